This design comes from an exercise in tuning for small area, a short achievable clock period and few clock cycles on the open sky130 flow, not from production work.
RTL that was checked went through simulation tests only; none was proved equivalent to the original.
Runs are listed by start time; runs that overlapped did not see each other's results, and the first one shown may already differ from the original design.
Some runs may be left out. An edit can pass the tests and still lose a function that they never use.
Function not checked in runs 2 to 4, 7 to 9, 11 and 13 to 16: the RTL went through the layout flow alone.
The clock port is modelled as an ideal driver; clocking choices that lean on that would not hold on a real chip.

==> flow/design.v <==
module conv_yt(
input             rst,
input             clk, 
output            M0_R_req,
output     [31:0] M0_addr,
input      [31:0] M0_R_data,
output     [3:0]  M0_W_req,
output     [31:0] M0_W_data,
output            M1_R_req,
output     [31:0] M1_addr,
input      [31:0] M1_R_data,
output reg [3:0]  M1_W_req,
output     [31:0] M1_W_data,
input             start,
output reg        finish
);
parameter [2:0] STATE_IDLE   = 3'b000,
                STATE_SETW   = 3'b001,
                STATE_CAL    = 3'b010,
                STATE_FINISH = 3'b011;
reg               weights_write_latched;
reg               buff_write_latched;
reg        [31:0] licnt;
reg        [31:0] limit;
reg               stop_M1_W;
reg        [31:0] delay_weight2;
reg        [31:0] weight_delay;
reg        [31:0] delay_buff;
reg        [31:0] delay_buff2;
reg        [ 2:0] state;
reg        [ 2:0] nxt_state;
reg               setw_b;
reg        [31:0] cnt;
reg               cnt_rst;
reg signed [31:0] weights         [0: 9];
reg signed [31:0] buff            [0:58];
wire        [31:0]partial_product_round[0:8]; 
wire        [63:0]partial_product [0: 8];
reg               weights_input;
reg               buff_write;
reg               weights_write;
wire              state_setw_done;
wire              state_cal_done;
wire       [31:0] out;
integer           i;
reg               licnt_write;
assign partial_product[0] = buff[0] * weights[0];
assign partial_product[1] = buff[1] * weights[1];
assign partial_product[2] = buff[2] * weights[2];
assign partial_product[3] = buff[28] * weights[3];
assign partial_product[4] = buff[29] * weights[4];
assign partial_product[5] = buff[30] * weights[5];
assign partial_product[6] = buff[56] * weights[6];
assign partial_product[7] = buff[57] * weights[7];
assign partial_product[8] = buff[58] * weights[8];
assign partial_product_round[0] = partial_product[0][47:16] + {31'b0 , partial_product[0][15]};
assign partial_product_round[1] = partial_product[1][47:16] + {31'b0 , partial_product[1][15]};
assign partial_product_round[2] = partial_product[2][47:16] + {31'b0 , partial_product[2][15]};
assign partial_product_round[3] = partial_product[3][47:16] + {31'b0 , partial_product[3][15]};
assign partial_product_round[4] = partial_product[4][47:16] + {31'b0 , partial_product[4][15]};
assign partial_product_round[5] = partial_product[5][47:16] + {31'b0 , partial_product[5][15]};
assign partial_product_round[6] = partial_product[6][47:16] + {31'b0 , partial_product[6][15]};
assign partial_product_round[7] = partial_product[7][47:16] + {31'b0 , partial_product[7][15]};
assign partial_product_round[8] = partial_product[8][47:16] + {31'b0 , partial_product[8][15]};
assign out = partial_product_round[0] + partial_product_round[1] + partial_product_round[2] +
             partial_product_round[3] + partial_product_round[4] + partial_product_round[5] +
             partial_product_round[6] + partial_product_round[7] + partial_product_round[8] +
             weights[9];
assign M0_R_req   = 1'b1;
assign M0_W_req   = 4'b0000;
assign M0_W_data  = 32'b0;
assign M1_R_req   = 1'b1;
assign M0_addr    = weights_input ? {20'b0, licnt, 2'b0} : {20'b0, cnt + 10'd784, 2'b0};
assign M1_addr    = {20'b0, cnt-32'd56 ,2'b0};
assign M1_W_data  = out;
assign state_setw_done   = cnt == 32'd9;
assign state_cal_done    = cnt == 32'd783;
reg    [31:0]  M1_addr_delay2;
reg    [31:0]  M1_addr_delay;
always @(posedge clk) begin
    if (~rst) state <= STATE_IDLE;
    else      state <= nxt_state;
end
always @(*) begin
    nxt_state = state;
    case(state)
        STATE_IDLE  :   nxt_state = start                ? STATE_SETW     : STATE_IDLE;
        STATE_SETW  :   nxt_state = state_setw_done      ? STATE_CAL      : STATE_SETW;
        STATE_CAL   :   nxt_state = state_cal_done       ? STATE_FINISH   : STATE_CAL;
        STATE_FINISH:   nxt_state = STATE_IDLE;
    endcase
end
always @(*) begin
    cnt_rst       = 1'b0;
    weights_write = 1'b0;
    buff_write    = 1'b0;
    finish        = 1'b0;
    M1_W_req      = 4'b0000;
    licnt_write   = 1'b0;
    weights_input = 1'b0;
    case(state)
        STATE_IDLE:   begin 
            cnt_rst       = start;
        end
        STATE_SETW:   begin 
            cnt_rst       = state_setw_done;
            weights_write = 1'b1;
            weights_input = 1'b0;
        end
        STATE_CAL:    begin 
            cnt_rst       = state_cal_done;
            buff_write    = 1'b1;
            licnt_write   = 1'b1;
            weights_input = 1'b1;
            if((licnt>=58)&&stop_M1_W==1'b1)begin
                M1_W_req  = 4'b1111;
            end
        end
        STATE_FINISH: begin 
            finish            = 1'b1;
        end
    endcase
end
always @(posedge clk) begin
    if (~rst) begin
        buff_write_latched <= 1'b0;
    end
    else begin
        buff_write_latched <= buff_write;
    end
end
always @(posedge clk) begin
    if (~rst) begin
        weights_write_latched <= 1'b0;
    end
    else begin
        weights_write_latched <= weights_write;
    end
end
always @(posedge clk) begin
    if (~licnt_write) begin
        limit     <= 32'd30;
        licnt     <= 32'b0;
    end
    else begin
        if(licnt==783||licnt==784)begin
            stop_M1_W <= 1'b1;
        end
        else begin
            if(licnt<=limit)begin
                if(licnt < limit-1)begin
                    licnt <= licnt + 32'b1;
                stop_M1_W <= 1'b1;
            end
                else begin
                    licnt <= licnt + 32'b1;
                    stop_M1_W <= 1'b0;
                end
            end
            else begin
                licnt <= licnt + 32'b1;
                stop_M1_W <= 1'b1;
                limit <= limit + 28;
            end
        end
    end
end
always @(posedge clk) begin
    if (~rst) begin
        cnt <= 32'b0;
    end
    else begin
        if(cnt_rst==1)begin
            cnt <= 32'b0;
        end
        else begin
            if(licnt!=limit)begin
                if(licnt!=limit+1)begin
                   cnt <= cnt + 32'b1;
                end
            end
        end
    end
end
always @(posedge clk) begin
    if (~rst) begin
        for (i = 0; i < 10; i = i + 1) begin
            weights[i] <= 32'b0;
        end
    end
    else begin
        if (weights_write_latched) begin
            weights[9] <= M0_R_data;
            for (i = 0; i < 9; i = i + 1) begin
                weights[i] <= weights[i + 1];
            end
        end
    end
end
always @(posedge clk) begin
    if (~rst) begin
        for (i = 0; i < 59; i = i + 1) begin
            buff[i] <= 32'b0;
        end
    end
    else begin
        if (buff_write_latched) begin 
            buff[58]   <= M0_R_data;
            for (i = 0; i < 58; i = i + 1) begin
                buff[i] <= buff[i + 1];
            end
        end
    end
end
endmodule
==> flow/run.sh <==
#!/bin/bash
# synth_recipe.tcl (not shown) runs the flow's synth.tcl, then flattens the netlist and writes it again
# the make line also repeats each setting of config.mk as NAME=value (left out here)
make -C /OpenROAD-flow-scripts/flow DESIGN_CONFIG=/design/flow/config.mk WORK_HOME=/design/flow/orfs CLKGATE_MAP_FILE= SYNTH_SCRIPT=/design/flow/synth_recipe.tcl finish
==> flow/config.mk <==
export PLATFORM = sky130hd
export DESIGN_NAME = conv_yt
export DESIGN_NICKNAME = conv_yt
export VERILOG_FILES = /design/flow/design.v
export SDC_FILE = /design/flow/constraint.sdc
export NUM_CORES = 4
export LEC_CHECK = 0
export CAP_MARGIN = 20
export CORE_MARGIN = 2
export CORE_UTILIZATION = 40
export SLEW_MARGIN = 20
==> flow/constraint.sdc <==
create_clock -name core_clock -period 26.0 [get_ports {clk}]
set_input_delay 5.2000 -clock core_clock [delete_from_list [all_inputs] [get_ports {clk}]]
set_output_delay 5.2000 -clock core_clock [all_outputs]
set_load 0.01 [all_outputs]
==> flow_summary.ini, run 1 <==
[outcome]
status = finished clean

[place]
placed_cell_area_sq_um = 364700
portBuffers = 131
routabilityCongestion = 0.9779
dp_slack_ns = 3.790
hpwl_mm = 786.7

[detailed_routing]
wl_met3_mm = 97.41
via_count = 240500
wl_mm = 1054
wl_per_cell_um = 22.27
drt_first_pass_iters = 6
vias_per_cell = 5.078
highest_layer = met5
met1_length_mm = 422.6
drc = 0
antenna_left = 0
drt_iter0_drc = 16900
wl_met2_mm = 470.7

[worst_setup_path]
slowest_stage = a221oi_1
crit_top_cell = fa_1
max_stage_delay_ns = 0.96
critPathMaxFanout = 24
critPathKind = reg2out
worstSetupStartpointType = flip-flop
cp.required_ns = 20.80
cp.arrival_ns = 18.37
cp-end-kind = output port

[global_routing]
grt_max_degree = 284
grt.total_usage_pct = 24.00
gr-total-overflow = 0
grt_pass1_vias = 263900
antenna_found_initial = 61
grt_pass1_wl_mm = 1631

[layout]
nFillCells = 84490
final_util_pct = 42.67
syn_to_final_growth_pct = 6.375
fin_nets = 44920
final_cell_area_sq_um = 374300
drive_above_1_share_pct = 3.466
layout_commonest_cell = fa_1
regArea_sq_um = 46270
most-common-layout-cells = 7,791 x fa_1, 7,748 x inv_1, 4,324 x nand2_1
multi_input_area_sq_um = 268600

[flow_run]
max-cap-violations = 0

[sta]
skew_ns = 0.1364
setup-violations-final = 0
clock.fmax_ghz = 0.04243
finalHoldViolCount = 0
period_minus_slack_ns = 23.57
finalMaxSlewViolations = 0
period_share_pct = 90.64
tightest_slew_ns = 1.332
final.setup.tns_ns = 0
grt_setup_unrepaired = no
max-slew-margin-rel_pct = 10.93
worst_slack_ns = 2.433

[logic_synthesis]
synth.avg_cell_area_sq_um = 9.609
synthCells = 36620
ys_seq_elements = 2307
netlist.area_leader.share_pct = 44.33
yosysTopAreaCell = fa_1
ys_warn_count = 3
synth_edf_count = 1
ys.flop_type = dfxtp_1
async_flop_share_pct = 0
ys_seq_area_share_pct = 13.13
yosysUniqueCellTypes = 83
synth_top_cells_by_area = fa_1 44%, dfxtp_1 13%, inv_1 8.3%
syn_area_sq_um = 351900

[clocking]
cts_buffers = 279
post_cts_buffers = 0
cts.htree.levels = 5
root_buffer = clkbuf_16
cts_tree = yes
ctsResizeCount = 0
cts_max_path_buffers = 4
cts_hold_buf = 0
clk_pin_slew_ns = 0.06
clock_sinks = 2307
clkLatencyLatePin_ns = 1.01

[floorplanning]
dieHeight_um = 941.9
row_count = 344
io_pins = 206
start_util_pct = 40.12
coreArea_sq_um = 877200
dieArea_sq_um = 887200
die_w_um = 941.9

[min_path]
hold_path_class = reg2reg
==> logic make-up (layout without fill, tap and decap cells) <==
| group | count (synthesis) | in the layout | share of synthesized area, % |
|---|---|---|---|
| other cells | 2 | 85 | 0.002134 |
| compound gates | 709 | 709 | 1.312 |
| simple gates | 11320 | 11320 | 16.83 |
| xor+xnor | 774 | 774 | 1.936 |
| flops | 2307 | 2307 | 13.13 |
| fa+ha+maj | 9334 | 9334 | 49.81 |
| mux | 2214 | 2214 | 6.299 |
| buf+inv | 9965 | 9023 | 10.68 |
==> metrics by stage <==
step	std cells	hold slack (ns)
2_1_floorplan	36660	0.4643
3_3_place_gp	46820	0.4738
3_5_place_dp	46820	0.4925
4_1_cts	47310	0.4220
5_1_grt	47320	0.4793
6_report	47350	0.3963
==> state kept, by name, indices dropped and copies added, names as in the netlist, named ones only <==
register	cells
stop_M1_W	1
weights_write_latched	1
buff	1888
licnt	32
weights	320
cnt	32
state	1
limit	30
buff_write_latched	1
==> Yosys cell counts (all sizes together) (59+ instances only) <==
master  count
a21o      118
a21oi     197
and2     3852
buf       188
clkbuf   2029
dfxtp    2306
fa       7792
ha       1542
inv      7748
mux2i    2210
nand2    4324
nand2b    119
nand3      85
nand4      59
nor2      255
nor2b    2368
nor3       90
o21a       74
o21ai     145
xnor2     567
xor2      205
==> critical path, delay by kind of cell (launching register included) <==
family          cells  cell delay [ns]
flops               1             0.81
xor+xnor           14             4.20
simple gates        4             0.50
buf+inv             7             1.54
fa+ha+maj          14             7.42
compound gates     10             2.78
==> final timing paths <==
check,start,slack [ns],endpoint,cells past startpoint
setup / recovery,buff[58][6],2.43,M1_W_data[31],49
setup reg to reg,buff_write_latched,19.01,buff[6][29],9
hold reg to reg,buff[22][28],0.40,buff[21][28],2
hold / removal,buff[22][28],0.40,buff[21][28],2
==> layout make-up <==
type,count,share of cell area [%]
antenna,43,0.02875
clock buffer,382,2.126
clock inverter,105,0.3737
timing repair buffer,788,1.704
multi-input combinational,24390,71.76
inverter,7748,7.770
tap,11590,3.874
sequential,2307,12.36
==> routing by layer <==
layer  up-vias  global-route usage (%)
li1     103600                       -
met1    125100                   31.14
met2      9498                   37.93
met3      2233                   5.875
met4        34                   11.32
met5         -                 0.06928
Testbench counts, summed over its fixed seeds: cycles 20,400.
Power of run 1 is not shown: the default activity estimate is doubtful for this run.
==> inputs of run 2 (changes only) <==
==> flow/design.v (replaced) <==
module conv_yt(
input             rst,
input             clk,
output            M0_R_req,
output     [31:0] M0_addr,
input      [31:0] M0_R_data,
output     [3:0]  M0_W_req,
output     [31:0] M0_W_data,
output            M1_R_req,
output     [31:0] M1_addr,
input      [31:0] M1_R_data,
output reg [3:0]  M1_W_req,
output     [31:0] M1_W_data,
input             start,
output reg        finish
);
localparam [1:0] S_IDLE = 2'd0, S_LOAD = 2'd1, S_PIX = 2'd2;
function [9:0] waddr;
    input [3:0] k;
    case (k)
        4'd0: waddr = 10'd787;
        4'd1: waddr = 10'd790;
        4'd2: waddr = 10'd784;
        4'd3: waddr = 10'd788;
        4'd4: waddr = 10'd791;
        4'd5: waddr = 10'd785;
        4'd6: waddr = 10'd789;
        4'd7: waddr = 10'd792;
        4'd8: waddr = 10'd786;
        4'd9: waddr = 10'd793;
        default: waddr = 10'd0;
    endcase
endfunction
reg  [1:0]  st;
reg  [3:0]  k;           
reg  [9:0]  raddr;       
reg  [2:0]  ph;          
reg  [4:0]  x;           
reg         nar;         
reg         dld_v;       
reg  [3:0]  dld_k;
reg         dlw;         
reg         d_v, d_pass, d_col, d_wr, d_last;
reg         m_v, m_pass, m_col, m_wr, m_last;
reg  [31:0] px;                  
reg  [31:0] s0 [0:2];            
reg  [31:0] s1 [0:2];
reg  [31:0] s2 [0:2];
reg  [31:0] bias;
reg  [31:0] acc0, acc1, acc2;
reg  [31:0] outd;
reg         wr_r;
reg         fin_r;
reg  [9:0]  widx;
wire last_ph = (ph == (nar ? 3'd2 : 3'd5));
wire r_last  = (raddr == 10'd783) && last_ph;
wire narrow_new = (s2[2][31:17] == {15{s2[2][31]}});
always @(posedge clk) begin
    if (~rst) begin
        st    <= S_IDLE;
        k     <= 4'd0;
        raddr <= waddr(4'd0);
        ph    <= 3'd0;
        x     <= 5'd0;
        dld_v <= 1'b0;
        d_v   <= 1'b0;
    end else begin
        dld_v <= 1'b0;
        d_v   <= 1'b0;
        case (st)
        S_IDLE: begin
            if (start) begin
                st    <= S_LOAD;
                k     <= 4'd1;
                raddr <= waddr(4'd1);
                dld_v <= 1'b1;
                dld_k <= 4'd0;
            end
        end
        S_LOAD: begin
            dld_v <= 1'b1;
            dld_k <= k;
            k     <= k + 4'd1;
            raddr <= waddr(k + 4'd1);
            if (k == 4'd9) begin
                st <= S_PIX;
                ph <= 3'd0;
                x  <= 5'd0;
            end
        end
        default: begin
            d_v    <= 1'b1;
            d_pass <= ph[2] | (ph == 3'd3);
            d_col  <= last_ph;
            d_wr   <= (x >= 5'd2);
            d_last <= r_last;
            if (last_ph) begin
                ph <= 3'd0;
                x  <= (x == 5'd27) ? 5'd0 : x + 5'd1;
                raddr <= raddr - 10'd55;
            end else begin
                ph <= ph + 3'd1;
                raddr <= (ph == 3'd2) ? raddr - 10'd56 : raddr + 10'd28;
            end
            if (r_last) begin
                st    <= S_IDLE;
                raddr <= waddr(4'd0);
            end
        end
        endcase
    end
end
always @(posedge clk) begin
    s0[0] <= s1[0]; s0[1] <= s1[1]; s0[2] <= s1[2];
    s1[0] <= s2[0]; s1[1] <= s2[1]; s1[2] <= s2[2];
    if (dld_v && dld_k != 4'd9) begin
        s2[0] <= s0[1]; s2[1] <= s0[2]; s2[2] <= M0_R_data;
    end else begin
        s2[0] <= s0[0]; s2[1] <= s0[1]; s2[2] <= s0[2];
    end
    if (dld_v && dld_k == 4'd9) bias <= M0_R_data;
    dlw <= dld_v && dld_k != 4'd9;
    if (st == S_IDLE) nar <= 1'b1;
    else if (dlw) nar <= nar & narrow_new;
    px <= M0_R_data;
end
wire [18:0] e0 = m_pass ? {{4{s0[0][31]}}, s0[0][31:17]} : {s0[0][17:0], 1'b0};
wire [18:0] e1 = m_pass ? {{4{s0[1][31]}}, s0[1][31:17]} : {s0[1][17:0], 1'b0};
wire [18:0] e2 = m_pass ? {{4{s0[2][31]}}, s0[2][31:17]} : {s0[2][17:0], 1'b0};
wire [47:0] a0 = m_pass ? {18'b0, acc0[31:2]} : {acc0, 16'b0};
wire [47:0] a1 = m_pass ? {18'b0, acc1[31:2]} : {acc1, 16'b0};
wire [47:0] a2 = m_pass ? {18'b0, acc2[31:2]} : {acc2, 16'b0};
wire [47:0] t0, t1, t2;
mac9 u0(.x(px), .e(e0), .a(a0), .rnd(~m_pass), .s(t0));
mac9 u1(.x(px), .e(e1), .a(a1), .rnd(~m_pass), .s(t1));
mac9 u2(.x(px), .e(e2), .a(a2), .rnd(~m_pass), .s(t2));
wire [31:0] r0 = m_pass ? {t0[29:0], acc0[1:0]} : t0[47:16];
wire [31:0] r1 = m_pass ? {t1[29:0], acc1[1:0]} : t1[47:16];
wire [31:0] r2 = m_pass ? {t2[29:0], acc2[1:0]} : t2[47:16];
always @(posedge clk) begin
    if (~rst) begin
        m_v  <= 1'b0;
        wr_r <= 1'b0;
        fin_r <= 1'b0;
    end else begin
        m_v   <= d_v;
        wr_r  <= m_v & m_col & m_wr;
        fin_r <= m_v & m_last;
    end
    m_pass <= d_pass;
    m_col  <= d_col;
    m_wr   <= d_wr;
    m_last <= d_last;
    if (m_col | ~m_v) begin
        acc0 <= bias;
        acc1 <= r0;
        acc2 <= r1;
    end else begin
        acc0 <= r0;
        acc1 <= r1;
        acc2 <= r2;
    end
    outd <= r2;
    if (st == S_IDLE && start) widx <= 10'd0;
    else if (wr_r) widx <= widx + 10'd1;
end
assign M0_R_req  = 1'b1;
assign M0_addr   = {20'b0, raddr, 2'b0};
assign M0_W_req  = 4'b0000;
assign M0_W_data = 32'b0;
assign M1_R_req  = 1'b1;
assign M1_addr   = {20'b0, widx, 2'b0};
assign M1_W_data = outd;
always @(*) begin
    M1_W_req = {4{wr_r}};
    finish   = fin_r;
end
endmodule
module mac9(input [31:0] x, input [18:0] e, input [47:0] a, input rnd, output [47:0] s);
  wire [8:0] neg, two, one;
  genvar g;
  generate for (g = 0; g < 9; g = g + 1) begin : enc
    assign neg[g] = e[2*g+2];
    assign one[g] = e[2*g+1] ^ e[2*g];
    assign two[g] = (e[2*g+2] & ~e[2*g+1] & ~e[2*g]) | (~e[2*g+2] & e[2*g+1] & e[2*g]);
  end endgenerate
  wire pp0_0;
  assign pp0_0 = ((one[0] & x[0])) ^ neg[0];
  wire pp0_1;
  assign pp0_1 = ((one[0] & x[1]) | (two[0] & x[0])) ^ neg[0];
  wire pp0_2;
  assign pp0_2 = ((one[0] & x[2]) | (two[0] & x[1])) ^ neg[0];
  wire pp0_3;
  assign pp0_3 = ((one[0] & x[3]) | (two[0] & x[2])) ^ neg[0];
  wire pp0_4;
  assign pp0_4 = ((one[0] & x[4]) | (two[0] & x[3])) ^ neg[0];
  wire pp0_5;
  assign pp0_5 = ((one[0] & x[5]) | (two[0] & x[4])) ^ neg[0];
  wire pp0_6;
  assign pp0_6 = ((one[0] & x[6]) | (two[0] & x[5])) ^ neg[0];
  wire pp0_7;
  assign pp0_7 = ((one[0] & x[7]) | (two[0] & x[6])) ^ neg[0];
  wire pp0_8;
  assign pp0_8 = ((one[0] & x[8]) | (two[0] & x[7])) ^ neg[0];
  wire pp0_9;
  assign pp0_9 = ((one[0] & x[9]) | (two[0] & x[8])) ^ neg[0];
  wire pp0_10;
  assign pp0_10 = ((one[0] & x[10]) | (two[0] & x[9])) ^ neg[0];
  wire pp0_11;
  assign pp0_11 = ((one[0] & x[11]) | (two[0] & x[10])) ^ neg[0];
  wire pp0_12;
  assign pp0_12 = ((one[0] & x[12]) | (two[0] & x[11])) ^ neg[0];
  wire pp0_13;
  assign pp0_13 = ((one[0] & x[13]) | (two[0] & x[12])) ^ neg[0];
  wire pp0_14;
  assign pp0_14 = ((one[0] & x[14]) | (two[0] & x[13])) ^ neg[0];
  wire pp0_15;
  assign pp0_15 = ((one[0] & x[15]) | (two[0] & x[14])) ^ neg[0];
  wire pp0_16;
  assign pp0_16 = ((one[0] & x[16]) | (two[0] & x[15])) ^ neg[0];
  wire pp0_17;
  assign pp0_17 = ((one[0] & x[17]) | (two[0] & x[16])) ^ neg[0];
  wire pp0_18;
  assign pp0_18 = ((one[0] & x[18]) | (two[0] & x[17])) ^ neg[0];
  wire pp0_19;
  assign pp0_19 = ((one[0] & x[19]) | (two[0] & x[18])) ^ neg[0];
  wire pp0_20;
  assign pp0_20 = ((one[0] & x[20]) | (two[0] & x[19])) ^ neg[0];
  wire pp0_21;
  assign pp0_21 = ((one[0] & x[21]) | (two[0] & x[20])) ^ neg[0];
  wire pp0_22;
  assign pp0_22 = ((one[0] & x[22]) | (two[0] & x[21])) ^ neg[0];
  wire pp0_23;
  assign pp0_23 = ((one[0] & x[23]) | (two[0] & x[22])) ^ neg[0];
  wire pp0_24;
  assign pp0_24 = ((one[0] & x[24]) | (two[0] & x[23])) ^ neg[0];
  wire pp0_25;
  assign pp0_25 = ((one[0] & x[25]) | (two[0] & x[24])) ^ neg[0];
  wire pp0_26;
  assign pp0_26 = ((one[0] & x[26]) | (two[0] & x[25])) ^ neg[0];
  wire pp0_27;
  assign pp0_27 = ((one[0] & x[27]) | (two[0] & x[26])) ^ neg[0];
  wire pp0_28;
  assign pp0_28 = ((one[0] & x[28]) | (two[0] & x[27])) ^ neg[0];
  wire pp0_29;
  assign pp0_29 = ((one[0] & x[29]) | (two[0] & x[28])) ^ neg[0];
  wire pp0_30;
  assign pp0_30 = ((one[0] & x[30]) | (two[0] & x[29])) ^ neg[0];
  wire pp0_31;
  assign pp0_31 = ((one[0] & x[31]) | (two[0] & x[30])) ^ neg[0];
  wire pp0_32;
  assign pp0_32 = ((one[0] & x[31]) | (two[0] & x[31])) ^ neg[0];
  wire pp0_33;
  assign pp0_33 = ~(((one[0] & x[31]) | (two[0] & x[31])) ^ neg[0]);
  wire pp1_0;
  assign pp1_0 = ((one[1] & x[0])) ^ neg[1];
  wire pp1_1;
  assign pp1_1 = ((one[1] & x[1]) | (two[1] & x[0])) ^ neg[1];
  wire pp1_2;
  assign pp1_2 = ((one[1] & x[2]) | (two[1] & x[1])) ^ neg[1];
  wire pp1_3;
  assign pp1_3 = ((one[1] & x[3]) | (two[1] & x[2])) ^ neg[1];
  wire pp1_4;
  assign pp1_4 = ((one[1] & x[4]) | (two[1] & x[3])) ^ neg[1];
  wire pp1_5;
  assign pp1_5 = ((one[1] & x[5]) | (two[1] & x[4])) ^ neg[1];
  wire pp1_6;
  assign pp1_6 = ((one[1] & x[6]) | (two[1] & x[5])) ^ neg[1];
  wire pp1_7;
  assign pp1_7 = ((one[1] & x[7]) | (two[1] & x[6])) ^ neg[1];
  wire pp1_8;
  assign pp1_8 = ((one[1] & x[8]) | (two[1] & x[7])) ^ neg[1];
  wire pp1_9;
  assign pp1_9 = ((one[1] & x[9]) | (two[1] & x[8])) ^ neg[1];
  wire pp1_10;
  assign pp1_10 = ((one[1] & x[10]) | (two[1] & x[9])) ^ neg[1];
  wire pp1_11;
  assign pp1_11 = ((one[1] & x[11]) | (two[1] & x[10])) ^ neg[1];
  wire pp1_12;
  assign pp1_12 = ((one[1] & x[12]) | (two[1] & x[11])) ^ neg[1];
  wire pp1_13;
  assign pp1_13 = ((one[1] & x[13]) | (two[1] & x[12])) ^ neg[1];
  wire pp1_14;
  assign pp1_14 = ((one[1] & x[14]) | (two[1] & x[13])) ^ neg[1];
  wire pp1_15;
  assign pp1_15 = ((one[1] & x[15]) | (two[1] & x[14])) ^ neg[1];
  wire pp1_16;
  assign pp1_16 = ((one[1] & x[16]) | (two[1] & x[15])) ^ neg[1];
  wire pp1_17;
  assign pp1_17 = ((one[1] & x[17]) | (two[1] & x[16])) ^ neg[1];
  wire pp1_18;
  assign pp1_18 = ((one[1] & x[18]) | (two[1] & x[17])) ^ neg[1];
  wire pp1_19;
  assign pp1_19 = ((one[1] & x[19]) | (two[1] & x[18])) ^ neg[1];
  wire pp1_20;
  assign pp1_20 = ((one[1] & x[20]) | (two[1] & x[19])) ^ neg[1];
  wire pp1_21;
  assign pp1_21 = ((one[1] & x[21]) | (two[1] & x[20])) ^ neg[1];
  wire pp1_22;
  assign pp1_22 = ((one[1] & x[22]) | (two[1] & x[21])) ^ neg[1];
  wire pp1_23;
  assign pp1_23 = ((one[1] & x[23]) | (two[1] & x[22])) ^ neg[1];
  wire pp1_24;
  assign pp1_24 = ((one[1] & x[24]) | (two[1] & x[23])) ^ neg[1];
  wire pp1_25;
  assign pp1_25 = ((one[1] & x[25]) | (two[1] & x[24])) ^ neg[1];
  wire pp1_26;
  assign pp1_26 = ((one[1] & x[26]) | (two[1] & x[25])) ^ neg[1];
  wire pp1_27;
  assign pp1_27 = ((one[1] & x[27]) | (two[1] & x[26])) ^ neg[1];
  wire pp1_28;
  assign pp1_28 = ((one[1] & x[28]) | (two[1] & x[27])) ^ neg[1];
  wire pp1_29;
  assign pp1_29 = ((one[1] & x[29]) | (two[1] & x[28])) ^ neg[1];
  wire pp1_30;
  assign pp1_30 = ((one[1] & x[30]) | (two[1] & x[29])) ^ neg[1];
  wire pp1_31;
  assign pp1_31 = ((one[1] & x[31]) | (two[1] & x[30])) ^ neg[1];
  wire pp1_32;
  assign pp1_32 = ((one[1] & x[31]) | (two[1] & x[31])) ^ neg[1];
  wire pp1_33;
  assign pp1_33 = ~(((one[1] & x[31]) | (two[1] & x[31])) ^ neg[1]);
  wire pp2_0;
  assign pp2_0 = ((one[2] & x[0])) ^ neg[2];
  wire pp2_1;
  assign pp2_1 = ((one[2] & x[1]) | (two[2] & x[0])) ^ neg[2];
  wire pp2_2;
  assign pp2_2 = ((one[2] & x[2]) | (two[2] & x[1])) ^ neg[2];
  wire pp2_3;
  assign pp2_3 = ((one[2] & x[3]) | (two[2] & x[2])) ^ neg[2];
  wire pp2_4;
  assign pp2_4 = ((one[2] & x[4]) | (two[2] & x[3])) ^ neg[2];
  wire pp2_5;
  assign pp2_5 = ((one[2] & x[5]) | (two[2] & x[4])) ^ neg[2];
  wire pp2_6;
  assign pp2_6 = ((one[2] & x[6]) | (two[2] & x[5])) ^ neg[2];
  wire pp2_7;
  assign pp2_7 = ((one[2] & x[7]) | (two[2] & x[6])) ^ neg[2];
  wire pp2_8;
  assign pp2_8 = ((one[2] & x[8]) | (two[2] & x[7])) ^ neg[2];
  wire pp2_9;
  assign pp2_9 = ((one[2] & x[9]) | (two[2] & x[8])) ^ neg[2];
  wire pp2_10;
  assign pp2_10 = ((one[2] & x[10]) | (two[2] & x[9])) ^ neg[2];
  wire pp2_11;
  assign pp2_11 = ((one[2] & x[11]) | (two[2] & x[10])) ^ neg[2];
  wire pp2_12;
  assign pp2_12 = ((one[2] & x[12]) | (two[2] & x[11])) ^ neg[2];
  wire pp2_13;
  assign pp2_13 = ((one[2] & x[13]) | (two[2] & x[12])) ^ neg[2];
  wire pp2_14;
  assign pp2_14 = ((one[2] & x[14]) | (two[2] & x[13])) ^ neg[2];
  wire pp2_15;
  assign pp2_15 = ((one[2] & x[15]) | (two[2] & x[14])) ^ neg[2];
  wire pp2_16;
  assign pp2_16 = ((one[2] & x[16]) | (two[2] & x[15])) ^ neg[2];
  wire pp2_17;
  assign pp2_17 = ((one[2] & x[17]) | (two[2] & x[16])) ^ neg[2];
  wire pp2_18;
  assign pp2_18 = ((one[2] & x[18]) | (two[2] & x[17])) ^ neg[2];
  wire pp2_19;
  assign pp2_19 = ((one[2] & x[19]) | (two[2] & x[18])) ^ neg[2];
  wire pp2_20;
  assign pp2_20 = ((one[2] & x[20]) | (two[2] & x[19])) ^ neg[2];
  wire pp2_21;
  assign pp2_21 = ((one[2] & x[21]) | (two[2] & x[20])) ^ neg[2];
  wire pp2_22;
  assign pp2_22 = ((one[2] & x[22]) | (two[2] & x[21])) ^ neg[2];
  wire pp2_23;
  assign pp2_23 = ((one[2] & x[23]) | (two[2] & x[22])) ^ neg[2];
  wire pp2_24;
  assign pp2_24 = ((one[2] & x[24]) | (two[2] & x[23])) ^ neg[2];
  wire pp2_25;
  assign pp2_25 = ((one[2] & x[25]) | (two[2] & x[24])) ^ neg[2];
  wire pp2_26;
  assign pp2_26 = ((one[2] & x[26]) | (two[2] & x[25])) ^ neg[2];
  wire pp2_27;
  assign pp2_27 = ((one[2] & x[27]) | (two[2] & x[26])) ^ neg[2];
  wire pp2_28;
  assign pp2_28 = ((one[2] & x[28]) | (two[2] & x[27])) ^ neg[2];
  wire pp2_29;
  assign pp2_29 = ((one[2] & x[29]) | (two[2] & x[28])) ^ neg[2];
  wire pp2_30;
  assign pp2_30 = ((one[2] & x[30]) | (two[2] & x[29])) ^ neg[2];
  wire pp2_31;
  assign pp2_31 = ((one[2] & x[31]) | (two[2] & x[30])) ^ neg[2];
  wire pp2_32;
  assign pp2_32 = ((one[2] & x[31]) | (two[2] & x[31])) ^ neg[2];
  wire pp2_33;
  assign pp2_33 = ~(((one[2] & x[31]) | (two[2] & x[31])) ^ neg[2]);
  wire pp3_0;
  assign pp3_0 = ((one[3] & x[0])) ^ neg[3];
  wire pp3_1;
  assign pp3_1 = ((one[3] & x[1]) | (two[3] & x[0])) ^ neg[3];
  wire pp3_2;
  assign pp3_2 = ((one[3] & x[2]) | (two[3] & x[1])) ^ neg[3];
  wire pp3_3;
  assign pp3_3 = ((one[3] & x[3]) | (two[3] & x[2])) ^ neg[3];
  wire pp3_4;
  assign pp3_4 = ((one[3] & x[4]) | (two[3] & x[3])) ^ neg[3];
  wire pp3_5;
  assign pp3_5 = ((one[3] & x[5]) | (two[3] & x[4])) ^ neg[3];
  wire pp3_6;
  assign pp3_6 = ((one[3] & x[6]) | (two[3] & x[5])) ^ neg[3];
  wire pp3_7;
  assign pp3_7 = ((one[3] & x[7]) | (two[3] & x[6])) ^ neg[3];
  wire pp3_8;
  assign pp3_8 = ((one[3] & x[8]) | (two[3] & x[7])) ^ neg[3];
  wire pp3_9;
  assign pp3_9 = ((one[3] & x[9]) | (two[3] & x[8])) ^ neg[3];
  wire pp3_10;
  assign pp3_10 = ((one[3] & x[10]) | (two[3] & x[9])) ^ neg[3];
  wire pp3_11;
  assign pp3_11 = ((one[3] & x[11]) | (two[3] & x[10])) ^ neg[3];
  wire pp3_12;
  assign pp3_12 = ((one[3] & x[12]) | (two[3] & x[11])) ^ neg[3];
  wire pp3_13;
  assign pp3_13 = ((one[3] & x[13]) | (two[3] & x[12])) ^ neg[3];
  wire pp3_14;
  assign pp3_14 = ((one[3] & x[14]) | (two[3] & x[13])) ^ neg[3];
  wire pp3_15;
  assign pp3_15 = ((one[3] & x[15]) | (two[3] & x[14])) ^ neg[3];
  wire pp3_16;
  assign pp3_16 = ((one[3] & x[16]) | (two[3] & x[15])) ^ neg[3];
  wire pp3_17;
  assign pp3_17 = ((one[3] & x[17]) | (two[3] & x[16])) ^ neg[3];
  wire pp3_18;
  assign pp3_18 = ((one[3] & x[18]) | (two[3] & x[17])) ^ neg[3];
  wire pp3_19;
  assign pp3_19 = ((one[3] & x[19]) | (two[3] & x[18])) ^ neg[3];
  wire pp3_20;
  assign pp3_20 = ((one[3] & x[20]) | (two[3] & x[19])) ^ neg[3];
  wire pp3_21;
  assign pp3_21 = ((one[3] & x[21]) | (two[3] & x[20])) ^ neg[3];
  wire pp3_22;
  assign pp3_22 = ((one[3] & x[22]) | (two[3] & x[21])) ^ neg[3];
  wire pp3_23;
  assign pp3_23 = ((one[3] & x[23]) | (two[3] & x[22])) ^ neg[3];
  wire pp3_24;
  assign pp3_24 = ((one[3] & x[24]) | (two[3] & x[23])) ^ neg[3];
  wire pp3_25;
  assign pp3_25 = ((one[3] & x[25]) | (two[3] & x[24])) ^ neg[3];
  wire pp3_26;
  assign pp3_26 = ((one[3] & x[26]) | (two[3] & x[25])) ^ neg[3];
  wire pp3_27;
  assign pp3_27 = ((one[3] & x[27]) | (two[3] & x[26])) ^ neg[3];
  wire pp3_28;
  assign pp3_28 = ((one[3] & x[28]) | (two[3] & x[27])) ^ neg[3];
  wire pp3_29;
  assign pp3_29 = ((one[3] & x[29]) | (two[3] & x[28])) ^ neg[3];
  wire pp3_30;
  assign pp3_30 = ((one[3] & x[30]) | (two[3] & x[29])) ^ neg[3];
  wire pp3_31;
  assign pp3_31 = ((one[3] & x[31]) | (two[3] & x[30])) ^ neg[3];
  wire pp3_32;
  assign pp3_32 = ((one[3] & x[31]) | (two[3] & x[31])) ^ neg[3];
  wire pp3_33;
  assign pp3_33 = ~(((one[3] & x[31]) | (two[3] & x[31])) ^ neg[3]);
  wire pp4_0;
  assign pp4_0 = ((one[4] & x[0])) ^ neg[4];
  wire pp4_1;
  assign pp4_1 = ((one[4] & x[1]) | (two[4] & x[0])) ^ neg[4];
  wire pp4_2;
  assign pp4_2 = ((one[4] & x[2]) | (two[4] & x[1])) ^ neg[4];
  wire pp4_3;
  assign pp4_3 = ((one[4] & x[3]) | (two[4] & x[2])) ^ neg[4];
  wire pp4_4;
  assign pp4_4 = ((one[4] & x[4]) | (two[4] & x[3])) ^ neg[4];
  wire pp4_5;
  assign pp4_5 = ((one[4] & x[5]) | (two[4] & x[4])) ^ neg[4];
  wire pp4_6;
  assign pp4_6 = ((one[4] & x[6]) | (two[4] & x[5])) ^ neg[4];
  wire pp4_7;
  assign pp4_7 = ((one[4] & x[7]) | (two[4] & x[6])) ^ neg[4];
  wire pp4_8;
  assign pp4_8 = ((one[4] & x[8]) | (two[4] & x[7])) ^ neg[4];
  wire pp4_9;
  assign pp4_9 = ((one[4] & x[9]) | (two[4] & x[8])) ^ neg[4];
  wire pp4_10;
  assign pp4_10 = ((one[4] & x[10]) | (two[4] & x[9])) ^ neg[4];
  wire pp4_11;
  assign pp4_11 = ((one[4] & x[11]) | (two[4] & x[10])) ^ neg[4];
  wire pp4_12;
  assign pp4_12 = ((one[4] & x[12]) | (two[4] & x[11])) ^ neg[4];
  wire pp4_13;
  assign pp4_13 = ((one[4] & x[13]) | (two[4] & x[12])) ^ neg[4];
  wire pp4_14;
  assign pp4_14 = ((one[4] & x[14]) | (two[4] & x[13])) ^ neg[4];
  wire pp4_15;
  assign pp4_15 = ((one[4] & x[15]) | (two[4] & x[14])) ^ neg[4];
  wire pp4_16;
  assign pp4_16 = ((one[4] & x[16]) | (two[4] & x[15])) ^ neg[4];
  wire pp4_17;
  assign pp4_17 = ((one[4] & x[17]) | (two[4] & x[16])) ^ neg[4];
  wire pp4_18;
  assign pp4_18 = ((one[4] & x[18]) | (two[4] & x[17])) ^ neg[4];
  wire pp4_19;
  assign pp4_19 = ((one[4] & x[19]) | (two[4] & x[18])) ^ neg[4];
  wire pp4_20;
  assign pp4_20 = ((one[4] & x[20]) | (two[4] & x[19])) ^ neg[4];
  wire pp4_21;
  assign pp4_21 = ((one[4] & x[21]) | (two[4] & x[20])) ^ neg[4];
  wire pp4_22;
  assign pp4_22 = ((one[4] & x[22]) | (two[4] & x[21])) ^ neg[4];
  wire pp4_23;
  assign pp4_23 = ((one[4] & x[23]) | (two[4] & x[22])) ^ neg[4];
  wire pp4_24;
  assign pp4_24 = ((one[4] & x[24]) | (two[4] & x[23])) ^ neg[4];
  wire pp4_25;
  assign pp4_25 = ((one[4] & x[25]) | (two[4] & x[24])) ^ neg[4];
  wire pp4_26;
  assign pp4_26 = ((one[4] & x[26]) | (two[4] & x[25])) ^ neg[4];
  wire pp4_27;
  assign pp4_27 = ((one[4] & x[27]) | (two[4] & x[26])) ^ neg[4];
  wire pp4_28;
  assign pp4_28 = ((one[4] & x[28]) | (two[4] & x[27])) ^ neg[4];
  wire pp4_29;
  assign pp4_29 = ((one[4] & x[29]) | (two[4] & x[28])) ^ neg[4];
  wire pp4_30;
  assign pp4_30 = ((one[4] & x[30]) | (two[4] & x[29])) ^ neg[4];
  wire pp4_31;
  assign pp4_31 = ((one[4] & x[31]) | (two[4] & x[30])) ^ neg[4];
  wire pp4_32;
  assign pp4_32 = ((one[4] & x[31]) | (two[4] & x[31])) ^ neg[4];
  wire pp4_33;
  assign pp4_33 = ~(((one[4] & x[31]) | (two[4] & x[31])) ^ neg[4]);
  wire pp5_0;
  assign pp5_0 = ((one[5] & x[0])) ^ neg[5];
  wire pp5_1;
  assign pp5_1 = ((one[5] & x[1]) | (two[5] & x[0])) ^ neg[5];
  wire pp5_2;
  assign pp5_2 = ((one[5] & x[2]) | (two[5] & x[1])) ^ neg[5];
  wire pp5_3;
  assign pp5_3 = ((one[5] & x[3]) | (two[5] & x[2])) ^ neg[5];
  wire pp5_4;
  assign pp5_4 = ((one[5] & x[4]) | (two[5] & x[3])) ^ neg[5];
  wire pp5_5;
  assign pp5_5 = ((one[5] & x[5]) | (two[5] & x[4])) ^ neg[5];
  wire pp5_6;
  assign pp5_6 = ((one[5] & x[6]) | (two[5] & x[5])) ^ neg[5];
  wire pp5_7;
  assign pp5_7 = ((one[5] & x[7]) | (two[5] & x[6])) ^ neg[5];
  wire pp5_8;
  assign pp5_8 = ((one[5] & x[8]) | (two[5] & x[7])) ^ neg[5];
  wire pp5_9;
  assign pp5_9 = ((one[5] & x[9]) | (two[5] & x[8])) ^ neg[5];
  wire pp5_10;
  assign pp5_10 = ((one[5] & x[10]) | (two[5] & x[9])) ^ neg[5];
  wire pp5_11;
  assign pp5_11 = ((one[5] & x[11]) | (two[5] & x[10])) ^ neg[5];
  wire pp5_12;
  assign pp5_12 = ((one[5] & x[12]) | (two[5] & x[11])) ^ neg[5];
  wire pp5_13;
  assign pp5_13 = ((one[5] & x[13]) | (two[5] & x[12])) ^ neg[5];
  wire pp5_14;
  assign pp5_14 = ((one[5] & x[14]) | (two[5] & x[13])) ^ neg[5];
  wire pp5_15;
  assign pp5_15 = ((one[5] & x[15]) | (two[5] & x[14])) ^ neg[5];
  wire pp5_16;
  assign pp5_16 = ((one[5] & x[16]) | (two[5] & x[15])) ^ neg[5];
  wire pp5_17;
  assign pp5_17 = ((one[5] & x[17]) | (two[5] & x[16])) ^ neg[5];
  wire pp5_18;
  assign pp5_18 = ((one[5] & x[18]) | (two[5] & x[17])) ^ neg[5];
  wire pp5_19;
  assign pp5_19 = ((one[5] & x[19]) | (two[5] & x[18])) ^ neg[5];
  wire pp5_20;
  assign pp5_20 = ((one[5] & x[20]) | (two[5] & x[19])) ^ neg[5];
  wire pp5_21;
  assign pp5_21 = ((one[5] & x[21]) | (two[5] & x[20])) ^ neg[5];
  wire pp5_22;
  assign pp5_22 = ((one[5] & x[22]) | (two[5] & x[21])) ^ neg[5];
  wire pp5_23;
  assign pp5_23 = ((one[5] & x[23]) | (two[5] & x[22])) ^ neg[5];
  wire pp5_24;
  assign pp5_24 = ((one[5] & x[24]) | (two[5] & x[23])) ^ neg[5];
  wire pp5_25;
  assign pp5_25 = ((one[5] & x[25]) | (two[5] & x[24])) ^ neg[5];
  wire pp5_26;
  assign pp5_26 = ((one[5] & x[26]) | (two[5] & x[25])) ^ neg[5];
  wire pp5_27;
  assign pp5_27 = ((one[5] & x[27]) | (two[5] & x[26])) ^ neg[5];
  wire pp5_28;
  assign pp5_28 = ((one[5] & x[28]) | (two[5] & x[27])) ^ neg[5];
  wire pp5_29;
  assign pp5_29 = ((one[5] & x[29]) | (two[5] & x[28])) ^ neg[5];
  wire pp5_30;
  assign pp5_30 = ((one[5] & x[30]) | (two[5] & x[29])) ^ neg[5];
  wire pp5_31;
  assign pp5_31 = ((one[5] & x[31]) | (two[5] & x[30])) ^ neg[5];
  wire pp5_32;
  assign pp5_32 = ((one[5] & x[31]) | (two[5] & x[31])) ^ neg[5];
  wire pp5_33;
  assign pp5_33 = ~(((one[5] & x[31]) | (two[5] & x[31])) ^ neg[5]);
  wire pp6_0;
  assign pp6_0 = ((one[6] & x[0])) ^ neg[6];
  wire pp6_1;
  assign pp6_1 = ((one[6] & x[1]) | (two[6] & x[0])) ^ neg[6];
  wire pp6_2;
  assign pp6_2 = ((one[6] & x[2]) | (two[6] & x[1])) ^ neg[6];
  wire pp6_3;
  assign pp6_3 = ((one[6] & x[3]) | (two[6] & x[2])) ^ neg[6];
  wire pp6_4;
  assign pp6_4 = ((one[6] & x[4]) | (two[6] & x[3])) ^ neg[6];
  wire pp6_5;
  assign pp6_5 = ((one[6] & x[5]) | (two[6] & x[4])) ^ neg[6];
  wire pp6_6;
  assign pp6_6 = ((one[6] & x[6]) | (two[6] & x[5])) ^ neg[6];
  wire pp6_7;
  assign pp6_7 = ((one[6] & x[7]) | (two[6] & x[6])) ^ neg[6];
  wire pp6_8;
  assign pp6_8 = ((one[6] & x[8]) | (two[6] & x[7])) ^ neg[6];
  wire pp6_9;
  assign pp6_9 = ((one[6] & x[9]) | (two[6] & x[8])) ^ neg[6];
  wire pp6_10;
  assign pp6_10 = ((one[6] & x[10]) | (two[6] & x[9])) ^ neg[6];
  wire pp6_11;
  assign pp6_11 = ((one[6] & x[11]) | (two[6] & x[10])) ^ neg[6];
  wire pp6_12;
  assign pp6_12 = ((one[6] & x[12]) | (two[6] & x[11])) ^ neg[6];
  wire pp6_13;
  assign pp6_13 = ((one[6] & x[13]) | (two[6] & x[12])) ^ neg[6];
  wire pp6_14;
  assign pp6_14 = ((one[6] & x[14]) | (two[6] & x[13])) ^ neg[6];
  wire pp6_15;
  assign pp6_15 = ((one[6] & x[15]) | (two[6] & x[14])) ^ neg[6];
  wire pp6_16;
  assign pp6_16 = ((one[6] & x[16]) | (two[6] & x[15])) ^ neg[6];
  wire pp6_17;
  assign pp6_17 = ((one[6] & x[17]) | (two[6] & x[16])) ^ neg[6];
  wire pp6_18;
  assign pp6_18 = ((one[6] & x[18]) | (two[6] & x[17])) ^ neg[6];
  wire pp6_19;
  assign pp6_19 = ((one[6] & x[19]) | (two[6] & x[18])) ^ neg[6];
  wire pp6_20;
  assign pp6_20 = ((one[6] & x[20]) | (two[6] & x[19])) ^ neg[6];
  wire pp6_21;
  assign pp6_21 = ((one[6] & x[21]) | (two[6] & x[20])) ^ neg[6];
  wire pp6_22;
  assign pp6_22 = ((one[6] & x[22]) | (two[6] & x[21])) ^ neg[6];
  wire pp6_23;
  assign pp6_23 = ((one[6] & x[23]) | (two[6] & x[22])) ^ neg[6];
  wire pp6_24;
  assign pp6_24 = ((one[6] & x[24]) | (two[6] & x[23])) ^ neg[6];
  wire pp6_25;
  assign pp6_25 = ((one[6] & x[25]) | (two[6] & x[24])) ^ neg[6];
  wire pp6_26;
  assign pp6_26 = ((one[6] & x[26]) | (two[6] & x[25])) ^ neg[6];
  wire pp6_27;
  assign pp6_27 = ((one[6] & x[27]) | (two[6] & x[26])) ^ neg[6];
  wire pp6_28;
  assign pp6_28 = ((one[6] & x[28]) | (two[6] & x[27])) ^ neg[6];
  wire pp6_29;
  assign pp6_29 = ((one[6] & x[29]) | (two[6] & x[28])) ^ neg[6];
  wire pp6_30;
  assign pp6_30 = ((one[6] & x[30]) | (two[6] & x[29])) ^ neg[6];
  wire pp6_31;
  assign pp6_31 = ((one[6] & x[31]) | (two[6] & x[30])) ^ neg[6];
  wire pp6_32;
  assign pp6_32 = ((one[6] & x[31]) | (two[6] & x[31])) ^ neg[6];
  wire pp6_33;
  assign pp6_33 = ~(((one[6] & x[31]) | (two[6] & x[31])) ^ neg[6]);
  wire pp7_0;
  assign pp7_0 = ((one[7] & x[0])) ^ neg[7];
  wire pp7_1;
  assign pp7_1 = ((one[7] & x[1]) | (two[7] & x[0])) ^ neg[7];
  wire pp7_2;
  assign pp7_2 = ((one[7] & x[2]) | (two[7] & x[1])) ^ neg[7];
  wire pp7_3;
  assign pp7_3 = ((one[7] & x[3]) | (two[7] & x[2])) ^ neg[7];
  wire pp7_4;
  assign pp7_4 = ((one[7] & x[4]) | (two[7] & x[3])) ^ neg[7];
  wire pp7_5;
  assign pp7_5 = ((one[7] & x[5]) | (two[7] & x[4])) ^ neg[7];
  wire pp7_6;
  assign pp7_6 = ((one[7] & x[6]) | (two[7] & x[5])) ^ neg[7];
  wire pp7_7;
  assign pp7_7 = ((one[7] & x[7]) | (two[7] & x[6])) ^ neg[7];
  wire pp7_8;
  assign pp7_8 = ((one[7] & x[8]) | (two[7] & x[7])) ^ neg[7];
  wire pp7_9;
  assign pp7_9 = ((one[7] & x[9]) | (two[7] & x[8])) ^ neg[7];
  wire pp7_10;
  assign pp7_10 = ((one[7] & x[10]) | (two[7] & x[9])) ^ neg[7];
  wire pp7_11;
  assign pp7_11 = ((one[7] & x[11]) | (two[7] & x[10])) ^ neg[7];
  wire pp7_12;
  assign pp7_12 = ((one[7] & x[12]) | (two[7] & x[11])) ^ neg[7];
  wire pp7_13;
  assign pp7_13 = ((one[7] & x[13]) | (two[7] & x[12])) ^ neg[7];
  wire pp7_14;
  assign pp7_14 = ((one[7] & x[14]) | (two[7] & x[13])) ^ neg[7];
  wire pp7_15;
  assign pp7_15 = ((one[7] & x[15]) | (two[7] & x[14])) ^ neg[7];
  wire pp7_16;
  assign pp7_16 = ((one[7] & x[16]) | (two[7] & x[15])) ^ neg[7];
  wire pp7_17;
  assign pp7_17 = ((one[7] & x[17]) | (two[7] & x[16])) ^ neg[7];
  wire pp7_18;
  assign pp7_18 = ((one[7] & x[18]) | (two[7] & x[17])) ^ neg[7];
  wire pp7_19;
  assign pp7_19 = ((one[7] & x[19]) | (two[7] & x[18])) ^ neg[7];
  wire pp7_20;
  assign pp7_20 = ((one[7] & x[20]) | (two[7] & x[19])) ^ neg[7];
  wire pp7_21;
  assign pp7_21 = ((one[7] & x[21]) | (two[7] & x[20])) ^ neg[7];
  wire pp7_22;
  assign pp7_22 = ((one[7] & x[22]) | (two[7] & x[21])) ^ neg[7];
  wire pp7_23;
  assign pp7_23 = ((one[7] & x[23]) | (two[7] & x[22])) ^ neg[7];
  wire pp7_24;
  assign pp7_24 = ((one[7] & x[24]) | (two[7] & x[23])) ^ neg[7];
  wire pp7_25;
  assign pp7_25 = ((one[7] & x[25]) | (two[7] & x[24])) ^ neg[7];
  wire pp7_26;
  assign pp7_26 = ((one[7] & x[26]) | (two[7] & x[25])) ^ neg[7];
  wire pp7_27;
  assign pp7_27 = ((one[7] & x[27]) | (two[7] & x[26])) ^ neg[7];
  wire pp7_28;
  assign pp7_28 = ((one[7] & x[28]) | (two[7] & x[27])) ^ neg[7];
  wire pp7_29;
  assign pp7_29 = ((one[7] & x[29]) | (two[7] & x[28])) ^ neg[7];
  wire pp7_30;
  assign pp7_30 = ((one[7] & x[30]) | (two[7] & x[29])) ^ neg[7];
  wire pp7_31;
  assign pp7_31 = ((one[7] & x[31]) | (two[7] & x[30])) ^ neg[7];
  wire pp7_32;
  assign pp7_32 = ((one[7] & x[31]) | (two[7] & x[31])) ^ neg[7];
  wire pp7_33;
  assign pp7_33 = ~(((one[7] & x[31]) | (two[7] & x[31])) ^ neg[7]);
  wire pp8_0;
  assign pp8_0 = ((one[8] & x[0])) ^ neg[8];
  wire pp8_1;
  assign pp8_1 = ((one[8] & x[1]) | (two[8] & x[0])) ^ neg[8];
  wire pp8_2;
  assign pp8_2 = ((one[8] & x[2]) | (two[8] & x[1])) ^ neg[8];
  wire pp8_3;
  assign pp8_3 = ((one[8] & x[3]) | (two[8] & x[2])) ^ neg[8];
  wire pp8_4;
  assign pp8_4 = ((one[8] & x[4]) | (two[8] & x[3])) ^ neg[8];
  wire pp8_5;
  assign pp8_5 = ((one[8] & x[5]) | (two[8] & x[4])) ^ neg[8];
  wire pp8_6;
  assign pp8_6 = ((one[8] & x[6]) | (two[8] & x[5])) ^ neg[8];
  wire pp8_7;
  assign pp8_7 = ((one[8] & x[7]) | (two[8] & x[6])) ^ neg[8];
  wire pp8_8;
  assign pp8_8 = ((one[8] & x[8]) | (two[8] & x[7])) ^ neg[8];
  wire pp8_9;
  assign pp8_9 = ((one[8] & x[9]) | (two[8] & x[8])) ^ neg[8];
  wire pp8_10;
  assign pp8_10 = ((one[8] & x[10]) | (two[8] & x[9])) ^ neg[8];
  wire pp8_11;
  assign pp8_11 = ((one[8] & x[11]) | (two[8] & x[10])) ^ neg[8];
  wire pp8_12;
  assign pp8_12 = ((one[8] & x[12]) | (two[8] & x[11])) ^ neg[8];
  wire pp8_13;
  assign pp8_13 = ((one[8] & x[13]) | (two[8] & x[12])) ^ neg[8];
  wire pp8_14;
  assign pp8_14 = ((one[8] & x[14]) | (two[8] & x[13])) ^ neg[8];
  wire pp8_15;
  assign pp8_15 = ((one[8] & x[15]) | (two[8] & x[14])) ^ neg[8];
  wire pp8_16;
  assign pp8_16 = ((one[8] & x[16]) | (two[8] & x[15])) ^ neg[8];
  wire pp8_17;
  assign pp8_17 = ((one[8] & x[17]) | (two[8] & x[16])) ^ neg[8];
  wire pp8_18;
  assign pp8_18 = ((one[8] & x[18]) | (two[8] & x[17])) ^ neg[8];
  wire pp8_19;
  assign pp8_19 = ((one[8] & x[19]) | (two[8] & x[18])) ^ neg[8];
  wire pp8_20;
  assign pp8_20 = ((one[8] & x[20]) | (two[8] & x[19])) ^ neg[8];
  wire pp8_21;
  assign pp8_21 = ((one[8] & x[21]) | (two[8] & x[20])) ^ neg[8];
  wire pp8_22;
  assign pp8_22 = ((one[8] & x[22]) | (two[8] & x[21])) ^ neg[8];
  wire pp8_23;
  assign pp8_23 = ((one[8] & x[23]) | (two[8] & x[22])) ^ neg[8];
  wire pp8_24;
  assign pp8_24 = ((one[8] & x[24]) | (two[8] & x[23])) ^ neg[8];
  wire pp8_25;
  assign pp8_25 = ((one[8] & x[25]) | (two[8] & x[24])) ^ neg[8];
  wire pp8_26;
  assign pp8_26 = ((one[8] & x[26]) | (two[8] & x[25])) ^ neg[8];
  wire pp8_27;
  assign pp8_27 = ((one[8] & x[27]) | (two[8] & x[26])) ^ neg[8];
  wire pp8_28;
  assign pp8_28 = ((one[8] & x[28]) | (two[8] & x[27])) ^ neg[8];
  wire pp8_29;
  assign pp8_29 = ((one[8] & x[29]) | (two[8] & x[28])) ^ neg[8];
  wire pp8_30;
  assign pp8_30 = ((one[8] & x[30]) | (two[8] & x[29])) ^ neg[8];
  wire pp8_31;
  assign pp8_31 = ((one[8] & x[31]) | (two[8] & x[30])) ^ neg[8];
  wire hs1;
  wire hc1;
  assign hs1 = pp0_14 ^ pp1_12;
  assign hc1 = pp0_14 & pp1_12;
  wire fs2;
  wire fc2;
  assign fs2 = pp0_15 ^ pp1_13 ^ pp2_11;
  assign fc2 = (pp0_15 & pp1_13) | (pp0_15 & pp2_11) | (pp1_13 & pp2_11);
  wire fs3;
  wire fc3;
  assign fs3 = pp0_16 ^ pp1_14 ^ pp2_12;
  assign fc3 = (pp0_16 & pp1_14) | (pp0_16 & pp2_12) | (pp1_14 & pp2_12);
  wire fs4;
  wire fc4;
  assign fs4 = pp0_17 ^ pp1_15 ^ pp2_13;
  assign fc4 = (pp0_17 & pp1_15) | (pp0_17 & pp2_13) | (pp1_15 & pp2_13);
  wire fs5;
  wire fc5;
  assign fs5 = pp0_18 ^ pp1_16 ^ pp2_14;
  assign fc5 = (pp0_18 & pp1_16) | (pp0_18 & pp2_14) | (pp1_16 & pp2_14);
  wire fs6;
  wire fc6;
  assign fs6 = pp0_19 ^ pp1_17 ^ pp2_15;
  assign fc6 = (pp0_19 & pp1_17) | (pp0_19 & pp2_15) | (pp1_17 & pp2_15);
  wire fs7;
  wire fc7;
  assign fs7 = pp0_20 ^ pp1_18 ^ pp2_16;
  assign fc7 = (pp0_20 & pp1_18) | (pp0_20 & pp2_16) | (pp1_18 & pp2_16);
  wire fs8;
  wire fc8;
  assign fs8 = pp0_21 ^ pp1_19 ^ pp2_17;
  assign fc8 = (pp0_21 & pp1_19) | (pp0_21 & pp2_17) | (pp1_19 & pp2_17);
  wire fs9;
  wire fc9;
  assign fs9 = pp0_22 ^ pp1_20 ^ pp2_18;
  assign fc9 = (pp0_22 & pp1_20) | (pp0_22 & pp2_18) | (pp1_20 & pp2_18);
  wire fs10;
  wire fc10;
  assign fs10 = pp0_23 ^ pp1_21 ^ pp2_19;
  assign fc10 = (pp0_23 & pp1_21) | (pp0_23 & pp2_19) | (pp1_21 & pp2_19);
  wire fs11;
  wire fc11;
  assign fs11 = pp0_24 ^ pp1_22 ^ pp2_20;
  assign fc11 = (pp0_24 & pp1_22) | (pp0_24 & pp2_20) | (pp1_22 & pp2_20);
  wire fs12;
  wire fc12;
  assign fs12 = pp0_25 ^ pp1_23 ^ pp2_21;
  assign fc12 = (pp0_25 & pp1_23) | (pp0_25 & pp2_21) | (pp1_23 & pp2_21);
  wire fs13;
  wire fc13;
  assign fs13 = pp0_26 ^ pp1_24 ^ pp2_22;
  assign fc13 = (pp0_26 & pp1_24) | (pp0_26 & pp2_22) | (pp1_24 & pp2_22);
  wire fs14;
  wire fc14;
  assign fs14 = pp0_27 ^ pp1_25 ^ pp2_23;
  assign fc14 = (pp0_27 & pp1_25) | (pp0_27 & pp2_23) | (pp1_25 & pp2_23);
  wire fs15;
  wire fc15;
  assign fs15 = pp0_28 ^ pp1_26 ^ pp2_24;
  assign fc15 = (pp0_28 & pp1_26) | (pp0_28 & pp2_24) | (pp1_26 & pp2_24);
  wire fs16;
  wire fc16;
  assign fs16 = pp0_29 ^ pp1_27 ^ pp2_25;
  assign fc16 = (pp0_29 & pp1_27) | (pp0_29 & pp2_25) | (pp1_27 & pp2_25);
  wire fs17;
  wire fc17;
  assign fs17 = pp0_30 ^ pp1_28 ^ pp2_26;
  assign fc17 = (pp0_30 & pp1_28) | (pp0_30 & pp2_26) | (pp1_28 & pp2_26);
  wire fs18;
  wire fc18;
  assign fs18 = pp0_31 ^ pp1_29 ^ pp2_27;
  assign fc18 = (pp0_31 & pp1_29) | (pp0_31 & pp2_27) | (pp1_29 & pp2_27);
  wire fs19;
  wire fc19;
  assign fs19 = pp0_32 ^ pp1_30 ^ pp2_28;
  assign fc19 = (pp0_32 & pp1_30) | (pp0_32 & pp2_28) | (pp1_30 & pp2_28);
  wire fs20;
  wire fc20;
  assign fs20 = pp0_33 ^ pp1_31 ^ pp2_29;
  assign fc20 = (pp0_33 & pp1_31) | (pp0_33 & pp2_29) | (pp1_31 & pp2_29);
  wire fs21;
  wire fc21;
  assign fs21 = pp1_32 ^ pp2_30 ^ pp3_28;
  assign fc21 = (pp1_32 & pp2_30) | (pp1_32 & pp3_28) | (pp2_30 & pp3_28);
  wire hs22;
  wire hc22;
  assign hs22 = pp1_33 ^ pp2_31;
  assign hc22 = pp1_33 & pp2_31;
  wire hs23;
  wire hc23;
  assign hs23 = pp2_32 ^ pp3_30;
  assign hc23 = pp2_32 & pp3_30;
  wire hs24;
  wire hc24;
  assign hs24 = pp0_8 ^ pp1_6;
  assign hc24 = pp0_8 & pp1_6;
  wire hs25;
  wire hc25;
  assign hs25 = pp0_9 ^ pp1_7;
  assign hc25 = pp0_9 & pp1_7;
  wire fs26;
  wire fc26;
  assign fs26 = pp0_10 ^ pp1_8 ^ pp2_6;
  assign fc26 = (pp0_10 & pp1_8) | (pp0_10 & pp2_6) | (pp1_8 & pp2_6);
  wire fs27;
  wire fc27;
  assign fs27 = pp0_11 ^ pp1_9 ^ pp2_7;
  assign fc27 = (pp0_11 & pp1_9) | (pp0_11 & pp2_7) | (pp1_9 & pp2_7);
  wire fs28;
  wire fc28;
  assign fs28 = pp0_12 ^ pp1_10 ^ pp2_8;
  assign fc28 = (pp0_12 & pp1_10) | (pp0_12 & pp2_8) | (pp1_10 & pp2_8);
  wire hs29;
  wire hc29;
  assign hs29 = pp3_6 ^ pp4_4;
  assign hc29 = pp3_6 & pp4_4;
  wire fs30;
  wire fc30;
  assign fs30 = pp0_13 ^ pp1_11 ^ pp2_9;
  assign fc30 = (pp0_13 & pp1_11) | (pp0_13 & pp2_9) | (pp1_11 & pp2_9);
  wire hs31;
  wire hc31;
  assign hs31 = pp3_7 ^ pp4_5;
  assign hc31 = pp3_7 & pp4_5;
  wire fs32;
  wire fc32;
  assign fs32 = hs1 ^ pp2_10 ^ pp3_8;
  assign fc32 = (hs1 & pp2_10) | (hs1 & pp3_8) | (pp2_10 & pp3_8);
  wire fs33;
  wire fc33;
  assign fs33 = pp4_6 ^ pp5_4 ^ pp6_2;
  assign fc33 = (pp4_6 & pp5_4) | (pp4_6 & pp6_2) | (pp5_4 & pp6_2);
  wire fs34;
  wire fc34;
  assign fs34 = fs2 ^ pp3_9 ^ pp4_7;
  assign fc34 = (fs2 & pp3_9) | (fs2 & pp4_7) | (pp3_9 & pp4_7);
  wire fs35;
  wire fc35;
  assign fs35 = pp5_5 ^ pp6_3 ^ pp7_1;
  assign fc35 = (pp5_5 & pp6_3) | (pp5_5 & pp7_1) | (pp6_3 & pp7_1);
  wire fs36;
  wire fc36;
  assign fs36 = fs3 ^ pp3_10 ^ pp4_8;
  assign fc36 = (fs3 & pp3_10) | (fs3 & pp4_8) | (pp3_10 & pp4_8);
  wire fs37;
  wire fc37;
  assign fs37 = pp5_6 ^ pp6_4 ^ pp7_2;
  assign fc37 = (pp5_6 & pp6_4) | (pp5_6 & pp7_2) | (pp6_4 & pp7_2);
  wire fs38;
  wire fc38;
  assign fs38 = fs4 ^ pp3_11 ^ pp4_9;
  assign fc38 = (fs4 & pp3_11) | (fs4 & pp4_9) | (pp3_11 & pp4_9);
  wire fs39;
  wire fc39;
  assign fs39 = pp5_7 ^ pp6_5 ^ pp7_3;
  assign fc39 = (pp5_7 & pp6_5) | (pp5_7 & pp7_3) | (pp6_5 & pp7_3);
  wire fs40;
  wire fc40;
  assign fs40 = fs5 ^ pp3_12 ^ pp4_10;
  assign fc40 = (fs5 & pp3_12) | (fs5 & pp4_10) | (pp3_12 & pp4_10);
  wire fs41;
  wire fc41;
  assign fs41 = pp5_8 ^ pp6_6 ^ pp7_4;
  assign fc41 = (pp5_8 & pp6_6) | (pp5_8 & pp7_4) | (pp6_6 & pp7_4);
  wire fs42;
  wire fc42;
  assign fs42 = fs6 ^ pp3_13 ^ pp4_11;
  assign fc42 = (fs6 & pp3_13) | (fs6 & pp4_11) | (pp3_13 & pp4_11);
  wire fs43;
  wire fc43;
  assign fs43 = pp5_9 ^ pp6_7 ^ pp7_5;
  assign fc43 = (pp5_9 & pp6_7) | (pp5_9 & pp7_5) | (pp6_7 & pp7_5);
  wire fs44;
  wire fc44;
  assign fs44 = fs7 ^ pp3_14 ^ pp4_12;
  assign fc44 = (fs7 & pp3_14) | (fs7 & pp4_12) | (pp3_14 & pp4_12);
  wire fs45;
  wire fc45;
  assign fs45 = pp5_10 ^ pp6_8 ^ pp7_6;
  assign fc45 = (pp5_10 & pp6_8) | (pp5_10 & pp7_6) | (pp6_8 & pp7_6);
  wire fs46;
  wire fc46;
  assign fs46 = fs8 ^ pp3_15 ^ pp4_13;
  assign fc46 = (fs8 & pp3_15) | (fs8 & pp4_13) | (pp3_15 & pp4_13);
  wire fs47;
  wire fc47;
  assign fs47 = pp5_11 ^ pp6_9 ^ pp7_7;
  assign fc47 = (pp5_11 & pp6_9) | (pp5_11 & pp7_7) | (pp6_9 & pp7_7);
  wire fs48;
  wire fc48;
  assign fs48 = fs9 ^ pp3_16 ^ pp4_14;
  assign fc48 = (fs9 & pp3_16) | (fs9 & pp4_14) | (pp3_16 & pp4_14);
  wire fs49;
  wire fc49;
  assign fs49 = pp5_12 ^ pp6_10 ^ pp7_8;
  assign fc49 = (pp5_12 & pp6_10) | (pp5_12 & pp7_8) | (pp6_10 & pp7_8);
  wire fs50;
  wire fc50;
  assign fs50 = fs10 ^ pp3_17 ^ pp4_15;
  assign fc50 = (fs10 & pp3_17) | (fs10 & pp4_15) | (pp3_17 & pp4_15);
  wire fs51;
  wire fc51;
  assign fs51 = pp5_13 ^ pp6_11 ^ pp7_9;
  assign fc51 = (pp5_13 & pp6_11) | (pp5_13 & pp7_9) | (pp6_11 & pp7_9);
  wire fs52;
  wire fc52;
  assign fs52 = fs11 ^ pp3_18 ^ pp4_16;
  assign fc52 = (fs11 & pp3_18) | (fs11 & pp4_16) | (pp3_18 & pp4_16);
  wire fs53;
  wire fc53;
  assign fs53 = pp5_14 ^ pp6_12 ^ pp7_10;
  assign fc53 = (pp5_14 & pp6_12) | (pp5_14 & pp7_10) | (pp6_12 & pp7_10);
  wire fs54;
  wire fc54;
  assign fs54 = fs12 ^ pp3_19 ^ pp4_17;
  assign fc54 = (fs12 & pp3_19) | (fs12 & pp4_17) | (pp3_19 & pp4_17);
  wire fs55;
  wire fc55;
  assign fs55 = pp5_15 ^ pp6_13 ^ pp7_11;
  assign fc55 = (pp5_15 & pp6_13) | (pp5_15 & pp7_11) | (pp6_13 & pp7_11);
  wire fs56;
  wire fc56;
  assign fs56 = fs13 ^ pp3_20 ^ pp4_18;
  assign fc56 = (fs13 & pp3_20) | (fs13 & pp4_18) | (pp3_20 & pp4_18);
  wire fs57;
  wire fc57;
  assign fs57 = pp5_16 ^ pp6_14 ^ pp7_12;
  assign fc57 = (pp5_16 & pp6_14) | (pp5_16 & pp7_12) | (pp6_14 & pp7_12);
  wire fs58;
  wire fc58;
  assign fs58 = fs14 ^ pp3_21 ^ pp4_19;
  assign fc58 = (fs14 & pp3_21) | (fs14 & pp4_19) | (pp3_21 & pp4_19);
  wire fs59;
  wire fc59;
  assign fs59 = pp5_17 ^ pp6_15 ^ pp7_13;
  assign fc59 = (pp5_17 & pp6_15) | (pp5_17 & pp7_13) | (pp6_15 & pp7_13);
  wire fs60;
  wire fc60;
  assign fs60 = fs15 ^ pp3_22 ^ pp4_20;
  assign fc60 = (fs15 & pp3_22) | (fs15 & pp4_20) | (pp3_22 & pp4_20);
  wire fs61;
  wire fc61;
  assign fs61 = pp5_18 ^ pp6_16 ^ pp7_14;
  assign fc61 = (pp5_18 & pp6_16) | (pp5_18 & pp7_14) | (pp6_16 & pp7_14);
  wire fs62;
  wire fc62;
  assign fs62 = fs16 ^ pp3_23 ^ pp4_21;
  assign fc62 = (fs16 & pp3_23) | (fs16 & pp4_21) | (pp3_23 & pp4_21);
  wire fs63;
  wire fc63;
  assign fs63 = pp5_19 ^ pp6_17 ^ pp7_15;
  assign fc63 = (pp5_19 & pp6_17) | (pp5_19 & pp7_15) | (pp6_17 & pp7_15);
  wire fs64;
  wire fc64;
  assign fs64 = fs17 ^ pp3_24 ^ pp4_22;
  assign fc64 = (fs17 & pp3_24) | (fs17 & pp4_22) | (pp3_24 & pp4_22);
  wire fs65;
  wire fc65;
  assign fs65 = pp5_20 ^ pp6_18 ^ pp7_16;
  assign fc65 = (pp5_20 & pp6_18) | (pp5_20 & pp7_16) | (pp6_18 & pp7_16);
  wire fs66;
  wire fc66;
  assign fs66 = fs18 ^ pp3_25 ^ pp4_23;
  assign fc66 = (fs18 & pp3_25) | (fs18 & pp4_23) | (pp3_25 & pp4_23);
  wire fs67;
  wire fc67;
  assign fs67 = pp5_21 ^ pp6_19 ^ pp7_17;
  assign fc67 = (pp5_21 & pp6_19) | (pp5_21 & pp7_17) | (pp6_19 & pp7_17);
  wire fs68;
  wire fc68;
  assign fs68 = fs19 ^ pp3_26 ^ pp4_24;
  assign fc68 = (fs19 & pp3_26) | (fs19 & pp4_24) | (pp3_26 & pp4_24);
  wire fs69;
  wire fc69;
  assign fs69 = pp5_22 ^ pp6_20 ^ pp7_18;
  assign fc69 = (pp5_22 & pp6_20) | (pp5_22 & pp7_18) | (pp6_20 & pp7_18);
  wire fs70;
  wire fc70;
  assign fs70 = fs20 ^ pp3_27 ^ pp4_25;
  assign fc70 = (fs20 & pp3_27) | (fs20 & pp4_25) | (pp3_27 & pp4_25);
  wire fs71;
  wire fc71;
  assign fs71 = pp5_23 ^ pp6_21 ^ pp7_19;
  assign fc71 = (pp5_23 & pp6_21) | (pp5_23 & pp7_19) | (pp6_21 & pp7_19);
  wire fs72;
  wire fc72;
  assign fs72 = fs21 ^ pp4_26 ^ pp5_24;
  assign fc72 = (fs21 & pp4_26) | (fs21 & pp5_24) | (pp4_26 & pp5_24);
  wire fs73;
  wire fc73;
  assign fs73 = pp6_22 ^ pp7_20 ^ pp8_18;
  assign fc73 = (pp6_22 & pp7_20) | (pp6_22 & pp8_18) | (pp7_20 & pp8_18);
  wire fs74;
  wire fc74;
  assign fs74 = hs22 ^ pp3_29 ^ pp4_27;
  assign fc74 = (hs22 & pp3_29) | (hs22 & pp4_27) | (pp3_29 & pp4_27);
  wire fs75;
  wire fc75;
  assign fs75 = pp5_25 ^ pp6_23 ^ pp7_21;
  assign fc75 = (pp5_25 & pp6_23) | (pp5_25 & pp7_21) | (pp6_23 & pp7_21);
  wire fs76;
  wire fc76;
  assign fs76 = hs23 ^ pp4_28 ^ pp5_26;
  assign fc76 = (hs23 & pp4_28) | (hs23 & pp5_26) | (pp4_28 & pp5_26);
  wire fs77;
  wire fc77;
  assign fs77 = pp6_24 ^ pp7_22 ^ pp8_20;
  assign fc77 = (pp6_24 & pp7_22) | (pp6_24 & pp8_20) | (pp7_22 & pp8_20);
  wire fs78;
  wire fc78;
  assign fs78 = pp2_33 ^ pp3_31 ^ pp4_29;
  assign fc78 = (pp2_33 & pp3_31) | (pp2_33 & pp4_29) | (pp3_31 & pp4_29);
  wire fs79;
  wire fc79;
  assign fs79 = pp5_27 ^ pp6_25 ^ pp7_23;
  assign fc79 = (pp5_27 & pp6_25) | (pp5_27 & pp7_23) | (pp6_25 & pp7_23);
  wire fs80;
  wire fc80;
  assign fs80 = pp3_32 ^ pp4_30 ^ pp5_28;
  assign fc80 = (pp3_32 & pp4_30) | (pp3_32 & pp5_28) | (pp4_30 & pp5_28);
  wire hs81;
  wire hc81;
  assign hs81 = pp6_26 ^ pp7_24;
  assign hc81 = pp6_26 & pp7_24;
  wire fs82;
  wire fc82;
  assign fs82 = pp3_33 ^ pp4_31 ^ pp5_29;
  assign fc82 = (pp3_33 & pp4_31) | (pp3_33 & pp5_29) | (pp4_31 & pp5_29);
  wire fs83;
  wire fc83;
  assign fs83 = pp4_32 ^ pp5_30 ^ pp6_28;
  assign fc83 = (pp4_32 & pp5_30) | (pp4_32 & pp6_28) | (pp5_30 & pp6_28);
  wire hs84;
  wire hc84;
  assign hs84 = pp4_33 ^ pp5_31;
  assign hc84 = pp4_33 & pp5_31;
  wire hs85;
  wire hc85;
  assign hs85 = pp5_32 ^ pp6_30;
  assign hc85 = pp5_32 & pp6_30;
  wire hs86;
  wire hc86;
  assign hs86 = pp0_4 ^ pp1_2;
  assign hc86 = pp0_4 & pp1_2;
  wire hs87;
  wire hc87;
  assign hs87 = pp0_5 ^ pp1_3;
  assign hc87 = pp0_5 & pp1_3;
  wire fs88;
  wire fc88;
  assign fs88 = pp0_6 ^ pp1_4 ^ pp2_2;
  assign fc88 = (pp0_6 & pp1_4) | (pp0_6 & pp2_2) | (pp1_4 & pp2_2);
  wire fs89;
  wire fc89;
  assign fs89 = pp0_7 ^ pp1_5 ^ pp2_3;
  assign fc89 = (pp0_7 & pp1_5) | (pp0_7 & pp2_3) | (pp1_5 & pp2_3);
  wire fs90;
  wire fc90;
  assign fs90 = hs24 ^ pp2_4 ^ pp3_2;
  assign fc90 = (hs24 & pp2_4) | (hs24 & pp3_2) | (pp2_4 & pp3_2);
  wire fs91;
  wire fc91;
  assign fs91 = hs25 ^ pp2_5 ^ pp3_3;
  assign fc91 = (hs25 & pp2_5) | (hs25 & pp3_3) | (pp2_5 & pp3_3);
  wire fs92;
  wire fc92;
  assign fs92 = fs26 ^ pp3_4 ^ pp4_2;
  assign fc92 = (fs26 & pp3_4) | (fs26 & pp4_2) | (pp3_4 & pp4_2);
  wire hs93;
  wire hc93;
  assign hs93 = pp5_0 ^ neg[5];
  assign hc93 = pp5_0 & neg[5];
  wire fs94;
  wire fc94;
  assign fs94 = fs27 ^ pp3_5 ^ pp4_3;
  assign fc94 = (fs27 & pp3_5) | (fs27 & pp4_3) | (pp3_5 & pp4_3);
  wire hs95;
  wire hc95;
  assign hs95 = pp5_1 ^ a[11];
  assign hc95 = pp5_1 & a[11];
  wire fs96;
  wire fc96;
  assign fs96 = fs28 ^ hs29 ^ pp5_2;
  assign fc96 = (fs28 & hs29) | (fs28 & pp5_2) | (hs29 & pp5_2);
  wire fs97;
  wire fc97;
  assign fs97 = pp6_0 ^ neg[6] ^ a[12];
  assign fc97 = (pp6_0 & neg[6]) | (pp6_0 & a[12]) | (neg[6] & a[12]);
  wire fs98;
  wire fc98;
  assign fs98 = fs30 ^ hs31 ^ pp5_3;
  assign fc98 = (fs30 & hs31) | (fs30 & pp5_3) | (hs31 & pp5_3);
  wire fs99;
  wire fc99;
  assign fs99 = pp6_1 ^ a[13] ^ fc28;
  assign fc99 = (pp6_1 & a[13]) | (pp6_1 & fc28) | (a[13] & fc28);
  wire fs100;
  wire fc100;
  assign fs100 = fs32 ^ fs33 ^ pp7_0;
  assign fc100 = (fs32 & fs33) | (fs32 & pp7_0) | (fs33 & pp7_0);
  wire fs101;
  wire fc101;
  assign fs101 = neg[7] ^ a[14] ^ fc30;
  assign fc101 = (neg[7] & a[14]) | (neg[7] & fc30) | (a[14] & fc30);
  wire fs102;
  wire fc102;
  assign fs102 = fs34 ^ fs35 ^ rnd;
  assign fc102 = (fs34 & fs35) | (fs34 & rnd) | (fs35 & rnd);
  wire fs103;
  wire fc103;
  assign fs103 = a[15] ^ hc1 ^ fc32;
  assign fc103 = (a[15] & hc1) | (a[15] & fc32) | (hc1 & fc32);
  wire fs104;
  wire fc104;
  assign fs104 = fs36 ^ fs37 ^ pp8_0;
  assign fc104 = (fs36 & fs37) | (fs36 & pp8_0) | (fs37 & pp8_0);
  wire fs105;
  wire fc105;
  assign fs105 = neg[8] ^ a[16] ^ fc2;
  assign fc105 = (neg[8] & a[16]) | (neg[8] & fc2) | (a[16] & fc2);
  wire fs106;
  wire fc106;
  assign fs106 = fs38 ^ fs39 ^ pp8_1;
  assign fc106 = (fs38 & fs39) | (fs38 & pp8_1) | (fs39 & pp8_1);
  wire fs107;
  wire fc107;
  assign fs107 = a[17] ^ fc3 ^ fc36;
  assign fc107 = (a[17] & fc3) | (a[17] & fc36) | (fc3 & fc36);
  wire fs108;
  wire fc108;
  assign fs108 = fs40 ^ fs41 ^ pp8_2;
  assign fc108 = (fs40 & fs41) | (fs40 & pp8_2) | (fs41 & pp8_2);
  wire fs109;
  wire fc109;
  assign fs109 = a[18] ^ fc4 ^ fc38;
  assign fc109 = (a[18] & fc4) | (a[18] & fc38) | (fc4 & fc38);
  wire fs110;
  wire fc110;
  assign fs110 = fs42 ^ fs43 ^ pp8_3;
  assign fc110 = (fs42 & fs43) | (fs42 & pp8_3) | (fs43 & pp8_3);
  wire fs111;
  wire fc111;
  assign fs111 = a[19] ^ fc5 ^ fc40;
  assign fc111 = (a[19] & fc5) | (a[19] & fc40) | (fc5 & fc40);
  wire fs112;
  wire fc112;
  assign fs112 = fs44 ^ fs45 ^ pp8_4;
  assign fc112 = (fs44 & fs45) | (fs44 & pp8_4) | (fs45 & pp8_4);
  wire fs113;
  wire fc113;
  assign fs113 = a[20] ^ fc6 ^ fc42;
  assign fc113 = (a[20] & fc6) | (a[20] & fc42) | (fc6 & fc42);
  wire fs114;
  wire fc114;
  assign fs114 = fs46 ^ fs47 ^ pp8_5;
  assign fc114 = (fs46 & fs47) | (fs46 & pp8_5) | (fs47 & pp8_5);
  wire fs115;
  wire fc115;
  assign fs115 = a[21] ^ fc7 ^ fc44;
  assign fc115 = (a[21] & fc7) | (a[21] & fc44) | (fc7 & fc44);
  wire fs116;
  wire fc116;
  assign fs116 = fs48 ^ fs49 ^ pp8_6;
  assign fc116 = (fs48 & fs49) | (fs48 & pp8_6) | (fs49 & pp8_6);
  wire fs117;
  wire fc117;
  assign fs117 = a[22] ^ fc8 ^ fc46;
  assign fc117 = (a[22] & fc8) | (a[22] & fc46) | (fc8 & fc46);
  wire fs118;
  wire fc118;
  assign fs118 = fs50 ^ fs51 ^ pp8_7;
  assign fc118 = (fs50 & fs51) | (fs50 & pp8_7) | (fs51 & pp8_7);
  wire fs119;
  wire fc119;
  assign fs119 = a[23] ^ fc9 ^ fc48;
  assign fc119 = (a[23] & fc9) | (a[23] & fc48) | (fc9 & fc48);
  wire fs120;
  wire fc120;
  assign fs120 = fs52 ^ fs53 ^ pp8_8;
  assign fc120 = (fs52 & fs53) | (fs52 & pp8_8) | (fs53 & pp8_8);
  wire fs121;
  wire fc121;
  assign fs121 = a[24] ^ fc10 ^ fc50;
  assign fc121 = (a[24] & fc10) | (a[24] & fc50) | (fc10 & fc50);
  wire fs122;
  wire fc122;
  assign fs122 = fs54 ^ fs55 ^ pp8_9;
  assign fc122 = (fs54 & fs55) | (fs54 & pp8_9) | (fs55 & pp8_9);
  wire fs123;
  wire fc123;
  assign fs123 = a[25] ^ fc11 ^ fc52;
  assign fc123 = (a[25] & fc11) | (a[25] & fc52) | (fc11 & fc52);
  wire fs124;
  wire fc124;
  assign fs124 = fs56 ^ fs57 ^ pp8_10;
  assign fc124 = (fs56 & fs57) | (fs56 & pp8_10) | (fs57 & pp8_10);
  wire fs125;
  wire fc125;
  assign fs125 = a[26] ^ fc12 ^ fc54;
  assign fc125 = (a[26] & fc12) | (a[26] & fc54) | (fc12 & fc54);
  wire fs126;
  wire fc126;
  assign fs126 = fs58 ^ fs59 ^ pp8_11;
  assign fc126 = (fs58 & fs59) | (fs58 & pp8_11) | (fs59 & pp8_11);
  wire fs127;
  wire fc127;
  assign fs127 = a[27] ^ fc13 ^ fc56;
  assign fc127 = (a[27] & fc13) | (a[27] & fc56) | (fc13 & fc56);
  wire fs128;
  wire fc128;
  assign fs128 = fs60 ^ fs61 ^ pp8_12;
  assign fc128 = (fs60 & fs61) | (fs60 & pp8_12) | (fs61 & pp8_12);
  wire fs129;
  wire fc129;
  assign fs129 = a[28] ^ fc14 ^ fc58;
  assign fc129 = (a[28] & fc14) | (a[28] & fc58) | (fc14 & fc58);
  wire fs130;
  wire fc130;
  assign fs130 = fs62 ^ fs63 ^ pp8_13;
  assign fc130 = (fs62 & fs63) | (fs62 & pp8_13) | (fs63 & pp8_13);
  wire fs131;
  wire fc131;
  assign fs131 = a[29] ^ fc15 ^ fc60;
  assign fc131 = (a[29] & fc15) | (a[29] & fc60) | (fc15 & fc60);
  wire fs132;
  wire fc132;
  assign fs132 = fs64 ^ fs65 ^ pp8_14;
  assign fc132 = (fs64 & fs65) | (fs64 & pp8_14) | (fs65 & pp8_14);
  wire fs133;
  wire fc133;
  assign fs133 = a[30] ^ fc16 ^ fc62;
  assign fc133 = (a[30] & fc16) | (a[30] & fc62) | (fc16 & fc62);
  wire fs134;
  wire fc134;
  assign fs134 = fs66 ^ fs67 ^ pp8_15;
  assign fc134 = (fs66 & fs67) | (fs66 & pp8_15) | (fs67 & pp8_15);
  wire fs135;
  wire fc135;
  assign fs135 = a[31] ^ fc17 ^ fc64;
  assign fc135 = (a[31] & fc17) | (a[31] & fc64) | (fc17 & fc64);
  wire fs136;
  wire fc136;
  assign fs136 = fs68 ^ fs69 ^ pp8_16;
  assign fc136 = (fs68 & fs69) | (fs68 & pp8_16) | (fs69 & pp8_16);
  wire fs137;
  wire fc137;
  assign fs137 = a[32] ^ fc18 ^ fc66;
  assign fc137 = (a[32] & fc18) | (a[32] & fc66) | (fc18 & fc66);
  wire fs138;
  wire fc138;
  assign fs138 = fs70 ^ fs71 ^ pp8_17;
  assign fc138 = (fs70 & fs71) | (fs70 & pp8_17) | (fs71 & pp8_17);
  wire fs139;
  wire fc139;
  assign fs139 = 1'b1 ^ a[33] ^ fc19;
  assign fc139 = (1'b1 & a[33]) | (1'b1 & fc19) | (a[33] & fc19);
  wire fs140;
  wire fc140;
  assign fs140 = fs72 ^ fs73 ^ 1'b1;
  assign fc140 = (fs72 & fs73) | (fs72 & 1'b1) | (fs73 & 1'b1);
  wire fs141;
  wire fc141;
  assign fs141 = a[34] ^ fc20 ^ fc70;
  assign fc141 = (a[34] & fc20) | (a[34] & fc70) | (fc20 & fc70);
  wire fs142;
  wire fc142;
  assign fs142 = fs74 ^ fs75 ^ pp8_19;
  assign fc142 = (fs74 & fs75) | (fs74 & pp8_19) | (fs75 & pp8_19);
  wire fs143;
  wire fc143;
  assign fs143 = a[35] ^ fc21 ^ fc72;
  assign fc143 = (a[35] & fc21) | (a[35] & fc72) | (fc21 & fc72);
  wire fs144;
  wire fc144;
  assign fs144 = fs76 ^ fs77 ^ 1'b1;
  assign fc144 = (fs76 & fs77) | (fs76 & 1'b1) | (fs77 & 1'b1);
  wire fs145;
  wire fc145;
  assign fs145 = a[36] ^ hc22 ^ fc74;
  assign fc145 = (a[36] & hc22) | (a[36] & fc74) | (hc22 & fc74);
  wire fs146;
  wire fc146;
  assign fs146 = fs78 ^ fs79 ^ pp8_21;
  assign fc146 = (fs78 & fs79) | (fs78 & pp8_21) | (fs79 & pp8_21);
  wire fs147;
  wire fc147;
  assign fs147 = a[37] ^ hc23 ^ fc76;
  assign fc147 = (a[37] & hc23) | (a[37] & fc76) | (hc23 & fc76);
  wire fs148;
  wire fc148;
  assign fs148 = fs80 ^ hs81 ^ pp8_22;
  assign fc148 = (fs80 & hs81) | (fs80 & pp8_22) | (hs81 & pp8_22);
  wire fs149;
  wire fc149;
  assign fs149 = 1'b1 ^ a[38] ^ fc78;
  assign fc149 = (1'b1 & a[38]) | (1'b1 & fc78) | (a[38] & fc78);
  wire fs150;
  wire fc150;
  assign fs150 = fs82 ^ pp6_27 ^ pp7_25;
  assign fc150 = (fs82 & pp6_27) | (fs82 & pp7_25) | (pp6_27 & pp7_25);
  wire fs151;
  wire fc151;
  assign fs151 = pp8_23 ^ a[39] ^ fc80;
  assign fc151 = (pp8_23 & a[39]) | (pp8_23 & fc80) | (a[39] & fc80);
  wire fs152;
  wire fc152;
  assign fs152 = fs83 ^ pp7_26 ^ pp8_24;
  assign fc152 = (fs83 & pp7_26) | (fs83 & pp8_24) | (pp7_26 & pp8_24);
  wire hs153;
  wire hc153;
  assign hs153 = 1'b1 ^ a[40];
  assign hc153 = 1'b1 & a[40];
  wire fs154;
  wire fc154;
  assign fs154 = hs84 ^ pp6_29 ^ pp7_27;
  assign fc154 = (hs84 & pp6_29) | (hs84 & pp7_27) | (pp6_29 & pp7_27);
  wire hs155;
  wire hc155;
  assign hs155 = pp8_25 ^ a[41];
  assign hc155 = pp8_25 & a[41];
  wire fs156;
  wire fc156;
  assign fs156 = hs85 ^ pp7_28 ^ pp8_26;
  assign fc156 = (hs85 & pp7_28) | (hs85 & pp8_26) | (pp7_28 & pp8_26);
  wire hs157;
  wire hc157;
  assign hs157 = 1'b1 ^ a[42];
  assign hc157 = 1'b1 & a[42];
  wire fs158;
  wire fc158;
  assign fs158 = pp5_33 ^ pp6_31 ^ pp7_29;
  assign fc158 = (pp5_33 & pp6_31) | (pp5_33 & pp7_29) | (pp6_31 & pp7_29);
  wire hs159;
  wire hc159;
  assign hs159 = pp8_27 ^ a[43];
  assign hc159 = pp8_27 & a[43];
  wire fs160;
  wire fc160;
  assign fs160 = pp6_32 ^ pp7_30 ^ pp8_28;
  assign fc160 = (pp6_32 & pp7_30) | (pp6_32 & pp8_28) | (pp7_30 & pp8_28);
  wire hs161;
  wire hc161;
  assign hs161 = pp6_33 ^ pp7_31;
  assign hc161 = pp6_33 & pp7_31;
  wire hs162;
  wire hc162;
  assign hs162 = pp7_32 ^ pp8_30;
  assign hc162 = pp7_32 & pp8_30;
  wire hs163;
  wire hc163;
  assign hs163 = pp0_2 ^ pp1_0;
  assign hc163 = pp0_2 & pp1_0;
  wire hs164;
  wire hc164;
  assign hs164 = pp0_3 ^ pp1_1;
  assign hc164 = pp0_3 & pp1_1;
  wire fs165;
  wire fc165;
  assign fs165 = hs86 ^ pp2_0 ^ neg[2];
  assign fc165 = (hs86 & pp2_0) | (hs86 & neg[2]) | (pp2_0 & neg[2]);
  wire fs166;
  wire fc166;
  assign fs166 = hs87 ^ pp2_1 ^ a[5];
  assign fc166 = (hs87 & pp2_1) | (hs87 & a[5]) | (pp2_1 & a[5]);
  wire fs167;
  wire fc167;
  assign fs167 = fs88 ^ pp3_0 ^ neg[3];
  assign fc167 = (fs88 & pp3_0) | (fs88 & neg[3]) | (pp3_0 & neg[3]);
  wire fs168;
  wire fc168;
  assign fs168 = fs89 ^ pp3_1 ^ a[7];
  assign fc168 = (fs89 & pp3_1) | (fs89 & a[7]) | (pp3_1 & a[7]);
  wire fs169;
  wire fc169;
  assign fs169 = fs90 ^ pp4_0 ^ neg[4];
  assign fc169 = (fs90 & pp4_0) | (fs90 & neg[4]) | (pp4_0 & neg[4]);
  wire fs170;
  wire fc170;
  assign fs170 = fs91 ^ pp4_1 ^ a[9];
  assign fc170 = (fs91 & pp4_1) | (fs91 & a[9]) | (pp4_1 & a[9]);
  wire fs171;
  wire fc171;
  assign fs171 = fs92 ^ hs93 ^ a[10];
  assign fc171 = (fs92 & hs93) | (fs92 & a[10]) | (hs93 & a[10]);
  wire fs172;
  wire fc172;
  assign fs172 = fs94 ^ hs95 ^ fc26;
  assign fc172 = (fs94 & hs95) | (fs94 & fc26) | (hs95 & fc26);
  wire fs173;
  wire fc173;
  assign fs173 = fs96 ^ fs97 ^ fc27;
  assign fc173 = (fs96 & fs97) | (fs96 & fc27) | (fs97 & fc27);
  wire fs174;
  wire fc174;
  assign fs174 = fs98 ^ fs99 ^ hc29;
  assign fc174 = (fs98 & fs99) | (fs98 & hc29) | (fs99 & hc29);
  wire fs175;
  wire fc175;
  assign fs175 = fs100 ^ fs101 ^ hc31;
  assign fc175 = (fs100 & fs101) | (fs100 & hc31) | (fs101 & hc31);
  wire fs176;
  wire fc176;
  assign fs176 = fs102 ^ fs103 ^ fc33;
  assign fc176 = (fs102 & fs103) | (fs102 & fc33) | (fs103 & fc33);
  wire fs177;
  wire fc177;
  assign fs177 = fs104 ^ fs105 ^ fc34;
  assign fc177 = (fs104 & fs105) | (fs104 & fc34) | (fs105 & fc34);
  wire hs178;
  wire hc178;
  assign hs178 = fc35 ^ fc102;
  assign hc178 = fc35 & fc102;
  wire fs179;
  wire fc179;
  assign fs179 = fs106 ^ fs107 ^ fc37;
  assign fc179 = (fs106 & fs107) | (fs106 & fc37) | (fs107 & fc37);
  wire hs180;
  wire hc180;
  assign hs180 = fc104 ^ fc105;
  assign hc180 = fc104 & fc105;
  wire fs181;
  wire fc181;
  assign fs181 = fs108 ^ fs109 ^ fc39;
  assign fc181 = (fs108 & fs109) | (fs108 & fc39) | (fs109 & fc39);
  wire hs182;
  wire hc182;
  assign hs182 = fc106 ^ fc107;
  assign hc182 = fc106 & fc107;
  wire fs183;
  wire fc183;
  assign fs183 = fs110 ^ fs111 ^ fc41;
  assign fc183 = (fs110 & fs111) | (fs110 & fc41) | (fs111 & fc41);
  wire hs184;
  wire hc184;
  assign hs184 = fc108 ^ fc109;
  assign hc184 = fc108 & fc109;
  wire fs185;
  wire fc185;
  assign fs185 = fs112 ^ fs113 ^ fc43;
  assign fc185 = (fs112 & fs113) | (fs112 & fc43) | (fs113 & fc43);
  wire hs186;
  wire hc186;
  assign hs186 = fc110 ^ fc111;
  assign hc186 = fc110 & fc111;
  wire fs187;
  wire fc187;
  assign fs187 = fs114 ^ fs115 ^ fc45;
  assign fc187 = (fs114 & fs115) | (fs114 & fc45) | (fs115 & fc45);
  wire hs188;
  wire hc188;
  assign hs188 = fc112 ^ fc113;
  assign hc188 = fc112 & fc113;
  wire fs189;
  wire fc189;
  assign fs189 = fs116 ^ fs117 ^ fc47;
  assign fc189 = (fs116 & fs117) | (fs116 & fc47) | (fs117 & fc47);
  wire hs190;
  wire hc190;
  assign hs190 = fc114 ^ fc115;
  assign hc190 = fc114 & fc115;
  wire fs191;
  wire fc191;
  assign fs191 = fs118 ^ fs119 ^ fc49;
  assign fc191 = (fs118 & fs119) | (fs118 & fc49) | (fs119 & fc49);
  wire hs192;
  wire hc192;
  assign hs192 = fc116 ^ fc117;
  assign hc192 = fc116 & fc117;
  wire fs193;
  wire fc193;
  assign fs193 = fs120 ^ fs121 ^ fc51;
  assign fc193 = (fs120 & fs121) | (fs120 & fc51) | (fs121 & fc51);
  wire hs194;
  wire hc194;
  assign hs194 = fc118 ^ fc119;
  assign hc194 = fc118 & fc119;
  wire fs195;
  wire fc195;
  assign fs195 = fs122 ^ fs123 ^ fc53;
  assign fc195 = (fs122 & fs123) | (fs122 & fc53) | (fs123 & fc53);
  wire hs196;
  wire hc196;
  assign hs196 = fc120 ^ fc121;
  assign hc196 = fc120 & fc121;
  wire fs197;
  wire fc197;
  assign fs197 = fs124 ^ fs125 ^ fc55;
  assign fc197 = (fs124 & fs125) | (fs124 & fc55) | (fs125 & fc55);
  wire hs198;
  wire hc198;
  assign hs198 = fc122 ^ fc123;
  assign hc198 = fc122 & fc123;
  wire fs199;
  wire fc199;
  assign fs199 = fs126 ^ fs127 ^ fc57;
  assign fc199 = (fs126 & fs127) | (fs126 & fc57) | (fs127 & fc57);
  wire hs200;
  wire hc200;
  assign hs200 = fc124 ^ fc125;
  assign hc200 = fc124 & fc125;
  wire fs201;
  wire fc201;
  assign fs201 = fs128 ^ fs129 ^ fc59;
  assign fc201 = (fs128 & fs129) | (fs128 & fc59) | (fs129 & fc59);
  wire hs202;
  wire hc202;
  assign hs202 = fc126 ^ fc127;
  assign hc202 = fc126 & fc127;
  wire fs203;
  wire fc203;
  assign fs203 = fs130 ^ fs131 ^ fc61;
  assign fc203 = (fs130 & fs131) | (fs130 & fc61) | (fs131 & fc61);
  wire hs204;
  wire hc204;
  assign hs204 = fc128 ^ fc129;
  assign hc204 = fc128 & fc129;
  wire fs205;
  wire fc205;
  assign fs205 = fs132 ^ fs133 ^ fc63;
  assign fc205 = (fs132 & fs133) | (fs132 & fc63) | (fs133 & fc63);
  wire hs206;
  wire hc206;
  assign hs206 = fc130 ^ fc131;
  assign hc206 = fc130 & fc131;
  wire fs207;
  wire fc207;
  assign fs207 = fs134 ^ fs135 ^ fc65;
  assign fc207 = (fs134 & fs135) | (fs134 & fc65) | (fs135 & fc65);
  wire hs208;
  wire hc208;
  assign hs208 = fc132 ^ fc133;
  assign hc208 = fc132 & fc133;
  wire fs209;
  wire fc209;
  assign fs209 = fs136 ^ fs137 ^ fc67;
  assign fc209 = (fs136 & fs137) | (fs136 & fc67) | (fs137 & fc67);
  wire hs210;
  wire hc210;
  assign hs210 = fc134 ^ fc135;
  assign hc210 = fc134 & fc135;
  wire fs211;
  wire fc211;
  assign fs211 = fs138 ^ fs139 ^ fc68;
  assign fc211 = (fs138 & fs139) | (fs138 & fc68) | (fs139 & fc68);
  wire fs212;
  wire fc212;
  assign fs212 = fc69 ^ fc136 ^ fc137;
  assign fc212 = (fc69 & fc136) | (fc69 & fc137) | (fc136 & fc137);
  wire fs213;
  wire fc213;
  assign fs213 = fs140 ^ fs141 ^ fc71;
  assign fc213 = (fs140 & fs141) | (fs140 & fc71) | (fs141 & fc71);
  wire hs214;
  wire hc214;
  assign hs214 = fc138 ^ fc139;
  assign hc214 = fc138 & fc139;
  wire fs215;
  wire fc215;
  assign fs215 = fs142 ^ fs143 ^ fc73;
  assign fc215 = (fs142 & fs143) | (fs142 & fc73) | (fs143 & fc73);
  wire hs216;
  wire hc216;
  assign hs216 = fc140 ^ fc141;
  assign hc216 = fc140 & fc141;
  wire fs217;
  wire fc217;
  assign fs217 = fs144 ^ fs145 ^ fc75;
  assign fc217 = (fs144 & fs145) | (fs144 & fc75) | (fs145 & fc75);
  wire hs218;
  wire hc218;
  assign hs218 = fc142 ^ fc143;
  assign hc218 = fc142 & fc143;
  wire fs219;
  wire fc219;
  assign fs219 = fs146 ^ fs147 ^ fc77;
  assign fc219 = (fs146 & fs147) | (fs146 & fc77) | (fs147 & fc77);
  wire hs220;
  wire hc220;
  assign hs220 = fc144 ^ fc145;
  assign hc220 = fc144 & fc145;
  wire fs221;
  wire fc221;
  assign fs221 = fs148 ^ fs149 ^ fc79;
  assign fc221 = (fs148 & fs149) | (fs148 & fc79) | (fs149 & fc79);
  wire hs222;
  wire hc222;
  assign hs222 = fc146 ^ fc147;
  assign hc222 = fc146 & fc147;
  wire fs223;
  wire fc223;
  assign fs223 = fs150 ^ fs151 ^ hc81;
  assign fc223 = (fs150 & fs151) | (fs150 & hc81) | (fs151 & hc81);
  wire hs224;
  wire hc224;
  assign hs224 = fc148 ^ fc149;
  assign hc224 = fc148 & fc149;
  wire fs225;
  wire fc225;
  assign fs225 = fs152 ^ hs153 ^ fc82;
  assign fc225 = (fs152 & hs153) | (fs152 & fc82) | (hs153 & fc82);
  wire hs226;
  wire hc226;
  assign hs226 = fc150 ^ fc151;
  assign hc226 = fc150 & fc151;
  wire fs227;
  wire fc227;
  assign fs227 = fs154 ^ hs155 ^ fc83;
  assign fc227 = (fs154 & hs155) | (fs154 & fc83) | (hs155 & fc83);
  wire hs228;
  wire hc228;
  assign hs228 = fc152 ^ hc153;
  assign hc228 = fc152 & hc153;
  wire fs229;
  wire fc229;
  assign fs229 = fs156 ^ hs157 ^ hc84;
  assign fc229 = (fs156 & hs157) | (fs156 & hc84) | (hs157 & hc84);
  wire hs230;
  wire hc230;
  assign hs230 = fc154 ^ hc155;
  assign hc230 = fc154 & hc155;
  wire fs231;
  wire fc231;
  assign fs231 = fs158 ^ hs159 ^ hc85;
  assign fc231 = (fs158 & hs159) | (fs158 & hc85) | (hs159 & hc85);
  wire hs232;
  wire hc232;
  assign hs232 = fc156 ^ hc157;
  assign hc232 = fc156 & hc157;
  wire fs233;
  wire fc233;
  assign fs233 = fs160 ^ 1'b1 ^ a[44];
  assign fc233 = (fs160 & 1'b1) | (fs160 & a[44]) | (1'b1 & a[44]);
  wire hs234;
  wire hc234;
  assign hs234 = fc158 ^ hc159;
  assign hc234 = fc158 & hc159;
  wire fs235;
  wire fc235;
  assign fs235 = hs161 ^ pp8_29 ^ a[45];
  assign fc235 = (hs161 & pp8_29) | (hs161 & a[45]) | (pp8_29 & a[45]);
  wire fs236;
  wire fc236;
  assign fs236 = hs162 ^ 1'b1 ^ a[46];
  assign fc236 = (hs162 & 1'b1) | (hs162 & a[46]) | (1'b1 & a[46]);
  wire fs237;
  wire fc237;
  assign fs237 = pp7_33 ^ pp8_31 ^ a[47];
  assign fc237 = (pp7_33 & pp8_31) | (pp7_33 & a[47]) | (pp8_31 & a[47]);
  wire hs238;
  wire hc238;
  assign hs238 = pp0_0 ^ neg[0];
  assign hc238 = pp0_0 & neg[0];
  wire hs239;
  wire hc239;
  assign hs239 = pp0_1 ^ a[1];
  assign hc239 = pp0_1 & a[1];
  wire fs240;
  wire fc240;
  assign fs240 = hs163 ^ neg[1] ^ a[2];
  assign fc240 = (hs163 & neg[1]) | (hs163 & a[2]) | (neg[1] & a[2]);
  wire fs241;
  wire fc241;
  assign fs241 = hs164 ^ a[3] ^ hc163;
  assign fc241 = (hs164 & a[3]) | (hs164 & hc163) | (a[3] & hc163);
  wire fs242;
  wire fc242;
  assign fs242 = fs165 ^ a[4] ^ hc164;
  assign fc242 = (fs165 & a[4]) | (fs165 & hc164) | (a[4] & hc164);
  wire fs243;
  wire fc243;
  assign fs243 = fs166 ^ hc86 ^ fc165;
  assign fc243 = (fs166 & hc86) | (fs166 & fc165) | (hc86 & fc165);
  wire fs244;
  wire fc244;
  assign fs244 = fs167 ^ a[6] ^ hc87;
  assign fc244 = (fs167 & a[6]) | (fs167 & hc87) | (a[6] & hc87);
  wire fs245;
  wire fc245;
  assign fs245 = fs168 ^ fc88 ^ fc167;
  assign fc245 = (fs168 & fc88) | (fs168 & fc167) | (fc88 & fc167);
  wire fs246;
  wire fc246;
  assign fs246 = fs169 ^ a[8] ^ fc89;
  assign fc246 = (fs169 & a[8]) | (fs169 & fc89) | (a[8] & fc89);
  wire fs247;
  wire fc247;
  assign fs247 = fs170 ^ hc24 ^ fc90;
  assign fc247 = (fs170 & hc24) | (fs170 & fc90) | (hc24 & fc90);
  wire fs248;
  wire fc248;
  assign fs248 = fs171 ^ hc25 ^ fc91;
  assign fc248 = (fs171 & hc25) | (fs171 & fc91) | (hc25 & fc91);
  wire fs249;
  wire fc249;
  assign fs249 = fs172 ^ fc92 ^ hc93;
  assign fc249 = (fs172 & fc92) | (fs172 & hc93) | (fc92 & hc93);
  wire fs250;
  wire fc250;
  assign fs250 = fs173 ^ fc94 ^ hc95;
  assign fc250 = (fs173 & fc94) | (fs173 & hc95) | (fc94 & hc95);
  wire fs251;
  wire fc251;
  assign fs251 = fs174 ^ fc96 ^ fc97;
  assign fc251 = (fs174 & fc96) | (fs174 & fc97) | (fc96 & fc97);
  wire fs252;
  wire fc252;
  assign fs252 = fs175 ^ fc98 ^ fc99;
  assign fc252 = (fs175 & fc98) | (fs175 & fc99) | (fc98 & fc99);
  wire fs253;
  wire fc253;
  assign fs253 = fs176 ^ fc100 ^ fc101;
  assign fc253 = (fs176 & fc100) | (fs176 & fc101) | (fc100 & fc101);
  wire fs254;
  wire fc254;
  assign fs254 = fs177 ^ hs178 ^ fc103;
  assign fc254 = (fs177 & hs178) | (fs177 & fc103) | (hs178 & fc103);
  wire fs255;
  wire fc255;
  assign fs255 = fs179 ^ hs180 ^ fc177;
  assign fc255 = (fs179 & hs180) | (fs179 & fc177) | (hs180 & fc177);
  wire fs256;
  wire fc256;
  assign fs256 = fs181 ^ hs182 ^ fc179;
  assign fc256 = (fs181 & hs182) | (fs181 & fc179) | (hs182 & fc179);
  wire fs257;
  wire fc257;
  assign fs257 = fs183 ^ hs184 ^ fc181;
  assign fc257 = (fs183 & hs184) | (fs183 & fc181) | (hs184 & fc181);
  wire fs258;
  wire fc258;
  assign fs258 = fs185 ^ hs186 ^ fc183;
  assign fc258 = (fs185 & hs186) | (fs185 & fc183) | (hs186 & fc183);
  wire fs259;
  wire fc259;
  assign fs259 = fs187 ^ hs188 ^ fc185;
  assign fc259 = (fs187 & hs188) | (fs187 & fc185) | (hs188 & fc185);
  wire fs260;
  wire fc260;
  assign fs260 = fs189 ^ hs190 ^ fc187;
  assign fc260 = (fs189 & hs190) | (fs189 & fc187) | (hs190 & fc187);
  wire fs261;
  wire fc261;
  assign fs261 = fs191 ^ hs192 ^ fc189;
  assign fc261 = (fs191 & hs192) | (fs191 & fc189) | (hs192 & fc189);
  wire fs262;
  wire fc262;
  assign fs262 = fs193 ^ hs194 ^ fc191;
  assign fc262 = (fs193 & hs194) | (fs193 & fc191) | (hs194 & fc191);
  wire fs263;
  wire fc263;
  assign fs263 = fs195 ^ hs196 ^ fc193;
  assign fc263 = (fs195 & hs196) | (fs195 & fc193) | (hs196 & fc193);
  wire fs264;
  wire fc264;
  assign fs264 = fs197 ^ hs198 ^ fc195;
  assign fc264 = (fs197 & hs198) | (fs197 & fc195) | (hs198 & fc195);
  wire fs265;
  wire fc265;
  assign fs265 = fs199 ^ hs200 ^ fc197;
  assign fc265 = (fs199 & hs200) | (fs199 & fc197) | (hs200 & fc197);
  wire fs266;
  wire fc266;
  assign fs266 = fs201 ^ hs202 ^ fc199;
  assign fc266 = (fs201 & hs202) | (fs201 & fc199) | (hs202 & fc199);
  wire fs267;
  wire fc267;
  assign fs267 = fs203 ^ hs204 ^ fc201;
  assign fc267 = (fs203 & hs204) | (fs203 & fc201) | (hs204 & fc201);
  wire fs268;
  wire fc268;
  assign fs268 = fs205 ^ hs206 ^ fc203;
  assign fc268 = (fs205 & hs206) | (fs205 & fc203) | (hs206 & fc203);
  wire fs269;
  wire fc269;
  assign fs269 = fs207 ^ hs208 ^ fc205;
  assign fc269 = (fs207 & hs208) | (fs207 & fc205) | (hs208 & fc205);
  wire fs270;
  wire fc270;
  assign fs270 = fs209 ^ hs210 ^ fc207;
  assign fc270 = (fs209 & hs210) | (fs209 & fc207) | (hs210 & fc207);
  wire fs271;
  wire fc271;
  assign fs271 = fs211 ^ fs212 ^ fc209;
  assign fc271 = (fs211 & fs212) | (fs211 & fc209) | (fs212 & fc209);
  wire fs272;
  wire fc272;
  assign fs272 = fs213 ^ hs214 ^ fc211;
  assign fc272 = (fs213 & hs214) | (fs213 & fc211) | (hs214 & fc211);
  wire fs273;
  wire fc273;
  assign fs273 = fs215 ^ hs216 ^ fc213;
  assign fc273 = (fs215 & hs216) | (fs215 & fc213) | (hs216 & fc213);
  wire fs274;
  wire fc274;
  assign fs274 = fs217 ^ hs218 ^ fc215;
  assign fc274 = (fs217 & hs218) | (fs217 & fc215) | (hs218 & fc215);
  wire fs275;
  wire fc275;
  assign fs275 = fs219 ^ hs220 ^ fc217;
  assign fc275 = (fs219 & hs220) | (fs219 & fc217) | (hs220 & fc217);
  wire fs276;
  wire fc276;
  assign fs276 = fs221 ^ hs222 ^ fc219;
  assign fc276 = (fs221 & hs222) | (fs221 & fc219) | (hs222 & fc219);
  wire fs277;
  wire fc277;
  assign fs277 = fs223 ^ hs224 ^ fc221;
  assign fc277 = (fs223 & hs224) | (fs223 & fc221) | (hs224 & fc221);
  wire fs278;
  wire fc278;
  assign fs278 = fs225 ^ hs226 ^ fc223;
  assign fc278 = (fs225 & hs226) | (fs225 & fc223) | (hs226 & fc223);
  wire fs279;
  wire fc279;
  assign fs279 = fs227 ^ hs228 ^ fc225;
  assign fc279 = (fs227 & hs228) | (fs227 & fc225) | (hs228 & fc225);
  wire fs280;
  wire fc280;
  assign fs280 = fs229 ^ hs230 ^ fc227;
  assign fc280 = (fs229 & hs230) | (fs229 & fc227) | (hs230 & fc227);
  wire fs281;
  wire fc281;
  assign fs281 = fs231 ^ hs232 ^ fc229;
  assign fc281 = (fs231 & hs232) | (fs231 & fc229) | (hs232 & fc229);
  wire fs282;
  wire fc282;
  assign fs282 = fs233 ^ hs234 ^ fc231;
  assign fc282 = (fs233 & hs234) | (fs233 & fc231) | (hs234 & fc231);
  wire fs283;
  wire fc283;
  assign fs283 = fs235 ^ fc160 ^ fc233;
  assign fc283 = (fs235 & fc160) | (fs235 & fc233) | (fc160 & fc233);
  wire fs284;
  wire fc284;
  assign fs284 = fs236 ^ hc161 ^ fc235;
  assign fc284 = (fs236 & hc161) | (fs236 & fc235) | (hc161 & fc235);
  wire fs285;
  wire fc285;
  assign fs285 = fs237 ^ hc162 ^ fc236;
  assign fc285 = (fs237 & hc162) | (fs237 & fc236) | (hc162 & fc236);
  wire hs286;
  wire hc286;
  assign hs286 = fs244 ^ fc166;
  assign hc286 = fs244 & fc166;
  wire hs287;
  wire hc287;
  assign hs287 = fs245 ^ fc244;
  assign hc287 = fs245 & fc244;
  wire fs288;
  wire fc288;
  assign fs288 = fs246 ^ fc168 ^ fc245;
  assign fc288 = (fs246 & fc168) | (fs246 & fc245) | (fc168 & fc245);
  wire fs289;
  wire fc289;
  assign fs289 = fs247 ^ fc169 ^ fc246;
  assign fc289 = (fs247 & fc169) | (fs247 & fc246) | (fc169 & fc246);
  wire fs290;
  wire fc290;
  assign fs290 = fs248 ^ fc170 ^ fc247;
  assign fc290 = (fs248 & fc170) | (fs248 & fc247) | (fc170 & fc247);
  wire fs291;
  wire fc291;
  assign fs291 = fs249 ^ fc171 ^ fc248;
  assign fc291 = (fs249 & fc171) | (fs249 & fc248) | (fc171 & fc248);
  wire fs292;
  wire fc292;
  assign fs292 = fs250 ^ fc172 ^ fc249;
  assign fc292 = (fs250 & fc172) | (fs250 & fc249) | (fc172 & fc249);
  wire fs293;
  wire fc293;
  assign fs293 = fs251 ^ fc173 ^ fc250;
  assign fc293 = (fs251 & fc173) | (fs251 & fc250) | (fc173 & fc250);
  wire fs294;
  wire fc294;
  assign fs294 = fs252 ^ fc174 ^ fc251;
  assign fc294 = (fs252 & fc174) | (fs252 & fc251) | (fc174 & fc251);
  wire fs295;
  wire fc295;
  assign fs295 = fs253 ^ fc175 ^ fc252;
  assign fc295 = (fs253 & fc175) | (fs253 & fc252) | (fc175 & fc252);
  wire fs296;
  wire fc296;
  assign fs296 = fs254 ^ fc176 ^ fc253;
  assign fc296 = (fs254 & fc176) | (fs254 & fc253) | (fc176 & fc253);
  wire fs297;
  wire fc297;
  assign fs297 = fs255 ^ hc178 ^ fc254;
  assign fc297 = (fs255 & hc178) | (fs255 & fc254) | (hc178 & fc254);
  wire fs298;
  wire fc298;
  assign fs298 = fs256 ^ hc180 ^ fc255;
  assign fc298 = (fs256 & hc180) | (fs256 & fc255) | (hc180 & fc255);
  wire fs299;
  wire fc299;
  assign fs299 = fs257 ^ hc182 ^ fc256;
  assign fc299 = (fs257 & hc182) | (fs257 & fc256) | (hc182 & fc256);
  wire fs300;
  wire fc300;
  assign fs300 = fs258 ^ hc184 ^ fc257;
  assign fc300 = (fs258 & hc184) | (fs258 & fc257) | (hc184 & fc257);
  wire fs301;
  wire fc301;
  assign fs301 = fs259 ^ hc186 ^ fc258;
  assign fc301 = (fs259 & hc186) | (fs259 & fc258) | (hc186 & fc258);
  wire fs302;
  wire fc302;
  assign fs302 = fs260 ^ hc188 ^ fc259;
  assign fc302 = (fs260 & hc188) | (fs260 & fc259) | (hc188 & fc259);
  wire fs303;
  wire fc303;
  assign fs303 = fs261 ^ hc190 ^ fc260;
  assign fc303 = (fs261 & hc190) | (fs261 & fc260) | (hc190 & fc260);
  wire fs304;
  wire fc304;
  assign fs304 = fs262 ^ hc192 ^ fc261;
  assign fc304 = (fs262 & hc192) | (fs262 & fc261) | (hc192 & fc261);
  wire fs305;
  wire fc305;
  assign fs305 = fs263 ^ hc194 ^ fc262;
  assign fc305 = (fs263 & hc194) | (fs263 & fc262) | (hc194 & fc262);
  wire fs306;
  wire fc306;
  assign fs306 = fs264 ^ hc196 ^ fc263;
  assign fc306 = (fs264 & hc196) | (fs264 & fc263) | (hc196 & fc263);
  wire fs307;
  wire fc307;
  assign fs307 = fs265 ^ hc198 ^ fc264;
  assign fc307 = (fs265 & hc198) | (fs265 & fc264) | (hc198 & fc264);
  wire fs308;
  wire fc308;
  assign fs308 = fs266 ^ hc200 ^ fc265;
  assign fc308 = (fs266 & hc200) | (fs266 & fc265) | (hc200 & fc265);
  wire fs309;
  wire fc309;
  assign fs309 = fs267 ^ hc202 ^ fc266;
  assign fc309 = (fs267 & hc202) | (fs267 & fc266) | (hc202 & fc266);
  wire fs310;
  wire fc310;
  assign fs310 = fs268 ^ hc204 ^ fc267;
  assign fc310 = (fs268 & hc204) | (fs268 & fc267) | (hc204 & fc267);
  wire fs311;
  wire fc311;
  assign fs311 = fs269 ^ hc206 ^ fc268;
  assign fc311 = (fs269 & hc206) | (fs269 & fc268) | (hc206 & fc268);
  wire fs312;
  wire fc312;
  assign fs312 = fs270 ^ hc208 ^ fc269;
  assign fc312 = (fs270 & hc208) | (fs270 & fc269) | (hc208 & fc269);
  wire fs313;
  wire fc313;
  assign fs313 = fs271 ^ hc210 ^ fc270;
  assign fc313 = (fs271 & hc210) | (fs271 & fc270) | (hc210 & fc270);
  wire fs314;
  wire fc314;
  assign fs314 = fs272 ^ fc212 ^ fc271;
  assign fc314 = (fs272 & fc212) | (fs272 & fc271) | (fc212 & fc271);
  wire fs315;
  wire fc315;
  assign fs315 = fs273 ^ hc214 ^ fc272;
  assign fc315 = (fs273 & hc214) | (fs273 & fc272) | (hc214 & fc272);
  wire fs316;
  wire fc316;
  assign fs316 = fs274 ^ hc216 ^ fc273;
  assign fc316 = (fs274 & hc216) | (fs274 & fc273) | (hc216 & fc273);
  wire fs317;
  wire fc317;
  assign fs317 = fs275 ^ hc218 ^ fc274;
  assign fc317 = (fs275 & hc218) | (fs275 & fc274) | (hc218 & fc274);
  wire fs318;
  wire fc318;
  assign fs318 = fs276 ^ hc220 ^ fc275;
  assign fc318 = (fs276 & hc220) | (fs276 & fc275) | (hc220 & fc275);
  wire fs319;
  wire fc319;
  assign fs319 = fs277 ^ hc222 ^ fc276;
  assign fc319 = (fs277 & hc222) | (fs277 & fc276) | (hc222 & fc276);
  wire fs320;
  wire fc320;
  assign fs320 = fs278 ^ hc224 ^ fc277;
  assign fc320 = (fs278 & hc224) | (fs278 & fc277) | (hc224 & fc277);
  wire fs321;
  wire fc321;
  assign fs321 = fs279 ^ hc226 ^ fc278;
  assign fc321 = (fs279 & hc226) | (fs279 & fc278) | (hc226 & fc278);
  wire fs322;
  wire fc322;
  assign fs322 = fs280 ^ hc228 ^ fc279;
  assign fc322 = (fs280 & hc228) | (fs280 & fc279) | (hc228 & fc279);
  wire fs323;
  wire fc323;
  assign fs323 = fs281 ^ hc230 ^ fc280;
  assign fc323 = (fs281 & hc230) | (fs281 & fc280) | (hc230 & fc280);
  wire fs324;
  wire fc324;
  assign fs324 = fs282 ^ hc232 ^ fc281;
  assign fc324 = (fs282 & hc232) | (fs282 & fc281) | (hc232 & fc281);
  wire fs325;
  wire fc325;
  assign fs325 = fs283 ^ hc234 ^ fc282;
  assign fc325 = (fs283 & hc234) | (fs283 & fc282) | (hc234 & fc282);
  wire hs326;
  wire hc326;
  assign hs326 = fs284 ^ fc283;
  assign hc326 = fs284 & fc283;
  wire hs327;
  wire hc327;
  assign hs327 = fs285 ^ fc284;
  assign hc327 = fs285 & fc284;
  wire [47:0] ra = {hs327, hs326, fs325, fs324, fs323, fs322, fs321, fs320, fs319, fs318, fs317, fs316, fs315, fs314, fs313, fs312, fs311, fs310, fs309, fs308, fs307, fs306, fs305, fs304, fs303, fs302, fs301, fs300, fs299, fs298, fs297, fs296, fs295, fs294, fs293, fs292, fs291, fs290, fs289, fs288, hs287, hs286, fs243, fs242, fs241, fs240, hs239, hs238};
  wire [47:0] rb = {hc326, fc325, fc324, fc323, fc322, fc321, fc320, fc319, fc318, fc317, fc316, fc315, fc314, fc313, fc312, fc311, fc310, fc309, fc308, fc307, fc306, fc305, fc304, fc303, fc302, fc301, fc300, fc299, fc298, fc297, fc296, fc295, fc294, fc293, fc292, fc291, fc290, fc289, fc288, hc287, hc286, fc243, fc242, fc241, fc240, hc239, hc238, a[0]};
  assign s = ra + rb;
endmodule
--- a/flow/config.mk
+++ b/flow/config.mk
@@ -7,2 +7,3 @@
 export LEC_CHECK = 0
+export ABC_AREA = 1
 export CAP_MARGIN = 20
==> flow_summary.ini, run 2 <==
[outcome]
status = finished clean

[sta]
skew_ns = 0.07160
final.setup.tns_ns = 0
setup-violations-final = 0
finalMaxSlewViolations = 0
max-slew-margin-rel_pct = 22.06
tightest_slew_ns = 1.157
finalHoldViolCount = 0
grt_setup_unrepaired = no
period_share_pct = 40.48
period_minus_slack_ns = 10.52
clock.fmax_ghz = 0.09502

[worst_setup_path]
max_stage_delay_ns = 0.65
critPathKind = reg2reg
slowest_stage = inv_6
cp.required_ns = 26.48
cp-end-kind = flip-flop
critPathMaxFanout = 76
cp.arrival_ns = 11.00
worstSetupStartpointType = flip-flop
crit_top_cell = nand2_1

[logic_synthesis]
ys_warn_count = 4
netlist.area_leader.share_pct = 22.69
yosysUniqueCellTypes = 53
synth.avg_cell_area_sq_um = 7.659
synth_top_cells_by_area = fa_1 23%, dfxtp_1 14%, xor2_1 11%
ys_seq_area_share_pct = 16.21
ys.flop_type = dfxtp_1
ys_seq_elements = 533
yosysMostFrequentCell = nand2_1
synth_edf_count = 40
yosys-top-cells-count = 1,643 x nand2_1, 1,570 x inv_1, 846 x xor2_1
yosysTopAreaCell = fa_1
async_flop_share_pct = 0
syn_area_sq_um = 68280
synthCells = 8915

[floorplanning]
dieHeight_um = 417.2
dieArea_sq_um = 174000
coreArea_sq_um = 169500
die_w_um = 417.2
row_count = 151
io_pins = 206
start_util_pct = 40.29

[detailed_routing]
drt_first_pass_iters = 8
met1_length_mm = 108.9
vias_per_cell = 5.731
antenna_left = 0
drt_iter0_drc = 6914
wl_met2_mm = 120.2
drc = 0
wl_per_cell_um = 25.64
wl_met3_mm = 30.21
highest_layer = met5
wl_mm = 280.2
via_count = 62620

[layout]
largestRegisters = s0 (96), s1 (96), s2 (96)
layout_commonest_cell = nand2_1
fin_nets = 9843
drive_above_1_share_pct = 5.249
most-common-layout-cells = 1,617 x nand2_1, 1,567 x inv_1, 846 x xor2_1
num_antenna_cells = 0
syn_to_final_growth_pct = 5.697
nFillCells = 17180
final_util_pct = 42.59

[place]
routabilityCongestion = 1.046
portBuffers = 91
hpwl_mm = 202.4

[global_routing]
grt_pass1_wl_mm = 409.5
grt.total_usage_pct = 31.59
grt_max_degree = 77
grt_pass1_vias = 63000
gr-total-overflow = 0
antenna_found_initial = 5

[clocking]
root_buffer = clkbuf_16
ctsResizeCount = 0
cts.htree.levels = 2
clkLatencyLatePin_ns = 0.68
clk_pin_slew_ns = 0.07
cts_max_path_buffers = 3
post_cts_buffers = 0
cts_buffers = 50
clock_sinks = 533
cts_tree = yes
cts_hold_buf = 0

[min_path]
hold_path_class = reg2reg

[flow_run]
max-cap-violations = 0
run 2: changes by cell type in the layout (fill, tap and decap cells not counted), sizes merged, moves of 1813 or more:
cell / delta
inv: -6143
and2: -3836
nand2: -2670
mux2i: -2203
nor2b: -2368
dfxtp: -1813
fa: -7018
run 2: cells by family after synthesis:
group           count (synthesis)  share of synthesized area, %
xor+xnor                      937                         12.02
mux                             9                        0.1411
fa+ha+maj                    1108                         28.81
buf+inv                      2216                         13.13
flops                         533                         16.21
other cells                     2                       0.01100
compound gates               1442                         13.52
simple gates                 2668                         16.15
run 2: layer usage:
metal | vias to the layer above | track usage [%]
met5 | - | 0
met4 | 8 | 20.23
met3 | 876 | 7.961
met2 | 3706 | 48.04
met1 | 30540 | 39.86
li1 | 27490 | -
run 2: cell type report:
type	instances	area [sq um]	area share, %
Clock inverter	30	367.9	0.5097
Tap cell	2218	2775	3.845
Clock buffer	61	1324	1.834
Multi-Input combinational cell	6246	48700	67.48
Sequential cell	533	11070	15.34
Timing Repair Buffer	214	1834	2.541
Inverter	1623	6098	8.450
run 2: through the flow:
step / hold WS (ns) / instances / setup WS [ns] / cell area (sq um)
after floorplan: 0.3096 / 8995 / 19.54 / 68580
after global placement: 0.3097 / 10830 / 15.96 / 70470
after detailed placement: 0.3121 / 10830 / 15.90 / 70480
after CTS: 0.3017 / 10930 / 15.86 / 72170
after global routing: 0.3022 / 10930 / 15.22 / 72170
final: 0.2917 / 10930 / 15.48 / 72170
run 2: critical path: cells and delay by family (launching register included):
kind | cells | cell delay (ns)
AOI/OAI and AO/OA | 4 | 1.28
xor gates and xnor gates | 1 | 0.23
adders and majority gates | 6 | 2.86
buffers and inverters | 10 | 3.44
DFF | 1 | 0.57
and+or+nand+nor | 11 | 1.77
run 2: worst paths after layout:
path / from / end / slack (ns) / cells past startpoint
max: m_pass / acc1[23] / 15.48 / 32
min: s2[0][21] / s1[0][21] / 0.29 / 0
max reg2reg: m_pass / acc1[23] / 15.48 / 32
min reg2reg: s2[0][21] / s1[0][21] / 0.29 / 0
Power of run 2 is not shown: default switching activity piles up to over one toggle a cycle in this logic, so the estimate is an artifact.
==> inputs of run 3 (changes only) <==
--- a/flow/config.mk
+++ b/flow/config.mk
@@ -11,2 +11,3 @@
 export CORE_UTILIZATION = 40
+export GPL_TIMING_DRIVEN = 0
 export SLEW_MARGIN = 20
==> flow_summary.ini, run 3 <==
[clocking]
clkLatencyLatePin_ns = 0.82
post_cts_buffers = 0
cts_buffers = 61
clk_pin_slew_ns = 0.07
root_buffer = clkbuf_16
cts_hold_buf = 0
cts_max_path_buffers = 3
cts_tree = yes
cts.htree.levels = 2
ctsResizeCount = 0
clock_sinks = 533

[layout]
layout_commonest_cell = nand2_1
drive_above_1_share_pct = 8.188
nFillCells = 17760
final_cell_area_sq_um = 74890
regArea_sq_um = 11070
syn_to_final_growth_pct = 9.679
most-common-layout-cells = 1,643 x nand2_1, 1,570 x inv_1, 846 x xor2_1
largestRegisters = s0 (96), s1 (96), s2 (96)
final_util_pct = 44.19
multi_input_area_sq_um = 48570
fin_nets = 10340
layoutNonFillerInstCount = 11470

[worst_setup_path]
critPathMaxFanout = 10
cp.arrival_ns = 10.35
cp_num_buf_inv = 8
cp-end-kind = flip-flop
critPathKind = reg2reg
cp.required_ns = 26.68
worstSetupStartpointType = flip-flop
crit_top_cell = fa_1
max_stage_delay_ns = 0.79
slowest_stage = xor2_1
crit_family = adder cells
reg2reg_slack_ns = 16.33

[floorplanning]
row_count = 151
dieArea_sq_um = 174000
io_pins = 206
start_util_pct = 40.29
coreArea_sq_um = 169500
die_w_um = 417.2
dieHeight_um = 417.2

[sta]
skew_ns = 0.08863
finalHoldViolCount = 0
max-slew-margin-rel_pct = 6.349
period_minus_slack_ns = 9.671
period_share_pct = 37.20
clock.fmax_ghz = 0.1034
tightest_slew_ns = 1.405
final.setup.tns_ns = 0
finalMaxSlewViolations = 0
grt_setup_unrepaired = no
setup-violations-final = 0

[global_routing]
grt_pass1_vias = 67320
grt.total_usage_pct = 49.25
antenna_found_initial = 47
grt_max_degree = 21
gr-total-overflow = 0
grt_pass1_wl_mm = 579.0

[logic_synthesis]
synth.avg_cell_area_sq_um = 7.659
yosysTopAreaCell = fa_1
ys.flop_type = dfxtp_1
yosysUniqueCellTypes = 53
yosys-top-cells-count = 1,643 x nand2_1, 1,570 x inv_1, 846 x xor2_1
synth_top_cells_by_area = fa_1 23%, dfxtp_1 14%, xor2_1 11%
ys_seq_elements = 533
ys_seq_area_share_pct = 16.21
syn_area_sq_um = 68280
netlist.area_leader.share_pct = 22.69
synthCells = 8915
yosysMostFrequentCell = nand2_1
async_flop_share_pct = 0
ys_warn_count = 4
synth_edf_count = 40

[place]
hpwl_mm = 348.3
placed_cell_area_sq_um = 72690
portBuffers = 91
routabilityCongestion = 1.177
dp.cells = 11320

[min_path]
hold_path_class = reg2reg

[detailed_routing]
antenna_left = 0
vias_per_cell = 6.127
drt_iter0_drc = 10550
drt_first_pass_iters = 8
via_count = 70280
drc = 0
wl_mm = 437.1
wl_per_cell_um = 38.11

[flow_run]
max-cap-violations = 0

[outcome]
status = finished clean
[run 3: path summary, 6_finish.rpt]
check        startpoint        to  cells after the start
max              m_pass  acc1[12]                     28
min            s1[1][2]  s0[1][2]                      0
max reg2reg      m_pass  acc1[12]                     28
min reg2reg    s1[1][2]  s0[1][2]                      0
[run 3: logic make-up after synthesis]
family                     after synthesis  synth area share (%)
adders and majority gates             1108                 28.81
DFF                                    533                 16.21
muxes                                    9                0.1411
and+or+nand+nor                       2668                 16.15
other                                    2               0.01100
AOI/OAI and AO/OA                     1442                 13.52
buffers and inverters                 2216                 13.13
xor gates and xnor gates               937                 12.02
[run 3: layout make-up]
cell class              instances  share of cell area [%]
inverters                    1623                   8.135
plain buffers                 593                   4.127
clock inverters                29                  0.4678
clock buffers                  86                   2.311
repair buffers                111                   1.515
flip-flops and latches        533                   14.78
well taps                    2218                   3.706
multi-input cells            6246                   64.85
diodes                         31                  0.1036
[run 3: per-layer routing]
layer / GRT usage (%) / part of all wire (%)
met2: 66.94 / 38
met3: 24.25 / 15
met4: 36.70 / 9.6
met5: 1.834 / 0.17
met1: 59.11 / 37
[run 3: metrics by stage]
| stage | setup WS (ns) | hold slack [ns] |
|---|---|---|
| after floorplan | 19.54 | 0.3096 |
| after global placement | 16.39 | 0.3095 |
| after detailed placement | 16.79 | 0.3121 |
| after CTS | 16.72 | 0.3206 |
| after global routing | 16.40 | 0.3291 |
| final | 16.33 | 0.3043 |
Power of run 3 is left out for the same reason.
==> run 4: too many edits to list; what changed since run 3 <==
flow/design.v: 2106 -> 2294 lines; modules unchanged: 0
  conv_yt: edited, 178 -> 201 lines
  mac10: new, 2093 lines, shown in part
  removed: mac9
==> module conv_yt, changes in run 4 <==
@@ -44,3 +44,2 @@
 reg         m_v, m_pass, m_col, m_wr, m_last;
-reg  [31:0] px;                  
 reg  [31:0] s0 [0:2];            
@@ -56,3 +55,3 @@
 wire r_last  = (raddr == 10'd783) && last_ph;
-wire narrow_new = (s2[2][31:17] == {15{s2[2][31]}});
+wire narrow_new = (s2[2][31:19] == {13{s2[2][31]}});
 always @(posedge clk) begin
@@ -124,17 +123,41 @@
     else if (dlw) nar <= nar & narrow_new;
-    px <= M0_R_data;
-end
-wire [18:0] e0 = m_pass ? {{4{s0[0][31]}}, s0[0][31:17]} : {s0[0][17:0], 1'b0};
-wire [18:0] e1 = m_pass ? {{4{s0[1][31]}}, s0[1][31:17]} : {s0[1][17:0], 1'b0};
-wire [18:0] e2 = m_pass ? {{4{s0[2][31]}}, s0[2][31:17]} : {s0[2][17:0], 1'b0};
-wire [47:0] a0 = m_pass ? {18'b0, acc0[31:2]} : {acc0, 16'b0};
-wire [47:0] a1 = m_pass ? {18'b0, acc1[31:2]} : {acc1, 16'b0};
-wire [47:0] a2 = m_pass ? {18'b0, acc2[31:2]} : {acc2, 16'b0};
+end
+function [29:0] benc;    
+    input [20:0] e;
+    integer g;
+    begin
+        for (g = 0; g < 10; g = g + 1) begin
+            benc[g]      = e[2*g+2];
+            benc[10 + g] = e[2*g+1] ^ e[2*g];
+            benc[20 + g] = (e[2*g+2] & ~e[2*g+1] & ~e[2*g]) | (~e[2*g+2] & e[2*g+1] & e[2*g]);
+        end
+    end
+endfunction
+function [20:0] wsel;
+    input        hi;
+    input [31:0] w;
+    wsel = hi ? {{8{w[31]}}, w[31:19]} : {w[19:0], 1'b0};
+endfunction
+reg  [29:0] dg0, dg1, dg2;
+reg  [31:0] px0, px1n, px2;      
+reg         m_passn;             
+always @(posedge clk) begin
+    dg0 <= benc(wsel(d_pass, s1[0]));
+    dg1 <= benc(wsel(d_pass, s1[1]));
+    dg2 <= benc(wsel(d_pass, s1[2]));
+    px0  <= M0_R_data;
+    px1n <= ~M0_R_data;
+    if (d_v) px2 <= M0_R_data;
+    m_passn <= ~d_pass;
+end
+wire [47:0] a0 = m_pass ? {20'b0, acc0[31:4]} : {acc0, 16'b0};
+wire [47:0] a1 = m_pass ? {20'b0, acc1[31:4]} : {acc1, 16'b0};
+wire [47:0] a2 = m_pass ? {20'b0, acc2[31:4]} : {acc2, 16'b0};
 wire [47:0] t0, t1, t2;
-mac9 u0(.x(px), .e(e0), .a(a0), .rnd(~m_pass), .s(t0));
-mac9 u1(.x(px), .e(e1), .a(a1), .rnd(~m_pass), .s(t1));
-mac9 u2(.x(px), .e(e2), .a(a2), .rnd(~m_pass), .s(t2));
-wire [31:0] r0 = m_pass ? {t0[29:0], acc0[1:0]} : t0[47:16];
-wire [31:0] r1 = m_pass ? {t1[29:0], acc1[1:0]} : t1[47:16];
-wire [31:0] r2 = m_pass ? {t2[29:0], acc2[1:0]} : t2[47:16];
+mac10 u0(.x(px0),  .neg(dg0[9:0]), .one(dg0[19:10]), .two(dg0[29:20]), .a(a0), .rnd(m_passn), .s(t0));
+mac10 u1(.x(~px1n), .neg(dg1[9:0]), .one(dg1[19:10]), .two(dg1[29:20]), .a(a1), .rnd(m_passn), .s(t1));
+mac10 u2(.x(px2),  .neg(dg2[9:0]), .one(dg2[19:10]), .two(dg2[29:20]), .a(a2), .rnd(m_passn), .s(t2));
+wire [31:0] r0 = m_passn ? t0[47:16] : {t0[27:0], acc0[3:0]};
+wire [31:0] r1 = m_passn ? t1[47:16] : {t1[27:0], acc1[3:0]};
+wire [31:0] r2 = m_passn ? t2[47:16] : {t2[27:0], acc2[3:0]};
 always @(posedge clk) begin
==> module mac10 as of run 4, first 44 of 2093 lines <==
module mac10(input [31:0] x, input [9:0] neg, input [9:0] one, input [9:0] two, input [47:0] a, input rnd, output [47:0] s);
  wire pp0_0;
  assign pp0_0 = ((one[0] & x[0])) ^ neg[0];
  wire pp0_1;
  assign pp0_1 = ((one[0] & x[1]) | (two[0] & x[0])) ^ neg[0];
  wire pp0_2;
  assign pp0_2 = ((one[0] & x[2]) | (two[0] & x[1])) ^ neg[0];
  wire pp0_3;
  assign pp0_3 = ((one[0] & x[3]) | (two[0] & x[2])) ^ neg[0];
  wire pp0_4;
  assign pp0_4 = ((one[0] & x[4]) | (two[0] & x[3])) ^ neg[0];
  wire pp0_5;
  assign pp0_5 = ((one[0] & x[5]) | (two[0] & x[4])) ^ neg[0];
  wire pp0_6;
  assign pp0_6 = ((one[0] & x[6]) | (two[0] & x[5])) ^ neg[0];
  wire pp0_7;
  assign pp0_7 = ((one[0] & x[7]) | (two[0] & x[6])) ^ neg[0];
  wire pp0_8;
  assign pp0_8 = ((one[0] & x[8]) | (two[0] & x[7])) ^ neg[0];
  wire pp0_9;
  assign pp0_9 = ((one[0] & x[9]) | (two[0] & x[8])) ^ neg[0];
  wire pp0_10;
  assign pp0_10 = ((one[0] & x[10]) | (two[0] & x[9])) ^ neg[0];
  wire pp0_11;
  assign pp0_11 = ((one[0] & x[11]) | (two[0] & x[10])) ^ neg[0];
  wire pp0_12;
  assign pp0_12 = ((one[0] & x[12]) | (two[0] & x[11])) ^ neg[0];
  wire pp0_13;
  assign pp0_13 = ((one[0] & x[13]) | (two[0] & x[12])) ^ neg[0];
  wire pp0_14;
  assign pp0_14 = ((one[0] & x[14]) | (two[0] & x[13])) ^ neg[0];
  wire pp0_15;
  assign pp0_15 = ((one[0] & x[15]) | (two[0] & x[14])) ^ neg[0];
  wire pp0_16;
  assign pp0_16 = ((one[0] & x[16]) | (two[0] & x[15])) ^ neg[0];
  wire pp0_17;
  assign pp0_17 = ((one[0] & x[17]) | (two[0] & x[16])) ^ neg[0];
  wire pp0_18;
  assign pp0_18 = ((one[0] & x[18]) | (two[0] & x[17])) ^ neg[0];
  wire pp0_19;
  assign pp0_19 = ((one[0] & x[19]) | (two[0] & x[18])) ^ neg[0];
  wire pp0_20;
  assign pp0_20 = ((one[0] & x[20]) | (two[0] & x[19])) ^ neg[0];
  wire pp0_21;
--- a/flow/config.mk
+++ b/flow/config.mk
@@ -11,3 +11,2 @@
 export CORE_UTILIZATION = 40
-export GPL_TIMING_DRIVEN = 0
 export SLEW_MARGIN = 20
==> flow_summary.ini, run 4 <==
[logic_synthesis]
yosysMostFrequentCell = inv_1
ys_seq_area_share_pct = 19.21
synth_top_cells_by_area = fa_1 23%, dfxtp_1 16%, xor2_1 12%
yosys-top-cells-count = 1,838 x inv_1, 1,744 x nand2_1, 1,003 x xor2_1
yosysUniqueCellTypes = 57
netlist.area_leader.share_pct = 23.01
ys.flop_type = dfxtp_1
ys_seq_elements = 688
async_flop_share_pct = 0
syn_area_sq_um = 75440
synth_edf_count = 72
synthCells = 9685
synth.avg_cell_area_sq_um = 7.789
ys_warn_count = 4
yosysTopAreaCell = fa_1

[layout]
fin_nets = 10690
most-common-layout-cells = 1,828 x inv_1, 1,743 x nand2_1, 1,003 x xor2_1
final_util_pct = 42.99
largestRegisters = s0 (96), s1 (96), s2 (96)
layoutNonFillerInstCount = 11990
layout_commonest_cell = inv_1
drive_above_1_share_pct = 4.280
syn_to_final_growth_pct = 6.901

[detailed_routing]
wl_met2_mm = 130.6
wl_per_cell_um = 25.29
drt_iter0_drc = 7723
met1_length_mm = 122.0
vias_per_cell = 5.637
via_count = 67560
highest_layer = met5
drt_first_pass_iters = 8
wl_met3_mm = 32.04
drc = 0
wl_mm = 303.0
antenna_left = 0

[flow_run]
max-cap-violations = 0

[sta]
worst_slack_ns = 17.95
finalHoldViolCount = 0
period_minus_slack_ns = 8.047
max-slew-margin-rel_pct = 15.79
skew_ns = 0.06564
final.setup.tns_ns = 0
period_share_pct = 30.95
clock.fmax_ghz = 0.1243
tightest_slew_ns = 1.261
setup-violations-final = 0
grt_setup_unrepaired = no
finalMaxSlewViolations = 0

[global_routing]
antenna_found_initial = 16
grt_max_degree = 77
gr-total-overflow = 0
grt_pass1_vias = 67460
grt_pass1_wl_mm = 444.5
grt.total_usage_pct = 31.05

[worst_setup_path]
worstSetupStartpointType = flip-flop
crit_chain = clkinv_1 > buf_4 > o22ai_1 > xor2_1 > fa_1 > inv_1 > fa_1 > fa_1 > inv_1 > fa_1 > fa_1 > inv_1 > fa_1 > ha_1 > nand2_1 > nor2_1 > inv_1 > nor3_1 > nand4_1 > nand3_1 > nand2_1 > nand3_1 > nand3_1 > nand2_1
cp-end-kind = flip-flop
crit_family = adder cells
crit_top_cell = fa_1
critPathMaxFanout = 19
slowest_stage = clkinv_1
reg2reg_slack_ns = 17.95
cp.arrival_ns = 8.65
cp.required_ns = 26.60
critPathKind = reg2reg
max_stage_delay_ns = 0.66
cp_num_buf_inv = 6

[place]
portBuffers = 91
routabilityCongestion = 1.029
hpwl_mm = 225.7
dp.cells = 11840
dp_slack_ns = 18.29

[floorplanning]
coreArea_sq_um = 187600
dieHeight_um = 438.3
io_pins = 206
die_w_um = 438.3
start_util_pct = 40.21
row_count = 159
dieArea_sq_um = 192100

[min_path]
hold_path_class = reg2reg

[clocking]
clk_pin_slew_ns = 0.06
post_cts_buffers = 0
cts.htree.levels = 3
cts_buffers = 74
clock_sinks = 688
ctsResizeCount = 0
cts_tree = yes
cts_hold_buf = 0
cts_max_path_buffers = 3
root_buffer = clkbuf_16
clkLatencyLatePin_ns = 0.71

[outcome]
status = finished clean
run 4: logic make-up after synthesis:
group,after synthesis,synth area share [%]
other,2,0.009955
xor gates and xnor gates,1024,11.89
DFF,688,19.21
AOI/OAI and AO/OA,1486,11.76
buffers and inverters,2522,13.16
muxes,23,0.3068
adders and majority gates,1198,28.50
and+or+nand+nor,2742,15.16
run 4: through the flow:
| step | area [sq um] | hold slack [ns] |
|---|---|---|
| 5_1_grt | 80640 | 0.3247 |
| 2_1_floorplan | 75740 | 0.3096 |
| 3_5_place_dp | 77930 | 0.3121 |
| 3_3_place_gp | 77920 | 0.3102 |
| 4_1_cts | 80560 | 0.3133 |
| 6_report | 80640 | 0.3044 |
run 4: path summary, 6_finish.rpt:
check,from,endpoint,depth (start not counted)
hold reg to reg,s2[0][31],s1[0][31],0
setup reg to reg,dg1[13],acc2[24],24
hold / removal,s2[0][31],s1[0][31],0
setup / recovery,dg1[13],acc2[24],24
run 4: layout make-up:
type | count | area, sq um
fillers | 18950 | 107000
flip-flops and latches | 688 | 14510
clock buffers | 94 | 2069
inverters | 1883 | 7073
well taps | 2495 | 3122
repair buffers | 224 | 1964
clock inverters | 42 | 556.8
multi-input cells | 6555 | 51340
diodes | 4 | 10.01
run 4: worst reg2reg max path, stage by stage, from the launching register on:
cell and delay [ns]:
dfxtp_1 0.62, clkinv_1 0.67, buf_4 0.49, o22ai_1 0.23
xor2_1 0.14, fa_1 0.56, inv_1 0.05, fa_1 0.46
fa_1 0.50, inv_1 0.05, fa_1 0.45, fa_1 0.49
inv_1 0.05, fa_1 0.54, ha_1 0.58, nand2_1 0.17
nor2_1 0.26, inv_1 0.10, nor3_1 0.39, nand4_1 0.24
nand3_1 0.14, nand2_1 0.06, nand3_1 0.25, nand3_1 0.31
nand2_1 0.17
run 4: layer usage:
metal  GRT usage, %  vias to the layer above
li1               -                    29700
met1          41.40                    32850
met4          16.02                        8
met3          6.975                      913
met5         0.3970                        -
met2          46.99                     4088
Power of run 4 is left out for the same reason.
==> inputs of run 5 (changes only) <==
==> flow/design.v (replaced) <==
module conv_yt(
input             rst,
input             clk,
output            M0_R_req,
output     [31:0] M0_addr,
input      [31:0] M0_R_data,
output     [3:0]  M0_W_req,
output     [31:0] M0_W_data,
output            M1_R_req,
output     [31:0] M1_addr,
input      [31:0] M1_R_data,
output reg [3:0]  M1_W_req,
output     [31:0] M1_W_data,
input             start,
output reg        finish
);
localparam [1:0] S_IDLE = 2'd0, S_LOAD = 2'd1, S_PIX = 2'd2, S_WAIT = 2'd3;
function [9:0] waddr;
    input [3:0] k;
    case (k)
        4'd0: waddr = 10'd787;
        4'd1: waddr = 10'd790;
        4'd2: waddr = 10'd784;
        4'd3: waddr = 10'd788;
        4'd4: waddr = 10'd791;
        4'd5: waddr = 10'd785;
        4'd6: waddr = 10'd789;
        4'd7: waddr = 10'd792;
        4'd8: waddr = 10'd786;
        4'd9: waddr = 10'd793;
        default: waddr = 10'd0;
    endcase
endfunction
reg  [1:0]  st;
reg  [3:0]  k;           
reg  [9:0]  raddr;       
reg  [1:0]  ri;          
reg  [1:0]  pc;          
reg  [4:0]  x;           
reg         nar;         
reg         wx;          
reg         dld_v;       
reg  [3:0]  dld_k;
reg         dlw;         
reg         hit;         
reg         d_v, d_xh, d_yh, d_col, d_wr, d_last;
reg  [1:0]  d_al;
reg         m_v, m_col, m_wr, m_last;
reg  [1:0]  m_al, m_aln;         
reg  [31:0] s0 [0:2];            
reg  [31:0] s1 [0:2];
reg  [31:0] s2 [0:2];
reg  [31:0] bias;
reg  [31:0] acc0, acc1, acc2;
reg  [31:0] outd;
reg         wr_r;
reg         fin_r;
reg  [9:0]  widx;
wire        wy       = ~nar;
wire [1:0]  last_pc  = (wx & wy) ? 2'd3 : ((wx | wy) ? 2'd1 : 2'd0);
wire        last_col = (ri == 2'd2) && (pc == last_pc);
wire        r_last   = (raddr == 10'd783) && last_col;
wire        r_xh     = wx & pc[0];
wire        r_yh     = wy & (wx ? pc[1] : pc[0]);
wire        narrow_new = (s2[2][31:19] == {13{s2[2][31]}});
wire        px_wide  = (M0_R_data[31:20] != {12{M0_R_data[31]}});
always @(posedge clk) begin
    if (~rst) begin
        st    <= S_IDLE;
        k     <= 4'd0;
        raddr <= waddr(4'd0);
        ri    <= 2'd0;
        pc    <= 2'd0;
        x     <= 5'd0;
        dld_v <= 1'b0;
        d_v   <= 1'b0;
        hit   <= 1'b0;
        wx    <= 1'b0;
    end else begin
        dld_v <= 1'b0;
        d_v   <= 1'b0;
        hit   <= d_v & ~wx & px_wide;
        ri    <= (ri == 2'd2) ? 2'd0 : ri + 2'd1;
        if (hit) begin
            wx <= 1'b1;
            st <= S_WAIT;
        end else begin
            case (st)
            S_IDLE: begin
                if (start) begin
                    st    <= S_LOAD;
                    k     <= 4'd1;
                    raddr <= waddr(4'd1);
                    dld_v <= 1'b1;
                    dld_k <= 4'd0;
                    wx    <= 1'b0;
                end
            end
            S_LOAD: begin
                dld_v <= 1'b1;
                dld_k <= k;
                k     <= k + 4'd1;
                raddr <= waddr(k + 4'd1);
                if (k == 4'd9) begin
                    st <= S_PIX;
                    ri <= 2'd0;
                    pc <= 2'd0;
                    x  <= 5'd0;
                end
            end
            S_WAIT: begin
                if (ri == 2'd2) begin
                    st    <= S_PIX;
                    raddr <= 10'd0;
                    pc    <= 2'd0;
                    x     <= 5'd0;
                end
            end
            default: begin
                d_v    <= 1'b1;
                d_xh   <= r_xh;
                d_yh   <= r_yh;
                d_al   <= {r_xh & r_yh, r_xh ^ r_yh};
                d_col  <= last_col;
                d_wr   <= (x >= 5'd2);
                d_last <= r_last;
                if (ri != 2'd2) begin
                    raddr <= raddr + 10'd28;
                end else if (pc == last_pc) begin
                    pc    <= 2'd0;
                    x     <= (x == 5'd27) ? 5'd0 : x + 5'd1;
                    raddr <= raddr - 10'd55;
                end else begin
                    pc    <= pc + 2'd1;
                    raddr <= raddr - 10'd56;
                end
                if (r_last) begin
                    st    <= S_IDLE;
                    raddr <= waddr(4'd0);
                end
            end
            endcase
        end
    end
end
always @(posedge clk) begin
    s0[0] <= s1[0]; s0[1] <= s1[1]; s0[2] <= s1[2];
    s1[0] <= s2[0]; s1[1] <= s2[1]; s1[2] <= s2[2];
    if (dld_v && dld_k != 4'd9) begin
        s2[0] <= s0[1]; s2[1] <= s0[2]; s2[2] <= M0_R_data;
    end else begin
        s2[0] <= s0[0]; s2[1] <= s0[1]; s2[2] <= s0[2];
    end
    if (dld_v && dld_k == 4'd9) bias <= M0_R_data;
    dlw <= dld_v && dld_k != 4'd9;
    if (st == S_IDLE && start) nar <= 1'b1;
    else if (dlw) nar <= nar & narrow_new;
end
function [29:0] benc;    
    input [20:0] e;
    integer g;
    begin
        for (g = 0; g < 10; g = g + 1) begin
            benc[g]      = e[2*g+2];
            benc[10 + g] = e[2*g+1] ^ e[2*g];
            benc[20 + g] = (e[2*g+2] & ~e[2*g+1] & ~e[2*g]) | (~e[2*g+2] & e[2*g+1] & e[2*g]);
        end
    end
endfunction
function [20:0] wsel;
    input        hi;
    input [31:0] w;
    wsel = hi ? {{8{w[31]}}, w[31:19]} : {w[19:0], 1'b0};
endfunction
function [20:0] xsel;
    input        split;
    input        hi;
    input [31:0] p;
    xsel = hi ? {{9{p[31]}}, p[31:20]} : {p[20] & ~split, p[19:0]};
endfunction
reg  [29:0] dg0, dg1, dg2;
reg  [20:0] px0, px1n, px2;      
always @(posedge clk) begin
    dg0 <= benc(wsel(d_yh, s1[0]));
    dg1 <= benc(wsel(d_yh, s1[1]));
    dg2 <= benc(wsel(d_yh, s1[2]));
    px0  <= xsel(wx, d_xh, M0_R_data);
    px1n <= ~xsel(wx, d_xh, M0_R_data);
    if (d_v) px2 <= xsel(wx, d_xh, M0_R_data);
    m_al  <= d_al;
    m_aln <= ~d_al;
end
function [47:0] arow;
    input [1:0]  al;
    input [31:0] a;
    case (al)
        2'd0:    arow = {a, 16'b0};
        2'd1:    arow = {20'b0, a[31:4]};
        default: arow = {40'b0, a[31:24]};
    endcase
endfunction
function [31:0] res;
    input [1:0]  aln;
    input [47:0] t;
    input [31:0] a;
    case (aln)
        2'd3:    res = t[47:16];
        2'd2:    res = {t[27:0], a[3:0]};
        default: res = {t[7:0], a[23:0]};
    endcase
endfunction
wire [47:0] t0, t1, t2;
mac21 u0(.x(px0),   .neg(dg0[9:0]), .one(dg0[19:10]), .two(dg0[29:20]), .a(arow(m_al, acc0)), .rnd(m_aln == 2'd3), .s(t0));
mac21 u1(.x(~px1n), .neg(dg1[9:0]), .one(dg1[19:10]), .two(dg1[29:20]), .a(arow(m_al, acc1)), .rnd(m_aln == 2'd3), .s(t1));
mac21 u2(.x(px2),   .neg(dg2[9:0]), .one(dg2[19:10]), .two(dg2[29:20]), .a(arow(m_al, acc2)), .rnd(m_aln == 2'd3), .s(t2));
wire [31:0] r0 = res(m_aln, t0, acc0);
wire [31:0] r1 = res(m_aln, t1, acc1);
wire [31:0] r2 = res(m_aln, t2, acc2);
always @(posedge clk) begin
    if (~rst) begin
        m_v   <= 1'b0;
        wr_r  <= 1'b0;
        fin_r <= 1'b0;
    end else begin
        m_v   <= d_v & ~hit;
        wr_r  <= m_v & m_col & m_wr & ~hit;
        fin_r <= m_v & m_last & ~hit;
    end
    m_col  <= d_col;
    m_wr   <= d_wr;
    m_last <= d_last;
    if (m_col | ~m_v) begin
        acc0 <= bias;
        acc1 <= r0;
        acc2 <= r1;
    end else begin
        acc0 <= r0;
        acc1 <= r1;
        acc2 <= r2;
    end
    outd <= r2;
    if ((st == S_IDLE && start) || hit) widx <= 10'd0;
    else if (wr_r) widx <= widx + 10'd1;
end
assign M0_R_req  = 1'b1;
assign M0_addr   = {20'b0, raddr, 2'b0};
assign M0_W_req  = 4'b0000;
assign M0_W_data = 32'b0;
assign M1_R_req  = 1'b1;
assign M1_addr   = {20'b0, widx, 2'b0};
assign M1_W_data = outd;
always @(*) begin
    M1_W_req = {4{wr_r}};
    finish   = fin_r;
end
endmodule
module mac21(input [20:0] x, input [9:0] neg, input [9:0] one, input [9:0] two, input [47:0] a, input rnd, output [47:0] s);
  wire pp0_0;
  assign pp0_0 = ((one[0] & x[0])) ^ neg[0];
  wire pp0_1;
  assign pp0_1 = ((one[0] & x[1]) | (two[0] & x[0])) ^ neg[0];
  wire pp0_2;
  assign pp0_2 = ((one[0] & x[2]) | (two[0] & x[1])) ^ neg[0];
  wire pp0_3;
  assign pp0_3 = ((one[0] & x[3]) | (two[0] & x[2])) ^ neg[0];
  wire pp0_4;
  assign pp0_4 = ((one[0] & x[4]) | (two[0] & x[3])) ^ neg[0];
  wire pp0_5;
  assign pp0_5 = ((one[0] & x[5]) | (two[0] & x[4])) ^ neg[0];
  wire pp0_6;
  assign pp0_6 = ((one[0] & x[6]) | (two[0] & x[5])) ^ neg[0];
  wire pp0_7;
  assign pp0_7 = ((one[0] & x[7]) | (two[0] & x[6])) ^ neg[0];
  wire pp0_8;
  assign pp0_8 = ((one[0] & x[8]) | (two[0] & x[7])) ^ neg[0];
  wire pp0_9;
  assign pp0_9 = ((one[0] & x[9]) | (two[0] & x[8])) ^ neg[0];
  wire pp0_10;
  assign pp0_10 = ((one[0] & x[10]) | (two[0] & x[9])) ^ neg[0];
  wire pp0_11;
  assign pp0_11 = ((one[0] & x[11]) | (two[0] & x[10])) ^ neg[0];
  wire pp0_12;
  assign pp0_12 = ((one[0] & x[12]) | (two[0] & x[11])) ^ neg[0];
  wire pp0_13;
  assign pp0_13 = ((one[0] & x[13]) | (two[0] & x[12])) ^ neg[0];
  wire pp0_14;
  assign pp0_14 = ((one[0] & x[14]) | (two[0] & x[13])) ^ neg[0];
  wire pp0_15;
  assign pp0_15 = ((one[0] & x[15]) | (two[0] & x[14])) ^ neg[0];
  wire pp0_16;
  assign pp0_16 = ((one[0] & x[16]) | (two[0] & x[15])) ^ neg[0];
  wire pp0_17;
  assign pp0_17 = ((one[0] & x[17]) | (two[0] & x[16])) ^ neg[0];
  wire pp0_18;
  assign pp0_18 = ((one[0] & x[18]) | (two[0] & x[17])) ^ neg[0];
  wire pp0_19;
  assign pp0_19 = ((one[0] & x[19]) | (two[0] & x[18])) ^ neg[0];
  wire pp0_20;
  assign pp0_20 = ((one[0] & x[20]) | (two[0] & x[19])) ^ neg[0];
  wire pp0_21;
  assign pp0_21 = ~(((one[0] & x[20]) | (two[0] & x[20])) ^ neg[0]);
  wire pp1_0;
  assign pp1_0 = ((one[1] & x[0])) ^ neg[1];
  wire pp1_1;
  assign pp1_1 = ((one[1] & x[1]) | (two[1] & x[0])) ^ neg[1];
  wire pp1_2;
  assign pp1_2 = ((one[1] & x[2]) | (two[1] & x[1])) ^ neg[1];
  wire pp1_3;
  assign pp1_3 = ((one[1] & x[3]) | (two[1] & x[2])) ^ neg[1];
  wire pp1_4;
  assign pp1_4 = ((one[1] & x[4]) | (two[1] & x[3])) ^ neg[1];
  wire pp1_5;
  assign pp1_5 = ((one[1] & x[5]) | (two[1] & x[4])) ^ neg[1];
  wire pp1_6;
  assign pp1_6 = ((one[1] & x[6]) | (two[1] & x[5])) ^ neg[1];
  wire pp1_7;
  assign pp1_7 = ((one[1] & x[7]) | (two[1] & x[6])) ^ neg[1];
  wire pp1_8;
  assign pp1_8 = ((one[1] & x[8]) | (two[1] & x[7])) ^ neg[1];
  wire pp1_9;
  assign pp1_9 = ((one[1] & x[9]) | (two[1] & x[8])) ^ neg[1];
  wire pp1_10;
  assign pp1_10 = ((one[1] & x[10]) | (two[1] & x[9])) ^ neg[1];
  wire pp1_11;
  assign pp1_11 = ((one[1] & x[11]) | (two[1] & x[10])) ^ neg[1];
  wire pp1_12;
  assign pp1_12 = ((one[1] & x[12]) | (two[1] & x[11])) ^ neg[1];
  wire pp1_13;
  assign pp1_13 = ((one[1] & x[13]) | (two[1] & x[12])) ^ neg[1];
  wire pp1_14;
  assign pp1_14 = ((one[1] & x[14]) | (two[1] & x[13])) ^ neg[1];
  wire pp1_15;
  assign pp1_15 = ((one[1] & x[15]) | (two[1] & x[14])) ^ neg[1];
  wire pp1_16;
  assign pp1_16 = ((one[1] & x[16]) | (two[1] & x[15])) ^ neg[1];
  wire pp1_17;
  assign pp1_17 = ((one[1] & x[17]) | (two[1] & x[16])) ^ neg[1];
  wire pp1_18;
  assign pp1_18 = ((one[1] & x[18]) | (two[1] & x[17])) ^ neg[1];
  wire pp1_19;
  assign pp1_19 = ((one[1] & x[19]) | (two[1] & x[18])) ^ neg[1];
  wire pp1_20;
  assign pp1_20 = ((one[1] & x[20]) | (two[1] & x[19])) ^ neg[1];
  wire pp1_21;
  assign pp1_21 = ~(((one[1] & x[20]) | (two[1] & x[20])) ^ neg[1]);
  wire pp2_0;
  assign pp2_0 = ((one[2] & x[0])) ^ neg[2];
  wire pp2_1;
  assign pp2_1 = ((one[2] & x[1]) | (two[2] & x[0])) ^ neg[2];
  wire pp2_2;
  assign pp2_2 = ((one[2] & x[2]) | (two[2] & x[1])) ^ neg[2];
  wire pp2_3;
  assign pp2_3 = ((one[2] & x[3]) | (two[2] & x[2])) ^ neg[2];
  wire pp2_4;
  assign pp2_4 = ((one[2] & x[4]) | (two[2] & x[3])) ^ neg[2];
  wire pp2_5;
  assign pp2_5 = ((one[2] & x[5]) | (two[2] & x[4])) ^ neg[2];
  wire pp2_6;
  assign pp2_6 = ((one[2] & x[6]) | (two[2] & x[5])) ^ neg[2];
  wire pp2_7;
  assign pp2_7 = ((one[2] & x[7]) | (two[2] & x[6])) ^ neg[2];
  wire pp2_8;
  assign pp2_8 = ((one[2] & x[8]) | (two[2] & x[7])) ^ neg[2];
  wire pp2_9;
  assign pp2_9 = ((one[2] & x[9]) | (two[2] & x[8])) ^ neg[2];
  wire pp2_10;
  assign pp2_10 = ((one[2] & x[10]) | (two[2] & x[9])) ^ neg[2];
  wire pp2_11;
  assign pp2_11 = ((one[2] & x[11]) | (two[2] & x[10])) ^ neg[2];
  wire pp2_12;
  assign pp2_12 = ((one[2] & x[12]) | (two[2] & x[11])) ^ neg[2];
  wire pp2_13;
  assign pp2_13 = ((one[2] & x[13]) | (two[2] & x[12])) ^ neg[2];
  wire pp2_14;
  assign pp2_14 = ((one[2] & x[14]) | (two[2] & x[13])) ^ neg[2];
  wire pp2_15;
  assign pp2_15 = ((one[2] & x[15]) | (two[2] & x[14])) ^ neg[2];
  wire pp2_16;
  assign pp2_16 = ((one[2] & x[16]) | (two[2] & x[15])) ^ neg[2];
  wire pp2_17;
  assign pp2_17 = ((one[2] & x[17]) | (two[2] & x[16])) ^ neg[2];
  wire pp2_18;
  assign pp2_18 = ((one[2] & x[18]) | (two[2] & x[17])) ^ neg[2];
  wire pp2_19;
  assign pp2_19 = ((one[2] & x[19]) | (two[2] & x[18])) ^ neg[2];
  wire pp2_20;
  assign pp2_20 = ((one[2] & x[20]) | (two[2] & x[19])) ^ neg[2];
  wire pp2_21;
  assign pp2_21 = ~(((one[2] & x[20]) | (two[2] & x[20])) ^ neg[2]);
  wire pp3_0;
  assign pp3_0 = ((one[3] & x[0])) ^ neg[3];
  wire pp3_1;
  assign pp3_1 = ((one[3] & x[1]) | (two[3] & x[0])) ^ neg[3];
  wire pp3_2;
  assign pp3_2 = ((one[3] & x[2]) | (two[3] & x[1])) ^ neg[3];
  wire pp3_3;
  assign pp3_3 = ((one[3] & x[3]) | (two[3] & x[2])) ^ neg[3];
  wire pp3_4;
  assign pp3_4 = ((one[3] & x[4]) | (two[3] & x[3])) ^ neg[3];
  wire pp3_5;
  assign pp3_5 = ((one[3] & x[5]) | (two[3] & x[4])) ^ neg[3];
  wire pp3_6;
  assign pp3_6 = ((one[3] & x[6]) | (two[3] & x[5])) ^ neg[3];
  wire pp3_7;
  assign pp3_7 = ((one[3] & x[7]) | (two[3] & x[6])) ^ neg[3];
  wire pp3_8;
  assign pp3_8 = ((one[3] & x[8]) | (two[3] & x[7])) ^ neg[3];
  wire pp3_9;
  assign pp3_9 = ((one[3] & x[9]) | (two[3] & x[8])) ^ neg[3];
  wire pp3_10;
  assign pp3_10 = ((one[3] & x[10]) | (two[3] & x[9])) ^ neg[3];
  wire pp3_11;
  assign pp3_11 = ((one[3] & x[11]) | (two[3] & x[10])) ^ neg[3];
  wire pp3_12;
  assign pp3_12 = ((one[3] & x[12]) | (two[3] & x[11])) ^ neg[3];
  wire pp3_13;
  assign pp3_13 = ((one[3] & x[13]) | (two[3] & x[12])) ^ neg[3];
  wire pp3_14;
  assign pp3_14 = ((one[3] & x[14]) | (two[3] & x[13])) ^ neg[3];
  wire pp3_15;
  assign pp3_15 = ((one[3] & x[15]) | (two[3] & x[14])) ^ neg[3];
  wire pp3_16;
  assign pp3_16 = ((one[3] & x[16]) | (two[3] & x[15])) ^ neg[3];
  wire pp3_17;
  assign pp3_17 = ((one[3] & x[17]) | (two[3] & x[16])) ^ neg[3];
  wire pp3_18;
  assign pp3_18 = ((one[3] & x[18]) | (two[3] & x[17])) ^ neg[3];
  wire pp3_19;
  assign pp3_19 = ((one[3] & x[19]) | (two[3] & x[18])) ^ neg[3];
  wire pp3_20;
  assign pp3_20 = ((one[3] & x[20]) | (two[3] & x[19])) ^ neg[3];
  wire pp3_21;
  assign pp3_21 = ~(((one[3] & x[20]) | (two[3] & x[20])) ^ neg[3]);
  wire pp4_0;
  assign pp4_0 = ((one[4] & x[0])) ^ neg[4];
  wire pp4_1;
  assign pp4_1 = ((one[4] & x[1]) | (two[4] & x[0])) ^ neg[4];
  wire pp4_2;
  assign pp4_2 = ((one[4] & x[2]) | (two[4] & x[1])) ^ neg[4];
  wire pp4_3;
  assign pp4_3 = ((one[4] & x[3]) | (two[4] & x[2])) ^ neg[4];
  wire pp4_4;
  assign pp4_4 = ((one[4] & x[4]) | (two[4] & x[3])) ^ neg[4];
  wire pp4_5;
  assign pp4_5 = ((one[4] & x[5]) | (two[4] & x[4])) ^ neg[4];
  wire pp4_6;
  assign pp4_6 = ((one[4] & x[6]) | (two[4] & x[5])) ^ neg[4];
  wire pp4_7;
  assign pp4_7 = ((one[4] & x[7]) | (two[4] & x[6])) ^ neg[4];
  wire pp4_8;
  assign pp4_8 = ((one[4] & x[8]) | (two[4] & x[7])) ^ neg[4];
  wire pp4_9;
  assign pp4_9 = ((one[4] & x[9]) | (two[4] & x[8])) ^ neg[4];
  wire pp4_10;
  assign pp4_10 = ((one[4] & x[10]) | (two[4] & x[9])) ^ neg[4];
  wire pp4_11;
  assign pp4_11 = ((one[4] & x[11]) | (two[4] & x[10])) ^ neg[4];
  wire pp4_12;
  assign pp4_12 = ((one[4] & x[12]) | (two[4] & x[11])) ^ neg[4];
  wire pp4_13;
  assign pp4_13 = ((one[4] & x[13]) | (two[4] & x[12])) ^ neg[4];
  wire pp4_14;
  assign pp4_14 = ((one[4] & x[14]) | (two[4] & x[13])) ^ neg[4];
  wire pp4_15;
  assign pp4_15 = ((one[4] & x[15]) | (two[4] & x[14])) ^ neg[4];
  wire pp4_16;
  assign pp4_16 = ((one[4] & x[16]) | (two[4] & x[15])) ^ neg[4];
  wire pp4_17;
  assign pp4_17 = ((one[4] & x[17]) | (two[4] & x[16])) ^ neg[4];
  wire pp4_18;
  assign pp4_18 = ((one[4] & x[18]) | (two[4] & x[17])) ^ neg[4];
  wire pp4_19;
  assign pp4_19 = ((one[4] & x[19]) | (two[4] & x[18])) ^ neg[4];
  wire pp4_20;
  assign pp4_20 = ((one[4] & x[20]) | (two[4] & x[19])) ^ neg[4];
  wire pp4_21;
  assign pp4_21 = ~(((one[4] & x[20]) | (two[4] & x[20])) ^ neg[4]);
  wire pp5_0;
  assign pp5_0 = ((one[5] & x[0])) ^ neg[5];
  wire pp5_1;
  assign pp5_1 = ((one[5] & x[1]) | (two[5] & x[0])) ^ neg[5];
  wire pp5_2;
  assign pp5_2 = ((one[5] & x[2]) | (two[5] & x[1])) ^ neg[5];
  wire pp5_3;
  assign pp5_3 = ((one[5] & x[3]) | (two[5] & x[2])) ^ neg[5];
  wire pp5_4;
  assign pp5_4 = ((one[5] & x[4]) | (two[5] & x[3])) ^ neg[5];
  wire pp5_5;
  assign pp5_5 = ((one[5] & x[5]) | (two[5] & x[4])) ^ neg[5];
  wire pp5_6;
  assign pp5_6 = ((one[5] & x[6]) | (two[5] & x[5])) ^ neg[5];
  wire pp5_7;
  assign pp5_7 = ((one[5] & x[7]) | (two[5] & x[6])) ^ neg[5];
  wire pp5_8;
  assign pp5_8 = ((one[5] & x[8]) | (two[5] & x[7])) ^ neg[5];
  wire pp5_9;
  assign pp5_9 = ((one[5] & x[9]) | (two[5] & x[8])) ^ neg[5];
  wire pp5_10;
  assign pp5_10 = ((one[5] & x[10]) | (two[5] & x[9])) ^ neg[5];
  wire pp5_11;
  assign pp5_11 = ((one[5] & x[11]) | (two[5] & x[10])) ^ neg[5];
  wire pp5_12;
  assign pp5_12 = ((one[5] & x[12]) | (two[5] & x[11])) ^ neg[5];
  wire pp5_13;
  assign pp5_13 = ((one[5] & x[13]) | (two[5] & x[12])) ^ neg[5];
  wire pp5_14;
  assign pp5_14 = ((one[5] & x[14]) | (two[5] & x[13])) ^ neg[5];
  wire pp5_15;
  assign pp5_15 = ((one[5] & x[15]) | (two[5] & x[14])) ^ neg[5];
  wire pp5_16;
  assign pp5_16 = ((one[5] & x[16]) | (two[5] & x[15])) ^ neg[5];
  wire pp5_17;
  assign pp5_17 = ((one[5] & x[17]) | (two[5] & x[16])) ^ neg[5];
  wire pp5_18;
  assign pp5_18 = ((one[5] & x[18]) | (two[5] & x[17])) ^ neg[5];
  wire pp5_19;
  assign pp5_19 = ((one[5] & x[19]) | (two[5] & x[18])) ^ neg[5];
  wire pp5_20;
  assign pp5_20 = ((one[5] & x[20]) | (two[5] & x[19])) ^ neg[5];
  wire pp5_21;
  assign pp5_21 = ~(((one[5] & x[20]) | (two[5] & x[20])) ^ neg[5]);
  wire pp6_0;
  assign pp6_0 = ((one[6] & x[0])) ^ neg[6];
  wire pp6_1;
  assign pp6_1 = ((one[6] & x[1]) | (two[6] & x[0])) ^ neg[6];
  wire pp6_2;
  assign pp6_2 = ((one[6] & x[2]) | (two[6] & x[1])) ^ neg[6];
  wire pp6_3;
  assign pp6_3 = ((one[6] & x[3]) | (two[6] & x[2])) ^ neg[6];
  wire pp6_4;
  assign pp6_4 = ((one[6] & x[4]) | (two[6] & x[3])) ^ neg[6];
  wire pp6_5;
  assign pp6_5 = ((one[6] & x[5]) | (two[6] & x[4])) ^ neg[6];
  wire pp6_6;
  assign pp6_6 = ((one[6] & x[6]) | (two[6] & x[5])) ^ neg[6];
  wire pp6_7;
  assign pp6_7 = ((one[6] & x[7]) | (two[6] & x[6])) ^ neg[6];
  wire pp6_8;
  assign pp6_8 = ((one[6] & x[8]) | (two[6] & x[7])) ^ neg[6];
  wire pp6_9;
  assign pp6_9 = ((one[6] & x[9]) | (two[6] & x[8])) ^ neg[6];
  wire pp6_10;
  assign pp6_10 = ((one[6] & x[10]) | (two[6] & x[9])) ^ neg[6];
  wire pp6_11;
  assign pp6_11 = ((one[6] & x[11]) | (two[6] & x[10])) ^ neg[6];
  wire pp6_12;
  assign pp6_12 = ((one[6] & x[12]) | (two[6] & x[11])) ^ neg[6];
  wire pp6_13;
  assign pp6_13 = ((one[6] & x[13]) | (two[6] & x[12])) ^ neg[6];
  wire pp6_14;
  assign pp6_14 = ((one[6] & x[14]) | (two[6] & x[13])) ^ neg[6];
  wire pp6_15;
  assign pp6_15 = ((one[6] & x[15]) | (two[6] & x[14])) ^ neg[6];
  wire pp6_16;
  assign pp6_16 = ((one[6] & x[16]) | (two[6] & x[15])) ^ neg[6];
  wire pp6_17;
  assign pp6_17 = ((one[6] & x[17]) | (two[6] & x[16])) ^ neg[6];
  wire pp6_18;
  assign pp6_18 = ((one[6] & x[18]) | (two[6] & x[17])) ^ neg[6];
  wire pp6_19;
  assign pp6_19 = ((one[6] & x[19]) | (two[6] & x[18])) ^ neg[6];
  wire pp6_20;
  assign pp6_20 = ((one[6] & x[20]) | (two[6] & x[19])) ^ neg[6];
  wire pp6_21;
  assign pp6_21 = ~(((one[6] & x[20]) | (two[6] & x[20])) ^ neg[6]);
  wire pp7_0;
  assign pp7_0 = ((one[7] & x[0])) ^ neg[7];
  wire pp7_1;
  assign pp7_1 = ((one[7] & x[1]) | (two[7] & x[0])) ^ neg[7];
  wire pp7_2;
  assign pp7_2 = ((one[7] & x[2]) | (two[7] & x[1])) ^ neg[7];
  wire pp7_3;
  assign pp7_3 = ((one[7] & x[3]) | (two[7] & x[2])) ^ neg[7];
  wire pp7_4;
  assign pp7_4 = ((one[7] & x[4]) | (two[7] & x[3])) ^ neg[7];
  wire pp7_5;
  assign pp7_5 = ((one[7] & x[5]) | (two[7] & x[4])) ^ neg[7];
  wire pp7_6;
  assign pp7_6 = ((one[7] & x[6]) | (two[7] & x[5])) ^ neg[7];
  wire pp7_7;
  assign pp7_7 = ((one[7] & x[7]) | (two[7] & x[6])) ^ neg[7];
  wire pp7_8;
  assign pp7_8 = ((one[7] & x[8]) | (two[7] & x[7])) ^ neg[7];
  wire pp7_9;
  assign pp7_9 = ((one[7] & x[9]) | (two[7] & x[8])) ^ neg[7];
  wire pp7_10;
  assign pp7_10 = ((one[7] & x[10]) | (two[7] & x[9])) ^ neg[7];
  wire pp7_11;
  assign pp7_11 = ((one[7] & x[11]) | (two[7] & x[10])) ^ neg[7];
  wire pp7_12;
  assign pp7_12 = ((one[7] & x[12]) | (two[7] & x[11])) ^ neg[7];
  wire pp7_13;
  assign pp7_13 = ((one[7] & x[13]) | (two[7] & x[12])) ^ neg[7];
  wire pp7_14;
  assign pp7_14 = ((one[7] & x[14]) | (two[7] & x[13])) ^ neg[7];
  wire pp7_15;
  assign pp7_15 = ((one[7] & x[15]) | (two[7] & x[14])) ^ neg[7];
  wire pp7_16;
  assign pp7_16 = ((one[7] & x[16]) | (two[7] & x[15])) ^ neg[7];
  wire pp7_17;
  assign pp7_17 = ((one[7] & x[17]) | (two[7] & x[16])) ^ neg[7];
  wire pp7_18;
  assign pp7_18 = ((one[7] & x[18]) | (two[7] & x[17])) ^ neg[7];
  wire pp7_19;
  assign pp7_19 = ((one[7] & x[19]) | (two[7] & x[18])) ^ neg[7];
  wire pp7_20;
  assign pp7_20 = ((one[7] & x[20]) | (two[7] & x[19])) ^ neg[7];
  wire pp7_21;
  assign pp7_21 = ~(((one[7] & x[20]) | (two[7] & x[20])) ^ neg[7]);
  wire pp8_0;
  assign pp8_0 = ((one[8] & x[0])) ^ neg[8];
  wire pp8_1;
  assign pp8_1 = ((one[8] & x[1]) | (two[8] & x[0])) ^ neg[8];
  wire pp8_2;
  assign pp8_2 = ((one[8] & x[2]) | (two[8] & x[1])) ^ neg[8];
  wire pp8_3;
  assign pp8_3 = ((one[8] & x[3]) | (two[8] & x[2])) ^ neg[8];
  wire pp8_4;
  assign pp8_4 = ((one[8] & x[4]) | (two[8] & x[3])) ^ neg[8];
  wire pp8_5;
  assign pp8_5 = ((one[8] & x[5]) | (two[8] & x[4])) ^ neg[8];
  wire pp8_6;
  assign pp8_6 = ((one[8] & x[6]) | (two[8] & x[5])) ^ neg[8];
  wire pp8_7;
  assign pp8_7 = ((one[8] & x[7]) | (two[8] & x[6])) ^ neg[8];
  wire pp8_8;
  assign pp8_8 = ((one[8] & x[8]) | (two[8] & x[7])) ^ neg[8];
  wire pp8_9;
  assign pp8_9 = ((one[8] & x[9]) | (two[8] & x[8])) ^ neg[8];
  wire pp8_10;
  assign pp8_10 = ((one[8] & x[10]) | (two[8] & x[9])) ^ neg[8];
  wire pp8_11;
  assign pp8_11 = ((one[8] & x[11]) | (two[8] & x[10])) ^ neg[8];
  wire pp8_12;
  assign pp8_12 = ((one[8] & x[12]) | (two[8] & x[11])) ^ neg[8];
  wire pp8_13;
  assign pp8_13 = ((one[8] & x[13]) | (two[8] & x[12])) ^ neg[8];
  wire pp8_14;
  assign pp8_14 = ((one[8] & x[14]) | (two[8] & x[13])) ^ neg[8];
  wire pp8_15;
  assign pp8_15 = ((one[8] & x[15]) | (two[8] & x[14])) ^ neg[8];
  wire pp8_16;
  assign pp8_16 = ((one[8] & x[16]) | (two[8] & x[15])) ^ neg[8];
  wire pp8_17;
  assign pp8_17 = ((one[8] & x[17]) | (two[8] & x[16])) ^ neg[8];
  wire pp8_18;
  assign pp8_18 = ((one[8] & x[18]) | (two[8] & x[17])) ^ neg[8];
  wire pp8_19;
  assign pp8_19 = ((one[8] & x[19]) | (two[8] & x[18])) ^ neg[8];
  wire pp8_20;
  assign pp8_20 = ((one[8] & x[20]) | (two[8] & x[19])) ^ neg[8];
  wire pp8_21;
  assign pp8_21 = ~(((one[8] & x[20]) | (two[8] & x[20])) ^ neg[8]);
  wire pp9_0;
  assign pp9_0 = ((one[9] & x[0])) ^ neg[9];
  wire pp9_1;
  assign pp9_1 = ((one[9] & x[1]) | (two[9] & x[0])) ^ neg[9];
  wire pp9_2;
  assign pp9_2 = ((one[9] & x[2]) | (two[9] & x[1])) ^ neg[9];
  wire pp9_3;
  assign pp9_3 = ((one[9] & x[3]) | (two[9] & x[2])) ^ neg[9];
  wire pp9_4;
  assign pp9_4 = ((one[9] & x[4]) | (two[9] & x[3])) ^ neg[9];
  wire pp9_5;
  assign pp9_5 = ((one[9] & x[5]) | (two[9] & x[4])) ^ neg[9];
  wire pp9_6;
  assign pp9_6 = ((one[9] & x[6]) | (two[9] & x[5])) ^ neg[9];
  wire pp9_7;
  assign pp9_7 = ((one[9] & x[7]) | (two[9] & x[6])) ^ neg[9];
  wire pp9_8;
  assign pp9_8 = ((one[9] & x[8]) | (two[9] & x[7])) ^ neg[9];
  wire pp9_9;
  assign pp9_9 = ((one[9] & x[9]) | (two[9] & x[8])) ^ neg[9];
  wire pp9_10;
  assign pp9_10 = ((one[9] & x[10]) | (two[9] & x[9])) ^ neg[9];
  wire pp9_11;
  assign pp9_11 = ((one[9] & x[11]) | (two[9] & x[10])) ^ neg[9];
  wire pp9_12;
  assign pp9_12 = ((one[9] & x[12]) | (two[9] & x[11])) ^ neg[9];
  wire pp9_13;
  assign pp9_13 = ((one[9] & x[13]) | (two[9] & x[12])) ^ neg[9];
  wire pp9_14;
  assign pp9_14 = ((one[9] & x[14]) | (two[9] & x[13])) ^ neg[9];
  wire pp9_15;
  assign pp9_15 = ((one[9] & x[15]) | (two[9] & x[14])) ^ neg[9];
  wire pp9_16;
  assign pp9_16 = ((one[9] & x[16]) | (two[9] & x[15])) ^ neg[9];
  wire pp9_17;
  assign pp9_17 = ((one[9] & x[17]) | (two[9] & x[16])) ^ neg[9];
  wire pp9_18;
  assign pp9_18 = ((one[9] & x[18]) | (two[9] & x[17])) ^ neg[9];
  wire pp9_19;
  assign pp9_19 = ((one[9] & x[19]) | (two[9] & x[18])) ^ neg[9];
  wire pp9_20;
  assign pp9_20 = ((one[9] & x[20]) | (two[9] & x[19])) ^ neg[9];
  wire pp9_21;
  assign pp9_21 = ~(((one[9] & x[20]) | (two[9] & x[20])) ^ neg[9]);
  wire hs1;
  wire hc1;
  assign hs1 = pp0_14 ^ pp1_12;
  assign hc1 = pp0_14 & pp1_12;
  wire fs2;
  wire fc2;
  assign fs2 = pp0_15 ^ pp1_13 ^ pp2_11;
  assign fc2 = (pp0_15 & pp1_13) | (pp0_15 & pp2_11) | (pp1_13 & pp2_11);
  wire fs3;
  wire fc3;
  assign fs3 = pp0_16 ^ pp1_14 ^ pp2_12;
  assign fc3 = (pp0_16 & pp1_14) | (pp0_16 & pp2_12) | (pp1_14 & pp2_12);
  wire fs4;
  wire fc4;
  assign fs4 = pp0_17 ^ pp1_15 ^ pp2_13;
  assign fc4 = (pp0_17 & pp1_15) | (pp0_17 & pp2_13) | (pp1_15 & pp2_13);
  wire fs5;
  wire fc5;
  assign fs5 = pp0_18 ^ pp1_16 ^ pp2_14;
  assign fc5 = (pp0_18 & pp1_16) | (pp0_18 & pp2_14) | (pp1_16 & pp2_14);
  wire hs6;
  wire hc6;
  assign hs6 = pp3_12 ^ pp4_10;
  assign hc6 = pp3_12 & pp4_10;
  wire fs7;
  wire fc7;
  assign fs7 = pp0_19 ^ pp1_17 ^ pp2_15;
  assign fc7 = (pp0_19 & pp1_17) | (pp0_19 & pp2_15) | (pp1_17 & pp2_15);
  wire hs8;
  wire hc8;
  assign hs8 = pp3_13 ^ pp4_11;
  assign hc8 = pp3_13 & pp4_11;
  wire fs9;
  wire fc9;
  assign fs9 = pp0_20 ^ pp1_18 ^ pp2_16;
  assign fc9 = (pp0_20 & pp1_18) | (pp0_20 & pp2_16) | (pp1_18 & pp2_16);
  wire hs10;
  wire hc10;
  assign hs10 = pp3_14 ^ pp4_12;
  assign hc10 = pp3_14 & pp4_12;
  wire fs11;
  wire fc11;
  assign fs11 = pp0_21 ^ pp1_19 ^ pp2_17;
  assign fc11 = (pp0_21 & pp1_19) | (pp0_21 & pp2_17) | (pp1_19 & pp2_17);
  wire fs12;
  wire fc12;
  assign fs12 = pp3_15 ^ pp4_13 ^ pp5_11;
  assign fc12 = (pp3_15 & pp4_13) | (pp3_15 & pp5_11) | (pp4_13 & pp5_11);
  wire fs13;
  wire fc13;
  assign fs13 = pp1_20 ^ pp2_18 ^ pp3_16;
  assign fc13 = (pp1_20 & pp2_18) | (pp1_20 & pp3_16) | (pp2_18 & pp3_16);
  wire hs14;
  wire hc14;
  assign hs14 = pp4_14 ^ pp5_12;
  assign hc14 = pp4_14 & pp5_12;
  wire fs15;
  wire fc15;
  assign fs15 = pp1_21 ^ pp2_19 ^ pp3_17;
  assign fc15 = (pp1_21 & pp2_19) | (pp1_21 & pp3_17) | (pp2_19 & pp3_17);
  wire fs16;
  wire fc16;
  assign fs16 = pp2_20 ^ pp3_18 ^ pp4_16;
  assign fc16 = (pp2_20 & pp3_18) | (pp2_20 & pp4_16) | (pp3_18 & pp4_16);
  wire hs17;
  wire hc17;
  assign hs17 = pp2_21 ^ pp3_19;
  assign hc17 = pp2_21 & pp3_19;
  wire hs18;
  wire hc18;
  assign hs18 = pp3_20 ^ pp4_18;
  assign hc18 = pp3_20 & pp4_18;
  wire hs19;
  wire hc19;
  assign hs19 = pp0_8 ^ pp1_6;
  assign hc19 = pp0_8 & pp1_6;
  wire hs20;
  wire hc20;
  assign hs20 = pp0_9 ^ pp1_7;
  assign hc20 = pp0_9 & pp1_7;
  wire fs21;
  wire fc21;
  assign fs21 = pp0_10 ^ pp1_8 ^ pp2_6;
  assign fc21 = (pp0_10 & pp1_8) | (pp0_10 & pp2_6) | (pp1_8 & pp2_6);
  wire fs22;
  wire fc22;
  assign fs22 = pp0_11 ^ pp1_9 ^ pp2_7;
  assign fc22 = (pp0_11 & pp1_9) | (pp0_11 & pp2_7) | (pp1_9 & pp2_7);
  wire fs23;
  wire fc23;
  assign fs23 = pp0_12 ^ pp1_10 ^ pp2_8;
  assign fc23 = (pp0_12 & pp1_10) | (pp0_12 & pp2_8) | (pp1_10 & pp2_8);
  wire hs24;
  wire hc24;
  assign hs24 = pp3_6 ^ pp4_4;
  assign hc24 = pp3_6 & pp4_4;
  wire fs25;
  wire fc25;
  assign fs25 = pp0_13 ^ pp1_11 ^ pp2_9;
  assign fc25 = (pp0_13 & pp1_11) | (pp0_13 & pp2_9) | (pp1_11 & pp2_9);
  wire hs26;
  wire hc26;
  assign hs26 = pp3_7 ^ pp4_5;
  assign hc26 = pp3_7 & pp4_5;
  wire fs27;
  wire fc27;
  assign fs27 = hs1 ^ pp2_10 ^ pp3_8;
  assign fc27 = (hs1 & pp2_10) | (hs1 & pp3_8) | (pp2_10 & pp3_8);
  wire fs28;
  wire fc28;
  assign fs28 = pp4_6 ^ pp5_4 ^ pp6_2;
  assign fc28 = (pp4_6 & pp5_4) | (pp4_6 & pp6_2) | (pp5_4 & pp6_2);
  wire fs29;
  wire fc29;
  assign fs29 = fs2 ^ pp3_9 ^ pp4_7;
  assign fc29 = (fs2 & pp3_9) | (fs2 & pp4_7) | (pp3_9 & pp4_7);
  wire fs30;
  wire fc30;
  assign fs30 = pp5_5 ^ pp6_3 ^ pp7_1;
  assign fc30 = (pp5_5 & pp6_3) | (pp5_5 & pp7_1) | (pp6_3 & pp7_1);
  wire fs31;
  wire fc31;
  assign fs31 = fs3 ^ pp3_10 ^ pp4_8;
  assign fc31 = (fs3 & pp3_10) | (fs3 & pp4_8) | (pp3_10 & pp4_8);
  wire fs32;
  wire fc32;
  assign fs32 = pp5_6 ^ pp6_4 ^ pp7_2;
  assign fc32 = (pp5_6 & pp6_4) | (pp5_6 & pp7_2) | (pp6_4 & pp7_2);
  wire fs33;
  wire fc33;
  assign fs33 = fs4 ^ pp3_11 ^ pp4_9;
  assign fc33 = (fs4 & pp3_11) | (fs4 & pp4_9) | (pp3_11 & pp4_9);
  wire fs34;
  wire fc34;
  assign fs34 = pp5_7 ^ pp6_5 ^ pp7_3;
  assign fc34 = (pp5_7 & pp6_5) | (pp5_7 & pp7_3) | (pp6_5 & pp7_3);
  wire fs35;
  wire fc35;
  assign fs35 = fs5 ^ hs6 ^ pp5_8;
  assign fc35 = (fs5 & hs6) | (fs5 & pp5_8) | (hs6 & pp5_8);
  wire fs36;
  wire fc36;
  assign fs36 = pp6_6 ^ pp7_4 ^ pp8_2;
  assign fc36 = (pp6_6 & pp7_4) | (pp6_6 & pp8_2) | (pp7_4 & pp8_2);
  wire fs37;
  wire fc37;
  assign fs37 = fs7 ^ hs8 ^ pp5_9;
  assign fc37 = (fs7 & hs8) | (fs7 & pp5_9) | (hs8 & pp5_9);
  wire fs38;
  wire fc38;
  assign fs38 = pp6_7 ^ pp7_5 ^ pp8_3;
  assign fc38 = (pp6_7 & pp7_5) | (pp6_7 & pp8_3) | (pp7_5 & pp8_3);
  wire fs39;
  wire fc39;
  assign fs39 = fs9 ^ hs10 ^ pp5_10;
  assign fc39 = (fs9 & hs10) | (fs9 & pp5_10) | (hs10 & pp5_10);
  wire fs40;
  wire fc40;
  assign fs40 = pp6_8 ^ pp7_6 ^ pp8_4;
  assign fc40 = (pp6_8 & pp7_6) | (pp6_8 & pp8_4) | (pp7_6 & pp8_4);
  wire fs41;
  wire fc41;
  assign fs41 = fs11 ^ fs12 ^ pp6_9;
  assign fc41 = (fs11 & fs12) | (fs11 & pp6_9) | (fs12 & pp6_9);
  wire fs42;
  wire fc42;
  assign fs42 = pp7_7 ^ pp8_5 ^ pp9_3;
  assign fc42 = (pp7_7 & pp8_5) | (pp7_7 & pp9_3) | (pp8_5 & pp9_3);
  wire fs43;
  wire fc43;
  assign fs43 = fs13 ^ hs14 ^ pp6_10;
  assign fc43 = (fs13 & hs14) | (fs13 & pp6_10) | (hs14 & pp6_10);
  wire fs44;
  wire fc44;
  assign fs44 = pp7_8 ^ pp8_6 ^ pp9_4;
  assign fc44 = (pp7_8 & pp8_6) | (pp7_8 & pp9_4) | (pp8_6 & pp9_4);
  wire fs45;
  wire fc45;
  assign fs45 = fs15 ^ pp4_15 ^ pp5_13;
  assign fc45 = (fs15 & pp4_15) | (fs15 & pp5_13) | (pp4_15 & pp5_13);
  wire fs46;
  wire fc46;
  assign fs46 = pp6_11 ^ pp7_9 ^ pp8_7;
  assign fc46 = (pp6_11 & pp7_9) | (pp6_11 & pp8_7) | (pp7_9 & pp8_7);
  wire fs47;
  wire fc47;
  assign fs47 = fs16 ^ pp5_14 ^ pp6_12;
  assign fc47 = (fs16 & pp5_14) | (fs16 & pp6_12) | (pp5_14 & pp6_12);
  wire fs48;
  wire fc48;
  assign fs48 = pp7_10 ^ pp8_8 ^ pp9_6;
  assign fc48 = (pp7_10 & pp8_8) | (pp7_10 & pp9_6) | (pp8_8 & pp9_6);
  wire fs49;
  wire fc49;
  assign fs49 = hs17 ^ pp4_17 ^ pp5_15;
  assign fc49 = (hs17 & pp4_17) | (hs17 & pp5_15) | (pp4_17 & pp5_15);
  wire fs50;
  wire fc50;
  assign fs50 = pp6_13 ^ pp7_11 ^ pp8_9;
  assign fc50 = (pp6_13 & pp7_11) | (pp6_13 & pp8_9) | (pp7_11 & pp8_9);
  wire fs51;
  wire fc51;
  assign fs51 = hs18 ^ pp5_16 ^ pp6_14;
  assign fc51 = (hs18 & pp5_16) | (hs18 & pp6_14) | (pp5_16 & pp6_14);
  wire fs52;
  wire fc52;
  assign fs52 = pp7_12 ^ pp8_10 ^ pp9_8;
  assign fc52 = (pp7_12 & pp8_10) | (pp7_12 & pp9_8) | (pp8_10 & pp9_8);
  wire fs53;
  wire fc53;
  assign fs53 = pp3_21 ^ pp4_19 ^ pp5_17;
  assign fc53 = (pp3_21 & pp4_19) | (pp3_21 & pp5_17) | (pp4_19 & pp5_17);
  wire fs54;
  wire fc54;
  assign fs54 = pp6_15 ^ pp7_13 ^ pp8_11;
  assign fc54 = (pp6_15 & pp7_13) | (pp6_15 & pp8_11) | (pp7_13 & pp8_11);
  wire fs55;
  wire fc55;
  assign fs55 = pp4_20 ^ pp5_18 ^ pp6_16;
  assign fc55 = (pp4_20 & pp5_18) | (pp4_20 & pp6_16) | (pp5_18 & pp6_16);
  wire hs56;
  wire hc56;
  assign hs56 = pp7_14 ^ pp8_12;
  assign hc56 = pp7_14 & pp8_12;
  wire fs57;
  wire fc57;
  assign fs57 = pp4_21 ^ pp5_19 ^ pp6_17;
  assign fc57 = (pp4_21 & pp5_19) | (pp4_21 & pp6_17) | (pp5_19 & pp6_17);
  wire fs58;
  wire fc58;
  assign fs58 = pp5_20 ^ pp6_18 ^ pp7_16;
  assign fc58 = (pp5_20 & pp6_18) | (pp5_20 & pp7_16) | (pp6_18 & pp7_16);
  wire hs59;
  wire hc59;
  assign hs59 = pp5_21 ^ pp6_19;
  assign hc59 = pp5_21 & pp6_19;
  wire hs60;
  wire hc60;
  assign hs60 = pp6_20 ^ pp7_18;
  assign hc60 = pp6_20 & pp7_18;
  wire hs61;
  wire hc61;
  assign hs61 = pp0_4 ^ pp1_2;
  assign hc61 = pp0_4 & pp1_2;
  wire hs62;
  wire hc62;
  assign hs62 = pp0_5 ^ pp1_3;
  assign hc62 = pp0_5 & pp1_3;
  wire fs63;
  wire fc63;
  assign fs63 = pp0_6 ^ pp1_4 ^ pp2_2;
  assign fc63 = (pp0_6 & pp1_4) | (pp0_6 & pp2_2) | (pp1_4 & pp2_2);
  wire fs64;
  wire fc64;
  assign fs64 = pp0_7 ^ pp1_5 ^ pp2_3;
  assign fc64 = (pp0_7 & pp1_5) | (pp0_7 & pp2_3) | (pp1_5 & pp2_3);
  wire fs65;
  wire fc65;
  assign fs65 = hs19 ^ pp2_4 ^ pp3_2;
  assign fc65 = (hs19 & pp2_4) | (hs19 & pp3_2) | (pp2_4 & pp3_2);
  wire fs66;
  wire fc66;
  assign fs66 = hs20 ^ pp2_5 ^ pp3_3;
  assign fc66 = (hs20 & pp2_5) | (hs20 & pp3_3) | (pp2_5 & pp3_3);
  wire fs67;
  wire fc67;
  assign fs67 = fs21 ^ pp3_4 ^ pp4_2;
  assign fc67 = (fs21 & pp3_4) | (fs21 & pp4_2) | (pp3_4 & pp4_2);
  wire hs68;
  wire hc68;
  assign hs68 = pp5_0 ^ neg[5];
  assign hc68 = pp5_0 & neg[5];
  wire fs69;
  wire fc69;
  assign fs69 = fs22 ^ pp3_5 ^ pp4_3;
  assign fc69 = (fs22 & pp3_5) | (fs22 & pp4_3) | (pp3_5 & pp4_3);
  wire hs70;
  wire hc70;
  assign hs70 = pp5_1 ^ a[11];
  assign hc70 = pp5_1 & a[11];
  wire fs71;
  wire fc71;
  assign fs71 = fs23 ^ hs24 ^ pp5_2;
  assign fc71 = (fs23 & hs24) | (fs23 & pp5_2) | (hs24 & pp5_2);
  wire fs72;
  wire fc72;
  assign fs72 = pp6_0 ^ neg[6] ^ a[12];
  assign fc72 = (pp6_0 & neg[6]) | (pp6_0 & a[12]) | (neg[6] & a[12]);
  wire fs73;
  wire fc73;
  assign fs73 = fs25 ^ hs26 ^ pp5_3;
  assign fc73 = (fs25 & hs26) | (fs25 & pp5_3) | (hs26 & pp5_3);
  wire fs74;
  wire fc74;
  assign fs74 = pp6_1 ^ a[13] ^ fc23;
  assign fc74 = (pp6_1 & a[13]) | (pp6_1 & fc23) | (a[13] & fc23);
  wire fs75;
  wire fc75;
  assign fs75 = fs27 ^ fs28 ^ pp7_0;
  assign fc75 = (fs27 & fs28) | (fs27 & pp7_0) | (fs28 & pp7_0);
  wire fs76;
  wire fc76;
  assign fs76 = neg[7] ^ a[14] ^ fc25;
  assign fc76 = (neg[7] & a[14]) | (neg[7] & fc25) | (a[14] & fc25);
  wire fs77;
  wire fc77;
  assign fs77 = fs29 ^ fs30 ^ rnd;
  assign fc77 = (fs29 & fs30) | (fs29 & rnd) | (fs30 & rnd);
  wire fs78;
  wire fc78;
  assign fs78 = a[15] ^ hc1 ^ fc27;
  assign fc78 = (a[15] & hc1) | (a[15] & fc27) | (hc1 & fc27);
  wire fs79;
  wire fc79;
  assign fs79 = fs31 ^ fs32 ^ pp8_0;
  assign fc79 = (fs31 & fs32) | (fs31 & pp8_0) | (fs32 & pp8_0);
  wire fs80;
  wire fc80;
  assign fs80 = neg[8] ^ a[16] ^ fc2;
  assign fc80 = (neg[8] & a[16]) | (neg[8] & fc2) | (a[16] & fc2);
  wire fs81;
  wire fc81;
  assign fs81 = fs33 ^ fs34 ^ pp8_1;
  assign fc81 = (fs33 & fs34) | (fs33 & pp8_1) | (fs34 & pp8_1);
  wire fs82;
  wire fc82;
  assign fs82 = a[17] ^ fc3 ^ fc31;
  assign fc82 = (a[17] & fc3) | (a[17] & fc31) | (fc3 & fc31);
  wire fs83;
  wire fc83;
  assign fs83 = fs35 ^ fs36 ^ pp9_0;
  assign fc83 = (fs35 & fs36) | (fs35 & pp9_0) | (fs36 & pp9_0);
  wire fs84;
  wire fc84;
  assign fs84 = neg[9] ^ a[18] ^ fc4;
  assign fc84 = (neg[9] & a[18]) | (neg[9] & fc4) | (a[18] & fc4);
  wire fs85;
  wire fc85;
  assign fs85 = fs37 ^ fs38 ^ pp9_1;
  assign fc85 = (fs37 & fs38) | (fs37 & pp9_1) | (fs38 & pp9_1);
  wire fs86;
  wire fc86;
  assign fs86 = a[19] ^ fc5 ^ hc6;
  assign fc86 = (a[19] & fc5) | (a[19] & hc6) | (fc5 & hc6);
  wire fs87;
  wire fc87;
  assign fs87 = fs39 ^ fs40 ^ pp9_2;
  assign fc87 = (fs39 & fs40) | (fs39 & pp9_2) | (fs40 & pp9_2);
  wire fs88;
  wire fc88;
  assign fs88 = a[20] ^ fc7 ^ hc8;
  assign fc88 = (a[20] & fc7) | (a[20] & hc8) | (fc7 & hc8);
  wire fs89;
  wire fc89;
  assign fs89 = fs41 ^ fs42 ^ 1'b1;
  assign fc89 = (fs41 & fs42) | (fs41 & 1'b1) | (fs42 & 1'b1);
  wire fs90;
  wire fc90;
  assign fs90 = a[21] ^ fc9 ^ hc10;
  assign fc90 = (a[21] & fc9) | (a[21] & hc10) | (fc9 & hc10);
  wire fs91;
  wire fc91;
  assign fs91 = fs43 ^ fs44 ^ 1'b1;
  assign fc91 = (fs43 & fs44) | (fs43 & 1'b1) | (fs44 & 1'b1);
  wire fs92;
  wire fc92;
  assign fs92 = a[22] ^ fc11 ^ fc12;
  assign fc92 = (a[22] & fc11) | (a[22] & fc12) | (fc11 & fc12);
  wire fs93;
  wire fc93;
  assign fs93 = fs45 ^ fs46 ^ pp9_5;
  assign fc93 = (fs45 & fs46) | (fs45 & pp9_5) | (fs46 & pp9_5);
  wire fs94;
  wire fc94;
  assign fs94 = a[23] ^ fc13 ^ hc14;
  assign fc94 = (a[23] & fc13) | (a[23] & hc14) | (fc13 & hc14);
  wire fs95;
  wire fc95;
  assign fs95 = fs47 ^ fs48 ^ 1'b1;
  assign fc95 = (fs47 & fs48) | (fs47 & 1'b1) | (fs48 & 1'b1);
  wire fs96;
  wire fc96;
  assign fs96 = a[24] ^ fc15 ^ fc45;
  assign fc96 = (a[24] & fc15) | (a[24] & fc45) | (fc15 & fc45);
  wire fs97;
  wire fc97;
  assign fs97 = fs49 ^ fs50 ^ pp9_7;
  assign fc97 = (fs49 & fs50) | (fs49 & pp9_7) | (fs50 & pp9_7);
  wire fs98;
  wire fc98;
  assign fs98 = a[25] ^ fc16 ^ fc47;
  assign fc98 = (a[25] & fc16) | (a[25] & fc47) | (fc16 & fc47);
  wire fs99;
  wire fc99;
  assign fs99 = fs51 ^ fs52 ^ 1'b1;
  assign fc99 = (fs51 & fs52) | (fs51 & 1'b1) | (fs52 & 1'b1);
  wire fs100;
  wire fc100;
  assign fs100 = a[26] ^ hc17 ^ fc49;
  assign fc100 = (a[26] & hc17) | (a[26] & fc49) | (hc17 & fc49);
  wire fs101;
  wire fc101;
  assign fs101 = fs53 ^ fs54 ^ pp9_9;
  assign fc101 = (fs53 & fs54) | (fs53 & pp9_9) | (fs54 & pp9_9);
  wire fs102;
  wire fc102;
  assign fs102 = a[27] ^ hc18 ^ fc51;
  assign fc102 = (a[27] & hc18) | (a[27] & fc51) | (hc18 & fc51);
  wire fs103;
  wire fc103;
  assign fs103 = fs55 ^ hs56 ^ pp9_10;
  assign fc103 = (fs55 & hs56) | (fs55 & pp9_10) | (hs56 & pp9_10);
  wire fs104;
  wire fc104;
  assign fs104 = 1'b1 ^ a[28] ^ fc53;
  assign fc104 = (1'b1 & a[28]) | (1'b1 & fc53) | (a[28] & fc53);
  wire fs105;
  wire fc105;
  assign fs105 = fs57 ^ pp7_15 ^ pp8_13;
  assign fc105 = (fs57 & pp7_15) | (fs57 & pp8_13) | (pp7_15 & pp8_13);
  wire fs106;
  wire fc106;
  assign fs106 = pp9_11 ^ a[29] ^ fc55;
  assign fc106 = (pp9_11 & a[29]) | (pp9_11 & fc55) | (a[29] & fc55);
  wire fs107;
  wire fc107;
  assign fs107 = fs58 ^ pp8_14 ^ pp9_12;
  assign fc107 = (fs58 & pp8_14) | (fs58 & pp9_12) | (pp8_14 & pp9_12);
  wire hs108;
  wire hc108;
  assign hs108 = 1'b1 ^ a[30];
  assign hc108 = 1'b1 & a[30];
  wire fs109;
  wire fc109;
  assign fs109 = hs59 ^ pp7_17 ^ pp8_15;
  assign fc109 = (hs59 & pp7_17) | (hs59 & pp8_15) | (pp7_17 & pp8_15);
  wire hs110;
  wire hc110;
  assign hs110 = pp9_13 ^ a[31];
  assign hc110 = pp9_13 & a[31];
  wire fs111;
  wire fc111;
  assign fs111 = hs60 ^ pp8_16 ^ pp9_14;
  assign fc111 = (hs60 & pp8_16) | (hs60 & pp9_14) | (pp8_16 & pp9_14);
  wire hs112;
  wire hc112;
  assign hs112 = 1'b1 ^ a[32];
  assign hc112 = 1'b1 & a[32];
  wire fs113;
  wire fc113;
  assign fs113 = pp6_21 ^ pp7_19 ^ pp8_17;
  assign fc113 = (pp6_21 & pp7_19) | (pp6_21 & pp8_17) | (pp7_19 & pp8_17);
  wire hs114;
  wire hc114;
  assign hs114 = pp9_15 ^ a[33];
  assign hc114 = pp9_15 & a[33];
  wire fs115;
  wire fc115;
  assign fs115 = pp7_20 ^ pp8_18 ^ pp9_16;
  assign fc115 = (pp7_20 & pp8_18) | (pp7_20 & pp9_16) | (pp8_18 & pp9_16);
  wire hs116;
  wire hc116;
  assign hs116 = pp7_21 ^ pp8_19;
  assign hc116 = pp7_21 & pp8_19;
  wire hs117;
  wire hc117;
  assign hs117 = pp8_20 ^ pp9_18;
  assign hc117 = pp8_20 & pp9_18;
  wire hs118;
  wire hc118;
  assign hs118 = pp0_2 ^ pp1_0;
  assign hc118 = pp0_2 & pp1_0;
  wire hs119;
  wire hc119;
  assign hs119 = pp0_3 ^ pp1_1;
  assign hc119 = pp0_3 & pp1_1;
  wire fs120;
  wire fc120;
  assign fs120 = hs61 ^ pp2_0 ^ neg[2];
  assign fc120 = (hs61 & pp2_0) | (hs61 & neg[2]) | (pp2_0 & neg[2]);
  wire fs121;
  wire fc121;
  assign fs121 = hs62 ^ pp2_1 ^ a[5];
  assign fc121 = (hs62 & pp2_1) | (hs62 & a[5]) | (pp2_1 & a[5]);
  wire fs122;
  wire fc122;
  assign fs122 = fs63 ^ pp3_0 ^ neg[3];
  assign fc122 = (fs63 & pp3_0) | (fs63 & neg[3]) | (pp3_0 & neg[3]);
  wire fs123;
  wire fc123;
  assign fs123 = fs64 ^ pp3_1 ^ a[7];
  assign fc123 = (fs64 & pp3_1) | (fs64 & a[7]) | (pp3_1 & a[7]);
  wire fs124;
  wire fc124;
  assign fs124 = fs65 ^ pp4_0 ^ neg[4];
  assign fc124 = (fs65 & pp4_0) | (fs65 & neg[4]) | (pp4_0 & neg[4]);
  wire fs125;
  wire fc125;
  assign fs125 = fs66 ^ pp4_1 ^ a[9];
  assign fc125 = (fs66 & pp4_1) | (fs66 & a[9]) | (pp4_1 & a[9]);
  wire fs126;
  wire fc126;
  assign fs126 = fs67 ^ hs68 ^ a[10];
  assign fc126 = (fs67 & hs68) | (fs67 & a[10]) | (hs68 & a[10]);
  wire fs127;
  wire fc127;
  assign fs127 = fs69 ^ hs70 ^ fc21;
  assign fc127 = (fs69 & hs70) | (fs69 & fc21) | (hs70 & fc21);
  wire fs128;
  wire fc128;
  assign fs128 = fs71 ^ fs72 ^ fc22;
  assign fc128 = (fs71 & fs72) | (fs71 & fc22) | (fs72 & fc22);
  wire fs129;
  wire fc129;
  assign fs129 = fs73 ^ fs74 ^ hc24;
  assign fc129 = (fs73 & fs74) | (fs73 & hc24) | (fs74 & hc24);
  wire fs130;
  wire fc130;
  assign fs130 = fs75 ^ fs76 ^ hc26;
  assign fc130 = (fs75 & fs76) | (fs75 & hc26) | (fs76 & hc26);
  wire fs131;
  wire fc131;
  assign fs131 = fs77 ^ fs78 ^ fc28;
  assign fc131 = (fs77 & fs78) | (fs77 & fc28) | (fs78 & fc28);
  wire fs132;
  wire fc132;
  assign fs132 = fs79 ^ fs80 ^ fc29;
  assign fc132 = (fs79 & fs80) | (fs79 & fc29) | (fs80 & fc29);
  wire hs133;
  wire hc133;
  assign hs133 = fc30 ^ fc77;
  assign hc133 = fc30 & fc77;
  wire fs134;
  wire fc134;
  assign fs134 = fs81 ^ fs82 ^ fc32;
  assign fc134 = (fs81 & fs82) | (fs81 & fc32) | (fs82 & fc32);
  wire hs135;
  wire hc135;
  assign hs135 = fc79 ^ fc80;
  assign hc135 = fc79 & fc80;
  wire fs136;
  wire fc136;
  assign fs136 = fs83 ^ fs84 ^ fc33;
  assign fc136 = (fs83 & fs84) | (fs83 & fc33) | (fs84 & fc33);
  wire fs137;
  wire fc137;
  assign fs137 = fc34 ^ fc81 ^ fc82;
  assign fc137 = (fc34 & fc81) | (fc34 & fc82) | (fc81 & fc82);
  wire fs138;
  wire fc138;
  assign fs138 = fs85 ^ fs86 ^ fc35;
  assign fc138 = (fs85 & fs86) | (fs85 & fc35) | (fs86 & fc35);
  wire fs139;
  wire fc139;
  assign fs139 = fc36 ^ fc83 ^ fc84;
  assign fc139 = (fc36 & fc83) | (fc36 & fc84) | (fc83 & fc84);
  wire fs140;
  wire fc140;
  assign fs140 = fs87 ^ fs88 ^ fc37;
  assign fc140 = (fs87 & fs88) | (fs87 & fc37) | (fs88 & fc37);
  wire fs141;
  wire fc141;
  assign fs141 = fc38 ^ fc85 ^ fc86;
  assign fc141 = (fc38 & fc85) | (fc38 & fc86) | (fc85 & fc86);
  wire fs142;
  wire fc142;
  assign fs142 = fs89 ^ fs90 ^ fc39;
  assign fc142 = (fs89 & fs90) | (fs89 & fc39) | (fs90 & fc39);
  wire fs143;
  wire fc143;
  assign fs143 = fc40 ^ fc87 ^ fc88;
  assign fc143 = (fc40 & fc87) | (fc40 & fc88) | (fc87 & fc88);
  wire fs144;
  wire fc144;
  assign fs144 = fs91 ^ fs92 ^ fc41;
  assign fc144 = (fs91 & fs92) | (fs91 & fc41) | (fs92 & fc41);
  wire fs145;
  wire fc145;
  assign fs145 = fc42 ^ fc89 ^ fc90;
  assign fc145 = (fc42 & fc89) | (fc42 & fc90) | (fc89 & fc90);
  wire fs146;
  wire fc146;
  assign fs146 = fs93 ^ fs94 ^ fc43;
  assign fc146 = (fs93 & fs94) | (fs93 & fc43) | (fs94 & fc43);
  wire fs147;
  wire fc147;
  assign fs147 = fc44 ^ fc91 ^ fc92;
  assign fc147 = (fc44 & fc91) | (fc44 & fc92) | (fc91 & fc92);
  wire fs148;
  wire fc148;
  assign fs148 = fs95 ^ fs96 ^ fc46;
  assign fc148 = (fs95 & fs96) | (fs95 & fc46) | (fs96 & fc46);
  wire hs149;
  wire hc149;
  assign hs149 = fc93 ^ fc94;
  assign hc149 = fc93 & fc94;
  wire fs150;
  wire fc150;
  assign fs150 = fs97 ^ fs98 ^ fc48;
  assign fc150 = (fs97 & fs98) | (fs97 & fc48) | (fs98 & fc48);
  wire hs151;
  wire hc151;
  assign hs151 = fc95 ^ fc96;
  assign hc151 = fc95 & fc96;
  wire fs152;
  wire fc152;
  assign fs152 = fs99 ^ fs100 ^ fc50;
  assign fc152 = (fs99 & fs100) | (fs99 & fc50) | (fs100 & fc50);
  wire hs153;
  wire hc153;
  assign hs153 = fc97 ^ fc98;
  assign hc153 = fc97 & fc98;
  wire fs154;
  wire fc154;
  assign fs154 = fs101 ^ fs102 ^ fc52;
  assign fc154 = (fs101 & fs102) | (fs101 & fc52) | (fs102 & fc52);
  wire hs155;
  wire hc155;
  assign hs155 = fc99 ^ fc100;
  assign hc155 = fc99 & fc100;
  wire fs156;
  wire fc156;
  assign fs156 = fs103 ^ fs104 ^ fc54;
  assign fc156 = (fs103 & fs104) | (fs103 & fc54) | (fs104 & fc54);
  wire hs157;
  wire hc157;
  assign hs157 = fc101 ^ fc102;
  assign hc157 = fc101 & fc102;
  wire fs158;
  wire fc158;
  assign fs158 = fs105 ^ fs106 ^ hc56;
  assign fc158 = (fs105 & fs106) | (fs105 & hc56) | (fs106 & hc56);
  wire hs159;
  wire hc159;
  assign hs159 = fc103 ^ fc104;
  assign hc159 = fc103 & fc104;
  wire fs160;
  wire fc160;
  assign fs160 = fs107 ^ hs108 ^ fc57;
  assign fc160 = (fs107 & hs108) | (fs107 & fc57) | (hs108 & fc57);
  wire hs161;
  wire hc161;
  assign hs161 = fc105 ^ fc106;
  assign hc161 = fc105 & fc106;
  wire fs162;
  wire fc162;
  assign fs162 = fs109 ^ hs110 ^ fc58;
  assign fc162 = (fs109 & hs110) | (fs109 & fc58) | (hs110 & fc58);
  wire hs163;
  wire hc163;
  assign hs163 = fc107 ^ hc108;
  assign hc163 = fc107 & hc108;
  wire fs164;
  wire fc164;
  assign fs164 = fs111 ^ hs112 ^ hc59;
  assign fc164 = (fs111 & hs112) | (fs111 & hc59) | (hs112 & hc59);
  wire hs165;
  wire hc165;
  assign hs165 = fc109 ^ hc110;
  assign hc165 = fc109 & hc110;
  wire fs166;
  wire fc166;
  assign fs166 = fs113 ^ hs114 ^ hc60;
  assign fc166 = (fs113 & hs114) | (fs113 & hc60) | (hs114 & hc60);
  wire hs167;
  wire hc167;
  assign hs167 = fc111 ^ hc112;
  assign hc167 = fc111 & hc112;
  wire fs168;
  wire fc168;
  assign fs168 = fs115 ^ 1'b1 ^ a[34];
  assign fc168 = (fs115 & 1'b1) | (fs115 & a[34]) | (1'b1 & a[34]);
  wire hs169;
  wire hc169;
  assign hs169 = fc113 ^ hc114;
  assign hc169 = fc113 & hc114;
  wire fs170;
  wire fc170;
  assign fs170 = hs116 ^ pp9_17 ^ a[35];
  assign fc170 = (hs116 & pp9_17) | (hs116 & a[35]) | (pp9_17 & a[35]);
  wire fs171;
  wire fc171;
  assign fs171 = hs117 ^ 1'b1 ^ a[36];
  assign fc171 = (hs117 & 1'b1) | (hs117 & a[36]) | (1'b1 & a[36]);
  wire fs172;
  wire fc172;
  assign fs172 = pp8_21 ^ pp9_19 ^ a[37];
  assign fc172 = (pp8_21 & pp9_19) | (pp8_21 & a[37]) | (pp9_19 & a[37]);
  wire hs173;
  wire hc173;
  assign hs173 = pp9_20 ^ 1'b1;
  assign hc173 = pp9_20 & 1'b1;
  wire hs174;
  wire hc174;
  assign hs174 = pp0_0 ^ neg[0];
  assign hc174 = pp0_0 & neg[0];
  wire hs175;
  wire hc175;
  assign hs175 = pp0_1 ^ a[1];
  assign hc175 = pp0_1 & a[1];
  wire fs176;
  wire fc176;
  assign fs176 = hs118 ^ neg[1] ^ a[2];
  assign fc176 = (hs118 & neg[1]) | (hs118 & a[2]) | (neg[1] & a[2]);
  wire fs177;
  wire fc177;
  assign fs177 = hs119 ^ a[3] ^ hc118;
  assign fc177 = (hs119 & a[3]) | (hs119 & hc118) | (a[3] & hc118);
  wire fs178;
  wire fc178;
  assign fs178 = fs120 ^ a[4] ^ hc119;
  assign fc178 = (fs120 & a[4]) | (fs120 & hc119) | (a[4] & hc119);
  wire fs179;
  wire fc179;
  assign fs179 = fs121 ^ hc61 ^ fc120;
  assign fc179 = (fs121 & hc61) | (fs121 & fc120) | (hc61 & fc120);
  wire fs180;
  wire fc180;
  assign fs180 = fs122 ^ a[6] ^ hc62;
  assign fc180 = (fs122 & a[6]) | (fs122 & hc62) | (a[6] & hc62);
  wire fs181;
  wire fc181;
  assign fs181 = fs123 ^ fc63 ^ fc122;
  assign fc181 = (fs123 & fc63) | (fs123 & fc122) | (fc63 & fc122);
  wire fs182;
  wire fc182;
  assign fs182 = fs124 ^ a[8] ^ fc64;
  assign fc182 = (fs124 & a[8]) | (fs124 & fc64) | (a[8] & fc64);
  wire fs183;
  wire fc183;
  assign fs183 = fs125 ^ hc19 ^ fc65;
  assign fc183 = (fs125 & hc19) | (fs125 & fc65) | (hc19 & fc65);
  wire fs184;
  wire fc184;
  assign fs184 = fs126 ^ hc20 ^ fc66;
  assign fc184 = (fs126 & hc20) | (fs126 & fc66) | (hc20 & fc66);
  wire fs185;
  wire fc185;
  assign fs185 = fs127 ^ fc67 ^ hc68;
  assign fc185 = (fs127 & fc67) | (fs127 & hc68) | (fc67 & hc68);
  wire fs186;
  wire fc186;
  assign fs186 = fs128 ^ fc69 ^ hc70;
  assign fc186 = (fs128 & fc69) | (fs128 & hc70) | (fc69 & hc70);
  wire fs187;
  wire fc187;
  assign fs187 = fs129 ^ fc71 ^ fc72;
  assign fc187 = (fs129 & fc71) | (fs129 & fc72) | (fc71 & fc72);
  wire fs188;
  wire fc188;
  assign fs188 = fs130 ^ fc73 ^ fc74;
  assign fc188 = (fs130 & fc73) | (fs130 & fc74) | (fc73 & fc74);
  wire fs189;
  wire fc189;
  assign fs189 = fs131 ^ fc75 ^ fc76;
  assign fc189 = (fs131 & fc75) | (fs131 & fc76) | (fc75 & fc76);
  wire fs190;
  wire fc190;
  assign fs190 = fs132 ^ hs133 ^ fc78;
  assign fc190 = (fs132 & hs133) | (fs132 & fc78) | (hs133 & fc78);
  wire fs191;
  wire fc191;
  assign fs191 = fs134 ^ hs135 ^ fc132;
  assign fc191 = (fs134 & hs135) | (fs134 & fc132) | (hs135 & fc132);
  wire fs192;
  wire fc192;
  assign fs192 = fs136 ^ fs137 ^ fc134;
  assign fc192 = (fs136 & fs137) | (fs136 & fc134) | (fs137 & fc134);
  wire fs193;
  wire fc193;
  assign fs193 = fs138 ^ fs139 ^ fc136;
  assign fc193 = (fs138 & fs139) | (fs138 & fc136) | (fs139 & fc136);
  wire fs194;
  wire fc194;
  assign fs194 = fs140 ^ fs141 ^ fc138;
  assign fc194 = (fs140 & fs141) | (fs140 & fc138) | (fs141 & fc138);
  wire fs195;
  wire fc195;
  assign fs195 = fs142 ^ fs143 ^ fc140;
  assign fc195 = (fs142 & fs143) | (fs142 & fc140) | (fs143 & fc140);
  wire fs196;
  wire fc196;
  assign fs196 = fs144 ^ fs145 ^ fc142;
  assign fc196 = (fs144 & fs145) | (fs144 & fc142) | (fs145 & fc142);
  wire fs197;
  wire fc197;
  assign fs197 = fs146 ^ fs147 ^ fc144;
  assign fc197 = (fs146 & fs147) | (fs146 & fc144) | (fs147 & fc144);
  wire fs198;
  wire fc198;
  assign fs198 = fs148 ^ hs149 ^ fc146;
  assign fc198 = (fs148 & hs149) | (fs148 & fc146) | (hs149 & fc146);
  wire fs199;
  wire fc199;
  assign fs199 = fs150 ^ hs151 ^ fc148;
  assign fc199 = (fs150 & hs151) | (fs150 & fc148) | (hs151 & fc148);
  wire fs200;
  wire fc200;
  assign fs200 = fs152 ^ hs153 ^ fc150;
  assign fc200 = (fs152 & hs153) | (fs152 & fc150) | (hs153 & fc150);
  wire fs201;
  wire fc201;
  assign fs201 = fs154 ^ hs155 ^ fc152;
  assign fc201 = (fs154 & hs155) | (fs154 & fc152) | (hs155 & fc152);
  wire fs202;
  wire fc202;
  assign fs202 = fs156 ^ hs157 ^ fc154;
  assign fc202 = (fs156 & hs157) | (fs156 & fc154) | (hs157 & fc154);
  wire fs203;
  wire fc203;
  assign fs203 = fs158 ^ hs159 ^ fc156;
  assign fc203 = (fs158 & hs159) | (fs158 & fc156) | (hs159 & fc156);
  wire fs204;
  wire fc204;
  assign fs204 = fs160 ^ hs161 ^ fc158;
  assign fc204 = (fs160 & hs161) | (fs160 & fc158) | (hs161 & fc158);
  wire fs205;
  wire fc205;
  assign fs205 = fs162 ^ hs163 ^ fc160;
  assign fc205 = (fs162 & hs163) | (fs162 & fc160) | (hs163 & fc160);
  wire fs206;
  wire fc206;
  assign fs206 = fs164 ^ hs165 ^ fc162;
  assign fc206 = (fs164 & hs165) | (fs164 & fc162) | (hs165 & fc162);
  wire fs207;
  wire fc207;
  assign fs207 = fs166 ^ hs167 ^ fc164;
  assign fc207 = (fs166 & hs167) | (fs166 & fc164) | (hs167 & fc164);
  wire fs208;
  wire fc208;
  assign fs208 = fs168 ^ hs169 ^ fc166;
  assign fc208 = (fs168 & hs169) | (fs168 & fc166) | (hs169 & fc166);
  wire fs209;
  wire fc209;
  assign fs209 = fs170 ^ fc115 ^ fc168;
  assign fc209 = (fs170 & fc115) | (fs170 & fc168) | (fc115 & fc168);
  wire fs210;
  wire fc210;
  assign fs210 = fs171 ^ hc116 ^ fc170;
  assign fc210 = (fs171 & hc116) | (fs171 & fc170) | (hc116 & fc170);
  wire fs211;
  wire fc211;
  assign fs211 = fs172 ^ hc117 ^ fc171;
  assign fc211 = (fs172 & hc117) | (fs172 & fc171) | (hc117 & fc171);
  wire fs212;
  wire fc212;
  assign fs212 = hs173 ^ a[38] ^ fc172;
  assign fc212 = (hs173 & a[38]) | (hs173 & fc172) | (a[38] & fc172);
  wire fs213;
  wire fc213;
  assign fs213 = pp9_21 ^ a[39] ^ hc173;
  assign fc213 = (pp9_21 & a[39]) | (pp9_21 & hc173) | (a[39] & hc173);
  wire hs214;
  wire hc214;
  assign hs214 = 1'b1 ^ a[40];
  assign hc214 = 1'b1 & a[40];
  wire hs215;
  wire hc215;
  assign hs215 = 1'b1 ^ a[41];
  assign hc215 = 1'b1 & a[41];
  wire hs216;
  wire hc216;
  assign hs216 = 1'b1 ^ a[42];
  assign hc216 = 1'b1 & a[42];
  wire hs217;
  wire hc217;
  assign hs217 = 1'b1 ^ a[43];
  assign hc217 = 1'b1 & a[43];
  wire hs218;
  wire hc218;
  assign hs218 = 1'b1 ^ a[44];
  assign hc218 = 1'b1 & a[44];
  wire hs219;
  wire hc219;
  assign hs219 = 1'b1 ^ a[45];
  assign hc219 = 1'b1 & a[45];
  wire hs220;
  wire hc220;
  assign hs220 = 1'b1 ^ a[46];
  assign hc220 = 1'b1 & a[46];
  wire hs221;
  wire hc221;
  assign hs221 = 1'b1 ^ a[47];
  assign hc221 = 1'b1 & a[47];
  wire hs222;
  wire hc222;
  assign hs222 = fs180 ^ fc121;
  assign hc222 = fs180 & fc121;
  wire hs223;
  wire hc223;
  assign hs223 = fs181 ^ fc180;
  assign hc223 = fs181 & fc180;
  wire fs224;
  wire fc224;
  assign fs224 = fs182 ^ fc123 ^ fc181;
  assign fc224 = (fs182 & fc123) | (fs182 & fc181) | (fc123 & fc181);
  wire fs225;
  wire fc225;
  assign fs225 = fs183 ^ fc124 ^ fc182;
  assign fc225 = (fs183 & fc124) | (fs183 & fc182) | (fc124 & fc182);
  wire fs226;
  wire fc226;
  assign fs226 = fs184 ^ fc125 ^ fc183;
  assign fc226 = (fs184 & fc125) | (fs184 & fc183) | (fc125 & fc183);
  wire fs227;
  wire fc227;
  assign fs227 = fs185 ^ fc126 ^ fc184;
  assign fc227 = (fs185 & fc126) | (fs185 & fc184) | (fc126 & fc184);
  wire fs228;
  wire fc228;
  assign fs228 = fs186 ^ fc127 ^ fc185;
  assign fc228 = (fs186 & fc127) | (fs186 & fc185) | (fc127 & fc185);
  wire fs229;
  wire fc229;
  assign fs229 = fs187 ^ fc128 ^ fc186;
  assign fc229 = (fs187 & fc128) | (fs187 & fc186) | (fc128 & fc186);
  wire fs230;
  wire fc230;
  assign fs230 = fs188 ^ fc129 ^ fc187;
  assign fc230 = (fs188 & fc129) | (fs188 & fc187) | (fc129 & fc187);
  wire fs231;
  wire fc231;
  assign fs231 = fs189 ^ fc130 ^ fc188;
  assign fc231 = (fs189 & fc130) | (fs189 & fc188) | (fc130 & fc188);
  wire fs232;
  wire fc232;
  assign fs232 = fs190 ^ fc131 ^ fc189;
  assign fc232 = (fs190 & fc131) | (fs190 & fc189) | (fc131 & fc189);
  wire fs233;
  wire fc233;
  assign fs233 = fs191 ^ hc133 ^ fc190;
  assign fc233 = (fs191 & hc133) | (fs191 & fc190) | (hc133 & fc190);
  wire fs234;
  wire fc234;
  assign fs234 = fs192 ^ hc135 ^ fc191;
  assign fc234 = (fs192 & hc135) | (fs192 & fc191) | (hc135 & fc191);
  wire fs235;
  wire fc235;
  assign fs235 = fs193 ^ fc137 ^ fc192;
  assign fc235 = (fs193 & fc137) | (fs193 & fc192) | (fc137 & fc192);
  wire fs236;
  wire fc236;
  assign fs236 = fs194 ^ fc139 ^ fc193;
  assign fc236 = (fs194 & fc139) | (fs194 & fc193) | (fc139 & fc193);
  wire fs237;
  wire fc237;
  assign fs237 = fs195 ^ fc141 ^ fc194;
  assign fc237 = (fs195 & fc141) | (fs195 & fc194) | (fc141 & fc194);
  wire fs238;
  wire fc238;
  assign fs238 = fs196 ^ fc143 ^ fc195;
  assign fc238 = (fs196 & fc143) | (fs196 & fc195) | (fc143 & fc195);
  wire fs239;
  wire fc239;
  assign fs239 = fs197 ^ fc145 ^ fc196;
  assign fc239 = (fs197 & fc145) | (fs197 & fc196) | (fc145 & fc196);
  wire fs240;
  wire fc240;
  assign fs240 = fs198 ^ fc147 ^ fc197;
  assign fc240 = (fs198 & fc147) | (fs198 & fc197) | (fc147 & fc197);
  wire fs241;
  wire fc241;
  assign fs241 = fs199 ^ hc149 ^ fc198;
  assign fc241 = (fs199 & hc149) | (fs199 & fc198) | (hc149 & fc198);
  wire fs242;
  wire fc242;
  assign fs242 = fs200 ^ hc151 ^ fc199;
  assign fc242 = (fs200 & hc151) | (fs200 & fc199) | (hc151 & fc199);
  wire fs243;
  wire fc243;
  assign fs243 = fs201 ^ hc153 ^ fc200;
  assign fc243 = (fs201 & hc153) | (fs201 & fc200) | (hc153 & fc200);
  wire fs244;
  wire fc244;
  assign fs244 = fs202 ^ hc155 ^ fc201;
  assign fc244 = (fs202 & hc155) | (fs202 & fc201) | (hc155 & fc201);
  wire fs245;
  wire fc245;
  assign fs245 = fs203 ^ hc157 ^ fc202;
  assign fc245 = (fs203 & hc157) | (fs203 & fc202) | (hc157 & fc202);
  wire fs246;
  wire fc246;
  assign fs246 = fs204 ^ hc159 ^ fc203;
  assign fc246 = (fs204 & hc159) | (fs204 & fc203) | (hc159 & fc203);
  wire fs247;
  wire fc247;
  assign fs247 = fs205 ^ hc161 ^ fc204;
  assign fc247 = (fs205 & hc161) | (fs205 & fc204) | (hc161 & fc204);
  wire fs248;
  wire fc248;
  assign fs248 = fs206 ^ hc163 ^ fc205;
  assign fc248 = (fs206 & hc163) | (fs206 & fc205) | (hc163 & fc205);
  wire fs249;
  wire fc249;
  assign fs249 = fs207 ^ hc165 ^ fc206;
  assign fc249 = (fs207 & hc165) | (fs207 & fc206) | (hc165 & fc206);
  wire fs250;
  wire fc250;
  assign fs250 = fs208 ^ hc167 ^ fc207;
  assign fc250 = (fs208 & hc167) | (fs208 & fc207) | (hc167 & fc207);
  wire fs251;
  wire fc251;
  assign fs251 = fs209 ^ hc169 ^ fc208;
  assign fc251 = (fs209 & hc169) | (fs209 & fc208) | (hc169 & fc208);
  wire hs252;
  wire hc252;
  assign hs252 = fs210 ^ fc209;
  assign hc252 = fs210 & fc209;
  wire hs253;
  wire hc253;
  assign hs253 = fs211 ^ fc210;
  assign hc253 = fs211 & fc210;
  wire hs254;
  wire hc254;
  assign hs254 = fs212 ^ fc211;
  assign hc254 = fs212 & fc211;
  wire hs255;
  wire hc255;
  assign hs255 = fs213 ^ fc212;
  assign hc255 = fs213 & fc212;
  wire hs256;
  wire hc256;
  assign hs256 = hs214 ^ fc213;
  assign hc256 = hs214 & fc213;
  wire hs257;
  wire hc257;
  assign hs257 = hs215 ^ hc214;
  assign hc257 = hs215 & hc214;
  wire hs258;
  wire hc258;
  assign hs258 = hs216 ^ hc215;
  assign hc258 = hs216 & hc215;
  wire hs259;
  wire hc259;
  assign hs259 = hs217 ^ hc216;
  assign hc259 = hs217 & hc216;
  wire hs260;
  wire hc260;
  assign hs260 = hs218 ^ hc217;
  assign hc260 = hs218 & hc217;
  wire hs261;
  wire hc261;
  assign hs261 = hs219 ^ hc218;
  assign hc261 = hs219 & hc218;
  wire hs262;
  wire hc262;
  assign hs262 = hs220 ^ hc219;
  assign hc262 = hs220 & hc219;
  wire hs263;
  wire hc263;
  assign hs263 = hs221 ^ hc220;
  assign hc263 = hs221 & hc220;
  wire [47:0] ra = {hs263, hs262, hs261, hs260, hs259, hs258, hs257, hs256, hs255, hs254, hs253, hs252, fs251, fs250, fs249, fs248, fs247, fs246, fs245, fs244, fs243, fs242, fs241, fs240, fs239, fs238, fs237, fs236, fs235, fs234, fs233, fs232, fs231, fs230, fs229, fs228, fs227, fs226, fs225, fs224, hs223, hs222, fs179, fs178, fs177, fs176, hs175, hs174};
  wire [47:0] rb = {hc262, hc261, hc260, hc259, hc258, hc257, hc256, hc255, hc254, hc253, hc252, fc251, fc250, fc249, fc248, fc247, fc246, fc245, fc244, fc243, fc242, fc241, fc240, fc239, fc238, fc237, fc236, fc235, fc234, fc233, fc232, fc231, fc230, fc229, fc228, fc227, fc226, fc225, fc224, hc223, hc222, fc179, fc178, fc177, fc176, hc175, hc174, a[0]};
  assign s = ra + rb;
endmodule
--- a/flow/config.mk
+++ b/flow/config.mk
@@ -11,2 +11,3 @@
 export CORE_UTILIZATION = 40
+export GPL_TIMING_DRIVEN = 0
 export SLEW_MARGIN = 20
==> flow_summary.ini, run 5 <==
[floorplanning]
coreArea_sq_um = 158200
start_util_pct = 40.20
die_w_um = 402.7
dieHeight_um = 402.7
row_count = 146
io_pins = 206
dieArea_sq_um = 162200

[outcome]
status = finished clean

[detailed_routing]
wl_mm = 290.9
drt_first_pass_iters = 6
wl_per_cell_um = 26.49
vias_per_cell = 5.426
drc = 0
via_count = 59580
drt_iter0_drc = 6724
antenna_left = 0

[logic_synthesis]
yosysTopAreaCell = dfxtp_1
ys_warn_count = 4
yosysMostFrequentCell = nand2_1
ys_seq_area_share_pct = 21.88
syn_area_sq_um = 63590
synth_top_cells_by_area = dfxtp_1 19%, fa_1 18%, nand2_1 12%
synth_edf_count = 64
ys.flop_type = dfxtp_1
yosys-top-cells-count = 2,079 x nand2_1, 1,656 x inv_1, 703 x xor2_1
synth.avg_cell_area_sq_um = 7.386
async_flop_share_pct = 0
synthCells = 8610
yosysUniqueCellTypes = 61
netlist.area_leader.share_pct = 18.86
ys_seq_elements = 663

[global_routing]
grt_pass1_vias = 58330
grt_max_degree = 29
grt_pass1_wl_mm = 412.0
gr-total-overflow = 0
antenna_found_initial = 11
grt.total_usage_pct = 35.29

[worst_setup_path]
cp.arrival_ns = 8.55
reg2reg_slack_ns = 18.04
critPathMaxFanout = 10
worstSetupStartpointType = flip-flop
slowest_stage = clkbuf_1
max_stage_delay_ns = 0.69
crit_chain = clkbuf_1 > inv_1 > o21ai_0 > xor2_1 > fa_1 > fa_1 > fa_1 > inv_1 > fa_1 > fa_1 > fa_1 > inv_1 > ha_1 > a21oi_1 > o21bai_1 > a21oi_1 > nor2_1 > nor2_1 > nand2_1 > nand2_1 > nand3_1 > nand2_1 > nand2_1 > nand2_1
r2r-end = acc2[24]
rr_worst_depth = 24
cp.required_ns = 26.59
crit_start = px1n[20]
cp-end-kind = flip-flop
rr_startpoint = px1n[20]
crit_top_cell = fa_1
critPathKind = reg2reg

[place]
routabilityCongestion = 1.077
portBuffers = 91
hpwl_mm = 242.8

[sta]
clock.fmax_ghz = 0.1256
setup-violations-final = 0
period_share_pct = 30.63
grt_setup_unrepaired = no
finalMaxSlewViolations = 0
skew_ns = 0.05058
final.setup.tns_ns = 0
tightest_slew_ns = 1.196
finalHoldViolCount = 0
max-slew-margin-rel_pct = 20.00
period_minus_slack_ns = 7.964

[clocking]
clkLatencyLatePin_ns = 0.68
clk_pin_slew_ns = 0.07
cts_hold_buf = 0
cts.htree.levels = 3
post_cts_buffers = 0
root_buffer = clkbuf_16
ctsResizeCount = 0
cts_buffers = 66
clock_sinks = 663
cts_tree = yes
cts_max_path_buffers = 3

[layout]
most-common-layout-cells = 2,079 x nand2_1, 1,656 x inv_1, 703 x xor2_1
layout_commonest_cell = nand2_1
syn_to_final_growth_pct = 9.729
final_util_pct = 44.11
nFillCells = 16530
largestRegisters = s0 (96), s1 (96), s2 (96)
drive_above_1_share_pct = 4.357
fin_nets = 9821

[min_path]
min_to = s1[2][0]
hold_path_class = reg2reg
min_from = s2[2][0]
hold_depth = 0

[flow_run]
max-cap-violations = 0
==> run 5: worst max-delay path: cells and delay by family, from the launching register on <==
family / cells / cell delay [ns]
flops: 1 / 0.54
compound gates: 4 / 1.41
simple gates: 8 / 1.04
xor+xnor: 1 / 0.26
fa+ha+maj: 7 / 3.37
buf+inv: 4 / 1.24
==> run 5: layer usage <==
layer,GRT usage [%],vias to the layer above,part of all wire [%]
met5,0,-,0.031
met4,17.46,14,6.0
met3,8.811,673,10
met2,53.98,3132,43
met1,46.35,28690,41
li1,-,27070,-
==> run 5: kinds of logic (layout without fill, tap and decap cells) <==
family	count (synthesis)	count (layout)	synth area share [%]
AND/OR/NAND/NOR	2998	2998	19.25
buffers and inverters	2196	2412	13.59
AO/OA/AOI/OAI	1102	1102	10.49
adder cells (fa/ha/maj)	899	899	24.38
XOR/XNOR	728	728	10.05
flip-flops	663	663	21.88
multiplexers	22	22	0.3483
other	2	85	0.01181
==> run 5: layout make-up <==
| type | count | area (sq um) | share of cell area, % |
|---|---|---|---|
| clock inverter | 25 | 397.9 | 0.5702 |
| inverter | 1700 | 6381 | 9.145 |
| clock buffer | 94 | 1888 | 2.706 |
| sequential | 663 | 13910 | 19.94 |
| antenna | 3 | 7.507 | 0.01076 |
| tap | 2072 | 2592 | 3.715 |
| timing repair buffer | 97 | 983.4 | 1.409 |
| multi-input combinational | 5831 | 41350 | 59.25 |
| buffer | 496 | 2268 | 3.251 |
==> run 5: worst max path at each step <==
| stage | to | slack [ns] | cells after the start |
|---|---|---|---|
| 5_1_grt | acc2[20] | 17.94 | 24 |
| 3_5_place_dp | acc2[24] | 18.32 | 24 |
| 3_3_place_gp | acc2[16] | 18.23 | 26 |
| 4_1_cts | acc2[16] | 18.24 | 26 |
| 6_report | acc2[24] | 18.04 | 24 |
| 2_1_floorplan | dld_k[0] | 19.84 | 6 |
==> run 5: stage by stage <==
stage / worst slack [ns] / cell area, sq um / std cells / hold WS (ns)
2_1_floorplan: 19.84 / 63890 / 8690 / 0.3096
3_3_place_gp: 18.23 / 67400 / 10850 / 0.3102
3_5_place_dp: 18.32 / 67470 / 10860 / 0.3121
4_1_cts: 18.24 / 69750 / 10980 / 0.3059
5_1_grt: 17.94 / 69770 / 10980 / 0.3118
6_report: 18.04 / 69780 / 10980 / 0.3096
Testbench counts for the RTL of run 5, summed over its fixed seeds: cycles 52,728.
Power of run 5 is left out for the same reason.
==> inputs of run 6 (changes only) <==
==> flow/flow/run.sh (new file) <==
#!/bin/bash
# The standard layout (standard.sh), with one change: the buffers that
# buffer_ports puts on the ports become buf_4 instead of the default delay
# buffer (flow/ports.tcl, run before the placement's resizing step).
set -euo pipefail
here=$(pwd)
export PRE_RESIZE_TCL="$here/flow/ports.tcl"
bash standard.sh > "$here/standard_make.log" 2>&1
==> flow/flow/ports.tcl (new file) <==
# Port buffers: the buffers buffer_ports put on every input and output, as a
# stronger, faster buffer than the default delay cell.
set n 0
foreach inst [[ord::get_db_block] getInsts] {
  set name [$inst getName]
  if {[regexp {^(input|output)[0-9]+$} $name] && [[$inst getMaster] getName] eq "sky130_fd_sc_hd__clkdlybuf4s50_1"} {
    replace_cell $name sky130_fd_sc_hd__buf_4
    incr n
  }
}
puts "ports.tcl: replaced $n port buffers"
==> flow/standard.sh (new file) <==
#!/bin/bash
# synth_recipe.tcl (not shown) runs the flow's synth.tcl, then flattens the netlist and writes it again
# the make line also repeats each setting of config.mk as NAME=value (left out here)
make -C /OpenROAD-flow-scripts/flow DESIGN_CONFIG=/design/flow/config.mk WORK_HOME=/design/flow/orfs CLKGATE_MAP_FILE= SYNTH_SCRIPT=/design/flow/synth_recipe.tcl "${@:-finish}"
removed: flow/run.sh
==> flow_summary.ini, run 6 <==
[sta]
skew_ns = 0.04692
final.setup.tns_ns = 0
max-slew-margin-rel_pct = 13.94
hold_slack_ns = 0.3014
clock.fmax_ghz = 0.1267
period_minus_slack_ns = 7.894
finalHoldViolCount = 0
finalMaxSlewViolations = 0
period_share_pct = 30.36
tightest_slew_ns = 1.291
grt_setup_unrepaired = no
setup-violations-final = 0

[floorplanning]
io_pins = 206
dieArea_sq_um = 162200
die_w_um = 402.7
coreArea_sq_um = 158200
start_util_pct = 40.20
row_count = 146
dieHeight_um = 402.7

[global_routing]
busiest_layer = met2
antenna_found_initial = 16
use_met2_pct = 53.75
grt_pass1_wl_mm = 411.9
grt_use_met1_pct = 46.23
groute.layer.met3.usage_pct = 8.878
gr-total-overflow = 0
grt.total_usage_pct = 35.25
grt_max_degree = 29
grt_pass1_vias = 58440

[logic_synthesis]
synth_edf_count = 64
yosysTopAreaCell = dfxtp_1
yosysMostFrequentCell = nand2_1
synth.avg_cell_area_sq_um = 7.386
yosysUniqueCellTypes = 61
ys.flop_type = dfxtp_1
ys_seq_area_share_pct = 21.88
synthCells = 8610
async_flop_share_pct = 0
syn_area_sq_um = 63590
ys_warn_count = 4
ys_seq_elements = 663
yosys-top-cells-count = 2,079 x nand2_1, 1,656 x inv_1, 703 x xor2_1
synth_top_cells_by_area = dfxtp_1 19%, fa_1 18%, nand2_1 12%
netlist.area_leader.share_pct = 18.86

[clocking]
clk_pin_slew_ns = 0.07
clkLatencyLatePin_ns = 0.69
cts_tree = yes
cts_max_path_buffers = 3
clock_sinks = 663
cts_hold_buf = 0
cts.htree.levels = 3
ctsResizeCount = 0
root_buffer = clkbuf_16
post_cts_buffers = 0
cts_buffers = 69

[layout]
nFillCells = 16540
syn_to_final_growth_pct = 9.615
layoutNonFillerInstCount = 10990
final_util_pct = 44.06
largestRegisters = s0 (96), s1 (96), s2 (96)
layout_commonest_cell = nand2_1
multi_input_area_sq_um = 41350
drive_above_1_share_pct = 5.509
fin_nets = 9823
regArea_sq_um = 13910
most-common-layout-cells = 2,079 x nand2_1, 1,656 x inv_1, 703 x xor2_1

[detailed_routing]
wl_mm = 290.5
drc = 0
drt_iter0_drc = 6835
antenna_left = 0
via_count = 59440
wl_per_cell_um = 26.44
vias_per_cell = 5.410
drt_first_pass_iters = 6

[worst_setup_path]
slowest_stage = clkbuf_1
crit_start = px1n[20]
cp.arrival_ns = 8.50
cp-end-kind = flip-flop
worstSetupStartpointType = flip-flop
critPathKind = reg2reg
crit_family = adder cells
cp_num_buf_inv = 4
cp.required_ns = 26.60
max_stage_delay_ns = 0.68
rr_startpoint = px1n[20]
critPathMaxFanout = 10
crit_top_cell = nand2_1
reg2reg_slack_ns = 18.11

[flow_run]
max-cap-violations = 0

[place]
dp.cells = 10860
hpwl_mm = 242.8
portBuffers = 91
routabilityCongestion = 1.077

[outcome]
status = finished clean

[min_path]
min_from = s2[2][17]
hold_path_class = reg2reg
-- run 6: cell counts after synthesis --
Identical to the previous run, type by type.
-- run 6: path summary, 6_finish.rpt --
kind | depth (start not counted) | endpoint
worst max-delay path | 25 | acc2[24]
worst min-delay path | 0 | s1[2][17]
worst max register to register | 25 | acc2[24]
worst min register to register | 0 | s1[2][17]
-- run 6: logic make-up (layout without fill, tap and decap cells) --
family	after synthesis	count (layout)	share of synthesized area (%)
simple gates	2998	2998	19.25
buf+inv	2196	2419	13.59
compound gates	1102	1102	10.49
fa+ha+maj	899	899	24.38
xor+xnor	728	728	10.05
flops	663	663	21.88
mux	22	22	0.3483
other cells	2	84	0.01181
-- run 6: layout make-up --
cell class	instances	area share [%]
clock buffers	95	2.884
repair buffers	96	1.063
flip-flops and latches	663	19.96
plain buffers	496	3.254
well taps	2072	3.719
clock inverters	32	0.6444
multi-input cells	5831	59.31
diodes	2	0.007180
inverters	1700	9.154
-- run 6: stage by stage --
step                setup WS (ns)  cell area, sq um
finish                      18.11             69710
detailed placement          18.33             67240
floorplan                   19.84             63890
global placement            18.23             67400
global route                17.81             69700
CTS                         18.25             69700
-- run 6: layer usage --
layer	part of all wire, %	vias up
li1	-	27070
met1	41	28580
met2	43	3102
met3	10	664
met4	6.0	20
met5	0.047	-
Power of run 6 is left out for the same reason.
==> inputs of run 7 (changes only) <==
--- a/flow/design.v
+++ b/flow/design.v
@@ -45,2 +45,3 @@
 reg         hit;         
+reg         start_r;     
 reg         d_v, d_xh, d_yh, d_col, d_wr, d_last;
@@ -78,3 +79,5 @@
         wx    <= 1'b0;
+        start_r <= 1'b0;
     end else begin
+        start_r <= start;
         dld_v <= 1'b0;
@@ -89,3 +92,3 @@
             S_IDLE: begin
-                if (start) begin
+                if (start_r) begin
                     st    <= S_LOAD;
@@ -155,3 +158,3 @@
     dlw <= dld_v && dld_k != 4'd9;
-    if (st == S_IDLE && start) nar <= 1'b1;
+    if (st == S_IDLE && start_r) nar <= 1'b1;
     else if (dlw) nar <= nar & narrow_new;
@@ -241,3 +244,3 @@
     outd <= r2;
-    if ((st == S_IDLE && start) || hit) widx <= 10'd0;
+    if ((st == S_IDLE && start_r) || hit) widx <= 10'd0;
     else if (wr_r) widx <= widx + 10'd1;
@@ -1751,3 +1754,184 @@
   wire [47:0] rb = {hc262, hc261, hc260, hc259, hc258, hc257, hc256, hc255, hc254, hc253, hc252, fc251, fc250, fc249, fc248, fc247, fc246, fc245, fc244, fc243, fc242, fc241, fc240, fc239, fc238, fc237, fc236, fc235, fc234, fc233, fc232, fc231, fc230, fc229, fc228, fc227, fc226, fc225, fc224, hc223, hc222, fc179, fc178, fc177, fc176, hc175, hc174, a[0]};
-  assign s = ra + rb;
+  mac21_cpa cpa(.a(ra), .b(rb), .s(s));
+endmodule
+module mac21_cpa(input [47:0] a, input [47:0] b, output [47:0] s);
+  wire [47:0] p = a ^ b;
+  wire [47:0] g = a & b;
+  wire G1 = g[1] | (p[1] & g[0]);
+  wire G2 = g[3] | (p[3] & g[2]);
+  wire P2 = p[3] & p[2];
+  wire G3 = g[5] | (p[5] & g[4]);
+  wire P3 = p[5] & p[4];
+  wire G4 = g[7] | (p[7] & g[6]);
+  wire P4 = p[7] & p[6];
+  wire G5 = g[9] | (p[9] & g[8]);
+  wire P5 = p[9] & p[8];
+  wire G6 = g[11] | (p[11] & g[10]);
+  wire P6 = p[11] & p[10];
+  wire G7 = g[13] | (p[13] & g[12]);
+  wire P7 = p[13] & p[12];
+  wire G8 = g[15] | (p[15] & g[14]);
+  wire P8 = p[15] & p[14];
+  wire G9 = g[17] | (p[17] & g[16]);
+  wire P9 = p[17] & p[16];
+  wire G10 = g[19] | (p[19] & g[18]);
+  wire P10 = p[19] & p[18];
+  wire G11 = g[21] | (p[21] & g[20]);
+  wire P11 = p[21] & p[20];
+  wire G12 = g[23] | (p[23] & g[22]);
+  wire P12 = p[23] & p[22];
+  wire G13 = g[25] | (p[25] & g[24]);
+  wire P13 = p[25] & p[24];
+  wire G14 = g[27] | (p[27] & g[26]);
+  wire P14 = p[27] & p[26];
+  wire G15 = g[29] | (p[29] & g[28]);
+  wire P15 = p[29] & p[28];
+  wire G16 = g[31] | (p[31] & g[30]);
+  wire P16 = p[31] & p[30];
+  wire G17 = g[33] | (p[33] & g[32]);
+  wire P17 = p[33] & p[32];
+  wire G18 = g[35] | (p[35] & g[34]);
+  wire P18 = p[35] & p[34];
+  wire G19 = g[37] | (p[37] & g[36]);
+  wire P19 = p[37] & p[36];
+  wire G20 = g[39] | (p[39] & g[38]);
+  wire P20 = p[39] & p[38];
+  wire G21 = g[41] | (p[41] & g[40]);
+  wire P21 = p[41] & p[40];
+  wire G22 = g[43] | (p[43] & g[42]);
+  wire P22 = p[43] & p[42];
+  wire G23 = g[45] | (p[45] & g[44]);
+  wire P23 = p[45] & p[44];
+  wire G24 = g[47] | (p[47] & g[46]);
+  wire P24 = p[47] & p[46];
+  wire G25 = G2 | (P2 & G1);
+  wire G26 = G4 | (P4 & G3);
+  wire P26 = P4 & P3;
+  wire G27 = G6 | (P6 & G5);
+  wire P27 = P6 & P5;
+  wire G28 = G8 | (P8 & G7);
+  wire P28 = P8 & P7;
+  wire G29 = G10 | (P10 & G9);
+  wire P29 = P10 & P9;
+  wire G30 = G12 | (P12 & G11);
+  wire P30 = P12 & P11;
+  wire G31 = G14 | (P14 & G13);
+  wire P31 = P14 & P13;
+  wire G32 = G16 | (P16 & G15);
+  wire P32 = P16 & P15;
+  wire G33 = G18 | (P18 & G17);
+  wire P33 = P18 & P17;
+  wire G34 = G20 | (P20 & G19);
+  wire P34 = P20 & P19;
+  wire G35 = G22 | (P22 & G21);
+  wire P35 = P22 & P21;
+  wire G36 = G24 | (P24 & G23);
+  wire P36 = P24 & P23;
+  wire G37 = G26 | (P26 & G25);
+  wire G38 = G28 | (P28 & G27);
+  wire P38 = P28 & P27;
+  wire G39 = G30 | (P30 & G29);
+  wire P39 = P30 & P29;
+  wire G40 = G32 | (P32 & G31);
+  wire P40 = P32 & P31;
+  wire G41 = G34 | (P34 & G33);
+  wire P41 = P34 & P33;
+  wire G42 = G36 | (P36 & G35);
+  wire P42 = P36 & P35;
+  wire G43 = G38 | (P38 & G37);
+  wire G44 = G40 | (P40 & G39);
+  wire P44 = P40 & P39;
+  wire G45 = G42 | (P42 & G41);
+  wire P45 = P42 & P41;
+  wire G46 = G44 | (P44 & G43);
+  wire G47 = G45 | (P45 & G46);
+  wire G48 = G39 | (P39 & G43);
+  wire G49 = G41 | (P41 & G46);
+  wire G50 = G27 | (P27 & G37);
+  wire G51 = G29 | (P29 & G43);
+  wire G52 = G31 | (P31 & G48);
+  wire G53 = G33 | (P33 & G46);
+  wire G54 = G35 | (P35 & G49);
+  wire G55 = G3 | (P3 & G25);
+  wire G56 = G5 | (P5 & G37);
+  wire G57 = G7 | (P7 & G50);
+  wire G58 = G9 | (P9 & G43);
+  wire G59 = G11 | (P11 & G51);
+  wire G60 = G13 | (P13 & G48);
+  wire G61 = G15 | (P15 & G52);
+  wire G62 = G17 | (P17 & G46);
+  wire G63 = G19 | (P19 & G53);
+  wire G64 = G21 | (P21 & G49);
+  wire G65 = G23 | (P23 & G54);
+  wire G66 = g[2] | (p[2] & G1);
+  wire G67 = g[4] | (p[4] & G25);
+  wire G68 = g[6] | (p[6] & G55);
+  wire G69 = g[8] | (p[8] & G37);
+  wire G70 = g[10] | (p[10] & G56);
+  wire G71 = g[12] | (p[12] & G50);
+  wire G72 = g[14] | (p[14] & G57);
+  wire G73 = g[16] | (p[16] & G43);
+  wire G74 = g[18] | (p[18] & G58);
+  wire G75 = g[20] | (p[20] & G51);
+  wire G76 = g[22] | (p[22] & G59);
+  wire G77 = g[24] | (p[24] & G48);
+  wire G78 = g[26] | (p[26] & G60);
+  wire G79 = g[28] | (p[28] & G52);
+  wire G80 = g[30] | (p[30] & G61);
+  wire G81 = g[32] | (p[32] & G46);
+  wire G82 = g[34] | (p[34] & G62);
+  wire G83 = g[36] | (p[36] & G53);
+  wire G84 = g[38] | (p[38] & G63);
+  wire G85 = g[40] | (p[40] & G49);
+  wire G86 = g[42] | (p[42] & G64);
+  wire G87 = g[44] | (p[44] & G54);
+  wire G88 = g[46] | (p[46] & G65);
+  assign s[0] = p[0];
+  assign s[1] = p[1] ^ g[0];
+  assign s[2] = p[2] ^ G1;
+  assign s[3] = p[3] ^ G66;
+  assign s[4] = p[4] ^ G25;
+  assign s[5] = p[5] ^ G67;
+  assign s[6] = p[6] ^ G55;
+  assign s[7] = p[7] ^ G68;
+  assign s[8] = p[8] ^ G37;
+  assign s[9] = p[9] ^ G69;
+  assign s[10] = p[10] ^ G56;
+  assign s[11] = p[11] ^ G70;
+  assign s[12] = p[12] ^ G50;
+  assign s[13] = p[13] ^ G71;
+  assign s[14] = p[14] ^ G57;
+  assign s[15] = p[15] ^ G72;
+  assign s[16] = p[16] ^ G43;
+  assign s[17] = p[17] ^ G73;
+  assign s[18] = p[18] ^ G58;
+  assign s[19] = p[19] ^ G74;
+  assign s[20] = p[20] ^ G51;
+  assign s[21] = p[21] ^ G75;
+  assign s[22] = p[22] ^ G59;
+  assign s[23] = p[23] ^ G76;
+  assign s[24] = p[24] ^ G48;
+  assign s[25] = p[25] ^ G77;
+  assign s[26] = p[26] ^ G60;
+  assign s[27] = p[27] ^ G78;
+  assign s[28] = p[28] ^ G52;
+  assign s[29] = p[29] ^ G79;
+  assign s[30] = p[30] ^ G61;
+  assign s[31] = p[31] ^ G80;
+  assign s[32] = p[32] ^ G46;
+  assign s[33] = p[33] ^ G81;
+  assign s[34] = p[34] ^ G62;
+  assign s[35] = p[35] ^ G82;
+  assign s[36] = p[36] ^ G53;
+  assign s[37] = p[37] ^ G83;
+  assign s[38] = p[38] ^ G63;
+  assign s[39] = p[39] ^ G84;
+  assign s[40] = p[40] ^ G49;
+  assign s[41] = p[41] ^ G85;
+  assign s[42] = p[42] ^ G64;
+  assign s[43] = p[43] ^ G86;
+  assign s[44] = p[44] ^ G54;
+  assign s[45] = p[45] ^ G87;
+  assign s[46] = p[46] ^ G65;
+  assign s[47] = p[47] ^ G88;
 endmodule
==> flow/run.sh (new file) <==
#!/bin/bash
# synth_recipe.tcl (not shown) runs the flow's synth.tcl, then flattens the netlist and writes it again
# the make line also repeats each setting of config.mk as NAME=value (left out here)
make -C /OpenROAD-flow-scripts/flow DESIGN_CONFIG=/design/flow/config.mk WORK_HOME=/design/flow/orfs CLKGATE_MAP_FILE= SYNTH_SCRIPT=/design/flow/synth_recipe.tcl finish
removed: flow/flow/run.sh
removed: flow/flow/ports.tcl
removed: flow/standard.sh
==> flow_summary.ini, run 7 <==
[outcome]
status = finished clean

[clocking]
cts_hold_buf = 0
cts_tree = yes
cts_buffers = 70
root_buffer = clkbuf_16
clk_pin_slew_ns = 0.07
cts_max_path_buffers = 3
cts.htree.levels = 3
clkLatencyLatePin_ns = 0.65
clock_sinks = 664
post_cts_buffers = 0
ctsResizeCount = 0

[layout]
largestRegisters = s0 (96), s1 (96), s2 (96)
layout_commonest_cell = inv_1
most-common-layout-cells = 1,184 x inv_1, 896 x nand2_1, 720 x xor2_1
fin_nets = 7850
syn_to_final_growth_pct = 10.77
drive_above_1_share_pct = 5.147
nFillCells = 14220

[sta]
finalHoldViolCount = 0
grt_setup_unrepaired = no
max-slew-margin-rel_pct = 16.83
finalMaxSlewViolations = 0
worst_slack_ns = 16.96
tightest_slew_ns = 1.247
period_minus_slack_ns = 9.036
setup-violations-final = 0
period_share_pct = 34.75
clock.fmax_ghz = 0.1107
skew_ns = 0.03976
final.setup.tns_ns = 0

[logic_synthesis]
ys_seq_area_share_pct = 24.52
ys_warn_count = 4
ys_seq_elements = 664
yosys-top-cells-count = 1,184 x inv_1, 896 x nand2_1, 720 x xor2_1
yosysUniqueCellTypes = 60
yosysMostFrequentCell = inv_1
yosysTopAreaCell = fa_1
syn_area_sq_um = 56840
netlist.area_leader.share_pct = 22.40
ys.flop_type = dfxtp_1
synthCells = 6570
synth_edf_count = 64
async_flop_share_pct = 0
synth_top_cells_by_area = fa_1 22%, dfxtp_1 21%, xor2_1 11%
synth.avg_cell_area_sq_um = 8.651

[detailed_routing]
drt_iter0_drc = 5187
drt_first_pass_iters = 14
antenna_left = 0
via_count = 47500
wl_per_cell_um = 25.73
wl_mm = 225.8
drc = 0
vias_per_cell = 5.412

[worst_setup_path]
cp-end-kind = flip-flop
cp.arrival_ns = 9.50
worstSetupStartpointType = flip-flop
critPathKind = reg2reg
critPathMaxFanout = 10
slowest_stage = a221oi_1
crit_top_cell = nand2_1
cp.required_ns = 26.46
max_stage_delay_ns = 0.76

[flow_run]
max-cap-violations = 0

[global_routing]
gr-total-overflow = 0
grt.total_usage_pct = 30.78
grt_max_degree = 27
grt_pass1_vias = 47980
grt_pass1_wl_mm = 326.5
antenna_found_initial = 7

[min_path]
hold_path_class = reg2reg

[place]
portBuffers = 91
routabilityCongestion = 1.041
hpwl_mm = 185.1
dp_slack_ns = 16.99

[floorplanning]
start_util_pct = 40.24
dieArea_sq_um = 145100
coreArea_sq_um = 141200
row_count = 138
die_w_um = 380.9
io_pins = 206
dieHeight_um = 380.9
-- run 7: cell count changes after synthesis, moves of 42 or more --
cell | previous run | this run
nand3_1 | 323 | 61
nand2_1 | 2079 | 896
o21ai_0 | 157 | 208
nor2_1 | 375 | 213
fa_1 | 567 | 636
nand4_1 | 64 | 22
inv_1 | 1656 | 1184
-- run 7: routing by layer --
metal | wire, um | global-route usage [%] | vias up
li1 | - | - | 21210
met4 | 15940 | 17.79 | 10
met3 | 20050 | 5.970 | 618
met2 | 100100 | 48.74 | 2575
met1 | 89660 | 39.17 | 23080
met5 | 57 | 0 | -
-- run 7: worst max-delay path, delay by kind of cell, from the launching register on --
family / cells / cell delay, ns
AO/OA/AOI/OAI: 4 / 1.52
XOR/XNOR: 1 / 0.33
adder cells (fa/ha/maj): 8 / 4.03
buffers and inverters: 5 / 1.24
flip-flops: 1 / 0.44
multiplexers: 1 / 0.16
AND/OR/NAND/NOR: 9 / 1.10
-- run 7: final timing paths --
kind	slack, ns	to	cells past startpoint	from
hold / removal	0.32	s1[0][0]	0	s2[0][0]
setup / recovery	16.96	acc1[30]	28	px1n[20]
hold reg to reg	0.32	s1[0][0]	0	s2[0][0]
setup reg to reg	16.96	acc1[30]	28	px1n[20]
-- run 7: kinds of logic (layout without fill, tap and decap cells) --
kind of cell,Yosys count,in the layout,share of synthesized area (%)
other,2,90,0.01321
AOI/OAI and AO/OA,1154,1154,12.40
adders and majority gates,962,962,29.58
muxes,41,41,0.7221
and+or+nand+nor,1267,1267,9.008
DFF,664,664,24.52
buffers and inverters,1728,1956,12.13
xor gates and xnor gates,752,752,11.63
-- run 7: per-stage QoR --
| step | hold WS (ns) | cells | area (sq um) | util, % |
|---|---|---|---|---|
| finish | 0.3185 | 8776 | 62960 | 44.58 |
| global route | 0.3239 | 8768 | 62940 | 44.56 |
| CTS | 0.3193 | 8767 | 62930 | 44.56 |
| detailed placement | 0.3121 | 8638 | 60520 | 42.85 |
| global placement | 0.3100 | 8631 | 60410 | 42.77 |
| floorplan | 0.3096 | 6650 | 57140 | - |
-- run 7: final cells by class --
type / instances / area (sq um) / share of cell area [%]
clock inverter: 35 / 394.1 / 0.6260
sequential: 664 / 13930 / 22.13
clock buffer: 94 / 2016 / 3.202
tap: 1890 / 2365 / 3.756
antenna: 8 / 20.02 / 0.03180
inverter: 1230 / 4619 / 7.337
timing repair buffer: 99 / 1012 / 1.608
multi-input combinational: 4258 / 36320 / 57.69
buffer: 498 / 2275 / 3.613
Power of run 7 is left out for the same reason.
==> inputs of run 8 (changes only) <==
==> flow/flow/run.sh (new file) <==
#!/bin/bash
# The standard layout (standard.sh), with one change: the buffers that
# buffer_ports puts on the ports become buf_4 instead of the default delay
# buffer (flow/ports.tcl, run before the placement's resizing step).
set -euo pipefail
here=$(pwd)
export PRE_RESIZE_TCL="$here/flow/ports.tcl"
bash standard.sh > "$here/standard_make.log" 2>&1
==> flow/flow/ports.tcl (new file) <==
# Port buffers: the buffers buffer_ports put on every input and output, as a
# stronger, faster buffer than the default delay cell.
set n 0
foreach inst [[ord::get_db_block] getInsts] {
  set name [$inst getName]
  if {[regexp {^(input|output)[0-9]+$} $name] && [[$inst getMaster] getName] eq "sky130_fd_sc_hd__clkdlybuf4s50_1"} {
    replace_cell $name sky130_fd_sc_hd__buf_4
    incr n
  }
}
puts "ports.tcl: replaced $n port buffers"
==> flow/standard.sh (new file) <==
#!/bin/bash
# synth_recipe.tcl (not shown) runs the flow's synth.tcl, then flattens the netlist and writes it again
# the make line also repeats each setting of config.mk as NAME=value (left out here)
make -C /OpenROAD-flow-scripts/flow DESIGN_CONFIG=/design/flow/config.mk WORK_HOME=/design/flow/orfs CLKGATE_MAP_FILE= SYNTH_SCRIPT=/design/flow/synth_recipe.tcl "${@:-finish}"
--- a/flow/config.mk
+++ b/flow/config.mk
@@ -11,3 +11,2 @@
 export CORE_UTILIZATION = 40
-export GPL_TIMING_DRIVEN = 0
-export SLEW_MARGIN = 20
+export SLEW_MARGIN = 70
removed: flow/run.sh
==> flow_summary.ini, run 8 <==
[worst_setup_path]
critPathMaxFanout = 13
cp.arrival_ns = 8.75
rr_worst_depth = 29
cp.required_ns = 26.53
cp-end-kind = flip-flop
slowest_stage = clkdlybuf4s50_1
max_stage_delay_ns = 0.60
worstSetupStartpointType = flip-flop
critPathKind = reg2reg
crit_top_cell = nand2_1

[layout]
most-common-layout-cells = 1,106 x inv_1, 894 x nand2_1, 702 x xor2_1
layoutNonFillerInstCount = 8394
fin_nets = 7477
largestRegisters = s0 (96), s1 (96), s2 (96)
layout_commonest_cell = inv_1
syn_to_final_growth_pct = 10.12
drive_above_1_share_pct = 9.503
final_cell_area_sq_um = 62590

[logic_synthesis]
async_flop_share_pct = 0
ys_seq_area_share_pct = 24.52
ys.flop_type = dfxtp_1
synth-compound-area-share_pct = 12.40
synth_xor_area_share_pct = 11.63
synth-simple-area-share_pct = 9.008
synthCells = 6570
yosysMostFrequentCell = inv_1
synth.avg_cell_area_sq_um = 8.651
ys_seq_elements = 664
yosysUniqueCellTypes = 60
syn_area_sq_um = 56840
netlist.area_leader.share_pct = 22.40
yosys-top-cells-count = 1,184 x inv_1, 896 x nand2_1, 720 x xor2_1
synth_top_cells_by_area = fa_1 22%, dfxtp_1 21%, xor2_1 11%
synth_edf_count = 64
yosysTopAreaCell = fa_1
ys_warn_count = 4
synth_adder_area_share_pct = 29.58
muxShareOfSynthArea_pct = 0.7221
synth_top_family_by_area = adder cells

[clocking]
clock_sinks = 664
root_buffer = clkbuf_16
cts.htree.levels = 3
clk_pin_slew_ns = 0.07
cts_max_path_buffers = 3
cts_tree = yes
clkLatencyLatePin_ns = 0.66
cts_buffers = 68
post_cts_buffers = 0
cts_hold_buf = 0
ctsResizeCount = 0

[outcome]
status = finished clean

[floorplanning]
io_pins = 206
die_w_um = 380.9
coreArea_sq_um = 141200
start_util_pct = 40.24
dieArea_sq_um = 145100
row_count = 138
dieHeight_um = 380.9

[flow_run]
max-cap-violations = 0

[sta]
period_share_pct = 31.62
finalMaxSlewViolations = 0
finalHoldViolCount = 0
worst_slack_ns = 17.78
skew_ns = 0.04835
final.setup.tns_ns = 0
clock.fmax_ghz = 0.1216
setup-violations-final = 0
period_minus_slack_ns = 8.222
grt_setup_unrepaired = no

[detailed_routing]
vias_per_cell = 5.464
wl_per_cell_um = 23.17
drc = 0
drt_first_pass_iters = 8
antenna_left = 0
drt_iter0_drc = 5100
via_count = 45870
wl_mm = 194.5

[place]
placed_cell_area_sq_um = 59950
dp_slack_ns = 18.00
portBuffers = 91
hpwl_mm = 145.3
dp.cells = 8264
routabilityCongestion = 0.9488

[min_path]
hold_path_class = reg2reg
hold_depth = 0

[global_routing]
grt_max_degree = 65
grt_pass1_vias = 45560
grt.total_usage_pct = 26.57
grt_pass1_wl_mm = 291.2
gr-total-overflow = 0
antenna_found_initial = 7
==> run 8: critical path: cells and delay by family (launching register included) <==
family | cells | cell delay [ns]
AOI/OAI and AO/OA | 4 | 0.80
xor gates and xnor gates | 1 | 0.11
adders and majority gates | 8 | 3.99
buffers and inverters | 6 | 1.55
DFF | 1 | 0.43
and+or+nand+nor | 10 | 1.23
==> run 8: area by class of cell <==
type                    instances  area [sq um]
flip-flops and latches        664         13950
clock buffers                  93          1959
inverters                    1230          4766
multi-input cells            4258         37180
well taps                    1890          2365
fillers                     13870         78650
diodes                          1         2.502
repair buffers                226          1857
clock inverters                32         508.0
==> run 8: kinds of logic (layout without fill, tap and decap cells) <==
family / Yosys count / count (layout)
other: 2 / 83
AO/OA/AOI/OAI: 1154 / 1154
adder cells (fa/ha/maj): 962 / 962
XOR/XNOR: 752 / 752
buffers and inverters: 1728 / 1581
flip-flops: 664 / 664
multiplexers: 41 / 41
AND/OR/NAND/NOR: 1267 / 1267
==> run 8: worst paths after layout <==
path | from | endpoint | slack, ns
worst min-delay path | s2[0][20] | s1[0][20] | 0.31
worst min register to register | s2[0][20] | s1[0][20] | 0.31
worst max-delay path | dg1[11] | acc2[28] | 17.78
worst max register to register | dg1[11] | acc2[28] | 17.78
==> run 8: layer usage <==
layer / vias to the layer above / routed length, um / global-route usage, %
li1: 20430 / - / -
met1: 22230 / 75840 / 34.24
met2: 2600 / 85050 / 41.12
met3: 599 / 19630 / 5.602
met4: 10 / 13880 / 15.56
met5: - / 64 / 0
==> run 8: through the flow <==
step           utilization [%]  hold WS (ns)
2_1_floorplan                -        0.3096
6_report                 44.31        0.3104
4_1_cts                  44.19        0.3158
3_3_place_gp             41.73        0.3101
3_5_place_dp             42.45        0.3121
5_1_grt                  44.31        0.3175
Power of run 8 is left out for the same reason.
==> inputs of run 9 (changes only) <==
==> flow/flow/run.sh (replaced) <==
#!/bin/bash
# The standard layout (standard.sh) with two additions, both hooks of the
# ORFS scripts:
#  - flow/ports.tcl, before the placement's resizing step: the buffers that
#    buffer_ports puts on the ports become buf_4 instead of the default delay
#    buffer;
#  - flow/post_cts.tcl, after clock tree synthesis: setup repair aimed at a
#    shorter clock period than the design's (the constraints are unchanged).
set -euo pipefail
here=$(pwd)
export PRE_RESIZE_TCL="$here/flow/ports.tcl"
export POST_CTS_TCL="$here/flow/post_cts.tcl"
export FLOW_TARGET_NS=6.6
bash standard.sh > "$here/standard_make.log" 2>&1
==> flow/flow/post_cts.tcl (new file) <==
set target $::env(FLOW_TARGET_NS)
set margin [expr {$::env(FLOW_PERIOD_NS) - $target}]
puts "post_cts.tcl: repair_timing -setup_margin $margin (target $target ns)"
estimate_parasitics -placement
repair_timing -setup -setup_margin $margin -verbose
detailed_placement
check_placement -verbose
estimate_parasitics -placement
report_worst_slack -max
==> flow_summary.ini, run 9 <==
[outcome]
status = finished clean

[detailed_routing]
wl_per_cell_um = 23.57
drt_iter0_drc = 5013
drc = 0
wl_mm = 200.0
via_count = 46520
drt_first_pass_iters = 6
vias_per_cell = 5.482
antenna_left = 0

[worst_setup_path]
cp.arrival_ns = 7.43
critPathKind = reg2reg
cp.required_ns = 26.53
crit_family = adder cells
slowest_stage = fa_1
max_stage_delay_ns = 0.61
cp-end-kind = flip-flop
critPathMaxFanout = 20
cp_num_buf_inv = 7
crit_top_cell = inv_1
worstSetupStartpointType = flip-flop

[global_routing]
gr-total-overflow = 0
antenna_found_initial = 8
grt_pass1_vias = 46640
grt_pass1_wl_mm = 298.6
grt_max_degree = 65
grt.total_usage_pct = 27.32

[sta]
final.setup.tns_ns = 0
tightest_slew_ns = 0.5039
clock.fmax_ghz = 0.1449
worst_slack_ns = 19.10
setup-violations-final = 0
skew_ns = 0.04911
grt_setup_unrepaired = no
finalMaxSlewViolations = 0
max-slew-margin-rel_pct = 66.40
period_minus_slack_ns = 6.900
finalHoldViolCount = 0
period_share_pct = 26.54

[floorplanning]
dieArea_sq_um = 145100
dieHeight_um = 380.9
coreArea_sq_um = 141200
die_w_um = 380.9
io_pins = 206
start_util_pct = 40.24
row_count = 138

[logic_synthesis]
ys_warn_count = 4
yosysMostFrequentCell = inv_1
yosys-top-cells-count = 1,184 x inv_1, 896 x nand2_1, 720 x xor2_1
yosysTopAreaCell = fa_1
synth_edf_count = 64
ys.flop_type = dfxtp_1
ys_seq_elements = 664
async_flop_share_pct = 0
synth.avg_cell_area_sq_um = 8.651
syn_area_sq_um = 56840
synthCells = 6570
yosysUniqueCellTypes = 60
netlist.area_leader.share_pct = 22.40
ys_seq_area_share_pct = 24.52
synth_top_cells_by_area = fa_1 22%, dfxtp_1 21%, xor2_1 11%

[layout]
most-common-layout-cells = 1,087 x inv_1, 859 x nand2_1, 692 x xor2_1
fin_nets = 7568
drive_above_1_share_pct = 13.72
largestRegisters = s0 (96), s1 (96), s2 (96)
final_util_pct = 45.98
layout_commonest_cell = inv_1
final_cell_area_sq_um = 64940
syn_to_final_growth_pct = 14.26

[place]
placed_cell_area_sq_um = 59950
hpwl_mm = 145.3
dp_slack_ns = 18.00
portBuffers = 91
routabilityCongestion = 0.9488

[clocking]
cts_tree = yes
clock_sinks = 664
clkLatencyLatePin_ns = 0.66
clk_pin_slew_ns = 0.06

[min_path]
hold_path_class = reg2reg

[flow_run]
max-cap-violations = 0
[run 9: changes by cell type in the layout (fill, tap and decap cells not counted), moves of 18 or more]
cell     change
buf_4       +38
nand2_1     -35
dfxtp_1     -26
fa_1        -24
fa_2        +24
o22ai_1     -23
nand2_2     +22
inv_1       -19
buf_6       +18
o22ai_2     +18
[run 9: path summary, 6_finish.rpt]
kind | from | end | slack [ns] | cells after the start
worst max-delay path | dg2[15] | acc2[31] | 19.10 | 34
worst min-delay path | s2[0][20] | s1[0][20] | 0.31 | 0
worst max register to register | dg2[15] | acc2[31] | 19.10 | 34
worst min register to register | s2[0][20] | s1[0][20] | 0.31 | 0
[run 9: cell families (layout without fill, tap and decap cells)]
family / after synthesis / after routing / synth area share, %
flip-flops: 664 / 664 / 24.52
other: 2 / 83 / 0.01321
buffers and inverters: 1728 / 1672 / 12.13
AO/OA/AOI/OAI: 1154 / 1154 / 12.40
multiplexers: 41 / 41 / 0.7221
XOR/XNOR: 752 / 752 / 11.63
adder cells (fa/ha/maj): 962 / 962 / 29.58
AND/OR/NAND/NOR: 1267 / 1267 / 9.008
[run 9: cell type report]
| class | instances | area (sq um) |
|---|---|---|
| antenna | 1 | 2.502 |
| inverter | 1230 | 4922 |
| tap | 1890 | 2365 |
| fill | 13630 | 76300 |
| timing repair inverter | 6 | 37.54 |
| clock buffer | 93 | 1959 |
| timing repair buffer | 311 | 3012 |
| sequential | 664 | 14020 |
| multi-input combinational | 4258 | 38110 |
| clock inverter | 32 | 508.0 |
[run 9: metrics by stage]
step | hold WS, ns | std cells
floorplan | 0.3096 | 6650
global placement | 0.3101 | 8235
detailed placement | 0.3121 | 8264
global route | 0.3176 | 8484
finish | 0.3094 | 8485
[run 9: worst register-to-register path, delay by kind of cell, from the launching register on]
| family | cells | cell delay [ns] |
|---|---|---|
| adders and majority gates | 8 | 3.43 |
| DFF | 1 | 0.41 |
| AOI/OAI and AO/OA | 6 | 1.10 |
| xor gates and xnor gates | 2 | 0.28 |
| and+or+nand+nor | 11 | 0.85 |
| buffers and inverters | 7 | 0.68 |
[run 9: per-layer routing]
layer,up-vias,GRT usage (%),part of all wire [%]
met3,662,6.578,11
li1,20630,-,-
met4,12,16.70,7.6
met1,22530,34.69,39
met5,-,0,0.039
met2,2692,41.96,43
Power of run 9 is left out for the same reason.
==> inputs of run 10 (changes only) <==
==> flow/design.v: back to that of run 5 <==
==> flow/run.sh (new file) <==
#!/bin/bash
# synth_recipe.tcl (not shown) runs the flow's synth.tcl, then flattens the netlist and writes it again
# the make line also repeats each setting of config.mk as NAME=value (left out here)
make -C /OpenROAD-flow-scripts/flow DESIGN_CONFIG=/design/flow/config.mk WORK_HOME=/design/flow/orfs CLKGATE_MAP_FILE= SYNTH_SCRIPT=/design/flow/synth_recipe.tcl finish
--- a/flow/config.mk
+++ b/flow/config.mk
@@ -11,2 +11,2 @@
 export CORE_UTILIZATION = 40
-export SLEW_MARGIN = 70
+export SLEW_MARGIN = 20
removed: flow/flow/run.sh
removed: flow/flow/ports.tcl
removed: flow/flow/post_cts.tcl
removed: flow/standard.sh
==> flow_summary.ini, run 10 <==
[logic_synthesis]
yosysMostFrequentCell = nand2_1
yosys-top-cells-count = 2,079 x nand2_1, 1,656 x inv_1, 703 x xor2_1
synth_top_cells_by_area = dfxtp_1 19%, fa_1 18%, nand2_1 12%
synth.avg_cell_area_sq_um = 7.386
netlist.area_leader.share_pct = 18.86
async_flop_share_pct = 0
yosysTopAreaCell = dfxtp_1
syn_area_sq_um = 63590
ys.flop_type = dfxtp_1
yosysUniqueCellTypes = 61
ys_seq_elements = 663
ys_seq_area_share_pct = 21.88
synth_edf_count = 64
synthCells = 8610
ys_warn_count = 4

[outcome]
status = finished clean

[layout]
largestRegisters = s0 (96), s1 (96), s2 (96)
layout_commonest_cell = nand2_1
regArea_sq_um = 13920
most-common-layout-cells = 2,078 x nand2_1, 1,653 x inv_1, 703 x xor2_1
drive_above_1_share_pct = 3.817
nFillCells = 16270
fin_nets = 9399
syn_to_final_growth_pct = 7.296
multi_input_area_sq_um = 41380

[sta]
clock.fmax_ghz = 0.1290
period_minus_slack_ns = 7.753
final.setup.tns_ns = 0
tightest_slew_ns = 1.212
skew_ns = 0.06029
worst_slack_ns = 18.25
setup-violations-final = 0
grt_setup_unrepaired = no
max-slew-margin-rel_pct = 19.10
finalHoldViolCount = 0
period_share_pct = 29.82
finalMaxSlewViolations = 0

[worst_setup_path]
critPathMaxFanout = 11
critPathKind = reg2reg
cp.arrival_ns = 8.34
cp-end-kind = flip-flop
rr_worst_depth = 22
cp.required_ns = 26.58
worstSetupStartpointType = flip-flop

[global_routing]
groute.layer.met3.usage_pct = 6.670
grt_use_met1_pct = 41.79
grt_pass1_wl_mm = 361.5
busiest_layer = met2
grt.total_usage_pct = 29.81
grt_pass1_vias = 55280
gr-total-overflow = 0
use_met2_pct = 44.71
antenna_found_initial = 2
grt_max_degree = 67

[floorplanning]
dieArea_sq_um = 162200
die_w_um = 402.7
coreArea_sq_um = 158200
row_count = 146
io_pins = 206
start_util_pct = 40.20
dieHeight_um = 402.7

[detailed_routing]
drt_iter0_drc = 6670
antenna_left = 0
drc = 0
drt_first_pass_iters = 7
wl_mm = 246.2
vias_per_cell = 5.421
via_count = 57260
wl_per_cell_um = 23.31

[place]
routabilityCongestion = 1.005
portBuffers = 91
hpwl_mm = 193.5
dp_slack_ns = 18.55

[clocking]
clock_sinks = 663
root_buffer = clkbuf_16
clk_pin_slew_ns = 0.07
cts_hold_buf = 0
cts_max_path_buffers = 3
ctsResizeCount = 0
cts.htree.levels = 3
clkLatencyLatePin_ns = 0.70
cts_buffers = 70
post_cts_buffers = 0
cts_tree = yes

[flow_run]
max-cap-violations = 0

[min_path]
hold_depth = 0
hold_path_class = reg2reg
## run 10: area by class of cell
type / instances / share of cell area [%]
clock inverters: 32 / 0.7427
well taps: 2072 / 3.800
repair buffers: 167 / 2.189
clock buffers: 95 / 2.866
diodes: 3 / 0.01100
multi-input cells: 5831 / 60.64
inverters: 1700 / 9.356
flip-flops and latches: 663 / 20.39
## run 10: path summary, 6_finish.rpt
path / endpoint / from / slack [ns]
max: acc2[25] / px1n[20] / 18.25
min: s1[1][20] / s2[1][20] / 0.29
max reg2reg: acc2[25] / px1n[20] / 18.25
min reg2reg: s1[1][20] / s2[1][20] / 0.29
## run 10: cell families after synthesis
group | after synthesis | share of synthesized area (%)
other | 2 | 0.01181
multiplexers | 22 | 0.3483
AO/OA/AOI/OAI | 1102 | 10.49
AND/OR/NAND/NOR | 2998 | 19.25
XOR/XNOR | 728 | 10.05
adder cells (fa/ha/maj) | 899 | 24.38
buffers and inverters | 2196 | 13.59
flip-flops | 663 | 21.88
## run 10: critical path, stage by stage (launching register included)
cell and delay (ns):
dfxtp_1 0.95, inv_1 0.41, o21ai_0 0.20, xor2_1 0.53, ha_1 0.36, fa_1 0.48, fa_1 0.60, fa_1 0.46
fa_1 0.49, inv_1 0.05, fa_1 0.58, inv_1 0.06, ha_1 0.46, nand2_1 0.14, nor2_1 0.21, nand2_1 0.15
nor3_1 0.40, nand3_1 0.16, nand4_1 0.13, nand3_1 0.10, nand2_1 0.44, nand2_1 0.17, nand2_1 0.10
## run 10: layer usage
metal  vias up  wire (um)
li1      26210          -
met1     27400     104200
met2      3138     103500
met3       517      27530
met4         0      10920
met5         -          0
## run 10: stage by stage
stage	util [%]	area, sq um	hold WS, ns	std cells
4_1_cts	43.11	68200	0.2857	10560
3_5_place_dp	41.56	65740	0.3121	10430
3_3_place_gp	41.55	65730	0.3099	10430
2_1_floorplan	-	63890	0.3096	8690
5_1_grt	43.13	68220	0.2988	10560
6_report	43.13	68230	0.2921	10560
Testbench counts for the RTL of run 10, summed over its fixed seeds: cycles 52,728.
Power of run 10 is left out for the same reason.
==> inputs of run 11 (changes only) <==
--- a/flow/design.v
+++ b/flow/design.v
@@ -45,2 +45,3 @@
 reg         hit;         
+reg         start_r;     
 reg         d_v, d_xh, d_yh, d_col, d_wr, d_last;
@@ -54,3 +55,2 @@
 reg  [31:0] acc0, acc1, acc2;
-reg  [31:0] outd;
 reg         wr_r;
@@ -78,3 +78,5 @@
         wx    <= 1'b0;
+        start_r <= 1'b0;
     end else begin
+        start_r <= start;
         dld_v <= 1'b0;
@@ -89,3 +91,3 @@
             S_IDLE: begin
-                if (start) begin
+                if (start_r) begin
                     st    <= S_LOAD;
@@ -155,3 +157,3 @@
     dlw <= dld_v && dld_k != 4'd9;
-    if (st == S_IDLE && start) nar <= 1'b1;
+    if (st == S_IDLE && start_r) nar <= 1'b1;
     else if (dlw) nar <= nar & narrow_new;
@@ -211,9 +213,13 @@
 endfunction
+reg         sh;
+wire [31:0] ain0 = sh ? bias : acc0;
+wire [31:0] ain1 = sh ? acc0 : acc1;
+wire [31:0] ain2 = sh ? acc1 : acc2;
 wire [47:0] t0, t1, t2;
-mac21 u0(.x(px0),   .neg(dg0[9:0]), .one(dg0[19:10]), .two(dg0[29:20]), .a(arow(m_al, acc0)), .rnd(m_aln == 2'd3), .s(t0));
-mac21 u1(.x(~px1n), .neg(dg1[9:0]), .one(dg1[19:10]), .two(dg1[29:20]), .a(arow(m_al, acc1)), .rnd(m_aln == 2'd3), .s(t1));
-mac21 u2(.x(px2),   .neg(dg2[9:0]), .one(dg2[19:10]), .two(dg2[29:20]), .a(arow(m_al, acc2)), .rnd(m_aln == 2'd3), .s(t2));
-wire [31:0] r0 = res(m_aln, t0, acc0);
-wire [31:0] r1 = res(m_aln, t1, acc1);
-wire [31:0] r2 = res(m_aln, t2, acc2);
+mac21 u0(.x(px0),   .neg(dg0[9:0]), .one(dg0[19:10]), .two(dg0[29:20]), .a(arow(m_al, ain0)), .rnd(m_aln == 2'd3), .s(t0));
+mac21 u1(.x(~px1n), .neg(dg1[9:0]), .one(dg1[19:10]), .two(dg1[29:20]), .a(arow(m_al, ain1)), .rnd(m_aln == 2'd3), .s(t1));
+mac21 u2(.x(px2),   .neg(dg2[9:0]), .one(dg2[19:10]), .two(dg2[29:20]), .a(arow(m_al, ain2)), .rnd(m_aln == 2'd3), .s(t2));
+wire [31:0] r0 = res(m_aln, t0, ain0);
+wire [31:0] r1 = res(m_aln, t1, ain1);
+wire [31:0] r2 = res(m_aln, t2, ain2);
 always @(posedge clk) begin
@@ -231,13 +237,7 @@
     m_last <= d_last;
-    if (m_col | ~m_v) begin
-        acc0 <= bias;
-        acc1 <= r0;
-        acc2 <= r1;
-    end else begin
-        acc0 <= r0;
-        acc1 <= r1;
-        acc2 <= r2;
-    end
-    outd <= r2;
-    if ((st == S_IDLE && start) || hit) widx <= 10'd0;
+    sh     <= m_col | ~m_v;
+    acc0   <= r0;
+    acc1   <= r1;
+    acc2   <= r2;
+    if ((st == S_IDLE && start_r) || hit) widx <= 10'd0;
     else if (wr_r) widx <= widx + 10'd1;
@@ -250,3 +250,3 @@
 assign M1_addr   = {20'b0, widx, 2'b0};
-assign M1_W_data = outd;
+assign M1_W_data = acc2;    
 always @(*) begin
@@ -1751,3 +1751,184 @@
   wire [47:0] rb = {hc262, hc261, hc260, hc259, hc258, hc257, hc256, hc255, hc254, hc253, hc252, fc251, fc250, fc249, fc248, fc247, fc246, fc245, fc244, fc243, fc242, fc241, fc240, fc239, fc238, fc237, fc236, fc235, fc234, fc233, fc232, fc231, fc230, fc229, fc228, fc227, fc226, fc225, fc224, hc223, hc222, fc179, fc178, fc177, fc176, hc175, hc174, a[0]};
-  assign s = ra + rb;
+  mac21_cpa cpa(.a(ra), .b(rb), .s(s));
+endmodule
+module mac21_cpa(input [47:0] a, input [47:0] b, output [47:0] s);
+  wire [47:0] p = a ^ b;
+  wire [47:0] g = a & b;
+  wire G1 = g[1] | (p[1] & g[0]);
+  wire G2 = g[3] | (p[3] & g[2]);
+  wire P2 = p[3] & p[2];
+  wire G3 = g[5] | (p[5] & g[4]);
+  wire P3 = p[5] & p[4];
+  wire G4 = g[7] | (p[7] & g[6]);
+  wire P4 = p[7] & p[6];
+  wire G5 = g[9] | (p[9] & g[8]);
+  wire P5 = p[9] & p[8];
+  wire G6 = g[11] | (p[11] & g[10]);
+  wire P6 = p[11] & p[10];
+  wire G7 = g[13] | (p[13] & g[12]);
+  wire P7 = p[13] & p[12];
+  wire G8 = g[15] | (p[15] & g[14]);
+  wire P8 = p[15] & p[14];
+  wire G9 = g[17] | (p[17] & g[16]);
+  wire P9 = p[17] & p[16];
+  wire G10 = g[19] | (p[19] & g[18]);
+  wire P10 = p[19] & p[18];
+  wire G11 = g[21] | (p[21] & g[20]);
+  wire P11 = p[21] & p[20];
+  wire G12 = g[23] | (p[23] & g[22]);
+  wire P12 = p[23] & p[22];
+  wire G13 = g[25] | (p[25] & g[24]);
+  wire P13 = p[25] & p[24];
+  wire G14 = g[27] | (p[27] & g[26]);
+  wire P14 = p[27] & p[26];
+  wire G15 = g[29] | (p[29] & g[28]);
+  wire P15 = p[29] & p[28];
+  wire G16 = g[31] | (p[31] & g[30]);
+  wire P16 = p[31] & p[30];
+  wire G17 = g[33] | (p[33] & g[32]);
+  wire P17 = p[33] & p[32];
+  wire G18 = g[35] | (p[35] & g[34]);
+  wire P18 = p[35] & p[34];
+  wire G19 = g[37] | (p[37] & g[36]);
+  wire P19 = p[37] & p[36];
+  wire G20 = g[39] | (p[39] & g[38]);
+  wire P20 = p[39] & p[38];
+  wire G21 = g[41] | (p[41] & g[40]);
+  wire P21 = p[41] & p[40];
+  wire G22 = g[43] | (p[43] & g[42]);
+  wire P22 = p[43] & p[42];
+  wire G23 = g[45] | (p[45] & g[44]);
+  wire P23 = p[45] & p[44];
+  wire G24 = g[47] | (p[47] & g[46]);
+  wire P24 = p[47] & p[46];
+  wire G25 = G2 | (P2 & G1);
+  wire G26 = G4 | (P4 & G3);
+  wire P26 = P4 & P3;
+  wire G27 = G6 | (P6 & G5);
+  wire P27 = P6 & P5;
+  wire G28 = G8 | (P8 & G7);
+  wire P28 = P8 & P7;
+  wire G29 = G10 | (P10 & G9);
+  wire P29 = P10 & P9;
+  wire G30 = G12 | (P12 & G11);
+  wire P30 = P12 & P11;
+  wire G31 = G14 | (P14 & G13);
+  wire P31 = P14 & P13;
+  wire G32 = G16 | (P16 & G15);
+  wire P32 = P16 & P15;
+  wire G33 = G18 | (P18 & G17);
+  wire P33 = P18 & P17;
+  wire G34 = G20 | (P20 & G19);
+  wire P34 = P20 & P19;
+  wire G35 = G22 | (P22 & G21);
+  wire P35 = P22 & P21;
+  wire G36 = G24 | (P24 & G23);
+  wire P36 = P24 & P23;
+  wire G37 = G26 | (P26 & G25);
+  wire G38 = G28 | (P28 & G27);
+  wire P38 = P28 & P27;
+  wire G39 = G30 | (P30 & G29);
+  wire P39 = P30 & P29;
+  wire G40 = G32 | (P32 & G31);
+  wire P40 = P32 & P31;
+  wire G41 = G34 | (P34 & G33);
+  wire P41 = P34 & P33;
+  wire G42 = G36 | (P36 & G35);
+  wire P42 = P36 & P35;
+  wire G43 = G38 | (P38 & G37);
+  wire G44 = G40 | (P40 & G39);
+  wire P44 = P40 & P39;
+  wire G45 = G42 | (P42 & G41);
+  wire P45 = P42 & P41;
+  wire G46 = G44 | (P44 & G43);
+  wire G47 = G45 | (P45 & G46);
+  wire G48 = G39 | (P39 & G43);
+  wire G49 = G41 | (P41 & G46);
+  wire G50 = G27 | (P27 & G37);
+  wire G51 = G29 | (P29 & G43);
+  wire G52 = G31 | (P31 & G48);
+  wire G53 = G33 | (P33 & G46);
+  wire G54 = G35 | (P35 & G49);
+  wire G55 = G3 | (P3 & G25);
+  wire G56 = G5 | (P5 & G37);
+  wire G57 = G7 | (P7 & G50);
+  wire G58 = G9 | (P9 & G43);
+  wire G59 = G11 | (P11 & G51);
+  wire G60 = G13 | (P13 & G48);
+  wire G61 = G15 | (P15 & G52);
+  wire G62 = G17 | (P17 & G46);
+  wire G63 = G19 | (P19 & G53);
+  wire G64 = G21 | (P21 & G49);
+  wire G65 = G23 | (P23 & G54);
+  wire G66 = g[2] | (p[2] & G1);
+  wire G67 = g[4] | (p[4] & G25);
+  wire G68 = g[6] | (p[6] & G55);
+  wire G69 = g[8] | (p[8] & G37);
+  wire G70 = g[10] | (p[10] & G56);
+  wire G71 = g[12] | (p[12] & G50);
+  wire G72 = g[14] | (p[14] & G57);
+  wire G73 = g[16] | (p[16] & G43);
+  wire G74 = g[18] | (p[18] & G58);
+  wire G75 = g[20] | (p[20] & G51);
+  wire G76 = g[22] | (p[22] & G59);
+  wire G77 = g[24] | (p[24] & G48);
+  wire G78 = g[26] | (p[26] & G60);
+  wire G79 = g[28] | (p[28] & G52);
+  wire G80 = g[30] | (p[30] & G61);
+  wire G81 = g[32] | (p[32] & G46);
+  wire G82 = g[34] | (p[34] & G62);
+  wire G83 = g[36] | (p[36] & G53);
+  wire G84 = g[38] | (p[38] & G63);
+  wire G85 = g[40] | (p[40] & G49);
+  wire G86 = g[42] | (p[42] & G64);
+  wire G87 = g[44] | (p[44] & G54);
+  wire G88 = g[46] | (p[46] & G65);
+  assign s[0] = p[0];
+  assign s[1] = p[1] ^ g[0];
+  assign s[2] = p[2] ^ G1;
+  assign s[3] = p[3] ^ G66;
+  assign s[4] = p[4] ^ G25;
+  assign s[5] = p[5] ^ G67;
+  assign s[6] = p[6] ^ G55;
+  assign s[7] = p[7] ^ G68;
+  assign s[8] = p[8] ^ G37;
+  assign s[9] = p[9] ^ G69;
+  assign s[10] = p[10] ^ G56;
+  assign s[11] = p[11] ^ G70;
+  assign s[12] = p[12] ^ G50;
+  assign s[13] = p[13] ^ G71;
+  assign s[14] = p[14] ^ G57;
+  assign s[15] = p[15] ^ G72;
+  assign s[16] = p[16] ^ G43;
+  assign s[17] = p[17] ^ G73;
+  assign s[18] = p[18] ^ G58;
+  assign s[19] = p[19] ^ G74;
+  assign s[20] = p[20] ^ G51;
+  assign s[21] = p[21] ^ G75;
+  assign s[22] = p[22] ^ G59;
+  assign s[23] = p[23] ^ G76;
+  assign s[24] = p[24] ^ G48;
+  assign s[25] = p[25] ^ G77;
+  assign s[26] = p[26] ^ G60;
+  assign s[27] = p[27] ^ G78;
+  assign s[28] = p[28] ^ G52;
+  assign s[29] = p[29] ^ G79;
+  assign s[30] = p[30] ^ G61;
+  assign s[31] = p[31] ^ G80;
+  assign s[32] = p[32] ^ G46;
+  assign s[33] = p[33] ^ G81;
+  assign s[34] = p[34] ^ G62;
+  assign s[35] = p[35] ^ G82;
+  assign s[36] = p[36] ^ G53;
+  assign s[37] = p[37] ^ G83;
+  assign s[38] = p[38] ^ G63;
+  assign s[39] = p[39] ^ G84;
+  assign s[40] = p[40] ^ G49;
+  assign s[41] = p[41] ^ G85;
+  assign s[42] = p[42] ^ G64;
+  assign s[43] = p[43] ^ G86;
+  assign s[44] = p[44] ^ G54;
+  assign s[45] = p[45] ^ G87;
+  assign s[46] = p[46] ^ G65;
+  assign s[47] = p[47] ^ G88;
 endmodule
==> flow/flow/run.sh (new file) <==
#!/bin/bash
# The standard layout (standard.sh) with two additions, both hooks of the
# ORFS scripts:
#  - flow/ports.tcl, before the placement's resizing step: the buffers that
#    buffer_ports puts on the ports become buf_4 instead of the default delay
#    buffer;
#  - flow/post_cts.tcl, after clock tree synthesis: setup repair aimed at a
#    shorter clock period than the design's (the constraints are unchanged).
set -euo pipefail
here=$(pwd)
export PRE_RESIZE_TCL="$here/flow/ports.tcl"
export POST_CTS_TCL="$here/flow/post_cts.tcl"
export FLOW_TARGET_NS=6.4
bash standard.sh > "$here/standard_make.log" 2>&1
==> flow/flow/ports.tcl (new file) <==
# Port buffers: the buffers buffer_ports put on every input and output, as a
# stronger, faster buffer than the default delay cell.
set n 0
foreach inst [[ord::get_db_block] getInsts] {
  set name [$inst getName]
  if {[regexp {^(input|output)[0-9]+$} $name] && [[$inst getMaster] getName] eq "sky130_fd_sc_hd__clkdlybuf4s50_1"} {
    replace_cell $name sky130_fd_sc_hd__buf_4
    incr n
  }
}
puts "ports.tcl: replaced $n port buffers"
==> flow/flow/post_cts.tcl (new file) <==
set target $::env(FLOW_TARGET_NS)
set margin [expr {$::env(FLOW_PERIOD_NS) - $target}]
puts "post_cts.tcl: repair_timing -setup_margin $margin (target $target ns)"
estimate_parasitics -placement
repair_timing -setup -setup_margin $margin -verbose
detailed_placement
check_placement -verbose
estimate_parasitics -placement
report_worst_slack -max
==> flow/standard.sh (new file) <==
#!/bin/bash
# synth_recipe.tcl (not shown) runs the flow's synth.tcl, then flattens the netlist and writes it again
# the make line also repeats each setting of config.mk as NAME=value (left out here)
make -C /OpenROAD-flow-scripts/flow DESIGN_CONFIG=/design/flow/config.mk WORK_HOME=/design/flow/orfs CLKGATE_MAP_FILE= SYNTH_SCRIPT=/design/flow/synth_recipe.tcl "${@:-finish}"
--- a/flow/config.mk
+++ b/flow/config.mk
@@ -11,2 +11,2 @@
 export CORE_UTILIZATION = 40
-export SLEW_MARGIN = 20
+export SLEW_MARGIN = 70
removed: flow/run.sh
==> flow_summary.ini, run 11 <==
[logic_synthesis]
syn_area_sq_um = 56040
synth.avg_cell_area_sq_um = 8.686
async_flop_share_pct = 0
netlist.area_leader.share_pct = 22.72
yosys-top-cells-count = 1,150 x inv_1, 842 x nand2_1, 711 x xor2_1
synth_top_cells_by_area = fa_1 23%, dfxtp_1 20%, xor2_1 11%
synth_edf_count = 64
ys.flop_type = dfxtp_1
ys_warn_count = 4
synthCells = 6452
yosysTopAreaCell = fa_1
ys_seq_area_share_pct = 23.75
yosysUniqueCellTypes = 60
yosysMostFrequentCell = inv_1
ys_seq_elements = 633

[global_routing]
grt_pass1_wl_mm = 291.5
antenna_found_initial = 7
grt.total_usage_pct = 27.29
grt_max_degree = 51
grt_pass1_vias = 46480
gr-total-overflow = 0

[worst_setup_path]
crit_start = px2[17]
cp.required_ns = 26.47
cp.arrival_ns = 7.25
rr_startpoint = px2[17]
slowest_stage = fa_1
critPathKind = reg2reg
cp-end-kind = flip-flop
max_stage_delay_ns = 0.55
critPathMaxFanout = 7
worstSetupStartpointType = flip-flop

[detailed_routing]
via_count = 46110
wl_mm = 196.6
vias_per_cell = 5.531
drt_iter0_drc = 4731
antenna_left = 0
drt_first_pass_iters = 9
wl_per_cell_um = 23.58
drc = 0

[floorplanning]
dieHeight_um = 378.3
die_w_um = 378.3
io_pins = 206
dieArea_sq_um = 143100
row_count = 137
coreArea_sq_um = 139400
start_util_pct = 40.22

[sta]
clock.fmax_ghz = 0.1475
tightest_slew_ns = 0.4836
worst_slack_ns = 19.22
finalMaxSlewViolations = 0
grt_setup_unrepaired = no
hold_slack_ns = 0.2994
finalHoldViolCount = 0
max-slew-margin-rel_pct = 67.07
skew_ns = 0.04758
setup-violations-final = 0
period_minus_slack_ns = 6.781
period_share_pct = 26.08
final.setup.tns_ns = 0

[layout]
fin_nets = 7439
layout_commonest_cell = inv_1
largestRegisters = s0 (96), s1 (96), s2 (96)
most-common-layout-cells = 1,057 x inv_1, 809 x nand2_1, 698 x xor2_1
num_antenna_cells = 0
layoutNonFillerInstCount = 8336
syn_to_final_growth_pct = 13.31
drive_above_1_share_pct = 13.56

[clocking]
clkLatencyLatePin_ns = 0.66
clock_sinks = 633
clk_pin_slew_ns = 0.06
cts_tree = yes

[place]
dp_slack_ns = 18.46
portBuffers = 91
hpwl_mm = 142.3
dp.cells = 8105
routabilityCongestion = 0.9661

[outcome]
status = finished clean

[min_path]
hold_path_class = reg2reg
min_from = s2[1][22]

[flow_run]
max-cap-violations = 0
==> run 11: cell count changes after synthesis, sizes merged, moves of 18 or more <==
| cell | delta |
|---|---|
| a21oi | -36 |
| nand4 | -47 |
| fa | +69 |
| dfxtp | -30 |
| o221ai | +46 |
| nor2 | -179 |
| nand2 | -1247 |
| nor3 | -25 |
| o22ai | +25 |
| nand3 | -263 |
| inv | -510 |
| nand3b | -18 |
| xnor2 | +31 |
| mux2i | +31 |
==> run 11: cell families (layout without fill, tap and decap cells) <==
| logic type | count (synthesis) | count (layout) | synth area share [%] |
|---|---|---|---|
| buf+inv | 1689 | 1617 | 12.04 |
| simple gates | 1217 | 1217 | 8.794 |
| compound gates | 1129 | 1129 | 12.45 |
| fa+ha+maj | 962 | 962 | 30.00 |
| xor+xnor | 766 | 766 | 11.98 |
| flops | 633 | 633 | 23.75 |
| mux | 54 | 54 | 0.9689 |
| other cells | 2 | 82 | 0.01340 |
==> run 11: final timing paths <==
kind                     to  slack, ns  cells past startpoint
setup / recovery   acc2[31]      19.22                     30
hold / removal    s1[1][22]       0.30                      0
setup reg to reg   acc2[31]      19.22                     30
hold reg to reg   s1[1][22]       0.30                      0
==> run 11: critical path: cells and delay by family, from the launching register on <==
kind / cells / cell delay, ns
and+or+nand+nor: 11 / 1.15
AOI/OAI and AO/OA: 4 / 0.59
buffers and inverters: 5 / 0.49
adders and majority gates: 8 / 3.56
DFF: 1 / 0.42
xor gates and xnor gates: 2 / 0.38
==> run 11: routing by layer <==
metal  GRT usage, %  wire, um  vias to the layer above
li1               -         -                    20300
met1          34.62     75850                    22420
met2          41.90     85710                     2697
met3          8.934     24270                      688
met4          12.88     10660                        6
met5              0        74                        -
==> run 11: layout make-up <==
class	instances	area, sq um
fillers	13330	75860
multi-input cells	4210	37590
flip-flops and latches	633	13510
inverters	1198	4826
repair buffers	288	2888
well taps	1876	2347
clock buffers	89	1858
clock inverters	29	419.2
repair inverters	13	72.57
==> run 11: metrics by stage <==
step           instance area [sq um]  utilization, %
2_1_floorplan                  56340               -
3_3_place_gp                   57970           41.60
3_5_place_dp                   58850           42.23
5_1_grt                        63500           45.57
6_report                       63500           45.57
Power of run 11 is left out for the same reason.
==> inputs of run 12 (changes only) <==
--- a/flow/design.v
+++ b/flow/design.v
@@ -1804,83 +1804,179 @@
   wire G25 = G2 | (P2 & G1);
-  wire G26 = G4 | (P4 & G3);
-  wire P26 = P4 & P3;
-  wire G27 = G6 | (P6 & G5);
-  wire P27 = P6 & P5;
-  wire G28 = G8 | (P8 & G7);
-  wire P28 = P8 & P7;
-  wire G29 = G10 | (P10 & G9);
-  wire P29 = P10 & P9;
-  wire G30 = G12 | (P12 & G11);
-  wire P30 = P12 & P11;
-  wire G31 = G14 | (P14 & G13);
-  wire P31 = P14 & P13;
-  wire G32 = G16 | (P16 & G15);
-  wire P32 = P16 & P15;
-  wire G33 = G18 | (P18 & G17);
-  wire P33 = P18 & P17;
-  wire G34 = G20 | (P20 & G19);
-  wire P34 = P20 & P19;
-  wire G35 = G22 | (P22 & G21);
-  wire P35 = P22 & P21;
-  wire G36 = G24 | (P24 & G23);
-  wire P36 = P24 & P23;
-  wire G37 = G26 | (P26 & G25);
-  wire G38 = G28 | (P28 & G27);
-  wire P38 = P28 & P27;
-  wire G39 = G30 | (P30 & G29);
-  wire P39 = P30 & P29;
-  wire G40 = G32 | (P32 & G31);
-  wire P40 = P32 & P31;
-  wire G41 = G34 | (P34 & G33);
-  wire P41 = P34 & P33;
-  wire G42 = G36 | (P36 & G35);
-  wire P42 = P36 & P35;
-  wire G43 = G38 | (P38 & G37);
-  wire G44 = G40 | (P40 & G39);
-  wire P44 = P40 & P39;
-  wire G45 = G42 | (P42 & G41);
-  wire P45 = P42 & P41;
-  wire G46 = G44 | (P44 & G43);
-  wire G47 = G45 | (P45 & G46);
-  wire G48 = G39 | (P39 & G43);
-  wire G49 = G41 | (P41 & G46);
-  wire G50 = G27 | (P27 & G37);
-  wire G51 = G29 | (P29 & G43);
-  wire G52 = G31 | (P31 & G48);
-  wire G53 = G33 | (P33 & G46);
-  wire G54 = G35 | (P35 & G49);
-  wire G55 = G3 | (P3 & G25);
-  wire G56 = G5 | (P5 & G37);
-  wire G57 = G7 | (P7 & G50);
-  wire G58 = G9 | (P9 & G43);
-  wire G59 = G11 | (P11 & G51);
-  wire G60 = G13 | (P13 & G48);
-  wire G61 = G15 | (P15 & G52);
-  wire G62 = G17 | (P17 & G46);
-  wire G63 = G19 | (P19 & G53);
-  wire G64 = G21 | (P21 & G49);
-  wire G65 = G23 | (P23 & G54);
-  wire G66 = g[2] | (p[2] & G1);
-  wire G67 = g[4] | (p[4] & G25);
-  wire G68 = g[6] | (p[6] & G55);
-  wire G69 = g[8] | (p[8] & G37);
-  wire G70 = g[10] | (p[10] & G56);
-  wire G71 = g[12] | (p[12] & G50);
-  wire G72 = g[14] | (p[14] & G57);
-  wire G73 = g[16] | (p[16] & G43);
-  wire G74 = g[18] | (p[18] & G58);
-  wire G75 = g[20] | (p[20] & G51);
-  wire G76 = g[22] | (p[22] & G59);
-  wire G77 = g[24] | (p[24] & G48);
-  wire G78 = g[26] | (p[26] & G60);
-  wire G79 = g[28] | (p[28] & G52);
-  wire G80 = g[30] | (p[30] & G61);
-  wire G81 = g[32] | (p[32] & G46);
-  wire G82 = g[34] | (p[34] & G62);
-  wire G83 = g[36] | (p[36] & G53);
-  wire G84 = g[38] | (p[38] & G63);
-  wire G85 = g[40] | (p[40] & G49);
-  wire G86 = g[42] | (p[42] & G64);
-  wire G87 = g[44] | (p[44] & G54);
-  wire G88 = g[46] | (p[46] & G65);
+  wire G26 = G3 | (P3 & G2);
+  wire P26 = P3 & P2;
+  wire G27 = G4 | (P4 & G3);
+  wire P27 = P4 & P3;
+  wire G28 = G5 | (P5 & G4);
+  wire P28 = P5 & P4;
+  wire G29 = G6 | (P6 & G5);
+  wire P29 = P6 & P5;
+  wire G30 = G7 | (P7 & G6);
+  wire P30 = P7 & P6;
+  wire G31 = G8 | (P8 & G7);
+  wire P31 = P8 & P7;
+  wire G32 = G9 | (P9 & G8);
+  wire P32 = P9 & P8;
+  wire G33 = G10 | (P10 & G9);
+  wire P33 = P10 & P9;
+  wire G34 = G11 | (P11 & G10);
+  wire P34 = P11 & P10;
+  wire G35 = G12 | (P12 & G11);
+  wire P35 = P12 & P11;
+  wire G36 = G13 | (P13 & G12);
+  wire P36 = P13 & P12;
+  wire G37 = G14 | (P14 & G13);
+  wire P37 = P14 & P13;
+  wire G38 = G15 | (P15 & G14);
+  wire P38 = P15 & P14;
+  wire G39 = G16 | (P16 & G15);
+  wire P39 = P16 & P15;
+  wire G40 = G17 | (P17 & G16);
+  wire P40 = P17 & P16;
+  wire G41 = G18 | (P18 & G17);
+  wire P41 = P18 & P17;
+  wire G42 = G19 | (P19 & G18);
+  wire P42 = P19 & P18;
+  wire G43 = G20 | (P20 & G19);
+  wire P43 = P20 & P19;
+  wire G44 = G21 | (P21 & G20);
+  wire P44 = P21 & P20;
+  wire G45 = G22 | (P22 & G21);
+  wire P45 = P22 & P21;
+  wire G46 = G23 | (P23 & G22);
+  wire P46 = P23 & P22;
+  wire G47 = G24 | (P24 & G23);
+  wire P47 = P24 & P23;
+  wire G48 = G26 | (P26 & G1);
+  wire G49 = G27 | (P27 & G25);
+  wire G50 = G28 | (P28 & G26);
+  wire P50 = P28 & P26;
+  wire G51 = G29 | (P29 & G27);
+  wire P51 = P29 & P27;
+  wire G52 = G30 | (P30 & G28);
+  wire P52 = P30 & P28;
+  wire G53 = G31 | (P31 & G29);
+  wire P53 = P31 & P29;
+  wire G54 = G32 | (P32 & G30);
+  wire P54 = P32 & P30;
+  wire G55 = G33 | (P33 & G31);
+  wire P55 = P33 & P31;
+  wire G56 = G34 | (P34 & G32);
+  wire P56 = P34 & P32;
+  wire G57 = G35 | (P35 & G33);
+  wire P57 = P35 & P33;
+  wire G58 = G36 | (P36 & G34);
+  wire P58 = P36 & P34;
+  wire G59 = G37 | (P37 & G35);
+  wire P59 = P37 & P35;
+  wire G60 = G38 | (P38 & G36);
+  wire P60 = P38 & P36;
+  wire G61 = G39 | (P39 & G37);
+  wire P61 = P39 & P37;
+  wire G62 = G40 | (P40 & G38);
+  wire P62 = P40 & P38;
+  wire G63 = G41 | (P41 & G39);
+  wire P63 = P41 & P39;
+  wire G64 = G42 | (P42 & G40);
+  wire P64 = P42 & P40;
+  wire G65 = G43 | (P43 & G41);
+  wire P65 = P43 & P41;
+  wire G66 = G44 | (P44 & G42);
+  wire P66 = P44 & P42;
+  wire G67 = G45 | (P45 & G43);
+  wire P67 = P45 & P43;
+  wire G68 = G46 | (P46 & G44);
+  wire P68 = P46 & P44;
+  wire G69 = G47 | (P47 & G45);
+  wire P69 = P47 & P45;
+  wire G70 = G50 | (P50 & G1);
+  wire G71 = G51 | (P51 & G25);
+  wire G72 = G52 | (P52 & G48);
+  wire G73 = G53 | (P53 & G49);
+  wire G74 = G54 | (P54 & G50);
+  wire P74 = P54 & P50;
+  wire G75 = G55 | (P55 & G51);
+  wire P75 = P55 & P51;
+  wire G76 = G56 | (P56 & G52);
+  wire P76 = P56 & P52;
+  wire G77 = G57 | (P57 & G53);
+  wire P77 = P57 & P53;
+  wire G78 = G58 | (P58 & G54);
+  wire P78 = P58 & P54;
+  wire G79 = G59 | (P59 & G55);
+  wire P79 = P59 & P55;
+  wire G80 = G60 | (P60 & G56);
+  wire P80 = P60 & P56;
+  wire G81 = G61 | (P61 & G57);
+  wire P81 = P61 & P57;
+  wire G82 = G62 | (P62 & G58);
+  wire P82 = P62 & P58;
+  wire G83 = G63 | (P63 & G59);
+  wire P83 = P63 & P59;
+  wire G84 = G64 | (P64 & G60);
+  wire P84 = P64 & P60;
+  wire G85 = G65 | (P65 & G61);
+  wire P85 = P65 & P61;
+  wire G86 = G66 | (P66 & G62);
+  wire P86 = P66 & P62;
+  wire G87 = G67 | (P67 & G63);
+  wire P87 = P67 & P63;
+  wire G88 = G68 | (P68 & G64);
+  wire P88 = P68 & P64;
+  wire G89 = G69 | (P69 & G65);
+  wire P89 = P69 & P65;
+  wire G90 = G74 | (P74 & G1);
+  wire G91 = G75 | (P75 & G25);
+  wire G92 = G76 | (P76 & G48);
+  wire G93 = G77 | (P77 & G49);
+  wire G94 = G78 | (P78 & G70);
+  wire G95 = G79 | (P79 & G71);
+  wire G96 = G80 | (P80 & G72);
+  wire G97 = G81 | (P81 & G73);
+  wire G98 = G82 | (P82 & G74);
+  wire P98 = P82 & P74;
+  wire G99 = G83 | (P83 & G75);
+  wire P99 = P83 & P75;
+  wire G100 = G84 | (P84 & G76);
+  wire P100 = P84 & P76;
+  wire G101 = G85 | (P85 & G77);
+  wire P101 = P85 & P77;
+  wire G102 = G86 | (P86 & G78);
+  wire P102 = P86 & P78;
+  wire G103 = G87 | (P87 & G79);
+  wire P103 = P87 & P79;
+  wire G104 = G88 | (P88 & G80);
+  wire P104 = P88 & P80;
+  wire G105 = G89 | (P89 & G81);
+  wire P105 = P89 & P81;
+  wire G106 = G98 | (P98 & G1);
+  wire G107 = G99 | (P99 & G25);
+  wire G108 = G100 | (P100 & G48);
+  wire G109 = G101 | (P101 & G49);
+  wire G110 = G102 | (P102 & G70);
+  wire G111 = G103 | (P103 & G71);
+  wire G112 = G104 | (P104 & G72);
+  wire G113 = G105 | (P105 & G73);
+  wire G114 = g[2] | (p[2] & G1);
+  wire G115 = g[4] | (p[4] & G25);
+  wire G116 = g[6] | (p[6] & G48);
+  wire G117 = g[8] | (p[8] & G49);
+  wire G118 = g[10] | (p[10] & G70);
+  wire G119 = g[12] | (p[12] & G71);
+  wire G120 = g[14] | (p[14] & G72);
+  wire G121 = g[16] | (p[16] & G73);
+  wire G122 = g[18] | (p[18] & G90);
+  wire G123 = g[20] | (p[20] & G91);
+  wire G124 = g[22] | (p[22] & G92);
+  wire G125 = g[24] | (p[24] & G93);
+  wire G126 = g[26] | (p[26] & G94);
+  wire G127 = g[28] | (p[28] & G95);
+  wire G128 = g[30] | (p[30] & G96);
+  wire G129 = g[32] | (p[32] & G97);
+  wire G130 = g[34] | (p[34] & G106);
+  wire G131 = g[36] | (p[36] & G107);
+  wire G132 = g[38] | (p[38] & G108);
+  wire G133 = g[40] | (p[40] & G109);
+  wire G134 = g[42] | (p[42] & G110);
+  wire G135 = g[44] | (p[44] & G111);
+  wire G136 = g[46] | (p[46] & G112);
   assign s[0] = p[0];
@@ -1888,47 +1984,47 @@
   assign s[2] = p[2] ^ G1;
-  assign s[3] = p[3] ^ G66;
+  assign s[3] = p[3] ^ G114;
   assign s[4] = p[4] ^ G25;
-  assign s[5] = p[5] ^ G67;
-  assign s[6] = p[6] ^ G55;
-  assign s[7] = p[7] ^ G68;
-  assign s[8] = p[8] ^ G37;
-  assign s[9] = p[9] ^ G69;
-  assign s[10] = p[10] ^ G56;
-  assign s[11] = p[11] ^ G70;
-  assign s[12] = p[12] ^ G50;
-  assign s[13] = p[13] ^ G71;
-  assign s[14] = p[14] ^ G57;
-  assign s[15] = p[15] ^ G72;
-  assign s[16] = p[16] ^ G43;
-  assign s[17] = p[17] ^ G73;
-  assign s[18] = p[18] ^ G58;
-  assign s[19] = p[19] ^ G74;
-  assign s[20] = p[20] ^ G51;
-  assign s[21] = p[21] ^ G75;
-  assign s[22] = p[22] ^ G59;
-  assign s[23] = p[23] ^ G76;
-  assign s[24] = p[24] ^ G48;
-  assign s[25] = p[25] ^ G77;
-  assign s[26] = p[26] ^ G60;
-  assign s[27] = p[27] ^ G78;
-  assign s[28] = p[28] ^ G52;
-  assign s[29] = p[29] ^ G79;
-  assign s[30] = p[30] ^ G61;
-  assign s[31] = p[31] ^ G80;
-  assign s[32] = p[32] ^ G46;
-  assign s[33] = p[33] ^ G81;
-  assign s[34] = p[34] ^ G62;
-  assign s[35] = p[35] ^ G82;
-  assign s[36] = p[36] ^ G53;
-  assign s[37] = p[37] ^ G83;
-  assign s[38] = p[38] ^ G63;
-  assign s[39] = p[39] ^ G84;
-  assign s[40] = p[40] ^ G49;
-  assign s[41] = p[41] ^ G85;
-  assign s[42] = p[42] ^ G64;
-  assign s[43] = p[43] ^ G86;
-  assign s[44] = p[44] ^ G54;
-  assign s[45] = p[45] ^ G87;
-  assign s[46] = p[46] ^ G65;
-  assign s[47] = p[47] ^ G88;
+  assign s[5] = p[5] ^ G115;
+  assign s[6] = p[6] ^ G48;
+  assign s[7] = p[7] ^ G116;
+  assign s[8] = p[8] ^ G49;
+  assign s[9] = p[9] ^ G117;
+  assign s[10] = p[10] ^ G70;
+  assign s[11] = p[11] ^ G118;
+  assign s[12] = p[12] ^ G71;
+  assign s[13] = p[13] ^ G119;
+  assign s[14] = p[14] ^ G72;
+  assign s[15] = p[15] ^ G120;
+  assign s[16] = p[16] ^ G73;
+  assign s[17] = p[17] ^ G121;
+  assign s[18] = p[18] ^ G90;
+  assign s[19] = p[19] ^ G122;
+  assign s[20] = p[20] ^ G91;
+  assign s[21] = p[21] ^ G123;
+  assign s[22] = p[22] ^ G92;
+  assign s[23] = p[23] ^ G124;
+  assign s[24] = p[24] ^ G93;
+  assign s[25] = p[25] ^ G125;
+  assign s[26] = p[26] ^ G94;
+  assign s[27] = p[27] ^ G126;
+  assign s[28] = p[28] ^ G95;
+  assign s[29] = p[29] ^ G127;
+  assign s[30] = p[30] ^ G96;
+  assign s[31] = p[31] ^ G128;
+  assign s[32] = p[32] ^ G97;
+  assign s[33] = p[33] ^ G129;
+  assign s[34] = p[34] ^ G106;
+  assign s[35] = p[35] ^ G130;
+  assign s[36] = p[36] ^ G107;
+  assign s[37] = p[37] ^ G131;
+  assign s[38] = p[38] ^ G108;
+  assign s[39] = p[39] ^ G132;
+  assign s[40] = p[40] ^ G109;
+  assign s[41] = p[41] ^ G133;
+  assign s[42] = p[42] ^ G110;
+  assign s[43] = p[43] ^ G134;
+  assign s[44] = p[44] ^ G111;
+  assign s[45] = p[45] ^ G135;
+  assign s[46] = p[46] ^ G112;
+  assign s[47] = p[47] ^ G136;
 endmodule
==> flow_summary.ini, run 12 <==
[worst_setup_path]
crit_chain = inv_1 > buf_4 > o22ai_1 > xor2_1 > fa_1 > fa_1 > fa_1 > inv_1 > fa_1 > inv_1 > fa_1 > inv_1 > fa_2 > inv_1 > ha_1 > nand2_1 > o21ai_2 > a21oi_1 > o21bai_1 > a21oi_1 > fa_1 > xnor2_2 > nand2_1 > o221ai_1
r2r-end = acc0[13]
rr_worst_depth = 24
reg2reg_slack_ns = 19.41
critPathKind = reg2reg
cp.required_ns = 26.48
worstSetupStartpointType = flip-flop
critPathMaxFanout = 20
slowest_stage = fa_2
crit_start = px0[18]
rr_startpoint = px0[18]
crit_top_cell = fa_1
cp-end-kind = flip-flop
max_stage_delay_ns = 0.62
cp.arrival_ns = 7.07

[logic_synthesis]
synth-simple-area-share_pct = 9.439
async_flop_share_pct = 0
synth_xor_area_share_pct = 11.63
ys_seq_area_share_pct = 23.17
ys.flop_type = dfxtp_1
synth.avg_cell_area_sq_um = 8.516
yosysTopAreaCell = fa_1
synth_top_family_by_area = adder cells
ys_seq_elements = 633
synth_top_cells_by_area = fa_1 22%, dfxtp_1 20%, xor2_1 11%
yosysMostFrequentCell = inv_1
yosysUniqueCellTypes = 59
synth-compound-area-share_pct = 13.50
ys_warn_count = 4
synth_adder_area_share_pct = 29.26
syn_area_sq_um = 57460
muxShareOfSynthArea_pct = 0.8775
synthCells = 6748
netlist.area_leader.share_pct = 22.16
synth_edf_count = 64
yosys-top-cells-count = 1,198 x inv_1, 809 x nand2_1, 713 x xor2_1

[place]
portBuffers = 91
routabilityCongestion = 0.9956
dp_slack_ns = 18.77
hpwl_mm = 161.0

[detailed_routing]
drt_iter0_drc = 6145
vias_per_cell = 5.617
wl_mm = 213.8
via_count = 48390
antenna_left = 0
drt_first_pass_iters = 7
drc = 0
wl_per_cell_um = 24.81

[floorplanning]
coreArea_sq_um = 143100
dieArea_sq_um = 146700
start_util_pct = 40.15
row_count = 139
io_pins = 206
die_w_um = 383.0
dieHeight_um = 383.0

[flow_run]
max-cap-violations = 0

[global_routing]
gr-total-overflow = 0
grt_pass1_wl_mm = 315.2
antenna_found_initial = 8
grt_pass1_vias = 47850
grt.total_usage_pct = 28.81
grt_max_degree = 75

[sta]
grt_setup_unrepaired = no
skew_ns = 0.02720
setup-violations-final = 0
worst_slack_ns = 19.41
final.setup.tns_ns = 0
finalMaxSlewViolations = 0
finalHoldViolCount = 0
hold_slack_ns = 0.3214
clock.fmax_ghz = 0.1518
period_share_pct = 25.34
period_minus_slack_ns = 6.588

[layout]
fin_nets = 7683
largestRegisters = s0 (96), s1 (96), s2 (96)
syn_to_final_growth_pct = 12.10
layout_commonest_cell = inv_1
drive_above_1_share_pct = 12.63
most-common-layout-cells = 1,109 x inv_1, 798 x nand2_1, 695 x xor2_1

[clocking]
clkLatencyLatePin_ns = 0.67
clock_sinks = 633
clk_pin_slew_ns = 0.06
cts_tree = yes

[min_path]
hold_path_class = reg2reg
min_from = s2[2][5]
min_to = s1[2][5]
hold_depth = 0

[outcome]
status = finished clean
-- run 12: changes by cell type in the layout (fill, tap and decap cells not counted), sizes merged, moves of 12 or more --
cell	change
o21ai	+67
inv	+48
nor3	+12
nand3	+26
buf	-40
a21oi	+62
a21o	+18
nor2	+93
nand2	-37
-- run 12: how the worst max path moves through the flow --
stage	end	slack, ns	depth (start not counted)
finish	acc0[13]	19.41	24
detailed placement	acc1[14]	18.77	21
floorplan	acc1[29]	19.70	24
global placement	acc2[31]	18.46	23
global route	acc0[20]	19.19	26
-- run 12: worst max-delay path, delay by kind of cell (launching register included) --
family,cells,cell delay [ns]
xor+xnor,2,0.42
flops,1,0.40
compound gates,6,1.09
simple gates,2,0.22
fa+ha+maj,8,3.76
buf+inv,6,0.51
-- run 12: layer usage --
layer  global-route usage [%]  vias to the layer above  routed length [um]
met5                        0                        -                  74
met4                    12.88                       10               11560
met3                    7.601                      585               24190
met2                    43.07                     2901               91080
met1                    38.93                    23660               86850
li1                         -                    21240                   -
-- run 12: through the flow --
stage | instances | util, % | area (sq um)
global placement | 8413 | 41.52 | 59430
global route | 8611 | 45.00 | 64410
finish | 8615 | 45.01 | 64420
detailed placement | 8429 | 42.16 | 60340
floorplan | 6828 | - | 57760
-- run 12: cells by family after synthesis --
kind of cell | after synthesis
xor gates and xnor gates | 763
muxes | 50
DFF | 633
AOI/OAI and AO/OA | 1277
and+or+nand+nor | 1327
adders and majority gates | 962
other | 2
buffers and inverters | 1734
-- run 12: layout make-up --
type | instances | area, sq um
repair inverters | 10 | 50.05
flip-flops and latches | 633 | 13480
multi-input cells | 4461 | 38930
diodes | 4 | 10.01
inverters | 1240 | 4943
well taps | 1903 | 2381
fillers | 13910 | 78710
clock inverters | 27 | 395.4
clock buffers | 97 | 2014
repair buffers | 240 | 2216
Testbench counts for the RTL of run 12, summed over its fixed seeds: cycles 52,752.
Power of run 12 is left out for the same reason.
==> inputs of run 13 (changes only) <==
--- a/flow/design.v
+++ b/flow/design.v
@@ -16,3 +16,3 @@
 );
-localparam [1:0] S_IDLE = 2'd0, S_LOAD = 2'd1, S_PIX = 2'd2, S_WAIT = 2'd3;
+localparam [2:0] S_IDLE = 3'd0, S_LOAD = 3'd1, S_PIX = 3'd2, S_WAIT = 3'd3, S_RLD = 3'd4;
 function [9:0] waddr;
@@ -33,7 +33,24 @@
 endfunction
-reg  [1:0]  st;
+function [9:0] raddr_rl;
+    input [3:0] n;
+    case (n)
+        4'd0: raddr_rl = 10'd790;
+        4'd1: raddr_rl = 10'd784;
+        4'd2: raddr_rl = 10'd787;
+        4'd3: raddr_rl = 10'd791;
+        4'd4: raddr_rl = 10'd785;
+        4'd5: raddr_rl = 10'd788;
+        4'd6: raddr_rl = 10'd792;
+        4'd7: raddr_rl = 10'd786;
+        default: raddr_rl = 10'd789;
+    endcase
+endfunction
+reg  [2:0]  st;
 reg  [3:0]  k;           
 reg  [9:0]  raddr;       
+reg  [9:0]  cbase;       
 reg  [1:0]  ri;          
-reg  [1:0]  pc;          
+reg         pc;          
+reg         rph;         
+reg         rhi;         
 reg  [4:0]  x;           
@@ -42,7 +59,8 @@
 reg         dld_v;       
-reg  [3:0]  dld_k;
-reg         dlw;         
+reg         dld_b;       
+reg         dld_hi;      
+reg         dld_i;       
 reg         hit;         
 reg         start_r;     
-reg         d_v, d_xh, d_yh, d_col, d_wr, d_last;
+reg         d_v, d_col, d_wr, d_last, d_xh;
 reg  [1:0]  d_al;
@@ -50,30 +68,23 @@
 reg  [1:0]  m_al, m_aln;         
-reg  [31:0] s0 [0:2];            
-reg  [31:0] s1 [0:2];
-reg  [31:0] s2 [0:2];
-reg  [31:0] bias;
-reg  [31:0] acc0, acc1, acc2;
-reg         wr_r;
-reg         fin_r;
-reg  [9:0]  widx;
 wire        wy       = ~nar;
-wire [1:0]  last_pc  = (wx & wy) ? 2'd3 : ((wx | wy) ? 2'd1 : 2'd0);
-wire        last_col = (ri == 2'd2) && (pc == last_pc);
-wire        r_last   = (raddr == 10'd783) && last_col;
-wire        r_xh     = wx & pc[0];
-wire        r_yh     = wy & (wx ? pc[1] : pc[0]);
-wire        narrow_new = (s2[2][31:19] == {13{s2[2][31]}});
+wire        last_pc  = (pc == wx);
+wire        col_end  = last_pc && (rph == wy);
+wire        last_col = (cbase == 10'd727);
+wire        r_xh     = pc;
+wire        r_yh     = rph;
 wire        px_wide  = (M0_R_data[31:20] != {12{M0_R_data[31]}});
+wire        w_narrow = (M0_R_data[31:19] == {13{M0_R_data[31]}});
 always @(posedge clk) begin
     if (~rst) begin
-        st    <= S_IDLE;
-        k     <= 4'd0;
-        raddr <= waddr(4'd0);
-        ri    <= 2'd0;
-        pc    <= 2'd0;
-        x     <= 5'd0;
-        dld_v <= 1'b0;
-        d_v   <= 1'b0;
-        hit   <= 1'b0;
-        wx    <= 1'b0;
+        st      <= S_IDLE;
+        k       <= 4'd0;
+        raddr   <= waddr(4'd0);
+        ri      <= 2'd0;
+        pc      <= 1'b0;
+        rph     <= 1'b0;
+        x       <= 5'd0;
+        dld_v   <= 1'b0;
+        d_v     <= 1'b0;
+        hit     <= 1'b0;
+        wx      <= 1'b0;
         start_r <= 1'b0;
@@ -81,6 +92,7 @@
         start_r <= start;
-        dld_v <= 1'b0;
-        d_v   <= 1'b0;
-        hit   <= d_v & ~wx & px_wide;
-        ri    <= (ri == 2'd2) ? 2'd0 : ri + 2'd1;
+        dld_v   <= 1'b0;
+        d_v     <= 1'b0;
+        d_al    <= 2'd0;
+        hit     <= d_v & ~wx & px_wide;
+        ri      <= (ri == 2'd2) ? 2'd0 : ri + 2'd1;
         if (hit) begin
@@ -92,8 +104,10 @@
                 if (start_r) begin
-                    st    <= S_LOAD;
-                    k     <= 4'd1;
-                    raddr <= waddr(4'd1);
-                    dld_v <= 1'b1;
-                    dld_k <= 4'd0;
-                    wx    <= 1'b0;
+                    st     <= S_LOAD;
+                    k      <= 4'd1;
+                    raddr  <= waddr(4'd1);
+                    dld_v  <= 1'b1;
+                    dld_b  <= 1'b0;
+                    dld_hi <= 1'b0;
+                    dld_i  <= 1'b1;
+                    wx     <= 1'b0;
                 end
@@ -101,11 +115,15 @@
             S_LOAD: begin
-                dld_v <= 1'b1;
-                dld_k <= k;
-                k     <= k + 4'd1;
-                raddr <= waddr(k + 4'd1);
+                dld_v  <= 1'b1;
+                dld_b  <= (k == 4'd9);
+                dld_hi <= 1'b0;
+                dld_i  <= 1'b1;
+                k      <= k + 4'd1;
+                raddr  <= waddr(k + 4'd1);
                 if (k == 4'd9) begin
-                    st <= S_PIX;
-                    ri <= 2'd0;
-                    pc <= 2'd0;
-                    x  <= 5'd0;
+                    st    <= S_PIX;
+                    ri    <= 2'd0;
+                    pc    <= 1'b0;
+                    rph   <= 1'b0;
+                    x     <= 5'd0;
+                    cbase <= 10'd0;
                 end
@@ -114,6 +132,22 @@
                 if (ri == 2'd2) begin
-                    st    <= S_PIX;
-                    raddr <= 10'd0;
-                    pc    <= 2'd0;
+                    st    <= S_RLD;
+                    k     <= 4'd0;
+                    rhi   <= 1'b0;
+                    raddr <= raddr_rl(4'd0);
+                    pc    <= 1'b0;
                     x     <= 5'd0;
+                    cbase <= 10'd0;
+                end
+            end
+            S_RLD: begin
+                dld_v  <= 1'b1;
+                dld_b  <= 1'b0;
+                dld_hi <= rhi;
+                dld_i  <= 1'b0;
+                k      <= k + 4'd1;
+                raddr  <= raddr_rl(k + 4'd1);
+                if (k == 4'd8) begin
+                    st    <= S_PIX;
+                    rph   <= rhi;
+                    raddr <= cbase;
                 end
@@ -123,20 +157,32 @@
                 d_xh   <= r_xh;
-                d_yh   <= r_yh;
                 d_al   <= {r_xh & r_yh, r_xh ^ r_yh};
-                d_col  <= last_col;
+                d_col  <= (ri == 2'd2) && col_end;
                 d_wr   <= (x >= 5'd2);
-                d_last <= r_last;
+                d_last <= (ri == 2'd2) && col_end && last_col;
                 if (ri != 2'd2) begin
                     raddr <= raddr + 10'd28;
-                end else if (pc == last_pc) begin
-                    pc    <= 2'd0;
-                    x     <= (x == 5'd27) ? 5'd0 : x + 5'd1;
-                    raddr <= raddr - 10'd55;
-                end else begin
-                    pc    <= pc + 2'd1;
-                    raddr <= raddr - 10'd56;
-                end
-                if (r_last) begin
+                end else if (!last_pc) begin
+                    pc    <= 1'b1;
+                    raddr <= cbase;
+                end else if (!col_end) begin
+                    pc    <= 1'b0;
+                    st    <= S_RLD;
+                    k     <= 4'd0;
+                    rhi   <= 1'b1;
+                    raddr <= raddr_rl(4'd0);
+                end else if (last_col) begin
+                    pc    <= 1'b0;
                     st    <= S_IDLE;
                     raddr <= waddr(4'd0);
+                end else begin
+                    pc    <= 1'b0;
+                    cbase <= cbase + 10'd1;
+                    x     <= (x == 5'd27) ? 5'd0 : x + 5'd1;
+                    raddr <= cbase + 10'd1;
+                    if (rph) begin
+                        st    <= S_RLD;
+                        k     <= 4'd0;
+                        rhi   <= 1'b0;
+                        raddr <= raddr_rl(4'd0);
+                    end
                 end
@@ -147,16 +193,3 @@
 end
-always @(posedge clk) begin
-    s0[0] <= s1[0]; s0[1] <= s1[1]; s0[2] <= s1[2];
-    s1[0] <= s2[0]; s1[1] <= s2[1]; s1[2] <= s2[2];
-    if (dld_v && dld_k != 4'd9) begin
-        s2[0] <= s0[1]; s2[1] <= s0[2]; s2[2] <= M0_R_data;
-    end else begin
-        s2[0] <= s0[0]; s2[1] <= s0[1]; s2[2] <= s0[2];
-    end
-    if (dld_v && dld_k == 4'd9) bias <= M0_R_data;
-    dlw <= dld_v && dld_k != 4'd9;
-    if (st == S_IDLE && start_r) nar <= 1'b1;
-    else if (dlw) nar <= nar & narrow_new;
-end
-function [29:0] benc;    
+function [30:0] benc;
     input [20:0] e;
@@ -164,2 +197,3 @@
     begin
+        benc[30] = e[0];
         for (g = 0; g < 10; g = g + 1) begin
@@ -171,8 +205,32 @@
 endfunction
-function [20:0] wsel;
-    input        hi;
-    input [31:0] w;
-    wsel = hi ? {{8{w[31]}}, w[31:19]} : {w[19:0], 1'b0};
+function [20:0] bdec;
+    input [30:0] d;
+    integer g;
+    begin
+        bdec[0] = d[30];
+        for (g = 0; g < 10; g = g + 1) begin
+            bdec[2*g+2] = d[g];
+            bdec[2*g+1] = d[10 + g] ^ ((g == 0) ? d[30] : d[g - 1]);
+        end
+    end
 endfunction
+reg  [30:0] s0 [0:2];
+reg  [20:0] s1 [0:2];
+reg  [20:0] s2 [0:2];
+reg  [31:0] bias;
+wire [20:0] e_new = dld_hi ? {{8{M0_R_data[31]}}, M0_R_data[31:19]} : {M0_R_data[19:0], 1'b0};
+always @(posedge clk) begin
+    s0[0] <= benc(s1[0]); s0[1] <= benc(s1[1]); s0[2] <= benc(s1[2]);
+    s1[0] <= s2[0]; s1[1] <= s2[1]; s1[2] <= s2[2];
+    if (dld_v && !dld_b) begin
+        s2[0] <= bdec(s0[1]); s2[1] <= bdec(s0[2]); s2[2] <= e_new;
+    end else begin
+        s2[0] <= bdec(s0[0]); s2[1] <= bdec(s0[1]); s2[2] <= bdec(s0[2]);
+    end
+    if (dld_v && dld_b) bias <= M0_R_data;
+    if (st == S_IDLE && start_r) nar <= 1'b1;
+    else if (dld_v && dld_i && !dld_b) nar <= nar & w_narrow;
+end
 function [20:0] xsel;
+    input        v;
     input        split;
@@ -180,13 +238,10 @@
     input [31:0] p;
-    xsel = hi ? {{9{p[31]}}, p[31:20]} : {p[20] & ~split, p[19:0]};
+    xsel = ~v ? 21'd0 : (hi ? {{9{p[31]}}, p[31:20]} : {p[20] & ~split, p[19:0]});
 endfunction
-reg  [29:0] dg0, dg1, dg2;
 reg  [20:0] px0, px1n, px2;      
 always @(posedge clk) begin
-    dg0 <= benc(wsel(d_yh, s1[0]));
-    dg1 <= benc(wsel(d_yh, s1[1]));
-    dg2 <= benc(wsel(d_yh, s1[2]));
-    px0  <= xsel(wx, d_xh, M0_R_data);
-    px1n <= ~xsel(wx, d_xh, M0_R_data);
-    if (d_v) px2 <= xsel(wx, d_xh, M0_R_data);
+    px0  <= xsel(d_v, wx, d_xh, M0_R_data);
+    px1n <= ~xsel(d_v, wx, d_xh, M0_R_data);
+    if (~rst) px2 <= 21'd0;
+    else      px2 <= xsel(d_v, wx, d_xh, M0_R_data);
     m_al  <= d_al;
@@ -213,3 +268,9 @@
 endfunction
-reg         sh;
+reg  [31:0] acc0, acc1, acc2;
+reg         pend;        
+reg         sh;          
+reg         wr_r;
+reg         fin_r;
+reg  [9:0]  widx;
+wire        pend_n = (m_v & m_col) | (pend & ~m_v) | (dld_v & dld_i) | hit;
 wire [31:0] ain0 = sh ? bias : acc0;
@@ -218,5 +279,5 @@
 wire [47:0] t0, t1, t2;
-mac21 u0(.x(px0),   .neg(dg0[9:0]), .one(dg0[19:10]), .two(dg0[29:20]), .a(arow(m_al, ain0)), .rnd(m_aln == 2'd3), .s(t0));
-mac21 u1(.x(~px1n), .neg(dg1[9:0]), .one(dg1[19:10]), .two(dg1[29:20]), .a(arow(m_al, ain1)), .rnd(m_aln == 2'd3), .s(t1));
-mac21 u2(.x(px2),   .neg(dg2[9:0]), .one(dg2[19:10]), .two(dg2[29:20]), .a(arow(m_al, ain2)), .rnd(m_aln == 2'd3), .s(t2));
+mac21 u0(.x(px0),   .neg(s0[0][9:0]), .one(s0[0][19:10]), .two(s0[0][29:20]), .a(arow(m_al, ain0)), .rnd(m_aln == 2'd3), .s(t0));
+mac21 u1(.x(~px1n), .neg(s0[1][9:0]), .one(s0[1][19:10]), .two(s0[1][29:20]), .a(arow(m_al, ain1)), .rnd(m_aln == 2'd3), .s(t1));
+mac21 u2(.x(px2),   .neg(s0[2][9:0]), .one(s0[2][19:10]), .two(s0[2][29:20]), .a(arow(m_al, ain2)), .rnd(m_aln == 2'd3), .s(t2));
 wire [31:0] r0 = res(m_aln, t0, ain0);
@@ -237,3 +298,4 @@
     m_last <= d_last;
-    sh     <= m_col | ~m_v;
+    pend   <= pend_n;
+    sh     <= pend_n & d_v & ~hit;
     acc0   <= r0;
==> flow_summary.ini, run 13 <==
[outcome]
status = finished clean

[global_routing]
grt_max_degree = 71
antenna_found_initial = 12
grt.total_usage_pct = 29.66
grt_pass1_wl_mm = 303.7
gr-total-overflow = 0
grt_pass1_vias = 46910

[sta]
hold_slack_ns = 0.2833
period_share_pct = 25.30
finalHoldViolCount = 0
finalMaxSlewViolations = 0
grt_setup_unrepaired = no
setup-violations-final = 0
skew_ns = 0.06792
clock.fmax_ghz = 0.1520
period_minus_slack_ns = 6.577
final.setup.tns_ns = 0

[layout]
drive_above_1_share_pct = 13.72
fin_nets = 7433
multi_input_area_sq_um = 38910
nFillCells = 13140
most-common-layout-cells = 1,104 x inv_1, 680 x xor2_1, 636 x o22ai_1
syn_to_final_growth_pct = 12.59
top_register = s0
largestRegisters = s0 (93), s1 (63), s2 (63)
final_cell_area_sq_um = 60680
final_util_pct = 45.41
regArea_sq_um = 10370
layout_commonest_cell = inv_1
largest_reg_flops = 93

[detailed_routing]
drt_iter0_drc = 5121
via_count = 46620
drt_first_pass_iters = 8
antenna_left = 0
drc = 0
vias_per_cell = 5.673
wl_per_cell_um = 24.96
wl_mm = 205.1

[worst_setup_path]
critPathKind = reg2reg
max_stage_delay_ns = 0.56
crit_family = adder cells
crit_top_cell = fa_1
cp.depth = 25
rr_worst_depth = 25
cp-end-kind = flip-flop
slowest_stage = fa_1
worstSetupStartpointType = flip-flop
cp_num_buf_inv = 5
critPathMaxFanout = 10
cp.arrival_ns = 7.08
cp.required_ns = 26.51

[floorplanning]
row_count = 134
die_w_um = 371.1
coreArea_sq_um = 133600
dieArea_sq_um = 137700
io_pins = 206
start_util_pct = 40.33
dieHeight_um = 371.1

[logic_synthesis]
ys_seq_area_share_pct = 18.94
yosysMostFrequentCell = inv_1
syn_area_sq_um = 53900
netlist.area_leader.share_pct = 23.62
ys_seq_elements = 484
synth-simple-area-share_pct = 9.093
synth_xor_area_share_pct = 12.56
yosysTopAreaCell = fa_1
ys_warn_count = 7
ys.flop_type = dfxtp_1
synth_top_family_by_area = adder cells
async_flop_share_pct = 0
synth_edf_count = 52
muxShareOfSynthArea_pct = 1.268
yosys-top-cells-count = 1,181 x inv_1, 698 x xor2_1, 679 x o22ai_1
yosysUniqueCellTypes = 51
synth_adder_area_share_pct = 31.12
synth-compound-area-share_pct = 14.41
synthCells = 6485
synth_top_cells_by_area = fa_1 24%, dfxtp_1 16%, xor2_1 11%
synth.avg_cell_area_sq_um = 8.311

[place]
hpwl_mm = 154.6
portBuffers = 91
placed_cell_area_sq_um = 56790
routabilityCongestion = 1.023

[clocking]
cts_tree = yes
clock_sinks = 484
clk_pin_slew_ns = 0.06
clkLatencyLatePin_ns = 0.65

[flow_run]
max-cap-violations = 0

[min_path]
hold_path_class = reg2reg
hold_depth = 0
-- run 13: changes by cell type after synthesis, moves of 14 or more --
cell	previous run	this run
nand2_1	809	584
xnor2_1	50	75
mux2_2	3	34
a211oi_1	16	2
mux2i_1	47	30
xor2_1	713	698
buf_2	78	42
inv_1	1198	1181
clkbuf_1	314	342
nor2_1	303	424
a21oi_1	185	200
dfxtp_1	569	432
-- run 13: kinds of logic after synthesis --
group,count (synthesis)
compound gates,1289
simple gates,1207
buf+inv,1707
flops,484
other cells,2
fa+ha+maj,959
xor+xnor,773
mux,64
-- run 13: worst paths after layout --
path	start	to	slack [ns]
hold / removal	s2[0][0]	s1[0][0]	0.28
setup reg to reg	px1n[17]	acc1[31]	19.42
setup / recovery	px1n[17]	acc1[31]	19.42
hold reg to reg	s2[0][0]	s1[0][0]	0.28
-- run 13: area by class of cell --
type | instances | area share, %
multi-input cells | 4374 | 64.13
flip-flops and latches | 484 | 17.09
inverters | 1222 | 8.025
repair buffers | 273 | 4.246
well taps | 1768 | 3.646
clock buffers | 65 | 2.237
clock inverters | 29 | 0.5938
repair inverters | 2 | 0.02887
diodes | 1 | 0.004124
-- run 13: routing by layer --
metal,GRT usage [%],routed length (um)
met2,45.34,88830
met5,0,138
met1,38.41,80280
met3,8.605,24020
met4,14.14,11810
-- run 13: worst reg2reg max path: cells and delay by family, from the launching register on --
family	cells	cell delay, ns
xor gates and xnor gates	2	0.42
and+or+nand+nor	5	0.67
DFF	1	0.35
buffers and inverters	5	0.39
AOI/OAI and AO/OA	5	0.91
adders and majority gates	8	3.72
-- run 13: per-stage QoR --
step                      std cells  setup slack, ns
after global placement         8051            18.22
after global routing           8217            19.12
after floorplan                6565            19.42
after detailed placement       8068            18.63
final                          8218            19.42
Power of run 13 is left out for the same reason.
==> inputs of run 14 (changes only) <==
--- a/flow/config.mk
+++ b/flow/config.mk
@@ -10,3 +10,3 @@
 export CORE_MARGIN = 2
-export CORE_UTILIZATION = 40
+export CORE_UTILIZATION = 55
 export SLEW_MARGIN = 70
==> flow_summary.ini, run 14 <==
[worst_setup_path]
critPathKind = reg2reg
max_stage_delay_ns = 0.54
worstSetupStartpointType = flip-flop
critPathMaxFanout = 20
crit_chain = inv_4 > o22ai_1 > xor2_1 > fa_1 > fa_1 > fa_1 > inv_1 > fa_1 > inv_1 > fa_1 > inv_1 > fa_1 > inv_1 > ha_1 > nand2_1 > o21ai_1 > a21boi_1 > o21ai_0 > nand2_1 > nand3_1 > fa_1 > xnor2_1 > o221ai_1
rr_startpoint = px0[13]
slowest_stage = fa_1
crit_top_cell = fa_1
cp-end-kind = flip-flop
cp.arrival_ns = 7.08
cp.required_ns = 26.51
crit_start = px0[13]
reg2reg_slack_ns = 19.43
r2r-end = acc0[23]
rr_worst_depth = 23
cp-endpoint = acc0[23]

[logic_synthesis]
yosys-top-cells-count = 1,181 x inv_1, 698 x xor2_1, 679 x o22ai_1
ys_seq_area_share_pct = 18.94
synthCells = 6485
synth_top_cells_by_area = fa_1 24%, dfxtp_1 16%, xor2_1 11%
syn_area_sq_um = 53900
ys.flop_type = dfxtp_1
yosysMostFrequentCell = inv_1
synth_edf_count = 52
yosysUniqueCellTypes = 51
synth.avg_cell_area_sq_um = 8.311
yosysTopAreaCell = fa_1
ys_warn_count = 7
netlist.area_leader.share_pct = 23.62
ys_seq_elements = 484
async_flop_share_pct = 0

[layout]
multi_input_area_sq_um = 38530
fin_nets = 7437
syn_to_final_growth_pct = 11.70
top_register = s0
drive_above_1_share_pct = 13.21
most-common-layout-cells = 1,099 x inv_1, 675 x xor2_1, 646 x o22ai_1
largest_reg_flops = 93
final_cell_area_sq_um = 60200
largestRegisters = s0 (93), s1 (63), s2 (63)
layout_commonest_cell = inv_1
regArea_sq_um = 10380
nFillCells = 8698

[clocking]
clock_sinks = 484
clk_pin_slew_ns = 0.07
cts_tree = yes
clkLatencyLatePin_ns = 0.70

[detailed_routing]
drt_iter0_drc = 5149
drt_first_pass_iters = 6
vias_per_cell = 6.032
wl_mm = 203.3
drc = 0
antenna_left = 0
via_count = 46670
wl_per_cell_um = 26.28

[sta]
setup-violations-final = 0
clock.fmax_ghz = 0.1523
period_minus_slack_ns = 6.568
finalHoldViolCount = 0
finalMaxSlewViolations = 0
final.setup.tns_ns = 0
period_share_pct = 25.26
grt_setup_unrepaired = no
skew_ns = 0.1038

[global_routing]
grt.total_usage_pct = 40.77
grt_max_degree = 67
grt_pass1_vias = 46470
grt_pass1_wl_mm = 301.5
antenna_found_initial = 5
gr-total-overflow = 0

[floorplanning]
dieHeight_um = 317.0
dieArea_sq_um = 100500
die_w_um = 317.0
coreArea_sq_um = 96850
start_util_pct = 55.65
row_count = 114
io_pins = 206

[place]
hpwl_mm = 152.2
routabilityCongestion = 0.9884
placed_cell_area_sq_um = 55970
portBuffers = 91

[min_path]
hold_path_class = reg2reg
min_from = s2[1][11]

[outcome]
status = finished clean

[flow_run]
max-cap-violations = 0
-- run 14: cell counts after synthesis --
Identical to the previous run, type by type.
-- run 14: area by class of cell --
cell class | count | share of cell area [%]
diodes | 2 | 0.008313
well taps | 1276 | 2.652
repair buffers | 270 | 4.626
flip-flops and latches | 484 | 17.24
clock inverters | 32 | 0.6942
inverters | 1222 | 8.000
clock buffers | 75 | 2.756
multi-input cells | 4374 | 64.01
repair inverters | 2 | 0.02286
-- run 14: worst min-delay path by stage --
stage / end / slack, ns / cells after the start
floorplan: s1[0][0] / 0.31 / 0
global placement: s1[1][0] / 0.31 / 0
detailed placement: s1[0][15] / 0.31 / 0
global route: s1[1][20] / 0.30 / 0
finish: s1[1][11] / 0.28 / 0
-- run 14: stage by stage --
stage / utilization (%) / instances / hold WS, ns / setup slack [ns]
finish: 62.16 / 7737 / 0.2819 / 19.43
global route: 62.15 / 7735 / 0.3047 / 19.11
detailed placement: 57.79 / 7569 / 0.3121 / 18.63
global placement: 57.14 / 7554 / 0.3099 / 17.95
floorplan: - / 6565 / 0.3096 / 19.42
-- run 14: cell families (layout without fill, tap and decap cells) --
group / after synthesis / count (layout) / synth area share (%)
xor+xnor: 773 / 773 / 12.56
other cells: 2 / 84 / 0.01393
flops: 484 / 484 / 18.94
fa+ha+maj: 959 / 959 / 31.12
mux: 64 / 64 / 1.268
simple gates: 1207 / 1207 / 9.093
compound gates: 1289 / 1289 / 14.41
buf+inv: 1707 / 1601 / 12.59
-- run 14: worst max-delay path, delay by kind of cell, from the launching register on --
family / cells / cell delay [ns]
adder cells (fa/ha/maj): 8 / 3.75
XOR/XNOR: 2 / 0.40
buffers and inverters: 5 / 0.49
AO/OA/AOI/OAI: 5 / 0.94
flip-flops: 1 / 0.33
AND/OR/NAND/NOR: 3 / 0.46
-- run 14: routing by layer --
| layer | wire, um | GRT usage (%) | share of wire, % | up-vias |
|---|---|---|---|---|
| li1 | - | - | - | 20490 |
| met1 | 79940 | 54.13 | 39 | 22810 |
| met2 | 87130 | 61.39 | 43 | 2752 |
| met3 | 22290 | 9.424 | 11 | 612 |
| met4 | 13940 | 22.95 | 6.9 | 6 |
| met5 | 39 | 0 | 0.019 | - |
Power of run 14 is left out for the same reason.
==> inputs of run 15 (changes only) <==
--- a/flow/design.v
+++ b/flow/design.v
@@ -240,8 +240,5 @@
 endfunction
-reg  [20:0] px0, px1n, px2;      
+reg  [20:0] px;
 always @(posedge clk) begin
-    px0  <= xsel(d_v, wx, d_xh, M0_R_data);
-    px1n <= ~xsel(d_v, wx, d_xh, M0_R_data);
-    if (~rst) px2 <= 21'd0;
-    else      px2 <= xsel(d_v, wx, d_xh, M0_R_data);
+    px    <= xsel(d_v, wx, d_xh, M0_R_data);
     m_al  <= d_al;
@@ -279,5 +276,5 @@
 wire [47:0] t0, t1, t2;
-mac21 u0(.x(px0),   .neg(s0[0][9:0]), .one(s0[0][19:10]), .two(s0[0][29:20]), .a(arow(m_al, ain0)), .rnd(m_aln == 2'd3), .s(t0));
-mac21 u1(.x(~px1n), .neg(s0[1][9:0]), .one(s0[1][19:10]), .two(s0[1][29:20]), .a(arow(m_al, ain1)), .rnd(m_aln == 2'd3), .s(t1));
-mac21 u2(.x(px2),   .neg(s0[2][9:0]), .one(s0[2][19:10]), .two(s0[2][29:20]), .a(arow(m_al, ain2)), .rnd(m_aln == 2'd3), .s(t2));
+mac21 u0(.x(px),    .neg(s0[0][9:0]), .one(s0[0][19:10]), .two(s0[0][29:20]), .a(arow(m_al, ain0)), .rnd(m_aln == 2'd3), .s(t0));
+mac21 u1(.x(px),    .neg(s0[1][9:0]), .one(s0[1][19:10]), .two(s0[1][29:20]), .a(arow(m_al, ain1)), .rnd(m_aln == 2'd3), .s(t1));
+mac21 u2(.x(px),    .neg(s0[2][9:0]), .one(s0[2][19:10]), .two(s0[2][29:20]), .a(arow(m_al, ain2)), .rnd(m_aln == 2'd3), .s(t2));
 wire [31:0] r0 = res(m_aln, t0, ain0);
--- a/flow/config.mk
+++ b/flow/config.mk
@@ -10,3 +10,3 @@
 export CORE_MARGIN = 2
-export CORE_UTILIZATION = 55
+export CORE_UTILIZATION = 40
 export SLEW_MARGIN = 70
==> flow_summary.ini, run 15 <==
[detailed_routing]
via_count = 47690
vias_per_cell = 5.853
wl_per_cell_um = 27.53
drt_iter0_drc = 5897
antenna_left = 0
drc = 0
wl_mm = 224.4
drt_first_pass_iters = 7

[worst_setup_path]
cp.arrival_ns = 7.18
slowest_stage = fa_2
critPathKind = reg2reg
critPathMaxFanout = 8
crit_top_cell = fa_1
reg2reg_slack_ns = 19.35
cp.required_ns = 26.53
crit_chain = clkinv_8 > buf_6 > clkbuf_16 > o22ai_2 > xor2_1 > fa_1 > fa_1 > inv_1 > fa_1 > fa_1 > fa_1 > inv_1 > fa_1 > ha_4 > a21oi_4 > buf_4 > o21ai_2 > a21oi_2 > o21ai_1 > a31oi_2 > fa_2 > o221ai_1
worstSetupStartpointType = flip-flop
max_stage_delay_ns = 0.60
cp-end-kind = flip-flop

[layout]
final_util_pct = 46.53
top_register = s0
fin_nets = 7379
most-common-layout-cells = 1,081 x inv_1, 668 x xor2_1, 642 x o22ai_1
drive_above_1_share_pct = 15.71
layout_commonest_cell = inv_1
nFillCells = 12670
largest_reg_flops = 93
largestRegisters = s0 (93), s1 (63), s2 (63)
regArea_sq_um = 9502
multi_input_area_sq_um = 39140
syn_to_final_growth_pct = 15.43

[place]
dp_slack_ns = 18.50
hpwl_mm = 157.4
portBuffers = 91
routabilityCongestion = 0.9977

[sta]
finalHoldViolCount = 0
grt_setup_unrepaired = no
tightest_slew_ns = 0.5176
period_minus_slack_ns = 6.652
final.setup.tns_ns = 0
worst_slack_ns = 19.35
max-slew-margin-rel_pct = 65.36
finalMaxSlewViolations = 0
skew_ns = 0.04786
setup-violations-final = 0
clock.fmax_ghz = 0.1503
period_share_pct = 25.58
hold_slack_ns = 0.3130

[clocking]
clkLatencyLatePin_ns = 0.65
clock_sinks = 442
cts_tree = yes
clk_pin_slew_ns = 0.07

[outcome]
status = finished clean

[logic_synthesis]
yosysMostFrequentCell = inv_1
async_flop_share_pct = 0
ys_warn_count = 7
synth.avg_cell_area_sq_um = 8.285
ys_seq_elements = 442
synth_top_cells_by_area = fa_1 24%, dfxtp_1 15%, xor2_1 11%
netlist.area_leader.share_pct = 24.03
synthCells = 6396
ys_seq_area_share_pct = 17.68
synth_edf_count = 52
yosysUniqueCellTypes = 55
ys.flop_type = dfxtp_1
syn_area_sq_um = 52990
yosys-top-cells-count = 1,148 x inv_1, 692 x xor2_1, 679 x o22ai_1
yosysTopAreaCell = fa_1

[floorplanning]
start_util_pct = 40.31
dieArea_sq_um = 135400
die_w_um = 368.0
dieHeight_um = 368.0
coreArea_sq_um = 131500
row_count = 133
io_pins = 206

[min_path]
hold_path_class = reg2reg

[global_routing]
antenna_found_initial = 8
grt_pass1_wl_mm = 323.1
grt_max_degree = 51
grt.total_usage_pct = 32.44
gr-total-overflow = 0
grt_pass1_vias = 47190

[flow_run]
max-cap-violations = 0
[run 15: cell count changes in the layout (fill, tap and decap cells not counted), sizes merged, moves of 3 or more]
cell,before,now
nor3,42,31
o211ai,26,23
a21o,21,26
xor2,698,692
or2,18,22
mux2,34,39
bufinv,5,11
nand3,97,90
nor2,433,395
nand2,589,599
inv,1218,1212
dfxtp,432,390
buf,264,280
[run 15: layer usage]
metal | vias to the layer above | wire (um) | track usage (%)
li1 | 20270 | - | -
met1 | 23280 | 85020 | 41.59
met2 | 3341 | 90450 | 45.93
met3 | 793 | 33140 | 13.07
met4 | 12 | 15640 | 18.49
met5 | - | 96 | 0
[run 15: cell families (layout without fill, tap and decap cells)]
| kind of cell | Yosys count | after routing | synth area share (%) |
|---|---|---|---|
| buf+inv | 1702 | 1618 | 12.89 |
| compound gates | 1293 | 1293 | 14.76 |
| fa+ha+maj | 959 | 959 | 31.65 |
| mux | 68 | 68 | 1.376 |
| simple gates | 1165 | 1165 | 8.989 |
| xor+xnor | 765 | 765 | 12.64 |
| other cells | 2 | 83 | 0.01417 |
| flops | 442 | 442 | 17.68 |
[run 15: final cells by class]
cell class,count,area share (%)
Clock inverter,34,0.8795
Multi-Input combinational cell,4332,63.99
Inverter,1213,7.991
Timing Repair inverter,11,0.1575
Tap cell,1755,3.590
Clock buffer,55,2.140
Sequential cell,442,15.53
Antenna cell,1,0.004091
Timing Repair Buffer,305,5.719
[run 15: path summary, 6_finish.rpt]
check / from / to / depth (start not counted)
max: px[15] / acc1[16] / 22
min: s2[0][2] / s1[0][2] / 0
max reg2reg: px[15] / acc1[16] / 22
min reg2reg: s2[0][2] / s1[0][2] / 0
[run 15: worst max-delay path, delay by kind of cell, from the launching register on]
kind            cells  cell delay, ns
compound gates      7            1.36
fa+ha+maj           8            3.93
flops               1            0.39
buf+inv             6            0.67
xor+xnor            1            0.20
[run 15: stage by stage]
| step | cells | cell area [sq um] |
|---|---|---|
| after floorplan | 6476 | 53290 |
| after global placement | 7922 | 54820 |
| after detailed placement | 7931 | 55490 |
| after global routing | 8147 | 61170 |
| final | 8148 | 61170 |
Power of run 15 is left out for the same reason.
--- run 16: outline of the changes from run 15 ---
flow/design.v: 2089 -> 1988 lines; modules unchanged: 1
  conv_yt: edited, 315 -> 318 lines
  mac21: edited, 1497 -> 1393 lines, shown in part
==> module conv_yt, changes in run 16 <==
@@ -240,5 +240,8 @@
 endfunction
-reg  [20:0] px;
+reg  [20:0] px0, px1n, px2;      
 always @(posedge clk) begin
-    px    <= xsel(d_v, wx, d_xh, M0_R_data);
+    px0  <= xsel(d_v, wx, d_xh, M0_R_data);
+    px1n <= ~xsel(d_v, wx, d_xh, M0_R_data);
+    if (~rst) px2 <= 21'd0;
+    else      px2 <= xsel(d_v, wx, d_xh, M0_R_data);
     m_al  <= d_al;
@@ -276,5 +279,5 @@
 wire [47:0] t0, t1, t2;
-mac21 u0(.x(px),    .neg(s0[0][9:0]), .one(s0[0][19:10]), .two(s0[0][29:20]), .a(arow(m_al, ain0)), .rnd(m_aln == 2'd3), .s(t0));
-mac21 u1(.x(px),    .neg(s0[1][9:0]), .one(s0[1][19:10]), .two(s0[1][29:20]), .a(arow(m_al, ain1)), .rnd(m_aln == 2'd3), .s(t1));
-mac21 u2(.x(px),    .neg(s0[2][9:0]), .one(s0[2][19:10]), .two(s0[2][29:20]), .a(arow(m_al, ain2)), .rnd(m_aln == 2'd3), .s(t2));
+mac21 u0(.x(px0),   .neg(s0[0][9:0]), .one(s0[0][19:10]), .two(s0[0][29:20]), .a(arow(m_al, ain0)), .rnd(m_aln == 2'd3), .s(t0));
+mac21 u1(.x(~px1n), .neg(s0[1][9:0]), .one(s0[1][19:10]), .two(s0[1][29:20]), .a(arow(m_al, ain1)), .rnd(m_aln == 2'd3), .s(t1));
+mac21 u2(.x(px2),   .neg(s0[2][9:0]), .one(s0[2][19:10]), .two(s0[2][29:20]), .a(arow(m_al, ain2)), .rnd(m_aln == 2'd3), .s(t2));
 wire [31:0] r0 = res(m_aln, t0, ain0);
==> module mac21, changes in run 16, first 55 of 1681 lines <==
@@ -453,1044 +453,940 @@
   assign fc3 = (pp0_16 & pp1_14) | (pp0_16 & pp2_12) | (pp1_14 & pp2_12);
-  wire fs4;
-  wire fc4;
-  assign fs4 = pp0_17 ^ pp1_15 ^ pp2_13;
-  assign fc4 = (pp0_17 & pp1_15) | (pp0_17 & pp2_13) | (pp1_15 & pp2_13);
+  wire hs4;
+  wire hc4;
+  assign hs4 = pp3_10 ^ pp4_8;
+  assign hc4 = pp3_10 & pp4_8;
   wire fs5;
   wire fc5;
-  assign fs5 = pp0_18 ^ pp1_16 ^ pp2_14;
-  assign fc5 = (pp0_18 & pp1_16) | (pp0_18 & pp2_14) | (pp1_16 & pp2_14);
+  assign fs5 = pp0_17 ^ pp1_15 ^ pp2_13;
+  assign fc5 = (pp0_17 & pp1_15) | (pp0_17 & pp2_13) | (pp1_15 & pp2_13);
   wire hs6;
   wire hc6;
-  assign hs6 = pp3_12 ^ pp4_10;
-  assign hc6 = pp3_12 & pp4_10;
+  assign hs6 = pp3_11 ^ pp4_9;
+  assign hc6 = pp3_11 & pp4_9;
   wire fs7;
   wire fc7;
-  assign fs7 = pp0_19 ^ pp1_17 ^ pp2_15;
-  assign fc7 = (pp0_19 & pp1_17) | (pp0_19 & pp2_15) | (pp1_17 & pp2_15);
-  wire hs8;
-  wire hc8;
-  assign hs8 = pp3_13 ^ pp4_11;
-  assign hc8 = pp3_13 & pp4_11;
-  wire fs9;
-  wire fc9;
-  assign fs9 = pp0_20 ^ pp1_18 ^ pp2_16;
-  assign fc9 = (pp0_20 & pp1_18) | (pp0_20 & pp2_16) | (pp1_18 & pp2_16);
-  wire hs10;
-  wire hc10;
-  assign hs10 = pp3_14 ^ pp4_12;
-  assign hc10 = pp3_14 & pp4_12;
+  assign fs7 = pp0_18 ^ pp1_16 ^ pp2_14;
+  assign fc7 = (pp0_18 & pp1_16) | (pp0_18 & pp2_14) | (pp1_16 & pp2_14);
+  wire fs8;
+  wire fc8;
+  assign fs8 = pp3_12 ^ pp4_10 ^ pp5_8;
+  assign fc8 = (pp3_12 & pp4_10) | (pp3_12 & pp5_8) | (pp4_10 & pp5_8);
+  wire hs9;
+  wire hc9;
+  assign hs9 = pp6_6 ^ pp7_4;
+  assign hc9 = pp6_6 & pp7_4;
+  wire fs10;
+  wire fc10;
+  assign fs10 = pp0_19 ^ pp1_17 ^ pp2_15;
+  assign fc10 = (pp0_19 & pp1_17) | (pp0_19 & pp2_15) | (pp1_17 & pp2_15);
   wire fs11;
   wire fc11;
-  assign fs11 = pp0_21 ^ pp1_19 ^ pp2_17;
==> flow_summary.ini, run 16 <==
[worst_setup_path]
critPathKind = reg2reg
slowest_stage = fa_1
cp_num_buf_inv = 4
rr_worst_depth = 20
cp.arrival_ns = 7.14
r2r-end = acc1[8]
cp-end-kind = flip-flop
cp.required_ns = 26.55
reg2reg_slack_ns = 19.41
critPathMaxFanout = 14
crit_top_cell = fa_1
max_stage_delay_ns = 0.56
crit_family = adder cells
rr_startpoint = s0[1][11]
worstSetupStartpointType = flip-flop
crit_chain = inv_1 > buf_6 > o22ai_1 > xor2_1 > fa_1 > fa_1 > fa_1 > inv_1 > fa_1 > inv_1 > fa_1 > ha_1 > a21oi_2 > o21ai_1 > o21bai_1 > o21bai_1 > a21boi_1 > fa_1 > o22ai_1 > o21bai_1

[detailed_routing]
wl_per_cell_um = 24.73
vias_per_cell = 5.663
drt_iter0_drc = 5158
drt_first_pass_iters = 6
via_count = 45510
drc = 0
wl_mm = 198.8
antenna_left = 0

[global_routing]
groute.layer.met3.usage_pct = 6.469
grt_pass1_wl_mm = 294.0
antenna_found_initial = 9
grt.total_usage_pct = 28.98
grt_max_degree = 59
busiest_layer = met2
grt_use_met1_pct = 38.55
gr-total-overflow = 0
use_met2_pct = 44.19
grt_pass1_vias = 45650

[floorplanning]
die_w_um = 367.5
start_util_pct = 40.25
coreArea_sq_um = 131300
dieHeight_um = 367.5
dieArea_sq_um = 135000
row_count = 133
io_pins = 206

[logic_synthesis]
async_flop_share_pct = 0
yosys-top-cells-count = 1,153 x inv_1, 689 x xor2_1, 682 x o22ai_1
synth-simple-area-share_pct = 9.278
yosysTopAreaCell = fa_1
yosysUniqueCellTypes = 53
synth_top_family_by_area = adder cells
ys_warn_count = 7
muxShareOfSynthArea_pct = 1.271
synth_top_cells_by_area = fa_1 24%, dfxtp_1 16%, xor2_1 11%
syn_area_sq_um = 52850
synth_adder_area_share_pct = 30.01
ys.flop_type = dfxtp_1
synth_edf_count = 52
ys_seq_elements = 484
ys_seq_area_share_pct = 19.32
synthCells = 6356
synth.avg_cell_area_sq_um = 8.315
synth_xor_area_share_pct = 12.66
netlist.area_leader.share_pct = 24.21
synth-compound-area-share_pct = 14.68
yosysMostFrequentCell = inv_1

[min_path]
hold_depth = 0
hold_path_class = reg2reg
min_to = s1[1][2]
min_from = s2[1][2]

[sta]
skew_ns = 0.03339
period_minus_slack_ns = 6.592
finalMaxSlewViolations = 0
period_share_pct = 25.35
grt_setup_unrepaired = no
clock.fmax_ghz = 0.1517
finalHoldViolCount = 0
setup-violations-final = 0
final.setup.tns_ns = 0

[clocking]
clkLatencyLatePin_ns = 0.64
clk_pin_slew_ns = 0.06
cts_tree = yes
clock_sinks = 484

[place]
hpwl_mm = 149.4
routabilityCongestion = 0.9852
portBuffers = 91

[layout]
largest_reg_flops = 93
drive_above_1_share_pct = 9.712
largestRegisters = s0 (93), s1 (63), s2 (63)
top_register = s0
fin_nets = 7187
layout_commonest_cell = inv_1
most-common-layout-cells = 1,097 x inv_1, 679 x xor2_1, 667 x o22ai_1
syn_to_final_growth_pct = 8.985
final_util_pct = 43.87
nFillCells = 13020

[flow_run]
max-cap-violations = 0

[outcome]
status = finished clean
[run 16: metrics by stage]
| stage | hold WS [ns] | std cells | worst slack, ns | instance area, sq um |
|---|---|---|---|---|
| 2_1_floorplan | 0.3096 | 6436 | 19.62 | 53150 |
| 3_3_place_gp | 0.3099 | 7911 | 18.39 | 54910 |
| 3_5_place_dp | 0.3121 | 7925 | 19.26 | 55410 |
| 5_1_grt | 0.3278 | 8036 | 19.17 | 57600 |
| 6_report | 0.3034 | 8037 | 19.41 | 57600 |
[run 16: logic make-up after synthesis]
family,Yosys count
AO/OA/AOI/OAI,1285
XOR/XNOR,764
adder cells (fa/ha/maj),884
buffers and inverters,1679
flip-flops,484
multiplexers,63
other,2
AND/OR/NAND/NOR,1195
[run 16: routing by layer]
metal	vias to the layer above	share of wire, %
met5	-	0.0055
met4	2	6.0
met3	600	11
met2	2799	43
met1	22230	39
li1	19880	-
[run 16: how the worst max path moves through the flow]
stage | slack [ns] | end | startpoint | cells past startpoint
floorplan | 19.62 | d_col | rst | 5
global placement | 18.39 | acc2[12] | sh | 18
detailed placement | 19.26 | acc1[8] | s0[1][11] | 20
global route | 19.17 | acc1[29] | px1n[20] | 22
finish | 19.41 | acc1[8] | s0[1][11] | 20
[run 16: layout make-up]
| class | count | area (sq um) | share of cell area, % |
|---|---|---|---|
| Inverter | 1183 | 4576 | 7.944 |
| Clock buffer | 71 | 1475 | 2.561 |
| Antenna cell | 1 | 2.502 | 0.004345 |
| Timing Repair inverter | 1 | 5.005 | 0.008689 |
| Clock inverter | 29 | 404.1 | 0.7017 |
| Timing Repair Buffer | 240 | 2001 | 3.474 |
| Multi-Input combinational cell | 4273 | 36670 | 63.67 |
| Tap cell | 1755 | 2196 | 3.812 |
| Sequential cell | 484 | 10270 | 17.83 |
Power of run 16 is left out for the same reason.
==> inputs of run 17 (changes only) <==
--- a/flow/design.v
+++ b/flow/design.v
@@ -240,8 +240,5 @@
 endfunction
-reg  [20:0] px0, px1n, px2;      
+reg  [20:0] px;
 always @(posedge clk) begin
-    px0  <= xsel(d_v, wx, d_xh, M0_R_data);
-    px1n <= ~xsel(d_v, wx, d_xh, M0_R_data);
-    if (~rst) px2 <= 21'd0;
-    else      px2 <= xsel(d_v, wx, d_xh, M0_R_data);
+    px    <= xsel(d_v, wx, d_xh, M0_R_data);
     m_al  <= d_al;
@@ -279,5 +276,5 @@
 wire [47:0] t0, t1, t2;
-mac21 u0(.x(px0),   .neg(s0[0][9:0]), .one(s0[0][19:10]), .two(s0[0][29:20]), .a(arow(m_al, ain0)), .rnd(m_aln == 2'd3), .s(t0));
-mac21 u1(.x(~px1n), .neg(s0[1][9:0]), .one(s0[1][19:10]), .two(s0[1][29:20]), .a(arow(m_al, ain1)), .rnd(m_aln == 2'd3), .s(t1));
-mac21 u2(.x(px2),   .neg(s0[2][9:0]), .one(s0[2][19:10]), .two(s0[2][29:20]), .a(arow(m_al, ain2)), .rnd(m_aln == 2'd3), .s(t2));
+mac21 u0(.x(px),    .neg(s0[0][9:0]), .one(s0[0][19:10]), .two(s0[0][29:20]), .a(arow(m_al, ain0)), .rnd(m_aln == 2'd3), .s(t0));
+mac21 u1(.x(px),    .neg(s0[1][9:0]), .one(s0[1][19:10]), .two(s0[1][29:20]), .a(arow(m_al, ain1)), .rnd(m_aln == 2'd3), .s(t1));
+mac21 u2(.x(px),    .neg(s0[2][9:0]), .one(s0[2][19:10]), .two(s0[2][29:20]), .a(arow(m_al, ain2)), .rnd(m_aln == 2'd3), .s(t2));
 wire [31:0] r0 = res(m_aln, t0, ain0);
==> flow_summary.ini, run 17 <==
[detailed_routing]
wl_per_cell_um = 25.29
drt_iter0_drc = 5416
antenna_left = 0
wl_mm = 198.7
drc = 0
via_count = 44870
vias_per_cell = 5.710
drt_first_pass_iters = 6

[global_routing]
antenna_found_initial = 10
grt_pass1_vias = 44290
grt_pass1_wl_mm = 291.7
grt_max_degree = 71
gr-total-overflow = 0
grt.total_usage_pct = 29.82

[layout]
final_util_pct = 44.14
fin_nets = 7032
most-common-layout-cells = 1,030 x inv_1, 683 x xor2_1, 673 x o22ai_1
multi_input_area_sq_um = 36520
top_register = s0
syn_to_final_growth_pct = 9.233
layout_commonest_cell = inv_1
largestRegisters = s0 (93), s1 (63), s2 (63)
drive_above_1_share_pct = 9.474
largest_reg_flops = 93
regArea_sq_um = 9429
nFillCells = 12670

[logic_synthesis]
synth_xor_area_share_pct = 12.99
ys_seq_elements = 442
yosys-top-cells-count = 1,091 x inv_1, 694 x xor2_1, 685 x o22ai_1
muxShareOfSynthArea_pct = 1.301
yosysTopAreaCell = fa_1
synth_edf_count = 52
synth_adder_area_share_pct = 30.66
synth_top_family_by_area = adder cells
synth_top_cells_by_area = fa_1 25%, dfxtp_1 15%, xor2_1 12%
syn_area_sq_um = 51720
ys.flop_type = dfxtp_1
synth.avg_cell_area_sq_um = 8.296
synth-compound-area-share_pct = 15.24
netlist.area_leader.share_pct = 24.73
yosysUniqueCellTypes = 56
yosysMostFrequentCell = inv_1
ys_warn_count = 7
ys_seq_area_share_pct = 18.11
synth-simple-area-share_pct = 9.008
synthCells = 6235
async_flop_share_pct = 0

[flow_run]
max-cap-violations = 0

[worst_setup_path]
crit_start = s0[2][11]
max_stage_delay_ns = 0.58
worstSetupStartpointType = flip-flop
crit_chain = clkinv_2 > o22ai_1 > xor2_1 > fa_1 > fa_1 > fa_1 > inv_1 > fa_1 > inv_1 > fa_1 > ha_1 > nand2_1 > o21ai_0 > a21oi_1 > o21ai_0 > a21oi_2 > fa_1 > or2_2 > o221ai_1
slowest_stage = fa_1
critPathKind = reg2reg
rr_startpoint = s0[2][11]
crit_top_cell = fa_1
critPathMaxFanout = 20
cp.required_ns = 26.56
cp.arrival_ns = 7.17
cp-end-kind = flip-flop

[floorplanning]
start_util_pct = 40.41
row_count = 131
io_pins = 206
dieArea_sq_um = 132200
dieHeight_um = 363.6
coreArea_sq_um = 128000
die_w_um = 363.6

[sta]
skew_ns = 0.03409
finalHoldViolCount = 0
max-slew-margin-rel_pct = 66.44
clock.fmax_ghz = 0.1513
tightest_slew_ns = 0.5015
final.setup.tns_ns = 0
period_minus_slack_ns = 6.610
period_share_pct = 25.42
hold_slack_ns = 0.2993
grt_setup_unrepaired = no
setup-violations-final = 0
finalMaxSlewViolations = 0

[place]
hpwl_mm = 147.8
routabilityCongestion = 0.9994
portBuffers = 91

[outcome]
status = finished clean

[min_path]
hold_path_class = reg2reg
min_from = s2[1][16]

[clocking]
clock_sinks = 442
cts_tree = yes
clkLatencyLatePin_ns = 0.65
clk_pin_slew_ns = 0.06
[run 17: cell families (layout without fill, tap and decap cells)]
kind of cell,Yosys count,in the layout
adder cells (fa/ha/maj),884,884
AND/OR/NAND/NOR,1136,1136
flip-flops,442,442
other,2,88
multiplexers,63,63
buffers and inverters,1634,1441
XOR/XNOR,767,767
AO/OA/AOI/OAI,1307,1307
[run 17: area by class of cell]
cell class                 instances  area share (%)
tap                             1729           3.829
clock inverter                    31          0.6843
antenna                            6         0.02657
inverter                        1135           7.833
timing repair inverter             1        0.008858
multi-input combinational       4239           64.64
clock buffer                      63           2.467
timing repair buffer             211           3.822
sequential                       442           16.69
[run 17: critical path: cells and delay by family (launching register included)]
family,cells,cell delay [ns]
fa+ha+maj,7,3.65
compound gates,6,1.16
buf+inv,3,0.49
simple gates,2,0.52
xor+xnor,1,0.22
flops,1,0.48
[run 17: worst paths after layout]
check / end / cells past startpoint / slack, ns
hold reg to reg: s1[1][16] / 0 / 0.30
hold / removal: s1[1][16] / 0 / 0.30
setup / recovery: acc2[8] / 19 / 19.39
setup reg to reg: acc2[8] / 19 / 19.39
[run 17: through the flow]
step	instance area [sq um]	setup WS [ns]	std cells
after global routing	56490	19.03	7855
after detailed placement	54220	19.32	7747
after floorplan	52020	19.57	6315
final	56500	19.39	7857
after global placement	53440	18.22	7717
[run 17: per-layer routing]
metal,vias up,track usage (%),share of wire (%)
met5,-,0,0
li1,19530,-,-
met1,21990,38.85,39
met3,510,8.699,13
met2,2837,44.04,43
met4,0,17.00,6.2
Testbench counts for the RTL of run 17, summed over its fixed seeds: cycles 52,752.
Power of run 17 is left out for the same reason.
==> inputs of run 18 (changes only) <==
--- a/flow/design.v
+++ b/flow/design.v
@@ -1759,179 +1759,83 @@
   wire G25 = G2 | (P2 & G1);
-  wire G26 = G3 | (P3 & G2);
-  wire P26 = P3 & P2;
-  wire G27 = G4 | (P4 & G3);
-  wire P27 = P4 & P3;
-  wire G28 = G5 | (P5 & G4);
-  wire P28 = P5 & P4;
-  wire G29 = G6 | (P6 & G5);
-  wire P29 = P6 & P5;
-  wire G30 = G7 | (P7 & G6);
-  wire P30 = P7 & P6;
-  wire G31 = G8 | (P8 & G7);
-  wire P31 = P8 & P7;
-  wire G32 = G9 | (P9 & G8);
-  wire P32 = P9 & P8;
-  wire G33 = G10 | (P10 & G9);
-  wire P33 = P10 & P9;
-  wire G34 = G11 | (P11 & G10);
-  wire P34 = P11 & P10;
-  wire G35 = G12 | (P12 & G11);
-  wire P35 = P12 & P11;
-  wire G36 = G13 | (P13 & G12);
-  wire P36 = P13 & P12;
-  wire G37 = G14 | (P14 & G13);
-  wire P37 = P14 & P13;
-  wire G38 = G15 | (P15 & G14);
-  wire P38 = P15 & P14;
-  wire G39 = G16 | (P16 & G15);
-  wire P39 = P16 & P15;
-  wire G40 = G17 | (P17 & G16);
-  wire P40 = P17 & P16;
-  wire G41 = G18 | (P18 & G17);
-  wire P41 = P18 & P17;
-  wire G42 = G19 | (P19 & G18);
-  wire P42 = P19 & P18;
-  wire G43 = G20 | (P20 & G19);
-  wire P43 = P20 & P19;
-  wire G44 = G21 | (P21 & G20);
-  wire P44 = P21 & P20;
-  wire G45 = G22 | (P22 & G21);
-  wire P45 = P22 & P21;
-  wire G46 = G23 | (P23 & G22);
-  wire P46 = P23 & P22;
-  wire G47 = G24 | (P24 & G23);
-  wire P47 = P24 & P23;
-  wire G48 = G26 | (P26 & G1);
-  wire G49 = G27 | (P27 & G25);
-  wire G50 = G28 | (P28 & G26);
-  wire P50 = P28 & P26;
-  wire G51 = G29 | (P29 & G27);
-  wire P51 = P29 & P27;
-  wire G52 = G30 | (P30 & G28);
-  wire P52 = P30 & P28;
-  wire G53 = G31 | (P31 & G29);
-  wire P53 = P31 & P29;
-  wire G54 = G32 | (P32 & G30);
-  wire P54 = P32 & P30;
-  wire G55 = G33 | (P33 & G31);
-  wire P55 = P33 & P31;
-  wire G56 = G34 | (P34 & G32);
-  wire P56 = P34 & P32;
-  wire G57 = G35 | (P35 & G33);
-  wire P57 = P35 & P33;
-  wire G58 = G36 | (P36 & G34);
-  wire P58 = P36 & P34;
-  wire G59 = G37 | (P37 & G35);
-  wire P59 = P37 & P35;
-  wire G60 = G38 | (P38 & G36);
-  wire P60 = P38 & P36;
-  wire G61 = G39 | (P39 & G37);
-  wire P61 = P39 & P37;
-  wire G62 = G40 | (P40 & G38);
-  wire P62 = P40 & P38;
-  wire G63 = G41 | (P41 & G39);
-  wire P63 = P41 & P39;
-  wire G64 = G42 | (P42 & G40);
-  wire P64 = P42 & P40;
-  wire G65 = G43 | (P43 & G41);
-  wire P65 = P43 & P41;
-  wire G66 = G44 | (P44 & G42);
-  wire P66 = P44 & P42;
-  wire G67 = G45 | (P45 & G43);
-  wire P67 = P45 & P43;
-  wire G68 = G46 | (P46 & G44);
-  wire P68 = P46 & P44;
-  wire G69 = G47 | (P47 & G45);
-  wire P69 = P47 & P45;
-  wire G70 = G50 | (P50 & G1);
-  wire G71 = G51 | (P51 & G25);
-  wire G72 = G52 | (P52 & G48);
-  wire G73 = G53 | (P53 & G49);
-  wire G74 = G54 | (P54 & G50);
-  wire P74 = P54 & P50;
-  wire G75 = G55 | (P55 & G51);
-  wire P75 = P55 & P51;
-  wire G76 = G56 | (P56 & G52);
-  wire P76 = P56 & P52;
-  wire G77 = G57 | (P57 & G53);
-  wire P77 = P57 & P53;
-  wire G78 = G58 | (P58 & G54);
-  wire P78 = P58 & P54;
-  wire G79 = G59 | (P59 & G55);
-  wire P79 = P59 & P55;
-  wire G80 = G60 | (P60 & G56);
-  wire P80 = P60 & P56;
-  wire G81 = G61 | (P61 & G57);
-  wire P81 = P61 & P57;
-  wire G82 = G62 | (P62 & G58);
-  wire P82 = P62 & P58;
-  wire G83 = G63 | (P63 & G59);
-  wire P83 = P63 & P59;
-  wire G84 = G64 | (P64 & G60);
-  wire P84 = P64 & P60;
-  wire G85 = G65 | (P65 & G61);
-  wire P85 = P65 & P61;
-  wire G86 = G66 | (P66 & G62);
-  wire P86 = P66 & P62;
-  wire G87 = G67 | (P67 & G63);
-  wire P87 = P67 & P63;
-  wire G88 = G68 | (P68 & G64);
-  wire P88 = P68 & P64;
-  wire G89 = G69 | (P69 & G65);
-  wire P89 = P69 & P65;
-  wire G90 = G74 | (P74 & G1);
-  wire G91 = G75 | (P75 & G25);
-  wire G92 = G76 | (P76 & G48);
-  wire G93 = G77 | (P77 & G49);
-  wire G94 = G78 | (P78 & G70);
-  wire G95 = G79 | (P79 & G71);
-  wire G96 = G80 | (P80 & G72);
-  wire G97 = G81 | (P81 & G73);
-  wire G98 = G82 | (P82 & G74);
-  wire P98 = P82 & P74;
-  wire G99 = G83 | (P83 & G75);
-  wire P99 = P83 & P75;
-  wire G100 = G84 | (P84 & G76);
-  wire P100 = P84 & P76;
-  wire G101 = G85 | (P85 & G77);
-  wire P101 = P85 & P77;
-  wire G102 = G86 | (P86 & G78);
-  wire P102 = P86 & P78;
-  wire G103 = G87 | (P87 & G79);
-  wire P103 = P87 & P79;
-  wire G104 = G88 | (P88 & G80);
-  wire P104 = P88 & P80;
-  wire G105 = G89 | (P89 & G81);
-  wire P105 = P89 & P81;
-  wire G106 = G98 | (P98 & G1);
-  wire G107 = G99 | (P99 & G25);
-  wire G108 = G100 | (P100 & G48);
-  wire G109 = G101 | (P101 & G49);
-  wire G110 = G102 | (P102 & G70);
-  wire G111 = G103 | (P103 & G71);
-  wire G112 = G104 | (P104 & G72);
-  wire G113 = G105 | (P105 & G73);
-  wire G114 = g[2] | (p[2] & G1);
-  wire G115 = g[4] | (p[4] & G25);
-  wire G116 = g[6] | (p[6] & G48);
-  wire G117 = g[8] | (p[8] & G49);
-  wire G118 = g[10] | (p[10] & G70);
-  wire G119 = g[12] | (p[12] & G71);
-  wire G120 = g[14] | (p[14] & G72);
-  wire G121 = g[16] | (p[16] & G73);
-  wire G122 = g[18] | (p[18] & G90);
-  wire G123 = g[20] | (p[20] & G91);
-  wire G124 = g[22] | (p[22] & G92);
-  wire G125 = g[24] | (p[24] & G93);
-  wire G126 = g[26] | (p[26] & G94);
-  wire G127 = g[28] | (p[28] & G95);
-  wire G128 = g[30] | (p[30] & G96);
-  wire G129 = g[32] | (p[32] & G97);
-  wire G130 = g[34] | (p[34] & G106);
-  wire G131 = g[36] | (p[36] & G107);
-  wire G132 = g[38] | (p[38] & G108);
-  wire G133 = g[40] | (p[40] & G109);
-  wire G134 = g[42] | (p[42] & G110);
-  wire G135 = g[44] | (p[44] & G111);
-  wire G136 = g[46] | (p[46] & G112);
+  wire G26 = G4 | (P4 & G3);
+  wire P26 = P4 & P3;
+  wire G27 = G6 | (P6 & G5);
+  wire P27 = P6 & P5;
+  wire G28 = G8 | (P8 & G7);
+  wire P28 = P8 & P7;
+  wire G29 = G10 | (P10 & G9);
+  wire P29 = P10 & P9;
+  wire G30 = G12 | (P12 & G11);
+  wire P30 = P12 & P11;
+  wire G31 = G14 | (P14 & G13);
+  wire P31 = P14 & P13;
+  wire G32 = G16 | (P16 & G15);
+  wire P32 = P16 & P15;
+  wire G33 = G18 | (P18 & G17);
+  wire P33 = P18 & P17;
+  wire G34 = G20 | (P20 & G19);
+  wire P34 = P20 & P19;
+  wire G35 = G22 | (P22 & G21);
+  wire P35 = P22 & P21;
+  wire G36 = G24 | (P24 & G23);
+  wire P36 = P24 & P23;
+  wire G37 = G26 | (P26 & G25);
+  wire G38 = G28 | (P28 & G27);
+  wire P38 = P28 & P27;
+  wire G39 = G30 | (P30 & G29);
+  wire P39 = P30 & P29;
+  wire G40 = G32 | (P32 & G31);
+  wire P40 = P32 & P31;
+  wire G41 = G34 | (P34 & G33);
+  wire P41 = P34 & P33;
+  wire G42 = G36 | (P36 & G35);
+  wire P42 = P36 & P35;
+  wire G43 = G38 | (P38 & G37);
+  wire G44 = G40 | (P40 & G39);
+  wire P44 = P40 & P39;
+  wire G45 = G42 | (P42 & G41);
+  wire P45 = P42 & P41;
+  wire G46 = G44 | (P44 & G43);
+  wire G47 = G45 | (P45 & G46);
+  wire G48 = G39 | (P39 & G43);
+  wire G49 = G41 | (P41 & G46);
+  wire G50 = G27 | (P27 & G37);
+  wire G51 = G29 | (P29 & G43);
+  wire G52 = G31 | (P31 & G48);
+  wire G53 = G33 | (P33 & G46);
+  wire G54 = G35 | (P35 & G49);
+  wire G55 = G3 | (P3 & G25);
+  wire G56 = G5 | (P5 & G37);
+  wire G57 = G7 | (P7 & G50);
+  wire G58 = G9 | (P9 & G43);
+  wire G59 = G11 | (P11 & G51);
+  wire G60 = G13 | (P13 & G48);
+  wire G61 = G15 | (P15 & G52);
+  wire G62 = G17 | (P17 & G46);
+  wire G63 = G19 | (P19 & G53);
+  wire G64 = G21 | (P21 & G49);
+  wire G65 = G23 | (P23 & G54);
+  wire G66 = g[2] | (p[2] & G1);
+  wire G67 = g[4] | (p[4] & G25);
+  wire G68 = g[6] | (p[6] & G55);
+  wire G69 = g[8] | (p[8] & G37);
+  wire G70 = g[10] | (p[10] & G56);
+  wire G71 = g[12] | (p[12] & G50);
+  wire G72 = g[14] | (p[14] & G57);
+  wire G73 = g[16] | (p[16] & G43);
+  wire G74 = g[18] | (p[18] & G58);
+  wire G75 = g[20] | (p[20] & G51);
+  wire G76 = g[22] | (p[22] & G59);
+  wire G77 = g[24] | (p[24] & G48);
+  wire G78 = g[26] | (p[26] & G60);
+  wire G79 = g[28] | (p[28] & G52);
+  wire G80 = g[30] | (p[30] & G61);
+  wire G81 = g[32] | (p[32] & G46);
+  wire G82 = g[34] | (p[34] & G62);
+  wire G83 = g[36] | (p[36] & G53);
+  wire G84 = g[38] | (p[38] & G63);
+  wire G85 = g[40] | (p[40] & G49);
+  wire G86 = g[42] | (p[42] & G64);
+  wire G87 = g[44] | (p[44] & G54);
+  wire G88 = g[46] | (p[46] & G65);
   assign s[0] = p[0];
@@ -1939,47 +1843,47 @@
   assign s[2] = p[2] ^ G1;
-  assign s[3] = p[3] ^ G114;
+  assign s[3] = p[3] ^ G66;
   assign s[4] = p[4] ^ G25;
-  assign s[5] = p[5] ^ G115;
-  assign s[6] = p[6] ^ G48;
-  assign s[7] = p[7] ^ G116;
-  assign s[8] = p[8] ^ G49;
-  assign s[9] = p[9] ^ G117;
-  assign s[10] = p[10] ^ G70;
-  assign s[11] = p[11] ^ G118;
-  assign s[12] = p[12] ^ G71;
-  assign s[13] = p[13] ^ G119;
-  assign s[14] = p[14] ^ G72;
-  assign s[15] = p[15] ^ G120;
-  assign s[16] = p[16] ^ G73;
-  assign s[17] = p[17] ^ G121;
-  assign s[18] = p[18] ^ G90;
-  assign s[19] = p[19] ^ G122;
-  assign s[20] = p[20] ^ G91;
-  assign s[21] = p[21] ^ G123;
-  assign s[22] = p[22] ^ G92;
-  assign s[23] = p[23] ^ G124;
-  assign s[24] = p[24] ^ G93;
-  assign s[25] = p[25] ^ G125;
-  assign s[26] = p[26] ^ G94;
-  assign s[27] = p[27] ^ G126;
-  assign s[28] = p[28] ^ G95;
-  assign s[29] = p[29] ^ G127;
-  assign s[30] = p[30] ^ G96;
-  assign s[31] = p[31] ^ G128;
-  assign s[32] = p[32] ^ G97;
-  assign s[33] = p[33] ^ G129;
-  assign s[34] = p[34] ^ G106;
-  assign s[35] = p[35] ^ G130;
-  assign s[36] = p[36] ^ G107;
-  assign s[37] = p[37] ^ G131;
-  assign s[38] = p[38] ^ G108;
-  assign s[39] = p[39] ^ G132;
-  assign s[40] = p[40] ^ G109;
-  assign s[41] = p[41] ^ G133;
-  assign s[42] = p[42] ^ G110;
-  assign s[43] = p[43] ^ G134;
-  assign s[44] = p[44] ^ G111;
-  assign s[45] = p[45] ^ G135;
-  assign s[46] = p[46] ^ G112;
-  assign s[47] = p[47] ^ G136;
+  assign s[5] = p[5] ^ G67;
+  assign s[6] = p[6] ^ G55;
+  assign s[7] = p[7] ^ G68;
+  assign s[8] = p[8] ^ G37;
+  assign s[9] = p[9] ^ G69;
+  assign s[10] = p[10] ^ G56;
+  assign s[11] = p[11] ^ G70;
+  assign s[12] = p[12] ^ G50;
+  assign s[13] = p[13] ^ G71;
+  assign s[14] = p[14] ^ G57;
+  assign s[15] = p[15] ^ G72;
+  assign s[16] = p[16] ^ G43;
+  assign s[17] = p[17] ^ G73;
+  assign s[18] = p[18] ^ G58;
+  assign s[19] = p[19] ^ G74;
+  assign s[20] = p[20] ^ G51;
+  assign s[21] = p[21] ^ G75;
+  assign s[22] = p[22] ^ G59;
+  assign s[23] = p[23] ^ G76;
+  assign s[24] = p[24] ^ G48;
+  assign s[25] = p[25] ^ G77;
+  assign s[26] = p[26] ^ G60;
+  assign s[27] = p[27] ^ G78;
+  assign s[28] = p[28] ^ G52;
+  assign s[29] = p[29] ^ G79;
+  assign s[30] = p[30] ^ G61;
+  assign s[31] = p[31] ^ G80;
+  assign s[32] = p[32] ^ G46;
+  assign s[33] = p[33] ^ G81;
+  assign s[34] = p[34] ^ G62;
+  assign s[35] = p[35] ^ G82;
+  assign s[36] = p[36] ^ G53;
+  assign s[37] = p[37] ^ G83;
+  assign s[38] = p[38] ^ G63;
+  assign s[39] = p[39] ^ G84;
+  assign s[40] = p[40] ^ G49;
+  assign s[41] = p[41] ^ G85;
+  assign s[42] = p[42] ^ G64;
+  assign s[43] = p[43] ^ G86;
+  assign s[44] = p[44] ^ G54;
+  assign s[45] = p[45] ^ G87;
+  assign s[46] = p[46] ^ G65;
+  assign s[47] = p[47] ^ G88;
 endmodule
==> flow_summary.ini, run 18 <==
[clocking]
cts_tree = yes
clkLatencyLatePin_ns = 0.69
clock_sinks = 442
clk_pin_slew_ns = 0.07

[sta]
finalHoldViolCount = 0
grt_setup_unrepaired = no
clock.fmax_ghz = 0.1501
skew_ns = 0.08417
period_share_pct = 25.63
period_minus_slack_ns = 6.664
setup-violations-final = 0
final.setup.tns_ns = 0
finalMaxSlewViolations = 0

[layout]
most-common-layout-cells = 1,035 x inv_1, 674 x xor2_1, 670 x o22ai_1
largest_reg_flops = 93
syn_to_final_growth_pct = 11.51
nFillCells = 12150
drive_above_1_share_pct = 11.27
layout_commonest_cell = inv_1
top_register = s0
largestRegisters = s0 (93), s1 (63), s2 (63)
fin_nets = 6763

[logic_synthesis]
yosysTopAreaCell = fa_1
synth.avg_cell_area_sq_um = 8.526
ys_seq_elements = 442
netlist.area_leader.share_pct = 25.37
syn_area_sq_um = 50430
ys.flop_type = dfxtp_1
synth_edf_count = 52
async_flop_share_pct = 0
synth_top_cells_by_area = fa_1 25%, dfxtp_1 15%, xor2_1 12%
ys_warn_count = 7
ys_seq_area_share_pct = 18.58
yosysUniqueCellTypes = 51
synthCells = 5915
yosys-top-cells-count = 1,084 x inv_1, 689 x xor2_1, 684 x o22ai_1
yosysMostFrequentCell = inv_1

[place]
routabilityCongestion = 0.9538
portBuffers = 91
hpwl_mm = 134.6

[global_routing]
grt_pass1_vias = 42720
grt_max_degree = 50
gr-total-overflow = 0
grt_pass1_wl_mm = 285.2
antenna_found_initial = 3
grt.total_usage_pct = 29.74

[worst_setup_path]
critPathKind = reg2reg
critPathMaxFanout = 20
worstSetupStartpointType = flip-flop
cp-end-kind = flip-flop
cp.required_ns = 26.53
reg2reg_slack_ns = 19.34
cp.arrival_ns = 7.20

[floorplanning]
coreArea_sq_um = 125400
die_w_um = 359.1
dieArea_sq_um = 128900
row_count = 130
dieHeight_um = 359.1
io_pins = 206
start_util_pct = 40.21

[detailed_routing]
drc = 0
drt_iter0_drc = 4975
via_count = 43310
antenna_left = 0
vias_per_cell = 5.770
wl_per_cell_um = 26.16
drt_first_pass_iters = 8
wl_mm = 196.3

[min_path]
hold_path_class = reg2reg

[flow_run]
max-cap-violations = 0

[outcome]
status = finished clean
## run 18: per-stage QoR
stage / hold WS (ns) / std cells / setup WS (ns) / cell area [sq um] / utilization, %
2_1_floorplan: 0.3096 / 5995 / 19.80 / 50730 / -
3_3_place_gp: 0.3106 / 7341 / 18.48 / 52200 / 41.62
3_5_place_dp: 0.3121 / 7361 / 18.98 / 52860 / 42.15
5_1_grt: 0.3169 / 7504 / 18.92 / 56230 / 44.84
6_report: 0.2987 / 7505 / 19.34 / 56230 / 44.84
## run 18: worst paths after layout
| kind | cells past startpoint | to | start |
|---|---|---|---|
| setup reg to reg | 27 | acc0[31] | s0[0][13] |
| hold reg to reg | 0 | s1[1][6] | s2[1][6] |
| setup / recovery | 27 | acc0[31] | s0[0][13] |
| hold / removal | 0 | s1[1][6] | s2[1][6] |
## run 18: area by class of cell
type                            count  area (sq um)  share of cell area [%]
Multi-Input combinational cell   3930         35330                   62.83
Clock buffer                       74          1516                   2.697
Inverter                         1128          4532                   8.059
Tap cell                         1650          2064                   3.671
Sequential cell                   442          9497                   16.89
Antenna cell                        1         2.502                0.004450
Timing Repair inverter              6         45.04                 0.08010
Timing Repair Buffer              252          2973                   5.287
Clock inverter                     22         271.5                  0.4828
## run 18: kinds of logic (layout without fill, tap and decap cells)
group	Yosys count	in the layout	synth area share, %
fa+ha+maj	884	884	31.44
other cells	2	83	0.01489
flops	442	442	18.58
simple gates	970	970	7.989
buf+inv	1623	1482	12.95
compound gates	1140	1140	13.89
xor+xnor	761	761	13.22
mux	93	93	1.923
## run 18: routing by layer
layer | share of wire [%] | up-vias | track usage (%)
met4 | 6.6 | 0 | 16.31
met1 | 38 | 21160 | 38.16
met5 | 0 | - | 0
met3 | 14 | 625 | 9.937
met2 | 42 | 2990 | 43.98
li1 | - | 18530 | -
## run 18: critical path, cell delays in order, from the launching register on
cell and delay, ns:
dfxtp_1 0.50, clkinv_2 0.39, o22ai_1 0.27, xor2_1 0.22, fa_1 0.46, fa_1 0.55
inv_1 0.05, fa_1 0.51, fa_1 0.53, fa_1 0.60, inv_1 0.06, ha_1 0.34
nand2_1 0.10, inv_1 0.05, a21oi_2 0.17, nand2_1 0.10, a21oi_1 0.17, nand2_2 0.12
nand2_1 0.09, nand2_2 0.10, nand2_1 0.08, nand2_1 0.11, nand2_1 0.10, nand2_1 0.06
fa_1 0.38, nor3_1 0.17, nand3b_1 0.14, o221ai_1 0.10
Testbench counts for the RTL of run 18, summed over its fixed seeds: cycles 52,752.
Power of run 18 is left out for the same reason.
==> inputs of run 19 (changes only) <==
==> flow/design.v: back to that of run 17 <==
--- a/flow/flow/run.sh
+++ b/flow/flow/run.sh
@@ -1,4 +1,8 @@
 #!/bin/bash
-# The standard layout (standard.sh) with two additions, both hooks of the
-# ORFS scripts:
+# The standard layout (standard.sh) with three additions:
+#  - flow/fapol.py, after the standard synthesis: chooses, for each full-adder
+#    cell, whether it works on true or complemented signals (a full adder is
+#    self-dual), so that fewer inverters are needed between adders; the
+#    netlist's function and its registers are unchanged. The standard
+#    synthesis's netlist is kept as 1_2_yosys.standard.v;
 #  - flow/ports.tcl, before the placement's resizing step: the buffers that
@@ -13,2 +17,7 @@
 export FLOW_TARGET_NS=6.4
+res="$here/orfs/results/$FLOW_PLATFORM/conv_yt/base"
+bash standard.sh synth > "$here/standard_synth.log" 2>&1
+cp "$res/1_2_yosys.v" "$here/1_2_yosys.standard.v"
+python3 "$here/flow/fapol.py" "$here/1_2_yosys.standard.v" "$res/1_2_yosys.v" > "$here/fapol.log" 2>&1
+rm -f "$res/1_synth.odb" "$res/1_synth.sdc"
 bash standard.sh > "$here/standard_make.log" 2>&1
==> flow/flow/fapol.py (new file) <==
#!/usr/bin/env python3
"""Remove inverters around full adders in a flat gate-level netlist.

A full adder is self-dual: FA(~a, ~b, ~c) = (~sum, ~cout). So each
sky130_fd_sc_hd__fa_* cell may be fed the complements of its inputs, and then
drives the complements of its outputs. Yosys's adder extraction leaves many
inverters between adders; this script picks, for each adder, whether it works
on true or complemented signals so that fewer signals need an inverter, then
rewrites the netlist with one inverter per signal whose complement is still
needed. The function of the netlist is unchanged; registers are untouched.

usage: fapol.py IN.v OUT.v
"""
import re
import sys
from collections import defaultdict

src = open(sys.argv[1]).read()

# ---- parse the single flat module ----
cell_re = re.compile(r"^  (sky130_fd_sc_hd__\w+) (\\\S+ |\S+) \((.*?)\n  \);\n", re.S | re.M)
pin_re = re.compile(r"\.(\w+)\(((?:\\\S+ )|[^()]*?)\)")
cells = []
for m in cell_re.finditer(src):
    typ, name, body = m.group(1), m.group(2), m.group(3)
    pins = [(p, n.strip()) for p, n in pin_re.findall(body)]
    cells.append([typ, name, pins, m.start(), m.end()])

OUTPINS = {"X", "Y", "Q", "Q_N", "SUM", "COUT", "HI", "LO"}


def is_inv_type(t):
    return re.fullmatch(r"sky130_fd_sc_hd__(clk)?inv_\d+", t) is not None


port_out = set(re.findall(r"^\s*output (?:\[\d+:\d+\] )?(\S+);", src, re.M))
keep = set()
for ci, c in enumerate(cells):
    if is_inv_type(c[0]):
        y = dict(c[2])["Y"]
        if y.split("[")[0] in port_out:
            keep.add(ci)


def is_inv(t, ci=None):
    return is_inv_type(t) and ci not in keep


def is_fa(t):
    return re.fullmatch(r"sky130_fd_sc_hd__fa_\d+", t) is not None


driver = {}
for ci, (typ, name, pins, _, _) in enumerate(cells):
    for p, n in pins:
        if p in OUTPINS:
            driver[n] = (ci, p)

# the logical source of a net: follow inverters back; (source net, inversion)
def source(n):
    inv = 0
    seen = 0
    while n in driver and is_inv(cells[driver[n][0]][0], driver[n][0]) and seen < 100:
        ci = driver[n][0]
        n = dict(cells[ci][2])["A"]
        inv ^= 1
        seen += 1
    return n, inv


const_re = re.compile(r"^\d+'[bh][01]$")
fa_ids = [ci for ci, c in enumerate(cells) if is_fa(c[0])]
fa_of_net = {}
for ci in fa_ids:
    for p, n in cells[ci][2]:
        if p in ("SUM", "COUT"):
            fa_of_net[n] = ci

# loads of each logical signal: (kind, id, pin, inversion)
#   kind "fa": input pin of an adder; kind "fix": any other use, which must
#   see the original polarity
loads = defaultdict(list)
for ci, (typ, name, pins, _, _) in enumerate(cells):
    if is_inv(typ, ci):
        continue
    for p, n in pins:
        if p in OUTPINS:
            continue
        s, inv = source(n)
        if const_re.match(s):
            continue
        loads[s].append(("fa" if is_fa(typ) else "fix", ci, p, inv))
# nets that leave the module (ports) keep their polarity
assign_re = re.compile(r"^  assign (.*?) = (.*?);$", re.M)
for lhs, rhs in assign_re.findall(src):
    s, inv = source(rhs.strip())
    loads[s].append(("fix", -1, lhs, inv))
for n in list(driver):
    base = n.split("[")[0]
    if base in port_out:
        s, inv = source(n)
        loads[s].append(("fix", -1, n, inv))

d = {ci: 0 for ci in fa_ids}
# adders that drive a port, or a net with an escaped name, keep their polarity
frozen = set()
for ci in fa_ids:
    for p, n in cells[ci][2]:
        if p in ("SUM", "COUT") and (n.split("[")[0] in port_out or not re.fullmatch(r"[A-Za-z_][A-Za-z0-9_$]*", n)):
            frozen.add(ci)


def phys(s):
    ci = fa_of_net.get(s)
    return d[ci] if ci is not None else 0


def need(s):
    """1 if some load of signal s needs the complement of what its driver gives."""
    ps = phys(s)
    for kind, ci, p, inv in loads[s]:
        want = inv ^ (d[ci] if kind == "fa" else 0)
        if want != ps:
            return 1
    return 0


fa_in = {ci: [source(n) for p, n in cells[ci][2] if p in ("A", "B", "CIN")] for ci in fa_ids}
fa_out = {ci: [n for p, n in cells[ci][2] if p in ("SUM", "COUT")] for ci in fa_ids}


def touched(ci):
    ss = set(s for s, _ in fa_in[ci] if not const_re.match(s)) | set(fa_out[ci])
    return ss


before = sum(need(s) for s in loads)
for it in range(20):
    changed = 0
    for ci in fa_ids:
        if ci in frozen:
            continue
        ss = touched(ci)
        cur = sum(need(s) for s in ss)
        d[ci] ^= 1
        new = sum(need(s) for s in ss)
        if new < cur:
            changed += 1
        else:
            d[ci] ^= 1
    if not changed:
        break
after = sum(need(s) for s in loads)

# ---- rewrite ----
def esc(n):
    return n + " " if n.startswith("\\") else n



# complement nets: one inverter per signal that needs one
comp = {}
newcells = []
k = 0
for s in loads:
    if need(s):
        k += 1
        nn = f"_fapol_n{k}_"
        comp[s] = nn
        newcells.append((s, nn, k))


def pname(s):
    """the net that a signal's driver drives: renamed when complemented"""
    return s + "_fapol" if phys(s) else s


def net_for(s, want):
    """the physical net that carries logical signal s ^ want"""
    if const_re.match(s):
        width, val = s.split("'")
        bit = int(val[1:], 2 if val[0] == "b" else 16) & 1
        return f"1'b{bit ^ want}"
    return esc(pname(s)) if phys(s) == want else comp[s]


out = []
pos = 0
for ci, (typ, name, pins, a, b) in enumerate(cells):
    out.append(src[pos:a])
    pos = b
    if is_inv(typ, ci):
        continue  # replaced by the inverters above
    lines = []
    for p, n in pins:
        if p in OUTPINS:
            lines.append(f"    .{p}({esc(pname(n)) if is_fa(typ) else esc(n)})")
        else:
            s, inv = source(n)
            want = inv ^ (d[ci] if is_fa(typ) else 0)
            lines.append(f"    .{p}({net_for(s, want)})")
    out.append(f"  {typ} {name} (\n" + ",\n".join(lines) + "\n  );\n")
out.append(src[pos:])
res = "".join(out)
# declare the new nets and add the inverters before endmodule
decl = "".join(f"  wire {comp[s]};\n" for s in comp)
decl += "".join(f"  wire {n}_fapol;\n" for ci in fa_ids if d[ci] for n in fa_out[ci])
invs = "".join(f"  sky130_fd_sc_hd__inv_1 _fapol_i{k}_ (\n    .A({esc(pname(s))}),\n    .Y({nn})\n  );\n" for s, nn, k in newcells)
idx = res.rindex("endmodule")
res = res[:idx] + invs + res[idx:]
first_cell = re.search(r"^  sky130_fd_sc_hd__", res, re.M).start()
res = res[:first_cell] + decl + res[first_cell:]
# nets driven only through inverters that no longer exist: drive them again
# (ports and other fixed users were counted as loads, so they are covered)
open(sys.argv[2], "w").write(res)
ninv_before = sum(1 for ci, c in enumerate(cells) if is_inv(c[0], ci))
print(f"fapol: {len(fa_ids)} adders, {sum(d.values())} complemented; inverters {ninv_before} -> {len(comp)}"
      f" (signals needing one: {before} -> {after})")
==> flow_summary.ini, run 19 <==
[min_path]
hold_path_class = reg2reg

[clocking]
clock_sinks = 442
clk_pin_slew_ns = 0.06
clkLatencyLatePin_ns = 0.67
cts_tree = yes

[worst_setup_path]
crit_top_cell = fa_1
cp.required_ns = 26.50
rr_startpoint = px[13]
cp_num_buf_inv = 3
crit_family = adder cells
worstSetupStartpointType = flip-flop
reg2reg_slack_ns = 19.31
cp.depth = 21
crit_start = px[13]
max_stage_delay_ns = 0.54
rr_worst_depth = 21
crit_chain = inv_2 > buf_6 > buf_12 > o22ai_1 > xor2_1 > fa_1 > fa_1 > fa_1 > fa_1 > fa_1 > ha_1 > a21oi_2 > o21ai_1 > a21oi_1 > nand2_1 > nand2_1 > nand2_1 > nor2_2 > fa_1 > o22ai_1 > o21bai_1
r2r-end = acc1[18]
cp-endpoint = acc1[18]
cp.arrival_ns = 7.19
critPathMaxFanout = 31
cp-end-kind = flip-flop
slowest_stage = fa_1
critPathKind = reg2reg

[layout]
layout_commonest_cell = xor2_1
drive_above_1_share_pct = 11.00
largest_reg_flops = 93
final_util_pct = 44.43
top_register = s0
largestRegisters = s0 (93), s1 (63), s2 (63)
nFillCells = 12050
syn_to_final_growth_pct = 9.858
fin_nets = 6600
most-common-layout-cells = 684 x xor2_1, 669 x o22ai_1, 639 x fa_1

[floorplanning]
coreArea_sq_um = 124000
dieHeight_um = 358.0
dieArea_sq_um = 128200
row_count = 129
start_util_pct = 40.45
io_pins = 206
die_w_um = 358.0

[sta]
max-slew-margin-rel_pct = 66.81
setup-violations-final = 0
finalMaxSlewViolations = 0
grt_setup_unrepaired = no
clock.fmax_ghz = 0.1494
finalHoldViolCount = 0
period_minus_slack_ns = 6.695
tightest_slew_ns = 0.4927
final.setup.tns_ns = 0
skew_ns = 0.03946
period_share_pct = 25.75

[flow_run]
max-cap-violations = 0

[logic_synthesis]
synthCells = 5814
ys_warn_count = 7
synth.avg_cell_area_sq_um = 8.623
syn_area_sq_um = 50140

[detailed_routing]
antenna_left = 0
wl_per_cell_um = 27.36
met1_length_mm = 76.94
drt_iter0_drc = 4832
vias_per_cell = 5.933
wl_met2_mm = 83.35
via_count = 43480
wl_mm = 200.5
wl_met3_mm = 24.98
drt_first_pass_iters = 6
highest_layer = met5
drc = 0

[global_routing]
grt_pass1_wl_mm = 291.7
antenna_found_initial = 4
grt_max_degree = 73
grt_pass1_vias = 42660
grt.total_usage_pct = 31.01
gr-total-overflow = 0

[outcome]
status = finished clean

[place]
routabilityCongestion = 0.9661
portBuffers = 91
hpwl_mm = 150.9
[run 19: worst min-delay path by stage]
stage	depth (start not counted)	start	slack (ns)	endpoint
after global placement	0	s2[0][8]	0.31	s1[0][8]
after detailed placement	0	s2[1][11]	0.31	s1[1][11]
after global routing	0	s2[1][3]	0.33	s1[1][3]
final	0	s2[1][16]	0.31	s1[1][16]
after floorplan	0	s2[0][0]	0.31	s1[0][0]
[run 19: layout make-up]
class | instances | area, sq um | area share [%]
diodes | 1 | 2.502 | 0.004543
well taps | 1637 | 2048 | 3.719
inverters | 714 | 2874 | 5.218
repair buffers | 201 | 2177 | 3.953
clock inverters | 29 | 407.9 | 0.7406
flip-flops and latches | 442 | 9477 | 17.21
multi-input cells | 4239 | 36640 | 66.52
clock buffers | 65 | 1453 | 2.637
[run 19: stage by stage]
step / cell area [sq um] / hold WS, ns / instances / setup slack (ns)
final: 55080 / 0.3118 / 7328 / 19.31
after global placement: 51740 / 0.3099 / 7204 / 18.01
after floorplan: 50440 / 0.3096 / 5894 / 19.57
after global routing: 55080 / 0.3256 / 7327 / 19.07
after detailed placement: 52690 / 0.3121 / 7228 / 19.15
[run 19: metal layers]
metal	vias up	GRT usage, %
li1	18700	-
met1	21220	40.25
met5	-	0
met4	4	19.21
met2	2964	45.28
met3	592	9.125
Testbench counts for the RTL of run 19, summed over its fixed seeds: cycles 52,752.
Power of run 19 is left out for the same reason.
==> inputs of run 20 (changes only) <==
--- a/flow/flow/run.sh
+++ b/flow/flow/run.sh
@@ -16,3 +16,3 @@
 export POST_CTS_TCL="$here/flow/post_cts.tcl"
-export FLOW_TARGET_NS=6.4
+export FLOW_TARGET_NS=6.0
 res="$here/orfs/results/$FLOW_PLATFORM/conv_yt/base"
==> flow_summary.ini, run 20 <==
[layout]
drive_above_1_share_pct = 14.33
top_register = s0
fin_nets = 6673
largestRegisters = s0 (93), s1 (63), s2 (63)
regArea_sq_um = 9544
most-common-layout-cells = 683 x xor2_1, 657 x o22ai_1, 625 x fa_1
nFillCells = 11890
syn_to_final_growth_pct = 13.54
layout_commonest_cell = xor2_1
layoutNonFillerInstCount = 7403
largest_reg_flops = 93
multi_input_area_sq_um = 37190

[sta]
grt_setup_unrepaired = no
skew_ns = 0.04614
worst_slack_ns = 19.52
finalMaxSlewViolations = 0
clock.fmax_ghz = 0.1543
tightest_slew_ns = 0.4988
finalHoldViolCount = 0
max-slew-margin-rel_pct = 66.40
period_share_pct = 24.93
final.setup.tns_ns = 0
setup-violations-final = 0
period_minus_slack_ns = 6.482

[logic_synthesis]
synthCells = 5814
syn_area_sq_um = 50140
ys_warn_count = 7
synth.avg_cell_area_sq_um = 8.623

[clocking]
clk_pin_slew_ns = 0.06
cts_tree = yes
clkLatencyLatePin_ns = 0.67
clock_sinks = 442

[outcome]
status = finished clean

[place]
dp_slack_ns = 19.15
routabilityCongestion = 0.9661
portBuffers = 91
hpwl_mm = 150.9
dp.cells = 7228

[worst_setup_path]
critPathMaxFanout = 20
cp-end-kind = flip-flop
cp.arrival_ns = 7.05
reg2reg_slack_ns = 19.52
cp-endpoint = acc0[18]
worstSetupStartpointType = flip-flop
crit_start = s0[0][10]
r2r-end = acc0[18]
rr_worst_depth = 19
rr_startpoint = s0[0][10]
cp.required_ns = 26.57
critPathKind = reg2reg

[detailed_routing]
wl_per_cell_um = 28.14
drt_first_pass_iters = 8
via_count = 44400
drt_iter0_drc = 5468
antenna_left = 0
wl_mm = 208.3
vias_per_cell = 5.997
drc = 0

[global_routing]
grt_max_degree = 73
grt_pass1_vias = 43550
gr-total-overflow = 0
grt.total_usage_pct = 32.21
antenna_found_initial = 7
grt_pass1_wl_mm = 301.0

[min_path]
hold_depth = 0
hold_path_class = reg2reg

[floorplanning]
start_util_pct = 40.45
io_pins = 206
dieArea_sq_um = 128200
row_count = 129
dieHeight_um = 358.0
coreArea_sq_um = 124000
die_w_um = 358.0

[flow_run]
max-cap-violations = 0
## run 20: how the worst min path moves through the flow
| stage | startpoint | endpoint | slack, ns |
|---|---|---|---|
| global placement | s2[0][8] | s1[0][8] | 0.31 |
| global route | s2[0][5] | s1[0][5] | 0.33 |
| detailed placement | s2[1][11] | s1[1][11] | 0.31 |
| floorplan | s2[0][0] | s1[0][0] | 0.31 |
| finish | s2[1][2] | s1[1][2] | 0.31 |
## run 20: layout make-up
cell class / instances / area share [%]
inverters: 714 / 5.286
multi-input cells: 4239 / 65.33
flip-flops and latches: 442 / 16.77
clock inverters: 29 / 0.7166
well taps: 1637 / 3.598
repair buffers: 270 / 5.678
repair inverters: 4 / 0.06155
diodes: 3 / 0.01319
clock buffers: 65 / 2.552
## run 20: layer usage
layer  vias up  track usage, %  wire length, um
li1      18850               -                -
met1     21760           41.07            78320
met2      3056           46.69            85890
met3       717           10.48            26900
met4        14           20.85            17060
met5         -          0.3333              166
## run 20: worst max-delay path: stages, from the launching register on
cell      delay, ns
dfxtp_2        0.50
clkinv_2       0.39
o22ai_1        0.26
xor2_1         0.21
fa_1           0.47
fa_1           0.53
fa_1           0.44
fa_1           0.42
fa_1           0.57
ha_2           0.32
a21oi_4        0.35
o21ai_1        0.19
a21oi_1        0.20
o21ai_0        0.17
nand2_1        0.09
nand2_1        0.08
nor2_4         0.30
fa_1           0.53
o22ai_1        0.23
o21bai_1       0.14
## run 20: per-stage QoR
step,utilization [%],hold slack [ns],cell area [sq um]
after floorplan,-,0.3096,50440
after global placement,41.74,0.3099,51740
after detailed placement,42.51,0.3121,52690
after global routing,45.92,0.3280,56920
final,45.92,0.3076,56920
Power of run 20 is left out for the same reason.
==> inputs of run 21 (changes only) <==
==> flow/design.v: back to that of run 18 <==
==> flow_summary.ini, run 21 <==
[sta]
grt_setup_unrepaired = no
max-slew-margin-rel_pct = 68.29
setup-violations-final = 0
skew_ns = 0.04173
finalHoldViolCount = 0
final.setup.tns_ns = 0
tightest_slew_ns = 0.4624
clock.fmax_ghz = 0.1560
worst_slack_ns = 19.59
finalMaxSlewViolations = 0
period_share_pct = 24.65
period_minus_slack_ns = 6.408

[place]
portBuffers = 91
routabilityCongestion = 0.9531
dp.cells = 6925
hpwl_mm = 131.8
dp_slack_ns = 18.82

[worst_setup_path]
critPathMaxFanout = 2
cp.arrival_ns = 1.21
crit_family = flip-flops
cp_num_buf_inv = 1
critPathKind = reg2out
cp.required_ns = 20.80
max_stage_delay_ns = 0.41
crit_chain = buf_6
slowest_stage = dfxtp_4
cp-end-kind = output port
worstSetupStartpointType = flip-flop

[detailed_routing]
drc = 0
antenna_left = 0
wl_mm = 200.1
drt_first_pass_iters = 7
wl_per_cell_um = 27.86
vias_per_cell = 5.965
drt_iter0_drc = 5103
via_count = 42860

[layout]
layoutNonFillerInstCount = 7184
largestRegisters = s0 (93), s1 (63), s2 (63)
nFillCells = 11350
regArea_sq_um = 9595
syn_to_final_growth_pct = 16.07
most-common-layout-cells = 675 x xor2_1, 648 x o22ai_1, 631 x inv_1
drive_above_1_share_pct = 16.21
largest_reg_flops = 93
top_register = s0
final_util_pct = 46.72
fin_nets = 6464
multi_input_area_sq_um = 35840
layout_commonest_cell = xor2_1

[floorplanning]
row_count = 128
dieHeight_um = 353.7
start_util_pct = 40.25
io_pins = 206
coreArea_sq_um = 121600
die_w_um = 353.7
dieArea_sq_um = 125100

[logic_synthesis]
ys_warn_count = 7
synth.avg_cell_area_sq_um = 8.873
syn_area_sq_um = 48920
synthCells = 5514

[clocking]
clk_pin_slew_ns = 0.07
clkLatencyLatePin_ns = 0.69
cts_tree = yes
clock_sinks = 442

[global_routing]
grt.total_usage_pct = 31.42
grt_pass1_wl_mm = 290.3
antenna_found_initial = 10
gr-total-overflow = 0
grt_pass1_vias = 42900
grt_max_degree = 46

[outcome]
status = finished clean

[min_path]
hold_path_class = reg2reg

[flow_run]
max-cap-violations = 0
[run 21: final timing paths]
kind              from             to  slack [ns]  depth (start not counted)
max reg2reg  s0[0][12]       acc0[31]       19.77                         27
min           s2[0][8]       s1[0][8]        0.32                          0
min reg2reg   s2[0][8]       s1[0][8]        0.32                          0
max           acc2[14]  M1_W_data[14]       19.59                          1
[run 21: final cells by class]
type,count,share of cell area [%]
diodes,2,0.008813
clock buffers,67,2.587
clock inverters,32,0.6081
inverters,727,5.550
multi-input cells,3930,63.11
flip-flops and latches,442,16.90
well taps,1625,3.580
repair buffers,344,7.425
repair inverters,15,0.2314
[run 21: layer usage]
layer  GRT usage (%)  vias up  share of wire, %
met2           45.81     3184                41
met3           11.97      725                14
met4           19.15       10               7.5
met1           39.21    20970                36
met5          0.1509        -             0.030
li1                -    17970                 -
[run 21: stage by stage]
step / hold slack (ns) / cell area, sq um
5_1_grt: 0.3208 / 56780
3_3_place_gp: 0.3098 / 50580
2_1_floorplan: 0.3096 / 49220
6_report: 0.3199 / 56790
3_5_place_dp: 0.3121 / 51210
Testbench counts for the RTL of run 21, summed over its fixed seeds: cycles 52,752.
Power of run 21 is left out for the same reason.
==> inputs of run 22 (changes only) <==
--- a/flow/flow/run.sh
+++ b/flow/flow/run.sh
@@ -16,3 +16,3 @@
 export POST_CTS_TCL="$here/flow/post_cts.tcl"
-export FLOW_TARGET_NS=6.0
+export FLOW_TARGET_NS=6.2
 res="$here/orfs/results/$FLOW_PLATFORM/conv_yt/base"
==> flow_summary.ini, run 22 <==
[detailed_routing]
drc = 0
met1_length_mm = 73.10
wl_met2_mm = 81.02
via_count = 42190
highest_layer = met5
drt_iter0_drc = 5050
drt_first_pass_iters = 7
wl_mm = 195.4
vias_per_cell = 5.911
wl_met3_mm = 27.17
antenna_left = 0
wl_per_cell_um = 27.38

[floorplanning]
dieArea_sq_um = 125100
coreArea_sq_um = 121600
row_count = 128
start_util_pct = 40.25
io_pins = 206
dieHeight_um = 353.7
die_w_um = 353.7

[sta]
grt_setup_unrepaired = no
final.setup.tns_ns = 0
setup-violations-final = 0
finalHoldViolCount = 0
max-slew-margin-rel_pct = 65.79
tightest_slew_ns = 0.5125
hold_slack_ns = 0.3183
skew_ns = 0.03485
period_share_pct = 24.91
period_minus_slack_ns = 6.477
finalMaxSlewViolations = 0
clock.fmax_ghz = 0.1544

[global_routing]
grt_pass1_vias = 42260
grt.total_usage_pct = 30.62
antenna_found_initial = 6
grt_pass1_wl_mm = 283.5
grt_max_degree = 46
gr-total-overflow = 0

[worst_setup_path]
cp.arrival_ns = 7.06
critPathKind = reg2reg
crit_top_cell = fa_1
worstSetupStartpointType = flip-flop
max_stage_delay_ns = 0.59
r2r-end = acc1[14]
crit_chain = clkinv_2 > o22ai_1 > xor2_1 > fa_1 > fa_1 > fa_1 > fa_1 > fa_1 > ha_4 > nand2_1 > inv_1 > nand2_1 > nand2_1 > a21oi_1 > nand2_2 > nand3_1 > nand2_1 > a21oi_2 > nor2_1 > nor2_1 > fa_1 > o22ai_1 > o21bai_1
cp.required_ns = 26.58
rr_startpoint = s0[1][20]
cp-end-kind = flip-flop
rr_worst_depth = 23
reg2reg_slack_ns = 19.52
critPathMaxFanout = 20
slowest_stage = fa_1

[place]
portBuffers = 91
dp.cells = 6925
routabilityCongestion = 0.9531
hpwl_mm = 131.8

[layout]
layout_commonest_cell = xor2_1
fin_nets = 6418
largestRegisters = s0 (93), s1 (63), s2 (63)
layoutNonFillerInstCount = 7137
largest_reg_flops = 93
syn_to_final_growth_pct = 13.94
top_register = s0
most-common-layout-cells = 676 x xor2_1, 667 x o22ai_1, 636 x fa_1
drive_above_1_share_pct = 14.12

[outcome]
status = finished clean

[logic_synthesis]
synth.avg_cell_area_sq_um = 8.873
syn_area_sq_um = 48920
ys_warn_count = 7
synthCells = 5514

[min_path]
hold_depth = 0
min_from = s2[0][8]
min_to = s1[0][8]
hold_path_class = reg2reg

[flow_run]
max-cap-violations = 0

[clocking]
cts_tree = yes
clock_sinks = 442
clk_pin_slew_ns = 0.07
clkLatencyLatePin_ns = 0.68
[run 22: changes by cell type in the layout (fill, tap and decap cells not counted), sizes merged]
| cell | previous run | this run |
|---|---|---|
| bufinv | 6 | 8 |
| clkinvlp | 11 | 9 |
| buf | 311 | 277 |
| inv | 721 | 714 |
| diode | 2 | 1 |
| clkbuf | 99 | 94 |
[run 22: area by class of cell]
type                    instances  area (sq um)
repair buffers                305          3700
inverters                     727          3080
repair inverters                8         70.07
multi-input cells            3930         35480
clock inverters                32         345.3
clock buffers                  67          1469
diodes                          1         2.502
flip-flops and latches        442          9562
fillers                     11460         65810
well taps                    1625          2033
[run 22: how the worst max path moves through the flow]
stage          startpoint       end  cells after the start
3_3_place_gp           sh  acc2[14]                     24
2_1_floorplan         rst     dld_b                      4
6_report        s0[1][20]  acc1[14]                     23
3_5_place_dp           sh  acc2[14]                     26
5_1_grt         s0[1][20]  acc1[31]                     27
[run 22: metal layers]
layer	GRT usage (%)	vias up
li1	-	17850
met1	38.75	20640
met2	44.81	3025
met3	10.99	668
met4	17.92	4
met5	0.6792	-
[run 22: critical path: cells and delay by family (launching register included)]
family | cells | cell delay (ns)
adders and majority gates | 7 | 3.35
DFF | 1 | 0.46
xor gates and xnor gates | 1 | 0.22
buffers and inverters | 2 | 0.45
and+or+nand+nor | 8 | 0.77
AOI/OAI and AO/OA | 5 | 1.12
[run 22: metrics by stage]
stage | instance area (sq um) | worst slack [ns] | utilization [%]
floorplan | 49220 | 19.80 | -
global placement | 50580 | 18.00 | 41.61
detailed placement | 51210 | 18.82 | 42.13
global route | 55740 | 19.28 | 45.86
finish | 55740 | 19.52 | 45.86
Power of run 22 is left out for the same reason.
==> inputs of run 23 (changes only) <==
--- a/flow/flow/run.sh
+++ b/flow/flow/run.sh
@@ -16,3 +16,3 @@
 export POST_CTS_TCL="$here/flow/post_cts.tcl"
-export FLOW_TARGET_NS=6.2
+export FLOW_TARGET_NS=5.8
 res="$here/orfs/results/$FLOW_PLATFORM/conv_yt/base"
==> flow_summary.ini, run 23 <==
[sta]
period_minus_slack_ns = 6.410
period_share_pct = 24.65
grt_setup_unrepaired = no
finalMaxSlewViolations = 0
skew_ns = 0.04229
finalHoldViolCount = 0
worst_slack_ns = 19.59
clock.fmax_ghz = 0.1560
final.setup.tns_ns = 0
setup-violations-final = 0

[place]
portBuffers = 91
dp_slack_ns = 18.82
routabilityCongestion = 0.9531
hpwl_mm = 131.8
placed_cell_area_sq_um = 51210

[clocking]
clkLatencyLatePin_ns = 0.69
clock_sinks = 442
clk_pin_slew_ns = 0.07
cts_tree = yes

[worst_setup_path]
critPathMaxFanout = 5
cp-end-kind = output port
slowest_stage = dfxtp_4
crit_family = flip-flops
reg2reg_slack_ns = 19.77
worstSetupStartpointType = flip-flop
cp_num_buf_inv = 1
crit_chain = buf_6
max_stage_delay_ns = 0.41
cp.arrival_ns = 1.21
cp.required_ns = 20.80
critPathKind = reg2out

[floorplanning]
dieArea_sq_um = 125100
start_util_pct = 40.25
io_pins = 206
coreArea_sq_um = 121600
row_count = 128
die_w_um = 353.7
dieHeight_um = 353.7

[detailed_routing]
drc = 0
drt_iter0_drc = 5007
wl_per_cell_um = 27.99
drt_first_pass_iters = 8
wl_mm = 202.6
vias_per_cell = 5.958
via_count = 43110
antenna_left = 0

[global_routing]
gr-total-overflow = 0
grt_max_degree = 46
grt.total_usage_pct = 31.80
antenna_found_initial = 7
grt_pass1_vias = 43520
grt_pass1_wl_mm = 293.4

[layout]
most-common-layout-cells = 671 x xor2_1, 631 x o22ai_1, 620 x inv_1
layout_commonest_cell = xor2_1
top_register = s0
final_cell_area_sq_um = 58070
largestRegisters = s0 (93), s1 (63), s2 (63)
largest_reg_flops = 93
syn_to_final_growth_pct = 18.71
fin_nets = 6515
nFillCells = 11210
drive_above_1_share_pct = 19.08

[outcome]
status = finished clean

[logic_synthesis]
synth.avg_cell_area_sq_um = 8.873
syn_area_sq_um = 48920
synthCells = 5514
ys_warn_count = 7

[flow_run]
max-cap-violations = 0

[min_path]
hold_path_class = reg2reg
-- run 23: cell count changes in the layout (fill, tap and decap cells not counted), moves of 13 or more --
| cell | delta |
|---|---|
| nor2_1 | -17 |
| fa_1 | -42 |
| dfxtp_1 | -13 |
| o22ai_2 | +29 |
| buf_4 | +44 |
| buf_6 | +19 |
| o22ai_1 | -36 |
| inv_1 | -15 |
| nand2_2 | +14 |
| nand2_1 | -22 |
| ha_4 | +13 |
| ha_1 | -13 |
| buf_12 | +14 |
| fa_2 | +42 |
-- run 23: path summary, 6_finish.rpt --
kind / startpoint / to / cells past startpoint
setup reg to reg: s0[1][21] / acc1[31] / 25
hold / removal: s2[0][8] / s1[0][8] / 0
hold reg to reg: s2[0][8] / s1[0][8] / 0
setup / recovery: raddr[7] / M0_addr[9] / 1
-- run 23: per-stage QoR --
step	hold slack [ns]	instances	util [%]
6_report	0.3186	7236	47.78
5_1_grt	0.3208	7233	47.77
3_5_place_dp	0.3121	6925	42.13
3_3_place_gp	0.3098	6905	41.61
2_1_floorplan	0.3096	5594	-
-- run 23: routing by layer --
| layer | track usage, % | up-vias | share of wire (%) |
|---|---|---|---|
| li1 | - | 18050 | - |
| met1 | 39.48 | 21080 | 36 |
| met2 | 45.88 | 3173 | 41 |
| met3 | 12.29 | 806 | 14 |
| met4 | 20.29 | 8 | 7.8 |
| met5 | 1.623 | - | 0.15 |
-- run 23: area by class of cell --
| type | count | area [sq um] | area share (%) |
|---|---|---|---|
| Timing Repair inverter | 15 | 133.9 | 0.2305 |
| Clock inverter | 32 | 345.3 | 0.5946 |
| Tap cell | 1625 | 2033 | 3.501 |
| Inverter | 727 | 3157 | 5.436 |
| Sequential cell | 442 | 9603 | 16.54 |
| Clock buffer | 67 | 1469 | 2.529 |
| Timing Repair Buffer | 395 | 4802 | 8.269 |
| Antenna cell | 3 | 7.507 | 0.01293 |
| Multi-Input combinational cell | 3930 | 36520 | 62.89 |
Power of run 23 is left out for the same reason.
==> inputs of run 24 (changes only) <==
--- a/flow/flow/run.sh
+++ b/flow/flow/run.sh
@@ -16,3 +16,3 @@
 export POST_CTS_TCL="$here/flow/post_cts.tcl"
-export FLOW_TARGET_NS=5.8
+export FLOW_TARGET_NS=6.0
 res="$here/orfs/results/$FLOW_PLATFORM/conv_yt/base"
--- a/flow/config.mk
+++ b/flow/config.mk
@@ -11,2 +11,2 @@
 export CORE_UTILIZATION = 40
-export SLEW_MARGIN = 70
+export SLEW_MARGIN = 20
==> flow_summary.ini, run 24 <==
[outcome]
status = finished clean

[worst_setup_path]
critPathMaxFanout = 2
max_stage_delay_ns = 0.42
worstSetupStartpointType = flip-flop
cp_num_buf_inv = 1
critPathKind = reg2out
crit_chain = buf_6
slowest_stage = dfxtp_4
cp.required_ns = 20.80
cp.arrival_ns = 1.24
rr_startpoint = px[13]
crit_start = acc2[14]
cp-end-kind = output port
crit_family = flip-flops

[flow_run]
max-cap-violations = 0

[detailed_routing]
wl_per_cell_um = 28.34
drt_first_pass_iters = 10
antenna_left = 0
wl_mm = 208.1
via_count = 44000
drc = 0
vias_per_cell = 5.993
drt_iter0_drc = 5948

[sta]
period_minus_slack_ns = 6.442
final.setup.tns_ns = 0
worst_slack_ns = 19.56
finalHoldViolCount = 0
tightest_slew_ns = 1.036
skew_ns = 0.05259
setup-violations-final = 0
hold_slack_ns = 0.3171
max-slew-margin-rel_pct = 30.93
grt_setup_unrepaired = no
clock.fmax_ghz = 0.1552
finalMaxSlewViolations = 0
period_share_pct = 24.78

[layout]
nFillCells = 11290
fin_nets = 6623
largest_reg_flops = 93
largestRegisters = s0 (93), s1 (63), s2 (63)
layout_commonest_cell = xor2_1
syn_to_final_growth_pct = 18.48
top_register = s0
most-common-layout-cells = 679 x xor2_1, 654 x o22ai_1, 640 x inv_1
drive_above_1_share_pct = 18.41
layoutNonFillerInstCount = 7343

[floorplanning]
row_count = 128
die_w_um = 353.7
start_util_pct = 40.25
io_pins = 206
dieArea_sq_um = 125100
dieHeight_um = 353.7
coreArea_sq_um = 121600

[min_path]
min_from = s2[2][16]
hold_path_class = reg2reg

[place]
portBuffers = 91
dp_slack_ns = 17.94
routabilityCongestion = 0.9531
hpwl_mm = 129.9
dp.cells = 6905

[logic_synthesis]
synthCells = 5514
syn_area_sq_um = 48920
ys_warn_count = 7
synth.avg_cell_area_sq_um = 8.873

[clocking]
cts_tree = yes
clk_pin_slew_ns = 0.07
clkLatencyLatePin_ns = 0.69
clock_sinks = 442

[global_routing]
grt.total_usage_pct = 32.55
grt_pass1_wl_mm = 299.4
gr-total-overflow = 0
antenna_found_initial = 7
grt_pass1_vias = 43880
grt_max_degree = 88
[run 24: through the flow]
| stage | utilization (%) | area (sq um) |
|---|---|---|
| 2_1_floorplan | - | 49220 |
| 3_5_place_dp | 41.42 | 50350 |
| 5_1_grt | 47.68 | 57960 |
| 3_3_place_gp | 41.61 | 50580 |
| 6_report | 47.69 | 57960 |
[run 24: area by class of cell]
type | count | area (sq um) | area share, %
Antenna cell | 3 | 7.507 | 0.01295
Tap cell | 1625 | 2033 | 3.508
Inverter | 727 | 3191 | 5.504
Sequential cell | 442 | 9676 | 16.69
Multi-Input combinational cell | 3930 | 35790 | 61.75
Timing Repair inverter | 51 | 359.1 | 0.6195
Clock buffer | 70 | 1503 | 2.592
Timing Repair Buffer | 468 | 5119 | 8.831
Clock inverter | 27 | 284.0 | 0.4900
[run 24: path summary, 6_finish.rpt]
kind                                 endpoint  slack, ns  depth (start not counted)
worst max-delay path            M1_W_data[14]      19.56                          1
worst min-delay path                s1[2][16]       0.32                          0
worst max register to register       acc2[14]      19.74                         25
worst min register to register      s1[2][16]       0.32                          0
[run 24: layer usage]
metal	wire length (um)	GRT usage (%)	share of wire [%]	up-vias
li1	-	-	-	18260
met1	75020	39.76	36	21330
met2	84200	46.47	40	3526
met3	32680	14.89	16	878
met4	15950	19.90	7.7	12
met5	274	1.132	0.13	-
Power of run 24 is left out for the same reason.
==> inputs of run 25 (changes only) <==
--- a/flow/config.mk
+++ b/flow/config.mk
@@ -10,3 +10,3 @@
 export CORE_MARGIN = 2
-export CORE_UTILIZATION = 40
-export SLEW_MARGIN = 20
+export CORE_UTILIZATION = 50
+export SLEW_MARGIN = 70
==> flow_summary.ini, run 25 <==
[sta]
max-slew-margin-rel_pct = 66.37
skew_ns = 0.03508
tightest_slew_ns = 0.5038
final.setup.tns_ns = 0
period_minus_slack_ns = 6.406
grt_setup_unrepaired = no
setup-violations-final = 0
finalHoldViolCount = 0
period_share_pct = 24.64
clock.fmax_ghz = 0.1561
finalMaxSlewViolations = 0

[logic_synthesis]
synth.avg_cell_area_sq_um = 8.873
synthCells = 5514
syn_area_sq_um = 48920
ys_warn_count = 7

[detailed_routing]
antenna_left = 0
wl_per_cell_um = 28.15
drt_iter0_drc = 5579
wl_mm = 191.8
drc = 0
via_count = 42040
drt_first_pass_iters = 6
vias_per_cell = 6.170

[layout]
nFillCells = 8568
fin_nets = 6437
largest_reg_flops = 93
syn_to_final_growth_pct = 13.79
largestRegisters = s0 (93), s1 (63), s2 (63)
layout_commonest_cell = xor2_1
top_register = s0
most-common-layout-cells = 674 x xor2_1, 665 x o22ai_1, 634 x inv_1
drive_above_1_share_pct = 14.90

[floorplanning]
die_w_um = 316.8
coreArea_sq_um = 96850
dieHeight_um = 316.8
start_util_pct = 50.51
dieArea_sq_um = 100400
io_pins = 206
row_count = 114

[min_path]
hold_path_class = reg2reg

[outcome]
status = finished clean

[worst_setup_path]
slowest_stage = dfxtp_4
crit_chain = buf_6
critPathMaxFanout = 2
max_stage_delay_ns = 0.40
cp_num_buf_inv = 1
critPathKind = reg2out
crit_family = flip-flops
worstSetupStartpointType = flip-flop
cp.required_ns = 20.80
cp-end-kind = output port
cp.arrival_ns = 1.21

[global_routing]
grt_pass1_wl_mm = 276.8
antenna_found_initial = 7
grt.total_usage_pct = 38.06
grt_pass1_vias = 41370
gr-total-overflow = 0
grt_max_degree = 50

[clocking]
cts_tree = yes
clkLatencyLatePin_ns = 0.70
clk_pin_slew_ns = 0.06
clock_sinks = 442

[place]
portBuffers = 91
hpwl_mm = 132.4
routabilityCongestion = 0.9764

[flow_run]
max-cap-violations = 0
[run 25: changes by cell type in the layout (fill, tap and decap cells not counted), sizes merged]
| cell | change |
|---|---|
| clkbuf | -6 |
| clkinv | -3 |
| buf | -132 |
| inv | +36 |
| diode | +4 |
| bufinv | +6 |
| clkinvlp | -86 |
[run 25: per-layer routing]
metal	global-route usage [%]	part of all wire (%)
met1	47.57	37
met2	54.44	41
met3	15.88	15
met4	23.37	7.3
met5	0.7102	0.072
[run 25: final timing paths]
path / cells after the start / from / slack (ns) / endpoint
min reg2reg: 0 / s2[1][1] / 0.32 / s1[1][1]
min: 0 / s2[1][1] / 0.32 / s1[1][1]
max: 1 / acc2[3] / 19.59 / M1_W_data[3]
max reg2reg: 28 / px[4] / 19.66 / acc1[31]
[run 25: area by class of cell]
| class | instances | area (sq um) | share of cell area [%] |
|---|---|---|---|
| Antenna cell | 7 | 17.52 | 0.03146 |
| Clock buffer | 72 | 1555 | 2.794 |
| Clock inverter | 27 | 321.6 | 0.5776 |
| Inverter | 727 | 3037 | 5.455 |
| Multi-Input combinational cell | 3930 | 35710 | 64.14 |
| Sequential cell | 442 | 9534 | 17.13 |
| Tap cell | 1276 | 1597 | 2.868 |
| Timing Repair Buffer | 328 | 3869 | 6.949 |
| Timing Repair inverter | 4 | 35.03 | 0.06293 |
[run 25: per-stage QoR]
stage	hold slack, ns	cells	instance area, sq um	setup slack (ns)	util [%]
6_report	0.3167	6813	55670	19.59	57.48
5_1_grt	0.3254	6806	55650	19.31	57.46
2_1_floorplan	0.3096	5594	49220	19.80	-
3_5_place_dp	0.3121	6590	50960	19.17	52.61
3_3_place_gp	0.3101	6568	50230	17.90	51.86
Power of run 25 is left out for the same reason.
==> inputs of run 26 (changes only) <==
--- a/flow/config.mk
+++ b/flow/config.mk
@@ -10,3 +10,3 @@
 export CORE_MARGIN = 2
-export CORE_UTILIZATION = 50
+export CORE_UTILIZATION = 60
 export SLEW_MARGIN = 70
==> flow_summary.ini, run 26 <==
[outcome]
status = finished clean

[sta]
worst_slack_ns = 19.62
clock.fmax_ghz = 0.1567
skew_ns = 0.07046
grt_setup_unrepaired = no
period_minus_slack_ns = 6.381
finalHoldViolCount = 0
finalMaxSlewViolations = 0
final.setup.tns_ns = 0
setup-violations-final = 0
max-slew-margin-rel_pct = 66.70
period_share_pct = 24.54
tightest_slew_ns = 0.4988

[worst_setup_path]
crit_top_cell = nand2_1
cp-end-kind = flip-flop
critPathKind = reg2reg
crit_start = sh
worstSetupStartpointType = flip-flop
cp.required_ns = 26.51
rr_startpoint = sh
cp.arrival_ns = 6.90
slowest_stage = fa_1
max_stage_delay_ns = 0.55
critPathMaxFanout = 22

[global_routing]
antenna_found_initial = 8
grt_pass1_vias = 41620
gr-total-overflow = 0
grt_pass1_wl_mm = 276.2
grt.total_usage_pct = 45.54
grt_max_degree = 62

[detailed_routing]
wl_mm = 189.7
vias_per_cell = 6.393
via_count = 42090
drt_first_pass_iters = 6
drt_iter0_drc = 5297
wl_per_cell_um = 28.82
drc = 0
antenna_left = 0

[logic_synthesis]
syn_area_sq_um = 48920
synthCells = 5514
synth.avg_cell_area_sq_um = 8.873
ys_warn_count = 7

[layout]
fin_nets = 6427
final_util_pct = 68.65
top_register = s0
largestRegisters = s0 (93), s1 (63), s2 (63)
syn_to_final_growth_pct = 13.21
largest_reg_flops = 93
most-common-layout-cells = 669 x xor2_1, 656 x o22ai_1, 636 x inv_1
nFillCells = 6524
layout_commonest_cell = xor2_1
drive_above_1_share_pct = 15.10

[clocking]
cts_tree = yes
clock_sinks = 442
clkLatencyLatePin_ns = 0.66
clk_pin_slew_ns = 0.07

[floorplanning]
start_util_pct = 60.64
row_count = 104
dieHeight_um = 289.6
io_pins = 206
die_w_um = 289.6
dieArea_sq_um = 83840
coreArea_sq_um = 80680

[place]
portBuffers = 91
routabilityCongestion = 0.9750
dp_slack_ns = 19.06
hpwl_mm = 126.9

[flow_run]
max-cap-violations = 0

[min_path]
hold_path_class = reg2reg
min_from = s2[1][1]
run 26: final cells by class:
type                       instances  area [sq um]  area share, %
clock inverter                    31         394.1         0.7116
sequential                       442          9562          17.26
clock buffer                      64          1395          2.519
timing repair inverter            13         102.6         0.1852
tap                             1060          1326          2.395
inverter                         727          3070          5.544
antenna                            5         12.51        0.02259
multi-input combinational       3930         35780          64.61
timing repair buffer             311          3740          6.752
run 26: worst paths after layout:
kind         cells past startpoint  slack [ns]        to
max                             29       19.62  acc2[31]
min                              0        0.29  s1[1][1]
max reg2reg                     29       19.62  acc2[31]
min reg2reg                      0        0.29  s1[1][1]
run 26: layer usage:
metal | routed length, um | GRT usage (%)
met3 | 28440 | 18.92
met5 | 24 | 0
met1 | 68250 | 57.18
met4 | 15750 | 30.72
met2 | 77270 | 63.97
run 26: through the flow:
| stage | hold slack, ns | instances | instance area [sq um] |
|---|---|---|---|
| after global routing | 0.3027 | 6578 | 55370 |
| final | 0.2911 | 6583 | 55390 |
| after floorplan | 0.3096 | 5594 | 49220 |
| after detailed placement | 0.3121 | 6354 | 50470 |
| after global placement | 0.3100 | 6336 | 49840 |
run 26: worst max-delay path, delay by kind of cell (launching register included):
family          cells  cell delay (ns)
flops               1             0.40
buf+inv             5             0.84
simple gates       13             1.59
compound gates      5             0.65
fa+ha+maj           6             2.70
Power of run 26 is left out for the same reason.

==> separate check: timing with driven ports <==
Ports are ideal in the flow. The routed layouts listed here were re-timed in OpenROAD. Step 1 sets driving cells, clkbuf_16 on the clock port and buf_2 on the other inputs (assumed; they add their load-dependent delay and slew). Step 2 also shifts input and output timing later by t, the mid clock arrival at the registers, as if the neighbouring blocks saw the same clock. a / b / c = no drivers / after step 1 / after step 2; a / b = the first two.
run	t, ns	setup slack, ns	hold slack, ns	clock arrival spread, ns	worst data-port slew with drivers (ns)
run 1	1.118	2.433 / 2.283 / 3.401	0.396 / 0.396 / 0.396	0.180 / 0.179	0.11
run 2	0.712	15.476 / 15.476 / 15.476	0.292 / 0.292 / 0.292	0.071 / 0.072	0.06
run 3	0.861	16.329 / 16.329 / 16.329	0.304 / 0.304 / 0.304	0.088 / 0.089	0.05
run 4	0.742	17.953 / 17.953 / 17.953	0.304 / 0.304 / 0.304	0.066 / 0.065	0.06
run 5	0.722	18.036 / 18.036 / 18.036	0.310 / 0.310 / 0.310	0.052 / 0.052	0.13
run 6	0.734	18.106 / 18.106 / 18.106	0.301 / 0.301 / 0.301	0.048 / 0.049	0.14
run 7	0.698	16.964 / 16.964 / 16.964	0.318 / 0.318 / 0.318	0.040 / 0.040	0.10
run 8	0.701	17.778 / 17.778 / 17.778	0.310 / 0.310 / 0.310	0.048 / 0.049	0.14
run 9	0.701	19.100 / 19.100 / 19.100	0.309 / 0.309 / 0.309	0.050 / 0.050	0.13
run 10	0.738	18.247 / 18.247 / 18.247	0.292 / 0.292 / 0.292	0.067 / 0.067	0.05
run 11	0.720	19.220 / 19.220 / 19.220	0.299 / 0.299 / 0.299	0.062 / 0.063	0.05
run 12	0.728	19.412 / 19.412 / 19.222	0.321 / 0.321 / 0.321	0.029 / 0.029	0.04
run 13	0.685	19.423 / 19.423 / 19.124	0.283 / 0.283 / 0.283	0.070 / 0.070	0.08
run 14	0.727	19.432 / 19.432 / 19.200	0.282 / 0.282 / 0.282	0.106 / 0.106	0.05
run 15	0.697	19.348 / 19.348 / 19.348	0.313 / 0.313 / 0.313	0.047 / 0.047	0.10
run 16	0.695	19.408 / 19.408 / 19.393	0.303 / 0.303 / 0.303	0.033 / 0.033	0.07
run 17	0.702	19.390 / 19.390 / 19.318	0.299 / 0.299 / 0.299	0.039 / 0.040	0.23
run 18	0.726	19.336 / 19.336 / 19.088	0.299 / 0.299 / 0.299	0.088 / 0.089	0.07
run 19	0.716	19.306 / 19.306 / 18.999	0.312 / 0.312 / 0.312	0.043 / 0.043	0.07
run 20	0.720	19.518 / 19.518 / 19.110	0.308 / 0.308 / 0.308	0.046 / 0.046	0.07
run 21	0.739	19.592 / 19.518 / 19.285	0.320 / 0.320 / 0.320	0.042 / 0.042	0.07
run 22	0.735	19.523 / 19.519 / 19.110	0.318 / 0.318 / 0.318	0.036 / 0.036	0.07
run 23	0.742	19.590 / 19.516 / 19.507	0.319 / 0.319 / 0.319	0.043 / 0.043	0.07
run 24	0.738	19.558 / 19.484 / 19.303	0.317 / 0.317 / 0.317	0.054 / 0.053	0.09
run 25	0.756	19.594 / 19.520 / 19.313	0.317 / 0.317 / 0.317	0.035 / 0.035	0.09
run 26	0.702	19.618 / 19.560 / 19.328	0.291 / 0.291 / 0.291	0.075 / 0.075	0.08
After both steps setup and hold are still met in every run listed. For run 22, which loses most, drivers alone change the setup slack by -0.004 ns; drivers and shift together by -0.413 ns.
